Background: an optimization exercise with open tools, aiming at small area, a short achievable clock period and few clock cycles per item. Do not read the settings as production practice.
At most, simulation tests tie the RTL to the original design; equivalence was not proved.
Order is by start time. A run may have started before the one above it ended, and the first run may already hold edits.
The series may have gaps, and a smaller design here may also do less where the tests do not look.
Function not checked in runs 2 to 5, 8, 10, 12 to 15, 22, 25 to 27, 29 and 36: the RTL went through the layout flow alone.
No activity file was given, so power comes from the tool's default toggle rates.

### design/flow/config.mk
export PLATFORM = sky130hd
export DESIGN_NAME = ALU_top
export DESIGN_NICKNAME = ALU_top
export VERILOG_FILES = /design/flow/design.v
export SDC_FILE = /design/flow/constraint.sdc
export NUM_CORES = 4
export LEC_CHECK = 0
export CAP_MARGIN = 20
export CORE_MARGIN = 2
export CORE_UTILIZATION = 40
export SLEW_MARGIN = 20
### design/flow/run.sh
#!/bin/bash
# synth_recipe.tcl (not shown) runs the flow's synth.tcl, then flattens the netlist and writes it again
# the make line also repeats each setting of config.mk as NAME=value (left out here)
make -C /OpenROAD-flow-scripts/flow DESIGN_CONFIG=/design/flow/config.mk WORK_HOME=/design/flow/orfs CLKGATE_MAP_FILE= SYNTH_SCRIPT=/design/flow/synth_recipe.tcl finish
### design/flow/design.v
module fulladder (
    input  wire a,
    input  wire b,
    input  wire cin, 
    output wire sum,
    output wire cout
);
    wire axb;
    wire axbcin;
    wire ab;
    xor (axb, a, b);
    xor (sum, axb, cin);
    and (ab,   a, b);
    and (axbcin, axb, cin);
    or  (cout, ab, axbcin);
endmodule
module rippleadder (
    input  wire [31:0] A,
    input  wire [31:0] B,
    output wire [32:0] SUM
);
    wire [31:0] c;  
    genvar i;
    generate
        for (i = 0; i < 32; i = i + 1) begin : FA_BITS
            if (i == 0) begin
                fulladder FA (
                    .a    (A[i]),
                    .b    (B[i]),
                    .cin  (1'b0),
                    .sum  (SUM[i]),
                    .cout (c[i])
                );
            end else begin
                fulladder FA (
                    .a    (A[i]),
                    .b    (B[i]),
                    .cin  (c[i-1]),
                    .sum  (SUM[i]),
                    .cout (c[i])
                );
            end
        end
    endgenerate
    assign SUM[32] = c[31];
endmodule
module twoscomp (
    input [31:0] in,
    output [31:0] out
);
    assign out = ~in + 1;
endmodule
module AddSub(
    input soc_clk,
    input reset,
    input [31:0] ALU_dat1,
    input [31:0] ALU_dat2,
    input [4:0] Instruction_to_ALU,
    output [31:0] AddSub_out,
    output AddSub_overflow
);
wire [31:0] RA_dat1;
wire [31:0] RA_dat2;
wire [31:0] TC_dat2;
wire [32:0] AddSub_int;
assign RA_dat1 = ALU_dat1;
assign RA_dat2 =
    (Instruction_to_ALU == 7) ? TC_dat2 :    
    (Instruction_to_ALU == 6) ? ALU_dat2 :   
                                32'b0;
assign AddSub_out = AddSub_int[31:0];
assign AddSub_overflow =
    (Instruction_to_ALU == 6) ?   
        (~ALU_dat1[31] & ~ALU_dat2[31] &  AddSub_int[31]) |
        ( ALU_dat1[31] &  ALU_dat2[31] & ~AddSub_int[31])
    :
    (Instruction_to_ALU == 7) ?   
        ( ALU_dat1[31] & ~ALU_dat2[31] & ~AddSub_int[31]) |
        (~ALU_dat1[31] &  ALU_dat2[31] &  AddSub_int[31])
    :
    1'b0;
rippleadder RA(  
    .A(RA_dat1),
    .B(RA_dat2),
    .SUM(AddSub_int)
);
twoscomp TC(
    .in(ALU_dat2),
    .out(TC_dat2)
);
endmodule
module Comparator(
    input  [31:0] ALU_dat1,
    input  [31:0] ALU_dat2,
    input  [4:0]  Instruction_to_ALU,
    output reg        Comparator_con_met,
    output reg [31:0] Comparator_out
);
always @(*) begin
    Comparator_con_met = 1'b0;
    Comparator_out     = 32'b0;
    case (Instruction_to_ALU)
        5'd0: begin  
            Comparator_con_met = (ALU_dat1 == ALU_dat2);
        end
        5'd1: begin  
            Comparator_con_met = (ALU_dat1 != ALU_dat2);
        end
        5'd2: begin  
            Comparator_con_met = ($signed(ALU_dat1) < $signed(ALU_dat2));
        end
        5'd3: begin  
            Comparator_con_met = ($signed(ALU_dat1) >= $signed(ALU_dat2));
        end
        5'd4: begin  
            Comparator_con_met = (ALU_dat1 < ALU_dat2);
        end
        5'd5: begin  
            Comparator_con_met = (ALU_dat1 >= ALU_dat2);
        end
        5'd9: begin  
            Comparator_out = ($signed(ALU_dat1) < $signed(ALU_dat2)) ? 32'd1 : 32'd0;
        end
        5'd10: begin  
            Comparator_out = (ALU_dat1 < ALU_dat2) ? 32'd1 : 32'd0;
        end
        default: begin
        end
    endcase
end
endmodule
module LogOp(
    input soc_clk,
    input reset,
    input dat_ready,
    input [31:0] ALU_dat1,
    input [31:0] ALU_dat2,
    input [4:0] Instruction_to_ALU,
    output reg [31:0] LogOp_out
);
always @(*) begin
    LogOp_out = 32'b0;
    case (Instruction_to_ALU)
        5'd11: LogOp_out = ALU_dat1 ^ ALU_dat2;  
        5'd14: LogOp_out = ALU_dat1 | ALU_dat2;  
        5'd15: LogOp_out = ALU_dat1 & ALU_dat2;  
        default: LogOp_out = 32'b0;
    endcase
end
endmodule
module Shifter(
    input [31:0] ALU_dat1,
    input [31:0] ALU_dat2,
    input [4:0]  Instruction_to_ALU,
    output reg [31:0] Shifter_out
);
always @(*) begin
    Shifter_out = 32'b0;
    case (Instruction_to_ALU)
        5'd8:  Shifter_out = ALU_dat1 <<  ALU_dat2[4:0];                
        5'd12: Shifter_out = ALU_dat1 >>  ALU_dat2[4:0];                
        5'd13: Shifter_out = $signed(ALU_dat1) >>> ALU_dat2[4:0];       
        default: Shifter_out = 32'b0;
    endcase
end
endmodule
    module ALU_top(
        input soc_clk,
        input reset,
        input [31:0] ALU_dat1,
        input [31:0] ALU_dat2,
        input [5:0] Instruction_from_CU,  
        output reg ALU_overflow,
        output reg ALU_con_met,  
        output reg ALU_zero,
        output reg ALU_err,
        output reg ALU_ready,
        output reg [31:0] ALU_out,
        output ALU_accept
        );
        reg [1:0] ALU_result_counter;
        reg [4:0] Instruction_to_ALU;
        reg [31:0] reg_ALU_dat1;
        reg [31:0] reg_ALU_dat2;
        wire [31:0] AddSub_out;
        wire AddSub_overflow;   
        wire [31:0] Comparator_out;
        wire Comparator_con_met;  
        wire [31:0] LogOp_out;
        wire [31:0] Shifter_out;
        assign ALU_accept = (ALU_result_counter == 2'b00);
        always@(posedge soc_clk) begin
            if (reset) begin
                ALU_result_counter <= 0;
                ALU_ready <= 0;
                ALU_out <= 32'b0;
                ALU_overflow <= 1'b0;
                ALU_zero <= 1'b0;
                ALU_con_met <= 1'b0;
                Instruction_to_ALU <= 5'd16;
                reg_ALU_dat1 <= 32'b0;
                reg_ALU_dat2 <= 32'b0;
                ALU_err <= 1'b0;
            end
            else begin
                case(ALU_result_counter)
                    2'b00: begin
                        ALU_result_counter <= 01;
                        ALU_ready <= 1'b0;
                    end
                    2'b01: begin
                        ALU_ready <= 1'b0;
                            reg_ALU_dat1 <= ALU_dat1;
                            reg_ALU_dat2 <= ALU_dat2;
                            case(Instruction_from_CU)
                            4: Instruction_to_ALU <= 5'd0;  
                            5: Instruction_to_ALU <= 5'd1;  
                            6: Instruction_to_ALU <= 5'd2;  
                            7: Instruction_to_ALU <= 5'd3;  
                            8: Instruction_to_ALU <= 5'd4;  
                            9: Instruction_to_ALU <= 5'd5;  
                            27: Instruction_to_ALU <= 5'd6;  
                            18: Instruction_to_ALU <= 5'd6;  
                            28: Instruction_to_ALU <= 5'd7;  
                            29: Instruction_to_ALU <= 5'd8;  
                            24: Instruction_to_ALU <= 5'd8;  
                            30: Instruction_to_ALU <= 5'd9;  
                            19: Instruction_to_ALU <= 5'd9;  
                            31: Instruction_to_ALU <= 5'd10;  
                            20: Instruction_to_ALU <= 5'd10;  
                            32: Instruction_to_ALU <= 5'd11;  
                            21: Instruction_to_ALU <= 5'd11;  
                            33: Instruction_to_ALU <= 5'd12;  
                            25: Instruction_to_ALU <= 5'd12;  
                            34: Instruction_to_ALU <= 5'd13;  
                            26: Instruction_to_ALU <= 5'd13;  
                            35: Instruction_to_ALU <= 5'd14;  
                            22: Instruction_to_ALU <= 5'd14;  
                            36: Instruction_to_ALU <= 5'd15;  
                            23: Instruction_to_ALU <= 5'd15;  
                            default: Instruction_to_ALU <= 5'd16;  
                            endcase
                            ALU_result_counter <= 2'b10;
                    end
                    2'b10: begin 
                        ALU_result_counter <= 2'b11;
                        case(Instruction_to_ALU)
                            6, 7: begin
                                ALU_out <= AddSub_out;
                                ALU_overflow <= AddSub_overflow;
                                ALU_zero <= ~|AddSub_out;
                                ALU_con_met <= 0;
                            end
                            8, 12, 13: begin ALU_out <= Shifter_out;
                                ALU_overflow <= 0;
                                ALU_zero <= ~|Shifter_out;
                                ALU_con_met <= 0;
                            end
                            11, 14, 15: begin ALU_out <= LogOp_out;
                                ALU_overflow <= 0;
                                ALU_zero <= ~|LogOp_out;
                                ALU_con_met <= 0;
                            end
                            0, 1, 2, 3, 4, 5, 9, 10: begin
                                ALU_out <= Comparator_out;
                                ALU_con_met <= Comparator_con_met;
                                ALU_overflow <= 0;
                                ALU_zero <= (Comparator_out==0);
                            end
                            default: begin ALU_out <= 32'b0;
                            ALU_overflow <= 0;
                            ALU_zero <= 1;
                            ALU_con_met <= 0;
                            end
                        endcase
                        ALU_ready <= 1'b1;
                    end
                    2'b11: begin
                        ALU_ready <= 1'b0;
                        ALU_result_counter <= 2'b00;
                        end    
                endcase
            end 
        end
        AddSub AS(
            .ALU_dat1(reg_ALU_dat1),
            .ALU_dat2(reg_ALU_dat2),
            .Instruction_to_ALU(Instruction_to_ALU),
            .AddSub_out(AddSub_out),
            .AddSub_overflow(AddSub_overflow)
        );
        Comparator C(
            .ALU_dat1(reg_ALU_dat1),
            .ALU_dat2(reg_ALU_dat2),
            .Instruction_to_ALU(Instruction_to_ALU),
            .Comparator_out(Comparator_out),
            .Comparator_con_met(Comparator_con_met)
        );
        LogOp LO(
            .ALU_dat1(reg_ALU_dat1),
            .ALU_dat2(reg_ALU_dat2),
            .Instruction_to_ALU(Instruction_to_ALU),
            .LogOp_out(LogOp_out)
        );
        Shifter S(
            .ALU_dat1(reg_ALU_dat1),
            .ALU_dat2(reg_ALU_dat2),
            .Instruction_to_ALU(Instruction_to_ALU),
            .Shifter_out(Shifter_out)
        );
    endmodule
### design/flow/constraint.sdc
create_clock -name core_clock -period 14.0 [get_ports {soc_clk}]
set_input_delay 2.8000 -clock core_clock [delete_from_list [all_inputs] [get_ports {soc_clk}]]
set_output_delay 2.8000 -clock core_clock [all_outputs]
set_load 0.01 [all_outputs]
==> results of run 1 <==
==> area by class of cell <==
class                      instances  area, um^2
clock buffer                       9       225.2
clock inverter                     7       88.84
inverter                          87       326.6
timing repair buffer             164        1496
fill                            3103       16960
multi-input combinational       1195        9879
antenna                            1       2.502
sequential                       107        2158
tap                              402       503.0
==> flip-flops by register name (all words and copies together), names as in the netlist <==
| register | flops |
|---|---|
| ALU_con_met | 1 |
| ALU_out | 32 |
| ALU_overflow | 1 |
| ALU_ready | 1 |
| ALU_result_counter | 2 |
| ALU_zero | 1 |
| Instruction_to_ALU | 5 |
| reg_ALU_dat1 | 32 |
| reg_ALU_dat2 | 32 |
==> report_power, final <==
group,leakage [uW],total (uW),internal [uW],switching [uW]
Clock,0.000153,290,130,160
Sequential,0.000875,419,347,72.1
Combinational,0.00446,1010,398,616
==> cell usage after synthesis, drive strengths merged (30+ instances only) <==
library cell / count
clkbuf: 110
xnor2: 33
o21ai: 67
nor2: 197
mux2: 33
dfxtp: 107
inv: 87
fa: 30
mux2i: 109
a21oi: 55
nand2: 98
mux4: 68
buf: 40
nor3: 46
a211oi: 34
ha: 107
==> cell families (layout without fill, tap and decap cells) <==
group | after synthesis | after routing
other | 1 | 2
xor gates and xnor gates | 35 | 35
and+or+nand+nor | 469 | 469
buffers and inverters | 237 | 267
AOI/OAI and AO/OA | 343 | 343
DFF | 107 | 107
adders and majority gates | 137 | 137
muxes | 210 | 210
==> worst reg2reg max path, delay by kind of cell, from the launching register on <==
kind                     cells  cell delay [ns]
buffers and inverters        3             0.20
AND/OR/NAND/NOR              6             0.61
adder cells (fa/ha/maj)     31            11.68
flip-flops                   1             0.40
AO/OA/AOI/OAI                3             0.51
==> final timing paths <==
path,from,end,slack (ns)
max reg2reg,Instruction_to_ALU[4],ALU_zero,0.47
max,Instruction_to_ALU[4],ALU_zero,0.47
min,ALU_out[0],ALU_out[0],0.46
min reg2reg,ALU_out[0],ALU_out[0],0.46
==> placed cells by master (no fill, tap or decap), types with 7 or more instances in the layout <==
cell type,n
fa_1,26
a211oi_1,33
o31ai_1,12
o221ai_1,8
nand2b_1,9
nor2b_1,15
a221oi_1,7
inv_1,83
nand3_1,26
buf_4,56
clkdlybuf4s50_1,107
nor4_1,21
a31oi_1,17
o41ai_1,7
a21oi_1,55
o21ai_0,53
ha_1,106
dfxtp_1,102
mux2i_1,109
nand4_1,10
a221o_1,26
mux2_1,20
nor3_1,44
o22ai_1,12
xnor2_1,33
nand2_1,98
clkbuf_16,9
o21ai_1,14
a22oi_1,10
nor2_1,196
or4_1,14
mux2_2,11
mux4_2,68
o211ai_1,23
a2111oi_0,7
==> per-layer routing <==
layer | global-route usage, % | vias to the layer above | part of all wire, %
met2 | 46.78 | 769 | 43
met3 | 5.963 | 112 | 9.3
met1 | 44.40 | 6318 | 43
met4 | 13.66 | 0 | 4.6
li1 | - | 5716 | -
met5 | 0 | - | 0
==> metrics by stage <==
| stage | cells | hold WS, ns |
|---|---|---|
| CTS | 1971 | 0.4614 |
| finish | 1972 | 0.4572 |
| global placement | 1955 | 0.4335 |
| global route | 1971 | 0.4795 |
| detailed placement | 1955 | 0.4409 |
| floorplan | 1539 | 0.4666 |
==> impl_results.md, run 1 <==
* Outcome: no timing/DRC/antenna violations
* Clk latency of the worst-skew pair at 0.41 ns
* Vias per cell at 6.549
* Seq cells post-synth at 107
* RSZ-0062 raised after global routing: no
* Pwr Total at 1724 uW
* Multiplexer share of the synthesized area at 23.25%
* Top_reg_cell synth: dfxtp_1
* Final Cell Area at 14680 um^2
* Number of synthesized flops with an enable pin at 0
* Vias in the first global route at 11790
* PnR worst setup slack at 0.4710 ns
* Layout Utilization at 46.40%
* Setup WS pre-CTS at 0.1954 ns
* Remaining antenna violation count at 0
* Fin crit period at 13.53 ns
* PwrDens at 117.4 nW/um^2
* H-Tree Depth at 3
* Synthesized cell area at 12910 um^2
* Final setup viols at 0
* Post-Synth Simple-Gate Area at 16.72%
* Synthesized area per cell at 8.389 um^2
* Final setup TNS at 0 ns
* Combinational family with the most area after synthesis: multiplexers
* Post-CTS setup repair buffer count at 0
* Worst setup SP type: register
* Distinct cells, synth at 80
* Drt drc at 0
* Initial antenna violation count at 1
* Total CTS buffers at 9
* Initial drt markers at 2054
* DIE HEIGHT at 183.7 um
* Hold Crit Class: register to register
* Hold Path Depth at 2
* Worst Skew at 0.01256 ns
* Die W at 183.7 um
* Required time of the critical path at 14.29 ns
* WP buf/inv at 3
* Via count at 12920
* WS Path Type: register to register
* WL/cell at 26.92 um
* Synth top area share at 16.59%
* CP peak stage delay at 0.46 ns
* Crit path max-delay family: adder cells
* Hold Buf Count CTS at 0
* Clk sink count at 107
* GR Util All Layers at 31.48%
* CP dominant cell by count: fa_1
* R2R depth at 43
* # resized after CTS at 0
* First-pass GRT wire length at 79.02 mm
* Fin. Hold Viols at 0
* Core area at 31640 um^2
* Drt pass-1 iters at 6
* Row count at 65
* Ys async rst share at 0%
* Dpl cell area at 14350 um^2
* Critical Path AT at 13.81 ns
* XOR/XNOR Fraction of Synth Area at 2.374%
* Port Buf Inserts at 108
* Final period util at 96.64%
* Max cap viols at 0
* Mapped Cells at 1539
* Synthesized Nets at 1748
* Worst Tran Pin Value at 1.283 ns
* Fmax at 73.92 MHz
* Initial Utilization at 40.81%
* Global route overflow at 0
* GP Congestion at 1.028
* Area Overhead vs Synth at 13.70%
* Clock slew at reported path FFs at 0.10 ns
* Num ports at 110
* DP Wirelength at 39.78 mm
* DRT Wirelength at 53.09 mm
* Critical Path Stages at 43
* VDD IR max at 0.09262 mV
* Die area at 33730 um^2
* Layout cells sized above 1 at 11.47%
* CP max FO at 9
* Seq/Total Area, Yosys at 16.59%
* Top cells by area, synth: dfxtp_1 17%, mux4_2 12%, ha_1 10%
* Static Leakage at 0.005489 uW
* Final nets at 1773
* Pins Over Slew Limit at 0
* Pin count of the biggest net entering global routing at 55
* CTS tree: done
* CP max stage cell: fa_1
* Rel. slew slack at 13.81%
* Root buffer cell: clkbuf_16
* Maximum clock path buffer count at 2
* Synth area leader: dfxtp_1
* Post-synthesis adder-cell area fraction at 15.02%
* Worst setup EP type: register
* Synth Area in Compound Gates at 18.81%
* Number of synthesis warnings at 4
Testbench counts, summed over its fixed seeds: cycles 48,000, items 12,000.
==> inputs of run 2 (changes only) <==
==> design/flow/design.v (replaced) <==
module ALU_top(
    input soc_clk,
    input reset,
    input [31:0] ALU_dat1,
    input [31:0] ALU_dat2,
    input [5:0] Instruction_from_CU,
    output ALU_overflow,
    output ALU_con_met,
    output ALU_zero,
    output ALU_err,
    output ALU_ready,
    output [31:0] ALU_out,
    output ALU_accept
);
    reg busy;
    always @(posedge soc_clk) begin
        if (reset) busy <= 1'b0;
        else       busy <= ~busy;
    end
    assign ALU_accept = ~busy;
    assign ALU_ready  = busy;
    assign ALU_err    = 1'b0;
    wire [31:0] a = ALU_dat1;
    wire [31:0] b = ALU_dat2;
    wire [5:0]  c = Instruction_from_CU;
    wire is_beq  = (c == 6'd4);
    wire is_bne  = (c == 6'd5);
    wire is_blt  = (c == 6'd6);
    wire is_bge  = (c == 6'd7);
    wire is_bltu = (c == 6'd8);
    wire is_bgeu = (c == 6'd9);
    wire is_add  = (c == 6'd18) | (c == 6'd27);
    wire is_sub  = (c == 6'd28);
    wire is_sll  = (c == 6'd24) | (c == 6'd29);
    wire is_srl  = (c == 6'd25) | (c == 6'd33);
    wire is_sra  = (c == 6'd26) | (c == 6'd34);
    wire is_slt  = (c == 6'd19) | (c == 6'd30);
    wire is_sltu = (c == 6'd20) | (c == 6'd31);
    wire is_xor  = (c == 6'd21) | (c == 6'd32);
    wire is_or   = (c == 6'd22) | (c == 6'd35);
    wire is_and  = (c == 6'd23) | (c == 6'd36);
    wire        do_sub = ~is_add;
    wire [31:0] bx  = b ^ {32{do_sub}};
    wire [32:0] sum = {1'b0, a} + {1'b0, bx} + {32'd0, do_sub};
    wire ltu = ~sum[32];
    wire lts = (a[31] ^ b[31]) ? a[31] : sum[31];
    wire eq  = (a == b);
    wire ovf = (a[31] == bx[31]) & (sum[31] != a[31]);
    wire [31:0] sh_l = a << b[4:0];
    wire [31:0] sh_r = a >> b[4:0];
    wire [31:0] sh_a = $signed(a) >>> b[4:0];
    wire [31:0] res =
        ({32{is_add | is_sub}} & sum[31:0]) |
        ({32{is_sll}} & sh_l) |
        ({32{is_srl}} & sh_r) |
        ({32{is_sra}} & sh_a) |
        ({32{is_xor}} & (a ^ b)) |
        ({32{is_or}}  & (a | b)) |
        ({32{is_and}} & (a & b)) |
        {31'd0, (is_slt & lts) | (is_sltu & ltu)};
    wire cm = (is_beq & eq) | (is_bne & ~eq) | (is_blt & lts) | (is_bge & ~lts) |
              (is_bltu & ltu) | (is_bgeu & ~ltu);
    reg [31:0] out_r;
    reg        ovf_r, cm_r;
    always @(posedge soc_clk) begin
        out_r <= res;
        ovf_r <= (is_add | is_sub) & ovf;
        cm_r  <= cm;
    end
    assign ALU_out      = out_r;
    assign ALU_overflow = ovf_r;
    assign ALU_con_met  = cm_r;
    assign ALU_zero     = ~|out_r;
endmodule
==> run 2 against run 1 <==
Net effect:
- still clean on timing, DRC and antenna
- register-to-register slack better by 13 ns
- synthesized cell count is 29% lower
- critical path depth is 29 lower
- setup slack better by 6.6 ns
- clock skew is 0.013 ns lower
- flip-flop and latch count is 72 lower
- synthesized area is 32% lower
- sequential power is 73% lower
- global-route usage is 0.46 points lower
- count of clock-buffer cells in the layout is 3 lower
- die area is 31% lower
- utilization is 0.095 points higher
==> impl_results.md, run 2 <==
* GR Util All Layers at 31.02% (-0.46 points)
* Static Leakage at 0.004252 uW (-23%)
* Number of synthesized flops with an enable pin at 0 (unchanged)
* Synth area leader: ha_1
* Total CTS buffers at 5 (-4)
* DIE HEIGHT at 152.0 um (-17%)
* Drt pass-1 iters at 8 (+2)
* Worst Hold End: busy
* Synthesized Nets at 1274 (-27%)
* Synth top area share at 14.84% (-1.7 points)
* Worst setup EP type: register
* Die W at 152.0 um (-17%)
* Pins Over Slew Limit at 0 (unchanged)
* WL/cell at 25.91 um (-3.8%)
* Root buffer cell: clkbuf_16
* Dpl cell area at 9943 um^2 (-31%)
* Rel. slew slack at 31.74% (+18 points)
* Synthesized cell area at 8767 um^2 (-32%)
* Flop2flop setup slack at 13.51 ns (+13.04 ns)
* Fillers at 2203 (-29%)
* Most frequent cells in the layout: 105 x clkdlybuf4s50_1, 104 x nor2_1, 104 x ha_1
* Commonest non-fill, non-tap cell in the layout: clkdlybuf4s50_1
* Distinct cells, synth at 91 (+14%)
* WS Path Type: input pin to register
* Max reg flops at 32
* Die area at 23120 um^2 (-31%)
* Outcome: no timing/DRC/antenna violations
* Mapped Cells at 1097 (-29%)
* Diode count at 0 (-1)
* Top cells by area, synth: ha_1 15%, mux4_2 12%, dfxtp_1 8.0%
* Synth cell count leaders: 105 x nor2_1, 104 x ha_1, 77 x inv_1
* R2R depth at 1 (-98%)
* Clock slew at reported path FFs at 0.06 ns (-0.04 ns)
* Fin. Hold Viols at 0 (unchanged)
* Drt drc at 0 (unchanged)
* Worst Skew at 0 ns (-0.01256 ns)
* Seq cells post-synth at 35 (-67%)
* Largest Register: out_r
* CP max FO at 31 (+22)
* Via count at 9328 (-28%)
* Critical Path AT at 7.14 ns (-6.67 ns)
* Worst flop-to-flop path startpoint: busy
* RSZ-0062 raised after global routing: no
* Maximum clock path buffer count at 2 (unchanged)
* CTS tree: done
* Clk sink count at 35 (-67%)
* Initial drt markers at 990 (-52%)
* Final nets at 1330 (-25%)
* Initial antenna violation count at 0 (-1)
* DP Wirelength at 28.92 mm (-27%)
* Row count at 54 (-17%)
* Fin crit period at 6.963 ns (-6.566 ns)
* Layout cells sized above 1 at 9.185% (-2.3 points)
* First-pass GRT wire length at 55.23 mm (-30%)
* Synthesized area per cell at 7.992 um^2 (-4.7%)
* Port Buf Inserts at 108 (unchanged)
* Area Overhead vs Synth at 15.03%
* Core area at 21690 um^2 (-31%)
* Required time of the critical path at 14.18 ns (-0.11 ns)
* Worst Tran Pin Value at 1.014 ns (-0.2685 ns)
* H-Tree Depth at 2 (-1)
* Top_reg_cell synth: dfxtp_1
* Hold Path Depth at 1 (-1)
* VDD IR max at 0.03914 mV (-58%)
* Num ports at 110 (unchanged)
* Final setup viols at 0 (unchanged)
* Reg2reg end: busy
* Hold Crit Class: register to register
* GP Congestion at 0.9800 (-4.7%)
* DRT Wirelength at 37.15 mm (-30%)
* Post-CTS setup repair buffer count at 0 (unchanged)
* Hold_sp: busy
* # resized after CTS at 0 (unchanged)
* Count leader, synth: nor2_1
* Final Cell Area at 10080 um^2 (-31%)
* Number of synthesis warnings at 1 (-3)
* PwrDens at 59.10 nW/um^2 (-50%)
* Max cap viols at 0 (unchanged)
* Seq/Total Area, Yosys at 7.992% (-8.6 points)
* Remaining antenna violation count at 0 (unchanged)
* Pin count of the biggest net entering global routing at 66 (+20%)
* Hold Buf Count CTS at 0 (unchanged)
* Final setup TNS at 0 ns (unchanged)
* Final period util at 49.74% (-47 points)
* Clk latency of the worst-skew pair at 0.29 ns (-0.12 ns)
* Ys async rst share at 0% (unchanged)
* Vias in the first global route at 8586 (-27%)
* Fmax at 143.6 MHz (+94%)
* Vias per cell at 6.505 (-0.68%)
* Worst setup SP type: input pin
* Initial Utilization at 40.42% (-0.39 points)
* Global route overflow at 0 (unchanged)
## run 2: cell types whose count changed after synthesis, moves of 17 or more
cell	change
nand2_1	-27
mux2_1	-20
nor3_1	-23
mux2i_1	-51
a21o_1	+17
nand3_1	-18
a211oi_1	-20
fa_1	-29
dfxtp_1	-72
mux4_2	-22
a221o_1	-22
clkbuf_1	-72
nor2_1	-92
## run 2: per-stage QoR
stage / hold slack (ns) / instances / total power, uW / setup slack [ns] / util [%]
3_5_place_dp: 0.4338 / 1426 / 474.6 / 6.790 / 45.85
6_report: 0.4329 / 1434 / 596.0 / 7.037 / 46.50
5_1_grt: 0.4615 / 1434 / 624.9 / 6.759 / 46.50
3_3_place_gp: 0.4255 / 1426 / 475.2 / 6.845 / 45.85
2_1_floorplan: 0.4537 / 1097 / 343.0 / 8.063 / -
4_1_cts: 0.4421 / 1434 / 588.3 / 7.065 / 46.50
## run 2: cell type report
| type | count | area [um^2] | share of cell area [%] |
|---|---|---|---|
| Sequential cell | 35 | 700.7 | 6.948 |
| Clock inverter | 2 | 12.51 | 0.1241 |
| Inverter | 79 | 296.5 | 2.940 |
| Clock buffer | 6 | 128.9 | 1.278 |
| Multi-Input combinational cell | 908 | 7407 | 73.45 |
| Timing Repair Buffer | 124 | 1189 | 11.79 |
| Tap cell | 280 | 350.3 | 3.474 |
## run 2: layer usage
metal  share of wire, %  up-vias  track usage [%]
met5                  0        -                0
met2                 46      502            50.54
met4                3.5        0            9.390
met1                 43     4493            43.29
met3                7.5       75            3.366
li1                   -     4258                -
## run 2: power by group
part / switching, uW / internal (uW) / total, uW
Clock: 48.1 / 65.8 / 114
Combinational: 215 / 152 / 368
Sequential: 6.31 / 108 / 114
Total: 270 / 326 / 596
## run 2: critical path, cell delays in order
cell and delay (ns):
clkdlybuf4s50_1 0.60, nor2b_1 0.59, nand3_2 0.10, buf_4 0.33
xnor2_1 0.31, ha_1 0.32, a21o_1 0.17, a21o_1 0.17
a211oi_1 0.48, o31ai_1 0.21, a21boi_1 0.32, o221ai_1 0.19
mux2i_1 0.14, a221o_1 0.34
## run 2: worst max path at each step
stage / from / to / slack (ns) / cells after the start
6_report: Instruction_from_CU[4] / out_r[20] / 7.04 / 14
5_1_grt: Instruction_from_CU[4] / out_r[20] / 6.76 / 14
4_1_cts: Instruction_from_CU[4] / out_r[20] / 7.07 / 14
3_5_place_dp: Instruction_from_CU[4] / out_r[20] / 6.79 / 14
3_3_place_gp: Instruction_from_CU[4] / out_r[20] / 6.84 / 14
2_1_floorplan: Instruction_from_CU[3] / out_r[20] / 8.06 / 13
## run 2: logic make-up (layout without fill, tap and decap cells)
kind of cell | after synthesis | in the layout | share of synthesized area (%)
AOI/OAI and AO/OA | 331 | 331 | 26.53
and+or+nand+nor | 298 | 298 | 16.65
buffers and inverters | 154 | 211 | 7.664
muxes | 117 | 117 | 20.45
adders and majority gates | 105 | 105 | 15.07
xor gates and xnor gates | 56 | 56 | 5.594
DFF | 35 | 35 | 7.992
other | 1 | 1 | 0.04277
==> inputs of run 3 (changes only) <==
--- a/design/flow/design.v
+++ b/design/flow/design.v
@@ -41,19 +41,31 @@
     wire is_and  = (c == 6'd23) | (c == 6'd36);
     wire        do_sub = ~is_add;
     wire [31:0] bx  = b ^ {32{do_sub}};
-    wire [32:0] sum = {1'b0, a} + {1'b0, bx} + {32'd0, do_sub};
+    wire [33:0] sum1 = {1'b0, a, 1'b1} + {1'b0, bx, do_sub};
+    wire [32:0] sum = sum1[33:1];
     wire ltu = ~sum[32];
     wire lts = (a[31] ^ b[31]) ? a[31] : sum[31];
     wire eq  = (a == b);
     wire ovf = (a[31] == bx[31]) & (sum[31] != a[31]);
-    wire [31:0] sh_l = a << b[4:0];
-    wire [31:0] sh_r = a >> b[4:0];
-    wire [31:0] sh_a = $signed(a) >>> b[4:0];
+    wire [31:0] a_rev, sh_rev;
+    genvar gi;
+    generate
+        for (gi = 0; gi < 32; gi = gi + 1) begin : REV
+            assign a_rev[gi]  = a[31-gi];
+            assign sh_rev[gi] = sh_r[31-gi];
+        end
+    endgenerate
+    wire [31:0] sh_in = is_sll ? a_rev : a;
+    wire        fill  = is_sra & a[31];
+    wire [31:0] r0 = b[0] ? {fill, sh_in[31:1]} : sh_in;
+    wire [31:0] r1 = b[1] ? {{2{fill}}, r0[31:2]} : r0;
+    wire [31:0] r2 = b[2] ? {{4{fill}}, r1[31:4]} : r1;
+    wire [31:0] r3 = b[3] ? {{8{fill}}, r2[31:8]} : r2;
+    wire [31:0] sh_r = b[4] ? {{16{fill}}, r3[31:16]} : r3;
     wire [31:0] res =
         ({32{is_add | is_sub}} & sum[31:0]) |
-        ({32{is_sll}} & sh_l) |
-        ({32{is_srl}} & sh_r) |
-        ({32{is_sra}} & sh_a) |
+        ({32{is_sll}} & sh_rev) |
+        ({32{is_srl | is_sra}} & sh_r) |
         ({32{is_xor}} & (a ^ b)) |
         ({32{is_or}}  & (a | b)) |
         ({32{is_and}} & (a & b)) |
==> design/flow/flow/run.sh (new file) <==
#!/bin/bash
# Standard ORFS layout, with plain buffers on the ports and a setup margin for the repair steps.
set -euo pipefail
bash standard.sh "BUFFER_PORTS_ARGS=-buffer_cell sky130_fd_sc_hd__buf_2" SETUP_SLACK_MARGIN=8.5 finish > standard.log 2>&1
==> design/flow/standard.sh (new file) <==
#!/bin/bash
# synth_recipe.tcl (not shown) runs the flow's synth.tcl, then flattens the netlist and writes it again
# the make line also repeats each setting of config.mk as NAME=value (left out here)
make -C /OpenROAD-flow-scripts/flow DESIGN_CONFIG=/design/flow/config.mk WORK_HOME=/design/flow/orfs CLKGATE_MAP_FILE= SYNTH_SCRIPT=/design/flow/synth_recipe.tcl "${@:-finish}"
removed: design/flow/run.sh
==> run 3 against run 2 <==
Net effect:
- still clean on timing, DRC and antenna
- critical path depth grew 1
- worst hold slack worse by 0.0042 ns
- non-clock buffer count increased by 69
==> impl_results.md, run 3 <==
* Outcome: no timing/DRC/antenna violations
* Total CTS buffers at 5 (unchanged)
* Seq/Total Area, Yosys at 8.923% (+0.93 points)
* Root buffer cell: clkbuf_16
* Number of synthesized flops with an enable pin at 0 (unchanged)
* Sequential Power Share at 17.1% (-2.1 points)
* Hold Crit Class: register to register
* Reg2reg end: busy
* Final setup viols at 0 (unchanged)
* GP Congestion at 0.9902 (+1.0%)
* Hold Buf Count CTS at 0 (unchanged)
* GR Util All Layers at 33.57% (+2.5 points)
* Core area at 19330 um^2 (-11%)
* R2R depth at 1 (unchanged)
* Clock slew at reported path FFs at 0.06 ns (about the same)
* VDD IR max at 0.04823 mV (+23%)
* Switch Pwr at 289.6 uW (+7.4%)
* Vias in the first global route at 8085 (-5.8%)
* Commonest non-fill, non-tap cell in the layout: buf_2
* Ys async rst share at 0% (unchanged)
* DR top layer: met5
* Remaining antenna violation count at 0 (unchanged)
* CTS tree: done
* Distinct cells, synth at 72 (-21%)
* Synth area leader: ha_1
* Final period util at 40.83% (-8.9 points)
* DIE HEIGHT at 144.1 um (-5.2%)
* Dpl cell area at 8561 um^2 (-14%)
* Switching Share at 43.77% (-1.5 points)
* Fin crit period at 5.716 ns (-1.247 ns)
* Area Overhead vs Synth at 30.78%
* Row count at 51 (-5.6%)
* Mapped Cells at 940 (-14%)
* Worst setup EP type: register
* Met2 Wirelength at 15.47 mm (-9.2%)
* Initial antenna violation count at 2 (+2)
* Maximum clock path buffer count at 2 (unchanged)
* Worst setup SP type: input pin
* Synth cell count leaders: 105 x ha_1, 67 x inv_1, 59 x a21oi_1, 59 x nor2_1
* Die W at 144.1 um (-5.2%)
* Worst Hold End: busy
* Drt drc at 0 (unchanged)
* Critical Path AT at 5.89 ns (-1.25 ns)
* Fillers at 1784 (-19%)
* Flop2flop setup slack at 13.51 ns (about the same)
* Worst flop-to-flop path startpoint: busy
* WS Path Type: input pin to register
* Finished Layout Cells at 1341 (-6.5%)
* Layout cells sized above 1 at 37.77% (+29 points)
* Seq cells post-synth at 35 (unchanged)
* First-pass GRT wire length at 51.71 mm (-6.4%)
* Pin count of the biggest net entering global routing at 33 (-50%)
* Fmax at 175.0 MHz (+22%)
* Count leader, synth: ha_1
* Fin. Hold Viols at 0 (unchanged)
* Logic pwr share at 63.3% (+1.6 points)
* Required time of the critical path at 14.17 ns (about the same)
* Rel. slew slack at 31.65% (-0.090 points)
* Port Buf Inserts at 108 (unchanged)
* Die area at 20770 um^2 (-10%)
* Largest Register: out_r
* Initial drt markers at 1168 (+18%)
* Via count at 8938 (-4.2%)
* Final setup TNS at 0 ns (unchanged)
* Hold Path Depth at 1 (unchanged)
* Hold_sp: busy
* Post-route met1 wirelength at 13.90 mm (-13%)
* Synthesized area per cell at 8.354 um^2 (+4.5%)
* Max reg flops at 32 (unchanged)
* Placed cell count at 1246 (-13%)
* WL/cell at 26.42 um (+2.0%)
* RSZ-0062 raised after global routing: yes
* Synthesized Nets at 1117 (-12%)
* Clk latency of the worst-skew pair at 0.28 ns (about the same)
* Final nets at 1251 (-5.9%)
* Most frequent cells in the layout: 100 x buf_2, 83 x ha_1, 81 x buf_4
* Worst Tran Pin Value at 1.025 ns (+0.01070 ns)
* Num ports at 110 (unchanged)
* Pins Over Slew Limit at 0 (unchanged)
* CP max FO at 8 (-74%)
* DRT Wirelength at 35.42 mm (-4.7%)
* Top cells by area, synth: ha_1 17%, mux4_2 14%, dfxtp_1 8.9%
* Global route overflow at 0 (unchanged)
* Metal3 WL at 4.146 mm (+49%)
* Final Cell Area at 10270 um^2 (+1.8%)
* Worst Skew at 0 ns (unchanged)
* Vias per cell at 6.665 (+2.5%)
* Synthesized cell area at 7853 um^2 (-10%)
* Synth top area share at 16.73% (+1.9 points)
* Max cap viols at 0 (unchanged)
* Drt pass-1 iters at 7 (-1)
* Clk sink count at 35 (unchanged)
* PwrDens at 64.42 nW/um^2 (+9.0%)
* Top_reg_cell synth: dfxtp_1
* Number of synthesis warnings at 1 (unchanged)
* Clock share of power at 19.6% (+0.5 points)
* Internal power at 372.0 uW (+14%)
* Static Leakage at 0.004544 uW (+6.9%)
* Initial Utilization at 40.61% (+0.19 points)
* DP Wirelength at 25.32 mm (-12%)
* H-Tree Depth at 2 (unchanged)
## run 3: changes by cell type in the layout (fill, tap and decap cells not counted), sizes merged, moves of 11 or more
cell,change
clkdlybuf4s50,-105
nand2,-24
buf,+174
inv,-11
nand4,+14
o21ai,-17
mux2i,-34
nor2,-46
a211o,-11
## run 3: metrics by stage
stage	total power (uW)	hold slack [ns]	worst slack [ns]	util (%)
floorplan	338.8	0.4537	8.342	-
global placement	438.6	0.4122	6.933	44.28
detailed placement	436.9	0.4243	6.829	44.28
CTS	625.6	0.4326	8.359	51.39
global route	687.8	0.4745	8.178	53.12
finish	661.5	0.4287	8.284	53.12
## run 3: area by class of cell
class	count	area, um^2	share of cell area, %
timing repair buffer	193	1291	12.57
timing repair inverter	1	5.005	0.04873
antenna	1	2.502	0.02437
clock inverter	3	43.79	0.4264
sequential	35	700.7	6.823
clock buffer	5	125.1	1.218
tap	265	331.6	3.229
inverter	70	281.5	2.741
multi-input combinational	768	7488	72.92
## run 3: per-layer routing
layer / track usage [%] / vias up
li1: - / 3894
met1: 44.78 / 4232
met2: 52.66 / 666
met3: 7.086 / 144
met4: 14.19 / 2
met5: 0 / -
## run 3: kinds of logic (layout without fill, tap and decap cells)
logic type / Yosys count / after routing / synth area share, %
compound gates: 290 / 290 / 25.43
simple gates: 218 / 224 / 14.60
buf+inv: 143 / 272 / 7.409
fa+ha+maj: 105 / 105 / 16.73
mux: 85 / 85 / 19.74
xor+xnor: 63 / 63 / 7.122
flops: 35 / 35 / 8.923
other cells: 1 / 2 / 0.04776
## run 3: power groups by stage
stage          sequential, uW  clock, uW  combinational [uW]
3_5_place_dp              115          0                 322
6_report                  113        129                 419
2_1_floorplan             118          0                 221
5_1_grt                   114        134                 440
3_3_place_gp              115          0                 324
4_1_cts                   113        131                 382
## run 3: worst max path at each step
stage | startpoint | endpoint | cells after the start
after floorplan | Instruction_from_CU[5] | cm_r | 14
after global placement | Instruction_from_CU[1] | cm_r | 13
after detailed placement | Instruction_from_CU[1] | cm_r | 13
after CTS | Instruction_from_CU[5] | out_r[20] | 15
after global routing | Instruction_from_CU[5] | cm_r | 15
final | Instruction_from_CU[5] | cm_r | 15
## run 3: critical path: stages
cell	delay (ns)
buf_12	0.10
nor4bb_4	0.28
buf_6	0.22
nand2_8	0.15
xnor2_2	0.17
ha_2	0.33
nand4_1	0.13
buf_4	0.17
or4_4	0.48
nor3_2	0.11
a211o_1	0.20
o2111ai_4	0.17
o32ai_4	0.32
nand2b_1	0.14
a31oi_1	0.08
## run 3: repair_timing
item | in CTS | in global routing
pin swaps | 68 | 25
setup buffers | 68 | 11
gates resized for setup | 125 | 54
hold endpoints to repair | 0 | 0
setup endpoints to repair | 34 | 33
gates cloned | 7 | 0
==> inputs of run 4 (changes only) <==
==> design/flow/flow/run.sh (replaced) <==
#!/bin/bash
# Standard ORFS layout, with plain buffers on the ports instead of the default choice.
set -euo pipefail
bash standard.sh "BUFFER_PORTS_ARGS=-buffer_cell sky130_fd_sc_hd__buf_2" finish > standard.log 2>&1
==> run 4 against run 3 <==
Net effect:
- still clean
- first-iteration DRC count shrank 9.0%
- cell count shrank 6.3%
- synthesized cell count is the same
- global-route usage shrank 2.3 points
- fmax shrank 24%
- critical path depth shrank 2
- register-to-register slack is essentially flat
- routed wire length shrank 9.5%
- count of clock-buffer cells in the layout is the same
- via count shrank 8.4%
==> impl_results.md, run 4 <==
* Vias per cell at 6.513 (-2.3%)
* First-pass GRT wire length at 48.18 mm (-6.8%)
* Distinct cells, synth at 72 (unchanged)
* Top cells by area, synth: ha_1 17%, mux4_2 14%, dfxtp_1 8.9%
* Port Buf Inserts at 108 (unchanged)
* Most frequent cells in the layout: 108 x buf_2, 105 x ha_1, 67 x inv_1
* Pwr Total at 571.9 uW (-14%)
* Synthesized Nets at 1117 (unchanged)
* DP Wirelength at 25.71 mm (+1.5%)
* Maximum clock path buffer count at 2 (unchanged)
* Hold Buf Count CTS at 0 (unchanged)
* Clock share of power at 23.0% (+3.4 points)
* Synth top area share at 16.73% (unchanged)
* Fmax at 133.6 MHz (-24%)
* Die area at 20770 um^2 (unchanged)
* Critical Path AT at 7.68 ns (+1.79 ns)
* VDD IR max at 0.04355 mV (-9.7%)
* Vias in the first global route at 7558 (-6.5%)
* Synth area leader: ha_1
* Final setup viols at 0 (unchanged)
* Largest Register: out_r
* Worst Skew at 0 ns (unchanged)
* Seq cells post-synth at 35 (unchanged)
* Max cap viols at 0 (unchanged)
* Top_reg_cell synth: dfxtp_1
* CP dominant cell by count: o21ai_0
* Number of synthesis warnings at 1 (unchanged)
* Static Leakage at 0.003905 uW (-14%)
* Via count at 8187 (-8.4%)
* Finished Layout Cells at 1257 (-6.3%)
* GP Congestion at 1.018 (+2.8%)
* Initial drt markers at 1063 (-9.0%)
* Diode count at 0 (-1)
* Worst setup SP type: input pin
* CTS tree: done
* Post-CTS setup repair buffer count at 0 (-100%)
* Commonest non-fill, non-tap cell in the layout: buf_2
* Seq/Total Area, Yosys at 8.923% (unchanged)
* Max reg flops at 32 (unchanged)
* WL/cell at 25.50 um (-3.5%)
* Synth cell count leaders: 105 x ha_1, 67 x inv_1, 59 x a21oi_1, 59 x nor2_1
* Fin crit period at 7.487 ns (+1.771 ns)
* Post-synthesis adder-cell area fraction at 16.73% (unchanged)
* Synthesized area per cell at 8.354 um^2 (unchanged)
* Total CTS buffers at 5 (unchanged)
* Count leader, synth: ha_1
* Clk sink count at 35 (unchanged)
* Pins Over Slew Limit at 0 (unchanged)
* Post-Synth Simple-Gate Area at 14.60% (unchanged)
* Clock slew at reported path FFs at 0.06 ns (about the same)
* XOR/XNOR Fraction of Synth Area at 7.122% (unchanged)
* Dpl cell area at 8488 um^2 (-0.85%)
* Drt pass-1 iters at 5 (-2)
* Worst setup EP type: register
* CP peak stage delay at 0.79 ns (+0.31 ns)
* Pin count of the biggest net entering global routing at 39 (+18%)
* PwrDens at 66.06 nW/um^2 (+2.6%)
* RSZ-0062 raised after global routing: no
* CP max stage cell: nand2_2
* # resized after CTS at 0 (-100%)
* Hold Crit Class: register to register
* Worst Tran Pin Value at 1.061 ns (+0.03608 ns)
* DIE HEIGHT at 144.1 um (unchanged)
* FF/Latch Area at 700.7 um^2 (unchanged)
* Switch Pwr at 251.1 uW (-13%)
* Layout cells sized above 1 at 20.36% (-17 points)
* DRT Wirelength at 32.05 mm (-9.5%)
* Ys async rst share at 0% (unchanged)
* R2R depth at 1 (unchanged)
* Hold Path Depth at 1 (unchanged)
* Multi-input gate area at 6585 um^2 (-12%)
* Core area at 19330 um^2 (unchanged)
* Root buffer cell: clkbuf_16
* Multiplexer share of the synthesized area at 19.74% (unchanged)
* Crit-path cells: buf_2, nor4bb_1, nand2_2, xnor2_1, ha_1, a211o_1, a211oi_1, o21ai_0, o21ai_0, o21a_1, o21ai_0, xnor2_1, o21ai_0
* Final nets at 1168 (-6.6%)
* Initial Utilization at 40.61% (unchanged)
* Logic pwr share at 57.2% (-6.1 points)
* Final setup TNS at 0 ns (unchanged)
* Synthesized cell area at 7853 um^2 (unchanged)
* Num ports at 110 (unchanged)
* Sequential Power Share at 19.7% (+2.6 points)
* Internal power at 320.8 uW (-14%)
* Final period util at 53.48% (+13 points)
* Clk latency of the worst-skew pair at 0.28 ns (about the same)
* WS Path Type: input pin to register
* Outcome: no timing/DRC/antenna violations
* Combinational family with the most area after synthesis: compound AO/OA/AOI/OAI gates
* Rel. slew slack at 29.00% (-2.7 points)
* Row count at 51 (unchanged)
* Switching Share at 43.90% (+0.13 points)
* Fillers at 1944 (+9.0%)
* Number of synthesized flops with an enable pin at 0 (unchanged)
* Die W at 144.1 um (unchanged)
* Remaining antenna violation count at 0 (unchanged)
* Required time of the critical path at 14.20 ns (+0.03 ns)
* Area Overhead vs Synth at 10.25%
* Final Cell Area at 8657 um^2 (-16%)
* CP max FO at 32 (+24)
* Drt drc at 0 (unchanged)
* Fin. Hold Viols at 0 (unchanged)
* Layout Utilization at 44.77% (-8.3 points)
* Global route overflow at 0 (unchanged)
* H-Tree Depth at 2 (unchanged)
* Placed cell count at 1249 (+0.24%)
* Mapped Cells at 940 (unchanged)
* GR Util All Layers at 31.28% (-2.3 points)
* Initial antenna violation count at 1 (-1)
* Synth Area in Compound Gates at 25.43% (unchanged)
==> run 4: cell counts after synthesis <==
Identical to the previous run, type by type.
==> run 4: path summary, 6_finish.rpt <==
check                                            start   endpoint  slack, ns
worst max register to register                    busy       busy      13.51
worst min-delay path                              busy       busy       0.43
worst min register to register                    busy       busy       0.43
worst max-delay path            Instruction_from_CU[1]  out_r[31]       6.51
==> run 4: stage by stage <==
| step | hold slack (ns) | setup WS (ns) |
|---|---|---|
| floorplan | 0.4537 | 7.746 |
| global placement | 0.4123 | 6.379 |
| detailed placement | 0.4226 | 6.260 |
| CTS | 0.4307 | 6.580 |
| global route | 0.4661 | 6.129 |
| finish | 0.4266 | 6.513 |
==> run 4: power by group through the flow <==
stage                     Clock [uW]  Sequential, uW  Combinational, uW
after floorplan                    0             118                209
after global placement             0             115                320
after detailed placement           0             115                317
after CTS                        132             113                319
after global routing             136             114                351
final                            132             113                327
==> run 4: kinds of logic (layout without fill, tap and decap cells) <==
logic type / after synthesis / in the layout
xor+xnor: 63 / 63
mux: 85 / 85
compound gates: 290 / 290
other cells: 1 / 1
flops: 35 / 35
buf+inv: 143 / 195
fa+ha+maj: 105 / 105
simple gates: 218 / 218
==> run 4: cell type report <==
class                   count  share of cell area (%)
multi-input cells         762                   76.07
flip-flops and latches     35                   8.094
repair buffers            117                   7.024
well taps                 265                   3.830
inverters                  70                   3.035
clock buffers               5                   1.445
clock inverters             3                  0.5059
==> run 4: critical path: cells and delay by family <==
family                   cells  cell delay [ns]
buffers and inverters        1             0.25
XOR/XNOR                     2             0.58
adder cells (fa/ha/maj)      1             0.36
AO/OA/AOI/OAI                7             2.22
AND/OR/NAND/NOR              2             1.47
==> run 4: metal layers <==
layer	share of wire (%)	global-route usage, %
met4	3.8	11.04
met2	43	48.65
met5	0.041	0
met3	10	4.901
met1	42	43.99
==> inputs of run 5 (changes only) <==
--- a/design/flow/design.v
+++ b/design/flow/design.v
@@ -39,15 +39,347 @@
     wire is_xor  = (c == 6'd21) | (c == 6'd32);
     wire is_or   = (c == 6'd22) | (c == 6'd35);
     wire is_and  = (c == 6'd23) | (c == 6'd36);
-    wire        do_sub = ~is_add;
-    wire [31:0] bx  = b ^ {32{do_sub}};
-    wire [33:0] sum1 = {1'b0, a, 1'b1} + {1'b0, bx, do_sub};
-    wire [32:0] sum = sum1[33:1];
-    wire ltu = ~sum[32];
-    wire lts = (a[31] ^ b[31]) ? a[31] : sum[31];
-    wire eq  = (a == b);
+    wire do_sub = ~c[5] & (~c[4] | (c[3] & c[2]) | (~c[3] & ~c[2] & c[1] & c[0]) |
+                           (~c[3] & c[2] & ~c[1] & ~c[0]));
+    wire [31:0] bx = b ^ {32{do_sub}};
+    wire [31:0] p  = a ^ bx;
+    wire [31:0] g  = a & bx;
+    wire [31:0] G0 = {g[31:1], g[0] | (p[0] & do_sub)};
+    wire [31:0] P0 = p;
+    wire [31:0] G1, P1;
+    assign G1[0] = G0[0];
+    assign P1[0] = P0[0];
+    assign G1[1] = G0[1] | (P0[1] & G0[0]);
+    assign P1[1] = P0[1] & P0[0];
+    assign G1[2] = G0[2];
+    assign P1[2] = P0[2];
+    assign G1[3] = G0[3] | (P0[3] & G0[2]);
+    assign P1[3] = P0[3] & P0[2];
+    assign G1[4] = G0[4];
+    assign P1[4] = P0[4];
+    assign G1[5] = G0[5] | (P0[5] & G0[4]);
+    assign P1[5] = P0[5] & P0[4];
+    assign G1[6] = G0[6];
+    assign P1[6] = P0[6];
+    assign G1[7] = G0[7] | (P0[7] & G0[6]);
+    assign P1[7] = P0[7] & P0[6];
+    assign G1[8] = G0[8];
+    assign P1[8] = P0[8];
+    assign G1[9] = G0[9] | (P0[9] & G0[8]);
+    assign P1[9] = P0[9] & P0[8];
+    assign G1[10] = G0[10];
+    assign P1[10] = P0[10];
+    assign G1[11] = G0[11] | (P0[11] & G0[10]);
+    assign P1[11] = P0[11] & P0[10];
+    assign G1[12] = G0[12];
+    assign P1[12] = P0[12];
+    assign G1[13] = G0[13] | (P0[13] & G0[12]);
+    assign P1[13] = P0[13] & P0[12];
+    assign G1[14] = G0[14];
+    assign P1[14] = P0[14];
+    assign G1[15] = G0[15] | (P0[15] & G0[14]);
+    assign P1[15] = P0[15] & P0[14];
+    assign G1[16] = G0[16];
+    assign P1[16] = P0[16];
+    assign G1[17] = G0[17] | (P0[17] & G0[16]);
+    assign P1[17] = P0[17] & P0[16];
+    assign G1[18] = G0[18];
+    assign P1[18] = P0[18];
+    assign G1[19] = G0[19] | (P0[19] & G0[18]);
+    assign P1[19] = P0[19] & P0[18];
+    assign G1[20] = G0[20];
+    assign P1[20] = P0[20];
+    assign G1[21] = G0[21] | (P0[21] & G0[20]);
+    assign P1[21] = P0[21] & P0[20];
+    assign G1[22] = G0[22];
+    assign P1[22] = P0[22];
+    assign G1[23] = G0[23] | (P0[23] & G0[22]);
+    assign P1[23] = P0[23] & P0[22];
+    assign G1[24] = G0[24];
+    assign P1[24] = P0[24];
+    assign G1[25] = G0[25] | (P0[25] & G0[24]);
+    assign P1[25] = P0[25] & P0[24];
+    assign G1[26] = G0[26];
+    assign P1[26] = P0[26];
+    assign G1[27] = G0[27] | (P0[27] & G0[26]);
+    assign P1[27] = P0[27] & P0[26];
+    assign G1[28] = G0[28];
+    assign P1[28] = P0[28];
+    assign G1[29] = G0[29] | (P0[29] & G0[28]);
+    assign P1[29] = P0[29] & P0[28];
+    assign G1[30] = G0[30];
+    assign P1[30] = P0[30];
+    assign G1[31] = G0[31] | (P0[31] & G0[30]);
+    assign P1[31] = P0[31] & P0[30];
+    wire [31:0] G2, P2;
+    assign G2[0] = G1[0];
+    assign P2[0] = P1[0];
+    assign G2[1] = G1[1];
+    assign P2[1] = P1[1];
+    assign G2[2] = G1[2] | (P1[2] & G1[1]);
+    assign P2[2] = P1[2] & P1[1];
+    assign G2[3] = G1[3] | (P1[3] & G1[1]);
+    assign P2[3] = P1[3] & P1[1];
+    assign G2[4] = G1[4];
+    assign P2[4] = P1[4];
+    assign G2[5] = G1[5];
+    assign P2[5] = P1[5];
+    assign G2[6] = G1[6] | (P1[6] & G1[5]);
+    assign P2[6] = P1[6] & P1[5];
+    assign G2[7] = G1[7] | (P1[7] & G1[5]);
+    assign P2[7] = P1[7] & P1[5];
+    assign G2[8] = G1[8];
+    assign P2[8] = P1[8];
+    assign G2[9] = G1[9];
+    assign P2[9] = P1[9];
+    assign G2[10] = G1[10] | (P1[10] & G1[9]);
+    assign P2[10] = P1[10] & P1[9];
+    assign G2[11] = G1[11] | (P1[11] & G1[9]);
+    assign P2[11] = P1[11] & P1[9];
+    assign G2[12] = G1[12];
+    assign P2[12] = P1[12];
+    assign G2[13] = G1[13];
+    assign P2[13] = P1[13];
+    assign G2[14] = G1[14] | (P1[14] & G1[13]);
+    assign P2[14] = P1[14] & P1[13];
+    assign G2[15] = G1[15] | (P1[15] & G1[13]);
+    assign P2[15] = P1[15] & P1[13];
+    assign G2[16] = G1[16];
+    assign P2[16] = P1[16];
+    assign G2[17] = G1[17];
+    assign P2[17] = P1[17];
+    assign G2[18] = G1[18] | (P1[18] & G1[17]);
+    assign P2[18] = P1[18] & P1[17];
+    assign G2[19] = G1[19] | (P1[19] & G1[17]);
+    assign P2[19] = P1[19] & P1[17];
+    assign G2[20] = G1[20];
+    assign P2[20] = P1[20];
+    assign G2[21] = G1[21];
+    assign P2[21] = P1[21];
+    assign G2[22] = G1[22] | (P1[22] & G1[21]);
+    assign P2[22] = P1[22] & P1[21];
+    assign G2[23] = G1[23] | (P1[23] & G1[21]);
+    assign P2[23] = P1[23] & P1[21];
+    assign G2[24] = G1[24];
+    assign P2[24] = P1[24];
+    assign G2[25] = G1[25];
+    assign P2[25] = P1[25];
+    assign G2[26] = G1[26] | (P1[26] & G1[25]);
+    assign P2[26] = P1[26] & P1[25];
+    assign G2[27] = G1[27] | (P1[27] & G1[25]);
+    assign P2[27] = P1[27] & P1[25];
+    assign G2[28] = G1[28];
+    assign P2[28] = P1[28];
+    assign G2[29] = G1[29];
+    assign P2[29] = P1[29];
+    assign G2[30] = G1[30] | (P1[30] & G1[29]);
+    assign P2[30] = P1[30] & P1[29];
+    assign G2[31] = G1[31] | (P1[31] & G1[29]);
+    assign P2[31] = P1[31] & P1[29];
+    wire [31:0] G3, P3;
+    assign G3[0] = G2[0];
+    assign P3[0] = P2[0];
+    assign G3[1] = G2[1];
+    assign P3[1] = P2[1];
+    assign G3[2] = G2[2];
+    assign P3[2] = P2[2];
+    assign G3[3] = G2[3];
+    assign P3[3] = P2[3];
+    assign G3[4] = G2[4] | (P2[4] & G2[3]);
+    assign P3[4] = P2[4] & P2[3];
+    assign G3[5] = G2[5] | (P2[5] & G2[3]);
+    assign P3[5] = P2[5] & P2[3];
+    assign G3[6] = G2[6] | (P2[6] & G2[3]);
+    assign P3[6] = P2[6] & P2[3];
+    assign G3[7] = G2[7] | (P2[7] & G2[3]);
+    assign P3[7] = P2[7] & P2[3];
+    assign G3[8] = G2[8];
+    assign P3[8] = P2[8];
+    assign G3[9] = G2[9];
+    assign P3[9] = P2[9];
+    assign G3[10] = G2[10];
+    assign P3[10] = P2[10];
+    assign G3[11] = G2[11];
+    assign P3[11] = P2[11];
+    assign G3[12] = G2[12] | (P2[12] & G2[11]);
+    assign P3[12] = P2[12] & P2[11];
+    assign G3[13] = G2[13] | (P2[13] & G2[11]);
+    assign P3[13] = P2[13] & P2[11];
+    assign G3[14] = G2[14] | (P2[14] & G2[11]);
+    assign P3[14] = P2[14] & P2[11];
+    assign G3[15] = G2[15] | (P2[15] & G2[11]);
+    assign P3[15] = P2[15] & P2[11];
+    assign G3[16] = G2[16];
+    assign P3[16] = P2[16];
+    assign G3[17] = G2[17];
+    assign P3[17] = P2[17];
+    assign G3[18] = G2[18];
+    assign P3[18] = P2[18];
+    assign G3[19] = G2[19];
+    assign P3[19] = P2[19];
+    assign G3[20] = G2[20] | (P2[20] & G2[19]);
+    assign P3[20] = P2[20] & P2[19];
+    assign G3[21] = G2[21] | (P2[21] & G2[19]);
+    assign P3[21] = P2[21] & P2[19];
+    assign G3[22] = G2[22] | (P2[22] & G2[19]);
+    assign P3[22] = P2[22] & P2[19];
+    assign G3[23] = G2[23] | (P2[23] & G2[19]);
+    assign P3[23] = P2[23] & P2[19];
+    assign G3[24] = G2[24];
+    assign P3[24] = P2[24];
+    assign G3[25] = G2[25];
+    assign P3[25] = P2[25];
+    assign G3[26] = G2[26];
+    assign P3[26] = P2[26];
+    assign G3[27] = G2[27];
+    assign P3[27] = P2[27];
+    assign G3[28] = G2[28] | (P2[28] & G2[27]);
+    assign P3[28] = P2[28] & P2[27];
+    assign G3[29] = G2[29] | (P2[29] & G2[27]);
+    assign P3[29] = P2[29] & P2[27];
+    assign G3[30] = G2[30] | (P2[30] & G2[27]);
+    assign P3[30] = P2[30] & P2[27];
+    assign G3[31] = G2[31] | (P2[31] & G2[27]);
+    assign P3[31] = P2[31] & P2[27];
+    wire [31:0] G4, P4;
+    assign G4[0] = G3[0];
+    assign P4[0] = P3[0];
+    assign G4[1] = G3[1];
+    assign P4[1] = P3[1];
+    assign G4[2] = G3[2];
+    assign P4[2] = P3[2];
+    assign G4[3] = G3[3];
+    assign P4[3] = P3[3];
+    assign G4[4] = G3[4];
+    assign P4[4] = P3[4];
+    assign G4[5] = G3[5];
+    assign P4[5] = P3[5];
+    assign G4[6] = G3[6];
+    assign P4[6] = P3[6];
+    assign G4[7] = G3[7];
+    assign P4[7] = P3[7];
+    assign G4[8] = G3[8] | (P3[8] & G3[7]);
+    assign P4[8] = P3[8] & P3[7];
+    assign G4[9] = G3[9] | (P3[9] & G3[7]);
+    assign P4[9] = P3[9] & P3[7];
+    assign G4[10] = G3[10] | (P3[10] & G3[7]);
+    assign P4[10] = P3[10] & P3[7];
+    assign G4[11] = G3[11] | (P3[11] & G3[7]);
+    assign P4[11] = P3[11] & P3[7];
+    assign G4[12] = G3[12] | (P3[12] & G3[7]);
+    assign P4[12] = P3[12] & P3[7];
+    assign G4[13] = G3[13] | (P3[13] & G3[7]);
+    assign P4[13] = P3[13] & P3[7];
+    assign G4[14] = G3[14] | (P3[14] & G3[7]);
+    assign P4[14] = P3[14] & P3[7];
+    assign G4[15] = G3[15] | (P3[15] & G3[7]);
+    assign P4[15] = P3[15] & P3[7];
+    assign G4[16] = G3[16];
+    assign P4[16] = P3[16];
+    assign G4[17] = G3[17];
+    assign P4[17] = P3[17];
+    assign G4[18] = G3[18];
+    assign P4[18] = P3[18];
+    assign G4[19] = G3[19];
+    assign P4[19] = P3[19];
+    assign G4[20] = G3[20];
+    assign P4[20] = P3[20];
+    assign G4[21] = G3[21];
+    assign P4[21] = P3[21];
+    assign G4[22] = G3[22];
+    assign P4[22] = P3[22];
+    assign G4[23] = G3[23];
+    assign P4[23] = P3[23];
+    assign G4[24] = G3[24] | (P3[24] & G3[23]);
+    assign P4[24] = P3[24] & P3[23];
+    assign G4[25] = G3[25] | (P3[25] & G3[23]);
+    assign P4[25] = P3[25] & P3[23];
+    assign G4[26] = G3[26] | (P3[26] & G3[23]);
+    assign P4[26] = P3[26] & P3[23];
+    assign G4[27] = G3[27] | (P3[27] & G3[23]);
+    assign P4[27] = P3[27] & P3[23];
+    assign G4[28] = G3[28] | (P3[28] & G3[23]);
+    assign P4[28] = P3[28] & P3[23];
+    assign G4[29] = G3[29] | (P3[29] & G3[23]);
+    assign P4[29] = P3[29] & P3[23];
+    assign G4[30] = G3[30] | (P3[30] & G3[23]);
+    assign P4[30] = P3[30] & P3[23];
+    assign G4[31] = G3[31] | (P3[31] & G3[23]);
+    assign P4[31] = P3[31] & P3[23];
+    wire [31:0] G5, P5;
+    assign G5[0] = G4[0];
+    assign P5[0] = P4[0];
+    assign G5[1] = G4[1];
+    assign P5[1] = P4[1];
+    assign G5[2] = G4[2];
+    assign P5[2] = P4[2];
+    assign G5[3] = G4[3];
+    assign P5[3] = P4[3];
+    assign G5[4] = G4[4];
+    assign P5[4] = P4[4];
+    assign G5[5] = G4[5];
+    assign P5[5] = P4[5];
+    assign G5[6] = G4[6];
+    assign P5[6] = P4[6];
+    assign G5[7] = G4[7];
+    assign P5[7] = P4[7];
+    assign G5[8] = G4[8];
+    assign P5[8] = P4[8];
+    assign G5[9] = G4[9];
+    assign P5[9] = P4[9];
+    assign G5[10] = G4[10];
+    assign P5[10] = P4[10];
+    assign G5[11] = G4[11];
+    assign P5[11] = P4[11];
+    assign G5[12] = G4[12];
+    assign P5[12] = P4[12];
+    assign G5[13] = G4[13];
+    assign P5[13] = P4[13];
+    assign G5[14] = G4[14];
+    assign P5[14] = P4[14];
+    assign G5[15] = G4[15];
+    assign P5[15] = P4[15];
+    assign G5[16] = G4[16] | (P4[16] & G4[15]);
+    assign P5[16] = P4[16] & P4[15];
+    assign G5[17] = G4[17] | (P4[17] & G4[15]);
+    assign P5[17] = P4[17] & P4[15];
+    assign G5[18] = G4[18] | (P4[18] & G4[15]);
+    assign P5[18] = P4[18] & P4[15];
+    assign G5[19] = G4[19] | (P4[19] & G4[15]);
+    assign P5[19] = P4[19] & P4[15];
+    assign G5[20] = G4[20] | (P4[20] & G4[15]);
+    assign P5[20] = P4[20] & P4[15];
+    assign G5[21] = G4[21] | (P4[21] & G4[15]);
+    assign P5[21] = P4[21] & P4[15];
+    assign G5[22] = G4[22] | (P4[22] & G4[15]);
+    assign P5[22] = P4[22] & P4[15];
+    assign G5[23] = G4[23] | (P4[23] & G4[15]);
+    assign P5[23] = P4[23] & P4[15];
+    assign G5[24] = G4[24] | (P4[24] & G4[15]);
+    assign P5[24] = P4[24] & P4[15];
+    assign G5[25] = G4[25] | (P4[25] & G4[15]);
+    assign P5[25] = P4[25] & P4[15];
+    assign G5[26] = G4[26] | (P4[26] & G4[15]);
+    assign P5[26] = P4[26] & P4[15];
+    assign G5[27] = G4[27] | (P4[27] & G4[15]);
+    assign P5[27] = P4[27] & P4[15];
+    assign G5[28] = G4[28] | (P4[28] & G4[15]);
+    assign P5[28] = P4[28] & P4[15];
+    assign G5[29] = G4[29] | (P4[29] & G4[15]);
+    assign P5[29] = P4[29] & P4[15];
+    assign G5[30] = G4[30] | (P4[30] & G4[15]);
+    assign P5[30] = P4[30] & P4[15];
+    assign G5[31] = G4[31] | (P4[31] & G4[15]);
+    assign P5[31] = P4[31] & P4[15];
+    wire [31:0] cg = G5;    
+    wire        pall = P5[31];    
+    wire [31:0] sum = p ^ {cg[30:0], do_sub};
+    wire ltu = ~cg[31];                            
+    wire lts = (a[31] ^ b[31]) ? a[31] : sum[31];  
+    wire eq  = pall;                               
     wire ovf = (a[31] == bx[31]) & (sum[31] != a[31]);
-    wire [31:0] a_rev, sh_rev;
+    wire [31:0] a_rev;
+    wire [31:0] sh_r, sh_rev;
     genvar gi;
     generate
         for (gi = 0; gi < 32; gi = gi + 1) begin : REV
@@ -61,14 +393,13 @@
     wire [31:0] r1 = b[1] ? {{2{fill}}, r0[31:2]} : r0;
     wire [31:0] r2 = b[2] ? {{4{fill}}, r1[31:4]} : r1;
     wire [31:0] r3 = b[3] ? {{8{fill}}, r2[31:8]} : r2;
-    wire [31:0] sh_r = b[4] ? {{16{fill}}, r3[31:16]} : r3;
+    assign sh_r = b[4] ? {{16{fill}}, r3[31:16]} : r3;
     wire [31:0] res =
-        ({32{is_add | is_sub}} & sum[31:0]) |
+        ({32{is_add | is_sub}} & sum) |
         ({32{is_sll}} & sh_rev) |
         ({32{is_srl | is_sra}} & sh_r) |
-        ({32{is_xor}} & (a ^ b)) |
-        ({32{is_or}}  & (a | b)) |
-        ({32{is_and}} & (a & b)) |
+        ({32{is_xor | is_or}} & p) |
+        ({32{is_and | is_or}} & g) |
         {31'd0, (is_slt & lts) | (is_sltu & ltu)};
     wire cm = (is_beq & eq) | (is_bne & ~eq) | (is_blt & lts) | (is_bge & ~lts) |
               (is_bltu & ltu) | (is_bgeu & ~ltu);
==> design/flow/flow/run.sh (replaced) <==
#!/bin/bash
# Standard ORFS layout (standard.sh), with plain buf_2 port buffers and a
# setup margin so that the repair steps size the logic for a shorter period.
set -euo pipefail
bash standard.sh "BUFFER_PORTS_ARGS=-buffer_cell sky130_fd_sc_hd__buf_2" SETUP_SLACK_MARGIN=8.5 finish > standard.log 2>&1
==> run 5 against run 4 <==
Net effect:
- flip-flop and latch count unchanged
- fmax increased by 23%
- sequential share of layout area increased by 0.27 points
- first-iteration DRC count decreased by 13%
- synthesized cell count decreased by 22%
- combinational power increased by 25%
- sequential power increased by 4%
- worst hold slack improved by 0.0061 ns
- critical path depth increased by 3
- utilization increased by 11 points
- routed wire length decreased by 10%
==> impl_results.md, run 5 <==
* Rel. slew slack at 22.35% (-6.7 points)
* First-pass GRT wire length at 41.34 mm (-14%)
* Max cap viols at 0 (unchanged)
* Static Leakage at 0.003394 uW (-13%)
* Largest Register: out_r
* Clock slew at reported path FFs at 0.06 ns (about the same)
* Num ports at 110 (unchanged)
* Synthesized cell area at 6080 um^2 (-23%)
* Most frequent cells in the layout: 103 x buf_2, 65 x nand2_1, 51 x buf_4
* Worst setup EP type: register
* DIE HEIGHT at 127.3 um (-12%)
* Fin. Hold Viols at 0 (unchanged)
* Vias in the first global route at 6624 (-12%)
* Row count at 45 (-12%)
* Final setup viols at 0 (unchanged)
* DP Wirelength at 21.16 mm (-18%)
* Maximum clock path buffer count at 2 (unchanged)
* CP max FO at 5 (-84%)
* Placed cell count at 982 (-21%)
* Root buffer cell: clkbuf_16
* Multi-input gate area at 5867 um^2 (-11%)
* Port Buf Inserts at 108 (unchanged)
* Worst setup SP type: input pin
* Number of synthesized flops with an enable pin at 0 (unchanged)
* Top cells by area, synth: mux4_2 16%, dfxtp_1 12%, ha_1 6.6%
* Count leader, synth: nand2_1
* DRT Wirelength at 28.85 mm (-10%)
* Final setup TNS at 0 ns (unchanged)
* Distinct cells, synth at 74 (+2.8%)
* Critical Path AT at 6.22 ns (-1.46 ns)
* Layout cells sized above 1 at 41.45% (+21 points)
* Synth cell count leaders: 69 x nand2_1, 54 x nor2_1, 45 x a21oi_1
* Max reg flops at 32 (unchanged)
* Crit-path cells: buf_12, nand2b_4, or3b_4, a31oi_4, buf_6, buf_12, xor2_1, ha_2, and4_1, a221o_2, buf_6, nor2_4, fa_2, nor2_1, a221oi_2, o2111ai_2
* PwrDens at 80.72 nW/um^2 (+22%)
* Crit path max-delay family: compound AO/OA/AOI/OAI gates
* Total CTS buffers at 5 (unchanged)
* Outcome: no timing/DRC/antenna violations
* WL/cell at 27.24 um (+6.8%)
* Fin crit period at 6.098 ns (-1.388 ns)
* Diode count at 0 (unchanged)
* VDD IR max at 0.04954 mV (+14%)
* Commonest non-fill, non-tap cell in the layout: buf_2
* Pin count of the biggest net entering global routing at 47 (+21%)
* Ys async rst share at 0% (unchanged)
* GR Util All Layers at 33.89% (+2.6 points)
* Seq/Total Area, Yosys at 11.53% (+2.6 points)
* Finished Layout Cells at 1059 (-16%)
* FF/Latch Area at 700.7 um^2 (unchanged)
* Remaining antenna violation count at 0 (unchanged)
* Initial Utilization at 40.44% (-0.17 points)
* Global route overflow at 0 (unchanged)
* Fmax at 164.0 MHz (+23%)
* Initial antenna violation count at 0 (-1)
* Vias per cell at 6.858 (+5.3%)
* Die W at 127.3 um (-12%)
* Core area at 15030 um^2 (-22%)
* Clk sink count at 35 (unchanged)
* Synthesized Nets at 845 (-24%)
* H-Tree Depth at 2 (unchanged)
* Drt pass-1 iters at 6 (+1)
* Seq cells post-synth at 35 (unchanged)
* Required time of the critical path at 14.12 ns (-0.08 ns)
* Area Overhead vs Synth at 37.72%
* Hold Buf Count CTS at 0 (unchanged)
* Number of synthesis warnings at 1 (unchanged)
* Die area at 16200 um^2 (-22%)
* Clk latency of the worst-skew pair at 0.28 ns (about the same)
* RSZ-0062 raised after global routing: yes
* Worst Skew at 0 ns (unchanged)
* CP max stage cell: a221o_2
* Pins Over Slew Limit at 0 (unchanged)
* Hold Crit Class: register to register
* Drt drc at 0 (unchanged)
* Via count at 7263 (-11%)
* Final nets at 979 (-16%)
* GP Congestion at 1.037 (+1.8%)
* Mapped Cells at 736 (-22%)
* WS Path Type: input pin to register
* WP buf/inv at 4 (+3)
* CP peak stage delay at 0.47 ns (-0.32 ns)
* Fillers at 1357 (-30%)
* CTS tree: done
* Top_reg_cell synth: dfxtp_1
* Synth area leader: mux4_2
* Initial drt markers at 927 (-13%)
* Worst Tran Pin Value at 1.165 ns (+0.1035 ns)
* Synthesized area per cell at 8.260 um^2 (-1.1%)
* Synth top area share at 15.93% (-0.80 points)
* Final period util at 43.56% (-9.9 points)
-- run 5: cell count changes after synthesis, sizes merged, moves of 12 or more --
cell	previous run	this run
a21oi	59	45
a22oi	24	8
clkbuf	51	39
ha	105	32
inv	69	16
nand2	45	70
nand4	23	7
o221ai	19	7
xnor2	52	9
xor2	11	38
-- run 5: layer usage --
| layer | share of wire, % | global-route usage (%) |
|---|---|---|
| met1 | 40 | 45.91 |
| met5 | 0 | 0 |
| met3 | 11 | 8.710 |
| met4 | 5.4 | 13.38 |
| met2 | 43 | 51.81 |
-- run 5: power breakdown --
part | internal, uW | total [uW] | leakage (uW) | switching, uW
Clock | 102 | 150 | 0.0000900 | 47.5
Combinational | 179 | 409 | 0.00302 | 230
Sequential | 111 | 117 | 0.000287 | 6.03
Total | 392 | 676 | 0.00339 | 284
-- run 5: worst paths after layout --
| kind | depth (start not counted) | endpoint | start | slack, ns |
|---|---|---|---|---|
| min | 1 | busy | busy | 0.43 |
| max | 16 | out_r[16] | Instruction_from_CU[2] | 7.90 |
| max reg2reg | 1 | busy | busy | 13.50 |
| min reg2reg | 1 | busy | busy | 0.43 |
-- run 5: kinds of logic (layout without fill, tap and decap cells) --
group	Yosys count	count (layout)	share of synthesized area, %
buf+inv	75	208	5.412
fa+ha+maj	37	37	8.232
xor+xnor	47	47	6.895
flops	35	35	11.52
compound gates	237	237	27.70
mux	75	75	21.30
simple gates	229	231	18.87
other cells	1	1	0.06168
-- run 5: cell type report --
cell class / count / share of cell area [%]
repair buffers: 184 / 15.69
flip-flops and latches: 35 / 8.368
clock buffers: 5 / 1.494
clock inverters: 3 / 0.8069
inverters: 16 / 0.7621
well taps: 188 / 2.809
multi-input cells: 628 / 70.07
-- run 5: through the flow --
| step | cell area (um^2) | total power [uW] | utilization, % | hold WS (ns) | setup slack (ns) |
|---|---|---|---|---|---|
| 2_1_floorplan | 6247 | 324.9 | - | 0.4537 | 7.902 |
| 3_3_place_gp | 6765 | 415.6 | 45.00 | 0.4162 | 6.925 |
| 3_5_place_dp | 6765 | 418.1 | 45.00 | 0.4311 | 6.797 |
| 4_1_cts | 7779 | 618.8 | 51.74 | 0.4390 | 8.041 |
| 5_1_grt | 8373 | 702.1 | 55.70 | 0.4628 | 7.803 |
| 6_report | 8373 | 675.9 | 55.70 | 0.4328 | 7.902 |
-- run 5: repair_timing --
| item | 4_1_cts | 5_1_grt |
|---|---|---|
| resized for setup | 95 | 83 |
| endpoints found under the setup margin | 34 | 34 |
| pin swaps | 60 | 66 |
| buffers inserted | 43 | 23 |
| gates cloned | 2 | 1 |
==> inputs of run 6 (changes only) <==
--- a/design/flow/design.v
+++ b/design/flow/design.v
@@ -39,8 +39,8 @@
     wire is_xor  = (c == 6'd21) | (c == 6'd32);
     wire is_or   = (c == 6'd22) | (c == 6'd35);
     wire is_and  = (c == 6'd23) | (c == 6'd36);
-    wire do_sub = ~c[5] & (~c[4] | (c[3] & c[2]) | (~c[3] & ~c[2] & c[1] & c[0]) |
-                           (~c[3] & c[2] & ~c[1] & ~c[0]));
+    wire do_sub = is_sub | is_beq | is_bne | is_blt | is_bge | is_bltu | is_bgeu |
+                  is_slt | is_sltu;
     wire [31:0] bx = b ^ {32{do_sub}};
     wire [31:0] p  = a ^ bx;
     wire [31:0] g  = a & bx;
==> run 6 against run 5 <==
Net effect:
- cell count decreased by 3.3%
- routed wire length decreased by 2.5%
- via count decreased by 1.5%
- register-to-register slack improved by 0.02 ns
- utilization decreased by 0.14 points
- worst hold slack got worse by 0.0095 ns
- synthesized area decreased by 1.6%
- fmax increased by 0.46%
- largest power group unchanged
==> impl_results.md, run 6 <==
* Outcome: no timing/DRC/antenna violations
* Drt pass-1 iters at 7 (+1)
* Sequential Power Share at 18.7% (+1.4 points)
* Diode count at 0 (unchanged)
* VDD IR max at 0.04476 mV (-9.7%)
* Vias per cell at 6.984 (+1.8%)
* Via count at 7152 (-1.5%)
* Pins Over Slew Limit at 0 (unchanged)
* CP max FO at 12 (+7)
* Critical Path AT at 6.23 ns (about the same)
* Final period util at 43.36% (-0.20 points)
* FF/Latch Area at 700.7 um^2 (unchanged)
* Core area at 14590 um^2 (-3.0%)
* Final setup viols at 0 (unchanged)
* Total CTS buffers at 5 (unchanged)
* Hold Crit Class: register to register
* Fin crit period at 6.070 ns (-0.02796 ns)
* Die W at 126.3 um (-0.80%)
* Die area at 15940 um^2 (-1.6%)
* DIE HEIGHT at 126.3 um (-0.80%)
* Port Buf Inserts at 108 (unchanged)
* DRT Wirelength at 28.13 mm (-2.5%)
* Synthesized Nets at 817 (-3.3%)
* Clk latency of the worst-skew pair at 0.28 ns (about the same)
* Seq cells post-synth at 35 (unchanged)
* XOR/XNOR Fraction of Synth Area at 6.591% (-0.30 points)
* Maximum clock path buffer count at 2 (unchanged)
* Mapped Cells at 708 (-3.8%)
* Initial Utilization at 40.99% (+0.55 points)
* DP Wirelength at 20.77 mm (-1.8%)
* Clk sink count at 35 (unchanged)
* Synth area leader: mux4_2
* WL/cell at 27.47 um (+0.82%)
* Max reg flops at 32 (unchanged)
* Synthesized area per cell at 8.446 um^2 (+2.2%)
* Multiplexer share of the synthesized area at 22.39% (+1.1 points)
* Worst setup SP type: input pin
* Combinational family with the most area after synthesis: compound AO/OA/AOI/OAI gates
* Distinct cells, synth at 70 (-5.4%)
* Initial antenna violation count at 1 (+1)
* Required time of the critical path at 14.16 ns (+0.04 ns)
* Synth Area in Compound Gates at 27.75% (+0.045 points)
* Ys async rst share at 0% (unchanged)
* Fin. Hold Viols at 0 (unchanged)
* Row count at 44 (-2.2%)
* Final Cell Area at 8105 um^2 (-3.2%)
* CTS tree: done
* Internal power at 353.2 uW (-10%)
* WS Path Type: input pin to register
* Clock slew at reported path FFs at 0.06 ns (about the same)
* Worst Skew at 0 ns (unchanged)
* Number of synthesis warnings at 1 (unchanged)
* Switch Pwr at 269.0 uW (-5.2%)
* Remaining antenna violation count at 0 (unchanged)
* Logic pwr share at 63.3% (+2.7 points)
* First-pass GRT wire length at 41.09 mm (-0.62%)
* Area Overhead vs Synth at 35.55%
* Fmax at 164.7 MHz (+0.46%)
* Synth cell count leaders: 55 x nand2_1, 51 x nor2_1, 49 x mux4_2
* Final nets at 949 (-3.1%)
* Final setup TNS at 0 ns (unchanged)
* Flop2flop setup slack at 13.52 ns (+0.02 ns)
* GR Util All Layers at 33.81% (-0.078 points)
* H-Tree Depth at 2 (unchanged)
* Pin count of the biggest net entering global routing at 42 (-11%)
* Largest Register: out_r
* Worst Tran Pin Value at 0.9366 ns (-0.2282 ns)
* Dpl cell area at 6728 um^2 (-0.55%)
* Layout cells sized above 1 at 41.90% (+0.46 points)
* Post-Synth Simple-Gate Area at 19.08% (+0.21 points)
* Global route overflow at 0 (unchanged)
* Hold Buf Count CTS at 0 (unchanged)
* Synth top area share at 18.46% (+2.5 points)
* Post-synthesis adder-cell area fraction at 8.370% (+0.14 points)
* Commonest non-fill, non-tap cell in the layout: buf_2
* Num ports at 110 (unchanged)
* Clock share of power at 18.0% (-4.1 points)
* PwrDens at 76.76 nW/um^2 (-4.9%)
* Vias in the first global route at 6605 (-0.29%)
* Worst setup EP type: register
* Multi-input gate area at 5720 um^2 (-2.5%)
* Most frequent cells in the layout: 102 x buf_2, 51 x nand2_1, 49 x mux4_2, 49 x buf_4, 46 x nor2_1
* Rel. slew slack at 37.33% (+15 points)
* Top_reg_cell synth: dfxtp_1
* Drt drc at 0 (unchanged)
* RSZ-0062 raised after global routing: yes
* Root buffer cell: clkbuf_16
* Synthesized cell area at 5979 um^2 (-1.6%)
* Top cells by area, synth: mux4_2 18%, dfxtp_1 12%, ha_1 6.7%
* Fillers at 1296 (-4.5%)
* Seq/Total Area, Yosys at 11.72% (+0.19 points)
* Switching Share at 43.24% (+1.3 points)
* Number of synthesized flops with an enable pin at 0 (unchanged)
* Max cap viols at 0 (unchanged)
* Count leader, synth: nand2_1
* Initial drt markers at 962 (+3.8%)
* Static Leakage at 0.003356 uW (-1.1%)
* GP Congestion at 0.9734 (-6.1%)
-- run 6: changes by cell type after synthesis, moves of 6 or more --
cell      before  now
nand2_1       69   55
a211oi_1       6   14
a22o_1         4   10
inv_1         15    8
and2_1         4   12
mux4_2        43   49
a31oi_1       10    4
nand2b_1      12    4
mux2i_1       27   19
-- run 6: cell families (layout without fill, tap and decap cells) --
group	Yosys count	in the layout
other	1	1
xor gates and xnor gates	45	45
muxes	72	72
DFF	35	35
adders and majority gates	37	37
AOI/OAI and AO/OA	236	236
and+or+nand+nor	221	222
buffers and inverters	61	192
-- run 6: area by class of cell --
type / count / share of cell area, %
repair buffers: 175 / 15.61
inverters: 10 / 0.5557
well taps: 184 / 2.840
clock buffers: 6 / 1.713
clock inverters: 1 / 0.06175
flip-flops and latches: 35 / 8.645
multi-input cells: 613 / 70.58
-- run 6: stage by stage --
| step | hold slack, ns | utilization (%) | instances | setup WS (ns) | power, uW |
|---|---|---|---|---|---|
| floorplan | 0.4537 | - | 708 | 7.837 | 323.3 |
| global placement | 0.4129 | 46.11 | 959 | 7.037 | 415.5 |
| detailed placement | 0.4185 | 46.11 | 959 | 6.856 | 417.6 |
| CTS | 0.4267 | 53.38 | 1014 | 7.978 | 582.1 |
| global route | 0.4916 | 55.56 | 1024 | 7.806 | 650.5 |
| finish | 0.4233 | 55.56 | 1024 | 7.930 | 622.2 |
-- run 6: path summary, 6_finish.rpt --
check	startpoint	end	cells after the start
worst min register to register	busy	busy	1
worst max-delay path	Instruction_from_CU[2]	out_r[16]	20
worst max register to register	busy	busy	1
worst min-delay path	busy	busy	1
-- run 6: per-layer routing --
layer	global-route usage [%]	vias to the layer above	part of all wire [%]	routed length, um
met5	0	-	0.057	16
met4	13.19	2	4.2	1176
met3	4.333	63	9.1	2554
met2	52.21	466	45	12790
met1	48.20	3541	41	11590
li1	-	3080	-	-
-- run 6: power groups by stage --
stage | Clock [uW] | Combinational, uW | Sequential [uW]
3_5_place_dp | 0 | 299 | 119
4_1_cts | 112 | 353 | 117
3_3_place_gp | 0 | 298 | 118
2_1_floorplan | 0 | 201 | 123
6_report | 112 | 394 | 117
5_1_grt | 117 | 416 | 118
-- run 6: worst max-delay path, cell delays in order --
cell and delay, ns:
buf_12 0.11, nor2_4 0.11, nand2_4 0.06, nand3_2 0.06, o21ai_1 0.06, nand2_1 0.08
o21ai_2 0.08, nor2_4 0.15, buf_12 0.19, xor2_1 0.08, ha_1 0.40, and4_4 0.28
and2_4 0.18, o21ai_4 0.07, nand2_4 0.09, inv_4 0.05, fa_2 0.52, nor2_1 0.04
a221o_1 0.33, or4_1 0.47
-- run 6: what timing repair did --
action                                  in CTS  in global routing
buffers inserted                            45                 10
pin swaps                                   57                 39
cloned                                       3                  0
gates resized for setup                    106                 54
endpoints found under the setup margin      34                 34
Testbench counts for the RTL of run 6, summed over its fixed seeds: cycles 24,000, items 12,000.
==> inputs of run 7 (changes only) <==
==> design/flow/flow/run.sh (replaced) <==
#!/bin/bash
# Standard ORFS layout (standard.sh), with plain buf_2 port buffers and a
# setup margin so that the repair steps size the logic for a shorter period.
set -euo pipefail
bash standard.sh "BUFFER_PORTS_ARGS=-buffer_cell sky130_fd_sc_hd__buf_2" SETUP_SLACK_MARGIN=9.0 finish > standard.log 2>&1
==> run 7 against run 6 <==
Net effect:
- sequential power hardly changed
- die area unchanged
- first-iteration DRC count rose by 3.6%
- critical path depth is 2 higher
- via count increased by 4.6%
- combinational power up 16%
==> impl_results.md, run 7 <==
* Outcome: no timing/DRC/antenna violations
* DIE HEIGHT at 126.3 um (unchanged)
* Clk sink count at 35 (unchanged)
* Worst setup SP type: input pin
* Initial drt markers at 997 (+3.6%)
* H-Tree Depth at 2 (unchanged)
* Worst Hold End: busy
* Die W at 126.3 um (unchanged)
* Maximum clock path buffer count at 2 (unchanged)
* Rel. slew slack at 34.53% (-2.8 points)
* Max cap viols at 0 (unchanged)
* Worst Tran Pin Value at 0.9820 ns (+0.04539 ns)
* Vias in the first global route at 7010 (+6.1%)
* Vias per cell at 6.966 (-0.26%)
* RSZ-0062 raised after global routing: yes
* First-pass GRT wire length at 42.74 mm (+4.0%)
* Ys async rst share at 0% (unchanged)
* DRT Wirelength at 29.13 mm (+3.6%)
* Root buffer cell: clkbuf_16
* Most frequent cells in the layout: 102 x buf_2, 86 x buf_4, 49 x mux4_2
* Crit-path cells: buf_12, nor2b_4, o21ai_1, nand2_1, o21ai_2, nor2_4, buf_12, buf_12, buf_16, buf_4, buf_12, xor2_2, ha_1, buf_4, nand4_1, and3b_2, nand2_2, a21o_1, a31oi_4, or3_1, o211ai_1, a311o_1
* Seq/Total Area, Yosys at 11.72% (unchanged)
* CP startpoint: Instruction_from_CU[2]
* Final setup viols at 0 (unchanged)
* Fin. Hold Viols at 0 (unchanged)
* Synth cell count leaders: 55 x nand2_1, 51 x nor2_1, 49 x mux4_2
* Layout cells sized above 1 at 48.99% (+7.1 points)
* CP max stage cell: a311o_1
* Clock slew at reported path FFs at 0.06 ns (about the same)
* Reg2reg end: busy
* Worst setup EP type: register
* Critical Path AT at 6.31 ns (+0.08 ns)
* Required time of the critical path at 14.16 ns (about the same)
* Seq cells post-synth at 35 (unchanged)
* Dpl cell area at 6777 um^2 (+0.73%)
* Row count at 44 (unchanged)
* Max reg flops at 32 (unchanged)
* CP max FO at 9 (-3)
* Top cells by area, synth: mux4_2 18%, dfxtp_1 12%, ha_1 6.7%
* Synthesized Nets at 817 (unchanged)
* Clk latency of the worst-skew pair at 0.27 ns (about the same)
* Port Buf Inserts at 108 (unchanged)
* Flop2flop setup slack at 13.51 ns (about the same)
* Initial antenna violation count at 0 (-1)
* Mapped Cells at 708 (unchanged)
* Static Leakage at 0.003672 uW (+9.4%)
* WS Path Type: input pin to register
* Initial Utilization at 40.99% (unchanged)
* DP Wirelength at 20.06 mm (-3.4%)
* GR Util All Layers at 34.79% (+0.97 points)
* Pwr Total at 698.8 uW (+12%)
* Synth area leader: mux4_2
* VDD IR max at 0.05455 mV (+22%)
* Commonest non-fill, non-tap cell in the layout: buf_2
* Hold Path Depth at 1 (unchanged)
* Top_reg_cell synth: dfxtp_1
* Synth top area share at 18.46% (unchanged)
* Drt pass-1 iters at 6 (-1)
* Core area at 14590 um^2 (unchanged)
* CP peak stage delay at 0.34 ns (-0.18 ns)
* Fmax at 162.6 MHz (-1.3%)
* Synthesized area per cell at 8.446 um^2 (unchanged)
* GP Congestion at 1.019 (+4.6%)
* Worst Skew at 0 ns (unchanged)
* Final setup TNS at 0 ns (unchanged)
* Diode count at 0 (unchanged)
* Worst flop-to-flop path startpoint: busy
* WL/cell at 27.13 um (-1.2%)
* Number of synthesis warnings at 1 (unchanged)
* Die area at 15940 um^2 (unchanged)
* PwrDens at 78.55 nW/um^2 (+2.3%)
* R2R depth at 1 (unchanged)
* CP dominant cell by count: buf_12
* Remaining antenna violation count at 0 (unchanged)
* Hold_sp: busy
* Final Cell Area at 8896 um^2 (+9.8%)
* Count leader, synth: nand2_1
* Via count at 7482 (+4.6%)
* Area Overhead vs Synth at 48.78%
* Total CTS buffers at 5 (unchanged)
* Drt drc at 0 (unchanged)
* Hold Crit Class: register to register
* Synthesized cell area at 5979 um^2 (unchanged)
* Distinct cells, synth at 70 (unchanged)
* Final nets at 998 (+5.2%)
* CTS tree: done
* Final period util at 43.94% (+0.58 points)
* Largest Register: out_r
* Pin count of the biggest net entering global routing at 42 (unchanged)
* Global route overflow at 0 (unchanged)
* Pins Over Slew Limit at 0 (unchanged)
* Num ports at 110 (unchanged)
* Fin crit period at 6.151 ns (+0.08103 ns)
* Number of synthesized flops with an enable pin at 0 (unchanged)
==> run 7: cell types whose count changed in the layout (fill, tap and decap cells not counted), moves of 4 or more <==
cell,before,now
ha_1,28,21
buf_4,49,86
buf_6,11,22
nand2_1,51,47
ha_4,2,7
xor2_1,27,21
nand2_2,0,5
==> run 7: cell families after synthesis <==
group | count (synthesis) | synth area share, %
AOI/OAI and AO/OA | 236 | 27.75
xor gates and xnor gates | 45 | 6.591
adders and majority gates | 37 | 8.370
DFF | 35 | 11.72
other | 1 | 0.06271
muxes | 72 | 22.39
buffers and inverters | 61 | 4.038
and+or+nand+nor | 221 | 19.08
==> run 7: worst max path at each step <==
stage / end / slack [ns]
after detailed placement: out_r[16] / 7.04
final: out_r[0] / 7.85
after floorplan: out_r[16] / 7.84
after CTS: out_r[16] / 7.94
after global placement: out_r[16] / 6.81
after global routing: out_r[0] / 7.75
==> run 7: report_power, final <==
group	internal [uW]	total (uW)	switching [uW]
registers	111	116	5.82
logic	212	456	243
clock network	83.9	127	42.9
==> run 7: per-layer routing <==
layer | routed length (um) | GRT usage (%) | up-vias
met5 | 0 | 0 | -
met4 | 1801 | 16.68 | 0
met3 | 3064 | 5.692 | 106
met2 | 12880 | 53.76 | 559
met1 | 11390 | 47.51 | 3637
li1 | - | - | 3180
==> run 7: repair_timing <==
| action | 4_1_cts | 5_1_grt |
|---|---|---|
| gates resized for setup | 169 | 42 |
| gates cloned | 4 | 0 |
| buffers inserted | 85 | 18 |
| endpoints found under the setup margin | 34 | 34 |
| hold buffers | 0 | 0 |
| pin swaps | 92 | 46 |
==> run 7: final cells by class <==
cell class              count  area [um^2]
well taps                 184        230.2
repair buffers            224         1714
inverters                  10        48.80
clock buffers               5        125.1
fillers                  1203         5693
flip-flops and latches     35        700.7
multi-input cells         613         6033
clock inverters             3        43.79
==> run 7: through the flow <==
step                      worst slack [ns]  std cells  util [%]  hold slack [ns]
after floorplan                      7.837        708         -           0.4537
after CTS                            7.938       1056     58.19           0.4272
after global placement               6.813        958     46.26           0.4112
after detailed placement             7.035        959     46.45           0.4196
final                                7.849       1074     60.98           0.4234
after global routing                 7.748       1074     60.98           0.4735
==> run 7: critical path: cells and delay by family <==
kind	cells	cell delay, ns
compound gates	6	1.15
xor+xnor	1	0.14
fa+ha+maj	1	0.32
buf+inv	7	0.90
simple gates	7	0.98
==> inputs of run 8 (changes only) <==
==> design/flow/design.v (replaced) <==
module ALU_top(
    input soc_clk,
    input reset,
    input [31:0] ALU_dat1,
    input [31:0] ALU_dat2,
    input [5:0] Instruction_from_CU,
    output ALU_overflow,
    output ALU_con_met,
    output ALU_zero,
    output ALU_err,
    output ALU_ready,
    output [31:0] ALU_out,
    output ALU_accept
);
    reg busy;
    always @(posedge soc_clk) begin
        if (reset) busy <= 1'b0;
        else       busy <= ~busy;
    end
    assign ALU_accept = ~busy;
    assign ALU_ready  = busy;
    assign ALU_err    = 1'b0;
    wire [31:0] a = ALU_dat1;
    wire [31:0] b = ALU_dat2;
    wire [5:0]  c = Instruction_from_CU;
    wire is_beq  = (c == 6'd4);
    wire is_bne  = (c == 6'd5);
    wire is_blt  = (c == 6'd6);
    wire is_bge  = (c == 6'd7);
    wire is_bltu = (c == 6'd8);
    wire is_bgeu = (c == 6'd9);
    wire is_add  = (c == 6'd18) | (c == 6'd27);
    wire is_sub  = (c == 6'd28);
    wire is_sll  = (c == 6'd24) | (c == 6'd29);
    wire is_srl  = (c == 6'd25) | (c == 6'd33);
    wire is_sra  = (c == 6'd26) | (c == 6'd34);
    wire is_slt  = (c == 6'd19) | (c == 6'd30);
    wire is_sltu = (c == 6'd20) | (c == 6'd31);
    wire is_xor  = (c == 6'd21) | (c == 6'd32);
    wire is_or   = (c == 6'd22) | (c == 6'd35);
    wire is_and  = (c == 6'd23) | (c == 6'd36);
    wire do_sub = is_sub | is_beq | is_bne | is_blt | is_bge | is_bltu | is_bgeu |
                  is_slt | is_sltu;
    wire [31:0] bx = b ^ {32{do_sub}};
    wire [31:0] p  = a ^ bx;
    wire [31:0] g  = a & bx;
    wire [31:0] G0 = {g[31:1], g[0] | (p[0] & do_sub)};
    wire [31:0] P0 = p;
    wire [31:0] G1, P1;
    assign G1[0] = G0[0];
    assign P1[0] = P0[0];
    assign G1[1] = G0[1] | (P0[1] & G0[0]);
    assign P1[1] = P0[1] & P0[0];
    assign G1[2] = G0[2] | (P0[2] & G0[1]);
    assign P1[2] = P0[2] & P0[1];
    assign G1[3] = G0[3] | (P0[3] & G0[2]);
    assign P1[3] = P0[3] & P0[2];
    assign G1[4] = G0[4] | (P0[4] & G0[3]);
    assign P1[4] = P0[4] & P0[3];
    assign G1[5] = G0[5] | (P0[5] & G0[4]);
    assign P1[5] = P0[5] & P0[4];
    assign G1[6] = G0[6] | (P0[6] & G0[5]);
    assign P1[6] = P0[6] & P0[5];
    assign G1[7] = G0[7] | (P0[7] & G0[6]);
    assign P1[7] = P0[7] & P0[6];
    assign G1[8] = G0[8] | (P0[8] & G0[7]);
    assign P1[8] = P0[8] & P0[7];
    assign G1[9] = G0[9] | (P0[9] & G0[8]);
    assign P1[9] = P0[9] & P0[8];
    assign G1[10] = G0[10] | (P0[10] & G0[9]);
    assign P1[10] = P0[10] & P0[9];
    assign G1[11] = G0[11] | (P0[11] & G0[10]);
    assign P1[11] = P0[11] & P0[10];
    assign G1[12] = G0[12] | (P0[12] & G0[11]);
    assign P1[12] = P0[12] & P0[11];
    assign G1[13] = G0[13] | (P0[13] & G0[12]);
    assign P1[13] = P0[13] & P0[12];
    assign G1[14] = G0[14] | (P0[14] & G0[13]);
    assign P1[14] = P0[14] & P0[13];
    assign G1[15] = G0[15] | (P0[15] & G0[14]);
    assign P1[15] = P0[15] & P0[14];
    assign G1[16] = G0[16] | (P0[16] & G0[15]);
    assign P1[16] = P0[16] & P0[15];
    assign G1[17] = G0[17] | (P0[17] & G0[16]);
    assign P1[17] = P0[17] & P0[16];
    assign G1[18] = G0[18] | (P0[18] & G0[17]);
    assign P1[18] = P0[18] & P0[17];
    assign G1[19] = G0[19] | (P0[19] & G0[18]);
    assign P1[19] = P0[19] & P0[18];
    assign G1[20] = G0[20] | (P0[20] & G0[19]);
    assign P1[20] = P0[20] & P0[19];
    assign G1[21] = G0[21] | (P0[21] & G0[20]);
    assign P1[21] = P0[21] & P0[20];
    assign G1[22] = G0[22] | (P0[22] & G0[21]);
    assign P1[22] = P0[22] & P0[21];
    assign G1[23] = G0[23] | (P0[23] & G0[22]);
    assign P1[23] = P0[23] & P0[22];
    assign G1[24] = G0[24] | (P0[24] & G0[23]);
    assign P1[24] = P0[24] & P0[23];
    assign G1[25] = G0[25] | (P0[25] & G0[24]);
    assign P1[25] = P0[25] & P0[24];
    assign G1[26] = G0[26] | (P0[26] & G0[25]);
    assign P1[26] = P0[26] & P0[25];
    assign G1[27] = G0[27] | (P0[27] & G0[26]);
    assign P1[27] = P0[27] & P0[26];
    assign G1[28] = G0[28] | (P0[28] & G0[27]);
    assign P1[28] = P0[28] & P0[27];
    assign G1[29] = G0[29] | (P0[29] & G0[28]);
    assign P1[29] = P0[29] & P0[28];
    assign G1[30] = G0[30] | (P0[30] & G0[29]);
    assign P1[30] = P0[30] & P0[29];
    assign G1[31] = G0[31] | (P0[31] & G0[30]);
    assign P1[31] = P0[31] & P0[30];
    wire [31:0] G2, P2;
    assign G2[0] = G1[0];
    assign P2[0] = P1[0];
    assign G2[1] = G1[1];
    assign P2[1] = P1[1];
    assign G2[2] = G1[2] | (P1[2] & G1[0]);
    assign P2[2] = P1[2] & P1[0];
    assign G2[3] = G1[3] | (P1[3] & G1[1]);
    assign P2[3] = P1[3] & P1[1];
    assign G2[4] = G1[4] | (P1[4] & G1[2]);
    assign P2[4] = P1[4] & P1[2];
    assign G2[5] = G1[5] | (P1[5] & G1[3]);
    assign P2[5] = P1[5] & P1[3];
    assign G2[6] = G1[6] | (P1[6] & G1[4]);
    assign P2[6] = P1[6] & P1[4];
    assign G2[7] = G1[7] | (P1[7] & G1[5]);
    assign P2[7] = P1[7] & P1[5];
    assign G2[8] = G1[8] | (P1[8] & G1[6]);
    assign P2[8] = P1[8] & P1[6];
    assign G2[9] = G1[9] | (P1[9] & G1[7]);
    assign P2[9] = P1[9] & P1[7];
    assign G2[10] = G1[10] | (P1[10] & G1[8]);
    assign P2[10] = P1[10] & P1[8];
    assign G2[11] = G1[11] | (P1[11] & G1[9]);
    assign P2[11] = P1[11] & P1[9];
    assign G2[12] = G1[12] | (P1[12] & G1[10]);
    assign P2[12] = P1[12] & P1[10];
    assign G2[13] = G1[13] | (P1[13] & G1[11]);
    assign P2[13] = P1[13] & P1[11];
    assign G2[14] = G1[14] | (P1[14] & G1[12]);
    assign P2[14] = P1[14] & P1[12];
    assign G2[15] = G1[15] | (P1[15] & G1[13]);
    assign P2[15] = P1[15] & P1[13];
    assign G2[16] = G1[16] | (P1[16] & G1[14]);
    assign P2[16] = P1[16] & P1[14];
    assign G2[17] = G1[17] | (P1[17] & G1[15]);
    assign P2[17] = P1[17] & P1[15];
    assign G2[18] = G1[18] | (P1[18] & G1[16]);
    assign P2[18] = P1[18] & P1[16];
    assign G2[19] = G1[19] | (P1[19] & G1[17]);
    assign P2[19] = P1[19] & P1[17];
    assign G2[20] = G1[20] | (P1[20] & G1[18]);
    assign P2[20] = P1[20] & P1[18];
    assign G2[21] = G1[21] | (P1[21] & G1[19]);
    assign P2[21] = P1[21] & P1[19];
    assign G2[22] = G1[22] | (P1[22] & G1[20]);
    assign P2[22] = P1[22] & P1[20];
    assign G2[23] = G1[23] | (P1[23] & G1[21]);
    assign P2[23] = P1[23] & P1[21];
    assign G2[24] = G1[24] | (P1[24] & G1[22]);
    assign P2[24] = P1[24] & P1[22];
    assign G2[25] = G1[25] | (P1[25] & G1[23]);
    assign P2[25] = P1[25] & P1[23];
    assign G2[26] = G1[26] | (P1[26] & G1[24]);
    assign P2[26] = P1[26] & P1[24];
    assign G2[27] = G1[27] | (P1[27] & G1[25]);
    assign P2[27] = P1[27] & P1[25];
    assign G2[28] = G1[28] | (P1[28] & G1[26]);
    assign P2[28] = P1[28] & P1[26];
    assign G2[29] = G1[29] | (P1[29] & G1[27]);
    assign P2[29] = P1[29] & P1[27];
    assign G2[30] = G1[30] | (P1[30] & G1[28]);
    assign P2[30] = P1[30] & P1[28];
    assign G2[31] = G1[31] | (P1[31] & G1[29]);
    assign P2[31] = P1[31] & P1[29];
    wire [31:0] G3, P3;
    assign G3[0] = G2[0];
    assign P3[0] = P2[0];
    assign G3[1] = G2[1];
    assign P3[1] = P2[1];
    assign G3[2] = G2[2];
    assign P3[2] = P2[2];
    assign G3[3] = G2[3];
    assign P3[3] = P2[3];
    assign G3[4] = G2[4] | (P2[4] & G2[0]);
    assign P3[4] = P2[4] & P2[0];
    assign G3[5] = G2[5] | (P2[5] & G2[1]);
    assign P3[5] = P2[5] & P2[1];
    assign G3[6] = G2[6] | (P2[6] & G2[2]);
    assign P3[6] = P2[6] & P2[2];
    assign G3[7] = G2[7] | (P2[7] & G2[3]);
    assign P3[7] = P2[7] & P2[3];
    assign G3[8] = G2[8] | (P2[8] & G2[4]);
    assign P3[8] = P2[8] & P2[4];
    assign G3[9] = G2[9] | (P2[9] & G2[5]);
    assign P3[9] = P2[9] & P2[5];
    assign G3[10] = G2[10] | (P2[10] & G2[6]);
    assign P3[10] = P2[10] & P2[6];
    assign G3[11] = G2[11] | (P2[11] & G2[7]);
    assign P3[11] = P2[11] & P2[7];
    assign G3[12] = G2[12] | (P2[12] & G2[8]);
    assign P3[12] = P2[12] & P2[8];
    assign G3[13] = G2[13] | (P2[13] & G2[9]);
    assign P3[13] = P2[13] & P2[9];
    assign G3[14] = G2[14] | (P2[14] & G2[10]);
    assign P3[14] = P2[14] & P2[10];
    assign G3[15] = G2[15] | (P2[15] & G2[11]);
    assign P3[15] = P2[15] & P2[11];
    assign G3[16] = G2[16] | (P2[16] & G2[12]);
    assign P3[16] = P2[16] & P2[12];
    assign G3[17] = G2[17] | (P2[17] & G2[13]);
    assign P3[17] = P2[17] & P2[13];
    assign G3[18] = G2[18] | (P2[18] & G2[14]);
    assign P3[18] = P2[18] & P2[14];
    assign G3[19] = G2[19] | (P2[19] & G2[15]);
    assign P3[19] = P2[19] & P2[15];
    assign G3[20] = G2[20] | (P2[20] & G2[16]);
    assign P3[20] = P2[20] & P2[16];
    assign G3[21] = G2[21] | (P2[21] & G2[17]);
    assign P3[21] = P2[21] & P2[17];
    assign G3[22] = G2[22] | (P2[22] & G2[18]);
    assign P3[22] = P2[22] & P2[18];
    assign G3[23] = G2[23] | (P2[23] & G2[19]);
    assign P3[23] = P2[23] & P2[19];
    assign G3[24] = G2[24] | (P2[24] & G2[20]);
    assign P3[24] = P2[24] & P2[20];
    assign G3[25] = G2[25] | (P2[25] & G2[21]);
    assign P3[25] = P2[25] & P2[21];
    assign G3[26] = G2[26] | (P2[26] & G2[22]);
    assign P3[26] = P2[26] & P2[22];
    assign G3[27] = G2[27] | (P2[27] & G2[23]);
    assign P3[27] = P2[27] & P2[23];
    assign G3[28] = G2[28] | (P2[28] & G2[24]);
    assign P3[28] = P2[28] & P2[24];
    assign G3[29] = G2[29] | (P2[29] & G2[25]);
    assign P3[29] = P2[29] & P2[25];
    assign G3[30] = G2[30] | (P2[30] & G2[26]);
    assign P3[30] = P2[30] & P2[26];
    assign G3[31] = G2[31] | (P2[31] & G2[27]);
    assign P3[31] = P2[31] & P2[27];
    wire [31:0] G4, P4;
    assign G4[0] = G3[0];
    assign P4[0] = P3[0];
    assign G4[1] = G3[1];
    assign P4[1] = P3[1];
    assign G4[2] = G3[2];
    assign P4[2] = P3[2];
    assign G4[3] = G3[3];
    assign P4[3] = P3[3];
    assign G4[4] = G3[4];
    assign P4[4] = P3[4];
    assign G4[5] = G3[5];
    assign P4[5] = P3[5];
    assign G4[6] = G3[6];
    assign P4[6] = P3[6];
    assign G4[7] = G3[7];
    assign P4[7] = P3[7];
    assign G4[8] = G3[8] | (P3[8] & G3[0]);
    assign P4[8] = P3[8] & P3[0];
    assign G4[9] = G3[9] | (P3[9] & G3[1]);
    assign P4[9] = P3[9] & P3[1];
    assign G4[10] = G3[10] | (P3[10] & G3[2]);
    assign P4[10] = P3[10] & P3[2];
    assign G4[11] = G3[11] | (P3[11] & G3[3]);
    assign P4[11] = P3[11] & P3[3];
    assign G4[12] = G3[12] | (P3[12] & G3[4]);
    assign P4[12] = P3[12] & P3[4];
    assign G4[13] = G3[13] | (P3[13] & G3[5]);
    assign P4[13] = P3[13] & P3[5];
    assign G4[14] = G3[14] | (P3[14] & G3[6]);
    assign P4[14] = P3[14] & P3[6];
    assign G4[15] = G3[15] | (P3[15] & G3[7]);
    assign P4[15] = P3[15] & P3[7];
    assign G4[16] = G3[16] | (P3[16] & G3[8]);
    assign P4[16] = P3[16] & P3[8];
    assign G4[17] = G3[17] | (P3[17] & G3[9]);
    assign P4[17] = P3[17] & P3[9];
    assign G4[18] = G3[18] | (P3[18] & G3[10]);
    assign P4[18] = P3[18] & P3[10];
    assign G4[19] = G3[19] | (P3[19] & G3[11]);
    assign P4[19] = P3[19] & P3[11];
    assign G4[20] = G3[20] | (P3[20] & G3[12]);
    assign P4[20] = P3[20] & P3[12];
    assign G4[21] = G3[21] | (P3[21] & G3[13]);
    assign P4[21] = P3[21] & P3[13];
    assign G4[22] = G3[22] | (P3[22] & G3[14]);
    assign P4[22] = P3[22] & P3[14];
    assign G4[23] = G3[23] | (P3[23] & G3[15]);
    assign P4[23] = P3[23] & P3[15];
    assign G4[24] = G3[24] | (P3[24] & G3[16]);
    assign P4[24] = P3[24] & P3[16];
    assign G4[25] = G3[25] | (P3[25] & G3[17]);
    assign P4[25] = P3[25] & P3[17];
    assign G4[26] = G3[26] | (P3[26] & G3[18]);
    assign P4[26] = P3[26] & P3[18];
    assign G4[27] = G3[27] | (P3[27] & G3[19]);
    assign P4[27] = P3[27] & P3[19];
    assign G4[28] = G3[28] | (P3[28] & G3[20]);
    assign P4[28] = P3[28] & P3[20];
    assign G4[29] = G3[29] | (P3[29] & G3[21]);
    assign P4[29] = P3[29] & P3[21];
    assign G4[30] = G3[30] | (P3[30] & G3[22]);
    assign P4[30] = P3[30] & P3[22];
    assign G4[31] = G3[31] | (P3[31] & G3[23]);
    assign P4[31] = P3[31] & P3[23];
    wire [31:0] G5, P5;
    assign G5[0] = G4[0];
    assign P5[0] = P4[0];
    assign G5[1] = G4[1];
    assign P5[1] = P4[1];
    assign G5[2] = G4[2];
    assign P5[2] = P4[2];
    assign G5[3] = G4[3];
    assign P5[3] = P4[3];
    assign G5[4] = G4[4];
    assign P5[4] = P4[4];
    assign G5[5] = G4[5];
    assign P5[5] = P4[5];
    assign G5[6] = G4[6];
    assign P5[6] = P4[6];
    assign G5[7] = G4[7];
    assign P5[7] = P4[7];
    assign G5[8] = G4[8];
    assign P5[8] = P4[8];
    assign G5[9] = G4[9];
    assign P5[9] = P4[9];
    assign G5[10] = G4[10];
    assign P5[10] = P4[10];
    assign G5[11] = G4[11];
    assign P5[11] = P4[11];
    assign G5[12] = G4[12];
    assign P5[12] = P4[12];
    assign G5[13] = G4[13];
    assign P5[13] = P4[13];
    assign G5[14] = G4[14];
    assign P5[14] = P4[14];
    assign G5[15] = G4[15];
    assign P5[15] = P4[15];
    assign G5[16] = G4[16] | (P4[16] & G4[0]);
    assign P5[16] = P4[16] & P4[0];
    assign G5[17] = G4[17] | (P4[17] & G4[1]);
    assign P5[17] = P4[17] & P4[1];
    assign G5[18] = G4[18] | (P4[18] & G4[2]);
    assign P5[18] = P4[18] & P4[2];
    assign G5[19] = G4[19] | (P4[19] & G4[3]);
    assign P5[19] = P4[19] & P4[3];
    assign G5[20] = G4[20] | (P4[20] & G4[4]);
    assign P5[20] = P4[20] & P4[4];
    assign G5[21] = G4[21] | (P4[21] & G4[5]);
    assign P5[21] = P4[21] & P4[5];
    assign G5[22] = G4[22] | (P4[22] & G4[6]);
    assign P5[22] = P4[22] & P4[6];
    assign G5[23] = G4[23] | (P4[23] & G4[7]);
    assign P5[23] = P4[23] & P4[7];
    assign G5[24] = G4[24] | (P4[24] & G4[8]);
    assign P5[24] = P4[24] & P4[8];
    assign G5[25] = G4[25] | (P4[25] & G4[9]);
    assign P5[25] = P4[25] & P4[9];
    assign G5[26] = G4[26] | (P4[26] & G4[10]);
    assign P5[26] = P4[26] & P4[10];
    assign G5[27] = G4[27] | (P4[27] & G4[11]);
    assign P5[27] = P4[27] & P4[11];
    assign G5[28] = G4[28] | (P4[28] & G4[12]);
    assign P5[28] = P4[28] & P4[12];
    assign G5[29] = G4[29] | (P4[29] & G4[13]);
    assign P5[29] = P4[29] & P4[13];
    assign G5[30] = G4[30] | (P4[30] & G4[14]);
    assign P5[30] = P4[30] & P4[14];
    assign G5[31] = G4[31] | (P4[31] & G4[15]);
    assign P5[31] = P4[31] & P4[15];
    wire [31:0] cg = G5;    
    wire        pall = P5[31];    
    wire [31:0] sum = p ^ {cg[30:0], do_sub};
    wire ltu = ~cg[31];                            
    wire lts = (a[31] ^ b[31]) ? a[31] : sum[31];  
    wire eq  = pall;                               
    wire ovf = (a[31] == bx[31]) & (sum[31] != a[31]);
    wire [31:0] a_rev;
    wire [31:0] sh_r, sh_rev;
    genvar gi;
    generate
        for (gi = 0; gi < 32; gi = gi + 1) begin : REV
            assign a_rev[gi]  = a[31-gi];
            assign sh_rev[gi] = sh_r[31-gi];
        end
    endgenerate
    wire [31:0] sh_in = is_sll ? a_rev : a;
    wire        fill  = is_sra & a[31];
    wire [31:0] r0 = b[0] ? {fill, sh_in[31:1]} : sh_in;
    wire [31:0] r1 = b[1] ? {{2{fill}}, r0[31:2]} : r0;
    wire [31:0] r2 = b[2] ? {{4{fill}}, r1[31:4]} : r1;
    wire [31:0] r3 = b[3] ? {{8{fill}}, r2[31:8]} : r2;
    assign sh_r = b[4] ? {{16{fill}}, r3[31:16]} : r3;
    wire [31:0] res =
        ({32{is_add | is_sub}} & sum) |
        ({32{is_sll}} & sh_rev) |
        ({32{is_srl | is_sra}} & sh_r) |
        ({32{is_xor | is_or}} & p) |
        ({32{is_and | is_or}} & g) |
        {31'd0, (is_slt & lts) | (is_sltu & ltu)};
    wire cm = (is_beq & eq) | (is_bne & ~eq) | (is_blt & lts) | (is_bge & ~lts) |
              (is_bltu & ltu) | (is_bgeu & ~ltu);
    reg [31:0] out_r;
    reg        ovf_r, cm_r;
    always @(posedge soc_clk) begin
        out_r <= res;
        ovf_r <= (is_add | is_sub) & ovf;
        cm_r  <= cm;
    end
    assign ALU_out      = out_r;
    assign ALU_overflow = ovf_r;
    assign ALU_con_met  = cm_r;
    assign ALU_zero     = ~|out_r;
endmodule
==> design/flow/flow/run.sh (replaced) <==
#!/bin/bash
# Standard ORFS layout (standard.sh), with plain buf_2 port buffers and a
# setup margin so that the repair steps size the logic for a shorter period.
set -euo pipefail
bash standard.sh "BUFFER_PORTS_ARGS=-buffer_cell sky130_fd_sc_hd__buf_2" SETUP_SLACK_MARGIN=8.5 finish > standard.log 2>&1
==> run 8 against run 7 <==
Net effect:
- clock skew unchanged
- sequential share of layout area grew 0.31 points
- highest routed layer unchanged
- critical path depth shrank 5
- routed wire length up 3.1%
- count of clock-buffer cells in the layout is the same
- largest cell class unchanged
- fmax shrank 0.64%
- sequential power hardly changed
- die area up 8.3%
- utilization down 7.1 points
- critical endpoint is now out_r[27]
- cell count up 8.7%
- still clean
- flip-flop and latch count unchanged
==> impl_results.md, run 8 <==
* DP Wirelength at 22.10 mm (+10%)
* Static Leakage at 0.003461 uW (-5.8%)
* Number of synthesis warnings at 1 (unchanged)
* Num ports at 110 (unchanged)
* Hold Buf Count CTS at 0 (unchanged)
* Max reg flops at 32 (unchanged)
* PnR worst setup slack at 7.809 ns (-0.03960 ns)
* Synthesized cell area at 6495 um^2 (+8.6%)
* Pin count of the biggest net entering global routing at 38 (-9.5%)
* Vias in the first global route at 7395 (+5.5%)
* GR Util All Layers at 33.97% (-0.82 points)
* Setup WS pre-CTS at 6.756 ns (-0.2789 ns)
* Mapped Cells at 840 (+19%)
* Drt pass-1 iters at 6 (unchanged)
* Maximum clock path buffer count at 2 (unchanged)
* PwrDens at 79.18 nW/um^2 (+0.81%)
* Row count at 46 (+4.5%)
* Dpl cell area at 7272 um^2 (+7.3%)
* Synthesized area per cell at 7.732 um^2 (-8.4%)
* Count leader, synth: nand2_1
* Worst Skew at 0 ns (unchanged)
* Outcome: no timing/DRC/antenna violations
* Required time of the critical path at 14.14 ns (-0.02 ns)
* Fin. Hold Viols at 0 (unchanged)
* Initial antenna violation count at 0 (unchanged)
* Worst setup SP type: input pin
* Max cap viols at 0 (unchanged)
* Synth top area share at 14.56% (-3.9 points)
* Pins Over Slew Limit at 0 (unchanged)
* Reg2reg end: busy
* DIE HEIGHT at 131.4 um (+4.1%)
* Top cells by area, synth: mux4_2 15%, dfxtp_1 11%, ha_1 7.1%
* First-pass GRT wire length at 45.26 mm (+5.9%)
* Commonest non-fill, non-tap cell in the layout: buf_2
* Rel. slew slack at 38.52% (+4.0 points)
* Distinct cells, synth at 74 (+5.7%)
* CTS tree: done
* Initial drt markers at 951 (-4.6%)
* Hold Crit Class: register to register
* Initial Utilization at 40.89% (-0.099 points)
* Worst flop-to-flop path startpoint: busy
* Ys async rst share at 0% (unchanged)
* Final period util at 44.22% (+0.28 points)
* Root buffer cell: clkbuf_16
* Final Cell Area at 8558 um^2 (-3.8%)
* Layout cells sized above 1 at 35.44% (-14 points)
* Hold Path Depth at 1 (unchanged)
* WS Path Type: input pin to register
* Number of synthesized flops with an enable pin at 0 (unchanged)
* Flop2flop setup slack at 13.52 ns (about the same)
* Largest Register: out_r
* Critical Path AT at 6.33 ns (+0.02 ns)
* Fmax at 161.5 MHz (-0.64%)
* Final setup viols at 0 (unchanged)
* Final setup TNS at 0 ns (unchanged)
* Diode count at 0 (unchanged)
* Final nets at 1060 (+6.2%)
* Synth cell count leaders: 85 x nand2_1, 71 x a21oi_1, 64 x nor2_1
* DRT Wirelength at 30.05 mm (+3.1%)
* Clk latency of the worst-skew pair at 0.29 ns (+0.02 ns)
* Via count at 7946 (+6.2%)
* GP Congestion at 1.023 (+0.47%)
* Seq/Total Area, Yosys at 10.79% (-0.93 points)
* CP max FO at 5 (-4)
* Remaining antenna violation count at 0 (unchanged)
* VDD IR max at 0.04681 mV (-14%)
* Seq cells post-synth at 35 (unchanged)
* Hold_sp: busy
* R2R depth at 1 (unchanged)
* Area Overhead vs Synth at 31.77%
* H-Tree Depth at 2 (unchanged)
* Die area at 17270 um^2 (+8.3%)
* RSZ-0062 raised after global routing: yes
* Core area at 15890 um^2 (+8.9%)
* Top_reg_cell synth: dfxtp_1
* Clock slew at reported path FFs at 0.06 ns (about the same)
* Worst Tran Pin Value at 0.9188 ns (-0.06319 ns)
* Worst setup EP type: register
* Fillers at 1529 (+27%)
* Vias per cell at 6.809 (-2.3%)
* Clk sink count at 35 (unchanged)
* Synth area leader: mux4_2
* Fin crit period at 6.191 ns (+0.03960 ns)
* Port Buf Inserts at 108 (unchanged)
* Total CTS buffers at 5 (unchanged)
* Drt drc at 0 (unchanged)
* Worst Hold End: busy
* WL/cell at 25.75 um (-5.1%)
* Global route overflow at 0 (unchanged)
* Most frequent cells in the layout: 103 x buf_2, 82 x nand2_1, 60 x nor2_1
* Die W at 131.4 um (+4.1%)
* Synthesized Nets at 950 (+16%)
## run 8: cells by family after synthesis
group           count (synthesis)  synth area share [%]
simple gates                  263                 19.36
buf+inv                        91                 5.625
compound gates                290                 30.65
other cells                     1               0.05774
fa+ha+maj                      38                 7.436
flops                          35                 10.79
mux                            71                 19.21
xor+xnor                       51                 6.877
## run 8: final cells by class
class,instances,area [um^2],area share [%]
inverter,24,91.34,1.067
timing repair buffer,169,1234,14.42
sequential,35,700.7,8.187
clock buffer,5,125.1,1.462
multi-input combinational,715,6117,71.48
tap,216,270.3,3.158
clock inverter,3,20.02,0.2339
## run 8: what timing repair did
action,CTS,global route
cloned,5,0
buffers inserted,45,5
setup endpoints to repair,34,34
pin swaps,39,21
endpoints found under the hold margin,0,0
gates resized for setup,100,31
## run 8: metal layers
| layer | up-vias | wire [um] | GRT usage, % |
|---|---|---|---|
| li1 | 3486 | - | - |
| met1 | 3779 | 12000 | 46.82 |
| met2 | 578 | 12950 | 51.66 |
| met3 | 103 | 3469 | 6.211 |
| met4 | 0 | 1633 | 15.28 |
| met5 | - | 0 | 0 |
## run 8: how the worst max path moves through the flow
stage | depth (start not counted) | to | slack (ns) | from
global route | 18 | out_r[26] | 7.71 | Instruction_from_CU[3]
detailed placement | 16 | out_r[21] | 6.76 | Instruction_from_CU[0]
global placement | 16 | out_r[21] | 6.84 | Instruction_from_CU[0]
CTS | 20 | out_r[30] | 7.86 | Instruction_from_CU[2]
finish | 17 | out_r[27] | 7.81 | Instruction_from_CU[3]
floorplan | 16 | out_r[21] | 7.88 | Instruction_from_CU[2]
## run 8: worst max-delay path: stages
cell and delay, ns:
buf_12 0.10, or3b_4 0.41, a21boi_4 0.18, o311ai_4 0.14, buf_12 0.18, buf_16 0.15
xnor2_4 0.19, ha_4 0.24, a211oi_2 0.18, nor2_1 0.10, nor4_2 0.23, nor3_1 0.08
a211o_1 0.32, or4_4 0.53, a41oi_2 0.20, xor2_1 0.16, o2111ai_1 0.14
## run 8: where the power goes
part | internal [uW] | switching [uW]
Combinational | 187 | 260
Clock | 65.6 | 48.2
Sequential | 111 | 6.02
Total | 363 | 315
## run 8: through the flow
stage | hold slack (ns) | power (uW) | utilization [%] | instances
detailed placement | 0.4192 | 478.0 | 45.78 | 1104
floorplan | 0.4537 | 371.7 | - | 840
global route | 0.4420 | 708.6 | 53.88 | 1167
CTS | 0.4272 | 647.6 | 52.80 | 1162
finish | 0.4224 | 677.6 | 53.88 | 1167
global placement | 0.4145 | 480.3 | 45.78 | 1104
==> inputs of run 9 (changes only) <==
==> design/flow/design.v: back to that of run 6 <==
==> design/flow/flow/run.sh (replaced) <==
#!/bin/bash
# Standard ORFS layout (standard.sh), with plain buf_2 port buffers and a
# setup margin so that the repair steps size the logic for a shorter period.
set -euo pipefail
bash standard.sh "BUFFER_PORTS_ARGS=-buffer_cell sky130_fd_sc_hd__buf_2" SETUP_SLACK_MARGIN=8.0 finish > standard.log 2>&1
==> run 9 against run 8 <==
Net effect:
- routed wire length is 8.3% lower
- synthesized area fell by 7.9%
- sequential power hardly changed
- critical path depth increased by 6
- flip-flop and latch count stayed put
- worst hold slack gained 0.018 ns
- cell count decreased by 12%
- fmax fell by 0.37%
- register-to-register slack worse by 0.02 ns
- die area is 7.7% lower
- sequential share of layout area rose by 0.76 points
==> impl_results.md, run 9 <==
* Seq/Total Area, Yosys at 11.72% (+0.93 points)
* Crit-path cells: buf_12, nor2b_4, o21ai_2, nand2_1, o21ai_2, nor2_4, buf_12, buf_12, buf_16, buf_4, buf_6, buf_8, xor2_1, ha_1, inv_2, o21bai_2, a221o_1, a22o_1, buf_6, o31ai_4, a31oi_1, o31ai_2, a2bb2oi_2
* Synth cell count leaders: 55 x nand2_1, 51 x nor2_1, 49 x mux4_2
* RSZ-0062 raised after global routing: yes
* First-pass GRT wire length at 39.71 mm (-12%)
* Top cells by area, synth: mux4_2 18%, dfxtp_1 12%, ha_1 6.7%
* Clock slew at reported path FFs at 0.07 ns (about the same)
* Fmax at 160.9 MHz (-0.37%)
* Ys async rst share at 0% (unchanged)
* Internal power at 351.4 uW (-3.2%)
* PwrDens at 77.93 nW/um^2 (-1.6%)
* Final setup viols at 0 (unchanged)
* Fillers at 1306 (-15%)
* Global route overflow at 0 (unchanged)
* Switching Share at 42.44% (-4.0 points)
* Core area at 14590 um^2 (-8.2%)
* Area Overhead vs Synth at 30.99%
* Maximum clock path buffer count at 2 (unchanged)
* Worst Skew at 0 ns (unchanged)
* DRT Wirelength at 27.56 mm (-8.3%)
* Switch Pwr at 259.0 uW (-18%)
* Count leader, synth: nand2_1
* Reg2reg end: busy
* DP Wirelength at 20.43 mm (-7.5%)
* Dpl cell area at 6695 um^2 (-7.9%)
* Die area at 15940 um^2 (-7.7%)
* Row count at 44 (-4.3%)
* Initial Utilization at 40.99% (+0.099 points)
* Layout cells sized above 1 at 38.76% (+3.3 points)
* Synthesized Nets at 817 (-14%)
* Most frequent cells in the layout: 104 x buf_2, 55 x buf_4, 49 x nand2_1, 49 x mux4_2, 47 x nor2_1
* VDD IR max at 0.06110 mV (+31%)
* Commonest non-fill, non-tap cell in the layout: buf_2
* Outcome: no timing/DRC/antenna violations
* Worst setup EP type: register
* WS Path Type: input pin to register
* Pins Over Slew Limit at 0 (unchanged)
* Vias in the first global route at 6498 (-12%)
* Root buffer cell: clkbuf_16
* CP dominant cell by count: buf_12
* R2R depth at 1 (unchanged)
* Required time of the critical path at 14.15 ns (about the same)
* Worst flop-to-flop path startpoint: busy
* DIE HEIGHT at 126.3 um (-3.9%)
* Number of synthesized flops with an enable pin at 0 (unchanged)
* Die W at 126.3 um (-3.9%)
* Max reg flops at 32 (unchanged)
* Drt pass-1 iters at 6 (unchanged)
* Distinct cells, synth at 70 (-5.4%)
* Number of synthesis warnings at 1 (unchanged)
* Final Cell Area at 7833 um^2 (-8.5%)
* Num ports at 110 (unchanged)
* CTS tree: done
* Drt drc at 0 (unchanged)
* Synthesized cell area at 5979 um^2 (-7.9%)
* Synth top area share at 18.46% (+3.9 points)
* Via count at 7187 (-9.6%)
* Seq cells post-synth at 35 (unchanged)
* Largest Register: out_r
* GP Congestion at 1.068 (+4.4%)
* Diode count at 0 (unchanged)
* Remaining antenna violation count at 0 (unchanged)
* Clk sink count at 35 (unchanged)
* Fin crit period at 6.214 ns (+0.02270 ns)
* Vias per cell at 7.012 (+3.0%)
* CP peak stage delay at 0.38 ns (-0.15 ns)
* Multi-input gate area at 5477 um^2 (-10%)
* Rel. slew slack at 41.96% (+3.4 points)
* Flop2flop setup slack at 13.50 ns (-0.02 ns)
* Logic pwr share at 61.5% (-4.5 points)
* Fin. Hold Viols at 0 (unchanged)
* Synthesized area per cell at 8.446 um^2 (+9.2%)
* Total CTS buffers at 5 (unchanged)
* Max cap viols at 0 (unchanged)
* Clk latency of the worst-skew pair at 0.28 ns (about the same)
* Final nets at 949 (-10%)
* H-Tree Depth at 2 (unchanged)
* Initial drt markers at 779 (-18%)
* CP startpoint: Instruction_from_CU[2]
* Top_reg_cell synth: dfxtp_1
* CP max FO at 8 (+3)
* Port Buf Inserts at 108 (unchanged)
* Mapped Cells at 708 (-16%)
* Final setup TNS at 0 ns (unchanged)
* Setup WS pre-CTS at 6.860 ns (+0.1034 ns)
* Worst setup SP type: input pin
* FF/Latch Area at 700.7 um^2 (unchanged)
* Worst Tran Pin Value at 0.8706 ns (-0.04815 ns)
* Hold Crit Class: register to register
* Critical Path AT at 6.37 ns (+0.04 ns)
* WL/cell at 26.89 um (+4.4%)
* Clock share of power at 19.3% (+2.5 points)
* PnR worst setup slack at 7.786 ns (-0.02270 ns)
* Synth area leader: mux4_2
* Pin count of the biggest net entering global routing at 42 (+11%)
* Final period util at 44.38% (+0.16 points)
* Worst setup endpoint: cm_r
* Static Leakage at 0.003266 uW (-5.6%)
* GR Util All Layers at 32.51% (-1.5 points)
* CP max stage cell: a221o_1
* Sequential Power Share at 19.1% (+1.9 points)
* Initial antenna violation count at 0 (unchanged)
## run 9: cell types whose count changed in the layout (fill, tap and decap cells not counted), sizes merged, moves of 10 or more
cell   delta
xnor2    -30
nor2     -13
xor2     +24
a22oi    -11
inv      -16
nand2    -29
a21oi    -24
o21ai    -10
## run 9: routing by layer
metal | global-route usage [%] | routed length, um
met1 | 44.17 | 10920
met2 | 50.82 | 12080
met3 | 6.712 | 3162
met4 | 12.80 | 1392
met5 | 0 | 0
## run 9: cell type report
type,count,area share (%)
Multi-Input combinational cell,612,69.92
Timing Repair Buffer,176,15.66
Sequential cell,35,8.946
Tap cell,184,2.939
Clock buffer,8,1.997
Inverter,10,0.5431
## run 9: cells by family after synthesis
family | Yosys count | synth area share, %
and+or+nand+nor | 221 | 19.08
DFF | 35 | 11.72
buffers and inverters | 61 | 4.038
other | 1 | 0.06271
muxes | 72 | 22.39
xor gates and xnor gates | 45 | 6.591
AOI/OAI and AO/OA | 236 | 27.75
adders and majority gates | 37 | 8.370
## run 9: worst max-delay path: cells and delay by family
family	cells	cell delay, ns
AOI/OAI and AO/OA	9	1.65
xor gates and xnor gates	1	0.16
adders and majority gates	1	0.34
buffers and inverters	9	1.11
and+or+nand+nor	3	0.29
## run 9: stage by stage
step / total power (uW) / util, % / instances / hold WS, ns
6_report: 610.4 / 53.69 / 1025 / 0.4407
2_1_floorplan: 318.8 / - / 708 / 0.4537
5_1_grt: 634.4 / 53.69 / 1025 / 0.4662
3_3_place_gp: 407.4 / 45.75 / 957 / 0.4191
3_5_place_dp: 413.6 / 45.89 / 958 / 0.4468
4_1_cts: 563.9 / 50.73 / 1008 / 0.4556
## run 9: power groups by stage
stage | clock, uW | sequential (uW) | combinational [uW]
finish | 118 | 117 | 376
global route | 121 | 118 | 395
CTS | 118 | 117 | 329
detailed placement | 0 | 119 | 295
global placement | 0 | 118 | 289
floorplan | 0 | 123 | 196
## run 9: how the worst min path moves through the flow
stage	slack (ns)	depth (start not counted)	startpoint	to
6_report	0.44	1	busy	busy
5_1_grt	0.47	1	busy	busy
3_5_place_dp	0.45	1	busy	busy
4_1_cts	0.46	1	busy	busy
2_1_floorplan	0.45	1	busy	busy
3_3_place_gp	0.42	1	busy	busy
## run 9: timing repair
item / 4_1_cts / 5_1_grt
setup buffers: 40 / 17
hold endpoints to repair: 0 / 0
gates cloned: 2 / 0
pin swaps: 42 / 41
setup endpoints to repair: 27 / 23
resized for setup: 49 / 62
hold buffers: 0 / 0
Testbench counts for the RTL of run 9, summed over its fixed seeds: cycles 24,000, items 12,000.
==> inputs of run 10 (changes only) <==
--- a/design/flow/design.v
+++ b/design/flow/design.v
@@ -39,8 +39,8 @@
     wire is_xor  = (c == 6'd21) | (c == 6'd32);
     wire is_or   = (c == 6'd22) | (c == 6'd35);
     wire is_and  = (c == 6'd23) | (c == 6'd36);
-    wire do_sub = is_sub | is_beq | is_bne | is_blt | is_bge | is_bltu | is_bgeu |
-                  is_slt | is_sltu;
+    wire do_sub = ~c[5] & (~c[4] | (c[3] & c[2]) | (~c[3] & ~c[2] & c[1] & c[0]) |
+                           (~c[3] & c[2] & ~c[1] & ~c[0]));
     wire [31:0] bx = b ^ {32{do_sub}};
     wire [31:0] p  = a ^ bx;
     wire [31:0] g  = a & bx;
==> design/flow/flow/run.sh (replaced) <==
#!/bin/bash
# Standard ORFS layout (standard.sh), with plain buf_2 port buffers and a
# setup margin so that the repair steps size the logic for a shorter period.
set -euo pipefail
bash standard.sh "BUFFER_PORTS_ARGS=-buffer_cell sky130_fd_sc_hd__buf_2" SETUP_SLACK_MARGIN=8.5 finish > standard.log 2>&1
--- a/design/flow/config.mk
+++ b/design/flow/config.mk
@@ -5,6 +5,7 @@
 export SDC_FILE = /design/flow/constraint.sdc
 export NUM_CORES = 4
 export LEC_CHECK = 0
+export ABC_AREA = 1
 export CAP_MARGIN = 20
 export CORE_MARGIN = 2
 export CORE_UTILIZATION = 40
==> run 10 against run 9 <==
Net effect:
- synthesized area increased by 3.1%
- via count is 13% higher
- critical endpoint is now out_r[16]
- utilization down 3.5 points
- synthesized cell count grew 52%
- setup slack gained 0.64 ns
- fmax grew 11%
- power decreased by 7.3%
- non-clock buffer count fell by 31
- worst hold slack got worse by 0.012 ns
- global-route usage is 1.2 points lower
==> impl_results.md, run 10 <==
* GR Layer Usage met1 at 43.11% (-1.1 points)
* Hold Crit Class: register to register
* GP Congestion at 1.019 (-4.6%)
* Root buffer cell: clkbuf_16
* Fmax at 179.3 MHz (+11%)
* Synthesized cell area at 6165 um^2 (+3.1%)
* Port Buf Inserts at 108 (unchanged)
* Worst Skew at 0 ns (unchanged)
* Vias in the first global route at 6970 (+7.3%)
* CP startpoint: Instruction_from_CU[1]
* Most frequent cells in the layout: 365 x nand3_1, 220 x nand2_1, 103 x buf_2
* Seq/Total Area, Yosys at 11.37% (-0.35 points)
* Mapped Cells at 1079 (+52%)
* Pins Over Slew Limit at 0 (unchanged)
* Die area at 16420 um^2 (+3.0%)
* Worst Hold End: busy
* DRT Wirelength at 26.74 mm (-3.0%)
* PnR worst setup slack at 8.423 ns (+0.6370 ns)
* CTS tree: done
* Hold Buf Count CTS at 0 (unchanged)
* Area Overhead vs Synth at 23.40%
* Worst setup SP type: input pin
* Count leader, synth: nand3_1
* Drt pass-1 iters at 8 (+2)
* Num ports at 110 (unchanged)
* Worst Tran Pin Value at 0.8334 ns (-0.03729 ns)
* Layout cells sized above 1 at 22.08% (-17 points)
* Final setup TNS at 0 ns (unchanged)
* CP max FO at 8 (unchanged)
* Pwr Total at 565.7 uW (-7.3%)
* Via count at 8126 (+13%)
* Final setup viols at 0 (unchanged)
* Top_reg_cell synth: dfxtp_1
* Maximum clock path buffer count at 2 (unchanged)
* Clk latency of the worst-skew pair at 0.28 ns (about the same)
* First-pass GRT wire length at 39.46 mm (-0.62%)
* Clock slew at reported path FFs at 0.06 ns (about the same)
* Clk sink count at 35 (unchanged)
* Total CTS buffers at 5 (unchanged)
* Final period util at 39.83% (-4.5 points)
* Setup WS pre-CTS at 7.183 ns (+0.3229 ns)
* Most used routing layer: met2
* Core area at 15150 um^2 (+3.8%)
* Final nets at 1281 (+35%)
* VDD IR max at 0.04485 mV (-27%)
* CP peak stage delay at 0.50 ns (+0.12 ns)
* GR Util All Layers at 31.29% (-1.2 points)
* Flop2flop setup slack at 13.51 ns (about the same)
* Max reg flops at 32 (unchanged)
* Reg2reg end: busy
* Top cells by area, synth: nand3_1 31%, nand2_1 14%, dfxtp_1 11%
* Critical Path AT at 5.73 ns (-0.64 ns)
* Hold_ws at 0.4287 ns (-0.01206 ns)
* DIE HEIGHT at 128.1 um (+1.5%)
* Synth top area share at 30.53% (+12 points)
* Fin crit period at 5.577 ns (-0.6370 ns)
* Drt drc at 0 (unchanged)
* R2R depth at 1 (unchanged)
* Largest Register: out_r
* Commonest non-fill, non-tap cell in the layout: nand3_1
* Row count at 45 (+2.3%)
* Crit-path cells: buf_8, nor2_4, inv_2, nor2_4, o21ai_4, buf_12, buf_12, buf_16, xor2_2, ha_1, nand3_2, nand2_2, nand2_2, nand2_4, nand3_4, nand2_4, inv_2, fa_1, nor2_2, a221oi_2, nand3_1
* Static Leakage at 0.003690 uW (+13%)
* RSZ-0062 raised after global routing: yes
* DP Wirelength at 20.12 mm (-1.5%)
* Ys async rst share at 0% (unchanged)
* Initial drt markers at 995 (+28%)
* Synthesized Nets at 1188 (+45%)
* WS Path Type: input pin to register
* Required time of the critical path at 14.15 ns (about the same)
* CP max stage cell: fa_1
* Seq cells post-synth at 35 (unchanged)
* Outcome: no timing/DRC/antenna violations
* Synth cell count leaders: 376 x nand3_1, 237 x nand2_1, 75 x inv_1
* Rel. slew slack at 44.38% (+2.4 points)
* Fin. Hold Viols at 0 (unchanged)
* Max cap viols at 0 (unchanged)
* Die W at 128.1 um (+1.5%)
* Crit path max-delay family: simple AND/OR/NAND/NOR gates
* Distinct cells, synth at 43 (-39%)
* Diode count at 0 (unchanged)
* Synthesized area per cell at 5.713 um^2 (-32%)
* Number of synthesized flops with an enable pin at 0 (unchanged)
* GR Layer Usage met2 at 48.10% (-2.7 points)
* H-Tree Depth at 2 (unchanged)
* Hold_sp: busy
* WP buf/inv at 6 (-3)
* Initial antenna violation count at 0 (unchanged)
* Pin count of the biggest net entering global routing at 63 (+50%)
* GR Layer Usage met3 at 5.092% (-1.6 points)
* Global route overflow at 0 (unchanged)
* PwrDens at 74.36 nW/um^2 (-4.6%)
* Remaining antenna violation count at 0 (unchanged)
* WL/cell at 19.65 um (-27%)
* Synth area leader: nand3_1
* Worst setup EP type: register
* Vias per cell at 5.971 (-15%)
* Number of synthesis warnings at 1 (unchanged)
* Initial Utilization at 40.70% (-0.28 points)
* Worst flop-to-flop path startpoint: busy
* Hold Path Depth at 1 (unchanged)
* Fillers at 1554 (+19%)
## run 10: where the power goes
| part | internal [uW] | switching [uW] |
|---|---|---|
| Clock | 65.9 | 48.9 |
| Sequential | 109 | 5.25 |
| Combinational | 125 | 211 |
## run 10: final cells by class
type	count	area, um^2	area share, %
clock buffer	6	128.9	1.694
clock inverter	2	12.51	0.1645
inverter	87	341.6	4.490
multi-input combinational	898	5240	68.88
sequential	35	700.7	9.211
tap	188	235.2	3.092
timing repair buffer	145	948.4	12.47
## run 10: cell families (layout without fill, tap and decap cells)
group / count (synthesis) / after routing / synth area share, %
flops: 35 / 35 / 11.37
simple gates: 711 / 711 / 54.01
buf+inv: 146 / 240 / 10.05
xor+xnor: 36 / 36 / 5.115
compound gates: 113 / 113 / 11.28
fa+ha+maj: 37 / 37 / 8.119
other cells: 1 / 1 / 0.06083
## run 10: metal layers
metal  vias up  share of wire (%)
li1       3932                  -
met1      3682                 42
met3        59                8.7
met4         0                4.5
met5         -                  0
met2       453                 44
## run 10: per-stage QoR
stage / instance area, um^2 / cells / utilization (%)
2_1_floorplan: 6226 / 1079 / -
3_3_place_gp: 6731 / 1321 / 44.44
4_1_cts: 7136 / 1342 / 47.11
6_report: 7607 / 1361 / 50.23
5_1_grt: 7607 / 1361 / 50.23
3_5_place_dp: 6746 / 1322 / 44.54
## run 10: what timing repair did
item,4_1_cts,5_1_grt
endpoints found under the hold margin,0,0
buffers inserted,10,18
gates cloned,2,1
resized for setup,29,80
endpoints found under the setup margin,34,28
pin swaps,7,36
## run 10: worst max path at each step
stage,end,slack (ns),depth (start not counted)
finish,out_r[16],8.42,21
global route,out_r[16],8.34,21
CTS,out_r[16],8.44,20
detailed placement,out_r[16],7.18,15
global placement,out_r[16],7.29,15
floorplan,out_r[16],8.51,19
==> inputs of run 11 (changes only) <==
--- a/design/flow/design.v
+++ b/design/flow/design.v
@@ -39,8 +39,8 @@
     wire is_xor  = (c == 6'd21) | (c == 6'd32);
     wire is_or   = (c == 6'd22) | (c == 6'd35);
     wire is_and  = (c == 6'd23) | (c == 6'd36);
-    wire do_sub = ~c[5] & (~c[4] | (c[3] & c[2]) | (~c[3] & ~c[2] & c[1] & c[0]) |
-                           (~c[3] & c[2] & ~c[1] & ~c[0]));
+    wire do_sub = is_sub | is_beq | is_bne | is_blt | is_bge | is_bltu | is_bgeu |
+                  is_slt | is_sltu;
     wire [31:0] bx = b ^ {32{do_sub}};
     wire [31:0] p  = a ^ bx;
     wire [31:0] g  = a & bx;
==> run 11 against run 10 <==
Net effect:
- cell count shrank 0.44%
- still clean
- highest routed layer unchanged
- setup slack lost 0.43 ns
- via count shrank 0.70%
- worst hold slack lost 0.0034 ns
- sequential power is essentially flat
==> impl_results.md, run 11 <==
* Port Buf Inserts at 108 (unchanged)
* CP dominant cell by count: nand2_4
* Synthesized area per cell at 5.707 um^2 (-0.12%)
* Top_reg_cell synth: dfxtp_1
* Drt pass-1 iters at 5 (-3)
* Hold Buf Count CTS at 0 (unchanged)
* Fin crit period at 6.004 ns (+0.4273 ns)
* Finished Layout Cells at 1355 (-0.44%)
* CP max FO at 8 (unchanged)
* Max reg flops at 32 (unchanged)
* Number of synthesis warnings at 1 (unchanged)
* WL/cell at 19.43 um (-1.1%)
* Flop2flop setup slack at 13.51 ns (about the same)
* Critical Path AT at 6.16 ns (+0.43 ns)
* WS Path Type: input pin to register
* Synth area leader: nand3_1
* Final setup TNS at 0 ns (unchanged)
* Vias in the first global route at 7020 (+0.72%)
* Pin count of the biggest net entering global routing at 71 (+13%)
* Worst Tran Pin Value at 1.074 ns (+0.2402 ns)
* Via count at 8069 (-0.70%)
* Die W at 126.9 um (-0.96%)
* Worst setup EP type: register
* Vias per cell at 5.955 (-0.26%)
* VDD IR max at 0.04720 mV (+5.2%)
* WP buf/inv at 5 (-1)
* Seq cells post-synth at 35 (unchanged)
* Synthesized Nets at 1168 (-1.7%)
* RSZ-0062 raised after global routing: yes
* GR Util All Layers at 31.04% (-0.24 points)
* Layout Utilization at 53.60% (+3.4 points)
* Root buffer cell: clkbuf_16
* Area Overhead vs Synth at 29.88%
* Fmax at 166.6 MHz (-7.1%)
* DP Wirelength at 18.76 mm (-6.8%)
* Ys async rst share at 0% (unchanged)
* First-pass GRT wire length at 39.19 mm (-0.70%)
* Global route overflow at 0 (unchanged)
* Layout cells sized above 1 at 26.39% (+4.3 points)
* Required time of the critical path at 14.16 ns (about the same)
* Hold Crit Class: register to register
* Diode count at 0 (unchanged)
* CP startpoint: Instruction_from_CU[4]
* CP peak stage delay at 0.53 ns (+0.03 ns)
* Synthesized cell area at 6043 um^2 (-2.0%)
* Crit path max-delay family: simple AND/OR/NAND/NOR gates
* Placed cell count at 1296 (-2.0%)
* Num ports at 110 (unchanged)
* CTS tree: done
* Drt drc at 0 (unchanged)
* Worst Skew at 0 ns (unchanged)
* Final period util at 42.89% (+3.1 points)
* Top cells by area, synth: nand3_1 29%, nand2_1 16%, dfxtp_1 12%
* Count leader, synth: nand3_1
* Core area at 14640 um^2 (-3.3%)
* Most frequent cells in the layout: 331 x nand3_1, 227 x nand2_1, 104 x buf_2
* Fin. Hold Viols at 0 (unchanged)
* Final setup viols at 0 (unchanged)
* Initial antenna violation count at 1 (+1)
* Seq/Total Area, Yosys at 11.59% (+0.23 points)
* Die area at 16110 um^2 (-1.9%)
* H-Tree Depth at 2 (unchanged)
* Pwr Total at 611.7 uW (+8.1%)
* Worst setup SP type: input pin
* R2R depth at 1 (unchanged)
* Worst flop-to-flop path startpoint: busy
* Outcome: no timing/DRC/antenna violations
* Synth cell count leaders: 346 x nand3_1, 263 x nand2_1, 74 x inv_1
* Hold_ws at 0.4252 ns (-0.003413 ns)
* Clk sink count at 35 (unchanged)
* Hold_sp: busy
* Pins Over Slew Limit at 0 (unchanged)
* DRT Wirelength at 26.33 mm (-1.5%)
* Clk latency of the worst-skew pair at 0.28 ns (about the same)
* Largest Register: out_r
* Initial drt markers at 936 (-5.9%)
* DIE HEIGHT at 126.9 um (-0.96%)
* Worst Hold End: busy
* Crit-path cells: buf_12, inv_16, nor2_8, inv_4, nor2_2, a32oi_1, nand3b_1, buf_6, or3_4, xor2_1, ha_1, nand2_2, nor2_4, nand2_4, nand3_4, nand2_4, nand2_4, inv_4, fa_2, nor2_2, a221oi_2, nand3_1
* Total CTS buffers at 5 (unchanged)
* Static Leakage at 0.003863 uW (+4.7%)
* Rel. slew slack at 28.35% (-16 points)
* GP Congestion at 0.9367 (-8.1%)
* CP max stage cell: or3_4
* Clock slew at reported path FFs at 0.06 ns (about the same)
* Max cap viols at 0 (unchanged)
* Reg2reg end: busy
* Hold Path Depth at 1 (unchanged)
* Maximum clock path buffer count at 2 (unchanged)
* Row count at 44 (-2.2%)
* Distinct cells, synth at 47 (+9.3%)
* Synth top area share at 28.65% (-1.9 points)
* Number of synthesized flops with an enable pin at 0 (unchanged)
* Remaining antenna violation count at 0 (unchanged)
* Mapped Cells at 1059 (-1.9%)
* Initial Utilization at 41.27% (+0.57 points)
* Final nets at 1279 (-0.16%)
* PwrDens at 77.93 nW/um^2 (+4.8%)
* Commonest non-fill, non-tap cell in the layout: nand3_1
## run 11: kinds of logic after synthesis
kind of cell	synth area share, %
AO/OA/AOI/OAI	10.77
flip-flops	11.59
adder cells (fa/ha/maj)	8.282
XOR/XNOR	5.362
AND/OR/NAND/NOR	54.02
buffers and inverters	9.917
other	0.06205
## run 11: routing by layer
layer / GRT usage, % / wire (um) / up-vias
li1: - / - / 3879
met1: 42.33 / 10910 / 3681
met2: 50.00 / 11570 / 430
met3: 4.007 / 2501 / 79
met4: 11.76 / 1347 / 0
met5: 0 / 0 / -
## run 11: area by class of cell
class	count	area, um^2
sequential	35	700.7
fill	1498	6795
clock inverter	2	35.03
multi-input combinational	889	5424
tap	184	230.2
timing repair buffer	160	1002
clock buffer	6	138.9
inverter	79	317.8
## run 11: how the worst max path moves through the flow
stage / to / slack (ns) / cells after the start
finish: out_r[16] / 8.00 / 22
global route: out_r[16] / 7.90 / 22
CTS: out_r[16] / 8.17 / 22
detailed placement: out_r[16] / 7.14 / 19
global placement: out_r[16] / 7.25 / 19
floorplan: out_r[16] / 8.14 / 22
## run 11: stage by stage
stage          setup slack, ns  cell area (um^2)
2_1_floorplan            8.143              6120
4_1_cts                  8.173              7508
6_report                 7.996              7849
3_3_place_gp             7.255              6604
5_1_grt                  7.901              7849
3_5_place_dp             7.143              6604
## run 11: timing repair
action / CTS / global route
endpoints found under the setup margin: 34 / 33
gates resized for setup: 114 / 62
pin swaps: 49 / 45
cloned: 4 / 0
buffers inserted: 37 / 10
## run 11: report_power, final
part / switching, uW / internal [uW] / leakage (uW) / total, uW
registers: 5.24 / 110 / 0.000287 / 115
clock network: 45.9 / 88.6 / 0.0000868 / 135
logic: 225 / 137 / 0.00349 / 362
total: 276 / 336 / 0.00386 / 612
Testbench counts for the RTL of run 11, summed over its fixed seeds: cycles 24,000, items 12,000.
==> inputs of run 12 (changes only) <==
--- a/design/flow/design.v
+++ b/design/flow/design.v
@@ -39,8 +39,8 @@
     wire is_xor  = (c == 6'd21) | (c == 6'd32);
     wire is_or   = (c == 6'd22) | (c == 6'd35);
     wire is_and  = (c == 6'd23) | (c == 6'd36);
-    wire do_sub = is_sub | is_beq | is_bne | is_blt | is_bge | is_bltu | is_bgeu |
-                  is_slt | is_sltu;
+    wire do_sub = ~c[5] & (~c[4] | (c[3] & c[2]) | (~c[3] & ~c[2] & c[1] & c[0]) |
+                           (~c[3] & c[2] & ~c[1] & ~c[0]));
     wire [31:0] bx = b ^ {32{do_sub}};
     wire [31:0] p  = a ^ bx;
     wire [31:0] g  = a & bx;
@@ -394,13 +394,22 @@
     wire [31:0] r2 = b[2] ? {{4{fill}}, r1[31:4]} : r1;
     wire [31:0] r3 = b[3] ? {{8{fill}}, r2[31:8]} : r2;
     assign sh_r = b[4] ? {{16{fill}}, r3[31:16]} : r3;
-    wire [31:0] res =
-        ({32{is_add | is_sub}} & sum) |
+    wire        sel_sum = is_add | is_sub;
+    wire [31:0] res_o =
         ({32{is_sll}} & sh_rev) |
         ({32{is_srl | is_sra}} & sh_r) |
         ({32{is_xor | is_or}} & p) |
         ({32{is_and | is_or}} & g) |
         {31'd0, (is_slt & lts) | (is_sltu & ltu)};
+    wire [31:0] cin_v = {cg[30:0], do_sub};
+    wire [31:0] res0 = res_o | ({32{sel_sum}} & p);
+    wire [31:0] res1 = res_o | ({32{sel_sum}} & ~p);
+    wire [31:0] res;
+    generate
+        for (gi = 0; gi < 32; gi = gi + 1) begin : RES
+            assign res[gi] = cin_v[gi] ? res1[gi] : res0[gi];
+        end
+    endgenerate
     wire cm = (is_beq & eq) | (is_bne & ~eq) | (is_blt & lts) | (is_bge & ~lts) |
               (is_bltu & ltu) | (is_bgeu & ~ltu);
     reg [31:0] out_r;
==> run 12 against run 11 <==
Net effect:
- cell count shrank 4.4%
- global-route usage is 1.1 points lower
- final area is 10% lower
- setup slack gained 0.61 ns
- combinational power is 16% lower
- worst hold slack improved by 0.0070 ns
- critical path depth is the same
- critical path type unchanged
- still clean on timing, DRC and antenna
- register-to-register slack barely moved
- via count is 7.8% lower
- utilization fell by 3.2 points
- sequential power is essentially flat
- routed wire length decreased by 12%
- largest power group unchanged
==> impl_results.md, run 12 <==
* Outcome: no timing/DRC/antenna violations
* Hold Buf Count CTS at 0 (unchanged)
* Most frequent cells in the layout: 299 x nand2_1, 106 x buf_2, 103 x nand3_1
* Hold_sp: busy
* Fin crit period at 5.393 ns (-0.6107 ns)
* Worst Tran Pin Value at 1.112 ns (+0.03865 ns)
* Worst setup SP type: input pin
* H-Tree Depth at 2 (unchanged)
* DP Wirelength at 17.32 mm (-7.7%)
* Initial antenna violation count at 0 (-1)
* Hold Path Depth at 1 (unchanged)
* DIE HEIGHT at 124.2 um (-2.2%)
* Commonest non-fill, non-tap cell in the layout: nand2_1
* Top_reg_cell synth: dfxtp_1
* Core area at 13990 um^2 (-4.5%)
* Fmax at 185.4 MHz (+11%)
* Global route overflow at 0 (unchanged)
* Initial Utilization at 41.30% (about the same)
* Synth cell count leaders: 306 x nand2_1, 103 x nand3_1, 90 x o21ai_1
* Reg2reg end: busy
* Count leader, synth: nand2_1
* Synthesized cell area at 5777 um^2 (-4.4%)
* Synth area leader: nand2_1
* Clk sink count at 35 (unchanged)
* Drt pass-1 iters at 5 (unchanged)
* CTS tree: done
* VDD IR max at 0.04278 mV (-9.4%)
* Layout cells sized above 1 at 19.89% (-6.5 points)
* Number of synthesized flops with an enable pin at 0 (unchanged)
* Synthesized area per cell at 5.658 um^2 (-0.85%)
* Ys async rst share at 0% (unchanged)
* Distinct cells, synth at 48 (+2.1%)
* Rel. slew slack at 25.77% (-2.6 points)
* Vias in the first global route at 6596 (-6.0%)
* Clk latency of the worst-skew pair at 0.29 ns (about the same)
* Area Overhead vs Synth at 22.09%
* Root buffer cell: clkbuf_16
* Worst Hold End: busy
* Synthesized Nets at 1125 (-3.7%)
* Largest Register: out_r
* Remaining antenna violation count at 0 (unchanged)
* Worst flop-to-flop path startpoint: busy
* DRT Wirelength at 23.11 mm (-12%)
* Number of synthesis warnings at 1 (unchanged)
* Fillers at 1526 (+1.9%)
* Vias per cell at 5.742 (-3.6%)
* Port Buf Inserts at 108 (unchanged)
* Dpl cell area at 6345 um^2 (-3.9%)
* Final Cell Area at 7053 um^2 (-10%)
* Pins Over Slew Limit at 0 (unchanged)
* Drt drc at 0 (unchanged)
* Final setup TNS at 0 ns (unchanged)
* Static Leakage at 0.003454 uW (-11%)
* Worst setup EP type: register
* WS Path Type: input pin to register
* Top cells by area, synth: nand2_1 20%, dfxtp_1 12%, nand3_1 8.9%
* Seq/Total Area, Yosys at 12.13% (+0.53 points)
* Clock slew at reported path FFs at 0.06 ns (about the same)
* Flop2flop setup slack at 13.51 ns (about the same)
* Final nets at 1219 (-4.7%)
* Die W at 124.2 um (-2.2%)
* Synth top area share at 19.88% (-8.8 points)
* Fin. Hold Viols at 0 (unchanged)
* Total CTS buffers at 5 (unchanged)
* Final period util at 38.52% (-4.4 points)
* Row count at 43 (-2.3%)
* WL/cell at 17.83 um (-8.2%)
* Initial drt markers at 779 (-17%)
* GR Util All Layers at 29.93% (-1.1 points)
* Num ports at 110 (unchanged)
* Mapped Cells at 1021 (-3.6%)
* Critical Path AT at 5.58 ns (-0.58 ns)
* GP Congestion at 0.9920 (+5.9%)
* R2R depth at 1 (unchanged)
* Seq cells post-synth at 35 (unchanged)
* Diode count at 0 (unchanged)
* Maximum clock path buffer count at 2 (unchanged)
* Pin count of the biggest net entering global routing at 62 (-13%)
* RSZ-0062 raised after global routing: yes
* CP max FO at 6 (-2)
* Die area at 15420 um^2 (-4.3%)
* First-pass GRT wire length at 35.29 mm (-10%)
* PwrDens at 76.83 nW/um^2 (-1.4%)
* Required time of the critical path at 14.19 ns (+0.03 ns)
* Hold Crit Class: register to register
* Max reg flops at 32 (unchanged)
* Worst Skew at 0 ns (unchanged)
* Via count at 7442 (-7.8%)
* Final setup viols at 0 (unchanged)
* Max cap viols at 0 (unchanged)
-- run 12: changes by cell type after synthesis, moves of 10 or more --
cell and delta:
nand3_1 -243, mux2i_1 +13, o211ai_1 +15, nor2_1 +10, a21oi_1 +11, nand2_1 +43, o21ai_1 +80, nand3b_1 -13
o21ai_0 +17, xnor2_1 +21, clkbuf_1 +16, buf_1 -10, xor2_1 -26
-- run 12: critical path, stage by stage --
cell	delay [ns]
buf_2	0.15
a21oi_1	0.25
nand3_4	0.15
buf_12	0.18
nand2_8	0.12
xnor2_1	0.13
ha_1	0.26
inv_1	0.11
o21ai_0	0.13
a21oi_1	0.25
nor3_2	0.07
a211oi_2	0.14
buf_4	0.16
nand2_4	0.10
nand2_2	0.09
nand2_2	0.07
nand2_2	0.08
nand3_2	0.08
nand3_1	0.08
nand2_1	0.05
nor2_1	0.08
nor2_1	0.04
-- run 12: stage by stage --
step | util [%] | worst slack (ns) | power [uW] | hold slack, ns | std cells
2_1_floorplan | - | 8.439 | 301.5 | 0.4537 | 1021
3_3_place_gp | 45.36 | 7.806 | 376.9 | 0.4194 | 1261
4_1_cts | 48.18 | 8.494 | 514.5 | 0.4401 | 1282
6_report | 50.42 | 8.607 | 541.9 | 0.4322 | 1296
5_1_grt | 50.42 | 8.415 | 578.5 | 0.4621 | 1296
3_5_place_dp | 45.36 | 7.734 | 376.4 | 0.4320 | 1261
-- run 12: cell families after synthesis --
family / Yosys count / share of synthesized area, %
buffers and inverters: 140 / 9.725
DFF: 35 / 12.13
and+or+nand+nor: 533 / 40.55
other: 1 / 0.06491
AOI/OAI and AO/OA: 235 / 23.50
adders and majority gates: 32 / 6.931
xor gates and xnor gates: 32 / 4.852
muxes: 13 / 2.252
-- run 12: timing repair --
| action | CTS | global route |
|---|---|---|
| gates cloned | 3 | 1 |
| pin swaps | 8 | 15 |
| endpoints found under the setup margin | 34 | 34 |
| gates resized for setup | 20 | 49 |
| buffers inserted | 10 | 13 |
| hold endpoints to repair | 0 | 0 |
-- run 12: cell type report --
type | count | area [um^2] | area share [%]
Tap cell | 180 | 225.2 | 3.193
Inverter | 87 | 347.8 | 4.932
Clock buffer | 7 | 152.6 | 2.164
Clock inverter | 1 | 7.507 | 0.1064
Multi-Input combinational cell | 849 | 4793 | 67.96
Timing Repair Buffer | 136 | 818.3 | 11.60
Timing Repair inverter | 1 | 7.507 | 0.1064
Sequential cell | 35 | 700.7 | 9.934
-- run 12: where the power goes --
part           total (uW)  switching (uW)  leakage [uW]  internal (uW)
combinational         303             193       0.00309            110
clock                 124            48.4     0.0000761           75.8
sequential            114            4.90      0.000287            109
total                 542             246       0.00345            295
-- run 12: worst max-delay path by stage --
stage / cells after the start / slack [ns] / endpoint / from
2_1_floorplan: 22 / 8.44 / cm_r / Instruction_from_CU[0]
3_3_place_gp: 22 / 7.81 / cm_r / Instruction_from_CU[1]
3_5_place_dp: 22 / 7.73 / cm_r / Instruction_from_CU[1]
4_1_cts: 21 / 8.49 / cm_r / Instruction_from_CU[1]
5_1_grt: 22 / 8.42 / cm_r / Instruction_from_CU[3]
6_report: 22 / 8.61 / cm_r / Instruction_from_CU[3]
-- run 12: per-layer routing --
layer	vias up	wire length [um]	global-route usage [%]	share of wire, %
met1	3329	9727	39.86	42
met2	376	10280	48.19	44
met3	79	1986	4.670	8.6
li1	3658	-	-	-
met4	0	1112	11.94	4.8
met5	-	0	0	0
==> inputs of run 13 (changes only) <==
--- a/design/flow/design.v
+++ b/design/flow/design.v
@@ -399,19 +399,27 @@
         ({32{is_sll}} & sh_rev) |
         ({32{is_srl | is_sra}} & sh_r) |
         ({32{is_xor | is_or}} & p) |
-        ({32{is_and | is_or}} & g) |
-        {31'd0, (is_slt & lts) | (is_sltu & ltu)};
+        ({32{is_and | is_or}} & g);
     wire [31:0] cin_v = {cg[30:0], do_sub};
     wire [31:0] res0 = res_o | ({32{sel_sum}} & p);
     wire [31:0] res1 = res_o | ({32{sel_sum}} & ~p);
     wire [31:0] res;
     generate
         for (gi = 0; gi < 32; gi = gi + 1) begin : RES
-            assign res[gi] = cin_v[gi] ? res1[gi] : res0[gi];
+            if (gi == 0) begin : B0
+                assign res[gi] = (cin_v[gi] ? res1[gi] : res0[gi]) | slt_bit;
+            end else begin : BN
+                assign res[gi] = cin_v[gi] ? res1[gi] : res0[gi];
+            end
         end
     endgenerate
-    wire cm = (is_beq & eq) | (is_bne & ~eq) | (is_blt & lts) | (is_bge & ~lts) |
-              (is_bltu & ltu) | (is_bgeu & ~ltu);
+    wire sdiff = a[31] ^ b[31];
+    wire lts0  = sdiff ? a[31] : p[31];     
+    wire lts1  = sdiff ? a[31] : ~p[31];    
+    wire slt_bit = (cg[31] ? 1'b0 : is_sltu) | (cg[30] ? (is_slt & lts1) : (is_slt & lts0));
+    wire cm_u  = cg[31] ? is_bgeu : is_bltu;
+    wire cm_s  = cg[30] ? ((is_blt & lts1) | (is_bge & ~lts1)) : ((is_blt & lts0) | (is_bge & ~lts0));
+    wire cm    = (is_beq & eq) | (is_bne & ~eq) | cm_u | cm_s;
     reg [31:0] out_r;
     reg        ovf_r, cm_r;
     always @(posedge soc_clk) begin
==> design/flow/flow/run.sh (replaced) <==
#!/bin/bash
# Standard ORFS layout (standard.sh), with plain buf_2 port buffers and a
# setup margin so that the repair steps size the logic for a shorter period.
set -euo pipefail
bash standard.sh "BUFFER_PORTS_ARGS=-buffer_cell sky130_fd_sc_hd__buf_2" SETUP_SLACK_MARGIN=9.0 finish > standard.log 2>&1
==> run 13 against run 12 <==
Net effect:
- still clean
- synthesized cell count grew 8.6%
- register-to-register slack hardly changed
- cell count is 11% higher
- critical path type unchanged
- largest power group unchanged
- highest routed layer unchanged
==> impl_results.md, run 13 <==
* First-pass GRT wire length at 39.12 mm (+11%)
* Number of synthesized flops with an enable pin at 0 (unchanged)
* Final period util at 37.22% (-1.3 points)
* Commonest non-fill, non-tap cell in the layout: nand2_1
* Via count at 8540 (+15%)
* Ys async rst share at 0% (unchanged)
* H-Tree Depth at 2 (unchanged)
* CP peak stage delay at 0.24 ns (-0.02 ns)
* Distinct cells, synth at 50 (+4.2%)
* DIE HEIGHT at 128.1 um (+3.2%)
* Synth area leader: nand3_1
* Fmax at 191.9 MHz (+3.5%)
* Initial antenna violation count at 0 (unchanged)
* Initial Utilization at 40.70% (-0.59 points)
* Hold Crit Class: register to register
* Final setup viols at 0 (unchanged)
* Synthesized cell area at 6165 um^2 (+6.7%)
* Die area at 16420 um^2 (+6.5%)
* PwrDens at 72.78 nW/um^2 (-5.3%)
* Final setup TNS at 0 ns (unchanged)
* Top_reg_cell synth: dfxtp_1
* Most frequent cells in the layout: 280 x nand2_1, 224 x nand3_1, 101 x buf_2
* Clk latency of the worst-skew pair at 0.28 ns (about the same)
* Synthesized area per cell at 5.559 um^2 (-1.8%)
* Root buffer cell: clkbuf_16
* Critical Path AT at 5.45 ns (-0.13 ns)
* Static Leakage at 0.004250 uW (+23%)
* CP max FO at 6 (unchanged)
* Drt drc at 0 (unchanged)
* Clock slew at reported path FFs at 0.06 ns (about the same)
* RSZ-0062 raised after global routing: yes
* Total CTS buffers at 5 (unchanged)
* Hold Buf Count CTS at 0 (unchanged)
* Seq cells post-synth at 35 (unchanged)
* Remaining antenna violation count at 0 (unchanged)
* GP Congestion at 0.9778 (-1.4%)
* Number of synthesis warnings at 1 (unchanged)
* WS Path Type: input pin to register
* VDD IR max at 0.05055 mV (+18%)
* Multi-input gate area at 5764 um^2 (+20%)
* Outcome: no timing/DRC/antenna violations
* DRT Wirelength at 27.06 mm (+17%)
* CP dominant cell by count: nand2_4
* Worst Tran Pin Value at 0.7490 ns (-0.3632 ns)
* Seq/Total Area, Yosys at 11.37% (-0.76 points)
* Count leader, synth: nand2_1
* Rel. slew slack at 49.76% (+24 points)
* Fin crit period at 5.210 ns (-0.1829 ns)
* Top cells by area, synth: nand3_1 19%, nand2_1 19%, dfxtp_1 11%
* Mapped Cells at 1109 (+8.6%)
* Fillers at 1490 (-2.4%)
* WL/cell at 18.72 um (+5.0%)
* CTS tree: done
* Maximum clock path buffer count at 2 (unchanged)
* Max reg flops at 32 (unchanged)
* Vias per cell at 5.910 (+2.9%)
* Final Cell Area at 8632 um^2 (+22%)
* DP Wirelength at 18.24 mm (+5.3%)
* CP max stage cell: ha_4
* Largest Register: out_r
* Row count at 45 (+4.7%)
* Clk sink count at 35 (unchanged)
* Drt pass-1 iters at 7 (+2)
* Core area at 15150 um^2 (+8.3%)
* Pins Over Slew Limit at 0 (unchanged)
* Final nets at 1361 (+12%)
* Worst Skew at 0 ns (unchanged)
* Synth top area share at 19.24% (-0.64 points)
* Worst setup SP type: input pin
* GR Util All Layers at 30.34% (+0.40 points)
* Vias in the first global route at 7517 (+14%)
* Fin. Hold Viols at 0 (unchanged)
* Worst setup EP type: register
* Port Buf Inserts at 108 (unchanged)
* Layout cells sized above 1 at 30.31% (+10 points)
* Area Overhead vs Synth at 40.02%
* Flop2flop setup slack at 13.51 ns (about the same)
* Die W at 128.1 um (+3.2%)
* Global route overflow at 0 (unchanged)
* Synth cell count leaders: 315 x nand2_1, 237 x nand3_1, 90 x inv_1
* Diode count at 0 (unchanged)
* Crit-path cells: buf_8, nor2_4, nand2_4, nand3_4, buf_12, nand2_8, xnor2_4, ha_4, a21oi_4, o21ai_1, a21oi_1, inv_1, nand2_1, nand2_2, a21oi_4, nand2_4, nand2_4, nand2_4, a21oi_1, nand2_1, nand2_1
* Initial drt markers at 903 (+16%)
* Num ports at 110 (unchanged)
* Synthesized Nets at 1213 (+7.8%)
* Pin count of the biggest net entering global routing at 42 (-32%)
* FF/Latch Area at 700.7 um^2 (unchanged)
* Dpl cell area at 6780 um^2 (+6.9%)
* Hold_ws at 0.4264 ns (-0.005847 ns)
* Required time of the critical path at 14.24 ns (+0.05 ns)
* Max cap viols at 0 (unchanged)
run 13: cell count changes after synthesis, moves of 9 or more:
cell     previous run  this run
nand3_1           103       237
o21ai_1            90        33
inv_1              75        90
mux2i_1            13         2
nand2_1           306       315
run 13: path summary, 6_finish.rpt:
path | start | to | cells past startpoint
worst min-delay path | busy | busy | 1
worst max-delay path | Instruction_from_CU[1] | out_r[25] | 21
worst max register to register | busy | busy | 1
worst min register to register | busy | busy | 1
run 13: layout make-up:
| class | instances | share of cell area (%) |
|---|---|---|
| Clock buffer | 6 | 1.609 |
| Clock inverter | 1 | 0.05798 |
| Inverter | 99 | 4.711 |
| Multi-Input combinational cell | 922 | 66.78 |
| Sequential cell | 35 | 8.117 |
| Tap cell | 188 | 2.725 |
| Timing Repair Buffer | 193 | 15.94 |
| Timing Repair inverter | 1 | 0.05798 |
run 13: logic make-up after synthesis:
logic type / count (synthesis) / share of synthesized area (%)
AOI/OAI and AO/OA: 177 / 17.58
xor gates and xnor gates: 30 / 4.262
adders and majority gates: 32 / 6.495
and+or+nand+nor: 673 / 49.04
buffers and inverters: 159 / 10.88
DFF: 35 / 11.37
other: 1 / 0.06083
muxes: 2 / 0.3248
run 13: power by group:
group	leakage [uW]	total (uW)	switching [uW]	internal (uW)
combinational	0.00389	400	242	158
sequential	0.000287	115	5.29	110
clock	0.0000727	113	43.4	69.5
total	0.00425	628	291	337
run 13: worst max-delay path, delay by kind of cell:
| family | cells | cell delay, ns |
|---|---|---|
| XOR/XNOR | 1 | 0.21 |
| AO/OA/AOI/OAI | 5 | 0.81 |
| AND/OR/NAND/NOR | 11 | 1.08 |
| buffers and inverters | 3 | 0.30 |
| adder cells (fa/ha/maj) | 1 | 0.24 |
run 13: stage by stage:
step | cells | total power [uW] | util [%] | setup slack [ns]
after floorplan | 1109 | 319.1 | - | 8.910
after global placement | 1352 | 393.6 | 44.77 | 7.669
after detailed placement | 1352 | 393.6 | 44.77 | 7.590
after CTS | 1404 | 552.5 | 50.62 | 8.844
after global routing | 1445 | 664.8 | 56.99 | 8.657
final | 1445 | 628.2 | 56.99 | 8.790
run 13: repair_timing:
item | in CTS | in global routing
endpoints found under the setup margin | 34 | 34
gates cloned | 6 | 3
resized for setup | 77 | 138
buffers inserted | 39 | 38
pin swaps | 36 | 70
run 13: per-layer routing:
layer	track usage, %	share of wire [%]	vias to the layer above
li1	-	-	4090
met5	0	0	-
met3	4.424	7.0	110
met4	15.26	5.6	0
met1	38.87	41	3914
met2	49.67	46	426
==> inputs of run 14 (changes only) <==
==> design/flow/flow/run.sh (replaced) <==
#!/bin/bash
# Standard ORFS layout (standard.sh), with plain buf_2 port buffers and a
# setup margin so that the repair steps size the logic for a shorter period.
set -euo pipefail
bash standard.sh "BUFFER_PORTS_ARGS=-buffer_cell sky130_fd_sc_hd__buf_2" SETUP_SLACK_MARGIN=8.5 finish > standard.log 2>&1
==> run 14 against run 13 <==
Net effect:
- synthesized area is the same
- register-to-register slack is essentially flat
- combinational power shrank 18%
- worst hold slack lost 0.0040 ns
- global-route usage shrank 1.7 points
- via count shrank 5.1%
- die area is the same
- first-iteration DRC count shrank 13%
- count of clock-buffer cells in the layout is the same
- non-clock buffer count shrank 38
- critical path type unchanged
- largest power group unchanged
==> impl_results.md, run 14 <==
* GR Util All Layers at 28.65% (-1.7 points)
* Diode count at 0 (unchanged)
* Number of synthesized flops with an enable pin at 0 (unchanged)
* Hold Path Depth at 1 (unchanged)
* Top cells by area, synth: nand3_1 19%, nand2_1 19%, dfxtp_1 11%
* Setup WS pre-CTS at 7.592 ns (+0.002390 ns)
* Synthesized Nets at 1213 (unchanged)
* Worst Hold End: busy
* RSZ-0062 raised after global routing: no
* Seq/Total Area, Yosys at 11.37% (unchanged)
* Critical Path AT at 5.56 ns (+0.11 ns)
* Remaining antenna violation count at 0 (unchanged)
* Synth cell count leaders: 315 x nand2_1, 237 x nand3_1, 90 x inv_1
* Most frequent cells in the layout: 306 x nand2_1, 236 x nand3_1, 107 x buf_2
* Pins Over Slew Limit at 0 (unchanged)
* Synth top area share at 19.24% (unchanged)
* DRT Wirelength at 24.83 mm (-8.2%)
* Initial antenna violation count at 0 (unchanged)
* Commonest non-fill, non-tap cell in the layout: nand2_1
* Pin count of the biggest net entering global routing at 76 (+81%)
* Core area at 15150 um^2 (unchanged)
* Clock slew at reported path FFs at 0.06 ns (about the same)
* Drt drc at 0 (unchanged)
* Final period util at 38.53% (+1.3 points)
* Reg2reg end: busy
* Vias in the first global route at 7209 (-4.1%)
* Port Buf Inserts at 108 (unchanged)
* Mapped Cells at 1109 (unchanged)
* FF/Latch Area at 700.7 um^2 (unchanged)
* Drt pass-1 iters at 5 (-2)
* Synth area leader: nand3_1
* Fmax at 185.4 MHz (-3.4%)
* Synthesized cell area at 6165 um^2 (unchanged)
* Rel. slew slack at 39.67% (-10 points)
* Num ports at 110 (unchanged)
* Distinct cells, synth at 50 (unchanged)
* Fin crit period at 5.394 ns (+0.1838 ns)
* Root buffer cell: clkbuf_16
* DIE HEIGHT at 128.1 um (unchanged)
* Static Leakage at 0.003823 uW (-10%)
* Final setup viols at 0 (unchanged)
* Maximum clock path buffer count at 2 (unchanged)
* Vias per cell at 5.762 (-2.5%)
* GP Congestion at 0.9837 (+0.60%)
* Hold_sp: busy
* Max cap viols at 0 (unchanged)
* Worst setup EP type: register
* PwrDens at 72.75 nW/um^2 (about the same)
* Global route overflow at 0 (unchanged)
* Fin. Hold Viols at 0 (unchanged)
* DP Wirelength at 17.97 mm (-1.5%)
* Synthesized area per cell at 5.559 um^2 (unchanged)
* Worst Skew at 0 ns (unchanged)
* Top_reg_cell synth: dfxtp_1
* Outcome: no timing/DRC/antenna violations
* First-pass GRT wire length at 37.30 mm (-4.7%)
* CTS tree: done
* R2R depth at 1 (unchanged)
* Final setup TNS at 0 ns (unchanged)
* WS Path Type: input pin to register
* Worst Tran Pin Value at 0.8994 ns (+0.1504 ns)
* WL/cell at 17.66 um (-5.7%)
* Clk latency of the worst-skew pair at 0.28 ns (about the same)
* H-Tree Depth at 2 (unchanged)
* Ys async rst share at 0% (unchanged)
* Row count at 45 (unchanged)
* Worst setup SP type: input pin
* Die W at 128.1 um (unchanged)
* Required time of the critical path at 14.17 ns (-0.07 ns)
* Number of synthesis warnings at 1 (unchanged)
* Area Overhead vs Synth at 23.38%
* Worst flop-to-flop path startpoint: busy
* Final nets at 1322 (-2.9%)
* Largest Register: out_r
* Flop2flop setup slack at 13.52 ns (about the same)
* Layout cells sized above 1 at 21.43% (-8.9 points)
* Multi-input gate area at 5172 um^2 (-10%)
* PnR worst setup slack at 8.606 ns (-0.1838 ns)
* Total CTS buffers at 5 (unchanged)
* VDD IR max at 0.04999 mV (-1.1%)
* Die area at 16420 um^2 (unchanged)
* Count leader, synth: nand2_1
* Fillers at 1608 (+7.9%)
* Via count at 8101 (-5.1%)
* CP max FO at 9 (+3)
* Initial drt markers at 784 (-13%)
* Clk sink count at 35 (unchanged)
* Max reg flops at 32 (unchanged)
* Seq cells post-synth at 35 (unchanged)
* Hold Crit Class: register to register
* Initial Utilization at 40.70% (unchanged)
run 14: cell types whose count changed in the layout (fill, tap and decap cells not counted), moves of 10 or more:
cell | before | now
buf_4 | 67 | 41
buf_6 | 16 | 3
ha_1 | 18 | 29
nand2_1 | 280 | 306
nand2_2 | 24 | 13
nand2_4 | 22 | 8
nand3_1 | 224 | 236
nand3_2 | 11 | 1
run 14: cell families (layout without fill, tap and decap cells):
group / count (synthesis) / in the layout / share of synthesized area, %
and+or+nand+nor: 673 / 677 / 49.04
AOI/OAI and AO/OA: 177 / 177 / 17.58
buffers and inverters: 159 / 264 / 10.88
DFF: 35 / 35 / 11.37
adders and majority gates: 32 / 32 / 6.495
xor gates and xnor gates: 30 / 30 / 4.262
muxes: 2 / 2 / 0.3248
other: 1 / 1 / 0.06083
run 14: critical path, stage by stage:
cell	delay [ns]
clkbuf_4	0.14
inv_2	0.06
nor2_4	0.17
nand2_4	0.08
nand3_4	0.22
nand2_8	0.14
buf_4	0.19
xnor2_2	0.15
ha_1	0.34
inv_1	0.08
nor3_2	0.23
nand2_2	0.11
nand2_4	0.11
nand2_2	0.07
nand2_4	0.13
buf_6	0.12
nand3_4	0.08
nand2_4	0.11
nand2_1	0.06
o21ai_2	0.06
nand3_1	0.08
run 14: metal layers:
metal	GRT usage [%]	wire length, um
met5	0	0
met4	13.96	1459
met3	3.673	1822
met2	46.62	10930
met1	37.41	10620
run 14: what timing repair did:
action                                  CTS  global route
gates cloned                              3             4
hold buffers                              0             0
buffers inserted                          3            37
endpoints found under the setup margin   31            24
resized for setup                        19            65
pin swaps                                 3            30
run 14: cell type report:
class                           count  area share (%)
Clock buffer                        6           1.826
Clock inverter                      1         0.06580
Inverter                           99           5.149
Multi-Input combinational cell    919           68.00
Sequential cell                    35           9.212
Tap cell                          188           3.093
Timing Repair Buffer              155           12.42
Timing Repair inverter              3          0.2303
run 14: power breakdown:
part           switching [uW]  internal, uW  leakage, uW  total (uW)
clock                    39.8          69.4    0.0000727         109
combinational             209           120      0.00346         329
sequential               5.21           110     0.000287         115
run 14: how the worst max path moves through the flow:
stage / slack [ns] / startpoint / cells after the start / end
after global routing: 8.44 / Instruction_from_CU[2] / 19 / out_r[31]
after global placement: 7.69 / ALU_dat2[2] / 17 / out_r[26]
after floorplan: 8.61 / Instruction_from_CU[1] / 17 / cm_r
after detailed placement: 7.59 / ALU_dat2[2] / 17 / out_r[29]
after CTS: 8.51 / Instruction_from_CU[0] / 18 / cm_r
final: 8.61 / Instruction_from_CU[2] / 21 / cm_r
run 14: per-stage QoR:
stage	hold slack, ns	instance area [um^2]	instances	power, uW	util [%]
final	0.4224	7606	1406	553.3	50.22
after global routing	0.4443	7606	1406	592.1	50.22
after CTS	0.4265	6964	1365	505.8	45.98
after detailed placement	0.4192	6699	1352	387.3	44.23
after global placement	0.4123	6699	1352	386.9	44.23
after floorplan	0.4537	6165	1109	311.5	-
==> inputs of run 15 (changes only) <==
--- a/design/flow/design.v
+++ b/design/flow/design.v
@@ -399,27 +399,19 @@
         ({32{is_sll}} & sh_rev) |
         ({32{is_srl | is_sra}} & sh_r) |
         ({32{is_xor | is_or}} & p) |
-        ({32{is_and | is_or}} & g);
+        ({32{is_and | is_or}} & g) |
+        {31'd0, (is_slt & lts) | (is_sltu & ltu)};
     wire [31:0] cin_v = {cg[30:0], do_sub};
     wire [31:0] res0 = res_o | ({32{sel_sum}} & p);
     wire [31:0] res1 = res_o | ({32{sel_sum}} & ~p);
     wire [31:0] res;
     generate
         for (gi = 0; gi < 32; gi = gi + 1) begin : RES
-            if (gi == 0) begin : B0
-                assign res[gi] = (cin_v[gi] ? res1[gi] : res0[gi]) | slt_bit;
-            end else begin : BN
-                assign res[gi] = cin_v[gi] ? res1[gi] : res0[gi];
-            end
+            assign res[gi] = cin_v[gi] ? res1[gi] : res0[gi];
         end
     endgenerate
-    wire sdiff = a[31] ^ b[31];
-    wire lts0  = sdiff ? a[31] : p[31];     
-    wire lts1  = sdiff ? a[31] : ~p[31];    
-    wire slt_bit = (cg[31] ? 1'b0 : is_sltu) | (cg[30] ? (is_slt & lts1) : (is_slt & lts0));
-    wire cm_u  = cg[31] ? is_bgeu : is_bltu;
-    wire cm_s  = cg[30] ? ((is_blt & lts1) | (is_bge & ~lts1)) : ((is_blt & lts0) | (is_bge & ~lts0));
-    wire cm    = (is_beq & eq) | (is_bne & ~eq) | cm_u | cm_s;
+    wire cm = (is_beq & eq) | (is_bne & ~eq) | (is_blt & lts) | (is_bge & ~lts) |
+              (is_bltu & ltu) | (is_bgeu & ~ltu);
     reg [31:0] out_r;
     reg        ovf_r, cm_r;
     always @(posedge soc_clk) begin
==> design/flow/flow/run.sh (replaced) <==
#!/bin/bash
# Standard ORFS layout (standard.sh), with plain buf_2 port buffers and a
# setup margin so that the repair steps size the logic for a shorter period.
set -euo pipefail
bash standard.sh "BUFFER_PORTS_ARGS=-buffer_cell sky130_fd_sc_hd__buf_2" SETUP_SLACK_MARGIN=8.0 finish > standard.log 2>&1
==> run 15 against run 14 <==
Net effect:
- clock skew did not move
- still clean
- sequential share of layout area is 1.5 points higher
- routed wire length is 10% lower
- largest cell class unchanged
- largest power group unchanged
- final area is 14% lower
- utilization shrank 3.3 points
- global-route usage shrank 0.37 points
==> impl_results.md, run 15 <==
* Drt drc at 0 (unchanged)
* Pwr Total at 516.5 uW (-6.6%)
* Synthesized Nets at 1125 (-7.3%)
* Top_reg_cell synth: dfxtp_1
* Outcome: no timing/DRC/antenna violations
* Core area at 13990 um^2 (-7.6%)
* Top cells by area, synth: nand2_1 20%, dfxtp_1 12%, nand3_1 8.9%
* Global route overflow at 0 (unchanged)
* Max cap viols at 0 (unchanged)
* Via count at 7128 (-12%)
* Synthesized cell area at 5777 um^2 (-6.3%)
* Initial drt markers at 634 (-19%)
* DRT Wirelength at 22.29 mm (-10%)
* Initial antenna violation count at 0 (unchanged)
* Row count at 43 (-4.4%)
* Fillers at 1589 (-1.2%)
* Largest Register: out_r
* Critical Path AT at 5.96 ns (+0.40 ns)
* Distinct cells, synth at 48 (-4.0%)
* Pin count of the biggest net entering global routing at 62 (-18%)
* Clk latency of the worst-skew pair at 0.29 ns (about the same)
* Worst setup endpoint: cm_r
* Final setup TNS at 0 ns (unchanged)
* Static Leakage at 0.003264 uW (-15%)
* Fin. Hold Viols at 0 (unchanged)
* Diode count at 0 (unchanged)
* First-pass GRT wire length at 33.04 mm (-11%)
* RSZ-0062 raised after global routing: yes
* Flop2flop setup slack at 13.51 ns (about the same)
* Port Buf Inserts at 108 (unchanged)
* WP buf/inv at 2 (-3)
* Critical Path Stages at 18 (-14%)
* DP Wirelength at 17.53 mm (-2.5%)
* CP max stage cell: ha_1
* Synthesized area per cell at 5.658 um^2 (+1.8%)
* H-Tree Depth at 2 (unchanged)
* VDD IR max at 0.06814 mV (+36%)
* Final setup viols at 0 (unchanged)
* Mapped Cells at 1021 (-7.9%)
* GP Congestion at 0.9962 (+1.3%)
* CP max FO at 17 (+8)
* Layout Utilization at 46.95% (-3.3 points)
* Crit path max-delay family: simple AND/OR/NAND/NOR gates
* CTS tree: done
* Die area at 15420 um^2 (-6.1%)
* Final nets at 1194 (-9.7%)
* Worst flop-to-flop path startpoint: busy
* Ys async rst share at 0% (unchanged)
* DIE HEIGHT at 124.2 um (-3.1%)
* Hold Crit Class: register to register
* WS Path Type: input pin to register
* Final period util at 41.26% (+2.7 points)
* Worst Skew at 0 ns (unchanged)
* CP peak stage delay at 0.36 ns (+0.02 ns)
* Synth top area share at 19.88% (+0.64 points)
* Seq/Total Area, Yosys at 12.13% (+0.76 points)
* Commonest non-fill, non-tap cell in the layout: nand2_1
* Area Overhead vs Synth at 13.69%
* Worst setup SP type: input pin
* CP startpoint: Instruction_from_CU[2]
* Remaining antenna violation count at 0 (unchanged)
* Clock slew at reported path FFs at 0.06 ns (about the same)
* FF/Latch Area at 700.7 um^2 (unchanged)
* Required time of the critical path at 14.19 ns (+0.02 ns)
* WL/cell at 17.54 um (-0.68%)
* Count leader, synth: nand2_1
* GR Util All Layers at 28.27% (-0.37 points)
* Clk sink count at 35 (unchanged)
* Die W at 124.2 um (-3.1%)
* Fmax at 173.1 MHz (-6.6%)
* Layout cells sized above 1 at 14.76% (-6.7 points)
* Root buffer cell: clkbuf_16
* Vias per cell at 5.608 (-2.7%)
* Worst setup EP type: register
* Post-CTS setup repair buffer count at 0 (-3)
* Rel. slew slack at 32.50% (-7.2 points)
* Initial Utilization at 41.30% (+0.59 points)
* Number of synthesis warnings at 1 (unchanged)
* Worst Tran Pin Value at 1.003 ns (+0.1038 ns)
* Multi-input gate area at 4549 um^2 (-12%)
* Number of synthesized flops with an enable pin at 0 (unchanged)
* Drt pass-1 iters at 5 (unchanged)
* Synth area leader: nand2_1
* Most frequent cells in the layout: 306 x nand2_1, 108 x buf_2, 103 x nand3_1
* R2R depth at 1 (unchanged)
* Vias in the first global route at 6182 (-14%)
* Reg2reg end: busy
* Total CTS buffers at 5 (unchanged)
* Crit-path cells: buf_2, nor2_1, nand2_2, nand3_2, nand2_8, xnor2_1, ha_1, inv_1, nor3_1, nand2_1, nor4_1, nand4_1, mux2i_1, nand2_1, nor2_1, nand2_1, nor2_1, nor2_1
* Pins Over Slew Limit at 0 (unchanged)
* Max reg flops at 32 (unchanged)
* CP dominant cell by count: nor2_1
* Seq cells post-synth at 35 (unchanged)
* PwrDens at 78.65 nW/um^2 (+8.1%)
* Num ports at 110 (unchanged)
* Maximum clock path buffer count at 2 (unchanged)
* Synth cell count leaders: 306 x nand2_1, 103 x nand3_1, 90 x o21ai_1
* Fin crit period at 5.777 ns (+0.3827 ns)
==> run 15: cell count changes after synthesis, moves of 9 or more <==
cell and delta:
nand3_1 -134, o21ai_1 +57, nand2_1 -9, mux2i_1 +11, inv_1 -15
==> run 15: area by class of cell <==
cell class	count	area share, %
timing repair buffer	114	8.916
inverter	87	5.068
clock inverter	2	0.5334
clock buffer	6	2.115
tap	180	3.429
sequential	35	10.67
multi-input combinational	847	69.27
==> run 15: metrics by stage <==
| stage | setup WS (ns) | hold slack [ns] | cells | instance area, um^2 |
|---|---|---|---|---|
| after floorplan | 8.214 | 0.4537 | 1021 | 5777 |
| after global placement | 7.775 | 0.4226 | 1262 | 6352 |
| after detailed placement | 7.750 | 0.4227 | 1262 | 6352 |
| after CTS | 8.062 | 0.4305 | 1270 | 6526 |
| after global routing | 7.937 | 0.4644 | 1271 | 6568 |
| final | 8.223 | 0.4246 | 1271 | 6568 |
==> run 15: logic make-up after synthesis <==
logic type               after synthesis  synth area share (%)
other                                  1               0.06491
buffers and inverters                140                 9.725
AND/OR/NAND/NOR                      533                 40.55
AO/OA/AOI/OAI                        235                 23.50
flip-flops                            35                 12.13
multiplexers                          13                 2.252
XOR/XNOR                              32                 4.852
adder cells (fa/ha/maj)               32                 6.931
==> run 15: where the power goes <==
part           total (uW)  leakage, uW  switching, uW  internal, uW
clock                 133    0.0000868           44.3          88.5
sequential            114     0.000287           4.69           109
combinational         270      0.00289            178          92.1
==> run 15: routing by layer <==
layer,vias up,wire (um),GRT usage (%)
met4,0,1153,13.55
met5,-,0,0
met1,3133,9678,37.27
met3,62,1617,3.846
li1,3613,-,-
met2,320,9842,45.32
==> run 15: how the worst min path moves through the flow <==
stage / start / to / slack [ns] / cells past startpoint
final: busy / busy / 0.42 / 1
after global placement: busy / busy / 0.42 / 1
after CTS: busy / busy / 0.43 / 1
after global routing: busy / busy / 0.46 / 1
after floorplan: busy / busy / 0.45 / 1
after detailed placement: busy / busy / 0.42 / 1
==> run 15: timing repair <==
| action | CTS | global route |
|---|---|---|
| hold buffers | 0 | 0 |
| endpoints found under the hold margin | 0 | 0 |
| setup endpoints to repair | 0 | 24 |
| gates resized for setup | 0 | 7 |
--- run 16: outline of the changes from run 15 ---
design/flow/design.v: 426 -> 694 lines; modules unchanged: 0
  ALU_top: edited, 426 -> 694 lines, shown in part
==> module ALU_top, changes in run 16, first 54 of 593 lines <==
@@ -116,64 +116,64 @@
     assign P2[0] = P1[0];
     assign G2[1] = G1[1];
     assign P2[1] = P1[1];
-    assign G2[2] = G1[2] | (P1[2] & G1[1]);
-    assign P2[2] = P1[2] & P1[1];
+    assign G2[2] = G1[2];
+    assign P2[2] = P1[2];
     assign G2[3] = G1[3] | (P1[3] & G1[1]);
     assign P2[3] = P1[3] & P1[1];
     assign G2[4] = G1[4];
     assign P2[4] = P1[4];
     assign G2[5] = G1[5];
     assign P2[5] = P1[5];
-    assign G2[6] = G1[6] | (P1[6] & G1[5]);
-    assign P2[6] = P1[6] & P1[5];
+    assign G2[6] = G1[6];
+    assign P2[6] = P1[6];
     assign G2[7] = G1[7] | (P1[7] & G1[5]);
     assign P2[7] = P1[7] & P1[5];
     assign G2[8] = G1[8];
     assign P2[8] = P1[8];
     assign G2[9] = G1[9];
     assign P2[9] = P1[9];
-    assign G2[10] = G1[10] | (P1[10] & G1[9]);
-    assign P2[10] = P1[10] & P1[9];
+    assign G2[10] = G1[10];
+    assign P2[10] = P1[10];
     assign G2[11] = G1[11] | (P1[11] & G1[9]);
     assign P2[11] = P1[11] & P1[9];
     assign G2[12] = G1[12];
     assign P2[12] = P1[12];
     assign G2[13] = G1[13];
     assign P2[13] = P1[13];
-    assign G2[14] = G1[14] | (P1[14] & G1[13]);
-    assign P2[14] = P1[14] & P1[13];
+    assign G2[14] = G1[14];
+    assign P2[14] = P1[14];
     assign G2[15] = G1[15] | (P1[15] & G1[13]);
     assign P2[15] = P1[15] & P1[13];
     assign G2[16] = G1[16];
     assign P2[16] = P1[16];
     assign G2[17] = G1[17];
     assign P2[17] = P1[17];
-    assign G2[18] = G1[18] | (P1[18] & G1[17]);
-    assign P2[18] = P1[18] & P1[17];
+    assign G2[18] = G1[18];
+    assign P2[18] = P1[18];
     assign G2[19] = G1[19] | (P1[19] & G1[17]);
     assign P2[19] = P1[19] & P1[17];
     assign G2[20] = G1[20];
     assign P2[20] = P1[20];
     assign G2[21] = G1[21];
     assign P2[21] = P1[21];
==> design/flow/flow/run.sh (replaced) <==
#!/bin/bash
# Standard ORFS layout (standard.sh), with plain buf_2 port buffers and a
# setup margin so that the repair steps size the logic for a shorter period.
set -euo pipefail
bash standard.sh "BUFFER_PORTS_ARGS=-buffer_cell sky130_fd_sc_hd__buf_2" SETUP_SLACK_MARGIN=8.5 finish > standard.log 2>&1
==> run 16 against run 15 <==
Net effect:
- critical path type unchanged
- synthesized cell count down 0.88%
- routed wire length up 9.6%
- fmax up 4.8%
- largest cell class unchanged
- count of clock-buffer cells in the layout unchanged
- clock skew unchanged
- cell count up 1.8%
- still clean on timing, DRC and antenna
==> impl_results.md, run 16 <==
* Outcome: no timing/DRC/antenna violations
* Final Cell Area at 6997 um^2 (+6.5%)
* Mapped Cells at 1012 (-0.88%)
* Initial antenna violation count at 0 (unchanged)
* Diode count at 0 (unchanged)
* Remaining antenna violation count at 0 (unchanged)
* Commonest non-fill, non-tap cell in the layout: nand2_1
* Worst setup EP type: register
* Crit path max-delay family: simple AND/OR/NAND/NOR gates
* Fin. Hold Viols at 0 (unchanged)
* Fin crit period at 5.513 ns (-0.2640 ns)
* Max reg flops at 32 (unchanged)
* Root buffer cell: clkbuf_16
* Required time of the critical path at 14.17 ns (-0.02 ns)
* Synth cell count leaders: 259 x nand2_1, 131 x nand3_1, 100 x inv_1
* CP dominant cell by count: nand2_2
* Hold Crit Class: register to register
* H-Tree Depth at 2 (unchanged)
* DRT Wirelength at 24.44 mm (+9.6%)
* GP Congestion at 0.9972 (+0.10%)
* Synth top area share at 16.91% (-3.0 points)
* Die W at 123.9 um (-0.24%)
* Global route overflow at 0 (unchanged)
* First-pass GRT wire length at 35.36 mm (+7.0%)
* Most frequent cells in the layout: 256 x nand2_1, 127 x nand3_1, 101 x buf_2
* CP max stage cell: a221oi_1
* Layout cells sized above 1 at 19.66% (+4.9 points)
* Static Leakage at 0.003363 uW (+3.0%)
* Total CTS buffers at 5 (unchanged)
* Drt drc at 0 (unchanged)
* Num ports at 110 (unchanged)
* WS Path Type: input pin to register
* DIE HEIGHT at 123.9 um (-0.24%)
* Pins Over Slew Limit at 0 (unchanged)
* Area Overhead vs Synth at 21.72%
* Top cells by area, synth: nand2_1 17%, dfxtp_1 12%, nand3_1 11%
* Worst Skew at 0 ns (unchanged)
* Final setup viols at 0 (unchanged)
* Hold Buf Count CTS at 0 (unchanged)
* CP peak stage delay at 0.45 ns (+0.09 ns)
* Ys async rst share at 0% (unchanged)
* Top_reg_cell synth: dfxtp_1
* Initial drt markers at 820 (+29%)
* Number of synthesis warnings at 1 (unchanged)
* Vias per cell at 5.749 (+2.5%)
* Hold_ws at 0.4339 ns (+0.009362 ns)
* Vias in the first global route at 6236 (+0.87%)
* GR Util All Layers at 31.07% (+2.8 points)
* WP buf/inv at 3 (+1)
* CP max FO at 7 (-10)
* Fmax at 181.4 MHz (+4.8%)
* Seq cells post-synth at 35 (unchanged)
* Initial Utilization at 41.25% (-0.047 points)
* VDD IR max at 0.04137 mV (-39%)
* PwrDens at 74.21 nW/um^2 (-5.7%)
* Synthesized cell area at 5748 um^2 (-0.50%)
* Worst Tran Pin Value at 0.9223 ns (-0.08087 ns)
* Die area at 15350 um^2 (-0.48%)
* Crit-path cells: buf_2, inv_1, a21oi_2, nand3_4, nand2_8, buf_12, xnor2_1, ha_1, nand2_1, nand2_1, a21oi_1, o21bai_1, a221oi_1, nand2_4, nand2_2, nand2_2, nand2_2, nand2_2, nand2_4, nand2_4, nand3_2, nand3_2
* Clk sink count at 35 (unchanged)
* Row count at 43 (unchanged)
* Port Buf Inserts at 108 (unchanged)
* Maximum clock path buffer count at 2 (unchanged)
* Largest Register: out_r
* Max cap viols at 0 (unchanged)
* Rel. slew slack at 38.44% (+5.9 points)
* Count leader, synth: nand2_1
* Seq/Total Area, Yosys at 12.19% (+0.061 points)
* Dpl cell area at 6329 um^2 (-0.37%)
* Final nets at 1217 (+1.9%)
* Via count at 7439 (+4.4%)
* Core area at 13930 um^2 (-0.38%)
* Final period util at 39.38% (-1.9 points)
* Clk latency of the worst-skew pair at 0.28 ns (about the same)
* Distinct cells, synth at 45 (-6.3%)
* Worst setup SP type: input pin
* Critical Path AT at 5.68 ns (-0.28 ns)
* Drt pass-1 iters at 5 (unchanged)
* CTS tree: done
* Synth area leader: nand2_1
* Final setup TNS at 0 ns (unchanged)
* Pin count of the biggest net entering global routing at 80 (+29%)
* Synthesized area per cell at 5.680 um^2 (+0.39%)
* Number of synthesized flops with an enable pin at 0 (unchanged)
* RSZ-0062 raised after global routing: yes
* DP Wirelength at 18.95 mm (+8.1%)
* WL/cell at 18.88 um (+7.7%)
* Clock slew at reported path FFs at 0.06 ns (about the same)
* Fillers at 1499 (-5.7%)
* Synthesized Nets at 1116 (-0.80%)
## run 16: changes by cell type after synthesis, moves of 6 or more
cell	delta
o21ai_1	-62
o21ai_0	+49
nand2_1	-47
nand3_1	+28
inv_1	+25
a21oi_1	-14
or2_2	+6
## run 16: final timing paths
| check | slack (ns) | startpoint | depth (start not counted) | endpoint |
|---|---|---|---|---|
| hold reg to reg | 0.43 | busy | 1 | busy |
| setup / recovery | 8.49 | Instruction_from_CU[4] | 22 | out_r[31] |
| hold / removal | 0.43 | busy | 1 | busy |
| setup reg to reg | 13.50 | busy | 1 | busy |
## run 16: layout make-up
cell class	count	area [um^2]	share of cell area, %
Multi-Input combinational cell	820	4641	66.33
Clock buffer	6	128.9	1.842
Clock inverter	2	12.51	0.1788
Timing Repair inverter	2	12.51	0.1788
Inverter	109	429.2	6.134
Tap cell	180	225.2	3.219
Timing Repair Buffer	140	847.1	12.11
Sequential cell	35	700.7	10.01
## run 16: layer usage
layer  part of all wire, %  routed length, um  track usage, %
met1                    45              10910           45.26
met2                    42              10160           45.54
met3                   9.6               2337           5.128
met4                   4.2               1034           11.51
met5                     0                  0               0
## run 16: cell families (layout without fill, tap and decap cells)
kind of cell,Yosys count,count (layout),synth area share [%]
and+or+nand+nor,532,534,41.82
AOI/OAI and AO/OA,214,214,21.83
buffers and inverters,159,259,10.99
DFF,35,35,12.19
adders and majority gates,32,32,6.966
xor gates and xnor gates,30,30,4.571
muxes,9,9,1.567
other,1,1,0.06524
## run 16: through the flow
step	setup slack [ns]	util, %	total power (uW)	cells
after floorplan	8.538	-	295.7	1012
after detailed placement	7.741	45.42	374.2	1255
after CTS	8.502	47.64	492.2	1271
after global routing	8.323	50.21	554.4	1294
after global placement	7.726	45.42	375.5	1255
final	8.487	50.21	519.2	1294
## run 16: power by group
| part | leakage, uW | internal [uW] | total, uW | switching (uW) |
|---|---|---|---|---|
| registers | 0.000287 | 110 | 116 | 6.60 |
| clock network | 0.0000669 | 65.7 | 110 | 44.3 |
| logic | 0.00301 | 105 | 293 | 188 |
## run 16: what timing repair did
| item | 4_1_cts | 5_1_grt |
|---|---|---|
| buffers inserted | 5 | 22 |
| pin swaps | 8 | 34 |
| setup endpoints to repair | 34 | 34 |
| gates resized for setup | 20 | 53 |
| gates cloned | 3 | 1 |
Testbench counts for the RTL of run 16, summed over its fixed seeds: cycles 24,000, items 12,000.
==> inputs of run 17 (changes only) <==
==> design/flow/flow/run.sh (replaced) <==
#!/bin/bash
# Standard ORFS layout (standard.sh), with plain buf_2 port buffers and a
# setup margin so that the repair steps size the logic for a shorter period.
set -euo pipefail
bash standard.sh "BUFFER_PORTS_ARGS=-buffer_cell sky130_fd_sc_hd__buf_2" SETUP_SLACK_MARGIN=8.0 finish > standard.log 2>&1
==> run 17 against run 16 <==
Net effect:
- still clean on timing, DRC and antenna
- routed wire length fell by 3.4%
- count of clock-buffer cells in the layout unchanged
- sequential power barely moved
- critical path type unchanged
==> impl_results.md, run 17 <==
* Synthesized Nets at 1116 (unchanged)
* Clock share of power at 22.3% (+1.1 points)
* Initial drt markers at 843 (+2.8%)
* Worst Tran Pin Value at 0.9711 ns (+0.04875 ns)
* Post-route met1 wirelength at 10.48 mm (-4.0%)
* Synth cell count leaders: 259 x nand2_1, 131 x nand3_1, 100 x inv_1
* Drt drc at 0 (unchanged)
* Critical Path AT at 5.84 ns (+0.16 ns)
* Vias per cell at 5.669 (-1.4%)
* First-pass GRT wire length at 34.69 mm (-1.9%)
* Synth area leader: nand2_1
* Fin. Hold Viols at 0 (unchanged)
* DP Wirelength at 18.95 mm (unchanged)
* Clk sink count at 35 (unchanged)
* H-Tree Depth at 2 (unchanged)
* Hold Buf Count CTS at 0 (unchanged)
* Top_reg_cell synth: dfxtp_1
* Initial antenna violation count at 0 (unchanged)
* Commonest non-fill, non-tap cell in the layout: nand2_1
* Crit-path cells: buf_2, nor2_1, nand3_1, nand2_2, buf_6, inv_2, nand2_1, nand2_1, nand2_1, o21ai_1, mux2i_1, nand2_1, o21ai_0, o21ai_0, or2_1, nand3_1, o2111ai_1
* Internal power at 266.0 uW (-5.1%)
* Rel. slew slack at 35.19% (-3.3 points)
* Clk latency of the worst-skew pair at 0.28 ns (about the same)
* Worst setup EP type: register
* Synthesized cell area at 5748 um^2 (unchanged)
* Distinct cells, synth at 45 (unchanged)
* Synth top area share at 16.91% (unchanged)
* Number of synthesized flops with an enable pin at 0 (unchanged)
* Initial Utilization at 41.25% (unchanged)
* Worst Skew at 0 ns (unchanged)
* Hold Crit Class: register to register
* WS Path Type: input pin to register
* Clock slew at reported path FFs at 0.05 ns (about the same)
* Synthesized area per cell at 5.680 um^2 (unchanged)
* Drt pass-1 iters at 5 (unchanged)
* Pin count of the biggest net entering global routing at 80 (unchanged)
* Switching Share at 45.91% (-0.092 points)
* Max cap viols at 0 (unchanged)
* DIE HEIGHT at 123.9 um (unchanged)
* Root buffer cell: clkbuf_16
* Required time of the critical path at 14.10 ns (-0.07 ns)
* Fin crit period at 5.746 ns (+0.2330 ns)
* Die area at 15350 um^2 (unchanged)
* GP Congestion at 0.9972 (unchanged)
* Metal3 WL at 2.460 mm (+5.3%)
* Final period util at 41.04% (+1.7 points)
* Remaining antenna violation count at 0 (unchanged)
* GR Util All Layers at 30.48% (-0.59 points)
* Via count at 7166 (-3.7%)
* Die W at 123.9 um (unchanged)
* Static Leakage at 0.003150 uW (-6.3%)
* WL/cell at 18.68 um (-1.1%)
* Diode count at 0 (unchanged)
* Vias in the first global route at 6136 (-1.6%)
* Largest Register: out_r
* Top cells by area, synth: nand2_1 17%, dfxtp_1 12%, nand3_1 11%
* PwrDens at 75.42 nW/um^2 (+1.6%)
* Final setup TNS at 0 ns (unchanged)
* Most frequent cells in the layout: 259 x nand2_1, 131 x nand3_1, 107 x buf_2
* Maximum clock path buffer count at 2 (unchanged)
* Mapped Cells at 1012 (unchanged)
* VDD IR max at 0.04121 mV (-0.40%)
* PnR worst setup slack at 8.254 ns (-0.2330 ns)
* CP max stage cell: buf_6
* DRT Wirelength at 23.62 mm (-3.4%)
* Count leader, synth: nand2_1
* RSZ-0062 raised after global routing: yes
* Layout cells sized above 1 at 15.04% (-4.6 points)
* DR top layer: met4
* Sequential Power Share at 23.6% (+1.2 points)
* Final nets at 1187 (-2.5%)
* Seq/Total Area, Yosys at 12.19% (unchanged)
* Pins Over Slew Limit at 0 (unchanged)
* Seq cells post-synth at 35 (unchanged)
* Total CTS buffers at 5 (unchanged)
* Final setup viols at 0 (unchanged)
* Port Buf Inserts at 108 (unchanged)
* Met2 Wirelength at 9.699 mm (-4.5%)
* CTS tree: done
* CP peak stage delay at 0.43 ns (-0.02 ns)
* Setup WS pre-CTS at 7.741 ns (unchanged)
* Number of synthesis warnings at 1 (unchanged)
* Logic pwr share at 54.0% (-2.4 points)
* CP dominant cell by count: nand2_1
* CP max FO at 79 (+72)
* Fmax at 174.0 MHz (-4.1%)
* Ys async rst share at 0% (unchanged)
* Switch Pwr at 225.8 uW (-5.5%)
* Global route overflow at 0 (unchanged)
* Core area at 13930 um^2 (unchanged)
* Post-CTS setup repair buffer count at 0 (-5)
* Area Overhead vs Synth at 13.43%
* Max reg flops at 32 (unchanged)
* Row count at 43 (unchanged)
* Num ports at 110 (unchanged)
* Outcome: no timing/DRC/antenna violations
* Worst setup SP type: input pin
==> run 17: kinds of logic after synthesis <==
| kind of cell | count (synthesis) | share of synthesized area, % |
|---|---|---|
| AO/OA/AOI/OAI | 214 | 21.83 |
| XOR/XNOR | 30 | 4.571 |
| other | 1 | 0.06524 |
| buffers and inverters | 159 | 10.99 |
| AND/OR/NAND/NOR | 532 | 41.82 |
| multiplexers | 9 | 1.567 |
| adder cells (fa/ha/maj) | 32 | 6.966 |
| flip-flops | 35 | 12.19 |
==> run 17: final timing paths <==
path,from,to,slack [ns],cells past startpoint
max,Instruction_from_CU[1],out_r[5],8.25,17
min,busy,busy,0.43,1
max reg2reg,busy,busy,13.50,1
min reg2reg,busy,busy,0.43,1
==> run 17: cell type report <==
cell class / instances / area, um^2
clock buffers: 6 / 128.9
clock inverters: 2 / 12.51
fillers: 1550 / 7415
inverters: 109 / 412.9
multi-input cells: 818 / 4451
flip-flops and latches: 35 / 700.7
well taps: 180 / 225.2
repair buffers: 113 / 584.3
repair inverters: 1 / 5.005
==> run 17: worst max-delay path, delay by kind of cell <==
family                 cells  cell delay [ns]
buffers and inverters      3             0.88
AOI/OAI and AO/OA          4             0.66
and+or+nand+nor            9             1.14
muxes                      1             0.32
==> run 17: power groups by stage <==
stage	Sequential (uW)	Combinational [uW]	Clock, uW
after floorplan	121	174	0
after CTS	116	257	112
final	116	266	110
after global placement	118	258	0
after global routing	117	295	116
after detailed placement	118	256	0
==> run 17: through the flow <==
step	total power, uW	hold WS (ns)	utilization [%]	area, um^2	cells
6_report	491.7	0.4339	46.79	6520	1264
2_1_floorplan	295.7	0.4537	-	5748	1012
3_3_place_gp	375.5	0.4202	45.42	6329	1255
3_5_place_dp	374.2	0.4255	45.42	6329	1255
5_1_grt	528.1	0.4586	46.79	6520	1264
4_1_cts	484.8	0.4384	46.43	6470	1263
==> run 17: metal layers <==
| layer | up-vias | track usage (%) |
|---|---|---|
| li1 | 3582 | - |
| met1 | 3159 | 44.78 |
| met2 | 386 | 44.27 |
| met3 | 39 | 4.441 |
| met4 | 0 | 12.07 |
| met5 | - | 0 |
==> run 17: what timing repair did <==
| action | in CTS | in global routing |
|---|---|---|
| gates resized for setup | 0 | 8 |
| endpoints found under the setup margin | 0 | 28 |
| hold endpoints to repair | 0 | 0 |
==> inputs of run 18 (changes only) <==
--- a/design/flow/config.mk
+++ b/design/flow/config.mk
@@ -8,5 +8,6 @@
 export ABC_AREA = 1
 export CAP_MARGIN = 20
 export CORE_MARGIN = 2
-export CORE_UTILIZATION = 40
+export CORE_UTILIZATION = 60
+export CTS_BUF_LIST = sky130_fd_sc_hd__clkbuf_8
 export SLEW_MARGIN = 20
==> run 18 against run 17 <==
Net effect:
- largest cell class unchanged
- first-iteration DRC count is 41% higher
- sequential power hardly changed
- clock power is 14% lower
- critical path type unchanged
- still clean on timing, DRC and antenna
- die area is 32% lower
- synthesized cell count stayed put
- cell count is 4.2% lower
- largest power group unchanged
==> impl_results.md, run 18 <==
* Largest Register: out_r
* Pin count of the biggest net entering global routing at 80 (unchanged)
* Worst flop-to-flop path startpoint: busy
* Synth cell count leaders: 259 x nand2_1, 131 x nand3_1, 100 x inv_1
* Logic pwr share at 55.8% (+1.8 points)
* Most frequent cells in the layout: 259 x nand2_1, 131 x nand3_1, 108 x buf_2
* PnR worst setup slack at 8.246 ns (-0.008710 ns)
* Initial antenna violation count at 0 (unchanged)
* Worst setup SP type: input pin
* DIE HEIGHT at 101.9 um (-18%)
* Synthesized area per cell at 5.680 um^2 (unchanged)
* Via count at 7515 (+4.9%)
* Fmax at 173.8 MHz (-0.15%)
* H-Tree Depth at 2 (unchanged)
* Pwr Total at 474.9 uW (-3.4%)
* Worst Skew at 0 ns (unchanged)
* Max cap viols at 0 (unchanged)
* Hold Path Depth at 1 (unchanged)
* Flop2flop setup slack at 13.50 ns (about the same)
* Pins Over Slew Limit at 0 (unchanged)
* Core area at 9284 um^2 (-33%)
* Drt pass-1 iters at 9 (+4)
* Initial drt markers at 1187 (+41%)
* VDD IR max at 0.04407 mV (+6.9%)
* Global route overflow at 0 (unchanged)
* DRT Wirelength at 21.85 mm (-7.5%)
* Final nets at 1185 (-0.17%)
* Worst Tran Pin Value at 0.9417 ns (-0.02943 ns)
* Switching Share at 46.86% (+0.94 points)
* Number of synthesis warnings at 1 (unchanged)
* Static Leakage at 0.003121 uW (-0.94%)
* Top_reg_cell synth: dfxtp_1
* Synth area leader: nand2_1
* CP dominant cell by count: o21ai_0
* Area Overhead vs Synth at 11.36%
* Synth top area share at 16.91% (unchanged)
* Fin crit period at 5.754 ns (+0.008710 ns)
* Mapped Cells at 1012 (unchanged)
* Commonest non-fill, non-tap cell in the layout: nand2_1
* CP max stage cell: o21ai_0
* Drt drc at 0 (unchanged)
* Maximum clock path buffer count at 2 (unchanged)
* PwrDens at 74.19 nW/um^2 (-1.6%)
* WS Path Type: input pin to register
* Clk latency of the worst-skew pair at 0.29 ns (about the same)
* Layout cells sized above 1 at 15.16% (+0.12 points)
* Synthesized cell area at 5748 um^2 (unchanged)
* Vias per cell at 6.206 (+9.5%)
* Count leader, synth: nand2_1
* WL/cell at 18.04 um (-3.4%)
* First-pass GRT wire length at 33.48 mm (-3.5%)
* Rel. slew slack at 37.15% (+2.0 points)
* Final setup viols at 0 (unchanged)
* Final period util at 41.10% (+0.062 points)
* Total CTS buffers at 5 (unchanged)
* Max reg flops at 32 (unchanged)
* Hold_sp: busy
* Synthesized Nets at 1116 (unchanged)
* Num ports at 110 (unchanged)
* Crit-path cells: buf_2, nor2_1, nand3_1, nand2_2, clkbuf_8, inv_2, nand2_1, nand3_1, nand3_1, o21ai_0, o21ai_0, o21ai_0, o21ai_0, nor2_1, nor2_1, nand2_1
* RSZ-0062 raised after global routing: no
* Critical Path AT at 5.92 ns (+0.08 ns)
* Hold Crit Class: register to register
* Die area at 10380 um^2 (-32%)
* Switch Pwr at 222.5 uW (-1.4%)
* Ys async rst share at 0% (unchanged)
* Clock slew at reported path FFs at 0.08 ns (+0.03 ns)
* Required time of the critical path at 14.17 ns (+0.07 ns)
* Remaining antenna violation count at 0 (unchanged)
* Fillers at 982 (-37%)
* Vias in the first global route at 6468 (+5.4%)
* Clock share of power at 19.9% (-2.4 points)
* Initial Utilization at 61.91% (+21 points)
* Worst Hold End: busy
* CP max FO at 79 (unchanged)
* Number of synthesized flops with an enable pin at 0 (unchanged)
* Outcome: no timing/DRC/antenna violations
* CTS tree: done
* Reg2reg end: busy
* Final Cell Area at 6401 um^2 (-1.8%)
* Distinct cells, synth at 45 (unchanged)
* Setup WS pre-CTS at 7.663 ns (-0.07810 ns)
* Top cells by area, synth: nand2_1 17%, dfxtp_1 12%, nand3_1 11%
* GP Congestion at 1.075 (+7.8%)
* R2R depth at 1 (unchanged)
* Sequential Power Share at 24.3% (+0.7 points)
* DP Wirelength at 17.37 mm (-8.3%)
* Clk sink count at 35 (unchanged)
* Seq/Total Area, Yosys at 12.19% (unchanged)
* Port Buf Inserts at 108 (unchanged)
* GR Util All Layers at 41.79% (+11 points)
* Diode count at 0 (unchanged)
* Root buffer cell: clkbuf_8
* CP peak stage delay at 0.44 ns (about the same)
* Internal power at 252.4 uW (-5.1%)
* Die W at 101.9 um (-18%)
* Fin. Hold Viols at 0 (unchanged)
* Final setup TNS at 0 ns (unchanged)
* Row count at 35 (-19%)
* Seq cells post-synth at 35 (unchanged)
* Dpl cell area at 6235 um^2 (-1.5%)
* Hold Buf Count CTS at 0 (unchanged)
* Worst setup EP type: register
==> run 18: worst max-delay path by stage <==
| stage | start | endpoint | depth (start not counted) |
|---|---|---|---|
| 2_1_floorplan | Instruction_from_CU[2] | out_r[0] | 25 |
| 5_1_grt | Instruction_from_CU[1] | out_r[14] | 22 |
| 6_report | Instruction_from_CU[1] | out_r[21] | 16 |
| 3_3_place_gp | ALU_dat2[4] | cm_r | 19 |
| 3_5_place_dp | ALU_dat2[4] | out_r[14] | 19 |
| 4_1_cts | Instruction_from_CU[1] | out_r[28] | 22 |
==> run 18: critical path, delay by kind of cell <==
family	cells	cell delay [ns]
AOI/OAI and AO/OA	4	1.13
and+or+nand+nor	9	1.12
buffers and inverters	3	0.80
==> run 18: kinds of logic after synthesis <==
kind of cell,after synthesis,share of synthesized area (%)
AND/OR/NAND/NOR,532,41.82
AO/OA/AOI/OAI,214,21.83
buffers and inverters,159,10.99
flip-flops,35,12.19
adder cells (fa/ha/maj),32,6.966
XOR/XNOR,30,4.571
multiplexers,9,1.567
other,1,0.06524
==> run 18: layout make-up <==
cell class / instances / area [um^2] / area share [%]
inverter: 109 / 421.7 / 6.587
timing repair inverter: 3 / 15.01 / 0.2346
sequential: 35 / 700.7 / 10.95
timing repair buffer: 109 / 554.3 / 8.659
clock inverter: 3 / 43.79 / 0.6841
clock buffer: 5 / 68.82 / 1.075
multi-input combinational: 818 / 4436 / 69.29
tap: 129 / 161.4 / 2.522
==> run 18: power groups by stage <==
stage / sequential [uW] / clock [uW] / combinational (uW)
after floorplan: 121 / 0 / 174
after global placement: 117 / 0 / 248
after detailed placement: 118 / 0 / 251
after CTS: 115 / 92.9 / 252
after global routing: 116 / 98.4 / 291
final: 116 / 94.5 / 265
==> run 18: metal layers <==
| metal | vias up | track usage (%) | share of wire (%) |
|---|---|---|---|
| met2 | 580 | 60.12 | 40 |
| met3 | 80 | 10.40 | 15 |
| met5 | - | 0 | 0 |
| li1 | 3586 | - | - |
| met4 | 0 | 18.15 | 5.2 |
| met1 | 3269 | 59.03 | 40 |
==> run 18: what timing repair did <==
| action | in CTS | in global routing |
|---|---|---|
| gates cloned | 0 | 3 |
| pin swaps | 0 | 0 |
| setup buffers | 0 | 0 |
| gates resized for setup | 1 | 8 |
| setup endpoints to repair | 4 | 29 |
| hold endpoints to repair | 0 | 0 |
==> run 18: per-stage QoR <==
stage | std cells | utilization, % | hold WS (ns)
final | 1211 | 68.95 | 0.4426
after global routing | 1211 | 68.95 | 0.4620
after CTS | 1208 | 68.38 | 0.4471
after detailed placement | 1200 | 67.16 | 0.4365
after global placement | 1200 | 67.16 | 0.4124
after floorplan | 1012 | - | 0.4537
==> inputs of run 19 (changes only) <==
==> design/flow/flow/run.sh (replaced) <==
#!/bin/bash
# Standard ORFS layout (standard.sh), with plain buf_2 port buffers and a
# setup margin so that the repair steps size the logic for a shorter period.
set -euo pipefail
bash standard.sh "BUFFER_PORTS_ARGS=-buffer_cell sky130_fd_sc_hd__buf_2" SETUP_SLACK_MARGIN=8.3 finish > standard.log 2>&1
--- a/design/flow/config.mk
+++ b/design/flow/config.mk
@@ -9,5 +9,4 @@
 export CAP_MARGIN = 20
 export CORE_MARGIN = 2
 export CORE_UTILIZATION = 60
-export CTS_BUF_LIST = sky130_fd_sc_hd__clkbuf_8
 export SLEW_MARGIN = 20
==> run 19 against run 18 <==
Net effect:
- utilization up 3.4 points
- cell count increased by 1.5%
- setup slack gained 0.14 ns
- global-route usage is 0.17 points higher
- clock skew stayed put
- flip-flop and latch count is the same
- die area stayed put
- worst hold slack hardly changed
- critical endpoint is now out_r[28]
- largest cell class unchanged
==> impl_results.md, run 19 <==
* Outcome: no timing/DRC/antenna violations
* Synth cell count leaders: 259 x nand2_1, 131 x nand3_1, 100 x inv_1
* VDD IR max at 0.04429 mV (+0.51%)
* Max reg flops at 32 (unchanged)
* Top_reg_cell synth: dfxtp_1
* Distinct cells, synth at 45 (unchanged)
* Seq/Total Area, Yosys at 12.19% (unchanged)
* Initial antenna violation count at 0 (unchanged)
* DP Wirelength at 17.37 mm (unchanged)
* Synth area leader: nand2_1
* Fin crit period at 5.614 ns (-0.1404 ns)
* DRT Wirelength at 23.13 mm (+5.8%)
* Seq cells post-synth at 35 (unchanged)
* Diode count at 0 (unchanged)
* Vias in the first global route at 6460 (-0.12%)
* Pin count of the biggest net entering global routing at 80 (unchanged)
* Vias per cell at 6.295 (+1.4%)
* Row count at 35 (unchanged)
* FF/Latch Area at 700.7 um^2 (unchanged)
* Num ports at 110 (unchanged)
* Final setup viols at 0 (unchanged)
* Clk sink count at 35 (unchanged)
* Number of synthesis warnings at 1 (unchanged)
* GR Util All Layers at 41.96% (+0.17 points)
* WS Path Type: input pin to register
* CP max FO at 5 (-94%)
* Synthesized cell area at 5748 um^2 (unchanged)
* Largest Register: out_r
* Max cap viols at 0 (unchanged)
* H-Tree Depth at 2 (unchanged)
* Initial Utilization at 61.91% (unchanged)
* WL/cell at 18.82 um (+4.3%)
* Pins Over Slew Limit at 0 (unchanged)
* Multi-input gate area at 4582 um^2 (+3.3%)
* Layout Utilization at 72.33% (+3.4 points)
* Most frequent cells in the layout: 257 x nand2_1, 128 x nand3_1, 103 x buf_2
* Number of synthesized flops with an enable pin at 0 (unchanged)
* Rel. slew slack at 39.52% (+2.4 points)
* Fmax at 178.1 MHz (+2.5%)
* Die area at 10380 um^2 (unchanged)
* Layout cells sized above 1 at 17.91% (+2.8 points)
* Worst setup EP type: register
* Core area at 9284 um^2 (unchanged)
* Synthesized Nets at 1116 (unchanged)
* Final Cell Area at 6715 um^2 (+4.9%)
* Global route overflow at 0 (unchanged)
* Hold Buf Count CTS at 0 (unchanged)
* Drt pass-1 iters at 8 (-1)
* Maximum clock path buffer count at 2 (unchanged)
* First-pass GRT wire length at 33.64 mm (+0.50%)
* Hold Crit Class: register to register
* Static Leakage at 0.003277 uW (+5.0%)
* Die W at 101.9 um (unchanged)
* Synthesized area per cell at 5.680 um^2 (unchanged)
* Hold_ws at 0.4424 ns (-0.0002530 ns)
* Top cells by area, synth: nand2_1 17%, dfxtp_1 12%, nand3_1 11%
* Fillers at 912 (-7.1%)
* Worst Skew at 0 ns (unchanged)
* Commonest non-fill, non-tap cell in the layout: nand2_1
* Ys async rst share at 0% (unchanged)
* Clk latency of the worst-skew pair at 0.29 ns (about the same)
* CTS tree: done
* Via count at 7737 (+3.0%)
* Root buffer cell: clkbuf_8
* Area Overhead vs Synth at 16.83%
* PwrDens at 73.20 nW/um^2 (-1.3%)
* Synth top area share at 16.91% (unchanged)
* GP Congestion at 1.075 (unchanged)
* Required time of the critical path at 14.16 ns (about the same)
* Clock slew at reported path FFs at 0.07 ns (about the same)
* Critical Path AT at 5.77 ns (-0.15 ns)
* Finished Layout Cells at 1229 (+1.5%)
* Fin. Hold Viols at 0 (unchanged)
* Final nets at 1203 (+1.5%)
* Count leader, synth: nand2_1
* Remaining antenna violation count at 0 (unchanged)
* RSZ-0062 raised after global routing: yes
* Port Buf Inserts at 108 (unchanged)
* Final period util at 40.10% (-1.0 points)
* Worst Tran Pin Value at 0.9039 ns (-0.03781 ns)
* Total CTS buffers at 5 (unchanged)
* DIE HEIGHT at 101.9 um (unchanged)
* Drt drc at 0 (unchanged)
* Placed cell count at 1200 (unchanged)
* Initial drt markers at 1192 (+0.42%)
* Worst setup SP type: input pin
* Mapped Cells at 1012 (unchanged)
* Dpl cell area at 6235 um^2 (unchanged)
* Final setup TNS at 0 ns (unchanged)
## run 19: cell counts after synthesis
No cell type changed its count.
## run 19: routing by layer
layer / global-route usage (%) / vias up / share of wire, %
li1: - / 3624 / -
met1: 60.02 / 3365 / 39
met2: 60.07 / 639 / 40
met3: 9.234 / 109 / 15
met4: 18.77 / 0 / 5.9
met5: 0 / - / 0
## run 19: worst max-delay path, cell delays in order
cell and delay [ns]:
buf_12 0.10, inv_6 0.04, nor2_4 0.15, nand2_4 0.08, nand3_4 0.21, nand2_8 0.10
xnor2_2 0.15, ha_1 0.34, nand2_2 0.10, nand2_2 0.06, a31oi_1 0.16, nand2_1 0.11
inv_1 0.08, nor2_2 0.04, a211oi_2 0.34, nand2_4 0.12, nand2_4 0.10, nand2_4 0.07
nand2_2 0.08, nand2_2 0.07, or2_2 0.28, nand3_1 0.08, nand4_1 0.13
## run 19: stage by stage
| stage | setup WS (ns) | total power [uW] |
|---|---|---|
| after detailed placement | 7.663 | 368.3 |
| final | 8.386 | 491.6 |
| after global routing | 8.225 | 521.7 |
| after CTS | 8.313 | 461.5 |
| after floorplan | 8.538 | 295.7 |
| after global placement | 7.696 | 365.3 |
## run 19: logic make-up after synthesis
logic type / after synthesis / share of synthesized area (%)
and+or+nand+nor: 532 / 41.82
buffers and inverters: 159 / 10.99
adders and majority gates: 32 / 6.966
muxes: 9 / 1.567
other: 1 / 0.06524
xor gates and xnor gates: 30 / 4.571
AOI/OAI and AO/OA: 214 / 21.83
DFF: 35 / 12.19
## run 19: cell type report
cell class / instances / area share [%]
Clock buffer: 5 / 1.025
Clock inverter: 3 / 0.6521
Inverter: 109 / 6.484
Multi-Input combinational cell: 821 / 68.23
Sequential cell: 35 / 10.43
Tap cell: 129 / 2.404
Timing Repair Buffer: 125 / 10.62
Timing Repair inverter: 2 / 0.1491
## run 19: worst paths after layout
check / start / endpoint / slack (ns) / cells past startpoint
setup / recovery: Instruction_from_CU[2] / out_r[28] / 8.39 / 23
hold reg to reg: busy / busy / 0.44 / 1
setup reg to reg: busy / busy / 13.50 / 1
hold / removal: busy / busy / 0.44 / 1
## run 19: power breakdown
| group | internal (uW) | switching (uW) | total, uW |
|---|---|---|---|
| clock network | 53.0 | 41.1 | 94.2 |
| logic | 97.2 | 185 | 282 |
| registers | 110 | 5.93 | 116 |
| total | 260 | 232 | 492 |
## run 19: what timing repair did
action                     CTS  global route
pin swaps                    0            19
gates resized for setup      6            51
buffers inserted             0            16
cloned                       0             5
setup endpoints to repair   24            31
==> inputs of run 20 (changes only) <==
==> design/flow/flow/run.sh (replaced) <==
#!/bin/bash
# Standard ORFS layout (standard.sh), with plain buf_2 port buffers and a
# setup margin so that the repair steps size the logic for a shorter period.
set -euo pipefail
bash standard.sh "BUFFER_PORTS_ARGS=-buffer_cell sky130_fd_sc_hd__buf_2" SETUP_SLACK_MARGIN=7.0 finish > standard.log 2>&1
==> run 20 against run 19 <==
Net effect:
- still clean on timing, DRC and antenna
- power decreased by 4.0%
- non-clock buffer count decreased by 16
- count of clock-buffer cells in the layout did not move
- synthesized area unchanged
- final area decreased by 5.5%
- clock skew is the same
- flip-flop and latch count is the same
- die area stayed put
==> impl_results.md, run 20 <==
* Clock share of power at 20.0% (+0.8 points)
* Most frequent cells in the layout: 259 x nand2_1, 131 x nand3_1, 108 x buf_2
* Port Buf Inserts at 108 (unchanged)
* Vias in the first global route at 6468 (+0.12%)
* Synthesized Nets at 1116 (unchanged)
* PnR worst setup slack at 7.850 ns (-0.5360 ns)
* Final setup TNS at 0 ns (unchanged)
* Commonest non-fill, non-tap cell in the layout: nand2_1
* Number of synthesized flops with an enable pin at 0 (unchanged)
* Largest Register: out_r
* Clock slew at reported path FFs at 0.08 ns (about the same)
* Total CTS buffers at 5 (unchanged)
* Worst Skew at 0 ns (unchanged)
* Global route overflow at 0 (unchanged)
* Die area at 10380 um^2 (unchanged)
* Root buffer cell: clkbuf_8
* # resized after CTS at 0 (-6)
* Placed cell count at 1200 (unchanged)
* XOR/XNOR Fraction of Synth Area at 4.571% (unchanged)
* Post-route met1 wirelength at 8.607 mm (-5.3%)
* Worst setup SP type: input pin
* CTS tree: done
* Worst Hold End: busy
* DR top layer: met4
* Critical Path AT at 6.34 ns (+0.57 ns)
* Combinational family with the most area after synthesis: simple AND/OR/NAND/NOR gates
* CP max FO at 34 (+29)
* Sequential Power Share at 24.5% (+1.0 points)
* Drt drc at 0 (unchanged)
* Number of synthesis warnings at 1 (unchanged)
* Max reg flops at 32 (unchanged)
* Pin count of the biggest net entering global routing at 80 (unchanged)
* Clk sink count at 35 (unchanged)
* Top cells by area, synth: nand2_1 17%, dfxtp_1 12%, nand3_1 11%
* Outcome: no timing/DRC/antenna violations
* Max cap viols at 0 (unchanged)
* Multiplexer share of the synthesized area at 1.567% (unchanged)
* Static Leakage at 0.003124 uW (-4.7%)
* Drt pass-1 iters at 7 (-1)
* RSZ-0062 raised after global routing: no
* WS Path Type: input pin to register
* Post-synthesis adder-cell area fraction at 6.966% (unchanged)
* Post-CTS setup repair buffer count at 0 (unchanged)
* Num ports at 110 (unchanged)
* Metal3 WL at 3.288 mm (-5.4%)
* Mapped Cells at 1012 (unchanged)
* Final nets at 1182 (-1.7%)
* Hold Path Depth at 1 (unchanged)
* GP Congestion at 1.075 (unchanged)
* Hold Buf Count CTS at 0 (unchanged)
* Final setup viols at 0 (unchanged)
* Synth area leader: nand2_1
* Switch Pwr at 220.3 uW (-4.9%)
* Hold_sp: busy
* H-Tree Depth at 2 (unchanged)
* Die W at 101.9 um (unchanged)
* Required time of the critical path at 14.19 ns (+0.03 ns)
* Hold Crit Class: register to register
* Initial drt markers at 1120 (-6.0%)
* Via count at 7453 (-3.7%)
* Seq/Total Area, Yosys at 12.19% (unchanged)
* VDD IR max at 0.04411 mV (-0.42%)
* Clk latency of the worst-skew pair at 0.29 ns (about the same)
* First-pass GRT wire length at 33.48 mm (-0.49%)
* Maximum clock path buffer count at 2 (unchanged)
* Row count at 35 (unchanged)
* Synthesized cell area at 5748 um^2 (unchanged)
* Reg2reg end: busy
* Worst Tran Pin Value at 0.9541 ns (+0.05027 ns)
* DRT Wirelength at 21.55 mm (-6.8%)
* Remaining antenna violation count at 0 (unchanged)
* Finished Layout Cells at 1208 (-1.7%)
* Worst setup EP type: register
* Pins Over Slew Limit at 0 (unchanged)
* Setup WS pre-CTS at 7.663 ns (unchanged)
* Synth Area in Compound Gates at 21.83% (unchanged)
* R2R depth at 1 (unchanged)
* Distinct cells, synth at 45 (unchanged)
* Ys async rst share at 0% (unchanged)
* Layout cells sized above 1 at 14.37% (-3.5 points)
* Seq cells post-synth at 35 (unchanged)
* Diode count at 0 (unchanged)
* Worst flop-to-flop path startpoint: busy
* Post-Synth Simple-Gate Area at 41.82% (unchanged)
* Fin. Hold Viols at 0 (unchanged)
* Rel. slew slack at 36.32% (-3.2 points)
* WL/cell at 17.84 um (-5.2%)
* Vias per cell at 6.170 (-2.0%)
* Synthesized area per cell at 5.680 um^2 (unchanged)
* GR Util All Layers at 41.79% (-0.17 points)
* Area Overhead vs Synth at 10.43%
* Logic pwr share at 55.5% (-1.8 points)
* Switching Share at 46.69% (-0.46 points)
* Synth top area share at 16.91% (unchanged)
* DP Wirelength at 17.37 mm (unchanged)
* Fin crit period at 6.150 ns (+0.5360 ns)
* Initial Utilization at 61.91% (unchanged)
* Final period util at 43.93% (+3.8 points)
* CP startpoint: ALU_dat2[4]
* Internal power at 251.6 uW (-3.2%)
* Synth cell count leaders: 259 x nand2_1, 131 x nand3_1, 100 x inv_1
* Core area at 9284 um^2 (unchanged)
* PwrDens at 74.35 nW/um^2 (+1.6%)
* Count leader, synth: nand2_1
* Fmax at 162.6 MHz (-8.7%)
* Hold_ws at 0.4427 ns (+0.0003050 ns)
* Flop2flop setup slack at 13.50 ns (about the same)
* Final Cell Area at 6347 um^2 (-5.5%)
* Met2 Wirelength at 8.523 mm (-7.3%)
* DIE HEIGHT at 101.9 um (unchanged)
* Initial antenna violation count at 0 (unchanged)
* Top_reg_cell synth: dfxtp_1
* Dpl cell area at 6235 um^2 (unchanged)
==> run 20: worst max-delay path: stages <==
cell and delay, ns:
buf_2 0.27, clkinv_1 0.78, xor2_1 0.41, ha_1 0.34, inv_1 0.07, nor4_1 0.44
nand2_2 0.10, nand2_2 0.09, nand2_2 0.08, nand2_4 0.11, nand2_2 0.05, nand2_2 0.12
inv_1 0.10, o21bai_1 0.23, nand2_1 0.08, nand3_1 0.08, nand2_1 0.05, nand2_1 0.06
nand3_1 0.06
==> run 20: cell type report <==
cell class / instances / area (um^2)
clock inverter: 3 / 43.79
clock buffer: 5 / 68.82
inverter: 109 / 409.1
tap: 129 / 161.4
sequential: 35 / 700.7
timing repair buffer: 109 / 548.0
fill: 986 / 2937
multi-input combinational: 818 / 4415
==> run 20: per-stage QoR <==
step                total power (uW)  utilization (%)
floorplan                      295.7                -
global placement               365.3            67.16
detailed placement             368.3            67.16
CTS                            460.4            68.37
global route                   503.2            68.37
finish                         471.9            68.37
==> run 20: worst max path at each step <==
stage / endpoint / slack [ns] / cells past startpoint
final: cm_r / 7.85 / 19
after global routing: out_r[14] / 7.52 / 19
after CTS: out_r[14] / 7.95 / 19
after detailed placement: out_r[14] / 7.66 / 19
after global placement: cm_r / 7.70 / 19
after floorplan: out_r[0] / 8.54 / 25
==> run 20: routing by layer <==
layer | global-route usage (%) | vias up
met5 | 0 | -
met2 | 60.12 | 551
met3 | 10.40 | 76
met1 | 59.03 | 3238
li1 | - | 3588
met4 | 18.15 | 0
==> run 20: power by group through the flow <==
stage                     registers [uW]  clock network (uW)  logic, uW
after floorplan                      121                   0        174
after global placement               117                   0        248
after detailed placement             118                   0        251
after CTS                            115                92.9        252
after global routing                 116                98.4        288
final                                116                94.4        262
==> run 20: cells by family after synthesis <==
group	count (synthesis)
fa+ha+maj	32
simple gates	532
flops	35
xor+xnor	30
other cells	1
compound gates	214
mux	9
buf+inv	159
==> inputs of run 21 (changes only) <==
==> design/flow/flow/run.sh (replaced) <==
#!/bin/bash
# Standard ORFS layout (standard.sh), with plain buf_2 port buffers and a
# setup margin so that the repair steps size the logic for a shorter period.
set -euo pipefail
bash standard.sh "BUFFER_PORTS_ARGS=-buffer_cell sky130_fd_sc_hd__buf_2" SETUP_SLACK_MARGIN=7.5 finish > standard.log 2>&1
==> run 21 against run 20 <==
Net effect:
- synthesized area unchanged
- setup slack is the same
- via count stayed put
- flip-flop and latch count unchanged
- critical path depth unchanged
- cell count unchanged
- first-iteration DRC count stayed put
- power is the same
- routed wire length stayed put
- clock power is essentially flat
- count of clock-buffer cells in the layout is the same
- final area did not move
- critical path type unchanged
==> impl_results.md, run 21 <==
* Clock slew at reported path FFs at 0.08 ns (about the same)
* Critical Path AT at 6.34 ns (about the same)
* WS Path Type: input pin to register
* Synth cell count leaders: 259 x nand2_1, 131 x nand3_1, 100 x inv_1
* Synthesized area per cell at 5.680 um^2 (unchanged)
* Placed cell count at 1200 (unchanged)
* GR Util All Layers at 41.79% (unchanged)
* Clk sink count at 35 (unchanged)
* Vias in the first global route at 6468 (unchanged)
* Static Leakage at 0.003124 uW (unchanged)
* Final Cell Area at 6347 um^2 (unchanged)
* Fmax at 162.6 MHz (unchanged)
* Final setup viols at 0 (unchanged)
* Final setup TNS at 0 ns (unchanged)
* Most frequent cells in the layout: 259 x nand2_1, 131 x nand3_1, 108 x buf_2
* Post-CTS setup repair buffer count at 0 (unchanged)
* Pins Over Slew Limit at 0 (unchanged)
* Top_reg_cell synth: dfxtp_1
* Worst setup SP type: input pin
* Via count at 7453 (unchanged)
* Hold Crit Class: register to register
* Die W at 101.9 um (unchanged)
* Synth top area share at 16.91% (unchanged)
* Synthesized Nets at 1116 (unchanged)
* Fin crit period at 6.150 ns (unchanged)
* Most used routing layer: met2
* Core area at 9284 um^2 (unchanged)
* Die area at 10380 um^2 (unchanged)
* Outcome: no timing/DRC/antenna violations
* PwrDens at 74.35 nW/um^2 (unchanged)
* Drt pass-1 iters at 7 (unchanged)
* Global route overflow at 0 (unchanged)
* CP max FO at 34 (unchanged)
* H-Tree Depth at 2 (unchanged)
* # resized after CTS at 0 (unchanged)
* Num ports at 110 (unchanged)
* Max reg flops at 32 (unchanged)
* RSZ-0062 raised after global routing: no
* Number of synthesized flops with an enable pin at 0 (unchanged)
* Seq cells post-synth at 35 (unchanged)
* Hold Buf Count CTS at 0 (unchanged)
* Top cells by area, synth: nand2_1 17%, dfxtp_1 12%, nand3_1 11%
* Initial drt markers at 1120 (unchanged)
* Final nets at 1182 (unchanged)
* Ys async rst share at 0% (unchanged)
* Seq/Total Area, Yosys at 12.19% (unchanged)
* WL/cell at 17.84 um (unchanged)
* Maximum clock path buffer count at 2 (unchanged)
* Synthesized cell area at 5748 um^2 (unchanged)
* Initial antenna violation count at 0 (unchanged)
* Commonest non-fill, non-tap cell in the layout: nand2_1
* Root buffer cell: clkbuf_8
* Remaining antenna violation count at 0 (unchanged)
* First-pass GRT wire length at 33.48 mm (unchanged)
* DP Wirelength at 17.37 mm (unchanged)
* DIE HEIGHT at 101.9 um (unchanged)
* CTS tree: done
* Synth area leader: nand2_1
* Finished Layout Cells at 1208 (unchanged)
* Max cap viols at 0 (unchanged)
* GP Congestion at 1.075 (unchanged)
* Area Overhead vs Synth at 10.43% (unchanged)
* Mapped Cells at 1012 (unchanged)
* Fillers at 986 (unchanged)
* Worst Tran Pin Value at 0.9541 ns (unchanged)
* Worst Skew at 0 ns (unchanged)
* Initial Utilization at 61.91% (unchanged)
* Largest Register: out_r
* Distinct cells, synth at 45 (unchanged)
* GR Layer Usage met1 at 59.03% (unchanged)
* Count leader, synth: nand2_1
* Required time of the critical path at 14.19 ns (about the same)
* Final period util at 43.93% (unchanged)
* Worst setup EP type: register
* Clk latency of the worst-skew pair at 0.29 ns (about the same)
* GR Layer Usage met3 at 10.40% (unchanged)
* Dpl cell area at 6235 um^2 (unchanged)
* Port Buf Inserts at 108 (unchanged)
* Fin. Hold Viols at 0 (unchanged)
* Total CTS buffers at 5 (unchanged)
* Setup WS pre-CTS at 7.663 ns (unchanged)
* Vias per cell at 6.170 (unchanged)
* Drt drc at 0 (unchanged)
* Diode count at 0 (unchanged)
* Pin count of the biggest net entering global routing at 80 (unchanged)
* Rel. slew slack at 36.32% (unchanged)
* PnR worst setup slack at 7.850 ns (unchanged)
* GR Layer Usage met2 at 60.12% (unchanged)
* DRT Wirelength at 21.55 mm (unchanged)
* VDD IR max at 0.04411 mV (unchanged)
* Layout cells sized above 1 at 14.37% (unchanged)
* Number of synthesis warnings at 1 (unchanged)
* Row count at 35 (unchanged)
* Pwr Total at 471.9 uW (unchanged)
## run 21: area by class of cell
class / instances / area, um^2 / area share [%]
Sequential cell: 35 / 700.7 / 11.04
Clock inverter: 3 / 43.79 / 0.6899
Timing Repair Buffer: 109 / 548.0 / 8.634
Clock buffer: 5 / 68.82 / 1.084
Inverter: 109 / 409.1 / 6.446
Multi-Input combinational cell: 818 / 4415 / 69.56
Tap cell: 129 / 161.4 / 2.543
## run 21: per-layer routing
metal / share of wire, % / wire length, um
met1: 40 / 8607
met2: 40 / 8523
met3: 15 / 3288
met4: 5.3 / 1134
met5: 0 / 0
## run 21: worst paths after layout
path / from / depth (start not counted) / endpoint / slack [ns]
max reg2reg: busy / 1 / busy / 13.50
min: busy / 1 / busy / 0.44
min reg2reg: busy / 1 / busy / 0.44
max: ALU_dat2[4] / 19 / cm_r / 7.85
## run 21: critical path, cell delays in order
cell,delay (ns)
buf_2,0.27
clkinv_1,0.78
xor2_1,0.41
ha_1,0.34
inv_1,0.07
nor4_1,0.44
nand2_2,0.10
nand2_2,0.09
nand2_2,0.08
nand2_4,0.11
nand2_2,0.05
nand2_2,0.12
inv_1,0.10
o21bai_1,0.23
nand2_1,0.08
nand3_1,0.08
nand2_1,0.05
nand2_1,0.06
nand3_1,0.06
## run 21: through the flow
stage                     util (%)  hold slack [ns]
final                        68.37           0.4427
after global routing         68.37           0.4620
after CTS                    68.37           0.4471
after detailed placement     67.16           0.4365
after global placement       67.16           0.4124
after floorplan                  -           0.4537
## run 21: kinds of logic after synthesis
kind of cell	synth area share, %
muxes	1.567
DFF	12.19
buffers and inverters	10.99
and+or+nand+nor	41.82
other	0.06524
xor gates and xnor gates	4.571
adders and majority gates	6.966
AOI/OAI and AO/OA	21.83
## run 21: report_power, final
part / switching [uW] / internal, uW / total [uW]
Sequential: 5.91 / 110 / 116
Combinational: 173 / 88.9 / 262
Clock: 41.4 / 53.1 / 94.4
Total: 220 / 252 / 472
==> inputs of run 22 (changes only) <==
==> design/flow/design.v: back to that of run 12 <==
==> design/flow/flow/run.sh (replaced) <==
#!/bin/bash
# Standard ORFS layout (standard.sh), with plain buf_2 port buffers and a
# setup margin so that the repair steps size the logic for a shorter period.
set -euo pipefail
bash standard.sh "BUFFER_PORTS_ARGS=-buffer_cell sky130_fd_sc_hd__buf_2" SETUP_SLACK_MARGIN=8.0 finish > standard.log 2>&1
==> run 22 against run 21 <==
Net effect:
- clock power increased by 3.0%
- critical path type unchanged
- non-clock buffer count rose by 5
- clock skew did not move
- register-to-register slack about the same
- synthesized area increased by 0.50%
- fmax is 7.9% higher
- synthesized cell count is 0.89% higher
- sequential share of layout area down 0.18 points
- cell count grew 1.2%
- highest routed layer unchanged
==> impl_results.md, run 22 <==
* Required time of the critical path at 14.20 ns (about the same)
* Remaining antenna violation count at 0 (unchanged)
* Final setup viols at 0 (unchanged)
* DRT Wirelength at 21.12 mm (-2.0%)
* Port Buf Inserts at 108 (unchanged)
* Final nets at 1196 (+1.2%)
* Outcome: no timing/DRC/antenna violations
* Critical Path AT at 5.91 ns (-0.43 ns)
* Final setup TNS at 0 ns (unchanged)
* Synth cell count leaders: 306 x nand2_1, 103 x nand3_1, 90 x o21ai_1
* Area Overhead vs Synth at 11.74%
* Row count at 35 (unchanged)
* Top_reg_cell synth: dfxtp_1
* Hold_ws at 0.4290 ns (-0.01368 ns)
* Top cells by area, synth: nand2_1 20%, dfxtp_1 12%, nand3_1 8.9%
* Drt pass-1 iters at 6 (-1)
* Drt drc at 0 (unchanged)
* DP Wirelength at 16.05 mm (-7.6%)
* Fin crit period at 5.701 ns (-0.4493 ns)
* Seq/Total Area, Yosys at 12.13% (-0.061 points)
* Pins Over Slew Limit at 0 (unchanged)
* Via count at 7503 (+0.67%)
* Maximum clock path buffer count at 2 (unchanged)
* Initial Utilization at 62.22% (+0.31 points)
* Initial antenna violation count at 0 (unchanged)
* Hold Buf Count CTS at 0 (unchanged)
* Total CTS buffers at 5 (unchanged)
* WS Path Type: input pin to register
* Clk latency of the worst-skew pair at 0.30 ns (about the same)
* Number of synthesized flops with an enable pin at 0 (unchanged)
* Pwr Total at 481.1 uW (+1.9%)
* Final period util at 40.72% (-3.2 points)
* RSZ-0062 raised after global routing: no
* Worst setup SP type: input pin
* Seq cells post-synth at 35 (unchanged)
* Hold Crit Class: register to register
* Most frequent cells in the layout: 306 x nand2_1, 108 x buf_2, 103 x nand3_1
* CP dominant cell by count: nor2_1
* Mapped Cells at 1021 (+0.89%)
* CTS tree: done
* Synth area leader: nand2_1
* Synthesized cell area at 5777 um^2 (+0.50%)
* Fmax at 175.4 MHz (+7.9%)
* Synth top area share at 19.88% (+3.0 points)
* Worst setup EP type: register
* Synthesized Nets at 1125 (+0.81%)
* Root buffer cell: clkbuf_8
* Synthesized area per cell at 5.658 um^2 (-0.39%)
* Static Leakage at 0.003225 uW (+3.2%)
* Core area at 9284 um^2 (unchanged)
* DIE HEIGHT at 102.1 um (+0.24%)
* Num ports at 110 (unchanged)
* Die area at 10430 um^2 (+0.48%)
* Pin count of the biggest net entering global routing at 62 (-23%)
* Max reg flops at 32 (unchanged)
* Distinct cells, synth at 48 (+6.7%)
* CP peak stage delay at 0.34 ns (-0.44 ns)
* PwrDens at 74.53 nW/um^2 (+0.24%)
* Vias in the first global route at 6372 (-1.5%)
* VDD IR max at 0.03951 mV (-10%)
* Worst Tran Pin Value at 1.093 ns (+0.1388 ns)
* Clk sink count at 35 (unchanged)
* GP Congestion at 1.024 (-4.8%)
* Die W at 102.1 um (+0.24%)
* WP buf/inv at 3 (-1)
* Diode count at 0 (unchanged)
* Fin. Hold Viols at 0 (unchanged)
* Largest Register: out_r
* Ys async rst share at 0% (unchanged)
* Global route overflow at 0 (unchanged)
* Commonest non-fill, non-tap cell in the layout: nand2_1
* CP max FO at 13 (-62%)
* Initial drt markers at 859 (-23%)
* GR Util All Layers at 39.02% (-2.8 points)
* CP max stage cell: a21oi_1
* First-pass GRT wire length at 31.76 mm (-5.1%)
* Count leader, synth: nand2_1
* Clock slew at reported path FFs at 0.09 ns (about the same)
* Crit-path cells: buf_2, nor2_1, nand2_1, nand3_2, nand2_8, buf_4, xnor2_1, ha_1, inv_1, o21bai_1, a21oi_1, o21a_1, nor2_1, a211oi_2, nand2_2, nand2_2, nand3_2, nand3_1, nand2_1, nor2_1, nor2_1
* Number of synthesis warnings at 1 (unchanged)
* Crit path max-delay family: simple AND/OR/NAND/NOR gates
* H-Tree Depth at 2 (unchanged)
* Rel. slew slack at 27.06% (-9.3 points)
* Worst Skew at 0 ns (unchanged)
* Max cap viols at 0 (unchanged)
* WL/cell at 17.29 um (-3.1%)
* Vias per cell at 6.140 (-0.48%)
* Layout cells sized above 1 at 15.00% (+0.64 points)
## run 22: cell count changes in the layout (fill, tap and decap cells not counted), sizes merged, moves of 5 or more
cell | previous run | this run
nand2 | 280 | 324
or2 | 16 | 7
a21oi | 30 | 44
o2111ai | 7 | 2
clkinvlp | 0 | 5
inv | 104 | 80
nand3 | 133 | 106
buf | 109 | 114
o21ai | 111 | 127
## run 22: area by class of cell
cell class	instances	area, um^2
clock buffer	5	68.82
sequential	35	700.7
multi-input combinational	847	4544
tap	129	161.4
clock inverter	3	43.79
inverter	87	340.3
timing repair buffer	114	585.6
fill	961	2829
timing repair inverter	2	10.01
## run 22: final timing paths
check	start	slack, ns	to	depth (start not counted)
setup / recovery	Instruction_from_CU[1]	8.30	cm_r	21
hold / removal	busy	0.43	busy	1
setup reg to reg	busy	13.51	busy	1
hold reg to reg	busy	0.43	busy	1
## run 22: repair_timing
item / CTS / global route
endpoints found under the setup margin: 0 / 27
resized for setup: 0 / 8
setup buffers: 0 / 5
## run 22: metal layers
layer / vias to the layer above / GRT usage (%) / part of all wire (%)
li1: 3614 / - / -
met1: 3321 / 51.78 / 41
met2: 482 / 62.90 / 44
met3: 86 / 5.609 / 10
met4: 0 / 17.44 / 5.2
met5: - / 0 / 0
## run 22: kinds of logic after synthesis
group | Yosys count | synth area share (%)
compound gates | 235 | 23.50
flops | 35 | 12.13
mux | 13 | 2.252
other cells | 1 | 0.06491
fa+ha+maj | 32 | 6.931
buf+inv | 140 | 9.725
xor+xnor | 32 | 4.852
simple gates | 533 | 40.55
## run 22: through the flow
stage / setup slack [ns] / instance area [um^2] / cells / utilization (%)
after floorplan: 8.214 / 5777 / 1021 / -
after global placement: 7.782 / 6251 / 1206 / 67.33
after detailed placement: 7.798 / 6251 / 1206 / 67.33
after CTS: 8.096 / 6364 / 1214 / 68.54
after global routing: 7.991 / 6455 / 1222 / 69.53
final: 8.299 / 6455 / 1222 / 69.53
## run 22: report_power, final
group	total, uW	leakage (uW)	internal [uW]	switching [uW]
logic	269	0.00288	92.6	177
registers	115	0.000287	109	5.49
clock network	97.2	0.0000581	53.1	44.1
total	481	0.00323	255	226
==> inputs of run 23 (changes only) <==
==> design/flow/design.v: back to that of run 16 <==
==> run 23 against run 22 <==
Net effect:
- utilization fell by 0.58 points
- routed wire length rose by 3.5%
- sequential power barely moved
- largest power group unchanged
- cell count fell by 0.90%
- register-to-register slack barely moved
- still clean
- clock skew did not move
==> impl_results.md, run 23 <==
* Outcome: no timing/DRC/antenna violations
* Clk latency of the worst-skew pair at 0.29 ns (about the same)
* Top cells by area, synth: nand2_1 17%, dfxtp_1 12%, nand3_1 11%
* Pins Over Slew Limit at 0 (unchanged)
* Crit path max-delay family: compound AO/OA/AOI/OAI gates
* Row count at 35 (unchanged)
* Port Buf Inserts at 108 (unchanged)
* WL/cell at 18.04 um (+4.4%)
* Diode count at 0 (unchanged)
* Commonest non-fill, non-tap cell in the layout: nand2_1
* First-pass GRT wire length at 33.48 mm (+5.4%)
* Global route overflow at 0 (unchanged)
* Fin crit period at 5.754 ns (+0.05366 ns)
* Final period util at 41.10% (+0.38 points)
* Required time of the critical path at 14.17 ns (-0.03 ns)
* Rel. slew slack at 37.15% (+10 points)
* Final setup viols at 0 (unchanged)
* Synth top area share at 16.91% (-3.0 points)
* Root buffer cell: clkbuf_8
* GP Congestion at 1.075 (+5.0%)
* Seq cells post-synth at 35 (unchanged)
* Number of synthesized flops with an enable pin at 0 (unchanged)
* Initial Utilization at 61.91% (-0.31 points)
* Post-CTS setup repair buffer count at 0 (unchanged)
* Clk sink count at 35 (unchanged)
* Final setup TNS at 0 ns (unchanged)
* Hold Buf Count CTS at 0 (unchanged)
* Layout cells sized above 1 at 15.16% (+0.15 points)
* CP dominant cell by count: o21ai_0
* Die W at 101.9 um (-0.24%)
* Max cap viols at 0 (unchanged)
* Remaining antenna violation count at 0 (unchanged)
* WS Path Type: input pin to register
* Fmax at 173.8 MHz (-0.93%)
* CP max stage cell: o21ai_0
* CP peak stage delay at 0.44 ns (+0.10 ns)
* Worst Tran Pin Value at 0.9417 ns (-0.1512 ns)
* Vias in the first global route at 6468 (+1.5%)
* Static Leakage at 0.003121 uW (-3.2%)
* Final nets at 1185 (-0.92%)
* Total CTS buffers at 5 (unchanged)
* WP buf/inv at 3 (unchanged)
* Fin. Hold Viols at 0 (unchanged)
* Maximum clock path buffer count at 2 (unchanged)
* Area Overhead vs Synth at 11.36%
* Distinct cells, synth at 45 (-6.3%)
* Synthesized cell area at 5748 um^2 (-0.50%)
* CTS tree: done
* Max reg flops at 32 (unchanged)
* Via count at 7515 (+0.16%)
* DIE HEIGHT at 101.9 um (-0.24%)
* Largest Register: out_r
* Num ports at 110 (unchanged)
* Clock slew at reported path FFs at 0.08 ns (about the same)
* PwrDens at 74.19 nW/um^2 (-0.45%)
* Synth cell count leaders: 259 x nand2_1, 131 x nand3_1, 100 x inv_1
* Hold_ws at 0.4426 ns (+0.01363 ns)
* DP Wirelength at 17.37 mm (+8.2%)
* Ys async rst share at 0% (unchanged)
* DRT Wirelength at 21.85 mm (+3.5%)
* Drt drc at 0 (unchanged)
* Initial antenna violation count at 0 (unchanged)
* Crit-path cells: buf_2, nor2_1, nand3_1, nand2_2, clkbuf_8, inv_2, nand2_1, nand3_1, nand3_1, o21ai_0, o21ai_0, o21ai_0, o21ai_0, nor2_1, nor2_1, nand2_1
* Initial drt markers at 1187 (+38%)
* Count leader, synth: nand2_1
* Worst Skew at 0 ns (unchanged)
* Drt pass-1 iters at 9 (+3)
* Flop2flop setup slack at 13.50 ns (about the same)
* Core area at 9284 um^2 (unchanged)
* Most frequent cells in the layout: 259 x nand2_1, 131 x nand3_1, 108 x buf_2
* Worst setup SP type: input pin
* Synthesized area per cell at 5.680 um^2 (+0.39%)
* Die area at 10380 um^2 (-0.48%)
* GR Util All Layers at 41.79% (+2.8 points)
* Vias per cell at 6.206 (+1.1%)
* Synthesized Nets at 1116 (-0.80%)
* Number of synthesis warnings at 1 (unchanged)
* Mapped Cells at 1012 (-0.88%)
* Pin count of the biggest net entering global routing at 80 (+29%)
* Worst setup EP type: register
* Critical Path AT at 5.92 ns (about the same)
* Hold Crit Class: register to register
* Synth area leader: nand2_1
* Top_reg_cell synth: dfxtp_1
* VDD IR max at 0.04407 mV (+12%)
* Seq/Total Area, Yosys at 12.19% (+0.061 points)
* CP max FO at 79 (+66)
* RSZ-0062 raised after global routing: no
* H-Tree Depth at 2 (unchanged)
run 23: layout make-up:
cell class / count / area [um^2]
Clock buffer: 5 / 68.82
Clock inverter: 3 / 43.79
Fill cell: 982 / 2883
Inverter: 109 / 421.7
Multi-Input combinational cell: 818 / 4436
Sequential cell: 35 / 700.7
Tap cell: 129 / 161.4
Timing Repair Buffer: 109 / 554.3
Timing Repair inverter: 3 / 15.01
run 23: power by group:
part | switching, uW | internal, uW
Clock | 41.5 | 53.1
Sequential | 5.93 | 110
Combinational | 175 | 89.7
run 23: cell families after synthesis:
group / count (synthesis) / share of synthesized area [%]
xor+xnor: 30 / 4.571
compound gates: 214 / 21.83
other cells: 1 / 0.06524
simple gates: 532 / 41.82
buf+inv: 159 / 10.99
mux: 9 / 1.567
flops: 35 / 12.19
fa+ha+maj: 32 / 6.966
run 23: through the flow:
step | cell area (um^2) | setup WS (ns) | power (uW) | util (%) | cells
2_1_floorplan | 5748 | 8.538 | 295.7 | - | 1012
3_3_place_gp | 6235 | 7.696 | 365.3 | 67.16 | 1200
3_5_place_dp | 6235 | 7.663 | 368.3 | 67.16 | 1200
4_1_cts | 6349 | 8.064 | 460.5 | 68.38 | 1208
5_1_grt | 6401 | 7.997 | 506.0 | 68.95 | 1211
6_report | 6401 | 8.246 | 474.9 | 68.95 | 1211
run 23: timing repair:
item | 4_1_cts | 5_1_grt
cloned | 0 | 3
endpoints found under the setup margin | 4 | 29
hold endpoints to repair | 0 | 0
resized for setup | 1 | 8
run 23: final timing paths:
check                               from   endpoint  cells past startpoint
setup / recovery  Instruction_from_CU[1]  out_r[21]                     16
hold / removal                      busy       busy                      1
setup reg to reg                    busy       busy                      1
hold reg to reg                     busy       busy                      1
run 23: metal layers:
layer,GRT usage (%),wire length [um]
met3,10.40,3349
met5,0,0
met1,59.03,8736
met2,60.12,8637
met4,18.15,1128
Testbench counts for the RTL of run 23, summed over its fixed seeds: cycles 24,000, items 12,000.
==> inputs of run 24 (changes only) <==
--- a/design/flow/config.mk
+++ b/design/flow/config.mk
@@ -9,4 +9,5 @@
 export CAP_MARGIN = 20
 export CORE_MARGIN = 2
 export CORE_UTILIZATION = 60
+export GPL_TIMING_DRIVEN = 1
 export SLEW_MARGIN = 20
==> run 24 against run 23 <==
Net effect:
- largest power group unchanged
- global-route usage unchanged
- still clean
- synthesized area is the same
- fmax is the same
- critical endpoint unchanged
- clock power about the same
- first-iteration DRC count is the same
- die area stayed put
- routed wire length unchanged
- critical path depth is the same
==> impl_results.md, run 24 <==
* Outcome: no timing/DRC/antenna violations
* Synth cell count leaders: 259 x nand2_1, 131 x nand3_1, 100 x inv_1
* Max reg flops at 32 (unchanged)
* Area Overhead vs Synth at 11.36% (unchanged)
* DP Wirelength at 17.37 mm (unchanged)
* Num ports at 110 (unchanged)
* DIE HEIGHT at 101.9 um (unchanged)
* DRT Wirelength at 21.85 mm (unchanged)
* Worst setup SP type: input pin
* Synthesized Nets at 1116 (unchanged)
* PwrDens at 74.19 nW/um^2 (unchanged)
* Top cells by area, synth: nand2_1 17%, dfxtp_1 12%, nand3_1 11%
* Die area at 10380 um^2 (unchanged)
* Worst Tran Pin Value at 0.9417 ns (unchanged)
* Total CTS buffers at 5 (unchanged)
* XOR/XNOR Fraction of Synth Area at 4.571% (unchanged)
* Initial drt markers at 1187 (unchanged)
* Post-Synth Simple-Gate Area at 41.82% (unchanged)
* Initial Utilization at 61.91% (unchanged)
* Hold Crit Class: register to register
* Initial antenna violation count at 0 (unchanged)
* Fin. Hold Viols at 0 (unchanged)
* Seq/Total Area, Yosys at 12.19% (unchanged)
* Row count at 35 (unchanged)
* Vias per cell at 6.206 (unchanged)
* Clock slew at reported path FFs at 0.08 ns (about the same)
* Core area at 9284 um^2 (unchanged)
* Sequential Power Share at 24.3% (about the same)
* Ys async rst share at 0% (unchanged)
* Clock share of power at 19.9% (about the same)
* Critical Path AT at 5.92 ns (about the same)
* Clk latency of the worst-skew pair at 0.29 ns (about the same)
* GR Util All Layers at 41.79% (unchanged)
* VDD IR max at 0.04407 mV (unchanged)
* Combinational family with the most area after synthesis: simple AND/OR/NAND/NOR gates
* Synth top area share at 16.91% (unchanged)
* Final nets at 1185 (unchanged)
* Required time of the critical path at 14.17 ns (about the same)
* Pins Over Slew Limit at 0 (unchanged)
* Drt pass-1 iters at 9 (unchanged)
* Most frequent cells in the layout: 259 x nand2_1, 131 x nand3_1, 108 x buf_2
* Global route overflow at 0 (unchanged)
* WL/cell at 18.04 um (unchanged)
* Flop2flop setup slack at 13.50 ns (about the same)
* CTS tree: done
* Hold_ws at 0.4426 ns (unchanged)
* Root buffer cell: clkbuf_8
* Number of synthesized flops with an enable pin at 0 (unchanged)
* GP Congestion at 1.075 (unchanged)
* WS Path Type: input pin to register
* CP max FO at 79 (unchanged)
* Layout cells sized above 1 at 15.16% (unchanged)
* Switch Pwr at 222.5 uW (unchanged)
* Die W at 101.9 um (unchanged)
* Worst Skew at 0 ns (unchanged)
* Largest Register: out_r
* Final Cell Area at 6401 um^2 (unchanged)
* Pin count of the biggest net entering global routing at 80 (unchanged)
* Switching Share at 46.86% (unchanged)
* Via count at 7515 (unchanged)
* Commonest non-fill, non-tap cell in the layout: nand2_1
* Maximum clock path buffer count at 2 (unchanged)
* Dpl cell area at 6235 um^2 (unchanged)
* Logic pwr share at 55.8% (about the same)
* First-pass GRT wire length at 33.48 mm (unchanged)
* Worst setup EP type: register
* Clk sink count at 35 (unchanged)
* Synth Area in Compound Gates at 21.83% (unchanged)
* Internal power at 252.4 uW (unchanged)
* Final setup viols at 0 (unchanged)
* Vias in the first global route at 6468 (unchanged)
* Max cap viols at 0 (unchanged)
* Drt drc at 0 (unchanged)
* Synthesized area per cell at 5.680 um^2 (unchanged)
* Diode count at 0 (unchanged)
* Synthesized cell area at 5748 um^2 (unchanged)
* Final period util at 41.10% (unchanged)
* RSZ-0062 raised after global routing: no
* Remaining antenna violation count at 0 (unchanged)
* Number of synthesis warnings at 1 (unchanged)
* Count leader, synth: nand2_1
* Fin crit period at 5.754 ns (unchanged)
* Rel. slew slack at 37.15% (unchanged)
* Fmax at 173.8 MHz (unchanged)
* Top_reg_cell synth: dfxtp_1
* Multiplexer share of the synthesized area at 1.567% (unchanged)
* Static Leakage at 0.003121 uW (unchanged)
* Seq cells post-synth at 35 (unchanged)
* Distinct cells, synth at 45 (unchanged)
* H-Tree Depth at 2 (unchanged)
* Final setup TNS at 0 ns (unchanged)
* Mapped Cells at 1012 (unchanged)
* Post-synthesis adder-cell area fraction at 6.966% (unchanged)
* Synth area leader: nand2_1
* Port Buf Inserts at 108 (unchanged)
run 24: cell counts in the layout (fill, tap and decap cells not counted):
No cell type changed its count.
run 24: per-layer routing:
| metal | part of all wire (%) | wire length, um | track usage (%) |
|---|---|---|---|
| met5 | 0 | 0 | 0 |
| met4 | 5.2 | 1128 | 18.15 |
| met1 | 40 | 8736 | 59.03 |
| met2 | 40 | 8637 | 60.12 |
| met3 | 15 | 3349 | 10.40 |
run 24: cell type report:
cell class	count	area [um^2]
inverters	109	421.7
fillers	982	2883
repair inverters	3	15.01
clock inverters	3	43.79
multi-input cells	818	4436
well taps	129	161.4
repair buffers	109	554.3
clock buffers	5	68.82
flip-flops and latches	35	700.7
run 24: kinds of logic (layout without fill, tap and decap cells):
logic type / Yosys count / after routing
compound gates: 214 / 214
buf+inv: 159 / 229
fa+ha+maj: 32 / 32
simple gates: 532 / 532
other cells: 1 / 1
flops: 35 / 35
xor+xnor: 30 / 30
mux: 9 / 9
run 24: path summary, 6_finish.rpt:
check	startpoint	to	depth (start not counted)
min	busy	busy	1
min reg2reg	busy	busy	1
max	Instruction_from_CU[1]	out_r[21]	16
max reg2reg	busy	busy	1
run 24: stage by stage:
step                utilization, %  instances  total power [uW]  setup WS, ns
floorplan                        -       1012             295.7         8.538
global placement             67.16       1200             365.3         7.696
detailed placement           67.16       1200             368.3         7.663
CTS                          68.38       1208             460.5         8.064
global route                 68.95       1211             506.0         7.997
finish                       68.95       1211             474.9         8.246
run 24: power by group through the flow:
stage	clock network (uW)	logic, uW	registers, uW
2_1_floorplan	0	174	121
3_5_place_dp	0	251	118
3_3_place_gp	0	248	117
6_report	94.5	265	116
5_1_grt	98.4	291	116
4_1_cts	92.9	252	115
run 24: timing repair:
action,CTS,global route
setup endpoints to repair,4,29
resized for setup,1,8
setup buffers,0,0
cloned,0,3
endpoints found under the hold margin,0,0
hold buffers,0,0
run 24: critical path, cell delays in order:
cell and delay [ns]:
buf_2 0.13, nor2_1 0.21, nand3_1 0.12, nand2_2 0.08, clkbuf_8 0.39, inv_2 0.28, nand2_1 0.14, nand3_1 0.10
nand3_1 0.15, o21ai_0 0.22, o21ai_0 0.30, o21ai_0 0.17, o21ai_0 0.44, nor2_1 0.08, nor2_1 0.13, nand2_1 0.11
==> inputs of run 25 (changes only) <==
==> design/flow/design.v (replaced) <==
module ALU_top(
    input soc_clk,
    input reset,
    input [31:0] ALU_dat1,
    input [31:0] ALU_dat2,
    input [5:0] Instruction_from_CU,
    output ALU_overflow,
    output ALU_con_met,
    output ALU_zero,
    output ALU_err,
    output ALU_ready,
    output [31:0] ALU_out,
    output ALU_accept
);
    reg busy;
    always @(posedge soc_clk) begin
        if (reset) busy <= 1'b0;
        else       busy <= ~busy;
    end
    assign ALU_accept = ~busy;
    assign ALU_ready  = busy;
    assign ALU_err    = 1'b0;
    wire [31:0] a = ALU_dat1;
    wire [31:0] b = ALU_dat2;
    wire [5:0]  c = Instruction_from_CU;
    wire is_beq  = (c == 6'd4);
    wire is_bne  = (c == 6'd5);
    wire is_blt  = (c == 6'd6);
    wire is_bge  = (c == 6'd7);
    wire is_bltu = (c == 6'd8);
    wire is_bgeu = (c == 6'd9);
    wire is_add  = (c == 6'd18) | (c == 6'd27);
    wire is_sub  = (c == 6'd28);
    wire is_sll  = (c == 6'd24) | (c == 6'd29);
    wire is_srl  = (c == 6'd25) | (c == 6'd33);
    wire is_sra  = (c == 6'd26) | (c == 6'd34);
    wire is_slt  = (c == 6'd19) | (c == 6'd30);
    wire is_sltu = (c == 6'd20) | (c == 6'd31);
    wire is_xor  = (c == 6'd21) | (c == 6'd32);
    wire is_or   = (c == 6'd22) | (c == 6'd35);
    wire is_and  = (c == 6'd23) | (c == 6'd36);
    wire do_sub = ~c[5] & (~c[4] | (c[3] & c[2]) | (~c[3] & ~c[2] & c[1] & c[0]) |
                           (~c[3] & c[2] & ~c[1] & ~c[0]));
    wire [31:0] bx = b ^ {32{do_sub}};
    wire [31:0] x  = a ^ b;
    wire [31:0] p  = x ^ {32{do_sub}};
    wire [31:0] g  = a & bx;
    wire [31:0] G0 = {g[31:1], g[0] | (p[0] & do_sub)};
    wire [31:0] P0 = p;
    wire [31:0] G1, P1;
    assign G1[0] = G0[0];
    assign P1[0] = P0[0];
    assign G1[1] = G0[1] | (P0[1] & G0[0]);
    assign P1[1] = P0[1] & P0[0];
    assign G1[2] = G0[2];
    assign P1[2] = P0[2];
    assign G1[3] = G0[3] | (P0[3] & G0[2]);
    assign P1[3] = P0[3] & P0[2];
    assign G1[4] = G0[4];
    assign P1[4] = P0[4];
    assign G1[5] = G0[5] | (P0[5] & G0[4]);
    assign P1[5] = P0[5] & P0[4];
    assign G1[6] = G0[6];
    assign P1[6] = P0[6];
    assign G1[7] = G0[7] | (P0[7] & G0[6]);
    assign P1[7] = P0[7] & P0[6];
    assign G1[8] = G0[8];
    assign P1[8] = P0[8];
    assign G1[9] = G0[9] | (P0[9] & G0[8]);
    assign P1[9] = P0[9] & P0[8];
    assign G1[10] = G0[10];
    assign P1[10] = P0[10];
    assign G1[11] = G0[11] | (P0[11] & G0[10]);
    assign P1[11] = P0[11] & P0[10];
    assign G1[12] = G0[12];
    assign P1[12] = P0[12];
    assign G1[13] = G0[13] | (P0[13] & G0[12]);
    assign P1[13] = P0[13] & P0[12];
    assign G1[14] = G0[14];
    assign P1[14] = P0[14];
    assign G1[15] = G0[15] | (P0[15] & G0[14]);
    assign P1[15] = P0[15] & P0[14];
    assign G1[16] = G0[16];
    assign P1[16] = P0[16];
    assign G1[17] = G0[17] | (P0[17] & G0[16]);
    assign P1[17] = P0[17] & P0[16];
    assign G1[18] = G0[18];
    assign P1[18] = P0[18];
    assign G1[19] = G0[19] | (P0[19] & G0[18]);
    assign P1[19] = P0[19] & P0[18];
    assign G1[20] = G0[20];
    assign P1[20] = P0[20];
    assign G1[21] = G0[21] | (P0[21] & G0[20]);
    assign P1[21] = P0[21] & P0[20];
    assign G1[22] = G0[22];
    assign P1[22] = P0[22];
    assign G1[23] = G0[23] | (P0[23] & G0[22]);
    assign P1[23] = P0[23] & P0[22];
    assign G1[24] = G0[24];
    assign P1[24] = P0[24];
    assign G1[25] = G0[25] | (P0[25] & G0[24]);
    assign P1[25] = P0[25] & P0[24];
    assign G1[26] = G0[26];
    assign P1[26] = P0[26];
    assign G1[27] = G0[27] | (P0[27] & G0[26]);
    assign P1[27] = P0[27] & P0[26];
    assign G1[28] = G0[28];
    assign P1[28] = P0[28];
    assign G1[29] = G0[29] | (P0[29] & G0[28]);
    assign P1[29] = P0[29] & P0[28];
    assign G1[30] = G0[30];
    assign P1[30] = P0[30];
    assign G1[31] = G0[31] | (P0[31] & G0[30]);
    assign P1[31] = P0[31] & P0[30];
    wire [31:0] G2, P2;
    assign G2[0] = G1[0];
    assign P2[0] = P1[0];
    assign G2[1] = G1[1];
    assign P2[1] = P1[1];
    assign G2[2] = G1[2] | (P1[2] & G1[1]);
    assign P2[2] = P1[2] & P1[1];
    assign G2[3] = G1[3] | (P1[3] & G1[1]);
    assign P2[3] = P1[3] & P1[1];
    assign G2[4] = G1[4];
    assign P2[4] = P1[4];
    assign G2[5] = G1[5];
    assign P2[5] = P1[5];
    assign G2[6] = G1[6] | (P1[6] & G1[5]);
    assign P2[6] = P1[6] & P1[5];
    assign G2[7] = G1[7] | (P1[7] & G1[5]);
    assign P2[7] = P1[7] & P1[5];
    assign G2[8] = G1[8];
    assign P2[8] = P1[8];
    assign G2[9] = G1[9];
    assign P2[9] = P1[9];
    assign G2[10] = G1[10] | (P1[10] & G1[9]);
    assign P2[10] = P1[10] & P1[9];
    assign G2[11] = G1[11] | (P1[11] & G1[9]);
    assign P2[11] = P1[11] & P1[9];
    assign G2[12] = G1[12];
    assign P2[12] = P1[12];
    assign G2[13] = G1[13];
    assign P2[13] = P1[13];
    assign G2[14] = G1[14] | (P1[14] & G1[13]);
    assign P2[14] = P1[14] & P1[13];
    assign G2[15] = G1[15] | (P1[15] & G1[13]);
    assign P2[15] = P1[15] & P1[13];
    assign G2[16] = G1[16];
    assign P2[16] = P1[16];
    assign G2[17] = G1[17];
    assign P2[17] = P1[17];
    assign G2[18] = G1[18] | (P1[18] & G1[17]);
    assign P2[18] = P1[18] & P1[17];
    assign G2[19] = G1[19] | (P1[19] & G1[17]);
    assign P2[19] = P1[19] & P1[17];
    assign G2[20] = G1[20];
    assign P2[20] = P1[20];
    assign G2[21] = G1[21];
    assign P2[21] = P1[21];
    assign G2[22] = G1[22] | (P1[22] & G1[21]);
    assign P2[22] = P1[22] & P1[21];
    assign G2[23] = G1[23] | (P1[23] & G1[21]);
    assign P2[23] = P1[23] & P1[21];
    assign G2[24] = G1[24];
    assign P2[24] = P1[24];
    assign G2[25] = G1[25];
    assign P2[25] = P1[25];
    assign G2[26] = G1[26] | (P1[26] & G1[25]);
    assign P2[26] = P1[26] & P1[25];
    assign G2[27] = G1[27] | (P1[27] & G1[25]);
    assign P2[27] = P1[27] & P1[25];
    assign G2[28] = G1[28];
    assign P2[28] = P1[28];
    assign G2[29] = G1[29];
    assign P2[29] = P1[29];
    assign G2[30] = G1[30] | (P1[30] & G1[29]);
    assign P2[30] = P1[30] & P1[29];
    assign G2[31] = G1[31] | (P1[31] & G1[29]);
    assign P2[31] = P1[31] & P1[29];
    wire [31:0] G3, P3;
    assign G3[0] = G2[0];
    assign P3[0] = P2[0];
    assign G3[1] = G2[1];
    assign P3[1] = P2[1];
    assign G3[2] = G2[2];
    assign P3[2] = P2[2];
    assign G3[3] = G2[3];
    assign P3[3] = P2[3];
    assign G3[4] = G2[4] | (P2[4] & G2[3]);
    assign P3[4] = P2[4] & P2[3];
    assign G3[5] = G2[5] | (P2[5] & G2[3]);
    assign P3[5] = P2[5] & P2[3];
    assign G3[6] = G2[6] | (P2[6] & G2[3]);
    assign P3[6] = P2[6] & P2[3];
    assign G3[7] = G2[7] | (P2[7] & G2[3]);
    assign P3[7] = P2[7] & P2[3];
    assign G3[8] = G2[8];
    assign P3[8] = P2[8];
    assign G3[9] = G2[9];
    assign P3[9] = P2[9];
    assign G3[10] = G2[10];
    assign P3[10] = P2[10];
    assign G3[11] = G2[11];
    assign P3[11] = P2[11];
    assign G3[12] = G2[12] | (P2[12] & G2[11]);
    assign P3[12] = P2[12] & P2[11];
    assign G3[13] = G2[13] | (P2[13] & G2[11]);
    assign P3[13] = P2[13] & P2[11];
    assign G3[14] = G2[14] | (P2[14] & G2[11]);
    assign P3[14] = P2[14] & P2[11];
    assign G3[15] = G2[15] | (P2[15] & G2[11]);
    assign P3[15] = P2[15] & P2[11];
    assign G3[16] = G2[16];
    assign P3[16] = P2[16];
    assign G3[17] = G2[17];
    assign P3[17] = P2[17];
    assign G3[18] = G2[18];
    assign P3[18] = P2[18];
    assign G3[19] = G2[19];
    assign P3[19] = P2[19];
    assign G3[20] = G2[20] | (P2[20] & G2[19]);
    assign P3[20] = P2[20] & P2[19];
    assign G3[21] = G2[21] | (P2[21] & G2[19]);
    assign P3[21] = P2[21] & P2[19];
    assign G3[22] = G2[22] | (P2[22] & G2[19]);
    assign P3[22] = P2[22] & P2[19];
    assign G3[23] = G2[23] | (P2[23] & G2[19]);
    assign P3[23] = P2[23] & P2[19];
    assign G3[24] = G2[24];
    assign P3[24] = P2[24];
    assign G3[25] = G2[25];
    assign P3[25] = P2[25];
    assign G3[26] = G2[26];
    assign P3[26] = P2[26];
    assign G3[27] = G2[27];
    assign P3[27] = P2[27];
    assign G3[28] = G2[28] | (P2[28] & G2[27]);
    assign P3[28] = P2[28] & P2[27];
    assign G3[29] = G2[29] | (P2[29] & G2[27]);
    assign P3[29] = P2[29] & P2[27];
    assign G3[30] = G2[30] | (P2[30] & G2[27]);
    assign P3[30] = P2[30] & P2[27];
    assign G3[31] = G2[31] | (P2[31] & G2[27]);
    assign P3[31] = P2[31] & P2[27];
    wire [31:0] G4, P4;
    assign G4[0] = G3[0];
    assign P4[0] = P3[0];
    assign G4[1] = G3[1];
    assign P4[1] = P3[1];
    assign G4[2] = G3[2];
    assign P4[2] = P3[2];
    assign G4[3] = G3[3];
    assign P4[3] = P3[3];
    assign G4[4] = G3[4];
    assign P4[4] = P3[4];
    assign G4[5] = G3[5];
    assign P4[5] = P3[5];
    assign G4[6] = G3[6];
    assign P4[6] = P3[6];
    assign G4[7] = G3[7];
    assign P4[7] = P3[7];
    assign G4[8] = G3[8] | (P3[8] & G3[7]);
    assign P4[8] = P3[8] & P3[7];
    assign G4[9] = G3[9] | (P3[9] & G3[7]);
    assign P4[9] = P3[9] & P3[7];
    assign G4[10] = G3[10] | (P3[10] & G3[7]);
    assign P4[10] = P3[10] & P3[7];
    assign G4[11] = G3[11] | (P3[11] & G3[7]);
    assign P4[11] = P3[11] & P3[7];
    assign G4[12] = G3[12] | (P3[12] & G3[7]);
    assign P4[12] = P3[12] & P3[7];
    assign G4[13] = G3[13] | (P3[13] & G3[7]);
    assign P4[13] = P3[13] & P3[7];
    assign G4[14] = G3[14] | (P3[14] & G3[7]);
    assign P4[14] = P3[14] & P3[7];
    assign G4[15] = G3[15] | (P3[15] & G3[7]);
    assign P4[15] = P3[15] & P3[7];
    assign G4[16] = G3[16];
    assign P4[16] = P3[16];
    assign G4[17] = G3[17];
    assign P4[17] = P3[17];
    assign G4[18] = G3[18];
    assign P4[18] = P3[18];
    assign G4[19] = G3[19];
    assign P4[19] = P3[19];
    assign G4[20] = G3[20];
    assign P4[20] = P3[20];
    assign G4[21] = G3[21];
    assign P4[21] = P3[21];
    assign G4[22] = G3[22];
    assign P4[22] = P3[22];
    assign G4[23] = G3[23];
    assign P4[23] = P3[23];
    assign G4[24] = G3[24] | (P3[24] & G3[23]);
    assign P4[24] = P3[24] & P3[23];
    assign G4[25] = G3[25] | (P3[25] & G3[23]);
    assign P4[25] = P3[25] & P3[23];
    assign G4[26] = G3[26] | (P3[26] & G3[23]);
    assign P4[26] = P3[26] & P3[23];
    assign G4[27] = G3[27] | (P3[27] & G3[23]);
    assign P4[27] = P3[27] & P3[23];
    assign G4[28] = G3[28] | (P3[28] & G3[23]);
    assign P4[28] = P3[28] & P3[23];
    assign G4[29] = G3[29] | (P3[29] & G3[23]);
    assign P4[29] = P3[29] & P3[23];
    assign G4[30] = G3[30] | (P3[30] & G3[23]);
    assign P4[30] = P3[30] & P3[23];
    assign G4[31] = G3[31] | (P3[31] & G3[23]);
    assign P4[31] = P3[31] & P3[23];
    wire [31:0] G5, P5;
    assign G5[0] = G4[0];
    assign P5[0] = P4[0];
    assign G5[1] = G4[1];
    assign P5[1] = P4[1];
    assign G5[2] = G4[2];
    assign P5[2] = P4[2];
    assign G5[3] = G4[3];
    assign P5[3] = P4[3];
    assign G5[4] = G4[4];
    assign P5[4] = P4[4];
    assign G5[5] = G4[5];
    assign P5[5] = P4[5];
    assign G5[6] = G4[6];
    assign P5[6] = P4[6];
    assign G5[7] = G4[7];
    assign P5[7] = P4[7];
    assign G5[8] = G4[8];
    assign P5[8] = P4[8];
    assign G5[9] = G4[9];
    assign P5[9] = P4[9];
    assign G5[10] = G4[10];
    assign P5[10] = P4[10];
    assign G5[11] = G4[11];
    assign P5[11] = P4[11];
    assign G5[12] = G4[12];
    assign P5[12] = P4[12];
    assign G5[13] = G4[13];
    assign P5[13] = P4[13];
    assign G5[14] = G4[14];
    assign P5[14] = P4[14];
    assign G5[15] = G4[15];
    assign P5[15] = P4[15];
    assign G5[16] = G4[16] | (P4[16] & G4[15]);
    assign P5[16] = P4[16] & P4[15];
    assign G5[17] = G4[17] | (P4[17] & G4[15]);
    assign P5[17] = P4[17] & P4[15];
    assign G5[18] = G4[18] | (P4[18] & G4[15]);
    assign P5[18] = P4[18] & P4[15];
    assign G5[19] = G4[19] | (P4[19] & G4[15]);
    assign P5[19] = P4[19] & P4[15];
    assign G5[20] = G4[20] | (P4[20] & G4[15]);
    assign P5[20] = P4[20] & P4[15];
    assign G5[21] = G4[21] | (P4[21] & G4[15]);
    assign P5[21] = P4[21] & P4[15];
    assign G5[22] = G4[22] | (P4[22] & G4[15]);
    assign P5[22] = P4[22] & P4[15];
    assign G5[23] = G4[23] | (P4[23] & G4[15]);
    assign P5[23] = P4[23] & P4[15];
    assign G5[24] = G4[24] | (P4[24] & G4[15]);
    assign P5[24] = P4[24] & P4[15];
    assign G5[25] = G4[25] | (P4[25] & G4[15]);
    assign P5[25] = P4[25] & P4[15];
    assign G5[26] = G4[26] | (P4[26] & G4[15]);
    assign P5[26] = P4[26] & P4[15];
    assign G5[27] = G4[27] | (P4[27] & G4[15]);
    assign P5[27] = P4[27] & P4[15];
    assign G5[28] = G4[28] | (P4[28] & G4[15]);
    assign P5[28] = P4[28] & P4[15];
    assign G5[29] = G4[29] | (P4[29] & G4[15]);
    assign P5[29] = P4[29] & P4[15];
    assign G5[30] = G4[30] | (P4[30] & G4[15]);
    assign P5[30] = P4[30] & P4[15];
    assign G5[31] = G4[31] | (P4[31] & G4[15]);
    assign P5[31] = P4[31] & P4[15];
    wire [31:0] cg = G5;    
    wire        pall = P5[31];    
    wire [31:0] sum = p ^ {cg[30:0], do_sub};
    wire ltu = ~cg[31];                            
    wire lts = (a[31] ^ b[31]) ? a[31] : sum[31];  
    wire eq  = pall;                               
    wire ovf = (a[31] == bx[31]) & (sum[31] != a[31]);
    wire [31:0] a_rev;
    wire [31:0] sh_r, sh_rev;
    genvar gi;
    generate
        for (gi = 0; gi < 32; gi = gi + 1) begin : REV
            assign a_rev[gi]  = a[31-gi];
            assign sh_rev[gi] = sh_r[31-gi];
        end
    endgenerate
    wire [31:0] sh_in = is_sll ? a_rev : a;
    wire        fill  = is_sra & a[31];
    wire [31:0] r0 = b[0] ? {fill, sh_in[31:1]} : sh_in;
    wire [31:0] r1 = b[1] ? {{2{fill}}, r0[31:2]} : r0;
    wire [31:0] r2 = b[2] ? {{4{fill}}, r1[31:4]} : r1;
    wire [31:0] r3 = b[3] ? {{8{fill}}, r2[31:8]} : r2;
    assign sh_r = b[4] ? {{16{fill}}, r3[31:16]} : r3;
    wire        sel_sum = is_add | is_sub;
    wire [31:0] res_o =
        ({32{is_sll}} & sh_rev) |
        ({32{is_srl | is_sra}} & sh_r) |
        ({32{is_xor | is_or}} & p) |
        ({32{is_and | is_or}} & g);
    wire [31:0] cin_v = {cg[30:0], do_sub};
    wire [31:0] res0 = res_o | ({32{sel_sum}} & p);
    wire [31:0] res1 = res_o | ({32{sel_sum}} & ~p);
    wire [31:0] res;
    generate
        for (gi = 0; gi < 32; gi = gi + 1) begin : RES
            if (gi == 0) begin : B0
                assign res[gi] = (cin_v[gi] ? res1[gi] : res0[gi]) | slt_bit;
            end else begin : BN
                assign res[gi] = cin_v[gi] ? res1[gi] : res0[gi];
            end
        end
    endgenerate
    wire sdiff = a[31] ^ b[31];
    wire lts0  = sdiff ? a[31] : p[31];     
    wire lts1  = sdiff ? a[31] : ~p[31];    
    wire slt_bit = (cg[31] ? 1'b0 : is_sltu) | (cg[30] ? (is_slt & lts1) : (is_slt & lts0));
    wire cm_u  = cg[31] ? is_bgeu : is_bltu;
    wire cm_s  = cg[30] ? ((is_blt & lts1) | (is_bge & ~lts1)) : ((is_blt & lts0) | (is_bge & ~lts0));
    wire cm    = (is_beq & eq) | (is_bne & ~eq) | cm_u | cm_s;
    reg [31:0] out_r;
    reg        ovf_r, cm_r;
    always @(posedge soc_clk) begin
        out_r <= res;
        ovf_r <= (is_add | is_sub) & ovf;
        cm_r  <= cm;
    end
    assign ALU_out      = out_r;
    assign ALU_overflow = ovf_r;
    assign ALU_con_met  = cm_r;
    assign ALU_zero     = ~|out_r;
endmodule
--- a/design/flow/config.mk
+++ b/design/flow/config.mk
@@ -9,5 +9,4 @@
 export CAP_MARGIN = 20
 export CORE_MARGIN = 2
 export CORE_UTILIZATION = 60
-export GPL_TIMING_DRIVEN = 1
 export SLEW_MARGIN = 20
==> run 25 against run 24 <==
Net effect:
- die area is 19% higher
- global-route usage down 1.1 points
- synthesized area up 20%
- utilization is 2.1 points lower
- highest routed layer unchanged
- critical path type unchanged
- register-to-register slack hardly changed
- setup slack got worse by 0.11 ns
- clock power increased by 15%
- sequential share of layout area decreased by 1.7 points
- via count is 22% higher
==> impl_results.md, run 25 <==
* Clock slew at reported path FFs at 0.05 ns (-0.03 ns)
* Fin crit period at 5.865 ns (+0.1105 ns)
* Die area at 12360 um^2 (+19%)
* Commonest non-fill, non-tap cell in the layout: nand2_1
* Worst setup SP type: input pin
* Layout cells sized above 1 at 13.22% (-1.9 points)
* H-Tree Depth at 2 (unchanged)
* Fillers at 1185 (+21%)
* Outcome: no timing/DRC/antenna violations
* Worst setup EP type: register
* Top_reg_cell synth: dfxtp_1
* Pin count of the biggest net entering global routing at 90 (+13%)
* Rel. slew slack at 35.59% (-1.6 points)
* Hold_ws at 0.4322 ns (-0.01042 ns)
* Most frequent cells in the layout: 397 x nand2_1, 285 x nand3_1, 120 x inv_1
* Pins Over Slew Limit at 0 (unchanged)
* Synthesized area per cell at 5.286 um^2 (-6.9%)
* GP Congestion at 1.006 (-6.4%)
* GR Util All Layers at 40.67% (-1.1 points)
* Via count at 9167 (+22%)
* Critical Path AT at 6.09 ns (+0.17 ns)
* Distinct cells, synth at 49 (+8.9%)
* DRT Wirelength at 26.39 mm (+21%)
* Dpl cell area at 7335 um^2 (+18%)
* Maximum clock path buffer count at 2 (unchanged)
* Vias per cell at 6.091 (-1.8%)
* Final Cell Area at 7564 um^2 (+18%)
* Fmax at 170.5 MHz (-1.9%)
* Row count at 39 (+11%)
* Largest Register: out_r
* Initial drt markers at 1159 (-2.4%)
* Max reg flops at 32 (unchanged)
* First-pass GRT wire length at 40.27 mm (+20%)
* Synth top area share at 21.67% (+4.8 points)
* Clk latency of the worst-skew pair at 0.28 ns (about the same)
* VDD IR max at 0.08151 mV (+85%)
* Total CTS buffers at 5 (unchanged)
* Top cells by area, synth: nand2_1 22%, nand3_1 21%, dfxtp_1 10%
* Hold Buf Count CTS at 0 (unchanged)
* Diode count at 0 (unchanged)
* Ys async rst share at 0% (unchanged)
* Remaining antenna violation count at 0 (unchanged)
* Global route overflow at 0 (unchanged)
* Static Leakage at 0.003872 uW (+24%)
* Core area at 11320 um^2 (+22%)
* Clk sink count at 35 (unchanged)
* Hold Crit Class: register to register
* Count leader, synth: nand2_1
* DIE HEIGHT at 111.2 um (+9.1%)
* Number of synthesis warnings at 1 (unchanged)
* Seq/Total Area, Yosys at 10.17% (-2.0 points)
* Final setup viols at 0 (unchanged)
* Drt pass-1 iters at 6 (-3)
* Synthesized cell area at 6893 um^2 (+20%)
* Port Buf Inserts at 108 (unchanged)
* Root buffer cell: clkbuf_16
* CTS tree: done
* Num ports at 110 (unchanged)
* PwrDens at 70.01 nW/um^2 (-5.6%)
* Worst Skew at 0 ns (unchanged)
* Final setup TNS at 0 ns (unchanged)
* Number of synthesized flops with an enable pin at 0 (unchanged)
* DP Wirelength at 20.04 mm (+15%)
* Drt drc at 0 (unchanged)
* Fin. Hold Viols at 0 (unchanged)
* Worst Tran Pin Value at 0.9602 ns (+0.01855 ns)
* Max cap viols at 0 (unchanged)
* Seq cells post-synth at 35 (unchanged)
* Vias in the first global route at 7746 (+20%)
* WS Path Type: input pin to register
* Required time of the critical path at 14.23 ns (+0.06 ns)
* Synth area leader: nand2_1
* Area Overhead vs Synth at 9.729%
* Initial Utilization at 60.89% (-1.0 points)
* WL/cell at 17.53 um (-2.8%)
* Mapped Cells at 1304 (+29%)
* CP max FO at 26 (-67%)
* Final period util at 41.89% (+0.79 points)
* RSZ-0062 raised after global routing: yes
* Final nets at 1434 (+21%)
* Initial antenna violation count at 0 (unchanged)
* Synthesized Nets at 1377 (+23%)
* Synth cell count leaders: 398 x nand2_1, 285 x nand3_1, 123 x inv_1
* Die W at 111.2 um (+9.1%)
==> run 25: changes by cell type in the layout (fill, tap and decap cells not counted), sizes merged, moves of 10 or more <==
| cell | before | now |
|---|---|---|
| ha | 32 | 1 |
| nor2 | 59 | 90 |
| nand3 | 133 | 287 |
| a21oi | 30 | 44 |
| o21ai | 111 | 70 |
| a22oi | 20 | 5 |
| or2 | 16 | 6 |
| nand4 | 21 | 32 |
| nand2 | 280 | 413 |
| inv | 103 | 125 |
| xor2 | 4 | 38 |
==> run 25: repair_timing <==
action,4_1_cts,5_1_grt
pin swaps,1,1
setup endpoints to repair,27,34
setup buffers,0,2
gates resized for setup,2,8
cloned,0,2
==> run 25: final cells by class <==
| type | instances | area (um^2) | area share (%) |
|---|---|---|---|
| sequential | 35 | 700.7 | 9.264 |
| inverter | 133 | 520.5 | 6.882 |
| tap | 143 | 178.9 | 2.366 |
| multi-input combinational | 1071 | 5425 | 71.73 |
| timing repair buffer | 115 | 596.8 | 7.891 |
| clock buffer | 6 | 128.9 | 1.704 |
| clock inverter | 2 | 12.51 | 0.1654 |
==> run 25: kinds of logic after synthesis <==
kind of cell | synth area share, %
XOR/XNOR | 8.913
buffers and inverters | 11.94
adder cells (fa/ha/maj) | 0.1815
flip-flops | 10.17
multiplexers | 0.1452
other | 0.05440
AND/OR/NAND/NOR | 55.07
AO/OA/AOI/OAI | 13.52
==> run 25: path summary, 6_finish.rpt <==
path                                from  endpoint  slack (ns)  cells past startpoint
setup / recovery  Instruction_from_CU[5]  out_r[0]        8.13                     15
hold / removal                      busy      busy        0.43                      1
setup reg to reg                    busy      busy       13.51                      1
hold reg to reg                     busy      busy        0.43                      1
==> run 25: layer usage <==
metal / global-route usage (%) / vias to the layer above / routed length [um]
met1: 54.34 / 4019 / 10430
met5: 0 / - / 0
met3: 7.162 / 78 / 3209
met4: 17.70 / 0 / 1381
met2: 64.31 / 630 / 11370
li1: - / 4440 / -
==> run 25: critical path, cell delays in order <==
cell and delay [ns]:
buf_2 0.13, clkinvlp_4 0.54, nor2_1 0.46, nand3_1 0.11, o21ai_0 0.09, inv_1 0.07, nand3_1 0.51, clkinvlp_4 0.70
o22ai_1 0.30, a21oi_1 0.07, nand2_1 0.08, inv_1 0.05, nand3_1 0.07, inv_1 0.04, nand2_1 0.04
==> run 25: stage by stage <==
stage	total power (uW)	std cells	setup WS (ns)	util [%]
finish	529.6	1505	8.135	66.81
floorplan	330.3	1304	9.078	-
CTS	517.5	1501	8.038	66.14
detailed placement	409.4	1493	7.364	64.79
global placement	406.7	1493	7.446	64.79
global route	567.4	1505	7.864	66.81
==> run 25: report_power, final <==
group	internal [uW]	leakage, uW	switching (uW)
registers	111	0.000287	5.90
logic	97.2	0.00352	207
clock network	65.6	0.0000669	43.0
==> inputs of run 26 (changes only) <==
--- a/design/flow/design.v
+++ b/design/flow/design.v
@@ -39,11 +39,9 @@
     wire is_xor  = (c == 6'd21) | (c == 6'd32);
     wire is_or   = (c == 6'd22) | (c == 6'd35);
     wire is_and  = (c == 6'd23) | (c == 6'd36);
-    wire do_sub = ~c[5] & (~c[4] | (c[3] & c[2]) | (~c[3] & ~c[2] & c[1] & c[0]) |
-                           (~c[3] & c[2] & ~c[1] & ~c[0]));
+    wire do_sub = ~(c[4] & c[1] & ~c[2] & ~(c[0] ^ c[3]));
     wire [31:0] bx = b ^ {32{do_sub}};
-    wire [31:0] x  = a ^ b;
-    wire [31:0] p  = x ^ {32{do_sub}};
+    wire [31:0] p  = a ^ bx;
     wire [31:0] g  = a & bx;
     wire [31:0] G0 = {g[31:1], g[0] | (p[0] & do_sub)};
     wire [31:0] P0 = p;
@@ -117,64 +115,64 @@
     assign P2[0] = P1[0];
     assign G2[1] = G1[1];
     assign P2[1] = P1[1];
-    assign G2[2] = G1[2] | (P1[2] & G1[1]);
-    assign P2[2] = P1[2] & P1[1];
+    assign G2[2] = G1[2];
+    assign P2[2] = P1[2];
     assign G2[3] = G1[3] | (P1[3] & G1[1]);
     assign P2[3] = P1[3] & P1[1];
     assign G2[4] = G1[4];
     assign P2[4] = P1[4];
     assign G2[5] = G1[5];
     assign P2[5] = P1[5];
-    assign G2[6] = G1[6] | (P1[6] & G1[5]);
-    assign P2[6] = P1[6] & P1[5];
+    assign G2[6] = G1[6];
+    assign P2[6] = P1[6];
     assign G2[7] = G1[7] | (P1[7] & G1[5]);
     assign P2[7] = P1[7] & P1[5];
     assign G2[8] = G1[8];
     assign P2[8] = P1[8];
     assign G2[9] = G1[9];
     assign P2[9] = P1[9];
-    assign G2[10] = G1[10] | (P1[10] & G1[9]);
-    assign P2[10] = P1[10] & P1[9];
+    assign G2[10] = G1[10];
+    assign P2[10] = P1[10];
     assign G2[11] = G1[11] | (P1[11] & G1[9]);
     assign P2[11] = P1[11] & P1[9];
     assign G2[12] = G1[12];
     assign P2[12] = P1[12];
     assign G2[13] = G1[13];
     assign P2[13] = P1[13];
-    assign G2[14] = G1[14] | (P1[14] & G1[13]);
-    assign P2[14] = P1[14] & P1[13];
+    assign G2[14] = G1[14];
+    assign P2[14] = P1[14];
     assign G2[15] = G1[15] | (P1[15] & G1[13]);
     assign P2[15] = P1[15] & P1[13];
     assign G2[16] = G1[16];
     assign P2[16] = P1[16];
     assign G2[17] = G1[17];
     assign P2[17] = P1[17];
-    assign G2[18] = G1[18] | (P1[18] & G1[17]);
-    assign P2[18] = P1[18] & P1[17];
+    assign G2[18] = G1[18];
+    assign P2[18] = P1[18];
     assign G2[19] = G1[19] | (P1[19] & G1[17]);
     assign P2[19] = P1[19] & P1[17];
     assign G2[20] = G1[20];
     assign P2[20] = P1[20];
     assign G2[21] = G1[21];
     assign P2[21] = P1[21];
-    assign G2[22] = G1[22] | (P1[22] & G1[21]);
-    assign P2[22] = P1[22] & P1[21];
+    assign G2[22] = G1[22];
+    assign P2[22] = P1[22];
     assign G2[23] = G1[23] | (P1[23] & G1[21]);
     assign P2[23] = P1[23] & P1[21];
     assign G2[24] = G1[24];
     assign P2[24] = P1[24];
     assign G2[25] = G1[25];
     assign P2[25] = P1[25];
-    assign G2[26] = G1[26] | (P1[26] & G1[25]);
-    assign P2[26] = P1[26] & P1[25];
+    assign G2[26] = G1[26];
+    assign P2[26] = P1[26];
     assign G2[27] = G1[27] | (P1[27] & G1[25]);
     assign P2[27] = P1[27] & P1[25];
     assign G2[28] = G1[28];
     assign P2[28] = P1[28];
     assign G2[29] = G1[29];
     assign P2[29] = P1[29];
-    assign G2[30] = G1[30] | (P1[30] & G1[29]);
-    assign P2[30] = P1[30] & P1[29];
+    assign G2[30] = G1[30];
+    assign P2[30] = P1[30];
     assign G2[31] = G1[31] | (P1[31] & G1[29]);
     assign P2[31] = P1[31] & P1[29];
     wire [31:0] G3, P3;
@@ -186,12 +184,12 @@
     assign P3[2] = P2[2];
     assign G3[3] = G2[3];
     assign P3[3] = P2[3];
-    assign G3[4] = G2[4] | (P2[4] & G2[3]);
-    assign P3[4] = P2[4] & P2[3];
-    assign G3[5] = G2[5] | (P2[5] & G2[3]);
-    assign P3[5] = P2[5] & P2[3];
-    assign G3[6] = G2[6] | (P2[6] & G2[3]);
-    assign P3[6] = P2[6] & P2[3];
+    assign G3[4] = G2[4];
+    assign P3[4] = P2[4];
+    assign G3[5] = G2[5];
+    assign P3[5] = P2[5];
+    assign G3[6] = G2[6];
+    assign P3[6] = P2[6];
     assign G3[7] = G2[7] | (P2[7] & G2[3]);
     assign P3[7] = P2[7] & P2[3];
     assign G3[8] = G2[8];
@@ -202,12 +200,12 @@
     assign P3[10] = P2[10];
     assign G3[11] = G2[11];
     assign P3[11] = P2[11];
-    assign G3[12] = G2[12] | (P2[12] & G2[11]);
-    assign P3[12] = P2[12] & P2[11];
-    assign G3[13] = G2[13] | (P2[13] & G2[11]);
-    assign P3[13] = P2[13] & P2[11];
-    assign G3[14] = G2[14] | (P2[14] & G2[11]);
-    assign P3[14] = P2[14] & P2[11];
+    assign G3[12] = G2[12];
+    assign P3[12] = P2[12];
+    assign G3[13] = G2[13];
+    assign P3[13] = P2[13];
+    assign G3[14] = G2[14];
+    assign P3[14] = P2[14];
     assign G3[15] = G2[15] | (P2[15] & G2[11]);
     assign P3[15] = P2[15] & P2[11];
     assign G3[16] = G2[16];
@@ -218,12 +216,12 @@
     assign P3[18] = P2[18];
     assign G3[19] = G2[19];
     assign P3[19] = P2[19];
-    assign G3[20] = G2[20] | (P2[20] & G2[19]);
-    assign P3[20] = P2[20] & P2[19];
-    assign G3[21] = G2[21] | (P2[21] & G2[19]);
-    assign P3[21] = P2[21] & P2[19];
-    assign G3[22] = G2[22] | (P2[22] & G2[19]);
-    assign P3[22] = P2[22] & P2[19];
+    assign G3[20] = G2[20];
+    assign P3[20] = P2[20];
+    assign G3[21] = G2[21];
+    assign P3[21] = P2[21];
+    assign G3[22] = G2[22];
+    assign P3[22] = P2[22];
     assign G3[23] = G2[23] | (P2[23] & G2[19]);
     assign P3[23] = P2[23] & P2[19];
     assign G3[24] = G2[24];
@@ -234,12 +232,12 @@
     assign P3[26] = P2[26];
     assign G3[27] = G2[27];
     assign P3[27] = P2[27];
-    assign G3[28] = G2[28] | (P2[28] & G2[27]);
-    assign P3[28] = P2[28] & P2[27];
-    assign G3[29] = G2[29] | (P2[29] & G2[27]);
-    assign P3[29] = P2[29] & P2[27];
-    assign G3[30] = G2[30] | (P2[30] & G2[27]);
-    assign P3[30] = P2[30] & P2[27];
+    assign G3[28] = G2[28];
+    assign P3[28] = P2[28];
+    assign G3[29] = G2[29];
+    assign P3[29] = P2[29];
+    assign G3[30] = G2[30];
+    assign P3[30] = P2[30];
     assign G3[31] = G2[31] | (P2[31] & G2[27]);
     assign P3[31] = P2[31] & P2[27];
     wire [31:0] G4, P4;
@@ -259,20 +257,20 @@
     assign P4[6] = P3[6];
     assign G4[7] = G3[7];
     assign P4[7] = P3[7];
-    assign G4[8] = G3[8] | (P3[8] & G3[7]);
-    assign P4[8] = P3[8] & P3[7];
-    assign G4[9] = G3[9] | (P3[9] & G3[7]);
-    assign P4[9] = P3[9] & P3[7];
-    assign G4[10] = G3[10] | (P3[10] & G3[7]);
-    assign P4[10] = P3[10] & P3[7];
-    assign G4[11] = G3[11] | (P3[11] & G3[7]);
-    assign P4[11] = P3[11] & P3[7];
-    assign G4[12] = G3[12] | (P3[12] & G3[7]);
-    assign P4[12] = P3[12] & P3[7];
-    assign G4[13] = G3[13] | (P3[13] & G3[7]);
-    assign P4[13] = P3[13] & P3[7];
-    assign G4[14] = G3[14] | (P3[14] & G3[7]);
-    assign P4[14] = P3[14] & P3[7];
+    assign G4[8] = G3[8];
+    assign P4[8] = P3[8];
+    assign G4[9] = G3[9];
+    assign P4[9] = P3[9];
+    assign G4[10] = G3[10];
+    assign P4[10] = P3[10];
+    assign G4[11] = G3[11];
+    assign P4[11] = P3[11];
+    assign G4[12] = G3[12];
+    assign P4[12] = P3[12];
+    assign G4[13] = G3[13];
+    assign P4[13] = P3[13];
+    assign G4[14] = G3[14];
+    assign P4[14] = P3[14];
     assign G4[15] = G3[15] | (P3[15] & G3[7]);
     assign P4[15] = P3[15] & P3[7];
     assign G4[16] = G3[16];
@@ -291,20 +289,20 @@
     assign P4[22] = P3[22];
     assign G4[23] = G3[23];
     assign P4[23] = P3[23];
-    assign G4[24] = G3[24] | (P3[24] & G3[23]);
-    assign P4[24] = P3[24] & P3[23];
-    assign G4[25] = G3[25] | (P3[25] & G3[23]);
-    assign P4[25] = P3[25] & P3[23];
-    assign G4[26] = G3[26] | (P3[26] & G3[23]);
-    assign P4[26] = P3[26] & P3[23];
-    assign G4[27] = G3[27] | (P3[27] & G3[23]);
-    assign P4[27] = P3[27] & P3[23];
-    assign G4[28] = G3[28] | (P3[28] & G3[23]);
-    assign P4[28] = P3[28] & P3[23];
-    assign G4[29] = G3[29] | (P3[29] & G3[23]);
-    assign P4[29] = P3[29] & P3[23];
-    assign G4[30] = G3[30] | (P3[30] & G3[23]);
-    assign P4[30] = P3[30] & P3[23];
+    assign G4[24] = G3[24];
+    assign P4[24] = P3[24];
+    assign G4[25] = G3[25];
+    assign P4[25] = P3[25];
+    assign G4[26] = G3[26];
+    assign P4[26] = P3[26];
+    assign G4[27] = G3[27];
+    assign P4[27] = P3[27];
+    assign G4[28] = G3[28];
+    assign P4[28] = P3[28];
+    assign G4[29] = G3[29];
+    assign P4[29] = P3[29];
+    assign G4[30] = G3[30];
+    assign P4[30] = P3[30];
     assign G4[31] = G3[31] | (P3[31] & G3[23]);
     assign P4[31] = P3[31] & P3[23];
     wire [31:0] G5, P5;
@@ -340,40 +338,300 @@
     assign P5[14] = P4[14];
     assign G5[15] = G4[15];
     assign P5[15] = P4[15];
-    assign G5[16] = G4[16] | (P4[16] & G4[15]);
-    assign P5[16] = P4[16] & P4[15];
-    assign G5[17] = G4[17] | (P4[17] & G4[15]);
-    assign P5[17] = P4[17] & P4[15];
-    assign G5[18] = G4[18] | (P4[18] & G4[15]);
-    assign P5[18] = P4[18] & P4[15];
-    assign G5[19] = G4[19] | (P4[19] & G4[15]);
-    assign P5[19] = P4[19] & P4[15];
-    assign G5[20] = G4[20] | (P4[20] & G4[15]);
-    assign P5[20] = P4[20] & P4[15];
-    assign G5[21] = G4[21] | (P4[21] & G4[15]);
-    assign P5[21] = P4[21] & P4[15];
-    assign G5[22] = G4[22] | (P4[22] & G4[15]);
-    assign P5[22] = P4[22] & P4[15];
-    assign G5[23] = G4[23] | (P4[23] & G4[15]);
-    assign P5[23] = P4[23] & P4[15];
-    assign G5[24] = G4[24] | (P4[24] & G4[15]);
-    assign P5[24] = P4[24] & P4[15];
-    assign G5[25] = G4[25] | (P4[25] & G4[15]);
-    assign P5[25] = P4[25] & P4[15];
-    assign G5[26] = G4[26] | (P4[26] & G4[15]);
-    assign P5[26] = P4[26] & P4[15];
-    assign G5[27] = G4[27] | (P4[27] & G4[15]);
-    assign P5[27] = P4[27] & P4[15];
-    assign G5[28] = G4[28] | (P4[28] & G4[15]);
-    assign P5[28] = P4[28] & P4[15];
-    assign G5[29] = G4[29] | (P4[29] & G4[15]);
-    assign P5[29] = P4[29] & P4[15];
-    assign G5[30] = G4[30] | (P4[30] & G4[15]);
-    assign P5[30] = P4[30] & P4[15];
+    assign G5[16] = G4[16];
+    assign P5[16] = P4[16];
+    assign G5[17] = G4[17];
+    assign P5[17] = P4[17];
+    assign G5[18] = G4[18];
+    assign P5[18] = P4[18];
+    assign G5[19] = G4[19];
+    assign P5[19] = P4[19];
+    assign G5[20] = G4[20];
+    assign P5[20] = P4[20];
+    assign G5[21] = G4[21];
+    assign P5[21] = P4[21];
+    assign G5[22] = G4[22];
+    assign P5[22] = P4[22];
+    assign G5[23] = G4[23];
+    assign P5[23] = P4[23];
+    assign G5[24] = G4[24];
+    assign P5[24] = P4[24];
+    assign G5[25] = G4[25];
+    assign P5[25] = P4[25];
+    assign G5[26] = G4[26];
+    assign P5[26] = P4[26];
+    assign G5[27] = G4[27];
+    assign P5[27] = P4[27];
+    assign G5[28] = G4[28];
+    assign P5[28] = P4[28];
+    assign G5[29] = G4[29];
+    assign P5[29] = P4[29];
+    assign G5[30] = G4[30];
+    assign P5[30] = P4[30];
     assign G5[31] = G4[31] | (P4[31] & G4[15]);
     assign P5[31] = P4[31] & P4[15];
-    wire [31:0] cg = G5;    
-    wire        pall = P5[31];    
+    wire [31:0] G6, P6;
+    assign G6[0] = G5[0];
+    assign P6[0] = P5[0];
+    assign G6[1] = G5[1];
+    assign P6[1] = P5[1];
+    assign G6[2] = G5[2];
+    assign P6[2] = P5[2];
+    assign G6[3] = G5[3];
+    assign P6[3] = P5[3];
+    assign G6[4] = G5[4];
+    assign P6[4] = P5[4];
+    assign G6[5] = G5[5];
+    assign P6[5] = P5[5];
+    assign G6[6] = G5[6];
+    assign P6[6] = P5[6];
+    assign G6[7] = G5[7];
+    assign P6[7] = P5[7];
+    assign G6[8] = G5[8];
+    assign P6[8] = P5[8];
+    assign G6[9] = G5[9];
+    assign P6[9] = P5[9];
+    assign G6[10] = G5[10];
+    assign P6[10] = P5[10];
+    assign G6[11] = G5[11];
+    assign P6[11] = P5[11];
+    assign G6[12] = G5[12];
+    assign P6[12] = P5[12];
+    assign G6[13] = G5[13];
+    assign P6[13] = P5[13];
+    assign G6[14] = G5[14];
+    assign P6[14] = P5[14];
+    assign G6[15] = G5[15];
+    assign P6[15] = P5[15];
+    assign G6[16] = G5[16];
+    assign P6[16] = P5[16];
+    assign G6[17] = G5[17];
+    assign P6[17] = P5[17];
+    assign G6[18] = G5[18];
+    assign P6[18] = P5[18];
+    assign G6[19] = G5[19];
+    assign P6[19] = P5[19];
+    assign G6[20] = G5[20];
+    assign P6[20] = P5[20];
+    assign G6[21] = G5[21];
+    assign P6[21] = P5[21];
+    assign G6[22] = G5[22];
+    assign P6[22] = P5[22];
+    assign G6[23] = G5[23] | (P5[23] & G5[15]);
+    assign P6[23] = P5[23] & P5[15];
+    assign G6[24] = G5[24];
+    assign P6[24] = P5[24];
+    assign G6[25] = G5[25];
+    assign P6[25] = P5[25];
+    assign G6[26] = G5[26];
+    assign P6[26] = P5[26];
+    assign G6[27] = G5[27];
+    assign P6[27] = P5[27];
+    assign G6[28] = G5[28];
+    assign P6[28] = P5[28];
+    assign G6[29] = G5[29];
+    assign P6[29] = P5[29];
+    assign G6[30] = G5[30];
+    assign P6[30] = P5[30];
+    assign G6[31] = G5[31];
+    assign P6[31] = P5[31];
+    wire [31:0] G7, P7;
+    assign G7[0] = G6[0];
+    assign P7[0] = P6[0];
+    assign G7[1] = G6[1];
+    assign P7[1] = P6[1];
+    assign G7[2] = G6[2];
+    assign P7[2] = P6[2];
+    assign G7[3] = G6[3];
+    assign P7[3] = P6[3];
+    assign G7[4] = G6[4];
+    assign P7[4] = P6[4];
+    assign G7[5] = G6[5];
+    assign P7[5] = P6[5];
+    assign G7[6] = G6[6];
+    assign P7[6] = P6[6];
+    assign G7[7] = G6[7];
+    assign P7[7] = P6[7];
+    assign G7[8] = G6[8];
+    assign P7[8] = P6[8];
+    assign G7[9] = G6[9];
+    assign P7[9] = P6[9];
+    assign G7[10] = G6[10];
+    assign P7[10] = P6[10];
+    assign G7[11] = G6[11] | (P6[11] & G6[7]);
+    assign P7[11] = P6[11] & P6[7];
+    assign G7[12] = G6[12];
+    assign P7[12] = P6[12];
+    assign G7[13] = G6[13];
+    assign P7[13] = P6[13];
+    assign G7[14] = G6[14];
+    assign P7[14] = P6[14];
+    assign G7[15] = G6[15];
+    assign P7[15] = P6[15];
+    assign G7[16] = G6[16];
+    assign P7[16] = P6[16];
+    assign G7[17] = G6[17];
+    assign P7[17] = P6[17];
+    assign G7[18] = G6[18];
+    assign P7[18] = P6[18];
+    assign G7[19] = G6[19] | (P6[19] & G6[15]);
+    assign P7[19] = P6[19] & P6[15];
+    assign G7[20] = G6[20];
+    assign P7[20] = P6[20];
+    assign G7[21] = G6[21];
+    assign P7[21] = P6[21];
+    assign G7[22] = G6[22];
+    assign P7[22] = P6[22];
+    assign G7[23] = G6[23];
+    assign P7[23] = P6[23];
+    assign G7[24] = G6[24];
+    assign P7[24] = P6[24];
+    assign G7[25] = G6[25];
+    assign P7[25] = P6[25];
+    assign G7[26] = G6[26];
+    assign P7[26] = P6[26];
+    assign G7[27] = G6[27] | (P6[27] & G6[23]);
+    assign P7[27] = P6[27] & P6[23];
+    assign G7[28] = G6[28];
+    assign P7[28] = P6[28];
+    assign G7[29] = G6[29];
+    assign P7[29] = P6[29];
+    assign G7[30] = G6[30];
+    assign P7[30] = P6[30];
+    assign G7[31] = G6[31];
+    assign P7[31] = P6[31];
+    wire [31:0] G8, P8;
+    assign G8[0] = G7[0];
+    assign P8[0] = P7[0];
+    assign G8[1] = G7[1];
+    assign P8[1] = P7[1];
+    assign G8[2] = G7[2];
+    assign P8[2] = P7[2];
+    assign G8[3] = G7[3];
+    assign P8[3] = P7[3];
+    assign G8[4] = G7[4];
+    assign P8[4] = P7[4];
+    assign G8[5] = G7[5] | (P7[5] & G7[3]);
+    assign P8[5] = P7[5] & P7[3];
+    assign G8[6] = G7[6];
+    assign P8[6] = P7[6];
+    assign G8[7] = G7[7];
+    assign P8[7] = P7[7];
+    assign G8[8] = G7[8];
+    assign P8[8] = P7[8];
+    assign G8[9] = G7[9] | (P7[9] & G7[7]);
+    assign P8[9] = P7[9] & P7[7];
+    assign G8[10] = G7[10];
+    assign P8[10] = P7[10];
+    assign G8[11] = G7[11];
+    assign P8[11] = P7[11];
+    assign G8[12] = G7[12];
+    assign P8[12] = P7[12];
+    assign G8[13] = G7[13] | (P7[13] & G7[11]);
+    assign P8[13] = P7[13] & P7[11];
+    assign G8[14] = G7[14];
+    assign P8[14] = P7[14];
+    assign G8[15] = G7[15];
+    assign P8[15] = P7[15];
+    assign G8[16] = G7[16];
+    assign P8[16] = P7[16];
+    assign G8[17] = G7[17] | (P7[17] & G7[15]);
+    assign P8[17] = P7[17] & P7[15];
+    assign G8[18] = G7[18];
+    assign P8[18] = P7[18];
+    assign G8[19] = G7[19];
+    assign P8[19] = P7[19];
+    assign G8[20] = G7[20];
+    assign P8[20] = P7[20];
+    assign G8[21] = G7[21] | (P7[21] & G7[19]);
+    assign P8[21] = P7[21] & P7[19];
+    assign G8[22] = G7[22];
+    assign P8[22] = P7[22];
+    assign G8[23] = G7[23];
+    assign P8[23] = P7[23];
+    assign G8[24] = G7[24];
+    assign P8[24] = P7[24];
+    assign G8[25] = G7[25] | (P7[25] & G7[23]);
+    assign P8[25] = P7[25] & P7[23];
+    assign G8[26] = G7[26];
+    assign P8[26] = P7[26];
+    assign G8[27] = G7[27];
+    assign P8[27] = P7[27];
+    assign G8[28] = G7[28];
+    assign P8[28] = P7[28];
+    assign G8[29] = G7[29] | (P7[29] & G7[27]);
+    assign P8[29] = P7[29] & P7[27];
+    assign G8[30] = G7[30];
+    assign P8[30] = P7[30];
+    assign G8[31] = G7[31];
+    assign P8[31] = P7[31];
+    wire [31:0] G9, P9;
+    assign G9[0] = G8[0];
+    assign P9[0] = P8[0];
+    assign G9[1] = G8[1];
+    assign P9[1] = P8[1];
+    assign G9[2] = G8[2] | (P8[2] & G8[1]);
+    assign P9[2] = P8[2] & P8[1];
+    assign G9[3] = G8[3];
+    assign P9[3] = P8[3];
+    assign G9[4] = G8[4] | (P8[4] & G8[3]);
+    assign P9[4] = P8[4] & P8[3];
+    assign G9[5] = G8[5];
+    assign P9[5] = P8[5];
+    assign G9[6] = G8[6] | (P8[6] & G8[5]);
+    assign P9[6] = P8[6] & P8[5];
+    assign G9[7] = G8[7];
+    assign P9[7] = P8[7];
+    assign G9[8] = G8[8] | (P8[8] & G8[7]);
+    assign P9[8] = P8[8] & P8[7];
+    assign G9[9] = G8[9];
+    assign P9[9] = P8[9];
+    assign G9[10] = G8[10] | (P8[10] & G8[9]);
+    assign P9[10] = P8[10] & P8[9];
+    assign G9[11] = G8[11];
+    assign P9[11] = P8[11];
+    assign G9[12] = G8[12] | (P8[12] & G8[11]);
+    assign P9[12] = P8[12] & P8[11];
+    assign G9[13] = G8[13];
+    assign P9[13] = P8[13];
+    assign G9[14] = G8[14] | (P8[14] & G8[13]);
+    assign P9[14] = P8[14] & P8[13];
+    assign G9[15] = G8[15];
+    assign P9[15] = P8[15];
+    assign G9[16] = G8[16] | (P8[16] & G8[15]);
+    assign P9[16] = P8[16] & P8[15];
+    assign G9[17] = G8[17];
+    assign P9[17] = P8[17];
+    assign G9[18] = G8[18] | (P8[18] & G8[17]);
+    assign P9[18] = P8[18] & P8[17];
+    assign G9[19] = G8[19];
+    assign P9[19] = P8[19];
+    assign G9[20] = G8[20] | (P8[20] & G8[19]);
+    assign P9[20] = P8[20] & P8[19];
+    assign G9[21] = G8[21];
+    assign P9[21] = P8[21];
+    assign G9[22] = G8[22] | (P8[22] & G8[21]);
+    assign P9[22] = P8[22] & P8[21];
+    assign G9[23] = G8[23];
+    assign P9[23] = P8[23];
+    assign G9[24] = G8[24] | (P8[24] & G8[23]);
+    assign P9[24] = P8[24] & P8[23];
+    assign G9[25] = G8[25];
+    assign P9[25] = P8[25];
+    assign G9[26] = G8[26] | (P8[26] & G8[25]);
+    assign P9[26] = P8[26] & P8[25];
+    assign G9[27] = G8[27];
+    assign P9[27] = P8[27];
+    assign G9[28] = G8[28] | (P8[28] & G8[27]);
+    assign P9[28] = P8[28] & P8[27];
+    assign G9[29] = G8[29];
+    assign P9[29] = P8[29];
+    assign G9[30] = G8[30] | (P8[30] & G8[29]);
+    assign P9[30] = P8[30] & P8[29];
+    assign G9[31] = G8[31];
+    assign P9[31] = P8[31];
+    wire [31:0] cg = G9;    
+    wire        pall = P9[31];    
     wire [31:0] sum = p ^ {cg[30:0], do_sub};
     wire ltu = ~cg[31];                            
     wire lts = (a[31] ^ b[31]) ? a[31] : sum[31];  
@@ -399,8 +657,8 @@
     wire [31:0] res_o =
         ({32{is_sll}} & sh_rev) |
         ({32{is_srl | is_sra}} & sh_r) |
-        ({32{is_xor | is_or}} & p) |
-        ({32{is_and | is_or}} & g);
+        ({32{is_xor | is_or}} & ~p) |
+        ({32{is_and | is_or}} & a & ~g);
     wire [31:0] cin_v = {cg[30:0], do_sub};
     wire [31:0] res0 = res_o | ({32{sel_sum}} & p);
     wire [31:0] res1 = res_o | ({32{sel_sum}} & ~p);
==> run 26 against run 25 <==
Net effect:
- global-route usage fell by 1.6 points
- die area is 10% lower
- critical path depth increased by 8
- synthesized area down 11%
- sequential power hardly changed
- routed wire length down 17%
- clock power decreased by 21%
==> impl_results.md, run 26 <==
* CP startpoint: Instruction_from_CU[0]
* Top_reg_cell synth: dfxtp_1
* WS Path Type: input pin to register
* Diode count at 0 (unchanged)
* Layout cells sized above 1 at 17.47% (+4.3 points)
* Drt pass-1 iters at 6 (unchanged)
* Total CTS buffers at 5 (unchanged)
* Row count at 36 (-7.7%)
* Initial drt markers at 729 (-37%)
* Synthesized area per cell at 5.816 um^2 (+10%)
* Worst flop-to-flop path startpoint: busy
* First-pass GRT wire length at 34.82 mm (-14%)
* Setup WS pre-CTS at 7.768 ns (+0.4043 ns)
* Worst setup endpoint: out_r[0]
* Via count at 7703 (-16%)
* Fin crit period at 5.813 ns (-0.05211 ns)
* Synth area leader: nand2_1
* Worst Skew at 0 ns (unchanged)
* Largest Register: out_r
* Core area at 9864 um^2 (-13%)
* Static Leakage at 0.003319 uW (-14%)
* PwrDens at 64.96 nW/um^2 (-7.2%)
* Commonest non-fill, non-tap cell in the layout: nand2_1
* Max reg flops at 32 (unchanged)
* CP max FO at 35 (+35%)
* CTS tree: done
* Hold Crit Class: register to register
* Number of synthesized flops with an enable pin at 0 (unchanged)
* Fin. Hold Viols at 0 (unchanged)
* DP Wirelength at 17.14 mm (-14%)
* Seq cells post-synth at 35 (unchanged)
* Fmax at 172.0 MHz (+0.90%)
* Synth cell count leaders: 257 x nand2_1, 154 x nand3_1, 103 x inv_1
* Max cap viols at 0 (unchanged)
* Worst setup SP type: input pin
* Pin count of the biggest net entering global routing at 90 (unchanged)
* Initial Utilization at 62.44% (+1.6 points)
* H-Tree Depth at 2 (unchanged)
* Outcome: no timing/DRC/antenna violations
* GR Util All Layers at 39.05% (-1.6 points)
* PnR worst setup slack at 8.187 ns (+0.05211 ns)
* Reg2reg end: busy
* Clock slew at reported path FFs at 0.07 ns (+0.02 ns)
* DRT Wirelength at 21.91 mm (-17%)
* Vias in the first global route at 7095 (-8.4%)
* Hold_sp: busy
* Num ports at 110 (unchanged)
* Layout Utilization at 68.34% (+1.5 points)
* WL/cell at 17.46 um (-0.42%)
* Distinct cells, synth at 51 (+4.1%)
* Pins Over Slew Limit at 0 (unchanged)
* Drt drc at 0 (unchanged)
* Mapped Cells at 1059 (-19%)
* Maximum clock path buffer count at 2 (unchanged)
* R2R depth at 1 (unchanged)
* Die W at 105.3 um (-5.3%)
* Initial antenna violation count at 0 (unchanged)
* Final setup viols at 0 (unchanged)
* Synth top area share at 15.66% (-6.0 points)
* Most frequent cells in the layout: 256 x nand2_1, 154 x nand3_1, 108 x buf_2
* Root buffer cell: clkbuf_8
* Synthesized Nets at 1163 (-16%)
* Clk latency of the worst-skew pair at 0.30 ns (+0.02 ns)
* Final nets at 1225 (-15%)
* RSZ-0062 raised after global routing: yes
* Worst Tran Pin Value at 0.9692 ns (+0.009013 ns)
* Vias per cell at 6.138 (+0.77%)
* Die area at 11090 um^2 (-10%)
* Number of synthesis warnings at 1 (unchanged)
* Critical Path AT at 6.06 ns (-0.03 ns)
* Area Overhead vs Synth at 9.446%
* Flop2flop setup slack at 13.48 ns (-0.03 ns)
* Required time of the critical path at 14.24 ns (about the same)
* Final setup TNS at 0 ns (unchanged)
* Worst setup EP type: register
* Synthesized cell area at 6160 um^2 (-11%)
* Seq/Total Area, Yosys at 11.38% (+1.2 points)
* Post-CTS setup repair buffer count at 0 (unchanged)
* Port Buf Inserts at 108 (unchanged)
* DIE HEIGHT at 105.3 um (-5.3%)
* Final period util at 41.52% (-0.37 points)
* Top cells by area, synth: nand2_1 16%, nand3_1 13%, dfxtp_1 11%
* Count leader, synth: nand2_1
* Rel. slew slack at 35.15% (-0.44 points)
* Pwr Total at 437.9 uW (-17%)
* Ys async rst share at 0% (unchanged)
* Global route overflow at 0 (unchanged)
* Clk sink count at 35 (unchanged)
* VDD IR max at 0.04819 mV (-41%)
* GP Congestion at 1.016 (+0.99%)
* Remaining antenna violation count at 0 (unchanged)
-- run 26: metrics by stage --
| stage | area [um^2] | cells | hold slack, ns |
|---|---|---|---|
| after global routing | 6741 | 1255 | 0.4796 |
| after CTS | 6724 | 1255 | 0.4657 |
| after detailed placement | 6620 | 1247 | 0.4553 |
| after global placement | 6620 | 1247 | 0.4138 |
| final | 6741 | 1255 | 0.4598 |
| after floorplan | 6160 | 1059 | 0.4537 |
-- run 26: how the worst min path moves through the flow --
stage               slack, ns    to  depth (start not counted)
floorplan                0.45  busy                          1
global placement         0.41  busy                          1
detailed placement       0.46  busy                          1
CTS                      0.47  busy                          1
global route             0.48  busy                          1
finish                   0.46  busy                          1
-- run 26: critical path, cell delays in order --
cell,delay [ns]
buf_2,0.15
inv_2,0.06
nand2_1,0.07
nand2_2,0.07
nand2_2,0.06
buf_6,0.37
xor2_1,0.23
ha_1,0.29
nand2_1,0.07
inv_1,0.06
o21ai_0,0.18
nand2_1,0.09
a21oi_1,0.29
nand2_2,0.12
nand2_2,0.10
nand2_4,0.07
nand2_4,0.07
nand2_4,0.07
a21oi_1,0.32
inv_1,0.10
nor3_1,0.20
nor2_1,0.09
nand2_1,0.07
-- run 26: kinds of logic after synthesis --
logic type,synth area share [%]
adders and majority gates,6.500
other,0.06088
xor gates and xnor gates,4.266
buffers and inverters,11.78
muxes,0.5484
DFF,11.38
AOI/OAI and AO/OA,22.87
and+or+nand+nor,42.60
-- run 26: power by group --
group	switching [uW]	internal, uW	leakage (uW)
Clock	41.3	44.8	0.0000505
Combinational	159	79.1	0.00298
Sequential	4.98	109	0.000287
-- run 26: what timing repair did --
item | in CTS | in global routing
hold buffers | 0 | 0
hold endpoints to repair | 0 | 0
endpoints found under the setup margin | 0 | 14
gates resized for setup | 0 | 3
-- run 26: area by class of cell --
class                      instances  area (um^2)
multi-input combinational        849         4750
fill                            1024         3123
sequential                        35        700.7
timing repair buffer             113        581.8
inverter                         117        439.2
tap                              133        166.4
clock buffer                       7        96.34
clock inverter                     1        7.507
-- run 26: per-layer routing --
metal / GRT usage, % / up-vias / wire (um)
met5: 0 / - / 0
met4: 24.67 / 0 / 1608
met3: 6.494 / 99 / 2027
met2: 63.36 / 459 / 9675
met1: 47.76 / 3379 / 8601
li1: - / 3766 / -
==> inputs of run 27 (changes only) <==
==> design/flow/design.v: back to that of run 12 <==
==> design/flow/flow/run.sh (replaced) <==
#!/bin/bash
# Standard ORFS layout (standard.sh), with plain buf_2 port buffers, a
# setup margin so that the repair steps size the logic for a shorter period,
# and clock tree synthesis without dummy balancing loads.
set -euo pipefail
bash standard.sh "BUFFER_PORTS_ARGS=-buffer_cell sky130_fd_sc_hd__buf_2" SETUP_SLACK_MARGIN=8.0 \
  "CTS_ARGS=-sink_clustering_enable -repair_clock_nets -dont_use_dummy_load" finish > standard.log 2>&1
==> run 27 against run 26 <==
Net effect:
- highest routed layer unchanged
- count of clock-buffer cells in the layout is 2 lower
- first-iteration DRC count is 33% higher
- worst hold slack worse by 0.032 ns
- sequential share of layout area is 0.57 points higher
- register-to-register slack better by 0.03 ns
- critical path type unchanged
- fmax is 1.5% higher
- cell count is 3.0% lower
- non-clock buffer count is 1 lower
==> impl_results.md, run 27 <==
* Final setup viols at 0 (unchanged)
* First-pass GRT wire length at 31.70 mm (-9.0%)
* Fin. Hold Viols at 0 (unchanged)
* Worst setup endpoint: out_r[15]
* Diode count at 0 (unchanged)
* Total CTS buffers at 5 (unchanged)
* Most frequent cells in the layout: 306 x nand2_1, 108 x buf_2, 103 x nand3_1
* R2R depth at 1 (unchanged)
* Row count at 35 (-2.8%)
* CTS tree: done
* Seq cells post-synth at 35 (unchanged)
* Largest Register: out_r
* Critical Path AT at 5.90 ns (-0.16 ns)
* Synth top area share at 19.88% (+4.2 points)
* Worst flop-to-flop path startpoint: busy
* Vias per cell at 6.086 (-0.84%)
* CP startpoint: Instruction_from_CU[5]
* DRT Wirelength at 21.00 mm (-4.2%)
* Static Leakage at 0.003194 uW (-3.8%)
* Remaining antenna violation count at 0 (unchanged)
* Final period util at 40.90% (-0.62 points)
* Final setup TNS at 0 ns (unchanged)
* Multi-input gate area at 4539 um^2 (-4.4%)
* Outcome: no timing/DRC/antenna violations
* DIE HEIGHT at 102.1 um (-3.0%)
* H-Tree Depth at 2 (unchanged)
* CP peak stage delay at 0.55 ns (+0.18 ns)
* Synthesized cell area at 5777 um^2 (-6.2%)
* Root buffer cell: clkbuf_8
* Synthesized Nets at 1125 (-3.3%)
* PnR worst setup slack at 8.274 ns (+0.08724 ns)
* Initial Utilization at 62.22% (-0.22 points)
* GP Congestion at 1.024 (+0.76%)
* Fillers at 963 (-6.0%)
* Max cap viols at 0 (unchanged)
* Port Buf Inserts at 108 (unchanged)
* Pins Over Slew Limit at 0 (unchanged)
* Initial antenna violation count at 0 (unchanged)
* FF/Latch Area at 700.7 um^2 (unchanged)
* Worst Skew at 0 ns (unchanged)
* Synthesized area per cell at 5.658 um^2 (-2.7%)
* Global route overflow at 0 (unchanged)
* Top_reg_cell synth: dfxtp_1
* Reg2reg end: busy
* Clk latency of the worst-skew pair at 0.29 ns (about the same)
* Drt pass-1 iters at 6 (unchanged)
* Vias in the first global route at 6367 (-10%)
* CP dominant cell by count: nand2_1
* Initial drt markers at 970 (+33%)
* Distinct cells, synth at 48 (-5.9%)
* Fmax at 174.7 MHz (+1.5%)
* Max reg flops at 32 (unchanged)
* Required time of the critical path at 14.17 ns (-0.07 ns)
* WS Path Type: input pin to register
* Synth cell count leaders: 306 x nand2_1, 103 x nand3_1, 90 x o21ai_1
* PwrDens at 70.65 nW/um^2 (+8.8%)
* GR Util All Layers at 39.19% (+0.14 points)
* Rel. slew slack at 28.96% (-6.2 points)
* Hold Crit Class: register to register
* VDD IR max at 0.04340 mV (-9.9%)
* Worst setup EP type: register
* CP max stage cell: inv_2
* Number of synthesized flops with an enable pin at 0 (unchanged)
* Worst setup SP type: input pin
* RSZ-0062 raised after global routing: yes
* Ys async rst share at 0% (unchanged)
* Core area at 9284 um^2 (-5.9%)
* DP Wirelength at 16.05 mm (-6.4%)
* Area Overhead vs Synth at 10.59%
* Seq/Total Area, Yosys at 12.13% (+0.75 points)
* Flop2flop setup slack at 13.51 ns (+0.03 ns)
* Crit-path cells: buf_2, inv_2, nand2_1, inv_1, nand2_2, buf_4, inv_2, nand2_1, nand2_1, nand2_1, o21ai_1, nand2_1, o21ai_1, nand2_1, o21ai_0, nand2_1, a31oi_1, nor2_1, nor2_1, nand2_1
* Worst Tran Pin Value at 1.064 ns (+0.09521 ns)
* Fin crit period at 5.726 ns (-0.08724 ns)
* Clk sink count at 35 (unchanged)
* Top cells by area, synth: nand2_1 20%, dfxtp_1 12%, nand3_1 8.9%
* Die area at 10430 um^2 (-6.0%)
* Pin count of the biggest net entering global routing at 62 (-31%)
* CP max FO at 61 (+74%)
* Commonest non-fill, non-tap cell in the layout: nand2_1
* Layout cells sized above 1 at 14.52% (-2.9 points)
* Number of synthesis warnings at 1 (unchanged)
* Setup WS pre-CTS at 7.798 ns (+0.02962 ns)
* Drt drc at 0 (unchanged)
* Clock slew at reported path FFs at 0.08 ns (about the same)
* WL/cell at 17.25 um (-1.2%)
* Num ports at 110 (unchanged)
* Count leader, synth: nand2_1
* Maximum clock path buffer count at 2 (unchanged)
* Die W at 102.1 um (-3.0%)
* Via count at 7407 (-3.8%)
* Final nets at 1194 (-2.5%)
* Mapped Cells at 1021 (-3.6%)
* Synth area leader: nand2_1
[run 27: worst min path at each step]
stage,startpoint,to,slack [ns],cells past startpoint
final,busy,busy,0.43,1
after global routing,busy,busy,0.46,1
after CTS,busy,busy,0.43,1
after detailed placement,busy,busy,0.42,1
after global placement,busy,busy,0.41,1
after floorplan,busy,busy,0.45,1
[run 27: area by class of cell]
| class | instances | share of cell area [%] |
|---|---|---|
| Tap cell | 129 | 2.526 |
| Sequential cell | 35 | 10.97 |
| Timing Repair Buffer | 112 | 8.931 |
| Timing Repair inverter | 2 | 0.1567 |
| Multi-Input combinational cell | 847 | 71.05 |
| Inverter | 87 | 5.288 |
| Clock buffer | 5 | 1.077 |
[run 27: what timing repair did]
action / in CTS / in global routing
buffers inserted: 0 / 3
endpoints found under the setup margin: 0 / 27
resized for setup: 0 / 5
hold buffers: 0 / 0
[run 27: cell families (layout without fill, tap and decap cells)]
group | count (synthesis) | in the layout | share of synthesized area, %
fa+ha+maj | 32 | 32 | 6.931
other cells | 1 | 1 | 0.06491
mux | 13 | 13 | 2.252
buf+inv | 140 | 206 | 9.725
flops | 35 | 35 | 12.13
xor+xnor | 32 | 32 | 4.852
simple gates | 533 | 534 | 40.55
compound gates | 235 | 235 | 23.50
[run 27: worst max-delay path, delay by kind of cell]
kind | cells | cell delay (ns)
AOI/OAI and AO/OA | 4 | 0.79
buffers and inverters | 5 | 1.27
and+or+nand+nor | 11 | 1.00
[run 27: report_power, final]
group,leakage [uW],internal [uW],switching [uW],total [uW]
registers,0.000287,109,5.35,115
logic,0.00287,92.0,176,268
clock network,0.0000359,32.1,36.5,68.6
total,0.00319,233,218,451
[run 27: through the flow]
step                      util [%]  cell area [um^2]  hold slack [ns]  power, uW  std cells
final                        68.81              6389           0.4281      451.3       1217
after global routing         68.81              6389           0.4554      484.3       1217
after CTS                    68.07              6320           0.4340      439.0       1211
after detailed placement     67.33              6251           0.4226      372.0       1206
after global placement       67.33              6251           0.4125      370.3       1206
after floorplan                  -              5777           0.4537      301.3       1021
[run 27: per-layer routing]
layer	routed length [um]	GRT usage [%]	up-vias
li1	-	-	3621
met1	8496	51.78	3262
met2	9106	62.60	440
met3	2264	6.019	84
met4	1130	18.67	0
met5	0	0	-
==> inputs of run 28 (changes only) <==
==> design/flow/design.v: back to that of run 16 <==
==> run 28 against run 27 <==
Net effect:
- largest power group unchanged
- highest routed layer unchanged
- clock power hardly changed
- final area shrank 0.47%
- utilization fell by 0.32 points
- register-to-register slack about the same
- synthesized area down 0.50%
- cell count down 0.74%
- flip-flop and latch count is the same
- still clean
- worst hold slack gained 0.015 ns
- critical endpoint is now out_r[11]
==> impl_results.md, run 28 <==
* Outcome: no timing/DRC/antenna violations
* Total CTS buffers at 5 (unchanged)
* CP max stage cell: o21ai_0
* Max reg flops at 32 (unchanged)
* Most frequent cells in the layout: 259 x nand2_1, 131 x nand3_1, 108 x buf_2
* VDD IR max at 0.03890 mV (-10%)
* Pin count of the biggest net entering global routing at 80 (+29%)
* Pwr Total at 448.6 uW (-0.61%)
* Clock slew at reported path FFs at 0.07 ns (about the same)
* H-Tree Depth at 2 (unchanged)
* Number of synthesized flops with an enable pin at 0 (unchanged)
* Vias in the first global route at 6439 (+1.1%)
* Final period util at 40.88% (about the same)
* Post-CTS setup repair buffer count at 0 (unchanged)
* Fin. Hold Viols at 0 (unchanged)
* Synth top area share at 16.91% (-3.0 points)
* Hold_ws at 0.4427 ns (+0.01467 ns)
* Layout cells sized above 1 at 14.92% (+0.40 points)
* Die W at 101.9 um (-0.24%)
* CP startpoint: Instruction_from_CU[2]
* Initial Utilization at 61.91% (-0.31 points)
* Fin crit period at 5.724 ns (-0.001910 ns)
* Count leader, synth: nand2_1
* GP Congestion at 1.075 (+5.0%)
* RSZ-0062 raised after global routing: no
* Worst Skew at 0 ns (unchanged)
* Worst setup EP type: register
* Required time of the critical path at 14.16 ns (about the same)
* DIE HEIGHT at 101.9 um (-0.24%)
* Distinct cells, synth at 45 (-6.3%)
* Vias per cell at 6.240 (+2.5%)
* Initial antenna violation count at 0 (unchanged)
* Finished Layout Cells at 1208 (-0.74%)
* Clk latency of the worst-skew pair at 0.29 ns (about the same)
* CTS tree: done
* WL/cell at 18.12 um (+5.0%)
* Drt drc at 0 (unchanged)
* Rel. slew slack at 37.49% (+8.5 points)
* Via count at 7538 (+1.8%)
* Clk sink count at 35 (unchanged)
* Global route overflow at 0 (unchanged)
* Commonest non-fill, non-tap cell in the layout: nand2_1
* Final setup viols at 0 (unchanged)
* Placed cell count at 1200 (-0.50%)
* Static Leakage at 0.003099 uW (-3.0%)
* Setup WS pre-CTS at 7.663 ns (-0.1346 ns)
* Diode count at 0 (unchanged)
* PwrDens at 70.55 nW/um^2 (-0.14%)
* Num ports at 110 (unchanged)
* WS Path Type: input pin to register
* Root buffer cell: clkbuf_8
* Flop2flop setup slack at 13.50 ns (about the same)
* Remaining antenna violation count at 0 (unchanged)
* Initial drt markers at 1144 (+18%)
* Synthesized area per cell at 5.680 um^2 (+0.39%)
* Fmax at 174.7 MHz (about the same)
* Maximum clock path buffer count at 2 (unchanged)
* Area Overhead vs Synth at 10.62% (about the same)
* GR Util All Layers at 41.85% (+2.7 points)
* Worst Tran Pin Value at 0.9366 ns (-0.1278 ns)
* Hold Path Depth at 1 (unchanged)
* PnR worst setup slack at 8.276 ns (+0.001910 ns)
* Core area at 9284 um^2 (unchanged)
* Die area at 10380 um^2 (-0.48%)
* First-pass GRT wire length at 33.47 mm (+5.6%)
* Seq cells post-synth at 35 (unchanged)
* Number of synthesis warnings at 1 (unchanged)
* DRT Wirelength at 21.89 mm (+4.2%)
* Final nets at 1185 (-0.75%)
* CP max FO at 34 (-44%)
* Worst setup SP type: input pin
* Port Buf Inserts at 108 (unchanged)
* Reg2reg end: busy
* Drt pass-1 iters at 9 (+3)
* Worst setup endpoint: out_r[11]
* Crit-path cells: buf_2, nor2_1, nand2_2, nand3_2, nand2_8, xnor2_1, ha_1, nand2_1, inv_1, o21ai_0, nand2_1, a21oi_1, nand2_2, nand2_1, nor2_2, nor2_1, nor2_1, nor2_1, inv_1, o21ai_0, nand2_1
* DP Wirelength at 17.37 mm (+8.2%)
* CP peak stage delay at 0.44 ns (-0.11 ns)
* Synthesized cell area at 5748 um^2 (-0.50%)
* Row count at 35 (unchanged)
* Top cells by area, synth: nand2_1 17%, dfxtp_1 12%, nand3_1 11%
* Final setup TNS at 0 ns (unchanged)
* Pins Over Slew Limit at 0 (unchanged)
* Hold Crit Class: register to register
* Ys async rst share at 0% (unchanged)
* Synthesized Nets at 1116 (-0.80%)
* Worst flop-to-flop path startpoint: busy
* Synth cell count leaders: 259 x nand2_1, 131 x nand3_1, 100 x inv_1
* Seq/Total Area, Yosys at 12.19% (+0.061 points)
* Synth area leader: nand2_1
* Critical Path AT at 5.89 ns (about the same)
* R2R depth at 1 (unchanged)
* Top_reg_cell synth: dfxtp_1
* Max cap viols at 0 (unchanged)
* Mapped Cells at 1012 (-0.88%)
* Largest Register: out_r
==> run 28: changes by cell type in the layout (fill, tap and decap cells not counted), sizes merged, moves of 5 or more <==
| cell | change |
|---|---|
| or2 | +9 |
| o2111ai | +5 |
| a21oi | -14 |
| nand2 | -44 |
| nand3 | +27 |
| o21ai | -16 |
| inv | +23 |
==> run 28: timing repair <==
| action | CTS | global route |
|---|---|---|
| resized for setup | 1 | 9 |
| cloned | 0 | 3 |
| hold buffers | 0 | 0 |
| pin swaps | 0 | 1 |
| endpoints found under the setup margin | 6 | 29 |
==> run 28: power by group <==
| group | leakage [uW] | switching (uW) | internal, uW |
|---|---|---|---|
| clock network | 0.0000359 | 36.2 | 32.1 |
| registers | 0.000287 | 5.92 | 110 |
| logic | 0.00278 | 175 | 89.7 |
| total | 0.00310 | 217 | 231 |
==> run 28: cell families (layout without fill, tap and decap cells) <==
kind of cell	Yosys count	after routing	synth area share, %
buf+inv	159	226	10.99
flops	35	35	12.19
mux	9	9	1.567
compound gates	214	214	21.83
xor+xnor	30	30	4.571
other cells	1	1	0.06524
simple gates	532	532	41.82
fa+ha+maj	32	32	6.966
==> run 28: worst min-delay path by stage <==
stage,startpoint,end
after floorplan,busy,busy
after global placement,busy,busy
after detailed placement,busy,busy
after CTS,busy,busy
after global routing,busy,busy
final,busy,busy
==> run 28: critical path: cells and delay by family <==
family	cells	cell delay (ns)
xor gates and xnor gates	1	0.32
and+or+nand+nor	13	1.44
adders and majority gates	1	0.31
AOI/OAI and AO/OA	3	0.75
buffers and inverters	3	0.23
==> run 28: layer usage <==
metal | global-route usage, % | vias up | routed length [um]
li1 | - | 3578 | -
met1 | 59.53 | 3247 | 8689
met2 | 60.73 | 629 | 8622
met3 | 9.713 | 84 | 3450
met4 | 17.13 | 0 | 1125
met5 | 0 | - | 0
==> run 28: layout make-up <==
class	count	area, um^2
multi-input combinational	818	4436
fill	985	2925
sequential	35	700.7
timing repair buffer	109	555.5
inverter	109	421.7
tap	129	161.4
clock buffer	5	68.82
timing repair inverter	3	15.01
==> run 28: stage by stage <==
step	cell area, um^2	utilization [%]
2_1_floorplan	5748	-
3_3_place_gp	6235	67.16
3_5_place_dp	6235	67.16
4_1_cts	6305	67.91
5_1_grt	6359	68.49
6_report	6359	68.49
Testbench counts for the RTL of run 28, summed over its fixed seeds: cycles 24,000, items 12,000.
==> inputs of run 29 (changes only) <==
==> design/flow/design.v: back to that of run 12 <==
==> design/flow/flow/run.sh (replaced) <==
#!/bin/bash
# The standard ORFS layout (standard.sh) with these changes:
# - synthesis leaves adders to ABC instead of extracting half/full-adder cells
#   (ADDER_MAP_FILE empty); everything else in synthesis is the standard script,
#   so the registers and their names are the standard synthesis's;
# - plain buf_2 port buffers;
# - a setup margin so that the repair steps size the logic for a shorter period;
# - clock tree synthesis without dummy balancing loads.
set -euo pipefail
bash standard.sh ADDER_MAP_FILE= "BUFFER_PORTS_ARGS=-buffer_cell sky130_fd_sc_hd__buf_2" SETUP_SLACK_MARGIN=8.0 \
  "CTS_ARGS=-sink_clustering_enable -repair_clock_nets -dont_use_dummy_load" finish > standard.log 2>&1
==> run 29 against run 28 <==
Net effect:
- setup slack lost 0.13 ns
- count of clock-buffer cells in the layout is the same
- non-clock buffer count grew 6
- sequential power is essentially flat
- first-iteration DRC count grew 4.6%
- critical path depth shrank 11
- fmax shrank 2.2%
- synthesized cell count grew 20%
- via count grew 12%
- die area grew 8.8%
- combinational power shrank 2%
- cell count grew 17%
- highest routed layer unchanged
==> impl_results.md, run 29 <==
* DP Wirelength at 19.11 mm (+10%)
* Critical Path AT at 6.08 ns (+0.19 ns)
* Fin. Hold Viols at 0 (unchanged)
* Number of synthesized flops with an enable pin at 0 (unchanged)
* Row count at 37 (+5.7%)
* Reg2reg end: busy
* Clk latency of the worst-skew pair at 0.28 ns (about the same)
* Diode count at 0 (unchanged)
* Top_reg_cell synth: dfxtp_1
* Final setup viols at 0 (unchanged)
* Pins Over Slew Limit at 0 (unchanged)
* Die W at 106.3 um (+4.3%)
* Number of synthesis warnings at 1 (unchanged)
* Static Leakage at 0.003588 uW (+16%)
* Largest Register: out_r
* Global route overflow at 0 (unchanged)
* GR Util All Layers at 42.02% (+0.17 points)
* Via count at 8455 (+12%)
* Vias in the first global route at 7033 (+9.2%)
* Root buffer cell: clkbuf_8
* Rel. slew slack at 24.60% (-13 points)
* Fmax at 170.9 MHz (-2.2%)
* Synth top area share at 24.22% (+7.3 points)
* Count leader, synth: nand2_1
* Pwr Total at 441.6 uW (-1.6%)
* PwrDens at 64.33 nW/um^2 (-8.8%)
* Worst setup EP type: register
* Flop2flop setup slack at 13.51 ns (about the same)
* FF/Latch Area at 700.7 um^2 (unchanged)
* RSZ-0062 raised after global routing: no
* First-pass GRT wire length at 37.05 mm (+11%)
* GP Congestion at 1.093 (+1.6%)
* Drt pass-1 iters at 9 (unchanged)
* Seq/Total Area, Yosys at 11.16% (-1.0 points)
* Ys async rst share at 0% (unchanged)
* Synthesized area per cell at 5.148 um^2 (-9.4%)
* Synthesized Nets at 1291 (+16%)
* Distinct cells, synth at 50 (+11%)
* Initial Utilization at 61.34% (-0.57 points)
* Max cap viols at 0 (unchanged)
* Num ports at 110 (unchanged)
* VDD IR max at 0.04345 mV (+12%)
* Vias per cell at 5.975 (-4.2%)
* Hold Path Depth at 1 (unchanged)
* Pin count of the biggest net entering global routing at 49 (-39%)
* Fin crit period at 5.852 ns (+0.1284 ns)
* Clock slew at reported path FFs at 0.07 ns (about the same)
* Hold_sp: busy
* Drt drc at 0 (unchanged)
* XOR/XNOR Fraction of Synth Area at 1.096% (-3.5 points)
* Multiplexer share of the synthesized area at 1.116% (-0.45 points)
* Commonest non-fill, non-tap cell in the layout: nand2_1
* Worst Hold End: busy
* Core area at 10230 um^2 (+10%)
* CTS tree: done
* Worst flop-to-flop path startpoint: busy
* CP max stage cell: clkinv_1
* Max reg flops at 32 (unchanged)
* Outcome: no timing/DRC/antenna violations
* Combinational family with the most area after synthesis: simple AND/OR/NAND/NOR gates
* Worst Tran Pin Value at 1.130 ns (+0.1931 ns)
* Mapped Cells at 1219 (+20%)
* Post-synthesis adder-cell area fraction at 0% (-7.0 points)
* Maximum clock path buffer count at 2 (unchanged)
* Clk sink count at 35 (unchanged)
* Synth Area in Compound Gates at 24.02% (+2.2 points)
* Die area at 11290 um^2 (+8.8%)
* Worst Skew at 0 ns (unchanged)
* R2R depth at 1 (unchanged)
* Synthesized cell area at 6276 um^2 (+9.2%)
* Final setup TNS at 0 ns (unchanged)
* CP max FO at 26 (-24%)
* Area Overhead vs Synth at 9.370%
* Most frequent cells in the layout: 405 x nand2_1, 140 x nand3_1, 136 x o21ai_0
* Hold Crit Class: register to register
* Post-CTS setup repair buffer count at 0 (unchanged)
* Top cells by area, synth: nand2_1 24%, dfxtp_1 11%, nand3_1 11%
* DIE HEIGHT at 106.3 um (+4.3%)
* Fillers at 1077 (+9.3%)
* WL/cell at 17.02 um (-6.1%)
* Multi-input gate area at 4775 um^2 (+7.6%)
* Seq cells post-synth at 35 (unchanged)
* Final nets at 1353 (+14%)
* WS Path Type: input pin to register
* DRT Wirelength at 24.08 mm (+10%)
* Synth cell count leaders: 405 x nand2_1, 140 x nand3_1, 136 x o21ai_0
* Worst setup SP type: input pin
* Layout cells sized above 1 at 15.79% (+0.87 points)
* Required time of the critical path at 14.23 ns (+0.07 ns)
* Post-Synth Simple-Gate Area at 49.24% (+7.4 points)
* Total CTS buffers at 5 (unchanged)
* Crit-path cells: buf_2, clkinvlp_4, nor2_1, a32o_1, inv_1, nand3_1, clkinv_1, o22ai_1, and3b_1, o21ai_1
* Final period util at 41.80% (+0.92 points)
* H-Tree Depth at 2 (unchanged)
* CP peak stage delay at 0.90 ns (+0.46 ns)
* Remaining antenna violation count at 0 (unchanged)
* Synth area leader: nand2_1
* Port Buf Inserts at 108 (unchanged)
* Initial drt markers at 1197 (+4.6%)
* Initial antenna violation count at 0 (unchanged)
==> run 29: cell types whose count changed after synthesis, moves of 7 or more <==
cell,before,now
nand2_1,259,405
o21ai_0,83,136
ha_1,32,0
inv_1,100,130
o21ai_1,28,4
xnor2_1,26,4
a22oi_1,20,0
o22ai_1,7,24
nand2_2,17,33
nor2_1,56,71
nand3_1,131,140
inv_2,4,12
or2_1,8,1
==> run 29: timing repair <==
| action | CTS | global route |
|---|---|---|
| endpoints found under the setup margin | 0 | 27 |
| hold buffers | 0 | 0 |
| gates resized for setup | 0 | 8 |
==> run 29: area by class of cell <==
class / instances / share of cell area, %
multi-input combinational: 978 / 69.56
sequential: 35 / 10.21
timing repair buffer: 115 / 8.640
inverter: 146 / 8.112
tap: 136 / 2.479
clock buffer: 5 / 1.003
==> run 29: worst max path at each step <==
stage / startpoint / to / slack, ns / cells after the start
4_1_cts: Instruction_from_CU[2] / out_r[30] / 8.01 / 23
2_1_floorplan: Instruction_from_CU[2] / cm_r / 9.00 / 21
3_5_place_dp: Instruction_from_CU[2] / out_r[30] / 7.72 / 23
5_1_grt: Instruction_from_CU[5] / out_r[27] / 8.01 / 17
3_3_place_gp: Instruction_from_CU[2] / out_r[30] / 7.78 / 23
6_report: Instruction_from_CU[5] / out_r[21] / 8.15 / 10
==> run 29: logic make-up (layout without fill, tap and decap cells) <==
group | Yosys count | count (layout)
buffers and inverters | 207 | 266
and+or+nand+nor | 704 | 705
DFF | 35 | 35
other | 1 | 1
muxes | 7 | 7
AOI/OAI and AO/OA | 258 | 258
xor gates and xnor gates | 7 | 7
==> run 29: stage by stage <==
stage	hold WS [ns]	setup WS, ns	instance area (um^2)	util [%]	cells
2_1_floorplan	0.4537	8.997	6276	-	1219
3_3_place_gp	0.4130	7.781	6759	66.06	1409
3_5_place_dp	0.4166	7.716	6759	66.06	1409
4_1_cts	0.4247	8.006	6828	66.74	1414
5_1_grt	0.4393	8.011	6864	67.09	1415
6_report	0.4250	8.148	6864	67.09	1415
==> run 29: worst max-delay path, delay by kind of cell <==
kind / cells / cell delay (ns)
and+or+nand+nor: 3 / 1.03
buffers and inverters: 4 / 1.48
AOI/OAI and AO/OA: 3 / 0.75
==> run 29: where the power goes <==
part	internal [uW]	switching (uW)	leakage [uW]
logic	81.0	180	0.00327
registers	109	5.60	0.000287
clock network	32.0	34.1	0.0000359
total	222	219	0.00359
==> run 29: metal layers <==
| metal | track usage [%] | up-vias | part of all wire (%) |
|---|---|---|---|
| li1 | - | 4156 | - |
| met1 | 58.76 | 3593 | 41 |
| met2 | 61.49 | 606 | 40 |
| met3 | 8.032 | 100 | 13 |
| met4 | 20.39 | 0 | 5.9 |
| met5 | 0 | - | 0 |
==> inputs of run 30 (changes only) <==
==> design/flow/design.v: back to that of run 16 <==
==> run 30 against run 29 <==
Net effect:
- non-clock buffer count rose by 12
- clock skew did not move
- setup slack improved by 0.096 ns
- flip-flop and latch count did not move
- combinational power fell by 2%
- cell count fell by 4.4%
- sequential power barely moved
- critical path depth rose by 1
- die area fell by 4.6%
- global-route usage fell by 1.4 points
- largest power group unchanged
==> impl_results.md, run 30 <==
* Synthesized cell area at 5974 um^2 (-4.8%)
* Mapped Cells at 1143 (-6.2%)
* Drt drc at 0 (unchanged)
* Top_reg_cell synth: dfxtp_1
* Critical Path AT at 5.97 ns (-0.11 ns)
* Worst setup SP type: input pin
* Global route overflow at 0 (unchanged)
* Required time of the critical path at 14.21 ns (-0.02 ns)
* Clk sink count at 35 (unchanged)
* Hold Buf Count CTS at 0 (unchanged)
* CP max FO at 25 (-3.8%)
* Fmax at 173.7 MHz (+1.7%)
* Seq/Total Area, Yosys at 11.73% (+0.56 points)
* Vias in the first global route at 6896 (-1.9%)
* WL/cell at 16.73 um (-1.7%)
* Hold Crit Class: register to register
* Worst setup EP type: register
* RSZ-0062 raised after global routing: no
* Remaining antenna violation count at 0 (unchanged)
* Ys async rst share at 0% (unchanged)
* Multi-input gate area at 4607 um^2 (-3.5%)
* Clk latency of the worst-skew pair at 0.30 ns (+0.02 ns)
* Max cap viols at 0 (unchanged)
* CP peak stage delay at 0.84 ns (-0.06 ns)
* Final period util at 41.12% (-0.68 points)
* PnR worst setup slack at 8.244 ns (+0.09585 ns)
* Initial drt markers at 842 (-30%)
* CP dominant cell by count: inv_1
* Static Leakage at 0.003402 uW (-5.2%)
* Outcome: no timing/DRC/antenna violations
* Hold_ws at 0.4323 ns (+0.007304 ns)
* Final setup viols at 0 (unchanged)
* Vias per cell at 5.973 (about the same)
* Rel. slew slack at 45.09% (+20 points)
* Synth cell count leaders: 382 x nand2_1, 152 x o21ai_0, 108 x inv_1
* Final setup TNS at 0 ns (unchanged)
* Count leader, synth: nand2_1
* Synth area leader: nand2_1
* Max reg flops at 32 (unchanged)
* Seq cells post-synth at 35 (unchanged)
* Via count at 8081 (-4.4%)
* Setup WS pre-CTS at 7.638 ns (-0.07736 ns)
* Pin count of the biggest net entering global routing at 85 (+73%)
* Die W at 103.8 um (-2.3%)
* Layout cells sized above 1 at 16.07% (+0.27 points)
* Distinct cells, synth at 53 (+6.0%)
* WP buf/inv at 5 (+1)
* WS Path Type: input pin to register
* Crit path max-delay family: buffers and inverters
* Most frequent cells in the layout: 381 x nand2_1, 151 x o21ai_0, 108 x buf_2
* Number of synthesized flops with an enable pin at 0 (unchanged)
* Fin. Hold Viols at 0 (unchanged)
* Row count at 36 (-2.7%)
* GP Congestion at 1.052 (-3.7%)
* Largest Register: out_r
* Top cells by area, synth: nand2_1 24%, o21ai_0 13%, dfxtp_1 12%
* Num ports at 110 (unchanged)
* H-Tree Depth at 2 (unchanged)
* Die area at 10770 um^2 (-4.6%)
* Worst Tran Pin Value at 0.8186 ns (-0.3112 ns)
* Pins Over Slew Limit at 0 (unchanged)
* Total CTS buffers at 5 (unchanged)
* Area Overhead vs Synth at 12.19%
* Worst Skew at 0 ns (unchanged)
* Root buffer cell: clkbuf_8
* Initial Utilization at 61.41% (+0.064 points)
* Crit-path cells: buf_2, inv_1, nor2_1, inv_1, o22ai_1, inv_1, nand3_1, clkinv_1, o2111ai_1, a21oi_1, o21ai_1
* Drt pass-1 iters at 6 (-3)
* Fillers at 994 (-7.7%)
* Synth top area share at 24.00% (-0.22 points)
* DIE HEIGHT at 103.8 um (-2.3%)
* GR Util All Layers at 40.60% (-1.4 points)
* Fin crit period at 5.756 ns (-0.09585 ns)
* CTS tree: done
* DP Wirelength at 17.46 mm (-8.6%)
* CP max stage cell: clkinv_1
* DRT Wirelength at 22.64 mm (-6.0%)
* Number of synthesis warnings at 1 (unchanged)
* First-pass GRT wire length at 35.29 mm (-4.7%)
* Initial antenna violation count at 0 (unchanged)
* Core area at 9729 um^2 (-4.9%)
* Synthesized area per cell at 5.227 um^2 (+1.5%)
* FF/Latch Area at 700.7 um^2 (unchanged)
* PwrDens at 65.45 nW/um^2 (+1.7%)
* Synthesized Nets at 1215 (-5.9%)
* Port Buf Inserts at 108 (unchanged)
* Maximum clock path buffer count at 2 (unchanged)
* Final nets at 1294 (-4.4%)
* VDD IR max at 0.03596 mV (-17%)
* Clock slew at reported path FFs at 0.07 ns (about the same)
* Diode count at 0 (unchanged)
* Commonest non-fill, non-tap cell in the layout: nand2_1
run 30: cell count changes after synthesis, sizes merged, moves of 5 or more:
cell	previous run	this run
nand3	145	93
xor2	3	15
nand2	439	403
o2111ai	10	4
o21ai	140	162
inv	142	114
nand4	15	6
nor2	79	84
mux2i	7	13
run 30: metrics by stage:
stage	util, %	cells	power [uW]	cell area [um^2]
after global routing	68.89	1353	470.0	6703
final	68.89	1353	438.7	6703
after detailed placement	66.69	1334	359.7	6489
after floorplan	-	1143	287.7	5974
after CTS	67.53	1339	425.6	6570
after global placement	66.69	1334	357.6	6489
run 30: area by class of cell:
class                   instances  share of cell area, %
inverters                     118                  6.851
clock buffers                   5                  1.027
repair inverters                1                0.07467
well taps                     133                  2.483
flip-flops and latches         35                  10.45
repair buffers                127                  10.38
multi-input cells             934                  68.73
run 30: worst paths after layout:
| path | start | end | slack, ns | cells after the start |
|---|---|---|---|---|
| max | Instruction_from_CU[5] | out_r[15] | 8.24 | 11 |
| min | busy | busy | 0.43 | 1 |
| min reg2reg | busy | busy | 0.43 | 1 |
| max reg2reg | busy | busy | 13.51 | 1 |
run 30: cell families after synthesis:
group                  count (synthesis)  synth area share (%)
multiplexers                          13                 2.178
other                                  1               0.06277
AND/OR/NAND/NOR                      621                 44.71
buffers and inverters                175                 11.85
XOR/XNOR                              23                 3.623
flip-flops                            35                 11.73
AO/OA/AOI/OAI                        275                 25.84
run 30: repair_timing:
action / in CTS / in global routing
setup buffers: 0 / 12
hold endpoints to repair: 0 / 0
gates cloned: 0 / 2
resized for setup: 2 / 10
endpoints found under the setup margin: 10 / 31
pin swaps: 0 / 1
run 30: power breakdown:
part | internal, uW | switching, uW
clock network | 32.1 | 35.9
logic | 82.5 | 174
registers | 109 | 5.00
run 30: routing by layer:
metal,part of all wire [%],GRT usage (%)
met2,43,63.06
met1,40,54.42
met3,13,8.433
met4,4.7,17.47
met5,0,0
Testbench counts for the RTL of run 30, summed over its fixed seeds: cycles 24,000, items 12,000.
==> inputs of run 31 (changes only) <==
==> design/flow/flow/run.sh (replaced) <==
#!/bin/bash
# Standard ORFS layout (standard.sh), with plain buf_2 port buffers, a
# setup margin so that the repair steps size the logic for a shorter period,
# and clock tree synthesis without dummy balancing loads.
set -euo pipefail
bash standard.sh "BUFFER_PORTS_ARGS=-buffer_cell sky130_fd_sc_hd__buf_2" SETUP_SLACK_MARGIN=7.9 \
  "CTS_ARGS=-sink_clustering_enable -repair_clock_nets -dont_use_dummy_load" finish > standard.log 2>&1
==> run 31 against run 30 <==
Net effect:
- critical path type unchanged
- still clean on timing, DRC and antenna
- flip-flop and latch count did not move
- non-clock buffer count fell by 18
- fmax fell by 0.59%
==> impl_results.md, run 31 <==
* Flop2flop setup slack at 13.50 ns (about the same)
* Die area at 10380 um^2 (-3.6%)
* Root buffer cell: clkbuf_8
* Die W at 101.9 um (-1.8%)
* Top cells by area, synth: nand2_1 17%, dfxtp_1 12%, nand3_1 11%
* DP Wirelength at 17.37 mm (-0.51%)
* Worst setup EP type: register
* Synthesized cell area at 5748 um^2 (-3.8%)
* Fmax at 172.7 MHz (-0.59%)
* Maximum clock path buffer count at 2 (unchanged)
* Layout Utilization at 68.26% (-0.63 points)
* Synthesized area per cell at 5.680 um^2 (+8.7%)
* Most frequent cells in the layout: 259 x nand2_1, 131 x nand3_1, 108 x buf_2
* GR Util All Layers at 41.85% (+1.3 points)
* Synth top area share at 16.91% (-7.1 points)
* RSZ-0062 raised after global routing: yes
* Synth area leader: nand2_1
* Core area at 9284 um^2 (-4.6%)
* CP max FO at 35 (+40%)
* Hold_ws at 0.4426 ns (+0.01030 ns)
* Initial drt markers at 1127 (+34%)
* Mapped Cells at 1012 (-11%)
* Drt pass-1 iters at 7 (+1)
* Diode count at 0 (unchanged)
* Number of synthesized flops with an enable pin at 0 (unchanged)
* Pins Over Slew Limit at 0 (unchanged)
* PwrDens at 70.42 nW/um^2 (+7.6%)
* FF/Latch Area at 700.7 um^2 (unchanged)
* GP Congestion at 1.075 (+2.2%)
* Most used routing layer: met2
* Clk sink count at 35 (unchanged)
* WS Path Type: input pin to register
* Static Leakage at 0.003099 uW (-8.9%)
* Num ports at 110 (unchanged)
* Critical Path AT at 5.95 ns (-0.02 ns)
* Largest Register: out_r
* Final period util at 41.36% (+0.25 points)
* Clk latency of the worst-skew pair at 0.29 ns (about the same)
* Fin crit period at 5.791 ns (+0.03442 ns)
* Finished Layout Cells at 1206 (-11%)
* Worst setup SP type: input pin
* GR Layer Usage met3 at 9.713% (+1.3 points)
* Area Overhead vs Synth at 10.25%
* Top_reg_cell synth: dfxtp_1
* Fillers at 984 (-1.0%)
* Vias in the first global route at 6439 (-6.6%)
* Placed cell count at 1200 (-10%)
* GR Layer Usage met2 at 60.73% (-2.3 points)
* Hold Crit Class: register to register
* Max cap viols at 0 (unchanged)
* Outcome: no timing/DRC/antenna violations
* Number of synthesis warnings at 1 (unchanged)
* Rel. slew slack at 36.37% (-8.7 points)
* Pin count of the biggest net entering global routing at 80 (-5.9%)
* Row count at 35 (-2.8%)
* Remaining antenna violation count at 0 (unchanged)
* Via count at 7433 (-8.0%)
* Commonest non-fill, non-tap cell in the layout: nand2_1
* Global route overflow at 0 (unchanged)
* Final nets at 1183 (-8.6%)
* Count leader, synth: nand2_1
* VDD IR max at 0.03824 mV (+6.3%)
* DRT Wirelength at 21.62 mm (-4.5%)
* DIE HEIGHT at 101.9 um (-1.8%)
* Seq/Total Area, Yosys at 12.19% (+0.46 points)
* Required time of the critical path at 14.16 ns (-0.05 ns)
* Multi-input gate area at 4429 um^2 (-3.9%)
* Ys async rst share at 0% (unchanged)
* Seq cells post-synth at 35 (unchanged)
* Initial antenna violation count at 0 (unchanged)
* Worst Tran Pin Value at 0.9534 ns (+0.1349 ns)
* Initial Utilization at 61.91% (+0.51 points)
* CTS tree: done
* Synthesized Nets at 1116 (-8.1%)
* Final setup viols at 0 (unchanged)
* First-pass GRT wire length at 33.47 mm (-5.2%)
* Fin. Hold Viols at 0 (unchanged)
* Worst Skew at 0 ns (unchanged)
* Total CTS buffers at 5 (unchanged)
* Synth cell count leaders: 259 x nand2_1, 131 x nand3_1, 100 x inv_1
* WL/cell at 17.93 um (+7.1%)
* Max reg flops at 32 (unchanged)
* GR Layer Usage met1 at 59.53% (+5.1 points)
* Distinct cells, synth at 45 (-15%)
* Layout cells sized above 1 at 14.58% (-1.5 points)
* H-Tree Depth at 2 (unchanged)
* Port Buf Inserts at 108 (unchanged)
* Final setup TNS at 0 ns (unchanged)
* Clock slew at reported path FFs at 0.07 ns (about the same)
* Drt drc at 0 (unchanged)
* Vias per cell at 6.163 (+3.2%)
## run 31: cell count changes in the layout (fill, tap and decap cells not counted), moves of 6 or more
cell     delta
a21oi_1     -6
o21ai_0    -68
nor2_1     -24
xnor2_1    +18
a22oi_1    +20
xor2_1      -9
nand2_1   -122
nand4_1    +15
nand3_1    +43
inv_1       -6
ha_1       +32
buf_4      -18
o21ai_1    +17
o22ai_1    -20
## run 31: metrics by stage
step	total power, uW	cell area (um^2)	setup WS [ns]
after floorplan	295.7	5748	8.538
after global placement	365.3	6235	7.696
after detailed placement	368.3	6235	7.663
after CTS	433.3	6304	7.932
after global routing	477.4	6337	7.887
final	446.3	6337	8.209
## run 31: cell type report
cell class | count | area share [%]
multi-input cells | 818 | 69.89
flip-flops and latches | 35 | 11.06
repair buffers | 109 | 8.707
inverters | 109 | 6.634
well taps | 129 | 2.547
clock buffers | 5 | 1.086
repair inverters | 1 | 0.07897
## run 31: path summary, 6_finish.rpt
check / start / endpoint / cells after the start
max reg2reg: busy / busy / 1
max: ALU_dat2[2] / out_r[11] / 18
min: busy / busy / 1
min reg2reg: busy / busy / 1
## run 31: repair_timing
item,CTS,global route
setup endpoints to repair,0,25
hold buffers,0,0
resized for setup,0,6
buffers inserted,0,0
## run 31: cells by family (layout without fill, tap and decap cells)
family	count (synthesis)	in the layout	synth area share, %
muxes	9	9	1.567
adders and majority gates	32	32	6.966
and+or+nand+nor	532	532	41.82
DFF	35	35	12.19
buffers and inverters	159	224	10.99
xor gates and xnor gates	30	30	4.571
AOI/OAI and AO/OA	214	214	21.83
other	1	1	0.06524
## run 31: critical path, stage by stage
cell	delay (ns)
buf_2	0.40
clkinvlp_4	0.60
xor2_1	0.31
ha_1	0.33
nand2_1	0.10
inv_1	0.05
nand2_2	0.09
nand2_2	0.07
nand2_2	0.07
nand2_2	0.06
nand2_1	0.12
nor2_2	0.05
nor2_1	0.11
nor2_1	0.07
nor2_1	0.08
inv_1	0.05
o21ai_0	0.47
nand2_1	0.09
## run 31: power by group
group          internal (uW)  switching [uW]  leakage [uW]
Sequential               110            5.95      0.000287
Clock                   32.1            35.4     0.0000359
Combinational           89.5             174       0.00278
## run 31: metal layers
layer	wire length, um	share of wire, %	vias to the layer above
met5	0	0	-
li1	-	-	3579
met1	8795	41	3227
met2	8557	40	554
met4	1098	5.1	0
met3	3168	15	73
==> inputs of run 32 (changes only) <==
==> design/flow/flow/run.sh (replaced) <==
#!/bin/bash
# Standard ORFS layout (standard.sh), with plain buf_2 port buffers, a
# setup margin so that the repair steps size the logic for a shorter period,
# and clock tree synthesis without dummy balancing loads.
set -euo pipefail
bash standard.sh "BUFFER_PORTS_ARGS=-buffer_cell sky130_fd_sc_hd__buf_2" SETUP_SLACK_MARGIN=8.4 \
  "CTS_ARGS=-sink_clustering_enable -repair_clock_nets -dont_use_dummy_load" finish > standard.log 2>&1
==> run 32 against run 31 <==
Net effect:
- largest power group unchanged
- final area is 9.0% higher
- routed wire length rose by 9.8%
- still clean on timing, DRC and antenna
- utilization grew 6.2 points
- largest cell class unchanged
==> impl_results.md, run 32 <==
* Outcome: no timing/DRC/antenna violations
* Via count at 7845 (+5.5%)
* Worst Hold End: busy
* Initial drt markers at 1194 (+5.9%)
* Worst Skew at 0 ns (unchanged)
* Multi-input gate area at 4633 um^2 (+4.6%)
* Rel. slew slack at 38.96% (+2.6 points)
* Clk latency of the worst-skew pair at 0.29 ns (about the same)
* Die W at 101.9 um (unchanged)
* Die area at 10380 um^2 (unchanged)
* Pin count of the biggest net entering global routing at 80 (unchanged)
* Ys async rst share at 0% (unchanged)
* Most frequent cells in the layout: 254 x nand2_1, 128 x nand3_1, 103 x buf_2
* Worst setup EP type: register
* R2R depth at 1 (unchanged)
* Fmax at 176.4 MHz (+2.2%)
* Worst setup SP type: input pin
* H-Tree Depth at 2 (unchanged)
* Synth top area share at 16.91% (unchanged)
* Total CTS buffers at 5 (unchanged)
* Global route overflow at 0 (unchanged)
* Hold Crit Class: register to register
* Fin. Hold Viols at 0 (unchanged)
* Remaining antenna violation count at 0 (unchanged)
* DP Wirelength at 17.37 mm (unchanged)
* Seq cells post-synth at 35 (unchanged)
* Maximum clock path buffer count at 2 (unchanged)
* Vias in the first global route at 6533 (+1.5%)
* Layout cells sized above 1 at 19.96% (+5.4 points)
* Final setup TNS at 0 ns (unchanged)
* Area Overhead vs Synth at 20.22%
* Fillers at 848 (-14%)
* VDD IR max at 0.03990 mV (+4.4%)
* Commonest non-fill, non-tap cell in the layout: nand2_1
* PwrDens at 70.01 nW/um^2 (-0.58%)
* Setup WS pre-CTS at 7.663 ns (unchanged)
* Num ports at 110 (unchanged)
* Number of synthesis warnings at 1 (unchanged)
* Hold_sp: busy
* Fin crit period at 5.668 ns (-0.1224 ns)
* Synth cell count leaders: 259 x nand2_1, 131 x nand3_1, 100 x inv_1
* Final setup viols at 0 (unchanged)
* Max reg flops at 32 (unchanged)
* Synthesized cell area at 5748 um^2 (unchanged)
* Clk sink count at 35 (unchanged)
* Final period util at 40.49% (-0.87 points)
* Diode count at 0 (unchanged)
* GP Congestion at 1.075 (unchanged)
* CTS tree: done
* Worst flop-to-flop path startpoint: busy
* Mapped Cells at 1012 (unchanged)
* Number of synthesized flops with an enable pin at 0 (unchanged)
* Layout Utilization at 74.43% (+6.2 points)
* Initial Utilization at 61.91% (unchanged)
* RSZ-0062 raised after global routing: yes
* FF/Latch Area at 700.7 um^2 (unchanged)
* Hold Buf Count CTS at 0 (unchanged)
* First-pass GRT wire length at 34.00 mm (+1.6%)
* Reg2reg end: busy
* Worst Tran Pin Value at 0.9100 ns (-0.04339 ns)
* Clock slew at reported path FFs at 0.07 ns (about the same)
* Synthesized Nets at 1116 (unchanged)
* Root buffer cell: clkbuf_8
* Row count at 35 (unchanged)
* WL/cell at 19.14 um (+6.7%)
* Pins Over Slew Limit at 0 (unchanged)
* Initial antenna violation count at 0 (unchanged)
* Vias per cell at 6.322 (+2.6%)
* GR Util All Layers at 42.59% (+0.74 points)
* Top_reg_cell synth: dfxtp_1
* Static Leakage at 0.003378 uW (+9.0%)
* Seq/Total Area, Yosys at 12.19% (unchanged)
* Largest Register: out_r
* Top cells by area, synth: nand2_1 17%, dfxtp_1 12%, nand3_1 11%
* DIE HEIGHT at 101.9 um (unchanged)
* Hold Path Depth at 1 (unchanged)
* Core area at 9284 um^2 (unchanged)
* Critical Path AT at 5.76 ns (-0.19 ns)
* Port Buf Inserts at 108 (unchanged)
* Synthesized area per cell at 5.680 um^2 (unchanged)
* Count leader, synth: nand2_1
* Synth area leader: nand2_1
* Drt drc at 0 (unchanged)
* Drt pass-1 iters at 7 (unchanged)
* PnR worst setup slack at 8.332 ns (+0.1224 ns)
* Required time of the critical path at 14.09 ns (-0.07 ns)
* Flop2flop setup slack at 13.50 ns (about the same)
* Final nets at 1218 (+3.0%)
* Distinct cells, synth at 45 (unchanged)
* WS Path Type: input pin to register
* DRT Wirelength at 23.75 mm (+9.8%)
* CP max FO at 23 (-34%)
* Max cap viols at 0 (unchanged)
==> run 32: cell count changes in the layout (fill, tap and decap cells not counted), sizes merged <==
| cell | previous run | this run |
|---|---|---|
| nand2 | 280 | 281 |
| inv | 104 | 105 |
| buf | 109 | 142 |
==> run 32: report_power, final <==
group	total, uW	switching (uW)	internal (uW)
Clock	68.3	36.2	32.1
Combinational	300	192	108
Sequential	116	5.94	110
Total	484	234	249
==> run 32: what timing repair did <==
item                       in CTS  in global routing
resized for setup              13                 70
cloned                          2                  1
setup buffers                   1                 32
pin swaps                       2                 28
setup endpoints to repair      30                 33
hold endpoints to repair        0                  0
==> run 32: worst max-delay path by stage <==
stage / slack (ns) / startpoint / end / cells after the start
final: 8.33 / Instruction_from_CU[5] / out_r[12] / 9
after global routing: 8.29 / Instruction_from_CU[4] / out_r[8] / 17
after CTS: 8.36 / ALU_dat2[1] / out_r[14] / 21
after detailed placement: 7.66 / ALU_dat2[4] / out_r[14] / 19
after global placement: 7.70 / ALU_dat2[4] / cm_r / 19
after floorplan: 8.54 / Instruction_from_CU[2] / out_r[0] / 25
==> run 32: through the flow <==
stage / cells / total power [uW] / hold WS, ns / area (um^2)
5_1_grt: 1241 / 511.3 / 0.4620 / 6910
4_1_cts: 1208 / 437.7 / 0.4471 / 6382
2_1_floorplan: 1012 / 295.7 / 0.4537 / 5748
3_5_place_dp: 1200 / 368.3 / 0.4365 / 6235
3_3_place_gp: 1200 / 365.3 / 0.4124 / 6235
6_report: 1241 / 483.8 / 0.4428 / 6910
==> run 32: layout make-up <==
type,count,area share [%]
clock buffers,5,0.9958
inverters,109,6.247
multi-input cells,819,67.05
flip-flops and latches,35,10.14
well taps,129,2.336
repair buffers,142,13.05
repair inverters,2,0.1811
==> run 32: logic make-up after synthesis <==
group | after synthesis | synth area share, %
AND/OR/NAND/NOR | 532 | 41.82
AO/OA/AOI/OAI | 214 | 21.83
buffers and inverters | 159 | 10.99
flip-flops | 35 | 12.19
adder cells (fa/ha/maj) | 32 | 6.966
XOR/XNOR | 30 | 4.571
multiplexers | 9 | 1.567
other | 1 | 0.06524
==> run 32: metal layers <==
metal	share of wire [%]	GRT usage [%]
met1	38	60.52
met2	40	61.29
met3	15	9.576
met4	6.3	19.08
met5	0	0
==> run 32: critical path: stages <==
cell and delay (ns):
buf_2 0.13, inv_1 0.31, nor2_1 0.12, inv_1 0.10, o22ai_1 0.10, nor2_1 0.71
inv_1 0.68, a22oi_1 0.52, o2111ai_1 0.28
==> inputs of run 33 (changes only) <==
==> design/flow/flow/run.sh (replaced) <==
#!/bin/bash
# Standard ORFS layout (standard.sh), with plain buf_2 port buffers, a
# setup margin so that the repair steps size the logic for a shorter period,
# and clock tree synthesis without dummy balancing loads.
set -euo pipefail
bash standard.sh "BUFFER_PORTS_ARGS=-buffer_cell sky130_fd_sc_hd__buf_2" SETUP_SLACK_MARGIN=8.25 \
  "CTS_ARGS=-sink_clustering_enable -repair_clock_nets -dont_use_dummy_load" finish > standard.log 2>&1
==> run 33 against run 32 <==
Net effect:
- die area did not move
- combinational power fell by 7.0%
- cell count fell by 1.4%
- utilization fell by 3.2 points
- routed wire length fell by 4.9%
- setup slack improved by 0.053 ns
- synthesized cell count did not move
- sequential power barely moved
- final area fell by 4.3%
- flip-flop and latch count did not move
- clock skew did not move
- sequential share of layout area rose by 0.45 points
==> impl_results.md, run 33 <==
* Largest Register: out_r
* Most frequent cells in the layout: 257 x nand2_1, 131 x nand3_1, 104 x buf_2
* Clk sink count at 35 (unchanged)
* GP Congestion at 1.075 (unchanged)
* Static Leakage at 0.003231 uW (-4.3%)
* Remaining antenna violation count at 0 (unchanged)
* Total CTS buffers at 5 (unchanged)
* Row count at 35 (unchanged)
* Synth cell count leaders: 259 x nand2_1, 131 x nand3_1, 100 x inv_1
* WL/cell at 18.45 um (-3.6%)
* Final setup TNS at 0 ns (unchanged)
* Area Overhead vs Synth at 15.06%
* Synthesized area per cell at 5.680 um^2 (unchanged)
* Synth area leader: nand2_1
* Initial Utilization at 61.91% (unchanged)
* Top_reg_cell synth: dfxtp_1
* Outcome: no timing/DRC/antenna violations
* Hold_ws at 0.4427 ns (-0.0001720 ns)
* PwrDens at 69.92 nW/um^2 (-0.12%)
* CTS tree: done
* CP max stage cell: ha_1
* Synthesized cell area at 5748 um^2 (unchanged)
* Drt pass-1 iters at 7 (unchanged)
* Number of synthesis warnings at 1 (unchanged)
* RSZ-0062 raised after global routing: yes
* Die W at 101.9 um (unchanged)
* Number of synthesized flops with an enable pin at 0 (unchanged)
* Clock slew at reported path FFs at 0.07 ns (about the same)
* Via count at 7670 (-2.2%)
* First-pass GRT wire length at 33.63 mm (-1.1%)
* Final nets at 1201 (-1.4%)
* Initial drt markers at 1207 (+1.1%)
* Synth top area share at 16.91% (unchanged)
* Seq cells post-synth at 35 (unchanged)
* Worst setup EP type: register
* Crit-path cells: buf_2, nor2_4, nand2_4, nand3_4, nand2_8, buf_4, xnor2_1, ha_1, a31oi_1, nand2_1, inv_1, nor2_1, a211oi_2, nand2_4, nand2_4, nand2_4, nand2_2, nand2_2, or2_2, nand3_1, nand4_1
* CP dominant cell by count: nand2_4
* Fin. Hold Viols at 0 (unchanged)
* Fillers at 928 (+9.4%)
* Ys async rst share at 0% (unchanged)
* Num ports at 110 (unchanged)
* Maximum clock path buffer count at 2 (unchanged)
* Max reg flops at 32 (unchanged)
* Initial antenna violation count at 0 (unchanged)
* Rel. slew slack at 37.79% (-1.2 points)
* Clk latency of the worst-skew pair at 0.29 ns (about the same)
* Distinct cells, synth at 45 (unchanged)
* Required time of the critical path at 14.16 ns (+0.07 ns)
* VDD IR max at 0.03881 mV (-2.7%)
* Root buffer cell: clkbuf_8
* DP Wirelength at 17.37 mm (unchanged)
* Layout Utilization at 71.24% (-3.2 points)
* Final period util at 40.11% (-0.38 points)
* CP max FO at 6 (-74%)
* Diode count at 0 (unchanged)
* H-Tree Depth at 2 (unchanged)
* DIE HEIGHT at 101.9 um (unchanged)
* Fmax at 178.1 MHz (+0.95%)
* Commonest non-fill, non-tap cell in the layout: nand2_1
* Count leader, synth: nand2_1
* Worst Tran Pin Value at 0.9297 ns (+0.01967 ns)
* Worst Skew at 0 ns (unchanged)
* Synthesized Nets at 1116 (unchanged)
* Fin crit period at 5.615 ns (-0.05324 ns)
* Final setup viols at 0 (unchanged)
* Layout cells sized above 1 at 17.17% (-2.8 points)
* DRT Wirelength at 22.58 mm (-4.9%)
* Mapped Cells at 1012 (unchanged)
* Worst setup SP type: input pin
* Hold Crit Class: register to register
* Die area at 10380 um^2 (unchanged)
* Drt drc at 0 (unchanged)
* Port Buf Inserts at 108 (unchanged)
* Core area at 9284 um^2 (unchanged)
* Pin count of the biggest net entering global routing at 80 (unchanged)
* Critical Path AT at 5.77 ns (about the same)
* CP peak stage delay at 0.36 ns (-0.35 ns)
* Pins Over Slew Limit at 0 (unchanged)
* WS Path Type: input pin to register
* Top cells by area, synth: nand2_1 17%, dfxtp_1 12%, nand3_1 11%
* GR Util All Layers at 41.94% (-0.65 points)
* Seq/Total Area, Yosys at 12.19% (unchanged)
* Max cap viols at 0 (unchanged)
* Global route overflow at 0 (unchanged)
* Vias in the first global route at 6477 (-0.86%)
* Vias per cell at 6.266 (-0.87%)
run 33: stage by stage:
step	instances	power (uW)	setup WS [ns]	area, um^2
final	1224	462.5	8.385	6614
after global routing	1224	492.6	8.200	6614
after CTS	1205	434.4	8.296	6325
after detailed placement	1200	368.3	7.663	6235
after global placement	1200	365.3	7.696	6235
after floorplan	1012	295.7	8.538	5748
run 33: repair_timing:
item / CTS / global route
pin swaps: 0 / 15
endpoints found under the setup margin: 22 / 27
hold buffers: 0 / 0
gates resized for setup: 6 / 39
gates cloned: 0 / 5
hold endpoints to repair: 0 / 0
buffers inserted: 0 / 14
run 33: worst max-delay path: cells and delay by family:
kind / cells / cell delay (ns)
buffers and inverters: 3 / 0.37
adder cells (fa/ha/maj): 1 / 0.36
AND/OR/NAND/NOR: 14 / 1.57
AO/OA/AOI/OAI: 2 / 0.53
XOR/XNOR: 1 / 0.12
run 33: worst paths after layout:
check	start	endpoint	slack, ns	cells past startpoint
setup reg to reg	busy	busy	13.50	1
setup / recovery	Instruction_from_CU[3]	out_r[28]	8.38	21
hold reg to reg	busy	busy	0.44	1
hold / removal	busy	busy	0.44	1
run 33: area by class of cell:
| cell class | count | area (um^2) | share of cell area (%) |
|---|---|---|---|
| Sequential cell | 35 | 700.7 | 10.59 |
| Timing Repair Buffer | 123 | 679.4 | 10.27 |
| Tap cell | 129 | 161.4 | 2.440 |
| Timing Repair inverter | 2 | 10.01 | 0.1513 |
| Clock buffer | 5 | 68.82 | 1.040 |
| Inverter | 109 | 430.4 | 6.508 |
| Multi-Input combinational cell | 821 | 4563 | 68.99 |
run 33: layer usage:
layer | up-vias | share of wire [%] | GRT usage, %
li1 | 3627 | - | -
met3 | 94 | 15 | 8.892
met4 | 0 | 5.4 | 17.33
met2 | 621 | 40 | 60.83
met5 | - | 0 | 0
met1 | 3328 | 39 | 60.11
run 33: report_power, final:
part	switching, uW	internal [uW]	total [uW]
clock	36.1	32.1	68.2
sequential	5.87	110	116
combinational	182	96.6	279
run 33: kinds of logic after synthesis:
logic type	count (synthesis)	share of synthesized area [%]
other cells	1	0.06524
compound gates	214	21.83
flops	35	12.19
fa+ha+maj	32	6.966
mux	9	1.567
simple gates	532	41.82
xor+xnor	30	4.571
buf+inv	159	10.99
==> inputs of run 34 (changes only) <==
==> design/flow/flow/run.sh (replaced) <==
#!/bin/bash
# Standard ORFS layout (standard.sh), with plain buf_2 port buffers, a
# setup margin so that the repair steps size the logic for a shorter period,
# and clock tree synthesis without dummy balancing loads.
set -euo pipefail
bash standard.sh "BUFFER_PORTS_ARGS=-buffer_cell sky130_fd_sc_hd__buf_2" SETUP_SLACK_MARGIN=8.15 \
  "CTS_ARGS=-sink_clustering_enable -repair_clock_nets -dont_use_dummy_load -sink_clustering_size 40 -buf_list sky130_fd_sc_hd__clkbuf_8" finish > standard.log 2>&1
==> run 34 against run 33 <==
Net effect:
- still clean
- worst hold slack about the same
- via count decreased by 2.2%
- non-clock buffer count decreased by 8
- combinational power decreased by 4%
- register-to-register slack about the same
- sequential share of layout area increased by 0.31 points
- cell count decreased by 0.90%
- setup slack got worse by 0.0079 ns
- die area unchanged
- largest power group unchanged
==> impl_results.md, run 34 <==
* Initial drt markers at 1231 (+2.0%)
* CP peak stage delay at 0.47 ns (+0.11 ns)
* Port Buf Inserts at 108 (unchanged)
* Synth top area share at 16.91% (unchanged)
* VDD IR max at 0.03894 mV (+0.33%)
* Clock share of power at 15.1% (+0.4 points)
* Rel. slew slack at 36.55% (-1.2 points)
* Seq/Total Area, Yosys at 12.19% (unchanged)
* Clock slew at reported path FFs at 0.07 ns (about the same)
* Outcome: no timing/DRC/antenna violations
* Critical Path AT at 5.78 ns (about the same)
* Final setup TNS at 0 ns (unchanged)
* Diode count at 0 (unchanged)
* Logic pwr share at 59.3% (-1.0 points)
* Switch Pwr at 218.2 uW (-2.7%)
* Total CTS buffers at 5 (unchanged)
* Hold Buf Count CTS at 0 (unchanged)
* Hold Crit Class: register to register
* Initial Utilization at 61.91% (unchanged)
* Die area at 10380 um^2 (unchanged)
* Internal power at 233.9 uW (-1.8%)
* DIE HEIGHT at 101.9 um (unchanged)
* Worst Tran Pin Value at 0.9507 ns (+0.02099 ns)
* Fin crit period at 5.623 ns (+0.007930 ns)
* Sequential Power Share at 25.6% (+0.6 points)
* CTS tree: done
* Worst Skew at 0 ns (unchanged)
* GP Congestion at 1.075 (unchanged)
* Pins Over Slew Limit at 0 (unchanged)
* WP buf/inv at 4 (+1)
* Worst setup SP type: input pin
* Drt drc at 0 (unchanged)
* Core area at 9284 um^2 (unchanged)
* Hold_ws at 0.4427 ns (+0.00003700 ns)
* Vias per cell at 6.186 (-1.3%)
* Layout cells sized above 1 at 15.50% (-1.7 points)
* Mapped Cells at 1012 (unchanged)
* Count leader, synth: nand2_1
* Crit-path cells: buf_2, nand2_2, inv_2, nand2_2, nand3_4, nand2_8, xnor2_1, ha_1, nand2_1, inv_1, o21ai_0, nand2_1, a21oi_1, nand2_2, nand2_1, nor2_2, nor2_1, nor2_1, nor2_1, inv_1, o21ai_0, nand2_1
* Remaining antenna violation count at 0 (unchanged)
* Fin. Hold Viols at 0 (unchanged)
* RSZ-0062 raised after global routing: no
* Fillers at 964 (+3.9%)
* Synthesized Nets at 1116 (unchanged)
* Number of synthesized flops with an enable pin at 0 (unchanged)
* PnR worst setup slack at 8.377 ns (-0.007930 ns)
* Row count at 35 (unchanged)
* Max cap viols at 0 (unchanged)
* Setup WS pre-CTS at 7.663 ns (unchanged)
* Top cells by area, synth: nand2_1 17%, dfxtp_1 12%, nand3_1 11%
* H-Tree Depth at 2 (unchanged)
* Final period util at 40.16% (+0.057 points)
* Final setup viols at 0 (unchanged)
* WL/cell at 18.03 um (-2.3%)
* DP Wirelength at 17.37 mm (unchanged)
* DRT Wirelength at 21.87 mm (-3.1%)
* Clk sink count at 35 (unchanged)
* First-pass GRT wire length at 33.49 mm (-0.43%)
* Final nets at 1190 (-0.92%)
* PwrDens at 70.32 nW/um^2 (+0.57%)
* Number of synthesis warnings at 1 (unchanged)
* Required time of the critical path at 14.16 ns (about the same)
* Num ports at 110 (unchanged)
* CP max FO at 17 (+11)
* WS Path Type: input pin to register
* Pin count of the biggest net entering global routing at 80 (unchanged)
* Max reg flops at 32 (unchanged)
* Most frequent cells in the layout: 259 x nand2_1, 131 x nand3_1, 107 x buf_2
* Synthesized cell area at 5748 um^2 (unchanged)
* Fmax at 177.8 MHz (-0.14%)
* Static Leakage at 0.003146 uW (-2.6%)
* Via count at 7504 (-2.2%)
* Synthesized area per cell at 5.680 um^2 (unchanged)
* Initial antenna violation count at 0 (unchanged)
* Synth cell count leaders: 259 x nand2_1, 131 x nand3_1, 100 x inv_1
* Distinct cells, synth at 45 (unchanged)
* Largest Register: out_r
* Area Overhead vs Synth at 11.84%
* CP max stage cell: o21ai_0
* Seq cells post-synth at 35 (unchanged)
* Top_reg_cell synth: dfxtp_1
* CP dominant cell by count: nand2_1
* Maximum clock path buffer count at 2 (unchanged)
* Crit path max-delay family: simple AND/OR/NAND/NOR gates
* Die W at 101.9 um (unchanged)
* Root buffer cell: clkbuf_8
* GR Util All Layers at 41.86% (-0.071 points)
* Commonest non-fill, non-tap cell in the layout: nand2_1
* Worst setup EP type: register
* Ys async rst share at 0% (unchanged)
* Clk latency of the worst-skew pair at 0.29 ns (about the same)
* Synth area leader: nand2_1
* Drt pass-1 iters at 6 (-1)
* Global route overflow at 0 (unchanged)
* Vias in the first global route at 6435 (-0.65%)
* Switching Share at 48.26% (-0.21 points)
[run 34: cell types whose count changed in the layout (fill, tap and decap cells not counted), moves of 3 or more]
cell	delta
nand2_2	+3
nand2_4	-6
buf_4	-9
buf_2	+3
[run 34: power by group through the flow]
stage	Combinational, uW	Sequential [uW]	Clock (uW)
after CTS	252	115	66.2
after global placement	248	117	0
final	268	116	68.3
after detailed placement	251	118	0
after global routing	295	116	71.1
after floorplan	174	121	0
[run 34: path summary, 6_finish.rpt]
path                     startpoint  slack [ns]        end  depth (start not counted)
max          Instruction_from_CU[0]        8.38  out_r[11]                         22
min                            busy        0.44       busy                          1
max reg2reg                    busy       13.50       busy                          1
min reg2reg                    busy        0.44       busy                          1
[run 34: logic make-up after synthesis]
| logic type | count (synthesis) | synth area share [%] |
|---|---|---|
| and+or+nand+nor | 532 | 41.82 |
| buffers and inverters | 159 | 10.99 |
| adders and majority gates | 32 | 6.966 |
| other | 1 | 0.06524 |
| muxes | 9 | 1.567 |
| xor gates and xnor gates | 30 | 4.571 |
| AOI/OAI and AO/OA | 214 | 21.83 |
| DFF | 35 | 12.19 |
[run 34: through the flow]
stage	utilization [%]	total power [uW]	instance area (um^2)	std cells
3_5_place_dp	67.16	368.3	6235	1200
6_report	69.25	452.1	6429	1213
4_1_cts	67.99	433.9	6312	1205
3_3_place_gp	67.16	365.3	6235	1200
2_1_floorplan	-	295.7	5748	1012
5_1_grt	69.25	482.4	6429	1213
[run 34: layout make-up]
| class | count | area [um^2] | share of cell area [%] |
|---|---|---|---|
| repair inverters | 1 | 5.005 | 0.07785 |
| clock buffers | 5 | 68.82 | 1.070 |
| well taps | 129 | 161.4 | 2.511 |
| repair buffers | 115 | 608.1 | 9.459 |
| flip-flops and latches | 35 | 700.7 | 10.90 |
| inverters | 109 | 420.4 | 6.540 |
| multi-input cells | 819 | 4464 | 69.44 |
[run 34: metal layers]
layer	global-route usage, %	routed length (um)	vias to the layer above
met5	0	0	-
met4	16.92	1157	0
met3	9.713	3315	79
met2	60.83	8614	566
met1	59.57	8780	3260
li1	-	-	3599
[run 34: what timing repair did]
action / 4_1_cts / 5_1_grt
resized for setup: 4 / 15
pin swaps: 0 / 2
setup buffers: 0 / 6
setup endpoints to repair: 17 / 32
cloned: 0 / 2
==> inputs of run 35 (changes only) <==
==> design/flow/flow/run.sh (replaced) <==
#!/bin/bash
# Standard ORFS layout (standard.sh), with plain buf_2 port buffers, a
# setup margin so that the repair steps size the logic for a shorter period,
# and clock tree synthesis without dummy balancing loads.
set -euo pipefail
bash standard.sh "BUFFER_PORTS_ARGS=-buffer_cell sky130_fd_sc_hd__buf_2" SETUP_SLACK_MARGIN=8.15 \
  "CTS_ARGS=-sink_clustering_enable -repair_clock_nets -dont_use_dummy_load" finish > standard.log 2>&1
==> run 35 against run 34 <==
Net effect:
- still clean on timing, DRC and antenna
- synthesized area is the same
- setup slack unchanged
- flip-flop and latch count did not move
- first-iteration DRC count unchanged
- worst hold slack is the same
- sequential share of layout area is the same
- die area is the same
- utilization is the same
==> impl_results.md, run 35 <==
* Fin crit period at 5.623 ns (unchanged)
* Area Overhead vs Synth at 11.84% (unchanged)
* Worst setup EP type: register
* DP Wirelength at 17.37 mm (unchanged)
* Metal3 WL at 3.315 mm (unchanged)
* Count leader, synth: nand2_1
* Die area at 10380 um^2 (unchanged)
* Synth top area share at 16.91% (unchanged)
* WS Path Type: input pin to register
* Number of synthesis warnings at 1 (unchanged)
* Number of synthesized flops with an enable pin at 0 (unchanged)
* Logic pwr share at 59.3% (about the same)
* Num ports at 110 (unchanged)
* CTS tree: done
* Synthesized area per cell at 5.680 um^2 (unchanged)
* Ys async rst share at 0% (unchanged)
* DRT Wirelength at 21.87 mm (unchanged)
* RSZ-0062 raised after global routing: no
* PnR worst setup slack at 8.377 ns (unchanged)
* Critical Path AT at 5.78 ns (about the same)
* Hold_ws at 0.4427 ns (unchanged)
* Die W at 101.9 um (unchanged)
* H-Tree Depth at 2 (unchanged)
* Drt pass-1 iters at 6 (unchanged)
* Switching Share at 48.26% (unchanged)
* Total CTS buffers at 5 (unchanged)
* Synthesized Nets at 1116 (unchanged)
* PwrDens at 70.32 nW/um^2 (unchanged)
* Outcome: no timing/DRC/antenna violations
* Layout cells sized above 1 at 15.50% (unchanged)
* DR top layer: met4
* Dpl cell area at 6235 um^2 (unchanged)
* Top_reg_cell synth: dfxtp_1
* Maximum clock path buffer count at 2 (unchanged)
* WL/cell at 18.03 um (unchanged)
* Largest Register: out_r
* Met2 Wirelength at 8.614 mm (unchanged)
* VDD IR max at 0.03894 mV (unchanged)
* Initial drt markers at 1231 (unchanged)
* Diode count at 0 (unchanged)
* Switch Pwr at 218.2 uW (unchanged)
* Seq cells post-synth at 35 (unchanged)
* Final setup TNS at 0 ns (unchanged)
* Top cells by area, synth: nand2_1 17%, dfxtp_1 12%, nand3_1 11%
* Fin. Hold Viols at 0 (unchanged)
* Initial antenna violation count at 0 (unchanged)
* Synth area leader: nand2_1
* Final Cell Area at 6429 um^2 (unchanged)
* Worst setup SP type: input pin
* Layout Utilization at 69.25% (unchanged)
* Static Leakage at 0.003146 uW (unchanged)
* DIE HEIGHT at 101.9 um (unchanged)
* Clk latency of the worst-skew pair at 0.29 ns (about the same)
* Core area at 9284 um^2 (unchanged)
* Synth cell count leaders: 259 x nand2_1, 131 x nand3_1, 100 x inv_1
* Remaining antenna violation count at 0 (unchanged)
* Sequential Power Share at 25.6% (about the same)
* Commonest non-fill, non-tap cell in the layout: nand2_1
* Setup WS pre-CTS at 7.663 ns (unchanged)
* Vias per cell at 6.186 (unchanged)
* Final setup viols at 0 (unchanged)
* Hold Buf Count CTS at 0 (unchanged)
* First-pass GRT wire length at 33.49 mm (unchanged)
* Mapped Cells at 1012 (unchanged)
* Synthesized cell area at 5748 um^2 (unchanged)
* Port Buf Inserts at 108 (unchanged)
* Worst Skew at 0 ns (unchanged)
* Initial Utilization at 61.91% (unchanged)
* Distinct cells, synth at 45 (unchanged)
* Drt drc at 0 (unchanged)
* Most frequent cells in the layout: 259 x nand2_1, 131 x nand3_1, 107 x buf_2
* Root buffer cell: clkbuf_8
* Via count at 7504 (unchanged)
* Required time of the critical path at 14.16 ns (about the same)
* Pin count of the biggest net entering global routing at 80 (unchanged)
* Clock share of power at 15.1% (about the same)
* Internal power at 233.9 uW (unchanged)
* Final period util at 40.16% (unchanged)
* Pins Over Slew Limit at 0 (unchanged)
* Row count at 35 (unchanged)
* Clock slew at reported path FFs at 0.07 ns (about the same)
* Fmax at 177.8 MHz (unchanged)
* Max cap viols at 0 (unchanged)
* Worst Tran Pin Value at 0.9507 ns (unchanged)
* Global route overflow at 0 (unchanged)
* GP Congestion at 1.075 (unchanged)
* Post-route met1 wirelength at 8.780 mm (unchanged)
* Hold Crit Class: register to register
* GR Util All Layers at 41.86% (unchanged)
* Max reg flops at 32 (unchanged)
* Vias in the first global route at 6435 (unchanged)
* CP max FO at 17 (unchanged)
* Seq/Total Area, Yosys at 12.19% (unchanged)
* Rel. slew slack at 36.55% (unchanged)
* Clk sink count at 35 (unchanged)
* Final nets at 1190 (unchanged)
## run 35: cell counts in the layout (fill, tap and decap cells not counted)
Identical to the previous run, type by type.
## run 35: power groups by stage
stage               clock network (uW)  registers (uW)  logic [uW]
floorplan                            0             121         174
global placement                     0             117         248
detailed placement                   0             118         251
CTS                               66.2             115         252
global route                      71.1             116         295
finish                            68.3             116         268
## run 35: layout make-up
type	instances	area (um^2)
Tap cell	129	161.4
Timing Repair Buffer	115	608.1
Inverter	109	420.4
Clock buffer	5	68.82
Timing Repair inverter	1	5.005
Multi-Input combinational cell	819	4464
Sequential cell	35	700.7
Fill cell	964	2855
## run 35: cell families (layout without fill, tap and decap cells)
logic type	Yosys count	after routing	synth area share, %
AOI/OAI and AO/OA	214	214	21.83
xor gates and xnor gates	30	30	4.571
adders and majority gates	32	32	6.966
buffers and inverters	159	230	10.99
DFF	35	35	12.19
muxes	9	9	1.567
other	1	1	0.06524
and+or+nand+nor	532	533	41.82
## run 35: layer usage
layer / track usage [%] / up-vias
li1: - / 3599
met1: 59.57 / 3260
met2: 60.83 / 566
met3: 9.713 / 79
met4: 16.92 / 0
met5: 0 / -
## run 35: metrics by stage
step	power [uW]	instances
2_1_floorplan	295.7	1012
3_3_place_gp	365.3	1200
3_5_place_dp	368.3	1200
4_1_cts	433.9	1205
5_1_grt	482.4	1213
6_report	452.1	1213
## run 35: final timing paths
path | depth (start not counted) | to | startpoint | slack [ns]
setup / recovery | 22 | out_r[11] | Instruction_from_CU[0] | 8.38
hold / removal | 1 | busy | busy | 0.44
setup reg to reg | 1 | busy | busy | 13.50
hold reg to reg | 1 | busy | busy | 0.44
## run 35: what timing repair did
item	CTS	global route
buffers inserted	0	6
endpoints found under the setup margin	17	32
resized for setup	4	15
gates cloned	0	2
pin swaps	0	2
## run 35: critical path, cell delays in order
cell and delay (ns):
buf_2 0.15, nand2_2 0.10, inv_2 0.10, nand2_2 0.09, nand3_4 0.14, nand2_8 0.14, xnor2_1 0.28, ha_1 0.31
nand2_1 0.08, inv_1 0.05, o21ai_0 0.15, nand2_1 0.07, a21oi_1 0.15, nand2_2 0.09, nand2_1 0.11, nor2_2 0.05
nor2_1 0.12, nor2_1 0.08, nor2_1 0.08, inv_1 0.05, o21ai_0 0.47, nand2_1 0.09
==> inputs of run 36 (changes only) <==
==> design/flow/design.v: back to that of run 12 <==
==> run 36 against run 35 <==
Net effect:
- clock skew stayed put
- count of clock-buffer cells in the layout stayed put
- synthesized cell count is 0.89% higher
- die area is 0.48% higher
- synthesized area is 0.50% higher
- setup slack worse by 0.046 ns
- critical path type unchanged
==> impl_results.md, run 36 <==
* Total CTS buffers at 5 (unchanged)
* Synthesized cell area at 5777 um^2 (+0.50%)
* Worst Skew at 0 ns (unchanged)
* Initial antenna violation count at 0 (unchanged)
* Final setup viols at 0 (unchanged)
* H-Tree Depth at 2 (unchanged)
* Critical Path AT at 5.86 ns (+0.08 ns)
* Count leader, synth: nand2_1
* Fin. Hold Viols at 0 (unchanged)
* Worst setup EP type: register
* Outcome: no timing/DRC/antenna violations
* Max cap viols at 0 (unchanged)
* Via count at 7451 (-0.71%)
* Largest Register: out_r
* Final setup TNS at 0 ns (unchanged)
* Sequential Power Share at 25.1% (-0.5 points)
* Synthesized area per cell at 5.658 um^2 (-0.39%)
* Clock slew at reported path FFs at 0.08 ns (about the same)
* Number of synthesized flops with an enable pin at 0 (unchanged)
* Max reg flops at 32 (unchanged)
* Worst setup SP type: input pin
* Diode count at 0 (unchanged)
* Top_reg_cell synth: dfxtp_1
* GP Congestion at 1.024 (-4.8%)
* Seq cells post-synth at 35 (unchanged)
* Vias in the first global route at 6360 (-1.2%)
* Pins Over Slew Limit at 0 (unchanged)
* Hold Buf Count CTS at 0 (unchanged)
* Static Leakage at 0.003229 uW (+2.7%)
* Initial drt markers at 829 (-33%)
* RSZ-0062 raised after global routing: yes
* First-pass GRT wire length at 31.72 mm (-5.3%)
* Logic pwr share at 59.8% (+0.5 points)
* DR top layer: met4
* PwrDens at 70.61 nW/um^2 (+0.42%)
* Clk sink count at 35 (unchanged)
* Vias per cell at 6.107 (-1.3%)
* FF/Latch Area at 700.7 um^2 (unchanged)
* Drt pass-1 iters at 9 (+3)
* Met2 Wirelength at 9.302 mm (+8.0%)
* Fmax at 176.4 MHz (-0.82%)
* Layout Utilization at 69.78% (+0.54 points)
* CP max FO at 7 (-10)
* Layout cells sized above 1 at 15.77% (+0.27 points)
* Die area at 10430 um^2 (+0.48%)
* Initial Utilization at 62.22% (+0.31 points)
* Top cells by area, synth: nand2_1 20%, dfxtp_1 12%, nand3_1 8.9%
* Placed cell count at 1206 (+0.50%)
* WL/cell at 17.33 um (-3.9%)
* Port Buf Inserts at 108 (unchanged)
* Finished Layout Cells at 1220 (+0.58%)
* GR Util All Layers at 39.19% (-2.7 points)
* Pin count of the biggest net entering global routing at 62 (-23%)
* Root buffer cell: clkbuf_8
* Drt drc at 0 (unchanged)
* Metal3 WL at 2.169 mm (-35%)
* CTS tree: done
* Synthesized Nets at 1125 (+0.81%)
* Seq/Total Area, Yosys at 12.13% (-0.061 points)
* Ys async rst share at 0% (unchanged)
* DRT Wirelength at 21.15 mm (-3.3%)
* Clock share of power at 15.1% (about the same)
* Switching Share at 48.38% (+0.12 points)
* Number of synthesis warnings at 1 (unchanged)
* Mapped Cells at 1021 (+0.89%)
* Maximum clock path buffer count at 2 (unchanged)
* Synth top area share at 19.88% (+3.0 points)
* Core area at 9284 um^2 (unchanged)
* Final period util at 40.50% (+0.33 points)
* Area Overhead vs Synth at 12.15%
* Switch Pwr at 221.3 uW (+1.5%)
* Final nets at 1197 (+0.59%)
* DP Wirelength at 16.05 mm (-7.6%)
* Hold Crit Class: register to register
* WS Path Type: input pin to register
* Post-route met1 wirelength at 8.579 mm (-2.3%)
* Worst Tran Pin Value at 1.077 ns (+0.1259 ns)
* Clk latency of the worst-skew pair at 0.29 ns (about the same)
* Dpl cell area at 6251 um^2 (+0.26%)
* Remaining antenna violation count at 0 (unchanged)
* Global route overflow at 0 (unchanged)
* Distinct cells, synth at 48 (+6.7%)
* Rel. slew slack at 28.14% (-8.4 points)
* Multi-input gate area at 4594 um^2 (+2.9%)
* DIE HEIGHT at 102.1 um (+0.24%)
* Final Cell Area at 6479 um^2 (+0.78%)
* Most frequent cells in the layout: 306 x nand2_1, 108 x buf_2, 103 x nand3_1
* Internal power at 236.1 uW (+0.96%)
* Num ports at 110 (unchanged)
* Synth area leader: nand2_1
* Fin crit period at 5.670 ns (+0.04648 ns)
* Die W at 102.1 um (+0.24%)
* Row count at 35 (unchanged)
* Commonest non-fill, non-tap cell in the layout: nand2_1
* Hold_ws at 0.4285 ns (-0.01416 ns)
* VDD IR max at 0.04424 mV (+14%)
* Required time of the critical path at 14.19 ns (+0.03 ns)
* Synth cell count leaders: 306 x nand2_1, 103 x nand3_1, 90 x o21ai_1
* Fillers at 956 (-0.83%)
-- run 36: cell count changes after synthesis, sizes merged, moves of 5 or more --
cell	previous run	this run
o2111ai	7	2
nand2	280	323
o21ai	111	127
nand3	133	106
inv	104	81
or2	16	7
a21oi	30	44
-- run 36: worst paths after layout --
path | startpoint | to | slack (ns) | depth (start not counted)
worst max-delay path | Instruction_from_CU[1] | cm_r | 8.33 | 20
worst min-delay path | busy | busy | 0.43 | 1
worst max register to register | busy | busy | 13.51 | 1
worst min register to register | busy | busy | 0.43 | 1
-- run 36: logic make-up (layout without fill, tap and decap cells) --
kind of cell	count (synthesis)	after routing	share of synthesized area, %
and+or+nand+nor	533	534	40.55
muxes	13	13	2.252
buffers and inverters	140	209	9.725
adders and majority gates	32	32	6.931
other	1	1	0.06491
AOI/OAI and AO/OA	235	235	23.50
DFF	35	35	12.13
xor gates and xnor gates	32	32	4.852
-- run 36: layout make-up --
cell class / instances / area share (%)
multi-input cells: 847 / 70.92
flip-flops and latches: 35 / 10.81
repair buffers: 115 / 9.347
inverters: 87 / 5.214
well taps: 129 / 2.491
clock buffers: 5 / 1.062
repair inverters: 2 / 0.1545
-- run 36: timing repair --
item | 4_1_cts | 5_1_grt
cloned | 0 | 3
pin swaps | 0 | 3
buffers inserted | 0 | 6
gates resized for setup | 2 | 17
setup endpoints to repair | 7 | 33
-- run 36: worst max-delay path, stage by stage --
cell     delay, ns
buf_2         0.12
nor2_1        0.17
nand2_1       0.14
nand3_2       0.20
nand2_8       0.12
buf_12        0.17
buf_4         0.14
xnor2_1       0.13
ha_2          0.38
nand2_1       0.06
nor2_1        0.19
nand2_1       0.16
nor4_2        0.31
nand4_1       0.20
mux2i_1       0.22
nand2_1       0.07
nor2_1        0.08
nand2_1       0.06
nor2_1        0.08
nor2_1        0.04
-- run 36: per-layer routing --
layer / track usage, % / vias to the layer above
met5: 0 / -
met4: 18.15 / 0
met3: 5.404 / 81
met2: 63.11 / 447
met1: 51.95 / 3305
li1: - / 3618
-- run 36: power by group through the flow --
| stage | logic, uW | registers, uW | clock network (uW) |
|---|---|---|---|
| after global placement | 254 | 116 | 0 |
| after floorplan | 181 | 121 | 0 |
| after CTS | 257 | 114 | 67.9 |
| after detailed placement | 255 | 117 | 0 |
| after global routing | 302 | 115 | 72.3 |
| final | 274 | 115 | 69.1 |
-- run 36: stage by stage --
stage / setup WS (ns) / power, uW
after global routing: 8.109 / 489.6
after detailed placement: 7.798 / 372.0
after CTS: 8.178 / 439.5
after floorplan: 8.214 / 301.3
after global placement: 7.782 / 370.3
final: 8.330 / 457.5
==> inputs of run 37 (changes only) <==
==> design/flow/design.v: back to that of run 16 <==
--- a/design/flow/config.mk
+++ b/design/flow/config.mk
@@ -8,5 +8,5 @@
 export ABC_AREA = 1
 export CAP_MARGIN = 20
 export CORE_MARGIN = 2
-export CORE_UTILIZATION = 60
+export CORE_UTILIZATION = 70
 export SLEW_MARGIN = 20
==> run 37 against run 36 <==
Net effect:
- still clean on timing, DRC and antenna
- synthesized cell count decreased by 0.88%
- combinational power decreased by 2%
- synthesized area decreased by 0.50%
- first-iteration DRC count increased by 48%
- fmax increased by 0.30%
- setup slack improved by 0.017 ns
- via count increased by 3.2%
- die area decreased by 14%
- count of clock-buffer cells in the layout unchanged
- register-to-register slack got worse by 0.02 ns
- global-route usage increased by 7.8 points
==> impl_results.md, run 37 <==
* Outcome: no timing/DRC/antenna violations
* Fin crit period at 5.653 ns (-0.01693 ns)
* Static Leakage at 0.003132 uW (-3.0%)
* Worst setup EP type: register
* Num ports at 110 (unchanged)
* Worst setup SP type: input pin
* Synth area leader: nand2_1
* Pwr Total at 452.4 uW (-1.1%)
* Commonest non-fill, non-tap cell in the layout: nand2_1
* Fin. Hold Viols at 0 (unchanged)
* Hold_ws at 0.4487 ns (+0.02015 ns)
* Number of synthesis warnings at 1 (unchanged)
* Clk latency of the worst-skew pair at 0.29 ns (about the same)
* Remaining antenna violation count at 0 (unchanged)
* Most frequent cells in the layout: 259 x nand2_1, 131 x nand3_1, 107 x buf_2
* GP Congestion at 1.165 (+14%)
* Final setup TNS at 0 ns (unchanged)
* Critical Path AT at 5.71 ns (-0.15 ns)
* Synthesized area per cell at 5.680 um^2 (+0.39%)
* CP max stage cell: o311ai_0
* Max cap viols at 0 (unchanged)
* Worst Skew at 0 ns (unchanged)
* Synthesized cell area at 5748 um^2 (-0.50%)
* WL/cell at 18.43 um (+6.3%)
* WP buf/inv at 4 (+1)
* Top cells by area, synth: nand2_1 17%, dfxtp_1 12%, nand3_1 11%
* Hold Crit Class: register to register
* Die W at 94.62 um (-7.3%)
* DRT Wirelength at 21.86 mm (+3.3%)
* Fmax at 176.9 MHz (+0.30%)
* Hold Buf Count CTS at 0 (unchanged)
* Finished Layout Cells at 1186 (-2.8%)
* Rel. slew slack at 39.02% (+11 points)
* WS Path Type: input pin to register
* Total CTS buffers at 5 (unchanged)
* Layout cells sized above 1 at 15.45% (-0.32 points)
* Final period util at 40.38% (-0.12 points)
* CP max FO at 79 (+72)
* Mapped Cells at 1012 (-0.88%)
* PnR worst setup slack at 8.347 ns (+0.01693 ns)
* DIE HEIGHT at 94.62 um (-7.3%)
* Vias in the first global route at 6294 (-1.0%)
* Setup WS pre-CTS at 7.787 ns (-0.01124 ns)
* Root buffer cell: clkbuf_8
* Largest Register: out_r
* H-Tree Depth at 2 (unchanged)
* CTS tree: done
* Clk sink count at 35 (unchanged)
* Maximum clock path buffer count at 2 (unchanged)
* Worst Tran Pin Value at 0.9136 ns (-0.1630 ns)
* Number of synthesized flops with an enable pin at 0 (unchanged)
* Die area at 8952 um^2 (-14%)
* Final setup viols at 0 (unchanged)
* Vias per cell at 6.485 (+6.2%)
* Initial Utilization at 71.03% (+8.8 points)
* Synthesized Nets at 1116 (-0.80%)
* Distinct cells, synth at 45 (-6.3%)
* First-pass GRT wire length at 32.35 mm (+2.0%)
* Fillers at 678 (-29%)
* CP dominant cell by count: nand2_1
* Area Overhead vs Synth at 11.21%
* Required time of the critical path at 14.06 ns (-0.13 ns)
* Max reg flops at 32 (unchanged)
* Drt pass-1 iters at 8 (-1)
* DP Wirelength at 17.07 mm (+6.3%)
* Seq/Total Area, Yosys at 12.19% (+0.061 points)
* Clock slew at reported path FFs at 0.07 ns (about the same)
* Crit path max-delay family: compound AO/OA/AOI/OAI gates
* Initial drt markers at 1225 (+48%)
* Drt drc at 0 (unchanged)
* Core area at 8093 um^2 (-13%)
* Via count at 7691 (+3.2%)
* PwrDens at 70.77 nW/um^2 (+0.22%)
* Port Buf Inserts at 108 (unchanged)
* Count leader, synth: nand2_1
* Top_reg_cell synth: dfxtp_1
* Crit-path cells: buf_2, nand2_1, inv_1, nand3_1, nand2_2, buf_12, inv_2, nand2_1, nand2_1, o21ai_1, o21ai_0, nand2_1, o21ai_1, o21ai_0, nand2_1, a31oi_1, o311ai_0
* Final nets at 1187 (-0.84%)
* Global route overflow at 0 (unchanged)
* Pins Over Slew Limit at 0 (unchanged)
* Pin count of the biggest net entering global routing at 80 (+29%)
* CP peak stage delay at 0.32 ns (-0.06 ns)
* Seq cells post-synth at 35 (unchanged)
* Synth cell count leaders: 259 x nand2_1, 131 x nand3_1, 100 x inv_1
* VDD IR max at 0.03952 mV (-11%)
* Ys async rst share at 0% (unchanged)
* Row count at 33 (-5.7%)
* GR Util All Layers at 46.95% (+7.8 points)
* Synth top area share at 16.91% (-3.0 points)
* Initial antenna violation count at 0 (unchanged)
* Placed cell count at 1177 (-2.4%)
* RSZ-0062 raised after global routing: yes
* Diode count at 0 (unchanged)
-- run 37: cell count changes after synthesis, moves of 6 or more --
cell     change
inv_1       +25
a21oi_1     -14
o21ai_1     -62
nand2_1     -47
nand3_1     +28
o21ai_0     +49
or2_2        +6
-- run 37: power by group --
group          internal (uW)  switching (uW)
Clock                   32.1            35.6
Sequential               110            6.23
Combinational           91.6             177
-- run 37: final cells by class --
type	count	area [um^2]	share of cell area (%)
multi-input cells	819	4486	70.17
flip-flops and latches	35	700.7	10.96
repair buffers	111	578.1	9.043
inverters	109	417.9	6.537
well taps	105	131.4	2.055
clock buffers	5	68.82	1.077
repair inverters	2	10.01	0.1566
-- run 37: worst paths after layout --
check                              start       end  slack, ns  cells after the start
setup reg to reg                    busy      busy      13.49                      1
hold / removal                      busy      busy       0.45                      1
setup / recovery  Instruction_from_CU[3]  out_r[8]       8.35                     17
hold reg to reg                     busy      busy       0.45                      1
-- run 37: logic make-up (layout without fill, tap and decap cells) --
kind of cell    after synthesis  in the layout  synth area share [%]
simple gates                532            533                 41.82
compound gates              214            214                 21.83
buf+inv                     159            227                 10.99
flops                        35             35                 12.19
fa+ha+maj                    32             32                 6.966
xor+xnor                     30             30                 4.571
mux                           9              9                 1.567
other cells                   1              1               0.06524
-- run 37: what timing repair did --
| action | 4_1_cts | 5_1_grt |
|---|---|---|
| resized for setup | 2 | 17 |
| cloned | 0 | 3 |
| buffers inserted | 0 | 1 |
| setup endpoints to repair | 13 | 32 |
| pin swaps | 0 | 2 |
| hold endpoints to repair | 0 | 0 |
-- run 37: per-stage QoR --
| stage | util, % | area (um^2) |
|---|---|---|
| 6_report | 78.99 | 6392 |
| 3_5_place_dp | 76.76 | 6212 |
| 4_1_cts | 77.69 | 6287 |
| 2_1_floorplan | - | 5748 |
| 3_3_place_gp | 76.76 | 6212 |
| 5_1_grt | 78.99 | 6392 |
-- run 37: per-layer routing --
| layer | track usage (%) | up-vias | wire length (um) |
|---|---|---|---|
| li1 | - | 3595 | - |
| met1 | 62.75 | 3328 | 8196 |
| met2 | 68.68 | 641 | 8666 |
| met3 | 14.45 | 127 | 3509 |
| met4 | 21.86 | 0 | 1482 |
| met5 | 0 | - | 0 |
Testbench counts for the RTL of run 37, summed over its fixed seeds: cycles 24,000, items 12,000.
==> inputs of run 38 (changes only) <==
==> design/flow/flow/run.sh (replaced) <==
#!/bin/bash
# Standard ORFS layout (standard.sh), with plain buf_2 port buffers, a
# setup margin so that the repair steps size the logic for a shorter period,
# and clock tree synthesis without dummy balancing loads.
set -euo pipefail
bash standard.sh "BUFFER_PORTS_ARGS=-buffer_cell sky130_fd_sc_hd__buf_2" SETUP_SLACK_MARGIN=8.15 RECOVER_POWER=50 \
  "CTS_ARGS=-sink_clustering_enable -repair_clock_nets -dont_use_dummy_load" finish > standard.log 2>&1
--- a/design/flow/config.mk
+++ b/design/flow/config.mk
@@ -8,5 +8,5 @@
 export ABC_AREA = 1
 export CAP_MARGIN = 20
 export CORE_MARGIN = 2
-export CORE_UTILIZATION = 70
+export CORE_UTILIZATION = 60
 export SLEW_MARGIN = 20
==> run 38 against run 37 <==
Net effect:
- clock power is 1% higher
- utilization is 10 points lower
- count of clock-buffer cells in the layout stayed put
- setup slack better by 0.040 ns
- synthesized cell count stayed put
- fmax is 0.72% higher
- final area is 0.12% lower
- routed wire length is 0.13% higher
- worst hold slack worse by 0.0042 ns
- power is 0.50% lower
- critical path depth is 6 higher
- largest power group unchanged
==> impl_results.md, run 38 <==
* Outcome: no timing/DRC/antenna violations
* CP max FO at 17 (-78%)
* Static Leakage at 0.003006 uW (-4.0%)
* Vias per cell at 6.202 (-4.4%)
* Initial Utilization at 61.91% (-9.1 points)
* Final Cell Area at 6385 um^2 (-0.12%)
* Dpl cell area at 6235 um^2 (+0.36%)
* Worst setup SP type: input pin
* Synth top area share at 16.91% (unchanged)
* WL/cell at 18.04 um (-2.1%)
* Worst setup EP type: register
* CP startpoint: Instruction_from_CU[0]
* Critical Path AT at 5.77 ns (+0.06 ns)
* Internal power at 231.4 uW (-0.87%)
* First-pass GRT wire length at 33.49 mm (+3.5%)
* Commonest non-fill, non-tap cell in the layout: nand2_1
* Final nets at 1190 (+0.25%)
* Clock slew at reported path FFs at 0.07 ns (about the same)
* Pin count of the biggest net entering global routing at 80 (unchanged)
* Remaining antenna violation count at 0 (unchanged)
* Worst flop-to-flop path startpoint: busy
* Worst setup endpoint: out_r[28]
* Via count at 7523 (-2.2%)
* Number of synthesis warnings at 1 (unchanged)
* DP Wirelength at 17.37 mm (+1.8%)
* Final setup viols at 0 (unchanged)
* Seq cells post-synth at 35 (unchanged)
* Vias in the first global route at 6435 (+2.2%)
* Hold Crit Class: register to register
* PwrDens at 70.49 nW/um^2 (-0.39%)
* Flop2flop setup slack at 13.49 ns (about the same)
* Diode count at 0 (unchanged)
* VDD IR max at 0.03839 mV (-2.9%)
* RSZ-0062 raised after global routing: no
* Most frequent cells in the layout: 259 x nand2_1, 131 x nand3_1, 99 x inv_1
* Total CTS buffers at 5 (unchanged)
* Hold Buf Count CTS at 0 (unchanged)
* Layout cells sized above 1 at 12.27% (-3.2 points)
* Synthesized area per cell at 5.680 um^2 (unchanged)
* Maximum clock path buffer count at 2 (unchanged)
* Max cap viols at 0 (unchanged)
* Seq/Total Area, Yosys at 12.19% (unchanged)
* Pwr Total at 450.1 uW (-0.50%)
* Num ports at 110 (unchanged)
* Clk latency of the worst-skew pair at 0.29 ns (about the same)
* Core area at 9284 um^2 (+15%)
* GR Util All Layers at 41.86% (-5.1 points)
* Switching Share at 48.60% (+0.19 points)
* Pins Over Slew Limit at 0 (unchanged)
* Row count at 35 (+6.1%)
* Initial antenna violation count at 0 (unchanged)
* Sequential Power Share at 25.8% (+0.2 points)
* Rel. slew slack at 37.15% (-1.9 points)
* Synthesized cell area at 5748 um^2 (unchanged)
* Top_reg_cell synth: dfxtp_1
* Worst Tran Pin Value at 0.9417 ns (+0.02808 ns)
* Global route overflow at 0 (unchanged)
* GP Congestion at 1.075 (-7.7%)
* Initial drt markers at 1274 (+4.0%)
* Area Overhead vs Synth at 11.08%
* Logic pwr share at 59.0% (-0.4 points)
* Synthesized Nets at 1116 (unchanged)
* Distinct cells, synth at 45 (unchanged)
* Count leader, synth: nand2_1
* Final period util at 40.09% (-0.29 points)
* WS Path Type: input pin to register
* Drt drc at 0 (unchanged)
* Port Buf Inserts at 108 (unchanged)
* Reg2reg end: busy
* DRT Wirelength at 21.88 mm (+0.13%)
* Max reg flops at 32 (unchanged)
* Largest Register: out_r
* Root buffer cell: clkbuf_8
* Die area at 10380 um^2 (+16%)
* Fin. Hold Viols at 0 (unchanged)
* CTS tree: done
* Fmax at 178.2 MHz (+0.72%)
* Number of synthesized flops with an enable pin at 0 (unchanged)
* Drt pass-1 iters at 6 (-2)
* Clk sink count at 35 (unchanged)
* Switch Pwr at 218.7 uW (-0.12%)
* DIE HEIGHT at 101.9 um (+7.7%)
* Fin crit period at 5.612 ns (-0.04039 ns)
* Synth area leader: nand2_1
* Mapped Cells at 1012 (unchanged)
* Clock share of power at 15.2% (+0.2 points)
* H-Tree Depth at 2 (unchanged)
* Ys async rst share at 0% (unchanged)
* Top cells by area, synth: nand2_1 17%, dfxtp_1 12%, nand3_1 11%
* Fillers at 975 (+44%)
* Die W at 101.9 um (+7.7%)
* Synth cell count leaders: 259 x nand2_1, 131 x nand3_1, 100 x inv_1
* R2R depth at 1 (unchanged)
* Worst Skew at 0 ns (unchanged)
* Final setup TNS at 0 ns (unchanged)
* Required time of the critical path at 14.16 ns (+0.10 ns)
run 38: cell families after synthesis:
logic type / Yosys count / synth area share, %
buf+inv: 159 / 10.99
compound gates: 214 / 21.83
mux: 9 / 1.567
xor+xnor: 30 / 4.571
flops: 35 / 12.19
fa+ha+maj: 32 / 6.966
simple gates: 532 / 41.82
other cells: 1 / 0.06524
run 38: power groups by stage:
stage	combinational [uW]	sequential, uW	clock (uW)
2_1_floorplan	174	121	0
3_3_place_gp	248	117	0
3_5_place_dp	251	118	0
4_1_cts	252	115	66.2
5_1_grt	292	117	71.1
6_report	266	116	68.4
run 38: metrics by stage:
| stage | utilization (%) | worst slack (ns) | instances | hold WS (ns) |
|---|---|---|---|---|
| floorplan | - | 8.538 | 1012 | 0.4537 |
| global placement | 67.16 | 7.696 | 1200 | 0.4124 |
| detailed placement | 67.16 | 7.663 | 1200 | 0.4365 |
| CTS | 67.99 | 8.174 | 1205 | 0.4471 |
| global route | 68.77 | 8.138 | 1213 | 0.4667 |
| finish | 68.77 | 8.388 | 1213 | 0.4444 |
run 38: worst min-delay path by stage:
stage,startpoint,endpoint,cells after the start
2_1_floorplan,busy,busy,1
3_3_place_gp,busy,busy,1
3_5_place_dp,busy,busy,1
4_1_cts,busy,busy,1
5_1_grt,busy,busy,1
6_report,busy,busy,1
run 38: repair_timing:
item / in CTS / in global routing
setup endpoints to repair: 17 / 32
endpoints found under the hold margin: 0 / 0
setup buffers: 0 / 6
pin swaps: 0 / 2
gates resized for setup: 4 / 15
cloned: 0 / 2
run 38: layer usage:
layer  GRT usage (%)  vias up  wire, um
li1                -     3599         -
met1           59.57     3280      8833
met2           60.83      553      8564
met3           9.713       91      3268
met4           16.92        0      1218
met5               0        -         0
run 38: area by class of cell:
type	instances	area, um^2	share of cell area (%)
Clock buffer	5	68.82	1.078
Tap cell	129	161.4	2.528
Timing Repair Buffer	115	564.3	8.838
Multi-Input combinational cell	819	4464	69.92
Inverter	109	420.4	6.584
Sequential cell	35	700.7	10.97
Timing Repair inverter	1	5.005	0.07839
run 38: critical path, cell delays in order:
cell and delay, ns:
buf_2 0.15, nand2_2 0.10, inv_2 0.10, nand2_2 0.09, nand3_4 0.14, nand2_8 0.14
xnor2_1 0.17, ha_1 0.31, nand2_1 0.09, nand2_1 0.07, a31oi_1 0.14, nand2_1 0.10
inv_1 0.06, nor2_1 0.04, a211oi_2 0.33, nand2_4 0.11, nand2_2 0.07, nand2_2 0.09
nand2_2 0.09, nand2_2 0.06, or2_2 0.28, nand3_1 0.09, nand4_1 0.13
==> inputs of run 39 (changes only) <==
==> design/flow/flow/run.sh (replaced) <==
#!/bin/bash
# Standard ORFS layout (standard.sh), with plain buf_2 port buffers, a
# setup margin so that the repair steps size the logic for a shorter period,
# and clock tree synthesis without dummy balancing loads.
set -euo pipefail
bash standard.sh "BUFFER_PORTS_ARGS=-buffer_cell sky130_fd_sc_hd__buf_2" SETUP_SLACK_MARGIN=8.15 RECOVER_POWER=100 \
  "CTS_ARGS=-sink_clustering_enable -repair_clock_nets -dont_use_dummy_load" finish > standard.log 2>&1
==> run 39 against run 38 <==
Net effect:
- count of clock-buffer cells in the layout unchanged
- global-route usage unchanged
- critical path type unchanged
- die area unchanged
- critical endpoint is now out_r[0]
- still clean
==> impl_results.md, run 39 <==
* Max reg flops at 32 (unchanged)
* Layout cells sized above 1 at 10.79% (-1.5 points)
* Ys async rst share at 0% (unchanged)
* DP Wirelength at 17.37 mm (unchanged)
* WL/cell at 18.14 um (+0.57%)
* Fmax at 148.4 MHz (-17%)
* Flop2flop setup slack at 13.49 ns (about the same)
* DRT Wirelength at 22.01 mm (+0.57%)
* Setup WS pre-CTS at 7.663 ns (unchanged)
* Synth top area share at 16.91% (unchanged)
* Clock slew at reported path FFs at 0.07 ns (about the same)
* Pwr Total at 445.8 uW (-0.95%)
* Seq cells post-synth at 35 (unchanged)
* Outcome: no timing/DRC/antenna violations
* Clk latency of the worst-skew pair at 0.29 ns (about the same)
* Most used routing layer: met2
* Worst setup SP type: input pin
* Required time of the critical path at 14.19 ns (+0.03 ns)
* CP max stage cell: clkbuf_1
* PwrDens at 70.36 nW/um^2 (-0.19%)
* Final Cell Area at 6336 um^2 (-0.76%)
* Top_reg_cell synth: dfxtp_1
* Via count at 7518 (-0.066%)
* Port Buf Inserts at 108 (unchanged)
* Top cells by area, synth: nand2_1 17%, dfxtp_1 12%, nand3_1 11%
* Initial drt markers at 1147 (-10%)
* Final nets at 1190 (unchanged)
* Commonest non-fill, non-tap cell in the layout: nand2_1
* Vias in the first global route at 6435 (unchanged)
* Count leader, synth: nand2_1
* CP peak stage delay at 1.00 ns (+0.67 ns)
* CTS tree: done
* Fin crit period at 6.740 ns (+1.127 ns)
* GR Layer Usage met2 at 60.83% (unchanged)
* Diode count at 0 (unchanged)
* RSZ-0062 raised after global routing: no
* Synthesized Nets at 1116 (unchanged)
* Worst Skew at 0 ns (unchanged)
* Core area at 9284 um^2 (unchanged)
* Hold Crit Class: register to register
* Worst Tran Pin Value at 1.401 ns (+0.4596 ns)
* Pin count of the biggest net entering global routing at 80 (unchanged)
* Pins Over Slew Limit at 0 (unchanged)
* Root buffer cell: clkbuf_8
* Clk sink count at 35 (unchanged)
* Final period util at 48.14% (+8.1 points)
* Synthesized cell area at 5748 um^2 (unchanged)
* Maximum clock path buffer count at 2 (unchanged)
* Synthesized area per cell at 5.680 um^2 (unchanged)
* Initial Utilization at 61.91% (unchanged)
* GR Util All Layers at 41.86% (unchanged)
* Synth cell count leaders: 259 x nand2_1, 131 x nand3_1, 100 x inv_1
* Crit-path cells: clkbuf_1, inv_1, nand2_1, nand3_1, nand2_1, nand2_1, nand2_1, nand2_2, nand2_1, nand2_1, nand2_1, nand2_2, nand2_1, nand2_2, nand2_1, nand2_2, nand2_1, nand2_1, nand2_4, nand2_1, nand3_1, nand2_1
* Drt pass-1 iters at 6 (unchanged)
* Area Overhead vs Synth at 10.23%
* First-pass GRT wire length at 33.49 mm (unchanged)
* Die area at 10380 um^2 (unchanged)
* Reg2reg end: busy
* WS Path Type: input pin to register
* GR Layer Usage met1 at 59.57% (unchanged)
* Num ports at 110 (unchanged)
* Dpl cell area at 6235 um^2 (unchanged)
* Number of synthesis warnings at 1 (unchanged)
* Worst flop-to-flop path startpoint: busy
* CP dominant cell by count: nand2_1
* Drt drc at 0 (unchanged)
* CP max FO at 33 (+16)
* Final setup viols at 0 (unchanged)
* Worst setup EP type: register
* Largest Register: out_r
* H-Tree Depth at 2 (unchanged)
* GR Layer Usage met3 at 9.713% (unchanged)
* VDD IR max at 0.03828 mV (-0.28%)
* CP startpoint: ALU_dat2[0]
* Total CTS buffers at 5 (unchanged)
* GP Congestion at 1.075 (unchanged)
* Fin. Hold Viols at 0 (unchanged)
* Final setup TNS at 0 ns (unchanged)
* PnR worst setup slack at 7.260 ns (-1.127 ns)
* Hold_ws at 0.4445 ns (+0.00005500 ns)
* Most frequent cells in the layout: 270 x nand2_1, 132 x nand3_1, 99 x inv_1
* Hold Buf Count CTS at 0 (unchanged)
* Distinct cells, synth at 45 (unchanged)
* Global route overflow at 0 (unchanged)
* Static Leakage at 0.002986 uW (-0.67%)
* Mapped Cells at 1012 (unchanged)
* Rel. slew slack at 6.580% (-31 points)
* Seq/Total Area, Yosys at 12.19% (unchanged)
* Die W at 101.9 um (unchanged)
* Worst setup endpoint: out_r[0]
* Synth area leader: nand2_1
* Number of synthesized flops with an enable pin at 0 (unchanged)
* Initial antenna violation count at 0 (unchanged)
* Row count at 35 (unchanged)
* Vias per cell at 6.198 (about the same)
* DIE HEIGHT at 101.9 um (unchanged)
* Max cap viols at 0 (unchanged)
* Critical Path AT at 6.93 ns (+1.16 ns)
* Remaining antenna violation count at 0 (unchanged)
* R2R depth at 1 (unchanged)
[run 39: cell counts after synthesis]
Identical to the previous run, type by type.
[run 39: layer usage]
| layer | up-vias | share of wire [%] | routed length [um] |
|---|---|---|---|
| met2 | 572 | 40 | 8700 |
| met5 | - | 0 | 0 |
| met1 | 3273 | 40 | 8777 |
| li1 | 3595 | - | - |
| met3 | 78 | 15 | 3394 |
| met4 | 0 | 5.2 | 1135 |
[run 39: cell type report]
class / count / area, um^2
Sequential cell: 35 / 700.7
Clock buffer: 5 / 68.82
Timing Repair inverter: 1 / 5.005
Timing Repair Buffer: 115 / 560.5
Tap cell: 129 / 161.4
Fill cell: 985 / 2948
Multi-Input combinational cell: 819 / 4419
Inverter: 109 / 420.4
[run 39: critical path, delay by kind of cell]
kind,cells,cell delay [ns]
buffers and inverters,2,1.85
and+or+nand+nor,20,2.27
[run 39: through the flow]
stage | cells | util, %
after floorplan | 1012 | -
after global placement | 1200 | 67.16
after detailed placement | 1200 | 67.16
after CTS | 1205 | 67.99
after global routing | 1213 | 68.25
final | 1213 | 68.25
[run 39: what timing repair did]
item,in CTS,in global routing
endpoints found under the hold margin,0,0
endpoints found under the setup margin,17,32
gates resized for setup,4,15
pin swaps,0,2
cloned,0,2
buffers inserted,0,6
[run 39: worst min path at each step]
stage          start    to  cells after the start
2_1_floorplan   busy  busy                      1
4_1_cts         busy  busy                      1
6_report        busy  busy                      1
3_3_place_gp    busy  busy                      1
3_5_place_dp    busy  busy                      1
5_1_grt         busy  busy                      1
[run 39: cell families (layout without fill, tap and decap cells)]
logic type | count (synthesis) | count (layout) | synth area share [%]
compound gates | 214 | 214 | 21.83
other cells | 1 | 1 | 0.06524
flops | 35 | 35 | 12.19
mux | 9 | 9 | 1.567
xor+xnor | 30 | 30 | 4.571
fa+ha+maj | 32 | 32 | 6.966
simple gates | 532 | 533 | 41.82
buf+inv | 159 | 230 | 10.99
[run 39: power breakdown]
group	total, uW	switching (uW)	internal (uW)
combinational	262	174	87.6
clock	68.2	36.1	32.1
sequential	116	6.28	110
total	446	216	229
==> inputs of run 40 (changes only) <==
==> design/flow/flow/run.sh (replaced) <==
#!/bin/bash
# Standard ORFS layout (standard.sh), with plain buf_2 port buffers, a
# setup margin so that the repair steps size the logic for a shorter period,
# and clock tree synthesis without dummy balancing loads.
set -euo pipefail
bash standard.sh "BUFFER_PORTS_ARGS=-buffer_cell sky130_fd_sc_hd__buf_2" SETUP_SLACK_MARGIN=8.5 RECOVER_POWER=100 \
  "CTS_ARGS=-sink_clustering_enable -repair_clock_nets -dont_use_dummy_load" finish > standard.log 2>&1
==> run 40 against run 39 <==
Net effect:
- now fails the layout checks on capacitance limit, slew limit
- synthesized area is the same
- highest routed layer unchanged
- critical endpoint is now out_r[15]
- utilization up 6.8 points
- die area did not move
- cell count increased by 3.1%
- count of clock-buffer cells in the layout unchanged
==> impl_results.md, run 40 <==
* Mapped Cells at 1012 (unchanged)
* Count leader, synth: nand2_1
* Initial Utilization at 61.91% (unchanged)
* Vias per cell at 6.425 (+3.7%)
* Pin count of the biggest net entering global routing at 80 (unchanged)
* Total CTS buffers at 5 (unchanged)
* Hold Path Depth at 1 (unchanged)
* GR Layer Usage met1 at 60.34% (+0.77 points)
* CP dominant cell by count: nand2_1
* Layout cells sized above 1 at 17.47% (+6.7 points)
* Area Overhead vs Synth at 21.22%
* Worst Skew at 0 ns (unchanged)
* Failing Checks: capacitance limit, slew limit
* Worst setup SP type: input pin
* GR Util All Layers at 43.39% (+1.5 points)
* Required time of the critical path at 14.18 ns (about the same)
* Final period util at 57.96% (+9.8 points)
* Clock slew at reported path FFs at 0.07 ns (about the same)
* Fin crit period at 8.114 ns (+1.374 ns)
* Hold_sp: busy
* Commonest non-fill, non-tap cell in the layout: nand2_1
* First-pass GRT wire length at 34.60 mm (+3.3%)
* Via count at 8038 (+6.9%)
* Initial antenna violation count at 0 (unchanged)
* Number of synthesis warnings at 1 (unchanged)
* Synthesized area per cell at 5.680 um^2 (unchanged)
* PwrDens at 70.46 nW/um^2 (+0.14%)
* Drt drc at 0 (unchanged)
* Combinational family with the most area after synthesis: simple AND/OR/NAND/NOR gates
* Final setup viols at 0 (unchanged)
* Clk sink count at 35 (unchanged)
* Top cells by area, synth: nand2_1 17%, dfxtp_1 12%, nand3_1 11%
* Final setup TNS at 0 ns (unchanged)
* Synthesized Nets at 1116 (unchanged)
* Drt pass-1 iters at 9 (+3)
* H-Tree Depth at 2 (unchanged)
* WS Path Type: input pin to register
* Max cap viols at 1 (+1)
* Synth top area share at 16.91% (unchanged)
* Flop2flop setup slack at 13.49 ns (about the same)
* Outcome: finished with violations
* Seq cells post-synth at 35 (unchanged)
* Initial drt markers at 1423 (+24%)
* DRT Wirelength at 24.57 mm (+12%)
* Most used routing layer: met2
* Pins Over Slew Limit at 41 (+41)
* Core area at 9284 um^2 (unchanged)
* Multiplexer share of the synthesized area at 1.567% (unchanged)
* RSZ-0062 raised after global routing: yes
* CP max FO at 40 (+21%)
* Global route overflow at 0 (unchanged)
* Final nets at 1228 (+3.2%)
* Die W at 101.9 um (unchanged)
* Post-synthesis adder-cell area fraction at 6.966% (unchanged)
* Synth cell count leaders: 259 x nand2_1, 131 x nand3_1, 100 x inv_1
* Static Leakage at 0.003272 uW (+9.6%)
* Vias in the first global route at 6644 (+3.2%)
* GR Layer Usage met2 at 62.35% (+1.5 points)
* Row count at 35 (unchanged)
* Hold Crit Class: register to register
* Layout Utilization at 75.05% (+6.8 points)
* WL/cell at 19.64 um (+8.3%)
* Most frequent cells in the layout: 256 x nand2_1, 128 x nand3_1, 92 x inv_1
* Fin. Hold Viols at 0 (unchanged)
* Remaining antenna violation count at 0 (unchanged)
* DIE HEIGHT at 101.9 um (unchanged)
* Worst Tran Pin Value at 1.634 ns (+0.2332 ns)
* Port Buf Inserts at 108 (unchanged)
* Pwr Total at 491.0 uW (+10%)
* Reg2reg end: busy
* Synth Area in Compound Gates at 21.83% (unchanged)
* Synth area leader: nand2_1
* Largest Register: out_r
* Seq/Total Area, Yosys at 12.19% (unchanged)
* GR Layer Usage met3 at 10.81% (+1.1 points)
* CP max stage cell: clkinvlp_2
* Number of synthesized flops with an enable pin at 0 (unchanged)
* Max reg flops at 32 (unchanged)
* Worst flop-to-flop path startpoint: busy
* Ys async rst share at 0% (unchanged)
* Worst Hold End: busy
* Die area at 10380 um^2 (unchanged)
* Fmax at 123.2 MHz (-17%)
* DP Wirelength at 17.37 mm (unchanged)
* Root buffer cell: clkbuf_8
* Worst setup EP type: register
* CP peak stage delay at 1.26 ns (+0.26 ns)
* GP Congestion at 1.075 (unchanged)
* Diode count at 0 (unchanged)
* R2R depth at 1 (unchanged)
* Top_reg_cell synth: dfxtp_1
* VDD IR max at 0.04192 mV (+9.5%)
* Clk latency of the worst-skew pair at 0.29 ns (about the same)
* Maximum clock path buffer count at 2 (unchanged)
* Num ports at 110 (unchanged)
* CTS tree: done
* XOR/XNOR Fraction of Synth Area at 4.571% (unchanged)
* Post-Synth Simple-Gate Area at 41.82% (unchanged)
* Crit-path cells: clkbuf_1, inv_1, nor2_1, nand3_1, nand2_1, clkbuf_1, clkinvlp_2, nand2_1, nand2_1, nand2_1, o21ai_0, nand2_1, o21ai_1, o21ai_0, nand2_1, nand3_1, o21ai_0, nand2_1, nand3_1, o21ai_1, nand2_1
* Synthesized cell area at 5748 um^2 (unchanged)
* Critical Path AT at 8.30 ns (+1.37 ns)
* Distinct cells, synth at 45 (unchanged)
* Hold Buf Count CTS at 0 (unchanged)
* Rel. slew slack at -8.966% (-16 points)
run 40: logic make-up (layout without fill, tap and decap cells):
logic type	Yosys count	in the layout
buf+inv	159	267
mux	9	9
compound gates	214	214
other cells	1	1
xor+xnor	30	30
fa+ha+maj	32	32
simple gates	532	534
flops	35	35
run 40: power by group:
group / internal, uW / switching, uW
combinational: 108 / 198
sequential: 110 / 6.26
clock: 32.1 / 36.6
run 40: per-layer routing:
metal | up-vias | share of wire [%]
li1 | 3688 | -
met1 | 3494 | 38
met2 | 692 | 40
met3 | 164 | 15
met4 | 0 | 7.4
met5 | - | 0
run 40: what timing repair did:
action,4_1_cts,5_1_grt
endpoints found under the setup margin,33,33
pin swaps,6,39
gates cloned,3,2
endpoints found under the hold margin,0,0
gates resized for setup,21,74
buffers inserted,8,33
run 40: cell type report:
type	instances	area (um^2)
tap	129	161.4
timing repair buffer	151	917.1
inverter	109	436.7
clock buffer	5	68.82
sequential	35	700.7
fill	843	2316
multi-input combinational	820	4671
timing repair inverter	2	12.51
run 40: worst max-delay path by stage:
| stage | from | to | slack (ns) | cells past startpoint |
|---|---|---|---|---|
| after global routing | Instruction_from_CU[4] | out_r[8] | 5.46 | 17 |
| after CTS | ALU_dat2[2] | out_r[14] | 8.47 | 21 |
| final | Instruction_from_CU[4] | out_r[15] | 5.89 | 21 |
| after detailed placement | ALU_dat2[4] | out_r[14] | 7.66 | 19 |
| after floorplan | Instruction_from_CU[2] | out_r[0] | 8.54 | 25 |
| after global placement | ALU_dat2[4] | cm_r | 7.70 | 19 |
run 40: worst max-delay path: cells and delay by family:
| kind | cells | cell delay [ns] |
|---|---|---|
| buffers and inverters | 4 | 2.77 |
| and+or+nand+nor | 12 | 1.84 |
| AOI/OAI and AO/OA | 5 | 0.85 |
run 40: stage by stage:
step           area [um^2]  hold slack, ns  instances  setup WS, ns
2_1_floorplan         5748          0.4537       1012         8.538
6_report              6968          0.4444       1251         5.886
4_1_cts               6475          0.4471       1216         8.468
3_3_place_gp          6235          0.4124       1200         7.696
3_5_place_dp          6235          0.4365       1200         7.663
5_1_grt               6968          0.4667       1251         5.464
==> inputs of run 41 (changes only) <==
==> design/flow/flow/run.sh (replaced) <==
#!/bin/bash
# Standard ORFS layout (standard.sh), with plain buf_2 port buffers, a
# setup margin so that the repair steps size the logic for a shorter period,
# and clock tree synthesis without dummy balancing loads.
set -euo pipefail
bash standard.sh "BUFFER_PORTS_ARGS=-buffer_cell sky130_fd_sc_hd__buf_2" SETUP_SLACK_MARGIN=8.15 RECOVER_POWER=70 \
  "CTS_ARGS=-sink_clustering_enable -repair_clock_nets -dont_use_dummy_load" finish > standard.log 2>&1
==> run 41 against run 40 <==
Net effect:
- critical path type unchanged
- largest power group unchanged
- die area stayed put
- first-iteration DRC count is 9.1% lower
- clock power is 0.9% higher
- now clean on timing, DRC and antenna
- critical path depth is 1 lower
==> impl_results.md, run 41 <==
* Row count at 35 (unchanged)
* Root buffer cell: clkbuf_8
* Synth area leader: nand2_1
* Remaining antenna violation count at 0 (unchanged)
* Number of synthesized flops with an enable pin at 0 (unchanged)
* Ys async rst share at 0% (unchanged)
* Synth cell count leaders: 259 x nand2_1, 131 x nand3_1, 100 x inv_1
* Initial Utilization at 61.91% (unchanged)
* Vias in the first global route at 6435 (-3.1%)
* Top cells by area, synth: nand2_1 17%, dfxtp_1 12%, nand3_1 11%
* Max cap viols at 0 (-1)
* Critical Path AT at 6.52 ns (-1.78 ns)
* WL/cell at 18.09 um (-7.9%)
* Rel. slew slack at 8.700% (+18 points)
* CP startpoint: ALU_dat2[0]
* Seq cells post-synth at 35 (unchanged)
* Port Buf Inserts at 108 (unchanged)
* H-Tree Depth at 2 (unchanged)
* DRT Wirelength at 21.94 mm (-11%)
* Final setup TNS at 0 ns (unchanged)
* Switching Share at 48.72% (-0.32 points)
* Worst setup SP type: input pin
* R2R depth at 1 (unchanged)
* Initial drt markers at 1293 (-9.1%)
* Hold_ws at 0.4446 ns (+0.0002270 ns)
* PwrDens at 70.66 nW/um^2 (+0.29%)
* Worst setup EP type: register
* Count leader, synth: nand2_1
* DP Wirelength at 17.37 mm (unchanged)
* WP buf/inv at 3 (-1)
* Final nets at 1190 (-3.1%)
* Synthesized cell area at 5748 um^2 (unchanged)
* Clk latency of the worst-skew pair at 0.29 ns (about the same)
* Sequential Power Share at 25.8% (+2.2 points)
* Required time of the critical path at 14.17 ns (about the same)
* WS Path Type: input pin to register
* Pins Over Slew Limit at 0 (-100%)
* Fillers at 977 (+16%)
* FF/Latch Area at 700.7 um^2 (unchanged)
* Outcome: no timing/DRC/antenna violations
* Seq/Total Area, Yosys at 12.19% (unchanged)
* DIE HEIGHT at 101.9 um (unchanged)
* Clock share of power at 15.4% (+1.4 points)
* Worst flop-to-flop path startpoint: busy
* Fin crit period at 6.350 ns (-1.764 ns)
* Number of synthesis warnings at 1 (unchanged)
* First-pass GRT wire length at 33.49 mm (-3.2%)
* Final period util at 45.36% (-13 points)
* Commonest non-fill, non-tap cell in the layout: nand2_1
* CTS tree: done
* Fin. Hold Viols at 0 (unchanged)
* Flop2flop setup slack at 13.49 ns (about the same)
* Die area at 10380 um^2 (unchanged)
* Diode count at 0 (unchanged)
* Crit path max-delay family: buffers and inverters
* Core area at 9284 um^2 (unchanged)
* Final setup viols at 0 (unchanged)
* VDD IR max at 0.03947 mV (-5.8%)
* Top_reg_cell synth: dfxtp_1
* Maximum clock path buffer count at 2 (unchanged)
* Global route overflow at 0 (unchanged)
* CP max FO at 33 (-18%)
* Layout Utilization at 68.63% (-6.4 points)
* Area Overhead vs Synth at 10.84%
* Placed cell count at 1200 (unchanged)
* Layout cells sized above 1 at 11.72% (-5.8 points)
* Mapped Cells at 1012 (unchanged)
* Multi-input gate area at 4454 um^2 (-4.6%)
* Max reg flops at 32 (unchanged)
* CP max stage cell: clkbuf_1
* Hold Path Depth at 1 (unchanged)
* GP Congestion at 1.075 (unchanged)
* Total CTS buffers at 5 (unchanged)
* Drt drc at 0 (unchanged)
* Initial antenna violation count at 0 (unchanged)
* Synthesized Nets at 1116 (unchanged)
* Hold Crit Class: register to register
* Pin count of the biggest net entering global routing at 80 (unchanged)
* Worst setup endpoint: out_r[14]
* Num ports at 110 (unchanged)
* Distinct cells, synth at 45 (unchanged)
* PnR worst setup slack at 7.650 ns (+1.764 ns)
* Internal power at 230.9 uW (-7.7%)
* Most frequent cells in the layout: 261 x nand2_1, 132 x nand3_1, 99 x inv_1
* Die W at 101.9 um (unchanged)
* Clk sink count at 35 (unchanged)
* Logic pwr share at 58.9% (-3.5 points)
* Synthesized area per cell at 5.680 um^2 (unchanged)
* CP dominant cell by count: nand2_1
* Reg2reg end: busy
* Hold Buf Count CTS at 0 (unchanged)
* Vias per cell at 6.245 (-2.8%)
* Setup WS pre-CTS at 7.663 ns (unchanged)
* Synth top area share at 16.91% (unchanged)
* Switch Pwr at 219.4 uW (-8.9%)
* Via count at 7575 (-5.8%)
* Crit-path cells: clkbuf_1, inv_1, nand2_1, nand3_1, nand2_1, nand2_2, nand2_2, nand2_2, nand2_2, nand2_1, nor2_2, inv_1, nor2_1, nor2_1, nor2_1, nand2_1, nand2_1, nand2_1, nand3_1, nand3_1
* Finished Layout Cells at 1213 (-3.0%)
* Fmax at 157.5 MHz (+28%)
* Worst Tran Pin Value at 1.370 ns (-0.2650 ns)
* Static Leakage at 0.002993 uW (-8.5%)
* CP peak stage delay at 0.97 ns (-0.29 ns)
* Clock slew at reported path FFs at 0.07 ns (about the same)
* GR Util All Layers at 41.86% (-1.5 points)
* Critical Path Stages at 20 (-4.8%)
* Worst Skew at 0 ns (unchanged)
* Drt pass-1 iters at 7 (-2)
* RSZ-0062 raised after global routing: no
* Largest Register: out_r
-- run 41: cell counts after synthesis --
Identical to the previous run, type by type.
-- run 41: layout make-up --
class                      instances  area share [%]
multi-input combinational        819           69.91
sequential                        35           11.00
timing repair buffer             115           8.798
inverter                         109           6.599
tap                              129           2.533
clock buffer                       5           1.080
timing repair inverter             1         0.07855
-- run 41: routing by layer --
layer / part of all wire, % / wire [um] / track usage [%]
met1: 40 / 8786 / 59.57
met2: 39 / 8565 / 60.83
met3: 16 / 3424 / 9.713
met4: 5.3 / 1166 / 16.92
met5: 0 / 0 / 0
-- run 41: kinds of logic after synthesis --
family / after synthesis / share of synthesized area (%)
and+or+nand+nor: 532 / 41.82
AOI/OAI and AO/OA: 214 / 21.83
buffers and inverters: 159 / 10.99
DFF: 35 / 12.19
adders and majority gates: 32 / 6.966
xor gates and xnor gates: 30 / 4.571
muxes: 9 / 1.567
other: 1 / 0.06524
-- run 41: how the worst min path moves through the flow --
stage | start | end | slack (ns)
finish | busy | busy | 0.44
CTS | busy | busy | 0.45
global placement | busy | busy | 0.41
global route | busy | busy | 0.47
floorplan | busy | busy | 0.45
detailed placement | busy | busy | 0.44
-- run 41: stage by stage --
step | power [uW] | cell area [um^2]
global placement | 365.3 | 6235
floorplan | 295.7 | 5748
finish | 450.2 | 6371
detailed placement | 368.3 | 6235
global route | 479.3 | 6371
CTS | 433.9 | 6312
-- run 41: power groups by stage --
stage / Sequential (uW) / Clock (uW) / Combinational [uW]
CTS: 115 / 66.2 / 252
global placement: 117 / 0 / 248
global route: 117 / 71.1 / 291
finish: 116 / 69.3 / 265
floorplan: 121 / 0 / 174
detailed placement: 118 / 0 / 251
-- run 41: what timing repair did --
item                                    CTS  global route
endpoints found under the setup margin   17            32
pin swaps                                 0             2
gates cloned                              0             2
gates resized for setup                   4            15
setup buffers                             0             6
==> inputs of run 42 (changes only) <==
==> design/flow/flow/run.sh (replaced) <==
#!/bin/bash
# Standard ORFS layout (standard.sh), with plain buf_2 port buffers, a
# setup margin so that the repair steps size the logic for a shorter period,
# and clock tree synthesis without dummy balancing loads.
set -euo pipefail
bash standard.sh "BUFFER_PORTS_ARGS=-buffer_cell sky130_fd_sc_hd__buf_2" SETUP_SLACK_MARGIN=8.15 RECOVER_POWER=30 \
  "CTS_ARGS=-sink_clustering_enable -repair_clock_nets -dont_use_dummy_load" finish > standard.log 2>&1
==> run 42 against run 41 <==
Net effect:
- still clean on timing, DRC and antenna
- utilization grew 0.35 points
- global-route usage is the same
- worst hold slack is essentially flat
==> impl_results.md, run 42 <==
* Outcome: no timing/DRC/antenna violations
* Maximum clock path buffer count at 2 (unchanged)
* First-pass GRT wire length at 33.49 mm (unchanged)
* CP startpoint: Instruction_from_CU[0]
* Clk latency of the worst-skew pair at 0.29 ns (about the same)
* Most frequent cells in the layout: 259 x nand2_1, 131 x nand3_1, 99 x inv_1
* Port Buf Inserts at 108 (unchanged)
* Final setup viols at 0 (unchanged)
* GR Layer Usage met1 at 59.57% (unchanged)
* Seq cells post-synth at 35 (unchanged)
* Diode count at 0 (unchanged)
* Initial drt markers at 1232 (-4.7%)
* Max reg flops at 32 (unchanged)
* Most used routing layer: met2
* Worst setup EP type: register
* Required time of the critical path at 14.16 ns (about the same)
* Critical Path AT at 5.79 ns (-0.73 ns)
* Hold Crit Class: register to register
* WS Path Type: input pin to register
* Synthesized area per cell at 5.680 um^2 (unchanged)
* GR Layer Usage met2 at 60.83% (unchanged)
* Total CTS buffers at 5 (unchanged)
* CP max FO at 17 (-48%)
* Ys async rst share at 0% (unchanged)
* Max cap viols at 0 (unchanged)
* Synth area leader: nand2_1
* Drt drc at 0 (unchanged)
* Via count at 7502 (-0.96%)
* Layout cells sized above 1 at 13.65% (+1.9 points)
* Fin crit period at 5.630 ns (-0.7198 ns)
* Vias per cell at 6.185 (-0.96%)
* Worst Tran Pin Value at 0.9404 ns (-0.4291 ns)
* Pin count of the biggest net entering global routing at 80 (unchanged)
* Dpl cell area at 6235 um^2 (unchanged)
* Clock slew at reported path FFs at 0.07 ns (about the same)
* Final period util at 40.21% (-5.1 points)
* Row count at 35 (unchanged)
* Final nets at 1190 (unchanged)
* Synth top area share at 16.91% (unchanged)
* GR Layer Usage met3 at 9.713% (unchanged)
* Vias in the first global route at 6435 (unchanged)
* GP Congestion at 1.075 (unchanged)
* Final Cell Area at 6404 um^2 (+0.51%)
* Rel. slew slack at 37.24% (+29 points)
* PwrDens at 70.30 nW/um^2 (-0.51%)
* DRT Wirelength at 21.85 mm (-0.44%)
* Mapped Cells at 1012 (unchanged)
* CTS tree: done
* Worst setup SP type: input pin
* Initial antenna violation count at 0 (unchanged)
* Final setup TNS at 0 ns (unchanged)
* CP peak stage delay at 0.46 ns (-0.51 ns)
* Pins Over Slew Limit at 0 (unchanged)
* Worst flop-to-flop path startpoint: busy
* Count leader, synth: nand2_1
* Drt pass-1 iters at 8 (+1)
* Fillers at 975 (-0.20%)
* Synthesized Nets at 1116 (unchanged)
* DP Wirelength at 17.37 mm (unchanged)
* DIE HEIGHT at 101.9 um (unchanged)
* Fmax at 177.6 MHz (+13%)
* Top cells by area, synth: nand2_1 17%, dfxtp_1 12%, nand3_1 11%
* GR Util All Layers at 41.86% (unchanged)
* H-Tree Depth at 2 (unchanged)
* Seq/Total Area, Yosys at 12.19% (unchanged)
* Initial Utilization at 61.91% (unchanged)
* Root buffer cell: clkbuf_8
* Num ports at 110 (unchanged)
* VDD IR max at 0.03864 mV (-2.1%)
* WL/cell at 18.01 um (-0.44%)
* Hold Buf Count CTS at 0 (unchanged)
* Static Leakage at 0.003064 uW (+2.4%)
* Worst Skew at 0 ns (unchanged)
* Die W at 101.9 um (unchanged)
* RSZ-0062 raised after global routing: no
* Number of synthesis warnings at 1 (unchanged)
* Area Overhead vs Synth at 11.41%
* Die area at 10380 um^2 (unchanged)
* Clk sink count at 35 (unchanged)
* Remaining antenna violation count at 0 (unchanged)
* Reg2reg end: busy
* CP max stage cell: o21ai_0
* Worst setup endpoint: out_r[11]
* Top_reg_cell synth: dfxtp_1
* CP dominant cell by count: nand2_1
* Core area at 9284 um^2 (unchanged)
* Multi-input gate area at 4464 um^2 (+0.22%)
* Number of synthesized flops with an enable pin at 0 (unchanged)
* Fin. Hold Viols at 0 (unchanged)
* Distinct cells, synth at 45 (unchanged)
* Global route overflow at 0 (unchanged)
* Flop2flop setup slack at 13.49 ns (about the same)
* Crit-path cells: buf_2, nand2_2, inv_2, nand2_2, nand3_4, nand2_8, xnor2_1, ha_1, nand2_1, inv_1, o21ai_0, nand2_1, a21oi_1, nand2_2, nand2_1, nor2_2, nor2_1, nor2_1, nor2_1, inv_1, o21ai_0, nand2_1
* Hold_ws at 0.4445 ns (-0.00009700 ns)
* Synth cell count leaders: 259 x nand2_1, 131 x nand3_1, 100 x inv_1
* Largest Register: out_r
* R2R depth at 1 (unchanged)
* Commonest non-fill, non-tap cell in the layout: nand2_1
* FF/Latch Area at 700.7 um^2 (unchanged)
* Synthesized cell area at 5748 um^2 (unchanged)
-- run 42: cells by family (layout without fill, tap and decap cells) --
kind of cell    Yosys count  count (layout)  share of synthesized area (%)
other cells               1               1                        0.06524
xor+xnor                 30              30                          4.571
simple gates            532             533                          41.82
mux                       9               9                          1.567
flops                    35              35                          12.19
fa+ha+maj                32              32                          6.966
buf+inv                 159             230                          10.99
compound gates          214             214                          21.83
-- run 42: worst max-delay path: cells and delay by family --
| kind | cells | cell delay (ns) |
|---|---|---|
| AOI/OAI and AO/OA | 3 | 0.76 |
| xor gates and xnor gates | 1 | 0.29 |
| adders and majority gates | 1 | 0.32 |
| buffers and inverters | 4 | 0.35 |
| and+or+nand+nor | 13 | 1.26 |
-- run 42: routing by layer --
layer | part of all wire (%) | wire [um]
met2 | 39 | 8598
met1 | 41 | 8873
met5 | 0 | 0
met4 | 5.3 | 1149
met3 | 15 | 3224
-- run 42: repair_timing --
item,4_1_cts,5_1_grt
cloned,0,2
buffers inserted,0,6
pin swaps,0,2
setup endpoints to repair,17,32
gates resized for setup,4,15
-- run 42: metrics by stage --
stage | utilization (%) | power (uW) | cells | worst slack [ns]
2_1_floorplan | - | 295.7 | 1012 | 8.538
3_3_place_gp | 67.16 | 365.3 | 1200 | 7.696
6_report | 68.98 | 450.2 | 1213 | 8.370
5_1_grt | 68.98 | 481.0 | 1213 | 8.138
3_5_place_dp | 67.16 | 368.3 | 1200 | 7.663
4_1_cts | 67.99 | 433.9 | 1205 | 8.174
-- run 42: cell type report --
class	count	share of cell area [%]
repair inverters	1	0.07816
inverters	109	6.565
flip-flops and latches	35	10.94
well taps	129	2.521
clock buffers	5	1.075
repair buffers	115	9.105
multi-input cells	819	69.71
-- run 42: report_power, final --
group	total, uW	leakage [uW]	switching (uW)	internal (uW)
combinational	267	0.00274	176	90.7
sequential	116	0.000287	6.10	110
clock	67.7	0.0000359	35.6	32.1
-- run 42: how the worst min path moves through the flow --
stage / cells after the start / endpoint / from
after detailed placement: 1 / busy / busy
after global routing: 1 / busy / busy
after global placement: 1 / busy / busy
after CTS: 1 / busy / busy
final: 1 / busy / busy
after floorplan: 1 / busy / busy
==> inputs of run 43 (changes only) <==
==> design/flow/flow/run.sh (replaced) <==
#!/bin/bash
# The standard ORFS layout (standard.sh) with these changes:
# - plain buf_2 port buffers (every port is still buffered);
# - a setup margin so that the repair steps size the logic for a shorter period;
# - clock tree synthesis without dummy balancing loads;
# - power recovery on half the paths after global routing (downsizes gates
#   that have slack to spare).
# Synthesis is the standard one. The full make output goes to standard.log.
set -euo pipefail
bash standard.sh "BUFFER_PORTS_ARGS=-buffer_cell sky130_fd_sc_hd__buf_2" SETUP_SLACK_MARGIN=8.15 RECOVER_POWER=50 \
  "CTS_ARGS=-sink_clustering_enable -repair_clock_nets -dont_use_dummy_load" finish > standard.log 2>&1
==> run 43 against run 42 <==
Net effect:
- cell count did not move
- critical path depth rose by 1
- count of clock-buffer cells in the layout did not move
- sequential power barely moved
- clock skew did not move
- routed wire length rose by 0.17%
- combinational power barely moved
- via count rose by 0.28%
- synthesized area did not move
- synthesized cell count did not move
- fmax rose by 0.32%
- critical endpoint is now out_r[28]
==> impl_results.md, run 43 <==
* Outcome: no timing/DRC/antenna violations
* Drt pass-1 iters at 6 (-2)
* Row count at 35 (unchanged)
* Critical Path AT at 5.77 ns (-0.02 ns)
* R2R depth at 1 (unchanged)
* Logic pwr share at 59.0% (-0.2 points)
* Initial drt markers at 1274 (+3.4%)
* Clk latency of the worst-skew pair at 0.29 ns (about the same)
* Remaining antenna violation count at 0 (unchanged)
* Count leader, synth: nand2_1
* Vias in the first global route at 6435 (unchanged)
* Core area at 9284 um^2 (unchanged)
* Hold Path Depth at 1 (unchanged)
* Fin crit period at 5.612 ns (-0.01788 ns)
* Multiplexer share of the synthesized area at 1.567% (unchanged)
* Rel. slew slack at 37.15% (-0.086 points)
* Reg2reg end: busy
* Required time of the critical path at 14.16 ns (about the same)
* Worst setup EP type: register
* CP max FO at 17 (unchanged)
* Combinational family with the most area after synthesis: simple AND/OR/NAND/NOR gates
* Number of synthesized flops with an enable pin at 0 (unchanged)
* Via count at 7523 (+0.28%)
* Final period util at 40.09% (-0.13 points)
* Worst setup SP type: input pin
* Port Buf Inserts at 108 (unchanged)
* Initial Utilization at 61.91% (unchanged)
* Diode count at 0 (unchanged)
* DRT Wirelength at 21.88 mm (+0.17%)
* RSZ-0062 raised after global routing: no
* Synth cell count leaders: 259 x nand2_1, 131 x nand3_1, 100 x inv_1
* Hold Crit Class: register to register
* Synth top area share at 16.91% (unchanged)
* GR Util All Layers at 41.86% (unchanged)
* XOR/XNOR Fraction of Synth Area at 4.571% (unchanged)
* Final Cell Area at 6385 um^2 (-0.29%)
* VDD IR max at 0.03839 mV (-0.65%)
* Top cells by area, synth: nand2_1 17%, dfxtp_1 12%, nand3_1 11%
* Number of synthesis warnings at 1 (unchanged)
* Max cap viols at 0 (unchanged)
* Final setup viols at 0 (unchanged)
* Most frequent cells in the layout: 259 x nand2_1, 131 x nand3_1, 99 x inv_1
* Synth area leader: nand2_1
* Synthesized Nets at 1116 (unchanged)
* DIE HEIGHT at 101.9 um (unchanged)
* Post-Synth Simple-Gate Area at 41.82% (unchanged)
* Fin. Hold Viols at 0 (unchanged)
* Num ports at 110 (unchanged)
* Fmax at 178.2 MHz (+0.32%)
* Placed cell count at 1200 (unchanged)
* Max reg flops at 32 (unchanged)
* PwrDens at 70.49 nW/um^2 (+0.27%)
* Layout cells sized above 1 at 12.27% (-1.4 points)
* DP Wirelength at 17.37 mm (unchanged)
* Dpl cell area at 6235 um^2 (unchanged)
* Maximum clock path buffer count at 2 (unchanged)
* Final nets at 1190 (unchanged)
* Fillers at 975 (unchanged)
* Pin count of the biggest net entering global routing at 80 (unchanged)
* Synthesized area per cell at 5.680 um^2 (unchanged)
* Seq cells post-synth at 35 (unchanged)
* Hold_ws at 0.4444 ns (-0.00008000 ns)
* Clock share of power at 15.2% (+0.2 points)
* Ys async rst share at 0% (unchanged)
* H-Tree Depth at 2 (unchanged)
* Initial antenna violation count at 0 (unchanged)
* Final setup TNS at 0 ns (unchanged)
* Largest Register: out_r
* Sequential Power Share at 25.8% (about the same)
* Clock slew at reported path FFs at 0.07 ns (about the same)
* Synthesized cell area at 5748 um^2 (unchanged)
* Distinct cells, synth at 45 (unchanged)
* Switching Share at 48.60% (+0.23 points)
* Switch Pwr at 218.7 uW (+0.44%)
* Synth Area in Compound Gates at 21.83% (unchanged)
* Pins Over Slew Limit at 0 (unchanged)
* WS Path Type: input pin to register
* Drt drc at 0 (unchanged)
* Area Overhead vs Synth at 11.08%
* CTS tree: done
* WL/cell at 18.04 um (+0.17%)
* Static Leakage at 0.003006 uW (-1.9%)
* Internal power at 231.4 uW (-0.46%)
* Clk sink count at 35 (unchanged)
* First-pass GRT wire length at 33.49 mm (unchanged)
* Flop2flop setup slack at 13.49 ns (about the same)
* Vias per cell at 6.202 (+0.28%)
* Finished Layout Cells at 1213 (unchanged)
* Global route overflow at 0 (unchanged)
* Root buffer cell: clkbuf_8
* Worst setup endpoint: out_r[28]
* Worst Tran Pin Value at 0.9417 ns (+0.001283 ns)
* Die area at 10380 um^2 (unchanged)
* CP startpoint: Instruction_from_CU[0]
* Hold Buf Count CTS at 0 (unchanged)
* Post-synthesis adder-cell area fraction at 6.966% (unchanged)
* Top_reg_cell synth: dfxtp_1
* Die W at 101.9 um (unchanged)
* Total CTS buffers at 5 (unchanged)
* Seq/Total Area, Yosys at 12.19% (unchanged)
* Commonest non-fill, non-tap cell in the layout: nand2_1
* Worst flop-to-flop path startpoint: busy
* Worst Skew at 0 ns (unchanged)
* Mapped Cells at 1012 (unchanged)
* GP Congestion at 1.075 (unchanged)
## run 43: cell counts after synthesis
Identical to the previous run, type by type.
## run 43: area by class of cell
cell class / instances / area (um^2) / area share [%]
clock buffer: 5 / 68.82 / 1.078
sequential: 35 / 700.7 / 10.97
multi-input combinational: 819 / 4464 / 69.92
tap: 129 / 161.4 / 2.528
timing repair buffer: 115 / 564.3 / 8.838
inverter: 109 / 420.4 / 6.584
timing repair inverter: 1 / 5.005 / 0.07839
## run 43: worst max-delay path, cell delays in order
cell and delay [ns]:
buf_2 0.15, nand2_2 0.10, inv_2 0.10, nand2_2 0.09, nand3_4 0.14, nand2_8 0.14
xnor2_1 0.17, ha_1 0.31, nand2_1 0.09, nand2_1 0.07, a31oi_1 0.14, nand2_1 0.10
inv_1 0.06, nor2_1 0.04, a211oi_2 0.33, nand2_4 0.11, nand2_2 0.07, nand2_2 0.09
nand2_2 0.09, nand2_2 0.06, or2_2 0.28, nand3_1 0.09, nand4_1 0.13
## run 43: kinds of logic (layout without fill, tap and decap cells)
kind of cell    Yosys count  count (layout)
compound gates          214             214
xor+xnor                 30              30
fa+ha+maj                32              32
buf+inv                 159             230
flops                    35              35
mux                       9               9
other cells               1               1
simple gates            532             533
## run 43: worst min-delay path by stage
stage               start  endpoint  slack [ns]
floorplan            busy      busy        0.45
global placement     busy      busy        0.41
detailed placement   busy      busy        0.44
CTS                  busy      busy        0.45
global route         busy      busy        0.47
finish               busy      busy        0.44
## run 43: metal layers
| layer | vias up | GRT usage [%] | share of wire, % | wire length, um |
|---|---|---|---|---|
| li1 | 3599 | - | - | - |
| met2 | 553 | 60.83 | 39 | 8564 |
| met4 | 0 | 16.92 | 5.6 | 1218 |
| met5 | - | 0 | 0 | 0 |
| met3 | 91 | 9.713 | 15 | 3268 |
| met1 | 3280 | 59.57 | 40 | 8833 |
## run 43: per-stage QoR
stage / setup slack [ns] / power [uW] / utilization [%]
after global routing: 8.138 / 480.1 / 68.77
after global placement: 7.696 / 365.3 / 67.16
final: 8.388 / 450.1 / 68.77
after floorplan: 8.538 / 295.7 / -
after detailed placement: 7.663 / 368.3 / 67.16
after CTS: 8.174 / 433.9 / 67.99
## run 43: power by group through the flow
stage               sequential [uW]  combinational, uW  clock (uW)
floorplan                       121                174           0
global placement                117                248           0
detailed placement              118                251           0
CTS                             115                252        66.2
global route                    117                292        71.1
finish                          116                266        68.4
## run 43: what timing repair did
action | in CTS | in global routing
endpoints found under the setup margin | 17 | 32
pin swaps | 0 | 2
gates cloned | 0 | 2
gates resized for setup | 4 | 15
setup buffers | 0 | 6
==> inputs of run 44 (changes only) <==
--- a/design/flow/flow/run.sh
+++ b/design/flow/flow/run.sh
@@ -7,5 +7,5 @@
 #   that have slack to spare).
 # Synthesis is the standard one. The full make output goes to standard.log.
 set -euo pipefail
-bash standard.sh "BUFFER_PORTS_ARGS=-buffer_cell sky130_fd_sc_hd__buf_2" SETUP_SLACK_MARGIN=8.15 RECOVER_POWER=50 \
+bash standard.sh "BUFFER_PORTS_ARGS=-buffer_cell sky130_fd_sc_hd__buf_2" SETUP_SLACK_MARGIN=8.3 RECOVER_POWER=50 \
   "CTS_ARGS=-sink_clustering_enable -repair_clock_nets -dont_use_dummy_load" finish > standard.log 2>&1
==> run 44 against run 43 <==
Net effect:
- critical path type unchanged
- worst hold slack is essentially flat
- cell count up 0.99%
- synthesized area unchanged
- utilization grew 2.5 points
- largest power group unchanged
- fmax shrank 0.24%
- via count rose by 1.9%
- register-to-register slack is essentially flat
- global-route usage increased by 0.071 points
==> impl_results.md, run 44 <==
* Commonest non-fill, non-tap cell in the layout: nand2_1
* Remaining antenna violation count at 0 (unchanged)
* Hold_sp: busy
* Logic pwr share at 60.1% (+1.1 points)
* Root buffer cell: clkbuf_8
* Switching Share at 48.76% (+0.16 points)
* Hold Path Depth at 1 (unchanged)
* Final period util at 40.18% (+0.096 points)
* Initial drt markers at 1139 (-11%)
* Synth cell count leaders: 259 x nand2_1, 131 x nand3_1, 100 x inv_1
* GP Congestion at 1.075 (unchanged)
* Outcome: no timing/DRC/antenna violations
* Mapped Cells at 1012 (unchanged)
* Ys async rst share at 0% (unchanged)
* Synthesized Nets at 1116 (unchanged)
* PwrDens at 69.57 nW/um^2 (-1.3%)
* Clk latency of the worst-skew pair at 0.29 ns (about the same)
* Flop2flop setup slack at 13.49 ns (about the same)
* VDD IR max at 0.03877 mV (+0.99%)
* Diode count at 0 (unchanged)
* Number of synthesized flops with an enable pin at 0 (unchanged)
* Most frequent cells in the layout: 256 x nand2_1, 129 x nand3_1, 96 x inv_1
* Top_reg_cell synth: dfxtp_1
* Port Buf Inserts at 108 (unchanged)
* Final setup viols at 0 (unchanged)
* Max reg flops at 32 (unchanged)
* Rel. slew slack at 39.43% (+2.3 points)
* Total CTS buffers at 5 (unchanged)
* Reg2reg end: busy
* Hold Crit Class: register to register
* GR Util All Layers at 41.94% (+0.071 points)
* Global route overflow at 0 (unchanged)
* Final setup TNS at 0 ns (unchanged)
* Fin. Hold Viols at 0 (unchanged)
* Drt pass-1 iters at 7 (+1)
* Synthesized area per cell at 5.680 um^2 (unchanged)
* Clk sink count at 35 (unchanged)
* Initial antenna violation count at 0 (unchanged)
* Layout cells sized above 1 at 14.23% (+2.0 points)
* Switch Pwr at 224.4 uW (+2.6%)
* Seq cells post-synth at 35 (unchanged)
* Via count at 7667 (+1.9%)
* Fin crit period at 5.626 ns (+0.01339 ns)
* Synth top area share at 16.91% (unchanged)
* First-pass GRT wire length at 33.63 mm (+0.43%)
* Count leader, synth: nand2_1
* RSZ-0062 raised after global routing: no
* Worst flop-to-flop path startpoint: busy
* Worst Skew at 0 ns (unchanged)
* Distinct cells, synth at 45 (unchanged)
* DRT Wirelength at 23.07 mm (+5.4%)
* WS Path Type: input pin to register
* Final nets at 1202 (+1.0%)
* Vias in the first global route at 6477 (+0.65%)
* Area Overhead vs Synth at 15.08%
* Die W at 101.9 um (unchanged)
* WL/cell at 18.83 um (+4.4%)
* Worst Tran Pin Value at 0.9052 ns (-0.03649 ns)
* Fillers at 918 (-5.8%)
* Num ports at 110 (unchanged)
* Die area at 10380 um^2 (unchanged)
* Clock slew at reported path FFs at 0.07 ns (about the same)
* Static Leakage at 0.003118 uW (+3.7%)
* Initial Utilization at 61.91% (unchanged)
* Synthesized cell area at 5748 um^2 (unchanged)
* Clock share of power at 14.7% (-0.5 points)
* R2R depth at 1 (unchanged)
* Hold Buf Count CTS at 0 (unchanged)
* H-Tree Depth at 2 (unchanged)
* CP max FO at 17 (unchanged)
* Sequential Power Share at 25.2% (-0.6 points)
* Internal power at 235.8 uW (+1.9%)
* Max cap viols at 0 (unchanged)
* DIE HEIGHT at 101.9 um (unchanged)
* Number of synthesis warnings at 1 (unchanged)
* Maximum clock path buffer count at 2 (unchanged)
* DP Wirelength at 17.37 mm (unchanged)
* Pin count of the biggest net entering global routing at 80 (unchanged)
* Drt drc at 0 (unchanged)
* Row count at 35 (unchanged)
* Core area at 9284 um^2 (unchanged)
* Fmax at 177.8 MHz (-0.24%)
* Top cells by area, synth: nand2_1 17%, dfxtp_1 12%, nand3_1 11%
* Synth area leader: nand2_1
* Seq/Total Area, Yosys at 12.19% (unchanged)
* Pins Over Slew Limit at 0 (unchanged)
* Vias per cell at 6.259 (+0.92%)
* Required time of the critical path at 14.18 ns (+0.02 ns)
* Critical Path AT at 5.81 ns (+0.04 ns)
* Pwr Total at 460.2 uW (+2.2%)
* Worst setup EP type: register
* Largest Register: out_r
* CTS tree: done
* Worst setup SP type: input pin
* Worst Hold End: busy
-- run 44: cell counts after synthesis --
No cell type changed its count.
-- run 44: power groups by stage --
stage	clock, uW	combinational (uW)	sequential, uW
floorplan	0	174	121
global placement	0	248	117
detailed placement	0	251	118
CTS	66.2	253	115
global route	71.1	303	117
finish	67.5	277	116
-- run 44: kinds of logic (layout without fill, tap and decap cells) --
group	after synthesis	in the layout	synth area share [%]
flip-flops	35	35	12.19
adder cells (fa/ha/maj)	32	32	6.966
XOR/XNOR	30	30	4.571
buffers and inverters	159	240	10.99
other	1	1	0.06524
multiplexers	9	9	1.567
AO/OA/AOI/OAI	214	214	21.83
AND/OR/NAND/NOR	532	535	41.82
-- run 44: worst max-delay path: stages --
cell     delay [ns]
buf_2          0.13
inv_2          0.07
a21oi_4        0.14
nand3_4        0.20
nand2_4        0.34
xnor2_1        0.15
ha_1           0.38
inv_1          0.08
nor4_1         0.59
nand2_1        0.19
nor2_1         0.16
nand4_1        0.16
mux2i_1        0.21
nand2_1        0.08
nand2_1        0.06
nand3_1        0.06
-- run 44: stage by stage --
stage / instance area (um^2) / utilization [%] / hold slack, ns / std cells / setup WS, ns
after floorplan: 5748 / - / 0.4537 / 1012 / 8.538
after global placement: 6235 / 67.16 / 0.4124 / 1200 / 7.696
after detailed placement: 6235 / 67.16 / 0.4365 / 1200 / 7.663
after CTS: 6325 / 68.13 / 0.4471 / 1205 / 8.296
after global routing: 6615 / 71.25 / 0.4667 / 1225 / 8.215
final: 6615 / 71.25 / 0.4443 / 1225 / 8.374
-- run 44: worst max-delay path by stage --
| stage | start | endpoint |
|---|---|---|
| finish | Instruction_from_CU[4] | cm_r |
| global route | Instruction_from_CU[2] | out_r[31] |
| CTS | Instruction_from_CU[2] | out_r[14] |
| detailed placement | ALU_dat2[4] | out_r[14] |
| global placement | ALU_dat2[4] | cm_r |
| floorplan | Instruction_from_CU[2] | out_r[0] |
-- run 44: cell type report --
type                            instances  area, um^2  share of cell area, %
Timing Repair inverter                  2       10.01                 0.1513
Multi-Input combinational cell        821        4562                  68.96
Timing Repair Buffer                  124       679.4                  10.27
Clock buffer                            5       68.82                  1.040
Sequential cell                        35       700.7                  10.59
Inverter                              109       432.9                  6.544
Tap cell                              129       161.4                  2.440
-- run 44: routing by layer --
layer	GRT usage [%]	wire (um)	vias up
met5	0	0	-
met2	60.83	9209	634
met4	17.33	1299	0
met1	60.11	8923	3301
met3	8.892	3633	105
li1	-	-	3627
-- run 44: timing repair --
action                                  4_1_cts  5_1_grt
buffers inserted                              0       14
pin swaps                                     0       20
endpoints found under the setup margin       25       32
gates resized for setup                       6       49
gates cloned                                  0        6

[port drivers added, routing unchanged]
No port has a modelled driver above. Below, the same layouts with a new extraction and two added sets of constraints.
Step 1 sets driving cells, clkbuf_16 on the clock port and buf_2 on the other inputs (assumed; they add their load-dependent delay and slew).
Step 2 times the ports against the registers' clock, not the clock port: input delays grow and output delays shrink by t, the midpoint of the rising clock arrivals with the driver on.
Three values: ideal ports, drivers, drivers and shift; two values: the first two.
run | t, ns | setup slack, ns | hold WS [ns] | worst register clock-pin slew, ns | cell pins on the clock port's net
run 1 | 0.458 | 0.471 / 0.471 / 0.471 | 0.457 / 0.457 / 0.457 | 0.10 / 0.10 | 1
run 2 | 0.333 | 7.037 / 7.055 / 6.722 | 0.433 / 0.433 / 0.433 | 0.07 / 0.07 | 1
run 3 | 0.323 | 8.284 / 8.278 / 7.955 | 0.429 / 0.429 / 0.429 | 0.06 / 0.06 | 1
run 4 | 0.326 | 6.513 / 6.531 / 6.205 | 0.427 / 0.427 / 0.427 | 0.06 / 0.06 | 1
run 5 | 0.327 | 7.902 / 7.893 / 7.567 | 0.433 / 0.433 / 0.433 | 0.07 / 0.07 | 1
run 6 | 0.312 | 7.930 / 7.919 / 7.607 | 0.423 / 0.423 / 0.423 | 0.06 / 0.06 | 1
run 7 | 0.306 | 7.849 / 7.821 / 7.514 | 0.423 / 0.423 / 0.423 | 0.06 / 0.06 | 1
run 8 | 0.331 | 7.809 / 7.801 / 7.471 | 0.422 / 0.422 / 0.422 | 0.07 / 0.07 | 1
run 9 | 0.316 | 7.786 / 7.781 / 7.465 | 0.441 / 0.441 / 0.441 | 0.07 / 0.07 | 1
run 10 | 0.323 | 8.423 / 8.427 / 8.104 | 0.429 / 0.429 / 0.429 | 0.07 / 0.07 | 1
run 11 | 0.324 | 7.996 / 7.989 / 7.665 | 0.425 / 0.425 / 0.425 | 0.07 / 0.07 | 1
run 12 | 0.328 | 8.607 / 8.628 / 8.300 | 0.432 / 0.432 / 0.432 | 0.06 / 0.06 | 1
run 13 | 0.322 | 8.790 / 8.765 / 8.444 | 0.426 / 0.426 / 0.426 | 0.06 / 0.06 | 1
run 14 | 0.311 | 8.606 / 8.619 / 8.308 | 0.422 / 0.422 / 0.422 | 0.06 / 0.06 | 1
run 15 | 0.323 | 8.223 / 8.243 / 7.920 | 0.425 / 0.425 / 0.425 | 0.06 / 0.06 | 1
run 16 | 0.320 | 8.487 / 8.479 / 8.159 | 0.434 / 0.434 / 0.434 | 0.06 / 0.06 | 1
run 17 | 0.319 | 8.254 / 8.270 / 7.951 | 0.434 / 0.434 / 0.434 | 0.06 / 0.06 | 1
run 18 | 0.320 | 8.246 / 8.255 / 7.935 | 0.443 / 0.443 / 0.443 | 0.09 / 0.09 | 1
run 19 | 0.322 | 8.386 / 8.350 / 8.028 | 0.442 / 0.442 / 0.442 | 0.09 / 0.09 | 1
run 20 | 0.320 | 7.850 / 7.856 / 7.536 | 0.443 / 0.443 / 0.443 | 0.09 / 0.09 | 1
run 21 | 0.320 | 7.850 / 7.856 / 7.536 | 0.443 / 0.443 / 0.443 | 0.09 / 0.09 | 1
run 22 | 0.329 | 8.299 / 8.314 / 7.985 | 0.429 / 0.429 / 0.429 | 0.09 / 0.09 | 1
run 23 | 0.320 | 8.246 / 8.255 / 7.935 | 0.443 / 0.443 / 0.443 | 0.09 / 0.09 | 1
run 24 | 0.320 | 8.246 / 8.255 / 7.935 | 0.443 / 0.443 / 0.443 | 0.09 / 0.09 | 1
run 25 | 0.324 | 8.135 / 8.156 / 7.832 | 0.432 / 0.432 / 0.432 | 0.06 / 0.06 | 1
run 26 | 0.328 | 8.187 / 8.196 / 7.868 | 0.460 / 0.460 / 0.460 | 0.08 / 0.08 | 1
run 27 | 0.327 | 8.274 / 8.294 / 7.967 | 0.428 / 0.428 / 0.428 | 0.08 / 0.08 | 1
run 28 | 0.316 | 8.276 / 8.286 / 7.970 | 0.443 / 0.443 / 0.443 | 0.07 / 0.07 | 1
run 29 | 0.318 | 8.148 / 8.155 / 7.838 | 0.425 / 0.425 / 0.425 | 0.07 / 0.07 | 1
run 30 | 0.326 | 8.244 / 8.260 / 7.934 | 0.432 / 0.432 / 0.432 | 0.07 / 0.07 | 1
run 31 | 0.316 | 8.209 / 8.217 / 7.901 | 0.443 / 0.443 / 0.443 | 0.07 / 0.07 | 1
run 32 | 0.315 | 8.332 / 8.343 / 8.028 | 0.443 / 0.443 / 0.443 | 0.07 / 0.07 | 1
run 33 | 0.316 | 8.385 / 8.382 / 8.066 | 0.443 / 0.443 / 0.443 | 0.07 / 0.07 | 1
run 34 | 0.315 | 8.377 / 8.374 / 8.059 | 0.443 / 0.443 / 0.443 | 0.07 / 0.07 | 1
run 35 | 0.315 | 8.377 / 8.374 / 8.059 | 0.443 / 0.443 / 0.443 | 0.07 / 0.07 | 1
run 36 | 0.327 | 8.330 / 8.354 / 8.027 | 0.429 / 0.429 / 0.429 | 0.08 / 0.08 | 1
run 37 | 0.316 | 8.347 / 8.356 / 8.041 | 0.449 / 0.449 / 0.449 | 0.08 / 0.08 | 1
run 38 | 0.318 | 8.388 / 8.387 / 8.069 | 0.444 / 0.444 / 0.444 | 0.07 / 0.07 | 1
run 39 | 0.316 | 7.260 / 7.253 / 6.937 | 0.445 / 0.444 / 0.444 | 0.07 / 0.07 | 1
run 40 | 0.318 | 5.886 / 5.896 / 5.578 | 0.444 / 0.444 / 0.444 | 0.07 / 0.07 | 1
run 41 | 0.317 | 7.650 / 7.643 / 7.326 | 0.445 / 0.445 / 0.445 | 0.08 / 0.08 | 1
run 42 | 0.316 | 8.370 / 8.369 / 8.053 | 0.445 / 0.445 / 0.445 | 0.07 / 0.07 | 1
run 43 | 0.318 | 8.388 / 8.387 / 8.069 | 0.444 / 0.444 / 0.444 | 0.07 / 0.07 | 1
run 44 | 0.315 | 8.374 / 8.341 / 8.026 | 0.444 / 0.444 / 0.444 | 0.07 / 0.07 | 1
For run 19, which loses most, drivers alone change the setup slack by -0.036 ns; drivers and shift together by -0.358 ns.
